Context: an optimization exercise on an open-source flow, tuned for small area and a short achievable clock period. The choices shown serve that exercise and are no tape-out recipe. At most, simulation tests tie the RTL to the original design; equivalence was not proved. Order is by start time. A run may have started before the one above it ended, and the first run may already hold edits. Not every run is shown, and edits may drop behaviour that the tests do not exercise. The RTL of runs 13 to 17, 19, 20, 23, 27 and 28 was laid out without a check of its function. Power and IR drop assume default switching activity.

[flow/design.v]
`timescale 1ns / 1ps
module full_adder(a,b,cin,cout,s);
input a;
input b;
input cin;
output cout;
output s;
xor xor1(x1, a, b);
xor xor2(s, x1, cin);
and and1(a1, x1, cin);
and and2(a2, a, b);
or or1(cout, a1, a2);
endmodule
`timescale 1ns / 1ps
module unsigned_add(OUT, Cout, A, B, Cin);
	input [15:0] A, B;
	input Cin;
	output [15:0] OUT;
	output Cout;
	wire [14:0] carry;
	full_adder 	fa1 				(A[0], 		B[0], 		Cin, 				carry[0], 		OUT[0]);
	full_adder 	fa_	[1:14] 	(A[14:1], 	B[14:1], 	carry[13:0], 	carry[14:1], 	OUT[14:1]);
	full_adder 	fa16 				(A[15], 		B[15], 		carry[14], 		Cout, 			OUT[15]);
endmodule
`timescale 1ns / 1ps
module twos_comp(OUT, Cout, overflow, A, B, sub_en);
	input [15:0] A, B;
	input sub_en;
	output [15:0] OUT;
	output Cout, overflow;
	wire [15:0] w;
	wire [14:0] c;
	assign w[15:0] = {16{sub_en}} ^ B[15:0];
	full_adder	FADD15 			(A[15],   w[15],   c[14],   Cout_buf,    OUT[15]);
	full_adder  FADD_	 [14:1] 	(A[14:1], w[14:1], c[13:0], c[14:1], OUT[14:1]);
	full_adder	FADD0				(A[0],    w[0],    sub_en,  c[0],    OUT[0]);
	xor	(overflow_buf, Cout, c[14]);
	xor   (Cout, Cout_buf, sub_en);
	xor 	(overflow, overflow_buf, sub_en);
endmodule
`timescale 1ns / 1ps
module comparator(IN, lt, gt, eq);
	input [15:0] IN; 
	output lt, gt, eq;
	nor nor1(eq, IN[0],IN[1],IN[2],IN[3],IN[4],IN[5],IN[6],IN[7],IN[8],IN[9],IN[10],IN[11],IN[12],IN[13],IN[14],IN[15]);
	not n1 (in_msb_not, IN[15]);
	not n2 (lt, in_msb_not);
	not n3 (noteq, eq);
	and a1 (gt, noteq, in_msb_not);
endmodule
`timescale 1ns / 1ps
module and_16bit(OUT, A, B);
	input  [15:0] A, B;
	output [15:0] OUT;
	assign OUT = A & B;
endmodule
`timescale 1ns / 1ps
module or_16bit(OUT, A, B);
	input  [15:0] A, B;
	output [15:0] OUT;
	assign OUT = A | B;
endmodule
`timescale 1ns / 1ps
module mux2_1bit(A, B, sel, OUT);
	input A, B, sel;
	output OUT;
	wire c, d;
	not 	NOT1 	(sel_n, sel);
	nand 	NA1	(c, A, sel_n);
	nand 	NA2	(d, B, sel);
	nand 	NA3	(OUT, c, d);
endmodule
`timescale 1ns / 1ps
module mux2_4bit (A, B, sel, OUT);
	input [3:0] A, B;
	input sel;
	output [3:0] OUT;
	mux2_1bit	MUX2_ 	[3:0] (A[3:0], B[3:0], sel, OUT[3:0]);
endmodule
`timescale 1ns / 1ps
module mux2_16bit(A, B, sel, OUT);
	input [15:0] A;
	input [15:0] B;
	input sel;
	output [15:0] OUT;
	mux2_1bit	mux1 	(A[0],	B[0],		sel,	OUT[0]);
	mux2_1bit 	mux2 	(A[1],	B[1],		sel, 	OUT[1]);
	mux2_1bit 	mux3 	(A[2],	B[2],		sel, 	OUT[2]);
	mux2_1bit 	mux4 	(A[3],	B[3],		sel, 	OUT[3]);
	mux2_1bit 	mux5 	(A[4],	B[4],		sel, 	OUT[4]);
	mux2_1bit 	mux6 	(A[5],	B[5],		sel, 	OUT[5]);
	mux2_1bit 	mux7 	(A[6],	B[6],		sel, 	OUT[6]);
	mux2_1bit 	mux8 	(A[7],	B[7],		sel, 	OUT[7]);
	mux2_1bit 	mux9 	(A[8],	B[8],		sel, 	OUT[8]);
	mux2_1bit 	mux10	(A[9],	B[9],		sel, 	OUT[9]);
	mux2_1bit 	mux11	(A[10],	B[10],	sel, 	OUT[10]);
	mux2_1bit 	mux12	(A[11],	B[11],	sel, 	OUT[11]);
	mux2_1bit 	mux13	(A[12],	B[12],	sel, 	OUT[12]);
	mux2_1bit 	mux14	(A[13],	B[13],	sel, 	OUT[13]);
	mux2_1bit 	mux15	(A[14],	B[14],	sel, 	OUT[14]);
	mux2_1bit 	mux16	(A[15],	B[15],	sel, 	OUT[15]);
endmodule
`timescale 1ns / 1ps
module mux8_1bit(in, sel, out);
	input [7:0] in;
	input [2:0] sel;
	output out;
	wire [5:0] temp;
	mux2_1bit mux1 (in[7],   in[6],   sel[0], temp[5]);
	mux2_1bit mux2 (in[5],   in[4],   sel[0], temp[4]);
	mux2_1bit mux3 (in[3],   in[2],   sel[0], temp[3]);
	mux2_1bit mux4 (in[1],   in[0],   sel[0], temp[2]);
	mux2_1bit mux5 (temp[5], temp[4], sel[1], temp[1]);
	mux2_1bit mux6 (temp[3], temp[2], sel[1], temp[0]);
	mux2_1bit mux7 (temp[1], temp[0], sel[2], out);
endmodule
`timescale 1ns / 1ps
module mux8_16bit(A, B, C, D, E, F, G, H, sel, out);
	input [15:0] A, B, C, D, E, F, G, H;
	input [2:0] sel;
	wire [15:0] i, j, k, l, m, n;
	output [15:0] out;
	mux2_16bit mux16_1 (A, B, sel[0], i);
	mux2_16bit mux16_2 (C, D, sel[0], j);
	mux2_16bit mux16_3 (E, F, sel[0], k);
	mux2_16bit mux16_4 (G, H, sel[0], l);
	mux2_16bit mux16_5 (i, j, sel[1], m);
	mux2_16bit mux16_6 (k, l, sel[1], n);
	mux2_16bit mux16_7 (m, n, sel[2], out);
endmodule
`timescale 1ns / 1ps
module mux16_16bit(OUT, SEL, A, B, C, D, E, F, G, H, I, J, K ,L, M, N, O, P);
	input [15:0] A, B, C, D, E, F, G, H, I, J, K, L, M, N, O, P;
	input [3:0]  SEL;
	output [15:0] OUT;
	wire [15:0] w0, w1;
	mux8_16bit	MUX1 	(A, B, C, D, E, F, G, H, SEL[2:0], w0);
	mux8_16bit 	MUX2	(I, J, K, L, M, N, O, P, SEL[2:0], w1);
	mux2_16bit	MUX3	(w0, w1, SEL[3], OUT);
endmodule
`timescale 1ns / 1ps
module demux16_1bit(s,out);
	input [3:0] s;
	output [15:0] out;
	not not1 (ns0, s[0]);
	not not2 (ns1, s[1]);
	not not3 (ns2, s[2]);
	not not4 (ns3, s[3]);
	and and0  (out[15], s[0], s[1], s[2], s[3]);
	and and1  (out[14], ns0,  s[1], s[2], s[3]);
	and and2  (out[13], s[0], ns1,  s[2], s[3]);
	and and3  (out[12], ns0,  ns1,  s[2], s[3]);
	and and4  (out[11], s[0], s[1], ns2,  s[3]);
	and and5  (out[10], ns0,  s[1], ns2,  s[3]);
	and and6  (out[9],  s[0], ns1,  ns2,  s[3]);
	and and7  (out[8],  ns0,  ns1,  ns2,  s[3]);
	and and8  (out[7],  s[0], s[1], s[2], ns3);
	and and9  (out[6],  ns0,  s[1], s[2], ns3);
	and and10 (out[5],  s[0], ns1,  s[2], ns3);
	and and11 (out[4],  ns0,  ns1,  s[2], ns3);
	and and12 (out[3],  s[0], s[1], ns2,  ns3);
	and and13 (out[2],  ns0,  s[1], ns2,  ns3);
	and and14 (out[1],  s[0], ns1,  ns2,  ns3);
	and and15 (out[0],  ns0,  ns1,  ns2,  ns3);
endmodule
`timescale 1ns / 1ps
module d_ff_beh (clk, D, Q, nClear);
	input clk, D, nClear;
	output reg Q;
	always @(posedge clk or negedge nClear)
	begin
		if (~nClear) 
			Q<=0; 
		else 
			Q<=D;
	end
endmodule
`timescale 1ns / 1ps
module reg_16bit(clk, IN, OUT, nClear);
	input clk, nClear;
	input [15:0] IN;
	output [15:0] OUT;
	d_ff_beh dff_ [15:0](clk, IN[15:0], OUT[15:0], nClear);
endmodule
`timescale 1ns / 1ps
module prog_count(PC, PC_next, clk, nClear);
	input 			clk, nClear;
	input  [15:0] 	PC_next;
	output [15:0] 	PC;
	d_ff_beh 		DFF		[15:0]	(clk, PC_next[15:0], PC[15:0], nClear);	
endmodule
`timescale 1ns / 1ps
module sign_extend(IN, OUT);
	input [3:0] IN;
	output [15:0] OUT;
	assign OUT[15:4] = {12{IN[3]}};
	assign OUT[3:0] = IN[3:0];
endmodule
`timescale 1ns / 1ps
module control (opcode,RegDst,Jump,Branch,MemRead,MemToReg,ALUop,MemWrite,ALUsrc,RegWrite);
	input [3:0] opcode;
	output reg RegDst, Jump, Branch, MemRead, MemToReg,
			MemWrite, ALUsrc, RegWrite;
	output reg [2:0] ALUop;
	always @(opcode) begin
		case (opcode)
			4'h2: begin  
					RegDst<=1;
					Jump<=0;
					Branch<=0;
					MemRead<=0;
					MemToReg<=0;
					ALUop<=3'b011;
					MemWrite<=0;
					ALUsrc<=0;
					RegWrite<=1;
			end
			4'h3: begin  
					RegDst<=0;
					Jump<=0;
					Branch<=0;
					MemRead<=0;
					MemToReg<=0;
					ALUop<=3'b011;
					MemWrite<=0;
					ALUsrc<=1;
					RegWrite<=1;
			end
			4'h6: begin  
					RegDst<=1;
					Jump<=0;
					Branch<=0;
					MemRead<=0;
					MemToReg<=0;
					ALUop<=3'b100;
					MemWrite<=0;
					ALUsrc<=0;
					RegWrite<=1;
			end
			4'h0: begin  
					RegDst<=1;
					Jump<=0;
					Branch<=0;
					MemRead<=0;
					MemToReg<=0;
					ALUop<=3'b000;
					MemWrite<=0;
					ALUsrc<=0;
					RegWrite<=1;
			end
			4'h1: begin  
					RegDst<=1;
					Jump<=0;
					Branch<=0;
					MemRead<=0;
					MemToReg<=0;
					ALUop<=3'b001;
					MemWrite<=0;
					ALUsrc<=0;
					RegWrite<=1;
			end
			4'h7: begin  
					RegDst<=1;
					Jump<=0;
					Branch<=0;
					MemRead<=0;
					MemToReg<=0;
					ALUop<=3'b101;
					MemWrite<=0;
					ALUsrc<=0;
					RegWrite<=1;
			end
			4'h8: begin  
					RegDst<=0;
					Jump<=0;
					Branch<=0;
					MemRead<=1;
					MemToReg<=1;
					ALUop<=3'b011;
					MemWrite<=0;
					ALUsrc<=1;
					RegWrite<=1;
			end
			4'hA: begin  
					RegDst<=0;
					Jump<=0;
					Branch<=0;
					MemRead<=0;
					MemToReg<=0;
					ALUop<=3'b011;
					MemWrite<=1;
					ALUsrc<=1;
					RegWrite<=0;
			end
			4'hE: begin  
					RegDst<=0;
					Jump<=0;
					Branch<=1;
					MemRead<=0;
					MemToReg<=0;
					ALUop<=3'b000;
					MemWrite<=0;
					ALUsrc<=0;
					RegWrite<=0;
			end
			4'hF: begin  
					RegDst<=0;
					Jump<=1;
					Branch<=0;
					MemRead<=0;
					MemToReg<=0;
					ALUop<=3'b000;
					MemWrite<=0;
					ALUsrc<=0;
					RegWrite<=0;
			end
			default: begin
					RegDst<=0;
					Jump<=0;
					Branch<=0;
					MemRead<=0;
					MemToReg<=0;
					ALUop<=3'b000;
					MemWrite<=0;
					ALUsrc<=0;
					RegWrite<=0;
			end
		endcase
	end
endmodule
`timescale 1ns / 1ps
module alu(A, B, Cin, opcod, OUT, Cout, overflow, lt, gt, eq);
	input [15:0] A, B;
	input [2:0] opcod;
	input Cin;
	output [15:0] OUT;
	output Cout, overflow, lt, gt, eq;
	wire [15:0] and_out, or_out, u_add_out, s_add_out, s_sub_out;
	wire nul=0;
	wire hi =1;
	wire [15:0] zero16 = 0;
	and_16bit 		AND 	(and_out, A, B);
	or_16bit			OR 	(or_out,  A, B);
	unsigned_add	UADD 	(u_add_out, Cout_1, A, B, Cin);
	twos_comp		TCadd	(s_add_out, Cout_2, overflow_2, A, B, nul);
	twos_comp		TCsub	(s_sub_out, Cout_3, overflow_3, A, B, hi);
	comparator		COMP 	(s_sub_out, lt, gt, eq);
	mux8_16bit		MUX1 	(and_out, or_out, u_add_out, s_add_out, s_sub_out, {15'b0, lt}, zero16, zero16, 	opcod, OUT);
	mux8_1bit		MUX2 	({nul,    nul,    Cout_1,    Cout_2,    Cout_3,    nul,  nul, 	nul}, 	opcod, Cout);
	mux8_1bit 		MUX3	({nul,    nul,    nul,       overflow_2,overflow_3,nul,  nul,  nul},  	opcod, overflow);
endmodule
`timescale 1ns / 1ps
module reg_file_struct(A, B, Aaddr, Baddr, Caddr, C, load, nClear, clk);
	input  [3:0] 	Aaddr, Baddr, Caddr;
	input  [15:0] 	C;
	input 			load, nClear, clk;
	output [15:0]	A, B;
	wire [15:0] demux_out;
	wire [15:0] load_out;
	wire [15:0] load_mux_out1,  load_mux_out2,  load_mux_out3,  load_mux_out4,
					load_mux_out5,  load_mux_out6,  load_mux_out7,  load_mux_out8,
					load_mux_out9,  load_mux_out10, load_mux_out11, load_mux_out12,
					load_mux_out13, load_mux_out14, load_mux_out15, load_mux_out16;
	wire [15:0] reg1_out,  reg2_out,  reg3_out,  reg4_out,  reg5_out,  reg6_out,
					reg7_out,  reg8_out,  reg9_out,  reg10_out, reg11_out, reg12_out,
					reg13_out, reg14_out, reg15_out, reg16_out;
	wire [15:0] reg1_in,   reg2_in,   reg3_in,   reg4_in,   reg5_in,  reg6_in,
					reg7_in,   reg8_in,   reg9_in,   reg10_in,  reg11_in, reg12_in,
					reg13_in,  reg14_in,  reg15_in,  reg16_in;
	demux16_1bit	DEMUX					(Caddr, demux_out);
	assign load_out[15:0] = {16{load}} & demux_out[15:0];
	mux2_16bit		MUX_LOAD1	(reg1_out,  C, load_out[0],  load_mux_out1),
						MUX_LOAD2	(reg2_out,  C, load_out[1],  load_mux_out2),
						MUX_LOAD3	(reg3_out,  C, load_out[2],  load_mux_out3),
						MUX_LOAD4	(reg4_out,  C, load_out[3],  load_mux_out4),
						MUX_LOAD5	(reg5_out,  C, load_out[4],  load_mux_out5),
						MUX_LOAD6	(reg6_out,  C, load_out[5],  load_mux_out6),
						MUX_LOAD7	(reg7_out,  C, load_out[6],  load_mux_out7),
						MUX_LOAD8	(reg8_out,  C, load_out[7],  load_mux_out8),
						MUX_LOAD9	(reg9_out,  C, load_out[8],  load_mux_out9),
						MUX_LOAD10	(reg10_out, C, load_out[9],  load_mux_out10),
						MUX_LOAD11	(reg11_out, C, load_out[10], load_mux_out11),
						MUX_LOAD12	(reg12_out, C, load_out[11], load_mux_out12),
						MUX_LOAD13	(reg13_out, C, load_out[12], load_mux_out13),
						MUX_LOAD14	(reg14_out, C, load_out[13], load_mux_out14),
						MUX_LOAD15	(reg15_out, C, load_out[14], load_mux_out15),
						MUX_LOAD16	(reg16_out, C, load_out[15], load_mux_out16);
	and_16bit		AND1		(reg1_in,  {16{nClear}}, load_mux_out1),
						AND2		(reg2_in,  {16{nClear}}, load_mux_out2),
						AND3		(reg3_in,  {16{nClear}}, load_mux_out3),
						AND4		(reg4_in,  {16{nClear}}, load_mux_out4),
						AND5		(reg5_in,  {16{nClear}}, load_mux_out5),
						AND6		(reg6_in,  {16{nClear}}, load_mux_out6),
						AND7		(reg7_in,  {16{nClear}}, load_mux_out7),
						AND8		(reg8_in,  {16{nClear}}, load_mux_out8),
						AND9		(reg9_in,  {16{nClear}}, load_mux_out9),
						AND10		(reg10_in, {16{nClear}}, load_mux_out10),
						AND11		(reg11_in, {16{nClear}}, load_mux_out11),
						AND12		(reg12_in, {16{nClear}}, load_mux_out12),
						AND13		(reg13_in, {16{nClear}}, load_mux_out13),
						AND14		(reg14_in, {16{nClear}}, load_mux_out14),
						AND15		(reg15_in, {16{nClear}}, load_mux_out15),
						AND16		(reg16_in, {16{nClear}}, load_mux_out16);
	reg_16bit		REG1		(clk, reg1_in,  reg1_out,  nClear),
						REG2		(clk, reg2_in,  reg2_out,  nClear),
						REG3		(clk, reg3_in,  reg3_out,  nClear),
						REG4		(clk, reg4_in,  reg4_out,  nClear),
						REG5		(clk, reg5_in,  reg5_out,  nClear),
						REG6		(clk, reg6_in,  reg6_out,  nClear),
						REG7		(clk, reg7_in,  reg7_out,  nClear),
						REG8		(clk, reg8_in,  reg8_out,  nClear),
						REG9		(clk, reg9_in,  reg9_out,  nClear),
						REG10		(clk, reg10_in, reg10_out, nClear),
						REG11		(clk, reg11_in, reg11_out, nClear),
						REG12		(clk, reg12_in, reg12_out, nClear),
						REG13		(clk, reg13_in, reg13_out, nClear),
						REG14		(clk, reg14_in, reg14_out, nClear),
						REG15		(clk, reg15_in, reg15_out, nClear),
						REG16		(clk, reg16_in, reg16_out, nClear);
	mux16_16bit		MUXA		(A, Aaddr, reg1_out, reg2_out, reg3_out, reg4_out, reg5_out, reg6_out, reg7_out, reg8_out, reg9_out, reg10_out, reg11_out, reg12_out, reg13_out, reg14_out, reg15_out, reg16_out);
	mux16_16bit		MUXB		(B, Baddr, reg1_out, reg2_out, reg3_out, reg4_out, reg5_out, reg6_out, reg7_out, reg8_out, reg9_out, reg10_out, reg11_out, reg12_out, reg13_out, reg14_out, reg15_out, reg16_out);
endmodule
`timescale 1ns / 1ps
module reg_data_mem (data_out, addr, data_in, MemWrite, MemRead, clk);
	input  [15:0] 	addr;
	input  [15:0] 	data_in;
	input 			MemWrite, MemRead, clk;
	output [15:0]	data_out;
	wire [15:0] demux_out, load_out, A;
	wire [15:0] reg1_out,  reg2_out,  reg3_out,  reg4_out,  reg5_out,  reg6_out,
					reg7_out,  reg8_out,  reg9_out,  reg10_out, reg11_out, reg12_out,
					reg13_out, reg14_out, reg15_out, reg16_out;
	wire [15:0] reg1_in,   reg2_in,   reg3_in,   reg4_in,   reg5_in,  reg6_in,
					reg7_in,   reg8_in,   reg9_in,   reg10_in,  reg11_in, reg12_in,
					reg13_in,  reg14_in,  reg15_in,  reg16_in;
	wire hi=1;
	demux16_1bit	DEMUX					(addr[3:0], demux_out);
	assign load_out[15:0] = {16{MemWrite}} & demux_out[15:0];
	mux2_16bit		MUX_LOAD1	(reg1_out,  data_in, load_out[0],  reg1_in),
						MUX_LOAD2	(reg2_out,  data_in, load_out[1],  reg2_in),
						MUX_LOAD3	(reg3_out,  data_in, load_out[2],  reg3_in),
						MUX_LOAD4	(reg4_out,  data_in, load_out[3],  reg4_in),
						MUX_LOAD5	(reg5_out,  data_in, load_out[4],  reg5_in),
						MUX_LOAD6	(reg6_out,  data_in, load_out[5],  reg6_in),
						MUX_LOAD7	(reg7_out,  data_in, load_out[6],  reg7_in),
						MUX_LOAD8	(reg8_out,  data_in, load_out[7],  reg8_in),
						MUX_LOAD9	(reg9_out,  data_in, load_out[8],  reg9_in),
						MUX_LOAD10	(reg10_out, data_in, load_out[9],  reg10_in),
						MUX_LOAD11	(reg11_out, data_in, load_out[10], reg11_in),
						MUX_LOAD12	(reg12_out, data_in, load_out[11], reg12_in),
						MUX_LOAD13	(reg13_out, data_in, load_out[12], reg13_in),
						MUX_LOAD14	(reg14_out, data_in, load_out[13], reg14_in),
						MUX_LOAD15	(reg15_out, data_in, load_out[14], reg15_in),
						MUX_LOAD16	(reg16_out, data_in, load_out[15], reg16_in);
	reg_16bit		DREG1		(clk, reg1_in,  reg1_out,  hi),
						DREG2		(clk, reg2_in,  reg2_out,  hi),
						DREG3		(clk, reg3_in,  reg3_out,  hi),
						DREG4		(clk, reg4_in,  reg4_out,  hi),
						DREG5		(clk, reg5_in,  reg5_out,  hi),
						DREG6		(clk, reg6_in,  reg6_out,  hi),
						DREG7		(clk, reg7_in,  reg7_out,  hi),
						DREG8		(clk, reg8_in,  reg8_out,  hi),
						DREG9		(clk, reg9_in,  reg9_out,  hi),
						DREG10	(clk, reg10_in, reg10_out, hi),
						DREG11	(clk, reg11_in, reg11_out, hi),
						DREG12	(clk, reg12_in, reg12_out, hi),
						DREG13	(clk, reg13_in, reg13_out, hi),
						DREG14	(clk, reg14_in, reg14_out, hi),
						DREG15	(clk, reg15_in, reg15_out, hi),
						DREG16	(clk, reg16_in, reg16_out, hi);
	mux16_16bit		MUX_OUT	(A, addr[3:0], reg1_out, reg2_out, reg3_out, reg4_out, reg5_out, reg6_out, reg7_out, reg8_out, reg9_out, reg10_out, reg11_out, reg12_out, reg13_out, reg14_out, reg15_out, reg16_out);
	and_16bit 		AND_OUT	(data_out, {16{MemRead}}, A);
endmodule
`timescale 1ns / 1ps
module mcu_single_cycle(clk, nClear, instr_in, pc_out, write_back_data);
	input clk, nClear;
	input [15:0] instr_in;
	output [15:0] pc_out;
	output [15:0] write_back_data;
	wire [15:0] INSTR, PC, PC_next, PC_plus1;
	wire [15:0] b_mux_out, alu_mux_out;
	wire [3:0]  reg_mux_out;
	wire [15:0] sign_ext_out, branch_addr;
	wire [15:0] data1, data2, write_back_data;
	wire [15:0] alu_out;
	wire [2:0]  ALUop;
	wire [15:0] data_out;
	wire nul=0;
	wire Cin=0;
	prog_count				PCount	(PC, PC_next, clk, nClear);
	unsigned_add			PCadd		(PC_plus1, , 16'b1, PC, nul);
	assign INSTR = instr_in;
	assign pc_out = PC;
	control 					CNTRL		(INSTR[15:12],RegDst,Jump,Branch,MemRead,MemToReg,ALUop,MemWrite,ALUsrc,RegWrite);
	sign_extend				SE			(INSTR[3:0], sign_ext_out);
	unsigned_add			TCadd		(branch_addr, , PC_plus1, sign_ext_out, nul);
	and									(b_mux_sel, Branch, ~E);
	mux2_16bit				B_mux		(PC_plus1, branch_addr, b_mux_sel, b_mux_out);
	mux2_16bit				J_mux		(b_mux_out, {PC_plus1[15:12], INSTR[11:0]}, Jump, PC_next);
	mux2_4bit				MUX_REG	(INSTR[7:4], INSTR[3:0], RegDst, reg_mux_out);
	reg_file_struct 		REG		(data1, data2, INSTR[11:8], INSTR[7:4], reg_mux_out, write_back_data, RegWrite, nClear, clk);
	mux2_16bit				MUX_ALU	(data2, sign_ext_out, ALUsrc, alu_mux_out);
	alu						ALU		(data1, alu_mux_out, Cin, ALUop, alu_out, Cout, V, L, G, E);
	reg_data_mem			DMem		(data_out, alu_out, data2, MemWrite, MemRead, clk);
	mux2_16bit				DOutMux	(alu_out, data_out, MemToReg, write_back_data);
endmodule
[flow/config.mk]
export PLATFORM = sky130hd
export DESIGN_NAME = mcu_single_cycle
export DESIGN_NICKNAME = mcu_single_cycle
export VERILOG_FILES = /design/flow/design.v
export SDC_FILE = /design/flow/constraint.sdc
export NUM_CORES = 4
export LEC_CHECK = 0
export CAP_MARGIN = 20
export CORE_MARGIN = 2
export CORE_UTILIZATION = 40
export PLACE_DENSITY = 0.6
export SETUP_SLACK_MARGIN = 1.5
export SLEW_MARGIN = 20
[flow/run.sh]
#!/bin/bash
# synth_recipe.tcl (not shown) runs the flow's synth.tcl, then flattens the netlist and writes it again
# the make line also repeats each setting of config.mk as NAME=value (left out here)
make -C /OpenROAD-flow-scripts/flow DESIGN_CONFIG=/design/flow/config.mk WORK_HOME=/design/flow/orfs CLKGATE_MAP_FILE= SYNTH_SCRIPT=/design/flow/synth_recipe.tcl finish
[flow/constraint.sdc]
create_clock -name core_clock -period 16.0 [get_ports {clk}]
set_input_delay 3.2000 -clock core_clock [delete_from_list [all_inputs] [get_ports {clk}]]
set_output_delay 3.2000 -clock core_clock [all_outputs]
set_load 0.01 [all_outputs]
==> flow_summary.rst, run 1 <==
.. list-table::
   :header-rows: 1

   * - Metric
     - Value
   * - Run status
     - no timing/DRC/antenna violations
   * - CTS Sinks
     - 528
   * - Final estimated routing congestion in global placement
     - 0.8652
   * - Cell row count
     - 97
   * - Sum of overflow across all layers after global routing
     - 0
   * - Cell count after synthesis
     - 2,344
   * - Post-route ant nets
     - 0
   * - Worst Path Required
     - 12.80 ns
   * - Die Span Y
     - 270.4 µm
   * - CTS tree
     - done
   * - Number of nets produced by synthesis
     - 2,452
   * - Crit-path max cell delay
     - 0.50 ns
   * - Synthesized-area fraction occupied by and/or/nand/nor cells
     - 10.16%
   * - All-layer global routing usage
     - 24.29%
   * - Commonest non-fill, non-tap cell in the layout
     - sky130_fd_sc_hd__dfrtp_1
   * - Count of routing violations after the opening detailed-route iteration
     - 2,266
   * - Worst min path class
     - register to register
   * - Post-Synth Adder-Cell Area
     - 5.077%
   * - Largest family of logic cells by synthesized area
     - multiplexers
   * - Post-synthesis sequential area ratio
     - 51.05%
   * - Setup TNS
     - 0 ns
   * - Leakage power summed over all cells
     - 12.71 nW
   * - DR vias
     - 21,010
   * - Netlist area before placement
     - 28,390 µm²
   * - Final routed wire length divided by cell count
     - 26.64 µm
   * - Endpoint type of the worst setup path
     - output pin
   * - Final number of setup-violating endpoints
     - 0
   * - Maximum buffer depth of the clock tree
     - 3
   * - Fraction of synthesis flops using an asynchronous set or reset pin
     - 51.52%
   * - Largest net degree at the start of global routing
     - 267
   * - Library cell used as clock root buffer
     - sky130_fd_sc_hd__clkbuf_16
   * - Yosys cell types
     - 91
   * - Detailed Route WL
     - 89.52 mm
   * - Maximum clock frequency
     - 66.56 MHz
   * - Initial cell density of the core
     - 40.47%
   * - Multiplexer share of the synthesized area
     - 15.60%
   * - Number of max-cap violations
     - 0
   * - Register bit total from synthesis
     - 528
   * - Rel. slew slack
     - 19.67%
   * - Met2 usage
     - 39.78%
   * - # H-tree levels
     - 2
   * - Maximum resistive drop on vdd
     - 0.08513 mV
   * - TritonRoute pass-1 iters
     - 6
   * - Clk_skew
     - 0.02999 ns
   * - Pin slew with the least headroom to its limit
     - 1.202 ns
   * - Pwr/cell area
     - 100.7 nW/µm²
   * - Cell with the most instances on the worst path
     - sky130_fd_sc_hd__fa_2
   * - CTS buffer count
     - 54
   * - Max-slew violation total from the final report
     - 0
   * - HPWL Detailed
     - 57.10 mm
   * - Final Critical Period
     - 15.02 ns
   * - Yosys Warn Count
     - 33
   * - Number of flops mapped to enable cells by yosys
     - 256
   * - Unrepaired setup endpoints after global routing
     - yes
   * - Cell area after layout
     - 33,030 µm²
   * - Via count of the first global-routing pass
     - 20,769
   * - Compound-gate portion of the synthesized area
     - 13.02%
   * - Met1 Usage GRT
     - 31.72%
   * - Most frequently used flop master after synthesis
     - sky130_fd_sc_hd__dfrtp_1
   * - Fin crit share
     - 93.90%
   * - Cell area after placement
     - 29,840 µm²
   * - Startpoint types
     - primary input
   * - Wire length of the first global-routing pass
     - 134.6 mm
   * - Met3 usage
     - 4.054%
   * - Avg Vias per Cell
     - 6.251
   * - Post-layout net count
     - 2,484
   * - Endpoints failing hold
     - 0
   * - Share of final-layout standard cells stronger than drive strength 1
     - 24.38%
   * - Initial antenna violation count
     - 1
   * - Reg clk slew, reported paths
     - 0.06 ns
   * - I/O Pins
     - 50
   * - Total core area
     - 70,150 µm²
   * - DRC viols
     - 0
   * - Port Buffer Count
     - 49
   * - Skew-Pair Late Insertion Delay
     - 0.63 ns
   * - Critical path type
     - primary input to output pin
   * - DIE AREA
     - 73,120 µm²
   * - Most used routing layer
     - met2
   * - Horizontal die dimension
     - 270.4 µm
   * - Per-instance average area after synthesis
     - 12.11 µm²
   * - Leading cell types in the layout, fill and taps excluded
     - sky130_fd_sc_hd__dfrtp_1, sky130_fd_sc_hd__edfxtp_1, sky130_fd_sc_hd__nand3_1
   * - XOR/XNOR share of the synthesized area
     - 0.1543%
   * - Signal arrival time at the worst endpoint
     - 11.82 ns
   * - Layout-stage area growth over the synthesis result
     - 16.33%
   * - CP max stage cell
     - sky130_fd_sc_hd__mux4_2
   * - Maximum fanout count along the critical path
     - 6
==> layout make-up <==
class                      count  area, µm²
tap                          940       1176
clock inverter                27      277.8
sequential                   528      14490
inverter                      71      266.5
multi-input combinational   1521      13360
timing repair buffer         200       1979
antenna                        1      2.502
clock buffer                  73       1473
fill                        6290      37120
==> layer usage <==
| layer | wire length (µm) | share of wire [%] |
|---|---|---|
| met5 | 0 | 0 |
| met1 | 35020 | 39 |
| met3 | 6846 | 7.6 |
| met4 | 4249 | 4.7 |
| met2 | 43400 | 48 |
==> timing repair <==
item / in CTS / in global routing
hold buffers: 0 / 0
gates cloned: 4 / 1
endpoints found under the setup margin: 16 / 16
pin swaps: 35 / 39
setup buffers: 46 / 18
hold endpoints to repair: 0 / 0
resized for setup: 144 / 72
==> synth_stat cells (7+ instances only) <==
master	instances	area, µm²
sky130_fd_sc_hd__o31ai_1	16	120.1
sky130_fd_sc_hd__nor3_1	7	35.03
sky130_fd_sc_hd__fa_1	42	840.8
sky130_fd_sc_hd__buf_1	20	75.07
sky130_fd_sc_hd__ha_1	48	600.6
sky130_fd_sc_hd__edfxtp_1	256	7687
sky130_fd_sc_hd__a221o_1	8	80.08
sky130_fd_sc_hd__dfrtp_1	272	6807
sky130_fd_sc_hd__o21ai_0	160	800.8
sky130_fd_sc_hd__a21oi_1	70	350.3
sky130_fd_sc_hd__a311oi_1	11	96.34
sky130_fd_sc_hd__mux4_2	160	3603
sky130_fd_sc_hd__a21oi_2	9	78.83
sky130_fd_sc_hd__o21ai_1	99	495.5
sky130_fd_sc_hd__buf_6	7	78.83
sky130_fd_sc_hd__nand2_1	178	668.1
sky130_fd_sc_hd__or2_2	8	50.05
sky130_fd_sc_hd__a211oi_1	10	75.07
sky130_fd_sc_hd__buf_2	33	165.2
sky130_fd_sc_hd__o22ai_1	24	150.1
sky130_fd_sc_hd__nand3_1	241	1206
sky130_fd_sc_hd__clkbuf_1	115	431.7
sky130_fd_sc_hd__and3_1	16	100.1
sky130_fd_sc_hd__nor2_1	123	461.7
sky130_fd_sc_hd__o211ai_1	7	52.55
sky130_fd_sc_hd__a31oi_1	29	181.4
sky130_fd_sc_hd__a221oi_1	24	210.2
sky130_fd_sc_hd__mux2i_1	75	750.7
sky130_fd_sc_hd__buf_4	51	382.9
sky130_fd_sc_hd__o221ai_1	35	306.5
sky130_fd_sc_hd__inv_1	67	251.5
==> power breakdown <==
part | switching, mW | total [mW] | leakage, nW | internal (mW)
registers | 0.0193 | 1.47 | 6.29 | 1.45
clock network | 0.560 | 1.27 | 0.861 | 0.714
logic | 0.346 | 0.586 | 5.56 | 0.240
==> path summary, 6_finish.rpt <==
| path | from | cells after the start | endpoint | slack [ns] |
|---|---|---|---|---|
| max | instr_in[4] | 33 | write_back_data[11] | 0.98 |
| min reg2reg | REG.REG15.dff_[13].Q | 2 | REG.REG15.dff_[13].Q | 0.53 |
| min | REG.REG15.dff_[13].Q | 2 | REG.REG15.dff_[13].Q | 0.53 |
| max in group asynchronous | nClear | 3 | REG.REG12.dff_[10].Q | 11.97 |
| max reg2reg | REG.REG3.dff_[0].Q | 27 | register | 6.67 |
| min in group asynchronous | nClear | 1 | REG.REG15.dff_[3].Q | 2.52 |
==> metrics by stage <==
stage / std cells / total power [mW] / util, % / setup WS (ns) / hold WS [ns]
finish: 3361 / 3.327 / 47.08 / 0.9759 / 0.5349
global route: 3361 / 3.446 / 47.08 / 0.7845 / 0.5561
CTS: 3337 / 3.312 / 46.28 / 0.8764 / 0.5346
detailed placement: 3187 / 2.018 / 42.54 / 0.1985 / 0.5195
global placement: 3186 / 2.000 / 42.48 / 0.2252 / 0.5032
floorplan: 2344 / 1.861 / - / 1.066 / 0.4890
==> cells by family (layout without fill, tap and decap cells) <==
family | count (synthesis) | in the layout
AOI/OAI and AO/OA | 563 | 565
xor gates and xnor gates | 5 | 5
adders and majority gates | 90 | 90
buffers and inverters | 297 | 371
DFF | 528 | 528
muxes | 241 | 241
other | 0 | 1
and+or+nand+nor | 620 | 620
==> worst max-delay path: cells and delay by family <==
family | cells | cell delay [ns]
xor+xnor | 1 | 0.17
buf+inv | 8 | 0.89
mux | 4 | 1.51
fa+ha+maj | 15 | 5.15
compound gates | 5 | 0.87
==> inputs of run 2 (changes only) <==
==> flow/design.v (replaced) <==
`timescale 1ns / 1ps
module mcu_single_cycle(clk, nClear, instr_in, pc_out, write_back_data);
	input clk, nClear;
	input [15:0] instr_in;
	output [15:0] pc_out;
	output [15:0] write_back_data;
	wire [3:0] op = instr_in[15:12];
	wire [3:0] fa = instr_in[11:8];
	wire [3:0] fb = instr_in[7:4];
	wire [3:0] fc = instr_in[3:0];
	wire [15:0] imm = {{12{fc[3]}}, fc};
	wire is_and  = (op == 4'h0);
	wire is_or   = (op == 4'h1);
	wire is_add  = (op == 4'h2);
	wire is_addi = (op == 4'h3);
	wire is_sub  = (op == 4'h6);
	wire is_slt  = (op == 4'h7);
	wire is_lw   = (op == 4'h8);
	wire is_sw   = (op == 4'hA);
	wire is_bne  = (op == 4'hE);
	wire is_jmp  = (op == 4'hF);
	wire reg_write = is_and | is_or | is_add | is_addi | is_sub | is_slt | is_lw;
	wire [3:0] dst = (is_addi | is_lw) ? fb : fc;
	reg [15:0] pc;
	wire [15:0] pc1 = pc + 16'd1;
	wire [15:0] pc_br = pc1 + imm;
	reg [15:0] rf [0:15];
	reg [15:0] valid;
	wire [15:0] ra = valid[fa] ? rf[fa] : 16'd0;
	wire [15:0] rb = valid[fb] ? rf[fb] : 16'd0;
	wire sub = is_sub | is_slt;
	wire [15:0] opb = is_addi ? imm : (sub ? ~rb : rb);
	wire [15:0] sum = ra + opb + {15'd0, sub};
	reg [15:0] dm [0:15];
	wire [3:0] maddr = ra[3:0] + fc;
	wire [15:0] mdata = dm[maddr];
	reg [15:0] wb;
	always @(*) begin
		if (is_lw)       wb = mdata;
		else if (is_and) wb = ra & rb;
		else if (is_or)  wb = ra | rb;
		else if (is_slt) wb = {15'd0, sum[15]};
		else             wb = sum;
	end
	assign write_back_data = wb;
	assign pc_out = pc;
	wire taken = is_bne & (ra != rb);
	wire [15:0] pc_next = is_jmp ? {pc1[15:12], instr_in[11:0]} : (taken ? pc_br : pc1);
	always @(posedge clk or negedge nClear)
		if (!nClear) pc <= 16'd0;
		else pc <= pc_next;
	always @(posedge clk or negedge nClear)
		if (!nClear) valid <= 16'd0;
		else if (reg_write) valid[dst] <= 1'b1;
	always @(posedge clk)
		if (reg_write) rf[dst] <= wb;
	always @(posedge clk)
		if (is_sw) dm[maddr] <= rb;
endmodule
==> flow_summary.rst, run 2 <==
.. list-table::
   :header-rows: 1

   * - Metric
     - Value
   * - Startpoint types
     - primary input (unchanged)
   * - Run status
     - no timing/DRC/antenna violations (unchanged)
   * - Yosys Warn Count
     - 1 (was 33)
   * - Number of nets produced by synthesis
     - 1,610 (was 2,452)
   * - Yosys cell types
     - 55 (was 91)
   * - Maximum buffer depth of the clock tree
     - 3 (unchanged)
   * - Critical path type
     - primary input to output pin (unchanged)
   * - Detailed Route WL
     - 66.95 mm (was 89.52 mm)
   * - Unrepaired setup endpoints after global routing
     - no (was yes)
   * - Endpoints failing hold
     - 0 (unchanged)
   * - Avg Vias per Cell
     - 5.888 (was 6.251)
   * - Library cell used as clock root buffer
     - sky130_fd_sc_hd__clkbuf_16 (unchanged)
   * - CTS Sinks
     - 544 (was 528)
   * - Cell-internal power
     - 3.434 mW (was 2.402 mW)
   * - Sum of overflow across all layers after global routing
     - 0 (unchanged)
   * - Layout-stage area growth over the synthesis result
     - 14.07% (was 16.33%)
   * - Combinational share of power
     - 35.0% (was 17.6%)
   * - Total core area
     - 64,580 µm² (was 70,150 µm²)
   * - Largest registers ranked by flip-flop count
     - dm x256, rf x256
   * - Switching part of the total
     - 32.70% (was 27.81%)
   * - Rel. slew slack
     - 31.04% (was 19.67%)
   * - Post-layout net count
     - 1,686 (was 2,484)
   * - Part of the power in registers
     - 38.3% (was 44.1%)
   * - Skew-Pair Late Insertion Delay
     - 0.62 ns (was 0.63 ns)
   * - Share of final-layout standard cells stronger than drive strength 1
     - 27.47% (was 24.38%)
   * - Largest net degree at the start of global routing
     - 48 (was 267)
   * - Maximum resistive drop on vdd
     - 0.08856 mV (was 0.08513 mV)
   * - Register bit total from synthesis
     - 544 (was 528)
   * - Cell row count
     - 93 (was 97)
   * - Crit-path max cell delay
     - 0.94 ns (was 0.50 ns)
   * - Per-instance average area after synthesis
     - 17.25 µm² (was 12.11 µm²)
   * - Endpoint type of the worst setup path
     - output pin (unchanged)
   * - Family of cells with the greatest summed delay on the critical path
     - buffers and inverters (was adder cells)
   * - Count of instances resized after the clock tree is built
     - 0 (was 144)
   * - Cell type with the largest total area after synthesis
     - sky130_fd_sc_hd__edfxtp_1 (unchanged)
   * - Die Span Y
     - 260.0 µm (was 270.4 µm)
   * - Leading cell types in the layout, fill and taps excluded
     - sky130_fd_sc_hd__edfxtp_1, sky130_fd_sc_hd__mux4_2, sky130_fd_sc_hd__nand2_1 (was sky130_fd_sc_hd__dfrtp_1, sky130_fd_sc_hd__edfxtp_1, sky130_fd_sc_hd__nand3_1)
   * - Pwr/cell area
     - 170.7 nW/µm² (was 100.7 nW/µm²)
   * - Most frequently used cell type in the post-synthesis netlist
     - sky130_fd_sc_hd__edfxtp_1 (was sky130_fd_sc_hd__dfrtp_1)
   * - Most instantiated cells after synthesis
     - sky130_fd_sc_hd__edfxtp_1, sky130_fd_sc_hd__mux4_2, sky130_fd_sc_hd__nor2_1, sky130_fd_sc_hd__nand2_1, sky130_fd_sc_hd__ha_1 (was sky130_fd_sc_hd__dfrtp_1, sky130_fd_sc_hd__edfxtp_1, sky130_fd_sc_hd__nand3_1, sky130_fd_sc_hd__nand2_1)
   * - CTS buffer count
     - 57 (was 54)
   * - HPWL Detailed
     - 41.02 mm (was 57.10 mm)
   * - Diodes inserted
     - 0 (was 1)
   * - CTS tree
     - done (unchanged)
   * - DIE AREA
     - 67,580 µm² (was 73,120 µm²)
   * - Final Power
     - 5.102 mW (was 3.327 mW)
   * - Wire length of the first global-routing pass
     - 99.75 mm (was 134.6 mm)
   * - Count of hold buffers inserted by post-cts repair
     - 0 (unchanged)
   * - I/O Pins
     - 50 (unchanged)
   * - Reg clk slew, reported paths
     - 0.06 ns (about the same)
   * - Initial cell density of the core
     - 40.58% (was 40.47%)
   * - Pin slew with the least headroom to its limit
     - 1.031 ns (was 1.202 ns)
   * - Setup TNS
     - 0 ns (unchanged)
   * - Final estimated routing congestion in global placement
     - 0.8217 (was 0.8652)
   * - Worst path cell trace
     - buf_4 -> buf_4 -> mux4_2 -> mux2_2 -> o211ai_1 -> inv_1 -> ha_4 -> fa_2 -> buf_4 -> mux4_2 -> mux4_2 -> a22o_1 -> clkdlybuf4s50_1
   * - Min Hold Slack
     - 0.4775 ns (was 0.5349 ns)
   * - TritonRoute pass-1 iters
     - 5 (was 6)
   * - Final Critical Period
     - 12.75 ns (was 15.02 ns)
   * - Post-synthesis sequential area ratio
     - 61.72% (was 51.05%)
   * - Maximum clock frequency
     - 78.43 MHz (was 66.56 MHz)
   * - Post-route ant nets
     - 0 (unchanged)
   * - Fraction of synthesis flops using an asynchronous set or reset pin
     - 5.882% (was 51.52%)
   * - DRC viols
     - 0 (unchanged)
   * - Worst min path class
     - register to register (unchanged)
   * - Filler instances
     - 5,466 (was 6,290)
   * - Horizontal die dimension
     - 260.0 µm (was 270.4 µm)
   * - Synth top area share
     - 58.67% (was 27.08%)
   * - Via count of the first global-routing pass
     - 15,249 (was 20,769)
   * - Count of routing violations after the opening detailed-route iteration
     - 1,374 (was 2,266)
   * - Maximum fanout count along the critical path
     - 47 (was 6)
   * - Signal arrival time at the worst endpoint
     - 9.55 ns (was 11.82 ns)
   * - Final routed wire length divided by cell count
     - 26.81 µm (was 26.64 µm)
   * - Commonest non-fill, non-tap cell in the layout
     - sky130_fd_sc_hd__edfxtp_1 (was sky130_fd_sc_hd__dfrtp_1)
   * - Netlist area before placement
     - 26,210 µm² (was 28,390 µm²)
   * - Port Buffer Count
     - 49 (unchanged)
   * - All-layer global routing usage
     - 20.04% (was 24.29%)
   * - Cell types with the largest area share after synthesis
     - sky130_fd_sc_hd__edfxtp_1, sky130_fd_sc_hd__mux4_2, sky130_fd_sc_hd__ha_1 (was sky130_fd_sc_hd__edfxtp_1, sky130_fd_sc_hd__dfrtp_1, sky130_fd_sc_hd__mux4_2)
   * - Most frequently used flop master after synthesis
     - sky130_fd_sc_hd__edfxtp_1 (was sky130_fd_sc_hd__dfrtp_1)
   * - Number of flops mapped to enable cells by yosys
     - 512 (was 256)
   * - Total buffers and inverters traversed by the critical path
     - 5 (was 8)
   * - # H-tree levels
     - 2 (unchanged)
   * - CP max stage cell
     - sky130_fd_sc_hd__fa_2 (was sky130_fd_sc_hd__mux4_2)
   * - Final number of setup-violating endpoints
     - 0 (unchanged)
   * - Worst Path Required
     - 12.80 ns (about the same)
   * - Clk_skew
     - 0.02266 ns (was 0.02999 ns)
   * - DR vias
     - 14,703 (was 21,010)
   * - Cell count after synthesis
     - 1,519 (was 2,344)
   * - Leakage power summed over all cells
     - 10.10 nW (was 12.71 nW)
   * - Max-slew violation total from the final report
     - 0 (unchanged)
   * - Clock network fraction of total power
     - 26.8% (was 38.3%)
   * - Switching Power
     - 1.668 mW (was 0.9253 mW)
   * - Post-CTS setup buffers
     - 0 (was 46)
   * - Number of max-cap violations
     - 0 (unchanged)
   * - Fin crit share
     - 79.69% (was 93.90%)
   * - Initial antenna violation count
     - 0 (was 1)
[run 2: worst paths after layout]
path,to,slack (ns),from,cells after the start
worst max-delay path,write_back_data[13],3.25,instr_in[8],13
min in group asynchronous,pc[5],2.99,nClear,2
worst min register to register,valid[6],0.48,valid[6],1
max in group asynchronous,pc[7],12.69,nClear,2
worst max register to register,rf[5][13],10.12,valid[11],10
worst min-delay path,valid[6],0.48,valid[6],1
[run 2: area by class of cell]
class,count,area (µm²),area share (%)
Clock buffer,65,1456,4.872
Clock inverter,41,469.2,1.569
Inverter,48,180.2,0.6027
Multi-Input combinational cell,840,9668,32.34
Sequential cell,544,16180,54.11
Tap cell,855,1070,3.578
Timing Repair Buffer,104,875.8,2.930
[run 2: per-stage QoR]
step / worst slack, ns / cell area [µm²] / instances / utilization (%)
floorplan: 4.349 / 26210 / 1519 / -
global placement: 3.053 / 27960 / 2391 / 43.30
detailed placement: 2.863 / 27960 / 2391 / 43.30
CTS: 2.871 / 29890 / 2497 / 46.28
global route: 2.899 / 29890 / 2497 / 46.29
finish: 3.250 / 29890 / 2497 / 46.29
[run 2: layer usage]
| metal | vias to the layer above | track usage [%] | part of all wire, % |
|---|---|---|---|
| met5 | - | 0 | 0 |
| met4 | 0 | 5.252 | 2.2 |
| met3 | 106 | 3.801 | 7.1 |
| met2 | 539 | 32.91 | 48 |
| met1 | 7687 | 27.51 | 42 |
| li1 | 6371 | - | - |
[run 2: power by group through the flow]
| stage | combinational [mW] | sequential (mW) | clock [mW] |
|---|---|---|---|
| 4_1_cts | 1.79 | 1.95 | 1.39 |
| 3_5_place_dp | 1.79 | 1.98 | 0 |
| 6_report | 1.78 | 1.95 | 1.36 |
| 5_1_grt | 1.95 | 1.96 | 1.44 |
| 2_1_floorplan | 1.13 | 1.97 | 0 |
| 3_3_place_gp | 1.76 | 1.98 | 0 |
[run 2: cells by family after synthesis]
| kind of cell | count (synthesis) | share of synthesized area, % |
|---|---|---|
| fa+ha+maj | 73 | 3.600 |
| xor+xnor | 56 | 1.872 |
| flops | 544 | 61.72 |
| simple gates | 246 | 4.273 |
| mux | 269 | 21.56 |
| buf+inv | 135 | 2.043 |
| compound gates | 196 | 4.927 |
[run 2: worst register-to-register path, stage by stage, from the launching register on]
cell and delay (ns):
sky130_fd_sc_hd__dfrtp_1 0.43, sky130_fd_sc_hd__mux4_2 0.46, sky130_fd_sc_hd__mux4_2 0.77, sky130_fd_sc_hd__o211ai_1 0.31, sky130_fd_sc_hd__inv_1 0.21, sky130_fd_sc_hd__ha_4 0.21, sky130_fd_sc_hd__fa_2 0.94, sky130_fd_sc_hd__buf_4 0.67
sky130_fd_sc_hd__mux4_2 0.46, sky130_fd_sc_hd__mux4_2 0.51, sky130_fd_sc_hd__a22o_1 0.51
==> inputs of run 3 (changes only) <==
--- a/flow/design.v
+++ b/flow/design.v
@@ -26,14 +26,31 @@
 	wire [15:0] pc_br = pc1 + imm;
 	reg [15:0] rf [0:15];
 	reg [15:0] valid;
-	wire [15:0] ra = valid[fa] ? rf[fa] : 16'd0;
-	wire [15:0] rb = valid[fb] ? rf[fb] : 16'd0;
+	wire [15:0] sel_a = valid & (16'd1 << fa);
+	wire [15:0] sel_b = valid & (16'd1 << fb);
+	reg [15:0] ra, rb;
+	integer i;
+	always @(*) begin
+		ra = 16'd0;
+		rb = 16'd0;
+		for (i = 0; i < 16; i = i + 1) begin
+			ra = ra | ({16{sel_a[i]}} & rf[i]);
+			rb = rb | ({16{sel_b[i]}} & rf[i]);
+		end
+	end
 	wire sub = is_sub | is_slt;
 	wire [15:0] opb = is_addi ? imm : (sub ? ~rb : rb);
 	wire [15:0] sum = ra + opb + {15'd0, sub};
 	reg [15:0] dm [0:15];
 	wire [3:0] maddr = ra[3:0] + fc;
-	wire [15:0] mdata = dm[maddr];
+	wire [15:0] sel_m = 16'd1 << maddr;
+	reg [15:0] mdata;
+	integer j;
+	always @(*) begin
+		mdata = 16'd0;
+		for (j = 0; j < 16; j = j + 1)
+			mdata = mdata | ({16{sel_m[j]}} & dm[j]);
+	end
 	reg [15:0] wb;
 	always @(*) begin
 		if (is_lw)       wb = mdata;
==> flow_summary.rst, run 3 <==
.. list-table::
   :header-rows: 1

   * - Metric
     - Value
   * - Fraction of synthesis flops using an asynchronous set or reset pin
     - 5.882% (unchanged)
   * - Wire length of the first global-routing pass
     - 125.7 mm (was 99.75 mm)
   * - Share of final-layout standard cells stronger than drive strength 1
     - 12.17% (was 27.47%)
   * - Post-layout net count
     - 2,096 (was 1,686)
   * - Count of instances resized after the clock tree is built
     - 0 (unchanged)
   * - Rel. slew slack
     - 21.25% (was 31.04%)
   * - Maximum buffer depth of the clock tree
     - 3 (unchanged)
   * - Worst min path class
     - register to register (unchanged)
   * - Most frequently used cell type in the post-synthesis netlist
     - sky130_fd_sc_hd__edfxtp_1 (unchanged)
   * - Max-slew violation total from the final report
     - 0 (unchanged)
   * - Largest net degree at the start of global routing
     - 42 (was 48)
   * - Leading cell types in the layout, fill and taps excluded
     - sky130_fd_sc_hd__edfxtp_1, sky130_fd_sc_hd__a22oi_1, sky130_fd_sc_hd__nand2_1 (was sky130_fd_sc_hd__edfxtp_1, sky130_fd_sc_hd__mux4_2, sky130_fd_sc_hd__nand2_1)
   * - Number of nets produced by synthesis
     - 2,041 (was 1,610)
   * - Final number of setup-violating endpoints
     - 0 (unchanged)
   * - Min-Delay Startpoint
     - valid[11] (was valid[6])
   * - Final Critical Period
     - 13.58 ns (was 12.75 ns)
   * - Final estimated routing congestion in global placement
     - 0.9031 (was 0.8217)
   * - Maximum fanout count along the critical path
     - 17 (was 47)
   * - Critical path type
     - primary input to output pin (unchanged)
   * - Synth top area share
     - 60.28% (was 58.67%)
   * - Register bit total from synthesis
     - 544 (unchanged)
   * - Pin slew with the least headroom to its limit
     - 1.181 ns (was 1.031 ns)
   * - Maximum clock frequency
     - 73.66 MHz (was 78.43 MHz)
   * - Reg-to-reg setup timing slack
     - 9.74 ns (was 10.12 ns)
   * - Cell area after placement
     - 27,330 µm² (was 27,960 µm²)
   * - Library cell used as clock root buffer
     - sky130_fd_sc_hd__clkbuf_16 (unchanged)
   * - Cell types with the largest area share after synthesis
     - sky130_fd_sc_hd__edfxtp_1, sky130_fd_sc_hd__a22oi_1, sky130_fd_sc_hd__ha_1 (was sky130_fd_sc_hd__edfxtp_1, sky130_fd_sc_hd__mux4_2, sky130_fd_sc_hd__ha_1)
   * - Setup TNS
     - 0 ns (unchanged)
   * - Number of flops mapped to enable cells by yosys
     - 512 (unchanged)
   * - Unrepaired setup endpoints after global routing
     - no (unchanged)
   * - CTS tree
     - done (unchanged)
   * - Largest registers ranked by flip-flop count
     - dm x256, rf x256 (unchanged)
   * - Endpoint type of the worst setup path
     - output pin (unchanged)
   * - Count of routing violations after the opening detailed-route iteration
     - 2,433 (was 1,374)
   * - Fin crit share
     - 84.85% (was 79.69%)
   * - Cell count after synthesis
     - 1,950 (was 1,519)
   * - Count of hold buffers inserted by post-cts repair
     - 0 (unchanged)
   * - End of the worst hold path
     - valid[11] (was valid[6])
   * - TritonRoute pass-1 iters
     - 9 (was 5)
   * - Initial cell density of the core
     - 40.43% (was 40.58%)
   * - All-layer global routing usage
     - 25.98% (was 20.04%)
   * - Via count of the first global-routing pass
     - 18,101 (was 15,249)
   * - Total core area
     - 63,080 µm² (was 64,580 µm²)
   * - Leakage power summed over all cells
     - 10.28 nW (was 10.10 nW)
   * - Number of max-cap violations
     - 0 (unchanged)
   * - Avg Vias per Cell
     - 6.384 (was 5.888)
   * - Cell area after layout
     - 29,410 µm² (was 29,890 µm²)
   * - Startpoint types
     - primary input (unchanged)
   * - Detailed Route WL
     - 87.51 mm (was 66.95 mm)
   * - CP max stage cell
     - sky130_fd_sc_hd__clkdlybuf4s50_1 (was sky130_fd_sc_hd__fa_2)
   * - Die Span Y
     - 256.5 µm (was 260.0 µm)
   * - I/O Pins
     - 50 (unchanged)
   * - Most instantiated cells after synthesis
     - sky130_fd_sc_hd__edfxtp_1, sky130_fd_sc_hd__a22oi_1, sky130_fd_sc_hd__nand2_1, sky130_fd_sc_hd__clkbuf_1, sky130_fd_sc_hd__nor2_1 (was sky130_fd_sc_hd__edfxtp_1, sky130_fd_sc_hd__mux4_2, sky130_fd_sc_hd__nor2_1, sky130_fd_sc_hd__nand2_1, sky130_fd_sc_hd__ha_1)
   * - Post-CTS setup buffers
     - 0 (unchanged)
   * - Yosys cell types
     - 79 (was 55)
   * - Maximum resistive drop on vdd
     - 0.1410 mV (was 0.08856 mV)
   * - Post-route ant nets
     - 0 (unchanged)
   * - Cell depth of the worst hold path
     - 1 (unchanged)
   * - CTS Sinks
     - 544 (unchanged)
   * - DIE AREA
     - 65,800 µm² (was 67,580 µm²)
   * - DR vias
     - 18,515 (was 14,703)
   * - Horizontal die dimension
     - 256.5 µm (was 260.0 µm)
   * - # H-tree levels
     - 2 (unchanged)
   * - Cell type with the largest total area after synthesis
     - sky130_fd_sc_hd__edfxtp_1 (unchanged)
   * - Commonest non-fill, non-tap cell in the layout
     - sky130_fd_sc_hd__edfxtp_1 (unchanged)
   * - Worst Reg-to-Reg Cells
     - 15 (was 10)
   * - Beginning of the worst register-to-register path
     - valid[5] (was valid[11])
   * - Cell row count
     - 92 (was 93)
   * - Port Buffer Count
     - 49 (unchanged)
   * - Worst Path Required
     - 12.80 ns (about the same)
   * - Diodes inserted
     - 0 (unchanged)
   * - HPWL Detailed
     - 54.24 mm (was 41.02 mm)
   * - Most frequently used flop master after synthesis
     - sky130_fd_sc_hd__edfxtp_1 (unchanged)
   * - Capture point of the worst reg-to-reg path
     - rf[9][8] (was rf[5][13])
   * - Clk_skew
     - 0.01762 ns (was 0.02266 ns)
   * - Endpoints failing hold
     - 0 (unchanged)
   * - Signal arrival time at the worst endpoint
     - 10.38 ns (was 9.55 ns)
   * - Netlist area before placement
     - 25,500 µm² (was 26,210 µm²)
   * - Yosys Warn Count
     - 1 (unchanged)
   * - Layout-stage area growth over the synthesis result
     - 15.32% (was 14.07%)
   * - Sum of overflow across all layers after global routing
     - 0 (unchanged)
   * - Crit-path max cell delay
     - 0.83 ns (was 0.94 ns)
   * - Skew-Pair Late Insertion Delay
     - 0.63 ns (was 0.62 ns)
   * - Pwr/cell area
     - 162.2 nW/µm² (was 170.7 nW/µm²)
   * - Worst path cell trace
     - clkdlybuf4s50_1 -> nor2b_1 -> and3_1 -> buf_4 -> a22oi_1 -> nand2_1 -> nor4_1 -> xnor2_1 -> nor2_1 -> a21o_1 -> ha_1 -> a211oi_1 -> o21ai_0 -> a211o_1 -> o311ai_0 -> a21boi_0 -> o21ai_0 -> nor3b_1 -> o32a_1 -> clkdlybuf4s50_1 (was buf_4 -> buf_4 -> mux4_2 -> mux2_2 -> o211ai_1 -> inv_1 -> ha_4 -> fa_2 -> buf_4 -> mux4_2 -> mux4_2 -> a22o_1 -> clkdlybuf4s50_1)
   * - Final routed wire length divided by cell count
     - 30.18 µm (was 26.81 µm)
   * - Post-synthesis sequential area ratio
     - 63.42% (was 61.72%)
   * - Initial antenna violation count
     - 0 (unchanged)
   * - Per-instance average area after synthesis
     - 13.08 µm² (was 17.25 µm²)
   * - DRC viols
     - 0 (unchanged)
   * - Run status
     - no timing/DRC/antenna violations (unchanged)
   * - Reg clk slew, reported paths
     - 0.06 ns (about the same)
   * - CTS buffer count
     - 58 (was 57)
## run 3: changes by cell type after synthesis, moves of 15 or more
cell | previous run | this run
sky130_fd_sc_hd__o21ai_0 | 32 | 67
sky130_fd_sc_hd__nand2_1 | 72 | 154
sky130_fd_sc_hd__nand3_1 | 18 | 40
sky130_fd_sc_hd__a221oi_1 | 0 | 33
sky130_fd_sc_hd__and3_1 | 11 | 46
sky130_fd_sc_hd__and4_1 | 0 | 24
sky130_fd_sc_hd__a22oi_1 | 0 | 226
sky130_fd_sc_hd__mux4_2 | 235 | 12
sky130_fd_sc_hd__nand4_1 | 8 | 27
sky130_fd_sc_hd__a21oi_1 | 51 | 68
sky130_fd_sc_hd__o211ai_1 | 25 | 10
sky130_fd_sc_hd__clkbuf_1 | 58 | 113
## run 3: layout make-up
class	count	area, µm²
Inverter	45	168.9
Tap cell	846	1059
Clock inverter	42	553.0
Clock buffer	67	1506
Multi-Input combinational cell	1234	8909
Sequential cell	544	16180
Fill cell	5639	33670
Timing Repair Buffer	122	1040
## run 3: how the worst max path moves through the flow
stage | to | from | slack [ns] | cells past startpoint
finish | write_back_data[0] | instr_in[6] | 2.42 | 20
global route | write_back_data[0] | instr_in[6] | 1.97 | 20
CTS | write_back_data[0] | instr_in[6] | 2.60 | 20
detailed placement | write_back_data[0] | instr_in[6] | 2.64 | 20
global placement | write_back_data[4] | instr_in[11] | 2.54 | 18
floorplan | write_back_data[7] | instr_in[10] | 4.98 | 16
## run 3: layer usage
layer | share of wire (%) | vias up | global-route usage [%]
li1 | - | 7828 | -
met1 | 41 | 9249 | 35.85
met4 | 4.4 | 0 | 10.35
met2 | 45 | 1162 | 41.04
met3 | 8.7 | 276 | 4.340
met5 | 0 | - | 0
## run 3: metrics by stage
stage               power (mW)  setup slack [ns]  cells  hold WS (ns)  util, %
global placement         3.285             2.540   2789        0.5506    43.28
floorplan                2.723             4.983   1950        0.4554        -
detailed placement       3.304             2.641   2790        0.5738    43.32
global route             4.958             1.970   2900        0.5959    46.62
finish                   4.769             2.424   2900        0.5942    46.62
CTS                      4.760             2.605   2899        0.5886    46.59
## run 3: worst max-delay path: cells and delay by family
family                     cells  cell delay, ns
AOI/OAI and AO/OA              9            2.91
adders and majority gates      1            0.31
xor gates and xnor gates       1            0.20
buffers and inverters          3            1.90
and+or+nand+nor                6            1.83
## run 3: cell families (layout without fill, tap and decap cells)
group                      Yosys count  count (layout)  synth area share, %
AOI/OAI and AO/OA                  549             549                15.38
DFF                                544             544                63.42
muxes                               53              53                2.737
and+or+nand+nor                    497             497                9.973
buffers and inverters              172             276                2.654
adders and majority gates           73              73                3.699
xor gates and xnor gates            62              62                2.129
## run 3: power by group
group	internal (mW)	leakage [nW]	switching [mW]
registers	1.80	5.03	0.0893
clock network	0.884	1.00	0.575
logic	0.512	4.25	0.914
==> inputs of run 4 (changes only) <==
--- a/flow/design.v
+++ b/flow/design.v
@@ -26,31 +26,14 @@
 	wire [15:0] pc_br = pc1 + imm;
 	reg [15:0] rf [0:15];
 	reg [15:0] valid;
-	wire [15:0] sel_a = valid & (16'd1 << fa);
-	wire [15:0] sel_b = valid & (16'd1 << fb);
-	reg [15:0] ra, rb;
-	integer i;
-	always @(*) begin
-		ra = 16'd0;
-		rb = 16'd0;
-		for (i = 0; i < 16; i = i + 1) begin
-			ra = ra | ({16{sel_a[i]}} & rf[i]);
-			rb = rb | ({16{sel_b[i]}} & rf[i]);
-		end
-	end
+	wire [15:0] ra = valid[fa] ? rf[fa] : 16'd0;
+	wire [15:0] rb = valid[fb] ? rf[fb] : 16'd0;
 	wire sub = is_sub | is_slt;
 	wire [15:0] opb = is_addi ? imm : (sub ? ~rb : rb);
 	wire [15:0] sum = ra + opb + {15'd0, sub};
 	reg [15:0] dm [0:15];
 	wire [3:0] maddr = ra[3:0] + fc;
-	wire [15:0] sel_m = 16'd1 << maddr;
-	reg [15:0] mdata;
-	integer j;
-	always @(*) begin
-		mdata = 16'd0;
-		for (j = 0; j < 16; j = j + 1)
-			mdata = mdata | ({16{sel_m[j]}} & dm[j]);
-	end
+	wire [15:0] mdata = dm[maddr];
 	reg [15:0] wb;
 	always @(*) begin
 		if (is_lw)       wb = mdata;
--- a/flow/config.mk
+++ b/flow/config.mk
@@ -9,5 +9,5 @@
 export CORE_MARGIN = 2
 export CORE_UTILIZATION = 40
 export PLACE_DENSITY = 0.6
-export SETUP_SLACK_MARGIN = 1.5
+export SETUP_SLACK_MARGIN = 5
 export SLEW_MARGIN = 20
==> flow_summary.rst, run 4 <==
.. list-table::
   :header-rows: 1

   * - Metric
     - Value
   * - Pin slew with the least headroom to its limit
     - 0.9381 ns (was 1.181 ns)
   * - Initial antenna violation count
     - 0 (unchanged)
   * - Combinational share of power
     - 37.7% (was 29.9%)
   * - Maximum buffer depth of the clock tree
     - 3 (unchanged)
   * - Horizontal die dimension
     - 260.0 µm (was 256.5 µm)
   * - Per-instance average area after synthesis
     - 17.25 µm² (was 13.08 µm²)
   * - Final Critical Period
     - 10.98 ns (was 13.58 ns)
   * - Most frequently used flop master after synthesis
     - sky130_fd_sc_hd__edfxtp_1 (unchanged)
   * - Endpoint type of the worst setup path
     - output pin (unchanged)
   * - Endpoints failing hold
     - 0 (unchanged)
   * - Post-synthesis sequential area ratio
     - 61.72% (was 63.42%)
   * - HPWL Detailed
     - 40.87 mm (was 54.24 mm)
   * - Most instantiated cells after synthesis
     - sky130_fd_sc_hd__edfxtp_1, sky130_fd_sc_hd__mux4_2, sky130_fd_sc_hd__nor2_1, sky130_fd_sc_hd__nand2_1, sky130_fd_sc_hd__ha_1 (was sky130_fd_sc_hd__edfxtp_1, sky130_fd_sc_hd__a22oi_1, sky130_fd_sc_hd__nand2_1, sky130_fd_sc_hd__clkbuf_1, sky130_fd_sc_hd__nor2_1)
   * - All-layer global routing usage
     - 20.54% (was 25.98%)
   * - Layout-stage area growth over the synthesis result
     - 17.30% (was 15.32%)
   * - CP max stage cell
     - sky130_fd_sc_hd__clkdlybuf4s50_1 (unchanged)
   * - Setup slack after layout
     - 5.024 ns (was 2.424 ns)
   * - Most frequently used cell type in the post-synthesis netlist
     - sky130_fd_sc_hd__edfxtp_1 (unchanged)
   * - Beginning of the worst register-to-register path
     - valid[12] (was valid[5])
   * - Cell-internal power
     - 3.516 mW (was 3.191 mW)
   * - Pwr/cell area
     - 170.6 nW/µm² (was 162.2 nW/µm²)
   * - Cell types with the largest area share after synthesis
     - sky130_fd_sc_hd__edfxtp_1, sky130_fd_sc_hd__mux4_2, sky130_fd_sc_hd__ha_1 (was sky130_fd_sc_hd__edfxtp_1, sky130_fd_sc_hd__a22oi_1, sky130_fd_sc_hd__ha_1)
   * - Reg clk slew, reported paths
     - 0.06 ns (about the same)
   * - CTS Sinks
     - 544 (unchanged)
   * - Clock network fraction of total power
     - 25.1% (was 30.6%)
   * - Maximum clock frequency
     - 91.11 MHz (was 73.66 MHz)
   * - Port Buffer Count
     - 49 (unchanged)
   * - Wire length of the first global-routing pass
     - 101.8 mm (was 125.7 mm)
   * - Cell count after synthesis
     - 1,519 (was 1,950)
   * - Largest registers ranked by flip-flop count
     - dm x256, rf x256 (unchanged)
   * - CTS tree
     - done (unchanged)
   * - TritonRoute pass-1 iters
     - 7 (was 9)
   * - CTS buffer count
     - 58 (unchanged)
   * - Initial cell density of the core
     - 40.58% (was 40.43%)
   * - Share of final-layout standard cells stronger than drive strength 1
     - 30.20% (was 12.17%)
   * - Worst min path class
     - register to register (unchanged)
   * - Register bit total from synthesis
     - 544 (unchanged)
   * - Diodes inserted
     - 0 (unchanged)
   * - Count of hold buffers inserted by post-cts repair
     - 0 (unchanged)
   * - Final estimated routing congestion in global placement
     - 0.9151 (was 0.9031)
   * - Max-slew violation total from the final report
     - 0 (unchanged)
   * - Count of routing violations after the opening detailed-route iteration
     - 1,270 (was 2,433)
   * - Yosys cell types
     - 55 (was 79)
   * - Count of non-filler cells in the finished layout
     - 2,537 (was 2,900)
   * - Skew-Pair Late Insertion Delay
     - 0.64 ns (was 0.63 ns)
   * - Avg Vias per Cell
     - 5.851 (was 6.384)
   * - Cell row count
     - 93 (was 92)
   * - # H-tree levels
     - 2 (unchanged)
   * - Maximum resistive drop on vdd
     - 0.1219 mV (was 0.1410 mV)
   * - Number of max-cap violations
     - 0 (unchanged)
   * - Worst Reg-to-Reg Cells
     - 17 (was 15)
   * - Fraction of synthesis flops using an asynchronous set or reset pin
     - 5.882% (unchanged)
   * - Crit-path max cell delay
     - 0.68 ns (was 0.83 ns)
   * - Post-route ant nets
     - 0 (unchanged)
   * - Synth top area share
     - 58.67% (was 60.28%)
   * - DRC viols
     - 0 (unchanged)
   * - Final Power
     - 5.243 mW (was 4.769 mW)
   * - Number of nets produced by synthesis
     - 1,610 (was 2,041)
   * - Min-Delay Startpoint
     - valid[4] (was valid[11])
   * - Die Span Y
     - 260.0 µm (was 256.5 µm)
   * - Sum of overflow across all layers after global routing
     - 0 (unchanged)
   * - Number of flops mapped to enable cells by yosys
     - 512 (unchanged)
   * - Worst Path Required
     - 12.80 ns (about the same)
   * - Critical path type
     - primary input to output pin (unchanged)
   * - Reg-to-reg setup timing slack
     - 11.16 ns (was 9.74 ns)
   * - Clk_skew
     - 0.04151 ns (was 0.01762 ns)
   * - Total core area
     - 64,580 µm² (was 63,080 µm²)
   * - Maximum fanout count along the critical path
     - 17 (unchanged)
   * - # placed instances
     - 2,384 (was 2,790)
   * - Detailed Route WL
     - 68.08 mm (was 87.51 mm)
   * - End of the worst hold path
     - valid[4] (was valid[11])
   * - Rel. slew slack
     - 37.31% (was 21.25%)
   * - I/O Pins
     - 50 (unchanged)
   * - DR vias
     - 14,844 (was 18,515)
   * - Final routed wire length divided by cell count
     - 26.83 µm (was 30.18 µm)
   * - Part of the power in registers
     - 37.2% (was 39.5%)
   * - DIE AREA
     - 67,580 µm² (was 65,800 µm²)
   * - Capture point of the worst reg-to-reg path
     - rf[1][12] (was rf[9][8])
   * - Switching Power
     - 1.727 mW (was 1.578 mW)
   * - Fin crit share
     - 68.60% (was 84.85%)
   * - Library cell used as clock root buffer
     - sky130_fd_sc_hd__clkbuf_16 (unchanged)
   * - Leakage power summed over all cells
     - 10.56 nW (was 10.28 nW)
   * - Largest net degree at the start of global routing
     - 39 (was 42)
   * - Final number of setup-violating endpoints
     - 0 (unchanged)
   * - Worst path cell trace
     - clkdlybuf4s50_1 -> nor2b_2 -> nand2_4 -> xnor2_1 -> a21oi_1 -> fa_2 -> fa_1 -> a21o_1 -> a211oi_2 -> o211ai_1 -> nand2_1 -> o2111a_1 -> xnor2_1 -> a21oi_1 -> nor2_4 -> clkdlybuf4s50_1 (was clkdlybuf4s50_1 -> nor2b_1 -> and3_1 -> buf_4 -> a22oi_1 -> nand2_1 -> nor4_1 -> xnor2_1 -> nor2_1 -> a21o_1 -> ha_1 -> a211oi_1 -> o21ai_0 -> a211o_1 -> o311ai_0 -> a21boi_0 -> o21ai_0 -> nor3b_1 -> o32a_1 -> clkdlybuf4s50_1)
   * - Yosys Warn Count
     - 1 (unchanged)
   * - Cell type with the largest total area after synthesis
     - sky130_fd_sc_hd__edfxtp_1 (unchanged)
   * - Startpoint types
     - primary input (unchanged)
   * - Unrepaired setup endpoints after global routing
     - yes (was no)
   * - Signal arrival time at the worst endpoint
     - 7.78 ns (was 10.38 ns)
   * - Leading cell types in the layout, fill and taps excluded
     - sky130_fd_sc_hd__edfxtp_1, sky130_fd_sc_hd__mux4_2, sky130_fd_sc_hd__nand2_1 (was sky130_fd_sc_hd__edfxtp_1, sky130_fd_sc_hd__a22oi_1, sky130_fd_sc_hd__nand2_1)
   * - Post-layout net count
     - 1,724 (was 2,096)
   * - Run status
     - no timing/DRC/antenna violations (unchanged)
   * - Commonest non-fill, non-tap cell in the layout
     - sky130_fd_sc_hd__edfxtp_1 (unchanged)
   * - Switching part of the total
     - 32.95% (was 33.08%)
   * - Cell depth of the worst hold path
     - 1 (unchanged)
   * - Netlist area before placement
     - 26,210 µm² (was 25,500 µm²)
   * - Via count of the first global-routing pass
     - 15,535 (was 18,101)
   * - Setup TNS
     - 0 ns (unchanged)
   * - Worst slack after detailed placement
     - 3.234 ns (was 2.641 ns)
==> run 4: cell types whose count changed in the layout (fill, tap and decap cells not counted), sizes merged, moves of 34 or more <==
cell | before | now
o21ai | 76 | 34
a221oi | 34 | 0
a22oi | 226 | 0
nand2 | 154 | 73
mux4 | 12 | 235
and3 | 47 | 11
==> run 4: cell type report <==
type | instances | area [µm²]
clock buffer | 70 | 1496
multi-input combinational | 840 | 9807
timing repair buffer | 141 | 1649
tap | 855 | 1070
fill | 5398 | 33840
inverter | 48 | 180.2
sequential | 544 | 16180
clock inverter | 39 | 361.6
==> run 4: worst max-delay path: cells and delay by family <==
| family | cells | cell delay, ns |
|---|---|---|
| AND/OR/NAND/NOR | 4 | 0.88 |
| buffers and inverters | 2 | 1.25 |
| adder cells (fa/ha/maj) | 2 | 0.92 |
| AO/OA/AOI/OAI | 6 | 1.13 |
| XOR/XNOR | 2 | 0.38 |
==> run 4: cells by family (layout without fill, tap and decap cells) <==
logic type / after synthesis / in the layout / synth area share [%]
flip-flops: 544 / 544 / 61.72
multiplexers: 269 / 269 / 21.56
AND/OR/NAND/NOR: 246 / 246 / 4.273
AO/OA/AOI/OAI: 196 / 196 / 4.927
buffers and inverters: 135 / 298 / 2.043
adder cells (fa/ha/maj): 73 / 73 / 3.600
XOR/XNOR: 56 / 56 / 1.872
==> run 4: per-stage QoR <==
stage	hold slack, ns	utilization [%]	area (µm²)
floorplan	0.4387	-	26240
global placement	0.4654	43.24	27930
detailed placement	0.4704	43.24	27930
CTS	0.4832	47.24	30510
global route	0.5000	47.60	30740
finish	0.4860	47.60	30740
==> run 4: layer usage <==
metal / GRT usage (%) / wire length (µm) / share of wire (%) / up-vias
li1: - / - / - / 6444
met1: 27.19 / 27970 / 41 / 7753
met2: 34.06 / 33740 / 50 / 509
met3: 3.947 / 4237 / 6.2 / 138
met4: 7.024 / 2133 / 3.1 / 0
met5: 0 / 0 / 0 / -
==> run 4: worst max-delay path by stage <==
stage / startpoint / endpoint / slack (ns) / depth (start not counted)
floorplan: instr_in[5] / write_back_data[12] / 4.96 / 18
global placement: instr_in[5] / write_back_data[12] / 3.29 / 18
detailed placement: instr_in[5] / write_back_data[12] / 3.23 / 18
CTS: instr_in[9] / write_back_data[13] / 4.99 / 15
global route: instr_in[14] / write_back_data[6] / 4.82 / 17
finish: instr_in[14] / write_back_data[14] / 5.02 / 16
==> run 4: power groups by stage <==
stage	Combinational, mW	Clock (mW)	Sequential [mW]
3_3_place_gp	1.74	0	1.98
2_1_floorplan	1.14	0	1.97
5_1_grt	2.13	1.40	1.96
3_5_place_dp	1.77	0	1.98
6_report	1.98	1.31	1.95
4_1_cts	1.92	1.34	1.95
==> run 4: what timing repair did <==
action	4_1_cts	5_1_grt
resized for setup	71	26
buffers inserted	17	17
pin swaps	10	7
endpoints found under the setup margin	16	15
gates cloned	9	0
==> inputs of run 5 (changes only) <==
==> flow/design.v (replaced) <==
`timescale 1ns / 1ps
module mcu_single_cycle(clk, nClear, instr_in, pc_out, write_back_data);
	input clk, nClear;
	input [15:0] instr_in;
	output [15:0] pc_out;
	output [15:0] write_back_data;
	wire [3:0] op = instr_in[15:12];
	wire [3:0] fa = instr_in[11:8];
	wire [3:0] fb = instr_in[7:4];
	wire [3:0] fc = instr_in[3:0];
	wire [15:0] imm = {{12{fc[3]}}, fc};
	wire is_and  = (op == 4'h0);
	wire is_or   = (op == 4'h1);
	wire is_add  = (op == 4'h2);
	wire is_addi = (op == 4'h3);
	wire is_sub  = (op == 4'h6);
	wire is_slt  = (op == 4'h7);
	wire is_lw   = (op == 4'h8);
	wire is_sw   = (op == 4'hA);
	wire is_bne  = (op == 4'hE);
	wire is_jmp  = (op == 4'hF);
	wire reg_write = is_and | is_or | is_add | is_addi | is_sub | is_slt | is_lw;
	wire [3:0] dst = (is_addi | is_lw) ? fb : fc;
	reg [15:0] rf [0:15];
	reg [15:0] valid;
	wire [15:0] sel_a = valid & (16'd1 << fa);
	wire [15:0] sel_b = valid & (16'd1 << fb);
	reg [15:0] ra, rb;
	integer i;
	always @(*) begin
		ra = 16'd0;
		rb = 16'd0;
		for (i = 0; i < 16; i = i + 1) begin
			ra = ra | ({16{sel_a[i]}} & rf[i]);
			rb = rb | ({16{sel_b[i]}} & rf[i]);
		end
	end
	reg [15:0] dm [0:15];
	reg [15:0] sel_m;
	reg [3:0] t;
	integer j;
	always @(*)
		for (j = 0; j < 16; j = j + 1) begin
			t = j[3:0] - fc;
			sel_m[j] = (ra[3:0] == t);
		end
	reg [15:0] mdata;
	always @(*) begin
		mdata = 16'd0;
		for (j = 0; j < 16; j = j + 1)
			mdata = mdata | ({16{sel_m[j]}} & dm[j]);
	end
	wire sub = is_sub | is_slt;
	wire [15:0] opb = is_addi ? imm : (sub ? ~rb : rb);
	wire [15:0] sum = ra + opb + {15'd0, sub};
	wire [15:0] wb = ({16{is_lw}} & mdata)
	               | ({16{is_and}} & (ra & rb))
	               | ({16{is_or}} & (ra | rb))
	               | ({16{is_slt}} & {15'd0, sum[15]})
	               | ({16{is_add | is_addi | is_sub}} & sum);
	assign write_back_data = wb;
	reg [15:0] pc;
	assign pc_out = pc;
	wire taken = is_bne & (ra != rb);
	wire [4:0] k = taken ? ({fc[3], fc} + 5'd1) : 5'd1;
	wire [5:0] lo = {1'b0, pc[4:0]} + {1'b0, k};
	wire [10:0] hi_inc = pc[15:5] + 11'd1;
	wire [10:0] hi_dec = pc[15:5] - 11'd1;
	wire [10:0] hi = (lo[5] & ~k[4]) ? hi_inc : ((~lo[5] & k[4]) ? hi_dec : pc[15:5]);
	wire [15:0] pc_add = {hi, lo[4:0]};
	wire [15:0] pc_next = is_jmp ? {pc_add[15:12], instr_in[11:0]} : pc_add;
	always @(posedge clk or negedge nClear)
		if (!nClear) pc <= 16'd0;
		else pc <= pc_next;
	always @(posedge clk or negedge nClear)
		if (!nClear) valid <= 16'd0;
		else if (reg_write) valid[dst] <= 1'b1;
	always @(posedge clk)
		if (reg_write) rf[dst] <= wb;
	integer w;
	always @(posedge clk)
		for (w = 0; w < 16; w = w + 1)
			if (is_sw & sel_m[w]) dm[w] <= rb;
endmodule
==> flow/flow/run.sh (new file) <==
#!/bin/bash
# Standard layout with a larger setup-repair target; the log is kept in flow.log.
bash standard.sh SETUP_SLACK_MARGIN=8 finish > flow.log 2>&1
==> flow/standard.sh (new file) <==
#!/bin/bash
# synth_recipe.tcl (not shown) runs the flow's synth.tcl, then flattens the netlist and writes it again
# the make line also repeats each setting of config.mk as NAME=value (left out here)
make -C /OpenROAD-flow-scripts/flow DESIGN_CONFIG=/design/flow/config.mk WORK_HOME=/design/flow/orfs CLKGATE_MAP_FILE= SYNTH_SCRIPT=/design/flow/synth_recipe.tcl "${@:-finish}"
removed: flow/run.sh
==> flow_summary.rst, run 5 <==
.. list-table::
   :header-rows: 1

   * - Metric
     - Value
   * - Detailed Route WL
     - 85.81 mm (was 68.08 mm)
   * - Switching part of the total
     - 30.21% (was 32.95%)
   * - Skew-Pair Late Insertion Delay
     - 0.63 ns (was 0.64 ns)
   * - Worst path cell trace
     - buf_6 -> nor2b_1 -> and3_1 -> buf_6 -> a22o_1 -> a221oi_1 -> nand3_1 -> nor2_4 -> xnor2_1 -> o21ai_0 -> ha_1 -> a21boi_2 -> nor4_4 -> o311ai_2 -> a21o_1 -> a21oi_2 -> o21ai_2 -> a31oi_4 -> xnor2_2 -> o311ai_2 -> buf_6 -> buf_6 (was clkdlybuf4s50_1 -> nor2b_2 -> nand2_4 -> xnor2_1 -> a21oi_1 -> fa_2 -> fa_1 -> a21o_1 -> a211oi_2 -> o211ai_1 -> nand2_1 -> o2111a_1 -> xnor2_1 -> a21oi_1 -> nor2_4 -> clkdlybuf4s50_1)
   * - Cell row count
     - 91 (was 93)
   * - Endpoints failing hold
     - 0 (unchanged)
   * - Total core area
     - 61,710 µm² (was 64,580 µm²)
   * - Post-route ant nets
     - 0 (unchanged)
   * - Count of non-filler cells in the finished layout
     - 2,998 (was 2,537)
   * - Pin slew with the least headroom to its limit
     - 1.037 ns (was 0.9381 ns)
   * - Cell-internal power
     - 2.940 mW (was 3.516 mW)
   * - Final number of setup-violating endpoints
     - 0 (unchanged)
   * - Clock network fraction of total power
     - 29.4% (was 25.1%)
   * - Combinational share of power
     - 29.3% (was 37.7%)
   * - Number of flops mapped to enable cells by yosys
     - 512 (unchanged)
   * - Cell count after synthesis
     - 1,828 (was 1,519)
   * - Run status
     - no timing/DRC/antenna violations (unchanged)
   * - # placed instances
     - 2,679 (was 2,384)
   * - Post-layout net count
     - 2,212 (was 1,724)
   * - I/O Pins
     - 50 (unchanged)
   * - Maximum clock frequency
     - 93.79 MHz (was 91.11 MHz)
   * - Count of routing violations after the opening detailed-route iteration
     - 2,425 (was 1,270)
   * - Avg Vias per Cell
     - 6.203 (was 5.851)
   * - Cell area after layout
     - 31,650 µm² (was 30,740 µm²)
   * - Unrepaired setup endpoints after global routing
     - yes (unchanged)
   * - Count of hold buffers inserted by post-cts repair
     - 0 (unchanged)
   * - CTS tree
     - done (unchanged)
   * - # H-tree levels
     - 2 (unchanged)
   * - Yosys cell types
     - 77 (was 55)
   * - Final estimated routing congestion in global placement
     - 0.9768 (was 0.9151)
   * - Pwr/cell area
     - 133.1 nW/µm² (was 170.6 nW/µm²)
   * - Most frequently used cell type in the post-synthesis netlist
     - sky130_fd_sc_hd__edfxtp_1 (unchanged)
   * - Share of final-layout standard cells stronger than drive strength 1
     - 28.69% (was 30.20%)
   * - Commonest non-fill, non-tap cell in the layout
     - sky130_fd_sc_hd__edfxtp_1 (unchanged)
   * - DRC viols
     - 0 (unchanged)
   * - Part of the power in registers
     - 41.2% (was 37.2%)
   * - Netlist area before placement
     - 24,950 µm² (was 26,210 µm²)
   * - Max-slew violation total from the final report
     - 0 (unchanged)
   * - Fin crit share
     - 66.64% (was 68.60%)
   * - Crit-path max cell delay
     - 0.37 ns (was 0.68 ns)
   * - Largest registers ranked by flip-flop count
     - dm x256, rf x256 (unchanged)
   * - Fraction of synthesis flops using an asynchronous set or reset pin
     - 5.882% (unchanged)
   * - Leading cell types in the layout, fill and taps excluded
     - sky130_fd_sc_hd__edfxtp_1, sky130_fd_sc_hd__a22oi_1, sky130_fd_sc_hd__buf_4 (was sky130_fd_sc_hd__edfxtp_1, sky130_fd_sc_hd__mux4_2, sky130_fd_sc_hd__nand2_1)
   * - Register bit total from synthesis
     - 544 (unchanged)
   * - Largest net degree at the start of global routing
     - 33 (was 39)
   * - Critical path type
     - primary input to output pin (unchanged)
   * - Sum of overflow across all layers after global routing
     - 0 (unchanged)
   * - CTS Sinks
     - 544 (unchanged)
   * - Cell with the most instances on the worst path
     - sky130_fd_sc_hd__buf_6
   * - Wire length of the first global-routing pass
     - 123.5 mm (was 101.8 mm)
   * - Initial antenna violation count
     - 0 (unchanged)
   * - Final routed wire length divided by cell count
     - 28.62 µm (was 26.83 µm)
   * - Horizontal die dimension
     - 253.7 µm (was 260.0 µm)
   * - Via count of the first global-routing pass
     - 18,276 (was 15,535)
   * - Most frequently used flop master after synthesis
     - sky130_fd_sc_hd__edfxtp_1 (unchanged)
   * - Final Critical Period
     - 10.66 ns (was 10.98 ns)
   * - Per-instance average area after synthesis
     - 13.65 µm² (was 17.25 µm²)
   * - Worst Path Required
     - 12.80 ns (about the same)
   * - DR vias
     - 18,597 (was 14,844)
   * - Clk_skew
     - 0.04689 ns (was 0.04151 ns)
   * - DIE AREA
     - 64,390 µm² (was 67,580 µm²)
   * - Maximum buffer depth of the clock tree
     - 3 (unchanged)
   * - All-layer global routing usage
     - 26.42% (was 20.54%)
   * - Setup TNS
     - 0 ns (unchanged)
   * - Signal arrival time at the worst endpoint
     - 7.46 ns (was 7.78 ns)
   * - Cell type with the largest total area after synthesis
     - sky130_fd_sc_hd__edfxtp_1 (unchanged)
   * - Layout-stage area growth over the synthesis result
     - 26.86% (was 17.30%)
   * - Startpoint types
     - primary input (unchanged)
   * - Initial cell density of the core
     - 40.43% (was 40.58%)
   * - Leakage power summed over all cells
     - 11.47 nW (was 10.56 nW)
   * - Post-synthesis sequential area ratio
     - 64.83% (was 61.72%)
   * - Library cell used as clock root buffer
     - sky130_fd_sc_hd__clkbuf_16 (unchanged)
   * - Cell area after placement
     - 26,760 µm² (was 27,930 µm²)
   * - Diodes inserted
     - 0 (unchanged)
   * - Number of max-cap violations
     - 0 (unchanged)
   * - Yosys Warn Count
     - 2 (was 1)
   * - Family of cells with the greatest summed delay on the critical path
     - compound AO/OA/AOI/OAI gates (was buffers and inverters)
   * - Reg clk slew, reported paths
     - 0.06 ns (about the same)
   * - CTS buffer count
     - 56 (was 58)
   * - TritonRoute pass-1 iters
     - 7 (unchanged)
   * - Number of nets produced by synthesis
     - 1,924 (was 1,610)
   * - Switching Power
     - 1.273 mW (was 1.727 mW)
   * - Synth top area share
     - 61.62% (was 58.67%)
   * - CP max stage cell
     - sky130_fd_sc_hd__ha_1 (was sky130_fd_sc_hd__clkdlybuf4s50_1)
   * - Port Buffer Count
     - 49 (unchanged)
   * - Die Span Y
     - 253.7 µm (was 260.0 µm)
   * - Worst min path class
     - register to register (unchanged)
   * - Maximum fanout count along the critical path
     - 15 (was 17)
   * - Maximum resistive drop on vdd
     - 0.08182 mV (was 0.1219 mV)
   * - HPWL Detailed
     - 50.69 mm (was 40.87 mm)
   * - Total buffers and inverters traversed by the critical path
     - 4 (was 2)
   * - Rel. slew slack
     - 30.86% (was 37.31%)
   * - Endpoint type of the worst setup path
     - output pin (unchanged)
   * - Most instantiated cells after synthesis
     - sky130_fd_sc_hd__edfxtp_1, sky130_fd_sc_hd__a22oi_1, sky130_fd_sc_hd__nand2_1, sky130_fd_sc_hd__nor2_1 (was sky130_fd_sc_hd__edfxtp_1, sky130_fd_sc_hd__mux4_2, sky130_fd_sc_hd__nor2_1, sky130_fd_sc_hd__nand2_1, sky130_fd_sc_hd__ha_1)
   * - Cell types with the largest area share after synthesis
     - sky130_fd_sc_hd__edfxtp_1, sky130_fd_sc_hd__a22oi_1, sky130_fd_sc_hd__ha_1 (was sky130_fd_sc_hd__edfxtp_1, sky130_fd_sc_hd__mux4_2, sky130_fd_sc_hd__ha_1)
-- run 5: worst paths after layout --
kind                              from                  to  slack (ns)  depth (start not counted)
min in group asynchronous       nClear           valid[11]        3.00                          2
setup / recovery           instr_in[7]  write_back_data[0]        5.34                         22
hold reg to reg                 pc[15]              pc[15]        0.47                          1
max in group asynchronous       nClear              pc[14]       12.66                          2
hold / removal                  pc[15]              pc[15]        0.47                          1
setup reg to reg              valid[4]              pc[15]        9.44                         29
-- run 5: routing by layer --
metal | up-vias | share of wire (%) | global-route usage (%)
met3 | 334 | 9.4 | 4.794
met4 | 0 | 6.2 | 14.61
met5 | - | 0 | 0
li1 | 7831 | - | -
met1 | 9201 | 38 | 33.60
met2 | 1231 | 47 | 42.85
-- run 5: worst reg2reg max path, delay by kind of cell (launching register included) --
kind            cells  cell delay (ns)
buf+inv             2             0.20
flops               1             0.51
fa+ha+maj           4             1.13
compound gates     11             1.80
simple gates       10             2.48
xor+xnor            2             0.32
-- run 5: kinds of logic after synthesis --
kind of cell               after synthesis  share of synthesized area (%)
DFF                                    544                          64.83
AOI/OAI and AO/OA                      510                          15.35
and+or+nand+nor                        445                          9.468
buffers and inverters                  171                          3.009
adders and majority gates               78                          4.032
xor gates and xnor gates                67                          2.743
muxes                                   13                         0.5667
-- run 5: area by class of cell --
cell class	count	area, µm²
Clock buffer	70	1474
Clock inverter	33	247.7
Fill cell	5165	30060
Inverter	75	302.8
Multi-Input combinational cell	1113	9278
Sequential cell	544	16180
Tap cell	837	1047
Timing Repair Buffer	326	3126
-- run 5: timing repair --
item,4_1_cts,5_1_grt
setup endpoints to repair,315,27
setup buffers,176,38
cloned,0,1
gates resized for setup,348,75
pin swaps,100,64
-- run 5: power groups by stage --
| stage | Combinational [mW] | Sequential [mW] | Clock (mW) |
|---|---|---|---|
| 4_1_cts | 1.09 | 1.73 | 1.25 |
| 2_1_floorplan | 0.531 | 1.75 | 0 |
| 5_1_grt | 1.31 | 1.74 | 1.31 |
| 6_report | 1.23 | 1.74 | 1.24 |
| 3_5_place_dp | 0.848 | 1.76 | 0 |
| 3_3_place_gp | 0.829 | 1.76 | 0 |
-- run 5: through the flow --
step / setup slack [ns] / util (%) / hold slack [ns] / power, mW
floorplan: 5.389 / - / 0.4332 / 2.281
detailed placement: 3.525 / 43.37 / 0.4676 / 2.610
CTS: 5.396 / 50.27 / 0.4792 / 4.075
global route: 5.094 / 51.29 / 0.4898 / 4.356
global placement: 3.622 / 43.35 / 0.4611 / 2.590
finish: 5.338 / 51.29 / 0.4736 / 4.212
==> inputs of run 6 (changes only) <==
==> flow/run.sh (new file) <==
#!/bin/bash
# synth_recipe.tcl (not shown) runs the flow's synth.tcl, then flattens the netlist and writes it again
# the make line also repeats each setting of config.mk as NAME=value (left out here)
make -C /OpenROAD-flow-scripts/flow DESIGN_CONFIG=/design/flow/config.mk WORK_HOME=/design/flow/orfs CLKGATE_MAP_FILE= SYNTH_SCRIPT=/design/flow/synth_recipe.tcl finish
--- a/flow/config.mk
+++ b/flow/config.mk
@@ -7,7 +7,7 @@
 export LEC_CHECK = 0
 export CAP_MARGIN = 20
 export CORE_MARGIN = 2
-export CORE_UTILIZATION = 40
-export PLACE_DENSITY = 0.6
+export CORE_UTILIZATION = 65
+export PLACE_DENSITY = 0.75
 export SETUP_SLACK_MARGIN = 5
 export SLEW_MARGIN = 20
removed: flow/flow/run.sh
removed: flow/standard.sh
==> flow_summary.rst, run 6 <==
.. list-table::
   :header-rows: 1

   * - Metric
     - Value
   * - Run status
     - no timing/DRC/antenna violations (unchanged)
   * - Maximum resistive drop on vdd
     - 0.1244 mV (was 0.08182 mV)
   * - Diodes inserted
     - 0 (unchanged)
   * - Yosys Warn Count
     - 2 (unchanged)
   * - Reg clk slew, reported paths
     - 0.06 ns (about the same)
   * - Sum of overflow across all layers after global routing
     - 0 (unchanged)
   * - Port Buffer Count
     - 49 (unchanged)
   * - Initial antenna violation count
     - 0 (unchanged)
   * - Post-layout net count
     - 2,072 (was 2,212)
   * - CTS Sinks
     - 544 (unchanged)
   * - Share of final-layout standard cells stronger than drive strength 1
     - 18.24% (was 28.69%)
   * - Cell type with the largest total area after synthesis
     - sky130_fd_sc_hd__edfxtp_1 (unchanged)
   * - Largest net degree at the start of global routing
     - 33 (unchanged)
   * - Yosys cell types
     - 77 (unchanged)
   * - Initial cell density of the core
     - 66.08% (was 40.43%)
   * - Filler instances
     - 2,206 (was 5,165)
   * - Maximum buffer depth of the clock tree
     - 3 (unchanged)
   * - HPWL Detailed
     - 49.95 mm (was 50.69 mm)
   * - Detailed Route WL
     - 83.74 mm (was 85.81 mm)
   * - Fin crit share
     - 68.92% (was 66.64%)
   * - Leading cell types in the layout, fill and taps excluded
     - sky130_fd_sc_hd__edfxtp_1, sky130_fd_sc_hd__a22oi_1, sky130_fd_sc_hd__buf_4 (unchanged)
   * - Cell row count
     - 71 (was 91)
   * - Area of the multi-input gates
     - 8516 µm² (was 9278 µm²)
   * - Synth top area share
     - 61.62% (unchanged)
   * - Maximum fanout count along the critical path
     - 16 (was 15)
   * - Startpoint types
     - primary input (unchanged)
   * - Final number of setup-violating endpoints
     - 0 (unchanged)
   * - Sequential cell area
     - 16,180 µm² (unchanged)
   * - Largest registers ranked by flip-flop count
     - dm x256, rf x256 (unchanged)
   * - Number of nets produced by synthesis
     - 1,924 (unchanged)
   * - Most frequently used cell type in the post-synthesis netlist
     - sky130_fd_sc_hd__edfxtp_1 (unchanged)
   * - Cell with the most instances on the worst path
     - sky130_fd_sc_hd__buf_6 (unchanged)
   * - Skew-Pair Late Insertion Delay
     - 0.61 ns (was 0.63 ns)
   * - CTS tree
     - done (unchanged)
   * - Beginning of the worst register-to-register path
     - valid[8] (was valid[4])
   * - Critical path type
     - primary input to output pin (unchanged)
   * - Library cell used as clock root buffer
     - sky130_fd_sc_hd__clkbuf_16 (unchanged)
   * - Final Critical Period
     - 11.03 ns (was 10.66 ns)
   * - Fraction of synthesis flops using an asynchronous set or reset pin
     - 5.882% (unchanged)
   * - Wire length of the first global-routing pass
     - 119.2 mm (was 123.5 mm)
   * - Crit path from
     - instr_in[4] (was instr_in[7])
   * - Clk_skew
     - 0.03157 ns (was 0.04689 ns)
   * - Endpoints failing hold
     - 0 (unchanged)
   * - Rel. slew slack
     - 29.83% (was 30.86%)
   * - Count of routing violations after the opening detailed-route iteration
     - 3,016 (was 2,425)
   * - Worst Path Required
     - 12.80 ns (about the same)
   * - Via count of the first global-routing pass
     - 17,868 (was 18,276)
   * - Netlist area before placement
     - 24,950 µm² (unchanged)
   * - I/O Pins
     - 50 (unchanged)
   * - Post-synthesis sequential area ratio
     - 64.83% (unchanged)
   * - # H-tree levels
     - 2 (unchanged)
   * - Post-route ant nets
     - 0 (unchanged)
   * - All-layer global routing usage
     - 42.07% (was 26.42%)
   * - Final estimated routing congestion in global placement
     - 0.9859 (was 0.9768)
   * - Count of hold buffers inserted by post-cts repair
     - 0 (unchanged)
   * - Number of max-cap violations
     - 0 (unchanged)
   * - Endpoint type of the worst setup path
     - output pin (unchanged)
   * - TritonRoute pass-1 iters
     - 6 (was 7)
   * - Cell types with the largest area share after synthesis
     - sky130_fd_sc_hd__edfxtp_1, sky130_fd_sc_hd__a22oi_1, sky130_fd_sc_hd__ha_1 (unchanged)
   * - Pwr/cell area
     - 136.4 nW/µm² (was 133.1 nW/µm²)
   * - Setup TNS
     - 0 ns (unchanged)
   * - Register bit total from synthesis
     - 544 (unchanged)
   * - Most frequently used flop master after synthesis
     - sky130_fd_sc_hd__edfxtp_1 (unchanged)
   * - Min Hold Slack
     - 0.4807 ns (was 0.4736 ns)
   * - Cell count after synthesis
     - 1,828 (unchanged)
   * - Layout-stage area growth over the synthesis result
     - 16.10% (was 26.86%)
   * - Worst min path class
     - register to register (unchanged)
   * - Unrepaired setup endpoints after global routing
     - yes (unchanged)
   * - Crit-path max cell delay
     - 0.44 ns (was 0.37 ns)
   * - Leakage power summed over all cells
     - 10.45 nW (was 11.47 nW)
   * - Avg Vias per Cell
     - 7.334 (was 6.203)
   * - Final routed wire length divided by cell count
     - 33.11 µm (was 28.62 µm)
   * - Horizontal die dimension
     - 199.9 µm (was 253.7 µm)
   * - CP max stage cell
     - sky130_fd_sc_hd__fa_2 (was sky130_fd_sc_hd__ha_1)
   * - Max-slew violation total from the final report
     - 0 (unchanged)
   * - Total core area
     - 37,760 µm² (was 61,710 µm²)
   * - Fraction of the core area covered by cells at the end of the flow
     - 76.72% (was 51.29%)
   * - Most instantiated cells after synthesis
     - sky130_fd_sc_hd__edfxtp_1, sky130_fd_sc_hd__a22oi_1, sky130_fd_sc_hd__nand2_1, sky130_fd_sc_hd__nor2_1 (unchanged)
   * - Pin slew with the least headroom to its limit
     - 1.053 ns (was 1.037 ns)
   * - DIE AREA
     - 39,970 µm² (was 64,390 µm²)
   * - Min-Delay Startpoint
     - pc[15] (unchanged)
   * - DR vias
     - 18,547 (was 18,597)
   * - Commonest non-fill, non-tap cell in the layout
     - sky130_fd_sc_hd__edfxtp_1 (unchanged)
   * - Signal arrival time at the worst endpoint
     - 7.83 ns (was 7.46 ns)
   * - Number of flops mapped to enable cells by yosys
     - 512 (unchanged)
   * - Maximum clock frequency
     - 90.68 MHz (was 93.79 MHz)
   * - DRC viols
     - 0 (unchanged)
   * - Die Span Y
     - 199.9 µm (was 253.7 µm)
   * - CTS buffer count
     - 52 (was 56)
   * - Per-instance average area after synthesis
     - 13.65 µm² (unchanged)
## run 6: changes by cell type in the layout (fill, tap and decap cells not counted), moves of 8 or more
cell / previous run / this run
sky130_fd_sc_hd__nor2_1: 57 / 67
sky130_fd_sc_hd__a21oi_1: 28 / 38
sky130_fd_sc_hd__buf_12: 26 / 10
sky130_fd_sc_hd__nor2_4: 23 / 14
sky130_fd_sc_hd__clkinv_2: 18 / 6
sky130_fd_sc_hd__buf_4: 207 / 122
sky130_fd_sc_hd__xnor2_1: 37 / 45
sky130_fd_sc_hd__clkdlybuf4s50_1: 21 / 34
sky130_fd_sc_hd__o21ai_2: 14 / 6
sky130_fd_sc_hd__o21ai_0: 19 / 29
sky130_fd_sc_hd__buf_6: 57 / 11
sky130_fd_sc_hd__a21oi_2: 13 / 3
## run 6: stage by stage
stage,area [µm²],instances,setup WS (ns),power [mW]
floorplan,24960,1828,5.048,2.269
global placement,26270,2362,3.355,2.574
detailed placement,26270,2362,3.345,2.600
CTS,28650,2509,5.003,3.873
global route,28970,2529,4.835,4.062
finish,28970,2529,4.972,3.951
## run 6: per-layer routing
layer / share of wire [%] / routed length, µm / track usage (%)
met1: 34 / 28650 / 55.68
met2: 45 / 38060 / 65.47
met3: 14 / 11440 / 9.795
met4: 6.7 / 5584 / 22.33
met5: 0 / 0 / 0
## run 6: cells by family after synthesis
family / count (synthesis) / share of synthesized area, %
buf+inv: 171 / 3.009
flops: 544 / 64.83
mux: 13 / 0.5667
simple gates: 445 / 9.468
fa+ha+maj: 78 / 4.032
xor+xnor: 67 / 2.743
compound gates: 510 / 15.35
## run 6: critical path: cells and delay by family
family	cells	cell delay (ns)
AOI/OAI and AO/OA	10	1.73
xor gates and xnor gates	2	0.18
adders and majority gates	2	0.86
buffers and inverters	5	0.79
and+or+nand+nor	7	1.06
## run 6: power by group
| part | leakage (nW) | switching, mW | internal, mW |
|---|---|---|---|
| Clock | 0.809 | 0.539 | 0.689 |
| Sequential | 5.05 | 0.0566 | 1.68 |
| Combinational | 4.58 | 0.610 | 0.373 |
## run 6: timing repair
item | in CTS | in global routing
resized for setup | 128 | 48
cloned | 0 | 2
buffers inserted | 51 | 18
pin swaps | 28 | 38
setup endpoints to repair | 16 | 16
## run 6: worst paths after layout
| path | endpoint | slack [ns] | cells past startpoint |
|---|---|---|---|
| min in group asynchronous | valid[14] | 3.00 | 2 |
| worst min register to register | pc[15] | 0.48 | 1 |
| worst max register to register | pc[15] | 8.23 | 32 |
| max in group asynchronous | pc[14] | 12.68 | 2 |
| worst min-delay path | pc[15] | 0.48 | 1 |
| worst max-delay path | write_back_data[14] | 4.97 | 26 |
## run 6: layout make-up
class,count,area share [%]
well taps,511,2.207
clock buffers,58,4.644
multi-input cells,1115,29.40
flip-flops and latches,544,55.84
clock inverters,38,1.158
repair buffers,188,5.775
inverters,75,0.9719
==> inputs of run 7 (changes only) <==
==> flow/flow/run.sh (new file) <==
#!/bin/bash
# Standard layout with smaller clock-tree buffers and no dummy clock loads; the log is kept in flow.log.
bash standard.sh "CTS_ARGS=-sink_clustering_enable -repair_clock_nets -dont_use_dummy_load -buf_list {sky130_fd_sc_hd__clkbuf_4 sky130_fd_sc_hd__clkbuf_8}" finish > flow.log 2>&1
==> flow/standard.sh (new file) <==
#!/bin/bash
# synth_recipe.tcl (not shown) runs the flow's synth.tcl, then flattens the netlist and writes it again
# the make line also repeats each setting of config.mk as NAME=value (left out here)
make -C /OpenROAD-flow-scripts/flow DESIGN_CONFIG=/design/flow/config.mk WORK_HOME=/design/flow/orfs CLKGATE_MAP_FILE= SYNTH_SCRIPT=/design/flow/synth_recipe.tcl "${@:-finish}"
--- a/flow/config.mk
+++ b/flow/config.mk
@@ -7,7 +7,7 @@
 export LEC_CHECK = 0
 export CAP_MARGIN = 20
 export CORE_MARGIN = 2
-export CORE_UTILIZATION = 65
-export PLACE_DENSITY = 0.75
+export CORE_UTILIZATION = 40
+export PLACE_DENSITY = 0.6
 export SETUP_SLACK_MARGIN = 5
 export SLEW_MARGIN = 20
removed: flow/run.sh
==> flow_summary.rst, run 7 <==
.. list-table::
   :header-rows: 1

   * - Metric
     - Value
   * - Run status
     - no timing/DRC/antenna violations (unchanged)
   * - Count of routing violations after the opening detailed-route iteration
     - 2,309 (was 3,016)
   * - Startpoint types
     - primary input (unchanged)
   * - # H-tree levels
     - 3 (was 2)
   * - Cell-internal power
     - 2.556 mW (was 2.745 mW)
   * - Layout-stage area growth over the synthesis result
     - 17.38% (was 16.10%)
   * - Met3 usage
     - 5.603% (was 9.795%)
   * - Compound-gate portion of the synthesized area
     - 15.35% (unchanged)
   * - Endpoints failing hold
     - 0 (unchanged)
   * - Yosys cell types
     - 77 (unchanged)
   * - Switching part of the total
     - 30.83% (was 30.52%)
   * - Netlist area before placement
     - 24,950 µm² (unchanged)
   * - Fin crit share
     - 68.17% (was 68.92%)
   * - HPWL Detailed
     - 50.82 mm (was 49.95 mm)
   * - Largest net degree at the start of global routing
     - 33 (unchanged)
   * - Diodes inserted
     - 0 (unchanged)
   * - Number of nets produced by synthesis
     - 1,924 (unchanged)
   * - I/O Pins
     - 50 (unchanged)
   * - Yosys Warn Count
     - 2 (unchanged)
   * - Die Span Y
     - 253.7 µm (was 199.9 µm)
   * - Total core area
     - 61,710 µm² (was 37,760 µm²)
   * - Met1 Usage GRT
     - 34.74% (was 55.68%)
   * - All-layer global routing usage
     - 26.24% (was 42.07%)
   * - Number of max-cap violations
     - 0 (unchanged)
   * - Cell type with the largest total area after synthesis
     - sky130_fd_sc_hd__edfxtp_1 (unchanged)
   * - Multiplexer share of the synthesized area
     - 0.5667% (unchanged)
   * - Critical path type
     - primary input to output pin (unchanged)
   * - Clk_skew
     - 0.08048 ns (was 0.03157 ns)
   * - Leading cell types in the layout, fill and taps excluded
     - sky130_fd_sc_hd__edfxtp_1, sky130_fd_sc_hd__a22oi_1, sky130_fd_sc_hd__buf_4 (unchanged)
   * - Cell row count
     - 91 (was 71)
   * - Leakage power summed over all cells
     - 10.46 nW (was 10.45 nW)
   * - Per-instance average area after synthesis
     - 13.65 µm² (unchanged)
   * - Final Critical Period
     - 10.91 ns (was 11.03 ns)
   * - Post-synthesis sequential area ratio
     - 64.83% (unchanged)
   * - Setup TNS
     - 0 ns (unchanged)
   * - CTS Sinks
     - 544 (unchanged)
   * - Signal arrival time at the worst endpoint
     - 7.71 ns (was 7.83 ns)
   * - Met2 usage
     - 41.54% (was 65.47%)
   * - Worst min path class
     - register to register (unchanged)
   * - Most instantiated cells after synthesis
     - sky130_fd_sc_hd__edfxtp_1, sky130_fd_sc_hd__a22oi_1, sky130_fd_sc_hd__nand2_1, sky130_fd_sc_hd__nor2_1 (unchanged)
   * - Port Buffer Count
     - 49 (unchanged)
   * - Reg clk slew, reported paths
     - 0.06 ns (about the same)
   * - Max-slew violation total from the final report
     - 0 (unchanged)
   * - Worst Path Required
     - 12.80 ns (about the same)
   * - CTS buffer count
     - 88 (was 52)
   * - Library cell used as clock root buffer
     - sky130_fd_sc_hd__clkbuf_8 (was sky130_fd_sc_hd__clkbuf_16)
   * - Part of the power in registers
     - 47.1% (was 44.0%)
   * - Maximum clock frequency
     - 91.69 MHz (was 90.68 MHz)
   * - Synth top area share
     - 61.62% (unchanged)
   * - Cell types with the largest area share after synthesis
     - sky130_fd_sc_hd__edfxtp_1, sky130_fd_sc_hd__a22oi_1, sky130_fd_sc_hd__ha_1 (unchanged)
   * - TritonRoute pass-1 iters
     - 6 (unchanged)
   * - Initial antenna violation count
     - 0 (unchanged)
   * - Maximum buffer depth of the clock tree
     - 3 (unchanged)
   * - Post-layout net count
     - 2,127 (was 2,072)
   * - Cell area after placement
     - 26,650 µm² (was 26,270 µm²)
   * - DR vias
     - 17,978 (was 18,547)
   * - XOR/XNOR share of the synthesized area
     - 2.743% (unchanged)
   * - Largest registers ranked by flip-flop count
     - dm x256, rf x256 (unchanged)
   * - Initial cell density of the core
     - 40.43% (was 66.08%)
   * - Maximum resistive drop on vdd
     - 0.07594 mV (was 0.1244 mV)
   * - Endpoint type of the worst setup path
     - output pin (unchanged)
   * - Filler instances
     - 5,454 (was 2,206)
   * - Rel. slew slack
     - 32.82% (was 29.83%)
   * - Most frequently used flop master after synthesis
     - sky130_fd_sc_hd__edfxtp_1 (unchanged)
   * - Synthesized-area fraction occupied by and/or/nand/nor cells
     - 9.468% (unchanged)
   * - Number of flops mapped to enable cells by yosys
     - 512 (unchanged)
   * - Most frequently used cell type in the post-synthesis netlist
     - sky130_fd_sc_hd__edfxtp_1 (unchanged)
   * - Share of final-layout standard cells stronger than drive strength 1
     - 20.21% (was 18.24%)
   * - Via count of the first global-routing pass
     - 17,839 (was 17,868)
   * - DRC viols
     - 0 (unchanged)
   * - Horizontal die dimension
     - 253.7 µm (was 199.9 µm)
   * - Register bit total from synthesis
     - 544 (unchanged)
   * - Most used routing layer
     - met2 (unchanged)
   * - Clock network fraction of total power
     - 26.5% (was 31.1%)
   * - Final routed wire length divided by cell count
     - 29.65 µm (was 33.11 µm)
   * - Final estimated routing congestion in global placement
     - 0.9168 (was 0.9859)
   * - DIE AREA
     - 64,390 µm² (was 39,970 µm²)
   * - Post-Synth Adder-Cell Area
     - 4.032% (unchanged)
   * - CTS tree
     - done (unchanged)
   * - Maximum fanout count along the critical path
     - 9 (was 16)
   * - Avg Vias per Cell
     - 6.273 (was 7.334)
   * - Wire length of the first global-routing pass
     - 121.5 mm (was 119.2 mm)
   * - Cell count after synthesis
     - 1,828 (unchanged)
   * - Pwr/cell area
     - 126.2 nW/µm² (was 136.4 nW/µm²)
   * - Unrepaired setup endpoints after global routing
     - yes (unchanged)
   * - Commonest non-fill, non-tap cell in the layout
     - sky130_fd_sc_hd__edfxtp_1 (unchanged)
   * - Skew-Pair Late Insertion Delay
     - 0.69 ns (was 0.61 ns)
   * - Final number of setup-violating endpoints
     - 0 (unchanged)
   * - Post-route ant nets
     - 0 (unchanged)
   * - Pin slew with the least headroom to its limit
     - 1.008 ns (was 1.053 ns)
   * - Cell area after layout
     - 29,290 µm² (was 28,970 µm²)
   * - Fraction of synthesis flops using an asynchronous set or reset pin
     - 5.882% (unchanged)
   * - Count of hold buffers inserted by post-cts repair
     - 0 (unchanged)
   * - Sum of overflow across all layers after global routing
     - 0 (unchanged)
   * - Detailed Route WL
     - 84.98 mm (was 83.74 mm)
   * - Switching Power
     - 1.139 mW (was 1.206 mW)
   * - Combinational share of power
     - 26.4% (was 24.9%)
   * - Largest family of logic cells by synthesized area
     - compound AO/OA/AOI/OAI gates (unchanged)
## run 7: cell counts after synthesis
No cell type changed its count.
## run 7: layout make-up
type                    instances  area, µm²  area share (%)
flip-flops and latches        544      16180           55.23
well taps                     837       1047           3.576
multi-input cells            1113       8615           29.42
clock buffers                  88       1211           4.136
inverters                      75      281.5          0.9613
repair buffers                209       1956           6.678
## run 7: stage by stage
step	setup slack (ns)	util (%)	instances	hold WS [ns]	power [mW]
after floorplan	5.048	-	1828	0.4332	2.269
after global placement	3.106	43.19	2679	0.4543	2.588
after detailed placement	3.010	43.19	2679	0.4695	2.606
after CTS	5.001	46.80	2846	0.4771	3.673
after global routing	4.878	47.46	2866	0.4876	3.837
final	5.093	47.46	2866	0.4684	3.695
## run 7: per-layer routing
metal,wire length (µm),up-vias
met1,33540,8973
met4,3982,0
met5,0,-
met3,8927,269
li1,-,7595
met2,38520,1141
## run 7: critical path: stages
cell and delay, ns:
sky130_fd_sc_hd__buf_6 0.12, sky130_fd_sc_hd__nor2b_2 0.17, sky130_fd_sc_hd__and3_4 0.26, sky130_fd_sc_hd__buf_6 0.19, sky130_fd_sc_hd__a221oi_2 0.30, sky130_fd_sc_hd__nand3_2 0.14, sky130_fd_sc_hd__nor2_4 0.18, sky130_fd_sc_hd__xnor2_1 0.10
sky130_fd_sc_hd__nor2_1 0.14, sky130_fd_sc_hd__a21oi_2 0.06, sky130_fd_sc_hd__fa_2 0.45, sky130_fd_sc_hd__fa_2 0.41, sky130_fd_sc_hd__nor2b_4 0.15, sky130_fd_sc_hd__o21ai_2 0.07, sky130_fd_sc_hd__nand2b_1 0.10, sky130_fd_sc_hd__a21o_1 0.16
sky130_fd_sc_hd__a21oi_4 0.07, sky130_fd_sc_hd__o21ai_2 0.17, sky130_fd_sc_hd__buf_4 0.14, sky130_fd_sc_hd__a21oi_2 0.06, sky130_fd_sc_hd__xor2_1 0.15, sky130_fd_sc_hd__o211ai_1 0.19, sky130_fd_sc_hd__buf_6 0.18, sky130_fd_sc_hd__clkdlybuf4s50_1 0.55
## run 7: worst paths after layout
path                       slack (ns)  depth (start not counted)                  to   startpoint
setup / recovery                 5.09                         24  write_back_data[8]  instr_in[4]
hold / removal                   0.47                          1              pc[15]       pc[15]
setup reg to reg                 8.37                         31              pc[15]     valid[8]
hold reg to reg                  0.47                          1              pc[15]       pc[15]
max in group asynchronous       12.71                          2               pc[7]       nClear
min in group asynchronous        2.91                          2            valid[6]       nClear
## run 7: power groups by stage
stage / Combinational (mW) / Clock, mW / Sequential (mW)
finish: 0.975 / 0.980 / 1.74
global route: 1.05 / 1.05 / 1.74
CTS: 0.940 / 0.994 / 1.74
detailed placement: 0.841 / 0 / 1.77
global placement: 0.823 / 0 / 1.76
floorplan: 0.518 / 0 / 1.75
## run 7: logic make-up after synthesis
kind of cell | after synthesis
AOI/OAI and AO/OA | 510
xor gates and xnor gates | 67
adders and majority gates | 78
buffers and inverters | 171
DFF | 544
muxes | 13
and+or+nand+nor | 445
## run 7: repair_timing
item | in CTS | in global routing
buffers inserted | 77 | 18
gates cloned | 2 | 1
setup endpoints to repair | 16 | 16
pin swaps | 38 | 36
resized for setup | 128 | 72
==> inputs of run 8 (changes only) <==
==> flow/flow/run.sh (replaced) <==
#!/bin/bash
# Standard layout without the adder-cell mapping (adders left to abc), with smaller clock-tree buffers and no dummy clock loads; the log is kept in flow.log.
bash standard.sh "ADDER_MAP_FILE=" "CTS_ARGS=-sink_clustering_enable -repair_clock_nets -dont_use_dummy_load -buf_list {sky130_fd_sc_hd__clkbuf_4 sky130_fd_sc_hd__clkbuf_8}" finish > flow.log 2>&1
==> flow_summary.rst, run 8 <==
.. list-table::
   :header-rows: 1

   * - Metric
     - Value
   * - Per-instance average area after synthesis
     - 12.30 µm² (was 13.65 µm²)
   * - Most frequently used cell type in the post-synthesis netlist
     - sky130_fd_sc_hd__edfxtp_1 (unchanged)
   * - Number of max-cap violations
     - 0 (unchanged)
   * - Largest net degree at the start of global routing
     - 33 (unchanged)
   * - Unrepaired setup endpoints after global routing
     - yes (unchanged)
   * - Cell area after placement
     - 27,950 µm² (was 26,650 µm²)
   * - Commonest non-fill, non-tap cell in the layout
     - sky130_fd_sc_hd__edfxtp_1 (unchanged)
   * - Number of flops mapped to enable cells by yosys
     - 512 (unchanged)
   * - Maximum resistive drop on vdd
     - 0.07821 mV (was 0.07594 mV)
   * - CTS Sinks
     - 544 (unchanged)
   * - HPWL Detailed
     - 60.20 mm (was 50.82 mm)
   * - Worst Path Required
     - 12.80 ns (about the same)
   * - Final routed wire length divided by cell count
     - 32.28 µm (was 29.65 µm)
   * - Maximum clock frequency
     - 90.08 MHz (was 91.69 MHz)
   * - Maximum fanout count along the critical path
     - 19 (was 9)
   * - Critical path type
     - primary input to output pin (unchanged)
   * - Maximum buffer depth of the clock tree
     - 3 (unchanged)
   * - Worst Reg-to-Reg Cells
     - 17 (was 31)
   * - Sum of overflow across all layers after global routing
     - 0 (unchanged)
   * - TritonRoute pass-1 iters
     - 10 (was 6)
   * - Fraction of the core area covered by cells at the end of the flow
     - 48.25% (was 47.46%)
   * - Share of final-layout standard cells stronger than drive strength 1
     - 23.11% (was 20.21%)
   * - Startpoint types
     - primary input (unchanged)
   * - Initial antenna violation count
     - 6 (was 0)
   * - Clk_skew
     - 0.06940 ns (was 0.08048 ns)
   * - Max-slew violation total from the final report
     - 0 (unchanged)
   * - Pin slew with the least headroom to its limit
     - 1.053 ns (was 1.008 ns)
   * - CTS tree
     - done (unchanged)
   * - Final Critical Period
     - 11.10 ns (was 10.91 ns)
   * - Horizontal die dimension
     - 258.8 µm (was 253.7 µm)
   * - Library cell used as clock root buffer
     - sky130_fd_sc_hd__clkbuf_8 (unchanged)
   * - Worst min path class
     - register to register (unchanged)
   * - Cell type with the largest total area after synthesis
     - sky130_fd_sc_hd__edfxtp_1 (unchanged)
   * - CP max stage cell
     - sky130_fd_sc_hd__clkdlybuf4s50_1 (unchanged)
   * - Pwr/cell area
     - 120.9 nW/µm² (was 126.2 nW/µm²)
   * - # H-tree levels
     - 3 (unchanged)
   * - DRC viols
     - 0 (unchanged)
   * - Rel. slew slack
     - 29.20% (was 32.82%)
   * - Cell row count
     - 93 (was 91)
   * - Final Power
     - 3.754 mW (was 3.695 mW)
   * - Count of routing violations after the opening detailed-route iteration
     - 4,324 (was 2,309)
   * - Most instantiated cells after synthesis
     - sky130_fd_sc_hd__edfxtp_1, sky130_fd_sc_hd__nand3_1, sky130_fd_sc_hd__nor2_1, sky130_fd_sc_hd__nand2_1, sky130_fd_sc_hd__a22oi_1 (was sky130_fd_sc_hd__edfxtp_1, sky130_fd_sc_hd__a22oi_1, sky130_fd_sc_hd__nand2_1, sky130_fd_sc_hd__nor2_1)
   * - Fin crit share
     - 69.39% (was 68.17%)
   * - Post-route ant nets
     - 0 (unchanged)
   * - All-layer global routing usage
     - 30.04% (was 26.24%)
   * - Initial cell density of the core
     - 40.35% (was 40.43%)
   * - Final number of setup-violating endpoints
     - 0 (unchanged)
   * - Filler instances
     - 5,633 (was 5,454)
   * - Run status
     - no timing/DRC/antenna violations (unchanged)
   * - Most frequently used flop master after synthesis
     - sky130_fd_sc_hd__edfxtp_1 (unchanged)
   * - Total core area
     - 64,350 µm² (was 61,710 µm²)
   * - Endpoint type of the worst setup path
     - output pin (unchanged)
   * - Signal arrival time at the worst endpoint
     - 7.90 ns (was 7.71 ns)
   * - Cell with the most instances on the worst path
     - sky130_fd_sc_hd__buf_4 (was sky130_fd_sc_hd__buf_6)
   * - Count of hold buffers inserted by post-cts repair
     - 0 (unchanged)
   * - Crit-path max cell delay
     - 0.54 ns (was 0.55 ns)
   * - Layout-stage area growth over the synthesis result
     - 19.55% (was 17.38%)
   * - Via count of the first global-routing pass
     - 20,572 (was 17,839)
   * - Yosys Warn Count
     - 2 (unchanged)
   * - Skew-Pair Late Insertion Delay
     - 0.70 ns (was 0.69 ns)
   * - Cell count after synthesis
     - 2,112 (was 1,828)
   * - Final estimated routing congestion in global placement
     - 1.014 (was 0.9168)
   * - DIE AREA
     - 66,970 µm² (was 64,390 µm²)
   * - Worst slack after detailed placement
     - 2.692 ns (was 3.010 ns)
   * - Wire length of the first global-routing pass
     - 144.6 mm (was 121.5 mm)
   * - Endpoints failing hold
     - 0 (unchanged)
   * - Cell area after layout
     - 31,040 µm² (was 29,290 µm²)
   * - Port Buffer Count
     - 49 (unchanged)
   * - CTS buffer count
     - 89 (was 88)
   * - Yosys cell types
     - 95 (was 77)
   * - I/O Pins
     - 50 (unchanged)
   * - Post-synthesis sequential area ratio
     - 62.29% (was 64.83%)
   * - DR vias
     - 21,496 (was 17,978)
   * - Avg Vias per Cell
     - 6.745 (was 6.273)
   * - Fraction of synthesis flops using an asynchronous set or reset pin
     - 5.882% (unchanged)
   * - Setup TNS
     - 0 ns (unchanged)
   * - Cell types with the largest area share after synthesis
     - sky130_fd_sc_hd__edfxtp_1, sky130_fd_sc_hd__nand3_1, sky130_fd_sc_hd__dfrtp_1 (was sky130_fd_sc_hd__edfxtp_1, sky130_fd_sc_hd__a22oi_1, sky130_fd_sc_hd__ha_1)
   * - Detailed Route WL
     - 102.9 mm (was 84.98 mm)
   * - Die Span Y
     - 258.8 µm (was 253.7 µm)
   * - Cell depth of the worst hold path
     - 1 (unchanged)
   * - Setup slack after layout
     - 4.898 ns (was 5.093 ns)
   * - Netlist area before placement
     - 25,970 µm² (was 24,950 µm²)
   * - Reg-to-reg setup timing slack
     - 10.60 ns (was 8.37 ns)
   * - Synth top area share
     - 59.21% (was 61.62%)
   * - Largest registers ranked by flip-flop count
     - dm x256, rf x256 (unchanged)
   * - Worst path cell trace
     - buf_4 -> buf_8 -> and2_2 -> buf_4 -> and3_1 -> a2111oi_2 -> nand4_1 -> buf_4 -> mux2i_1 -> a21oi_2 -> nor2_1 -> o31ai_4 -> buf_4 -> o21bai_2 -> a211oi_2 -> o221a_2 -> a41oi_2 -> or2_4 -> o211ai_1 -> buf_6 -> clkdlybuf4s50_1 (was buf_6 -> nor2b_2 -> and3_4 -> buf_6 -> a221oi_2 -> nand3_2 -> nor2_4 -> xnor2_1 -> nor2_1 -> a21oi_2 -> fa_2 -> fa_2 -> nor2b_4 -> o21ai_2 -> nand2b_1 -> a21o_1 -> a21oi_4 -> o21ai_2 -> buf_4 -> a21oi_2 -> xor2_1 -> o211ai_1 -> buf_6 -> clkdlybuf4s50_1)
   * - Post-layout net count
     - 2,348 (was 2,127)
   * - Leading cell types in the layout, fill and taps excluded
     - sky130_fd_sc_hd__edfxtp_1, sky130_fd_sc_hd__nand3_1, sky130_fd_sc_hd__buf_4 (was sky130_fd_sc_hd__edfxtp_1, sky130_fd_sc_hd__a22oi_1, sky130_fd_sc_hd__buf_4)
   * - Leakage power summed over all cells
     - 10.78 nW (was 10.46 nW)
   * - Number of nets produced by synthesis
     - 2,130 (was 1,924)
   * - Reg clk slew, reported paths
     - 0.05 ns (was 0.06 ns)
   * - Register bit total from synthesis
     - 544 (unchanged)
## run 8: changes by cell type after synthesis, sizes merged, moves of 28 or more
cell | previous run | this run
buf | 32 | 64
inv | 75 | 35
a22oi | 248 | 88
nor3 | 54 | 22
mux2i | 4 | 32
a22o | 45 | 3
nand3 | 60 | 323
and2 | 2 | 37
nand4 | 26 | 82
ha | 74 | 0
and3 | 30 | 84
## run 8: kinds of logic (layout without fill, tap and decap cells)
family	Yosys count	after routing	synth area share (%)
and+or+nand+nor	884	887	18.92
xor gates and xnor gates	65	65	2.192
DFF	544	544	62.29
AOI/OAI and AO/OA	387	387	11.39
muxes	35	35	1.378
adders and majority gates	19	19	0.7324
other	0	4	0
buffers and inverters	178	391	3.098
## run 8: worst paths after layout
kind / startpoint / endpoint
setup / recovery: instr_in[4] / write_back_data[15]
hold / removal: pc[15] / pc[15]
setup reg to reg: valid[12] / pc[14]
hold reg to reg: pc[15] / pc[15]
max in group asynchronous: nClear / pc[10]
min in group asynchronous: nClear / valid[7]
## run 8: layer usage
| metal | global-route usage (%) | share of wire [%] | vias up | wire [µm] |
|---|---|---|---|---|
| met1 | 38.10 | 37 | 10412 | 37940 |
| li1 | - | - | 8737 | - |
| met4 | 14.87 | 6.4 | 2 | 6620 |
| met3 | 9.214 | 12 | 536 | 12450 |
| met5 | 0 | 0.013 | - | 13 |
| met2 | 46.75 | 45 | 1809 | 45860 |
## run 8: where the power goes
part | internal (mW) | switching [mW]
registers | 1.67 | 0.0467
clock network | 0.488 | 0.498
logic | 0.379 | 0.677
## run 8: area by class of cell
type                       count  area (µm²)  share of cell area, %
timing repair buffer         265        2375                  7.650
clock buffer                  89        1225                  3.946
multi-input combinational   1393       10050                  32.36
sequential                   544       16180                  52.10
inverter                      36       138.9                 0.4474
antenna                        4       10.01                0.03224
timing repair inverter         1       5.005                0.01612
tap                          855        1070                  3.446
## run 8: critical path: cells and delay by family
kind,cells,cell delay [ns]
AO/OA/AOI/OAI,8,1.82
buffers and inverters,7,1.68
multiplexers,1,0.15
AND/OR/NAND/NOR,5,1.01
## run 8: through the flow
step	hold slack, ns	std cells
floorplan	0.4687	2112
detailed placement	0.4614	2985
global placement	0.4548	2985
global route	0.5234	3186
finish	0.4808	3187
CTS	0.4802	3137
## run 8: what timing repair did
item | CTS | global route
pin swaps | 43 | 34
gates resized for setup | 200 | 86
setup buffers | 57 | 43
cloned | 6 | 2
endpoints found under the setup margin | 16 | 16
==> inputs of run 9 (changes only) <==
==> flow/flow/run.sh (replaced) <==
#!/bin/bash
# The standard layout (standard.sh, with its standard synthesis), with these changes:
# - clock tree: small clock buffers, no dummy clock loads
# - port buffers: a plain buffer cell, which the repair steps can resize
# Everything make prints goes to flow.log; ORFS keeps each step's own log under orfs/logs.
bash standard.sh \
  "CTS_ARGS=-sink_clustering_enable -repair_clock_nets -dont_use_dummy_load -sink_clustering_size 18 -sink_clustering_max_diameter 60 -buf_list {sky130_fd_sc_hd__clkbuf_4 sky130_fd_sc_hd__clkbuf_8}" \
  "BUFFER_PORTS_ARGS=-buffer_cell sky130_fd_sc_hd__buf_4" \
  "SETUP_SLACK_MARGIN=7" \
  finish > flow.log 2>&1
--- a/flow/config.mk
+++ b/flow/config.mk
@@ -7,7 +7,7 @@
 export LEC_CHECK = 0
 export CAP_MARGIN = 20
 export CORE_MARGIN = 2
-export CORE_UTILIZATION = 40
-export PLACE_DENSITY = 0.6
+export CORE_UTILIZATION = 65
+export PLACE_DENSITY = 0.75
 export SETUP_SLACK_MARGIN = 5
 export SLEW_MARGIN = 20
==> flow_summary.rst, run 9 <==
.. list-table::
   :header-rows: 1

   * - Metric
     - Value
   * - Yosys Warn Count
     - 2 (unchanged)
   * - Worst min path class
     - register to register (unchanged)
   * - Fin crit share
     - 66.89% (was 69.39%)
   * - Initial cell density of the core
     - 66.08% (was 40.35%)
   * - Min-Delay Startpoint
     - valid[7] (was pc[15])
   * - Register bit total from synthesis
     - 544 (unchanged)
   * - Critical path type
     - primary input to output pin (unchanged)
   * - Cell count after synthesis
     - 1,828 (was 2,112)
   * - Count of routing violations after the opening detailed-route iteration
     - 2,633 (was 4,324)
   * - Via count of the first global-routing pass
     - 18,170 (was 20,572)
   * - CTS Sinks
     - 544 (unchanged)
   * - Maximum clock frequency
     - 93.43 MHz (was 90.08 MHz)
   * - Share of final-layout standard cells stronger than drive strength 1
     - 24.83% (was 23.11%)
   * - Netlist area before placement
     - 24,950 µm² (was 25,970 µm²)
   * - Leading cell types in the layout, fill and taps excluded
     - sky130_fd_sc_hd__edfxtp_1, sky130_fd_sc_hd__a22oi_1, sky130_fd_sc_hd__buf_4 (was sky130_fd_sc_hd__edfxtp_1, sky130_fd_sc_hd__nand3_1, sky130_fd_sc_hd__buf_4)
   * - Post-synthesis sequential area ratio
     - 64.83% (was 62.29%)
   * - Final estimated routing congestion in global placement
     - 1.061 (was 1.014)
   * - End of the worst hold path
     - valid[7] (was pc[15])
   * - Yosys cell types
     - 77 (was 95)
   * - Skew-Pair Late Insertion Delay
     - 0.66 ns (was 0.70 ns)
   * - Most frequently used cell type in the post-synthesis netlist
     - sky130_fd_sc_hd__edfxtp_1 (unchanged)
   * - Cell depth of the worst hold path
     - 2 (was 1)
   * - Sum of overflow across all layers after global routing
     - 0 (unchanged)
   * - Largest net degree at the start of global routing
     - 33 (unchanged)
   * - Signal arrival time at the worst endpoint
     - 7.50 ns (was 7.90 ns)
   * - Unrepaired setup endpoints after global routing
     - yes (unchanged)
   * - Die Span Y
     - 199.9 µm (was 258.8 µm)
   * - Worst Reg-to-Reg Cells
     - 33 (was 17)
   * - Leakage power summed over all cells
     - 10.52 nW (was 10.78 nW)
   * - Capture point of the worst reg-to-reg path
     - pc[15] (was pc[14])
   * - Worst Path Required
     - 12.80 ns (about the same)
   * - Run status
     - no timing/DRC/antenna violations (unchanged)
   * - CTS tree
     - done (unchanged)
   * - Wire length of the first global-routing pass
     - 115.2 mm (was 144.6 mm)
   * - Commonest non-fill, non-tap cell in the layout
     - sky130_fd_sc_hd__edfxtp_1 (unchanged)
   * - Post-route ant nets
     - 0 (unchanged)
   * - Most instantiated cells after synthesis
     - sky130_fd_sc_hd__edfxtp_1, sky130_fd_sc_hd__a22oi_1, sky130_fd_sc_hd__nand2_1, sky130_fd_sc_hd__nor2_1 (was sky130_fd_sc_hd__edfxtp_1, sky130_fd_sc_hd__nand3_1, sky130_fd_sc_hd__nor2_1, sky130_fd_sc_hd__nand2_1, sky130_fd_sc_hd__a22oi_1)
   * - Rel. slew slack
     - 29.38% (was 29.20%)
   * - Avg Vias per Cell
     - 7.302 (was 6.745)
   * - Startpoint types
     - primary input (unchanged)
   * - Reg-to-reg setup timing slack
     - 9.40 ns (was 10.60 ns)
   * - Cell types with the largest area share after synthesis
     - sky130_fd_sc_hd__edfxtp_1, sky130_fd_sc_hd__a22oi_1, sky130_fd_sc_hd__ha_1 (was sky130_fd_sc_hd__edfxtp_1, sky130_fd_sc_hd__nand3_1, sky130_fd_sc_hd__dfrtp_1)
   * - All-layer global routing usage
     - 40.32% (was 30.04%)
   * - Layout-stage area growth over the synthesis result
     - 16.69% (was 19.55%)
   * - Largest registers ranked by flip-flop count
     - dm x256, rf x256 (unchanged)
   * - Number of flops mapped to enable cells by yosys
     - 512 (unchanged)
   * - Maximum resistive drop on vdd
     - 0.1003 mV (was 0.07821 mV)
   * - Initial antenna violation count
     - 1 (was 6)
   * - DRC viols
     - 0 (unchanged)
   * - Cell type with the largest total area after synthesis
     - sky130_fd_sc_hd__edfxtp_1 (unchanged)
   * - Cell row count
     - 71 (was 93)
   * - Port Buffer Count
     - 49 (unchanged)
   * - Library cell used as clock root buffer
     - sky130_fd_sc_hd__clkbuf_8 (unchanged)
   * - Pin slew with the least headroom to its limit
     - 1.059 ns (was 1.053 ns)
   * - Most frequently used flop master after synthesis
     - sky130_fd_sc_hd__edfxtp_1 (unchanged)
   * - Count of non-filler cells in the finished layout
     - 2,546 (was 3,187)
   * - Clk_skew
     - 0.08177 ns (was 0.06940 ns)
   * - Total core area
     - 37,760 µm² (was 64,350 µm²)
   * - Fraction of synthesis flops using an asynchronous set or reset pin
     - 5.882% (unchanged)
   * - I/O Pins
     - 50 (unchanged)
   * - CTS buffer count
     - 40 (was 89)
   * - Horizontal die dimension
     - 199.9 µm (was 258.8 µm)
   * - HPWL Detailed
     - 47.99 mm (was 60.20 mm)
   * - Per-instance average area after synthesis
     - 13.65 µm² (was 12.30 µm²)
   * - Endpoint type of the worst setup path
     - output pin (unchanged)
   * - Maximum fanout count along the critical path
     - 7 (was 19)
   * - Fraction of the core area covered by cells at the end of the flow
     - 77.11% (was 48.25%)
   * - Filler instances
     - 2,247 (was 5,633)
   * - DIE AREA
     - 39,970 µm² (was 66,970 µm²)
   * - TritonRoute pass-1 iters
     - 6 (was 10)
   * - Endpoints failing hold
     - 0 (unchanged)
   * - DR vias
     - 18,591 (was 21,496)
   * - # H-tree levels
     - 2 (was 3)
   * - Pwr/cell area
     - 118.5 nW/µm² (was 120.9 nW/µm²)
   * - Synth top area share
     - 61.62% (was 59.21%)
   * - Number of nets produced by synthesis
     - 1,924 (was 2,130)
   * - Final Critical Period
     - 10.70 ns (was 11.10 ns)
   * - Setup TNS
     - 0 ns (unchanged)
   * - Reg clk slew, reported paths
     - 0.11 ns (was 0.05 ns)
   * - Count of hold buffers inserted by post-cts repair
     - 0 (unchanged)
   * - Final number of setup-violating endpoints
     - 0 (unchanged)
   * - Maximum buffer depth of the clock tree
     - 3 (unchanged)
   * - # placed instances
     - 2,355 (was 2,985)
   * - Detailed Route WL
     - 80.99 mm (was 102.9 mm)
   * - Number of max-cap violations
     - 0 (unchanged)
   * - Beginning of the worst register-to-register path
     - valid[5] (was valid[12])
   * - Final routed wire length divided by cell count
     - 31.81 µm (was 32.28 µm)
   * - Post-layout net count
     - 2,132 (was 2,348)
   * - Max-slew violation total from the final report
     - 0 (unchanged)
-- run 9: worst max path at each step --
stage	startpoint	to	slack, ns
floorplan	instr_in[6]	write_back_data[14]	5.39
finish	instr_in[6]	write_back_data[0]	5.30
global route	instr_in[6]	write_back_data[14]	5.15
CTS	instr_in[5]	write_back_data[14]	5.45
detailed placement	instr_in[4]	write_back_data[0]	4.58
global placement	instr_in[4]	write_back_data[0]	4.67
-- run 9: routing by layer --
layer  part of all wire [%]  vias to the layer above  wire length (µm)  GRT usage (%)
met5                      0                        -                 0         0.4938
met4                    7.0                        0              5706          23.21
met3                     13                      431             10260          10.69
met2                     46                     1613             37210          63.97
met1                     34                     8950             27810          50.51
li1                       -                     7597                 -              -
-- run 9: area by class of cell --
type | instances | area (µm²) | share of cell area, %
Multi-Input combinational cell | 1114 | 9014 | 30.96
Inverter | 75 | 307.8 | 1.057
Clock buffer | 40 | 550.5 | 1.891
Antenna cell | 1 | 2.502 | 0.008596
Sequential cell | 544 | 16180 | 55.56
Tap cell | 511 | 639.4 | 2.196
Timing Repair Buffer | 261 | 2424 | 8.325
-- run 9: critical path: stages --
cell and delay [ns]:
sky130_fd_sc_hd__buf_12 0.11, sky130_fd_sc_hd__and3b_1 0.18, sky130_fd_sc_hd__and3_4 0.19, sky130_fd_sc_hd__buf_12 0.12, sky130_fd_sc_hd__buf_12 0.12, sky130_fd_sc_hd__a22o_1 0.21, sky130_fd_sc_hd__a221oi_2 0.16, sky130_fd_sc_hd__nand3_1 0.14
sky130_fd_sc_hd__nor2_4 0.18, sky130_fd_sc_hd__xnor2_1 0.16, sky130_fd_sc_hd__nor2_1 0.06, sky130_fd_sc_hd__a21o_1 0.17, sky130_fd_sc_hd__ha_1 0.28, sky130_fd_sc_hd__nor2b_2 0.16, sky130_fd_sc_hd__o21ai_2 0.20, sky130_fd_sc_hd__a21boi_4 0.09
sky130_fd_sc_hd__nor4_4 0.27, sky130_fd_sc_hd__o311ai_2 0.14, sky130_fd_sc_hd__a21o_1 0.19, sky130_fd_sc_hd__a21oi_2 0.15, sky130_fd_sc_hd__o21ai_2 0.08, sky130_fd_sc_hd__a31oi_1 0.19, sky130_fd_sc_hd__xnor2_1 0.16, sky130_fd_sc_hd__o311ai_2 0.29
sky130_fd_sc_hd__buf_6 0.18, sky130_fd_sc_hd__buf_6 0.10
-- run 9: kinds of logic after synthesis --
family                     count (synthesis)  share of synthesized area (%)
AOI/OAI and AO/OA                        510                          15.35
xor gates and xnor gates                  67                          2.743
adders and majority gates                 78                          4.032
muxes                                     13                         0.5667
DFF                                      544                          64.83
buffers and inverters                    171                          3.009
and+or+nand+nor                          445                          9.468
-- run 9: power breakdown --
group	internal [mW]	switching [mW]
combinational	0.440	0.633
sequential	1.68	0.0564
clock	0.225	0.414
-- run 9: stage by stage --
| step | instance area (µm²) | hold slack, ns | setup WS (ns) | power [mW] |
|---|---|---|---|---|
| after global placement | 26170 | 0.4690 | 4.668 | 2.560 |
| final | 29110 | 0.5394 | 5.297 | 3.449 |
| after detailed placement | 26170 | 0.5033 | 4.584 | 2.583 |
| after global routing | 29110 | 0.5431 | 5.153 | 3.556 |
| after floorplan | 25070 | 0.4332 | 5.389 | 2.277 |
| after CTS | 28570 | 0.5321 | 5.452 | 3.339 |
-- run 9: timing repair --
action,4_1_cts,5_1_grt
gates resized for setup,188,69
endpoints found under the setup margin,24,21
pin swaps,86,75
buffers inserted,121,28
cloned,0,1
==> inputs of run 10 (changes only) <==
--- a/flow/flow/run.sh
+++ b/flow/flow/run.sh
@@ -6,5 +6,5 @@
 bash standard.sh \
   "CTS_ARGS=-sink_clustering_enable -repair_clock_nets -dont_use_dummy_load -sink_clustering_size 18 -sink_clustering_max_diameter 60 -buf_list {sky130_fd_sc_hd__clkbuf_4 sky130_fd_sc_hd__clkbuf_8}" \
   "BUFFER_PORTS_ARGS=-buffer_cell sky130_fd_sc_hd__buf_4" \
-  "SETUP_SLACK_MARGIN=7" \
+  "SETUP_SLACK_MARGIN=6" \
   finish > flow.log 2>&1
==> flow_summary.rst, run 10 <==
.. list-table::
   :header-rows: 1

   * - Metric
     - Value
   * - Maximum buffer depth of the clock tree
     - 3 (unchanged)
   * - Skew-Pair Late Insertion Delay
     - 0.66 ns (about the same)
   * - Max-slew violation total from the final report
     - 0 (unchanged)
   * - Yosys Warn Count
     - 2 (unchanged)
   * - Horizontal die dimension
     - 199.9 µm (unchanged)
   * - Synth top area share
     - 61.62% (unchanged)
   * - DIE AREA
     - 39,970 µm² (unchanged)
   * - CTS tree
     - done (unchanged)
   * - Count of routing violations after the opening detailed-route iteration
     - 3,173 (was 2,633)
   * - DR vias
     - 18,679 (was 18,591)
   * - # H-tree levels
     - 2 (unchanged)
   * - Most instantiated cells after synthesis
     - sky130_fd_sc_hd__edfxtp_1, sky130_fd_sc_hd__a22oi_1, sky130_fd_sc_hd__nand2_1, sky130_fd_sc_hd__nor2_1 (unchanged)
   * - Per-instance average area after synthesis
     - 13.65 µm² (unchanged)
   * - Reg clk slew, reported paths
     - 0.11 ns (about the same)
   * - Endpoints failing hold
     - 0 (unchanged)
   * - Via count of the first global-routing pass
     - 17,709 (was 18,170)
   * - Cell row count
     - 71 (unchanged)
   * - Signal arrival time at the worst endpoint
     - 7.54 ns (was 7.50 ns)
   * - Cell count after synthesis
     - 1,828 (unchanged)
   * - Filler instances
     - 2,225 (was 2,247)
   * - Detailed Route WL
     - 81.25 mm (was 80.99 mm)
   * - Final estimated routing congestion in global placement
     - 0.9606 (was 1.061)
   * - Worst min path class
     - register to register (unchanged)
   * - Initial antenna violation count
     - 0 (was 1)
   * - Leading cell types in the layout, fill and taps excluded
     - sky130_fd_sc_hd__edfxtp_1, sky130_fd_sc_hd__a22oi_1, sky130_fd_sc_hd__buf_4 (unchanged)
   * - Rel. slew slack
     - 28.83% (was 29.38%)
   * - Endpoint type of the worst setup path
     - output pin (unchanged)
   * - Min Hold Slack
     - 0.5015 ns (was 0.5394 ns)
   * - Initial cell density of the core
     - 66.08% (unchanged)
   * - Library cell used as clock root buffer
     - sky130_fd_sc_hd__clkbuf_8 (unchanged)
   * - DRC viols
     - 0 (unchanged)
   * - TritonRoute pass-1 iters
     - 8 (was 6)
   * - Cell-internal power
     - 2.342 mW (was 2.346 mW)
   * - Maximum resistive drop on vdd
     - 0.09169 mV (was 0.1003 mV)
   * - Commonest non-fill, non-tap cell in the layout
     - sky130_fd_sc_hd__edfxtp_1 (unchanged)
   * - Critical path type
     - primary input to output pin (unchanged)
   * - CTS Sinks
     - 544 (unchanged)
   * - Largest net degree at the start of global routing
     - 33 (unchanged)
   * - Combinational share of power
     - 30.7% (was 31.1%)
   * - Most frequently used flop master after synthesis
     - sky130_fd_sc_hd__edfxtp_1 (unchanged)
   * - Layout-stage area growth over the synthesis result
     - 16.77% (was 16.69%)
   * - Count of hold buffers inserted by post-cts repair
     - 0 (unchanged)
   * - I/O Pins
     - 50 (unchanged)
   * - Port Buffer Count
     - 49 (unchanged)
   * - Yosys cell types
     - 77 (unchanged)
   * - Part of the power in registers
     - 50.7% (was 50.3%)
   * - Fraction of synthesis flops using an asynchronous set or reset pin
     - 5.882% (unchanged)
   * - Final number of setup-violating endpoints
     - 0 (unchanged)
   * - Most frequently used cell type in the post-synthesis netlist
     - sky130_fd_sc_hd__edfxtp_1 (unchanged)
   * - Final Critical Period
     - 10.74 ns (was 10.70 ns)
   * - Leakage power summed over all cells
     - 10.67 nW (was 10.52 nW)
   * - Cell type with the largest total area after synthesis
     - sky130_fd_sc_hd__edfxtp_1 (unchanged)
   * - Switching part of the total
     - 31.65% (was 32.00%)
   * - Run status
     - no timing/DRC/antenna violations (unchanged)
   * - Cell types with the largest area share after synthesis
     - sky130_fd_sc_hd__edfxtp_1, sky130_fd_sc_hd__a22oi_1, sky130_fd_sc_hd__ha_1 (unchanged)
   * - CTS buffer count
     - 40 (unchanged)
   * - Number of max-cap violations
     - 0 (unchanged)
   * - Pwr/cell area
     - 117.6 nW/µm² (was 118.5 nW/µm²)
   * - Clk_skew
     - 0.09304 ns (was 0.08177 ns)
   * - Worst slack after detailed placement
     - 4.389 ns (was 4.584 ns)
   * - Total core area
     - 37,760 µm² (unchanged)
   * - Worst Path Required
     - 12.80 ns (about the same)
   * - Share of final-layout standard cells stronger than drive strength 1
     - 24.98% (was 24.83%)
   * - Maximum clock frequency
     - 93.10 MHz (was 93.43 MHz)
   * - Avg Vias per Cell
     - 7.260 (was 7.302)
   * - Die Span Y
     - 199.9 µm (unchanged)
   * - Diodes inserted
     - 0 (was 1)
   * - Clock network fraction of total power
     - 18.7% (was 18.5%)
   * - Largest registers ranked by flip-flop count
     - dm x256, rf x256 (unchanged)
   * - Wire length of the first global-routing pass
     - 115.4 mm (was 115.2 mm)
   * - Setup slack after layout
     - 5.259 ns (was 5.297 ns)
   * - Number of nets produced by synthesis
     - 1,924 (unchanged)
   * - Register bit total from synthesis
     - 544 (unchanged)
   * - Maximum fanout count along the critical path
     - 6 (was 7)
   * - Final routed wire length divided by cell count
     - 31.58 µm (was 31.81 µm)
   * - Netlist area before placement
     - 24,950 µm² (unchanged)
   * - Switching Power
     - 1.084 mW (was 1.104 mW)
   * - Number of flops mapped to enable cells by yosys
     - 512 (unchanged)
   * - Reg-to-reg setup timing slack
     - 8.66 ns (was 9.40 ns)
   * - Post-synthesis sequential area ratio
     - 64.83% (unchanged)
   * - Post-layout net count
     - 2,160 (was 2,132)
   * - All-layer global routing usage
     - 40.80% (was 40.32%)
   * - Sum of overflow across all layers after global routing
     - 0 (unchanged)
   * - Unrepaired setup endpoints after global routing
     - yes (unchanged)
   * - HPWL Detailed
     - 47.20 mm (was 47.99 mm)
   * - Pin slew with the least headroom to its limit
     - 1.068 ns (was 1.059 ns)
   * - Setup TNS
     - 0 ns (unchanged)
   * - Fin crit share
     - 67.13% (was 66.89%)
   * - Post-route ant nets
     - 0 (unchanged)
   * - Startpoint types
     - primary input (unchanged)
## run 10: path summary, 6_finish.rpt
| path | start | end | cells past startpoint |
|---|---|---|---|
| max reg2reg | valid[5] | pc[15] | 32 |
| max | instr_in[4] | write_back_data[14] | 25 |
| max in group asynchronous | nClear | pc[1] | 1 |
| min reg2reg | pc[15] | pc[15] | 1 |
| min | pc[15] | pc[15] | 1 |
| min in group asynchronous | nClear | pc[8] | 1 |
## run 10: logic make-up (layout without fill, tap and decap cells)
| family | count (synthesis) | in the layout | share of synthesized area [%] |
|---|---|---|---|
| AOI/OAI and AO/OA | 510 | 510 | 15.35 |
| xor gates and xnor gates | 67 | 67 | 2.743 |
| adders and majority gates | 78 | 78 | 4.032 |
| buffers and inverters | 171 | 404 | 3.009 |
| DFF | 544 | 544 | 64.83 |
| muxes | 13 | 13 | 0.5667 |
| and+or+nand+nor | 445 | 446 | 9.468 |
## run 10: area by class of cell
class / instances / area (µm²) / share of cell area, %
flip-flops and latches: 544 / 16180 / 55.52
well taps: 511 / 639.4 / 2.195
inverters: 75 / 285.3 / 0.9792
repair buffers: 289 / 2601 / 8.929
clock buffers: 40 / 550.5 / 1.890
multi-input cells: 1114 / 8881 / 30.48
## run 10: metrics by stage
step | cell area, µm² | power (mW) | utilization [%] | instances
2_1_floorplan | 25040 | 2.274 | - | 1828
3_3_place_gp | 26110 | 2.555 | 69.15 | 2350
3_5_place_dp | 26110 | 2.579 | 69.15 | 2350
4_1_cts | 28310 | 3.316 | 74.99 | 2515
5_1_grt | 29130 | 3.538 | 77.16 | 2573
6_report | 29130 | 3.427 | 77.16 | 2573
## run 10: timing repair
action / in CTS / in global routing
resized for setup: 143 / 69
setup endpoints to repair: 16 / 18
gates cloned: 2 / 1
buffers inserted: 123 / 57
pin swaps: 80 / 39
## run 10: layer usage
metal	routed length (µm)	up-vias	GRT usage [%]
li1	-	7655	-
met5	0	-	0
met3	10290	444	9.089
met4	5766	0	24.91
met1	27770	9001	52.64
met2	37420	1579	63.79
## run 10: power by group through the flow
stage               logic [mW]  clock network [mW]  registers, mW
floorplan                0.523                   0           1.75
global placement         0.794                   0           1.76
global route              1.11               0.690           1.74
CTS                      0.945               0.641           1.73
finish                    1.05               0.640           1.74
detailed placement       0.818                   0           1.76
## run 10: worst max-delay path, stage by stage
cell and delay [ns]:
sky130_fd_sc_hd__buf_12 0.11, sky130_fd_sc_hd__and3b_1 0.19, sky130_fd_sc_hd__and3_4 0.21, sky130_fd_sc_hd__a22o_1 0.24, sky130_fd_sc_hd__a221oi_2 0.18, sky130_fd_sc_hd__nand3_1 0.13, sky130_fd_sc_hd__nor2_2 0.19, sky130_fd_sc_hd__xnor2_1 0.08
sky130_fd_sc_hd__nor2_1 0.15, sky130_fd_sc_hd__a21oi_2 0.05, sky130_fd_sc_hd__fa_2 0.36, sky130_fd_sc_hd__fa_2 0.40, sky130_fd_sc_hd__nor2b_4 0.15, sky130_fd_sc_hd__o21ai_2 0.07, sky130_fd_sc_hd__nand2b_1 0.11, sky130_fd_sc_hd__a21o_1 0.15
sky130_fd_sc_hd__a21oi_2 0.10, sky130_fd_sc_hd__o21ai_2 0.24, sky130_fd_sc_hd__a41oi_2 0.16, sky130_fd_sc_hd__a211o_1 0.36, sky130_fd_sc_hd__o21ai_2 0.14, sky130_fd_sc_hd__xnor2_1 0.08, sky130_fd_sc_hd__o211ai_1 0.21, sky130_fd_sc_hd__buf_6 0.17
sky130_fd_sc_hd__buf_6 0.10
==> inputs of run 11 (changes only) <==
--- a/flow/flow/run.sh
+++ b/flow/flow/run.sh
@@ -6,5 +6,4 @@
 bash standard.sh \
   "CTS_ARGS=-sink_clustering_enable -repair_clock_nets -dont_use_dummy_load -sink_clustering_size 18 -sink_clustering_max_diameter 60 -buf_list {sky130_fd_sc_hd__clkbuf_4 sky130_fd_sc_hd__clkbuf_8}" \
   "BUFFER_PORTS_ARGS=-buffer_cell sky130_fd_sc_hd__buf_4" \
-  "SETUP_SLACK_MARGIN=6" \
   finish > flow.log 2>&1
==> flow_summary.rst, run 11 <==
.. list-table::
   :header-rows: 1

   * - Metric
     - Value
   * - Run status
     - no timing/DRC/antenna violations (unchanged)
   * - Register bit total from synthesis
     - 544 (unchanged)
   * - Final Critical Period
     - 10.87 ns (was 10.74 ns)
   * - Family of cells with the greatest summed delay on the critical path
     - simple AND/OR/NAND/NOR gates (was compound AO/OA/AOI/OAI gates)
   * - CTS Sinks
     - 544 (unchanged)
   * - Most used routing layer
     - met2 (unchanged)
   * - Setup TNS
     - 0 ns (unchanged)
   * - Endpoint type of the worst setup path
     - output pin (unchanged)
   * - Per-instance average area after synthesis
     - 13.65 µm² (unchanged)
   * - TritonRoute pass-1 iters
     - 8 (unchanged)
   * - Worst min path class
     - register to register (unchanged)
   * - Total buffers and inverters traversed by the critical path
     - 4 (was 3)
   * - Pin slew with the least headroom to its limit
     - 1.049 ns (was 1.068 ns)
   * - Layout-stage area growth over the synthesis result
     - 9.133% (was 16.77%)
   * - CTS tree
     - done (unchanged)
   * - Min Hold Slack
     - 0.4883 ns (was 0.5015 ns)
   * - Switching part of the total
     - 31.54% (was 31.65%)
   * - Worst path cell trace
     - buf_4 -> nand2b_2 -> nor2_1 -> buf_4 -> a2111oi_0 -> nand4_1 -> inv_2 -> xnor3_1 -> nand3b_1 -> nor2_4 -> a22oi_1 -> nand4_1 -> a21o_1 -> buf_4
   * - Initial antenna violation count
     - 0 (unchanged)
   * - Final estimated routing congestion in global placement
     - 0.9978 (was 0.9606)
   * - Share of final-layout standard cells stronger than drive strength 1
     - 15.82% (was 24.98%)
   * - Switching Power
     - 1.028 mW (was 1.084 mW)
   * - Unrepaired setup endpoints after global routing
     - yes (unchanged)
   * - Final routed wire length divided by cell count
     - 32.08 µm (was 31.58 µm)
   * - DRC viols
     - 0 (unchanged)
   * - Count of routing violations after the opening detailed-route iteration
     - 2,696 (was 3,173)
   * - Final number of setup-violating endpoints
     - 0 (unchanged)
   * - Avg Vias per Cell
     - 7.270 (was 7.260)
   * - Met1 Usage GRT
     - 51.04% (was 52.64%)
   * - Rel. slew slack
     - 30.10% (was 28.83%)
   * - Synth top area share
     - 61.62% (unchanged)
   * - All-layer global routing usage
     - 39.55% (was 40.80%)
   * - Number of nets produced by synthesis
     - 1,924 (unchanged)
   * - Detailed Route WL
     - 78.04 mm (was 81.25 mm)
   * - Cell count after synthesis
     - 1,828 (unchanged)
   * - Maximum resistive drop on vdd
     - 0.1009 mV (was 0.09169 mV)
   * - Clk_skew
     - 0.08475 ns (was 0.09304 ns)
   * - Most frequently used cell type in the post-synthesis netlist
     - sky130_fd_sc_hd__edfxtp_1 (unchanged)
   * - Yosys cell types
     - 77 (unchanged)
   * - Worst Path Required
     - 12.80 ns (about the same)
   * - Initial cell density of the core
     - 66.08% (unchanged)
   * - DR vias
     - 17,689 (was 18,679)
   * - Largest net degree at the start of global routing
     - 33 (unchanged)
   * - Skew-Pair Late Insertion Delay
     - 0.67 ns (was 0.66 ns)
   * - Met2 usage
     - 62.76% (was 63.79%)
   * - Maximum fanout count along the critical path
     - 17 (was 6)
   * - Part of the power in registers
     - 53.2% (was 50.7%)
   * - Horizontal die dimension
     - 199.9 µm (unchanged)
   * - # H-tree levels
     - 2 (unchanged)
   * - Most instantiated cells after synthesis
     - sky130_fd_sc_hd__edfxtp_1, sky130_fd_sc_hd__a22oi_1, sky130_fd_sc_hd__nand2_1, sky130_fd_sc_hd__nor2_1 (unchanged)
   * - I/O Pins
     - 50 (unchanged)
   * - Crit-path max cell delay
     - 0.54 ns (was 0.40 ns)
   * - CP max stage cell
     - sky130_fd_sc_hd__nor2_4 (was sky130_fd_sc_hd__fa_2)
   * - Wire length of the first global-routing pass
     - 111.5 mm (was 115.4 mm)
   * - Combinational share of power
     - 27.2% (was 30.7%)
   * - Diodes inserted
     - 0 (unchanged)
   * - Met3 usage
     - 9.661% (was 9.089%)
   * - Endpoints failing hold
     - 0 (unchanged)
   * - Reg clk slew, reported paths
     - 0.09 ns (was 0.11 ns)
   * - Post-synthesis sequential area ratio
     - 64.83% (unchanged)
   * - Post-layout net count
     - 2,020 (was 2,160)
   * - Fin crit share
     - 67.93% (was 67.13%)
   * - Total core area
     - 37,760 µm² (unchanged)
   * - Via count of the first global-routing pass
     - 17,131 (was 17,709)
   * - Port Buffer Count
     - 49 (unchanged)
   * - Cell type with the largest total area after synthesis
     - sky130_fd_sc_hd__edfxtp_1 (unchanged)
   * - Sum of overflow across all layers after global routing
     - 0 (unchanged)
   * - Startpoint types
     - primary input (unchanged)
   * - CTS buffer count
     - 40 (unchanged)
   * - Final Power
     - 3.259 mW (was 3.427 mW)
   * - Die Span Y
     - 199.9 µm (unchanged)
   * - Maximum buffer depth of the clock tree
     - 3 (unchanged)
   * - Maximum clock frequency
     - 92.01 MHz (was 93.10 MHz)
   * - Cell types with the largest area share after synthesis
     - sky130_fd_sc_hd__edfxtp_1, sky130_fd_sc_hd__a22oi_1, sky130_fd_sc_hd__ha_1 (unchanged)
   * - Count of non-filler cells in the finished layout
     - 2,433 (was 2,573)
   * - Cell area after layout
     - 27,230 µm² (was 29,130 µm²)
   * - Most frequently used flop master after synthesis
     - sky130_fd_sc_hd__edfxtp_1 (unchanged)
   * - Cell row count
     - 71 (unchanged)
   * - HPWL Detailed
     - 48.19 mm (was 47.20 mm)
   * - Number of max-cap violations
     - 0 (unchanged)
   * - Leading cell types in the layout, fill and taps excluded
     - sky130_fd_sc_hd__edfxtp_1, sky130_fd_sc_hd__a22oi_1, sky130_fd_sc_hd__buf_4 (unchanged)
   * - Signal arrival time at the worst endpoint
     - 7.67 ns (was 7.54 ns)
   * - Critical path type
     - primary input to output pin (unchanged)
   * - Number of flops mapped to enable cells by yosys
     - 512 (unchanged)
   * - Cell-internal power
     - 2.231 mW (was 2.342 mW)
   * - Largest registers ranked by flip-flop count
     - dm x256, rf x256 (unchanged)
   * - Max-slew violation total from the final report
     - 0 (unchanged)
   * - Pwr/cell area
     - 119.7 nW/µm² (was 117.6 nW/µm²)
   * - Fraction of synthesis flops using an asynchronous set or reset pin
     - 5.882% (unchanged)
   * - # placed instances
     - 2,358 (was 2,350)
   * - DIE AREA
     - 39,970 µm² (unchanged)
   * - Commonest non-fill, non-tap cell in the layout
     - sky130_fd_sc_hd__edfxtp_1 (unchanged)
   * - Library cell used as clock root buffer
     - sky130_fd_sc_hd__clkbuf_8 (unchanged)
   * - Clock network fraction of total power
     - 19.6% (was 18.7%)
   * - Post-route ant nets
     - 0 (unchanged)
   * - Cell with the most instances on the worst path
     - sky130_fd_sc_hd__buf_4 (was sky130_fd_sc_hd__o21ai_2)
   * - Leakage power summed over all cells
     - 9.696 nW (was 10.67 nW)
   * - Yosys Warn Count
     - 2 (unchanged)
   * - Netlist area before placement
     - 24,950 µm² (unchanged)
   * - Cell area after placement
     - 26,130 µm² (was 26,110 µm²)
[run 11: changes by cell type in the layout (fill, tap and decap cells not counted), sizes merged]
cell,change
bufbuf,-1
nor2,-1
inv,+1
clkbuf,-1
clkinvlp,-1
buf,-137
[run 11: layout make-up]
class                           count  area, µm²
Clock buffer                       40      550.5
Inverter                           75      281.5
Timing Repair Buffer              150       1219
Sequential cell                   544      16180
Fill cell                        2475      10530
Tap cell                          511      639.4
Multi-Input combinational cell   1113       8362
[run 11: logic make-up after synthesis]
logic type	share of synthesized area [%]
DFF	64.83
AOI/OAI and AO/OA	15.35
and+or+nand+nor	9.468
buffers and inverters	3.009
adders and majority gates	4.032
xor gates and xnor gates	2.743
muxes	0.5667
[run 11: routing by layer]
metal  vias up  share of wire [%]
met5         -                  0
met4         0                6.0
met3       327                 12
met2      1405                 46
met1      8596                 35
li1       7361                  -
[run 11: power by group through the flow]
stage | Clock, mW | Sequential [mW] | Combinational (mW)
after floorplan | 0 | 1.75 | 0.518
after global placement | 0 | 1.76 | 0.796
after detailed placement | 0 | 1.76 | 0.815
after CTS | 0.641 | 1.73 | 0.840
after global routing | 0.688 | 1.74 | 0.947
final | 0.639 | 1.73 | 0.886
[run 11: final timing paths]
path	start	endpoint	slack (ns)	cells after the start
max	instr_in[11]	write_back_data[4]	5.13	14
min	pc[15]	pc[15]	0.49	1
max reg2reg	valid[5]	pc[15]	8.22	31
min reg2reg	pc[15]	pc[15]	0.49	1
max in group asynchronous	nClear	valid[10]	13.14	1
min in group asynchronous	nClear	valid[14]	2.49	1
[run 11: timing repair]
item                                    4_1_cts  5_1_grt
hold buffers                                  0        0
pin swaps                                    11       21
hold endpoints to repair                      0        0
setup buffers                                16       19
resized for setup                            27       40
endpoints found under the setup margin       12       15
[run 11: metrics by stage]
step	utilization [%]	setup WS, ns
floorplan	-	5.048
global placement	69.21	4.427
detailed placement	69.21	4.358
CTS	71.24	5.005
global route	72.12	4.953
finish	72.12	5.132
[run 11: worst register-to-register path, delay by kind of cell (launching register included)]
family,cells,cell delay [ns]
compound gates,12,2.43
xor+xnor,2,0.29
fa+ha+maj,4,1.31
buf+inv,3,0.96
flops,1,0.57
simple gates,10,2.13
==> inputs of run 12 (changes only) <==
==> flow/flow/run.sh (replaced) <==
#!/bin/bash
# The standard layout (standard.sh), with these changes:
# - clock tree: small clock buffers, no dummy clock loads
# - port buffers: a plain buffer cell, which the repair steps can resize
# Everything make prints goes to flow.log; ORFS keeps each step's own log under orfs/logs.
here=$PWD
bash standard.sh \
  "CTS_ARGS=-sink_clustering_enable -repair_clock_nets -dont_use_dummy_load -sink_clustering_size 18 -sink_clustering_max_diameter 60 -buf_list {sky130_fd_sc_hd__clkbuf_4 sky130_fd_sc_hd__clkbuf_8}" \
  "BUFFER_PORTS_ARGS=-buffer_cell sky130_fd_sc_hd__buf_2" \
  finish > flow.log 2>&1
--- a/flow/config.mk
+++ b/flow/config.mk
@@ -7,7 +7,7 @@
 export LEC_CHECK = 0
 export CAP_MARGIN = 20
 export CORE_MARGIN = 2
-export CORE_UTILIZATION = 65
-export PLACE_DENSITY = 0.75
+export CORE_UTILIZATION = 72
+export PLACE_DENSITY = 0.8
 export SETUP_SLACK_MARGIN = 5
 export SLEW_MARGIN = 20
==> flow_summary.rst, run 12 <==
.. list-table::
   :header-rows: 1

   * - Metric
     - Value
   * - All-layer global routing usage
     - 43.55% (was 39.55%)
   * - Count of routing violations after the opening detailed-route iteration
     - 3,298 (was 2,696)
   * - DRC viols
     - 0 (unchanged)
   * - Post-route ant nets
     - 0 (unchanged)
   * - Clock network fraction of total power
     - 19.0% (was 19.6%)
   * - Layout-stage area growth over the synthesis result
     - 8.601% (was 9.133%)
   * - Cell type with the largest total area after synthesis
     - sky130_fd_sc_hd__edfxtp_1 (unchanged)
   * - CTS tree
     - done (unchanged)
   * - Die Span Y
     - 190.2 µm (was 199.9 µm)
   * - Leakage power summed over all cells
     - 9.693 nW (was 9.696 nW)
   * - I/O Pins
     - 50 (unchanged)
   * - Critical path type
     - primary input to output pin (unchanged)
   * - Wire length of the first global-routing pass
     - 113.1 mm (was 111.5 mm)
   * - Switching part of the total
     - 31.69% (was 31.54%)
   * - Number of max-cap violations
     - 0 (unchanged)
   * - Min Hold Slack
     - 0.4798 ns (was 0.4883 ns)
   * - Post-synthesis sequential area ratio
     - 64.83% (unchanged)
   * - Sum of overflow across all layers after global routing
     - 0 (unchanged)
   * - Fraction of the core area covered by cells at the end of the flow
     - 78.83% (was 72.12%)
   * - Register bit total from synthesis
     - 544 (unchanged)
   * - Commonest non-fill, non-tap cell in the layout
     - sky130_fd_sc_hd__edfxtp_1 (unchanged)
   * - Unrepaired setup endpoints after global routing
     - yes (unchanged)
   * - Horizontal die dimension
     - 190.2 µm (was 199.9 µm)
   * - Pwr/cell area
     - 119.7 nW/µm² (about the same)
   * - CTS buffer count
     - 38 (was 40)
   * - Maximum clock frequency
     - 91.84 MHz (was 92.01 MHz)
   * - Fin crit share
     - 68.05% (was 67.93%)
   * - Port Buffer Count
     - 49 (unchanged)
   * - Fraction of synthesis flops using an asynchronous set or reset pin
     - 5.882% (unchanged)
   * - Most frequently used cell type in the post-synthesis netlist
     - sky130_fd_sc_hd__edfxtp_1 (unchanged)
   * - CP max stage cell
     - sky130_fd_sc_hd__fa_2 (was sky130_fd_sc_hd__nor2_4)
   * - CTS Sinks
     - 544 (unchanged)
   * - Signal arrival time at the worst endpoint
     - 7.69 ns (was 7.67 ns)
   * - Final number of setup-violating endpoints
     - 0 (unchanged)
   * - HPWL Detailed
     - 48.86 mm (was 48.19 mm)
   * - Yosys cell types
     - 77 (unchanged)
   * - Count of hold buffers inserted by post-cts repair
     - 0 (unchanged)
   * - Final estimated routing congestion in global placement
     - 1.035 (was 0.9978)
   * - Cell row count
     - 68 (was 71)
   * - Startpoint types
     - primary input (unchanged)
   * - Netlist area before placement
     - 24,950 µm² (unchanged)
   * - Crit path from
     - instr_in[7] (was instr_in[11])
   * - Setup TNS
     - 0 ns (unchanged)
   * - Filler instances
     - 1,923 (was 2,475)
   * - Switching Power
     - 1.028 mW (about the same)
   * - Rel. slew slack
     - 30.08% (was 30.10%)
   * - Synth top area share
     - 61.62% (unchanged)
   * - Avg Vias per Cell
     - 7.702 (was 7.270)
   * - Cell count after synthesis
     - 1,828 (unchanged)
   * - DIE AREA
     - 36,160 µm² (was 39,970 µm²)
   * - Number of flops mapped to enable cells by yosys
     - 512 (unchanged)
   * - Worst Path Required
     - 12.80 ns (about the same)
   * - Maximum resistive drop on vdd
     - 0.08650 mV (was 0.1009 mV)
   * - Yosys Warn Count
     - 2 (unchanged)
   * - Most frequently used flop master after synthesis
     - sky130_fd_sc_hd__edfxtp_1 (unchanged)
   * - Diodes inserted
     - 0 (unchanged)
   * - Cell-internal power
     - 2.216 mW (was 2.231 mW)
   * - Final Critical Period
     - 10.89 ns (was 10.87 ns)
   * - Total buffers and inverters traversed by the critical path
     - 4 (unchanged)
   * - Reg clk slew, reported paths
     - 0.12 ns (was 0.09 ns)
   * - Maximum fanout count along the critical path
     - 8 (was 17)
   * - Largest registers ranked by flip-flop count
     - dm x256, rf x256 (unchanged)
   * - TritonRoute pass-1 iters
     - 9 (was 8)
   * - Min-Delay Startpoint
     - pc[15] (unchanged)
   * - Cell area after layout
     - 27,090 µm² (was 27,230 µm²)
   * - Most instantiated cells after synthesis
     - sky130_fd_sc_hd__edfxtp_1, sky130_fd_sc_hd__a22oi_1, sky130_fd_sc_hd__nand2_1, sky130_fd_sc_hd__nor2_1 (unchanged)
   * - Leading cell types in the layout, fill and taps excluded
     - sky130_fd_sc_hd__edfxtp_1, sky130_fd_sc_hd__a22oi_1, sky130_fd_sc_hd__nand2_1 (was sky130_fd_sc_hd__edfxtp_1, sky130_fd_sc_hd__a22oi_1, sky130_fd_sc_hd__buf_4)
   * - Max-slew violation total from the final report
     - 0 (unchanged)
   * - Initial cell density of the core
     - 72.58% (was 66.08%)
   * - Part of the power in registers
     - 53.4% (was 53.2%)
   * - Share of final-layout standard cells stronger than drive strength 1
     - 16.63% (was 15.82%)
   * - DR vias
     - 18,322 (was 17,689)
   * - Cell types with the largest area share after synthesis
     - sky130_fd_sc_hd__edfxtp_1, sky130_fd_sc_hd__a22oi_1, sky130_fd_sc_hd__ha_1 (unchanged)
   * - Largest net degree at the start of global routing
     - 33 (unchanged)
   * - Crit-path max cell delay
     - 0.44 ns (was 0.54 ns)
   * - Combinational share of power
     - 27.5% (was 27.2%)
   * - Clk_skew
     - 0.07458 ns (was 0.08475 ns)
   * - Final Power
     - 3.244 mW (was 3.259 mW)
   * - Library cell used as clock root buffer
     - sky130_fd_sc_hd__clkbuf_8 (unchanged)
   * - # H-tree levels
     - 2 (unchanged)
   * - Endpoints failing hold
     - 0 (unchanged)
   * - Post-layout net count
     - 2,022 (was 2,020)
   * - Run status
     - no timing/DRC/antenna violations (unchanged)
   * - Worst min path class
     - register to register (unchanged)
   * - Endpoint type of the worst setup path
     - output pin (unchanged)
   * - Total core area
     - 34,370 µm² (was 37,760 µm²)
   * - Maximum buffer depth of the clock tree
     - 3 (unchanged)
   * - Per-instance average area after synthesis
     - 13.65 µm² (unchanged)
   * - Number of nets produced by synthesis
     - 1,924 (unchanged)
   * - Via count of the first global-routing pass
     - 17,628 (was 17,131)
   * - Final routed wire length divided by cell count
     - 32.81 µm (was 32.08 µm)
   * - Family of cells with the greatest summed delay on the critical path
     - compound AO/OA/AOI/OAI gates (was simple AND/OR/NAND/NOR gates)
   * - Initial antenna violation count
     - 0 (unchanged)
   * - Skew-Pair Late Insertion Delay
     - 0.61 ns (was 0.67 ns)
   * - Cell area after placement
     - 25,910 µm² (was 26,130 µm²)
   * - Beginning of the worst register-to-register path
     - valid[8] (was valid[5])
   * - Detailed Route WL
     - 78.05 mm (was 78.04 mm)
   * - Pin slew with the least headroom to its limit
     - 1.049 ns (about the same)
==> run 12: timing repair <==
| action | CTS | global route |
|---|---|---|
| pin swaps | 14 | 25 |
| setup buffers | 22 | 17 |
| resized for setup | 41 | 48 |
| setup endpoints to repair | 16 | 16 |
==> run 12: cells by family (layout without fill, tap and decap cells) <==
| kind of cell | Yosys count | after routing | synth area share, % |
|---|---|---|---|
| AND/OR/NAND/NOR | 445 | 445 | 9.468 |
| flip-flops | 544 | 544 | 64.83 |
| XOR/XNOR | 67 | 67 | 2.743 |
| multiplexers | 13 | 13 | 0.5667 |
| buffers and inverters | 171 | 267 | 3.009 |
| adder cells (fa/ha/maj) | 78 | 78 | 4.032 |
| AO/OA/AOI/OAI | 510 | 510 | 15.35 |
==> run 12: final timing paths <==
check / cells after the start / slack, ns / end
hold / removal: 1 / 0.48 / pc[15]
min in group asynchronous: 1 / 2.66 / valid[1]
setup reg to reg: 31 / 8.56 / pc[15]
hold reg to reg: 1 / 0.48 / pc[15]
setup / recovery: 26 / 5.11 / write_back_data[14]
max in group asynchronous: 1 / 12.77 / valid[10]
==> run 12: final cells by class <==
cell class | count | area [µm²] | area share (%)
clock buffer | 38 | 523.0 | 1.930
timing repair buffer | 154 | 1125 | 4.151
sequential | 544 | 16180 | 59.70
multi-input combinational | 1113 | 8421 | 31.08
inverter | 75 | 281.5 | 1.039
tap | 455 | 569.3 | 2.101
==> run 12: per-layer routing <==
metal | routed length, µm | part of all wire [%] | up-vias | track usage [%]
li1 | - | - | 7373 | -
met1 | 26180 | 34 | 8756 | 57.58
met2 | 35080 | 45 | 1778 | 66.56
met3 | 11390 | 15 | 415 | 11.57
met4 | 5404 | 6.9 | 0 | 24.06
met5 | 0 | 0 | - | 0
==> run 12: power by group through the flow <==
| stage | clock (mW) | combinational [mW] | sequential, mW |
|---|---|---|---|
| global placement | 0 | 0.769 | 1.76 |
| CTS | 0.611 | 0.838 | 1.73 |
| floorplan | 0 | 0.518 | 1.75 |
| global route | 0.661 | 0.948 | 1.74 |
| finish | 0.617 | 0.894 | 1.73 |
| detailed placement | 0 | 0.797 | 1.76 |
==> run 12: worst register-to-register path: cells and delay by family, from the launching register on <==
| kind | cells | cell delay, ns |
|---|---|---|
| simple gates | 10 | 2.02 |
| compound gates | 12 | 2.21 |
| flops | 1 | 0.51 |
| buf+inv | 3 | 0.94 |
| xor+xnor | 2 | 0.28 |
| fa+ha+maj | 4 | 1.36 |
==> run 12: stage by stage <==
step           setup WS [ns]  cells
3_3_place_gp           4.453   2301
6_report               5.112   2379
5_1_grt                4.953   2379
2_1_floorplan          5.048   1828
4_1_cts                4.963   2361
3_5_place_dp           4.271   2301
==> inputs of run 13 (changes only) <==
--- a/flow/design.v
+++ b/flow/design.v
@@ -39,9 +39,12 @@
 	reg [15:0] sel_m;
 	reg [3:0] t;
 	integer j;
+	integer v;
 	always @(*)
 		for (j = 0; j < 16; j = j + 1) begin
-			t = j[3:0] - fc;
+			t = 4'd0;
+			for (v = 0; v < 16; v = v + 1)
+				if (fc == v) t = j - v;
 			sel_m[j] = (ra[3:0] == t);
 		end
 	reg [15:0] mdata;
@@ -64,9 +67,19 @@
 	wire taken = is_bne & (ra != rb);
 	wire [4:0] k = taken ? ({fc[3], fc} + 5'd1) : 5'd1;
 	wire [5:0] lo = {1'b0, pc[4:0]} + {1'b0, k};
-	wire [10:0] hi_inc = pc[15:5] + 11'd1;
-	wire [10:0] hi_dec = pc[15:5] - 11'd1;
-	wire [10:0] hi = (lo[5] & ~k[4]) ? hi_inc : ((~lo[5] & k[4]) ? hi_dec : pc[15:5]);
+	wire up = lo[5] & ~k[4];
+	wire down = ~lo[5] & k[4];
+	reg [10:0] ones, zeros;
+	integer h;
+	always @(*) begin
+		ones[0] = 1'b1;
+		zeros[0] = 1'b1;
+		for (h = 1; h < 11; h = h + 1) begin
+			ones[h] = ones[h-1] & pc[4+h];
+			zeros[h] = zeros[h-1] & ~pc[4+h];
+		end
+	end
+	wire [10:0] hi = pc[15:5] ^ (({11{up}} & ones) | ({11{down}} & zeros));
 	wire [15:0] pc_add = {hi, lo[4:0]};
 	wire [15:0] pc_next = is_jmp ? {pc_add[15:12], instr_in[11:0]} : pc_add;
 	always @(posedge clk or negedge nClear)
--- a/flow/flow/run.sh
+++ b/flow/flow/run.sh
@@ -6,5 +6,5 @@
 here=$PWD
 bash standard.sh \
   "CTS_ARGS=-sink_clustering_enable -repair_clock_nets -dont_use_dummy_load -sink_clustering_size 18 -sink_clustering_max_diameter 60 -buf_list {sky130_fd_sc_hd__clkbuf_4 sky130_fd_sc_hd__clkbuf_8}" \
-  "BUFFER_PORTS_ARGS=-buffer_cell sky130_fd_sc_hd__buf_2" \
+  "BUFFER_PORTS_ARGS=-buffer_cell sky130_fd_sc_hd__buf_4" \
   finish > flow.log 2>&1
--- a/flow/config.mk
+++ b/flow/config.mk
@@ -7,7 +7,7 @@
 export LEC_CHECK = 0
 export CAP_MARGIN = 20
 export CORE_MARGIN = 2
-export CORE_UTILIZATION = 72
-export PLACE_DENSITY = 0.8
+export CORE_UTILIZATION = 65
+export PLACE_DENSITY = 0.75
 export SETUP_SLACK_MARGIN = 5
 export SLEW_MARGIN = 20
==> flow_summary.rst, run 13 <==
.. list-table::
   :header-rows: 1

   * - Metric
     - Value
   * - Maximum buffer depth of the clock tree
     - 3 (unchanged)
   * - Layout-stage area growth over the synthesis result
     - 9.531% (was 8.601%)
   * - Final number of setup-violating endpoints
     - 0 (unchanged)
   * - HPWL Detailed
     - 49.83 mm (was 48.86 mm)
   * - Worst path cell trace
     - buf_4 -> nor2b_2 -> and3_4 -> buf_12 -> a22oi_1 -> nand2_1 -> nor4_4 -> xor2_1 -> o21ai_2 -> fa_2 -> inv_2 -> fa_2 -> nor2b_2 -> o21ai_2 -> a21boi_2 -> o211a_1 -> o21a_1 -> o21ai_2 -> a21oi_2 -> xor2_2 -> a221oi_2 -> o211ai_1 -> buf_4 -> buf_4
   * - Commonest non-fill, non-tap cell in the layout
     - sky130_fd_sc_hd__edfxtp_1 (unchanged)
   * - Crit-path max cell delay
     - 0.40 ns (was 0.44 ns)
   * - Wire length of the first global-routing pass
     - 114.4 mm (was 113.1 mm)
   * - Total core area
     - 38,650 µm² (was 34,370 µm²)
   * - Most instantiated cells after synthesis
     - sky130_fd_sc_hd__edfxtp_1, sky130_fd_sc_hd__a22oi_1, sky130_fd_sc_hd__nand2_1, sky130_fd_sc_hd__nor2_1, sky130_fd_sc_hd__clkbuf_1 (was sky130_fd_sc_hd__edfxtp_1, sky130_fd_sc_hd__a22oi_1, sky130_fd_sc_hd__nand2_1, sky130_fd_sc_hd__nor2_1)
   * - Worst Path Required
     - 12.80 ns (about the same)
   * - Min-Delay Startpoint
     - pc[15] (unchanged)
   * - I/O Pins
     - 50 (unchanged)
   * - Number of nets produced by synthesis
     - 1,992 (was 1,924)
   * - Die Span Y
     - 202.0 µm (was 190.2 µm)
   * - CTS buffer count
     - 41 (was 38)
   * - Run status
     - no timing/DRC/antenna violations (unchanged)
   * - Pwr/cell area
     - 121.5 nW/µm² (was 119.7 nW/µm²)
   * - Initial cell density of the core
     - 65.93% (was 72.58%)
   * - Share of final-layout standard cells stronger than drive strength 1
     - 18.06% (was 16.63%)
   * - Largest registers ranked by flip-flop count
     - dm x256, rf x256 (unchanged)
   * - Cell area after layout
     - 27,910 µm² (was 27,090 µm²)
   * - Cell types with the largest area share after synthesis
     - sky130_fd_sc_hd__edfxtp_1, sky130_fd_sc_hd__a22oi_1, sky130_fd_sc_hd__dfrtp_1 (was sky130_fd_sc_hd__edfxtp_1, sky130_fd_sc_hd__a22oi_1, sky130_fd_sc_hd__ha_1)
   * - Fin crit share
     - 68.17% (was 68.05%)
   * - Cell area after placement
     - 26,650 µm² (was 25,910 µm²)
   * - Critical path type
     - primary input to output pin (unchanged)
   * - Beginning of the worst register-to-register path
     - valid[10] (was valid[8])
   * - Number of max-cap violations
     - 0 (unchanged)
   * - Most frequently used flop master after synthesis
     - sky130_fd_sc_hd__edfxtp_1 (unchanged)
   * - Fraction of synthesis flops using an asynchronous set or reset pin
     - 5.882% (unchanged)
   * - Cell count after synthesis
     - 1,912 (was 1,828)
   * - Per-instance average area after synthesis
     - 13.33 µm² (was 13.65 µm²)
   * - Maximum fanout count along the critical path
     - 16 (was 8)
   * - DIE AREA
     - 40,800 µm² (was 36,160 µm²)
   * - Via count of the first global-routing pass
     - 17,872 (was 17,628)
   * - Setup slack after layout
     - 5.093 ns (was 5.112 ns)
   * - Max-slew violation total from the final report
     - 0 (unchanged)
   * - Sum of overflow across all layers after global routing
     - 0 (unchanged)
   * - Register bit total from synthesis
     - 544 (unchanged)
   * - Maximum resistive drop on vdd
     - 0.1124 mV (was 0.08650 mV)
   * - Most frequently used cell type in the post-synthesis netlist
     - sky130_fd_sc_hd__edfxtp_1 (unchanged)
   * - Leading cell types in the layout, fill and taps excluded
     - sky130_fd_sc_hd__edfxtp_1, sky130_fd_sc_hd__a22oi_1, sky130_fd_sc_hd__buf_4 (was sky130_fd_sc_hd__edfxtp_1, sky130_fd_sc_hd__a22oi_1, sky130_fd_sc_hd__nand2_1)
   * - DR vias
     - 18,376 (was 18,322)
   * - Endpoints failing hold
     - 0 (unchanged)
   * - Final Critical Period
     - 10.91 ns (was 10.89 ns)
   * - Pin slew with the least headroom to its limit
     - 0.9555 ns (was 1.049 ns)
   * - Final estimated routing congestion in global placement
     - 1.006 (was 1.035)
   * - Setup TNS
     - 0 ns (unchanged)
   * - CTS Sinks
     - 544 (unchanged)
   * - Crit path from
     - instr_in[6] (was instr_in[7])
   * - Maximum clock frequency
     - 91.68 MHz (was 91.84 MHz)
   * - Clk_skew
     - 0.08897 ns (was 0.07458 ns)
   * - Detailed Route WL
     - 79.01 mm (was 78.05 mm)
   * - Fraction of the core area covered by cells at the end of the flow
     - 72.22% (was 78.83%)
   * - CP max stage cell
     - sky130_fd_sc_hd__fa_2 (unchanged)
   * - Leakage power summed over all cells
     - 9.910 nW (was 9.693 nW)
   * - Reg clk slew, reported paths
     - 0.05 ns (was 0.12 ns)
   * - DRC viols
     - 0 (unchanged)
   * - Horizontal die dimension
     - 202.0 µm (was 190.2 µm)
   * - Final routed wire length divided by cell count
     - 31.24 µm (was 32.81 µm)
   * - Count of routing violations after the opening detailed-route iteration
     - 2,564 (was 3,298)
   * - Final Power
     - 3.392 mW (was 3.244 mW)
   * - Post-layout net count
     - 2,092 (was 2,022)
   * - Worst min path class
     - register to register (unchanged)
   * - Initial antenna violation count
     - 0 (unchanged)
   * - Synth top area share
     - 60.34% (was 61.62%)
   * - Signal arrival time at the worst endpoint
     - 7.71 ns (was 7.69 ns)
   * - Rel. slew slack
     - 36.11% (was 30.08%)
   * - Filler instances
     - 2,519 (was 1,923)
   * - Netlist area before placement
     - 25,480 µm² (was 24,950 µm²)
   * - Skew-Pair Late Insertion Delay
     - 0.66 ns (was 0.61 ns)
   * - All-layer global routing usage
     - 38.53% (was 43.55%)
   * - Total buffers and inverters traversed by the critical path
     - 5 (was 4)
   * - Cell type with the largest total area after synthesis
     - sky130_fd_sc_hd__edfxtp_1 (unchanged)
   * - Largest net degree at the start of global routing
     - 59 (was 33)
   * - Yosys cell types
     - 86 (was 77)
   * - Library cell used as clock root buffer
     - sky130_fd_sc_hd__clkbuf_8 (unchanged)
   * - Worst slack after detailed placement
     - 3.686 ns (was 4.271 ns)
   * - Post-route ant nets
     - 0 (unchanged)
   * - Port Buffer Count
     - 49 (unchanged)
   * - Cell row count
     - 72 (was 68)
   * - Endpoint type of the worst setup path
     - output pin (unchanged)
   * - Yosys Warn Count
     - 2 (unchanged)
   * - # placed instances
     - 2,448 (was 2,301)
   * - Sequential cell area
     - 16,180 µm² (unchanged)
   * - Min Hold Slack
     - 0.4688 ns (was 0.4798 ns)
   * - Area of the multi-input gates
     - 8971 µm² (was 8421 µm²)
   * - Family of cells with the greatest summed delay on the critical path
     - compound AO/OA/AOI/OAI gates (unchanged)
   * - Unrepaired setup endpoints after global routing
     - yes (unchanged)
   * - # H-tree levels
     - 2 (unchanged)
   * - Avg Vias per Cell
     - 7.266 (was 7.702)
   * - CTS tree
     - done (unchanged)
   * - Count of non-filler cells in the finished layout
     - 2,529 (was 2,379)
   * - TritonRoute pass-1 iters
     - 8 (was 9)
   * - Startpoint types
     - primary input (unchanged)
   * - Post-synthesis sequential area ratio
     - 63.48% (was 64.83%)
   * - Number of flops mapped to enable cells by yosys
     - 512 (unchanged)
run 13: logic make-up (layout without fill, tap and decap cells):
logic type,Yosys count,after routing,synth area share (%)
AOI/OAI and AO/OA,531,531,16.07
xor gates and xnor gates,69,69,2.799
adders and majority gates,62,62,3.133
buffers and inverters,169,267,3.079
DFF,544,544,63.48
muxes,11,11,0.4517
other,0,1,0
and+or+nand+nor,526,526,10.99
run 13: final cells by class:
| type | instances | area share (%) |
|---|---|---|
| Antenna cell | 1 | 0.008966 |
| Inverter | 59 | 0.8204 |
| Timing Repair Buffer | 167 | 4.729 |
| Multi-Input combinational cell | 1199 | 32.14 |
| Clock buffer | 41 | 2.022 |
| Sequential cell | 544 | 57.95 |
| Tap cell | 518 | 2.322 |
run 13: worst reg2reg max path: stages, from the launching register on:
cell and delay, ns:
sky130_fd_sc_hd__dfrtp_1 0.54, sky130_fd_sc_hd__and3_4 0.25, sky130_fd_sc_hd__buf_4 0.14, sky130_fd_sc_hd__buf_4 0.16, sky130_fd_sc_hd__a22o_1 0.23, sky130_fd_sc_hd__a221oi_1 0.20, sky130_fd_sc_hd__nand4_1 0.78, sky130_fd_sc_hd__ha_1 0.65
sky130_fd_sc_hd__nor4_1 0.45, sky130_fd_sc_hd__nand4_1 0.27, sky130_fd_sc_hd__and3b_1 0.28, sky130_fd_sc_hd__and2_1 0.19, sky130_fd_sc_hd__ha_1 0.27, sky130_fd_sc_hd__a21o_1 0.16, sky130_fd_sc_hd__a21oi_1 0.24, sky130_fd_sc_hd__o21bai_1 0.10
sky130_fd_sc_hd__a21o_1 0.19, sky130_fd_sc_hd__inv_1 0.05, sky130_fd_sc_hd__ha_1 0.18, sky130_fd_sc_hd__nor3b_1 0.27, sky130_fd_sc_hd__nand2b_1 0.13, sky130_fd_sc_hd__or3_1 0.39, sky130_fd_sc_hd__or3_1 0.37, sky130_fd_sc_hd__o41ai_1 0.39
sky130_fd_sc_hd__xor2_1 0.11
run 13: where the power goes:
part	leakage, nW	internal, mW	total, mW	switching [mW]
clock network	0.295	0.230	0.651	0.421
logic	4.54	0.352	0.960	0.608
registers	5.07	1.69	1.78	0.0862
run 13: path summary, 6_finish.rpt:
path | end | slack [ns] | cells after the start
max | write_back_data[12] | 5.09 | 24
min | pc[15] | 0.47 | 1
max reg2reg | pc[15] | 8.80 | 24
min reg2reg | pc[15] | 0.47 | 1
max in group asynchronous | pc[15] | 13.12 | 1
min in group asynchronous | valid[7] | 2.49 | 1
run 13: repair_timing:
item | in CTS | in global routing
gates resized for setup | 56 | 51
gates cloned | 0 | 0
setup endpoints to repair | 13 | 9
endpoints found under the hold margin | 0 | 0
hold buffers | 0 | 0
buffers inserted | 9 | 30
pin swaps | 11 | 32
run 13: per-layer routing:
metal,global-route usage (%),routed length (µm)
met5,0,0
met4,18.72,4523
met3,7.852,9413
met2,62.25,37030
met1,50.39,28040
==> inputs of run 14 (changes only) <==
--- a/flow/design.v
+++ b/flow/design.v
@@ -39,14 +39,21 @@
 	reg [15:0] sel_m;
 	reg [3:0] t;
 	integer j;
-	integer v;
-	always @(*)
-		for (j = 0; j < 16; j = j + 1) begin
-			t = 4'd0;
-			for (v = 0; v < 16; v = v + 1)
-				if (fc == v) t = j - v;
-			sel_m[j] = (ra[3:0] == t);
+	reg [3:0] m_lo;
+	reg [3:0] m_hi0, m_hi1;
+	reg [1:0] d;
+	always @(*) begin
+		for (j = 0; j < 4; j = j + 1) begin
+			d = j[1:0] - fc[1:0];
+			m_lo[j] = (ra[1:0] == d);
+			d = j[1:0] - fc[3:2];
+			m_hi0[j] = (ra[3:2] == d);
+			d = j[1:0] - fc[3:2] - 2'd1;
+			m_hi1[j] = (ra[3:2] == d);
 		end
+		for (j = 0; j < 16; j = j + 1)
+			sel_m[j] = m_lo[j % 4] & ((j % 4 < fc[1:0]) ? m_hi1[j / 4] : m_hi0[j / 4]);
+	end
 	reg [15:0] mdata;
 	always @(*) begin
 		mdata = 16'd0;
==> flow_summary.rst, run 14 <==
.. list-table::
   :header-rows: 1

   * - Metric
     - Value
   * - Post-synthesis sequential area ratio
     - 65.03% (was 63.48%)
   * - Cell depth of the worst hold path
     - 1 (unchanged)
   * - Post-layout net count
     - 1,988 (was 2,092)
   * - HPWL Detailed
     - 49.63 mm (was 49.83 mm)
   * - Count of non-filler cells in the finished layout
     - 2,416 (was 2,529)
   * - Leakage power summed over all cells
     - 9.610 nW (was 9.910 nW)
   * - Cell type with the largest total area after synthesis
     - sky130_fd_sc_hd__edfxtp_1 (unchanged)
   * - Final routed wire length divided by cell count
     - 33.17 µm (was 31.24 µm)
   * - Setup TNS
     - 0 ns (unchanged)
   * - Total buffers and inverters traversed by the critical path
     - 3 (was 5)
   * - Max-slew violation total from the final report
     - 0 (unchanged)
   * - Initial antenna violation count
     - 1 (was 0)
   * - CTS Sinks
     - 544 (unchanged)
   * - Cell with the most instances on the worst path
     - sky130_fd_sc_hd__buf_4
   * - Library cell used as clock root buffer
     - sky130_fd_sc_hd__clkbuf_8 (unchanged)
   * - Run status
     - no timing/DRC/antenna violations (unchanged)
   * - Maximum clock frequency
     - 91.36 MHz (was 91.68 MHz)
   * - Final Critical Period
     - 10.95 ns (was 10.91 ns)
   * - # placed instances
     - 2,347 (was 2,448)
   * - Yosys Warn Count
     - 2 (unchanged)
   * - Per-instance average area after synthesis
     - 13.68 µm² (was 13.33 µm²)
   * - DRC viols
     - 0 (unchanged)
   * - DIE AREA
     - 39,850 µm² (was 40,800 µm²)
   * - Critical path type
     - primary input to output pin (unchanged)
   * - Fin crit share
     - 68.41% (was 68.17%)
   * - I/O Pins
     - 50 (unchanged)
   * - Count of routing violations after the opening detailed-route iteration
     - 3,343 (was 2,564)
   * - Most instantiated cells after synthesis
     - sky130_fd_sc_hd__edfxtp_1, sky130_fd_sc_hd__a22oi_1, sky130_fd_sc_hd__nand2_1, sky130_fd_sc_hd__nor2_1, sky130_fd_sc_hd__clkbuf_1 (unchanged)
   * - Register bit total from synthesis
     - 544 (unchanged)
   * - Die Span Y
     - 199.6 µm (was 202.0 µm)
   * - Post-route ant nets
     - 0 (unchanged)
   * - Layout-stage area growth over the synthesis result
     - 9.371% (was 9.531%)
   * - XOR/XNOR share of the synthesized area
     - 2.611% (was 2.799%)
   * - Post-Synth Adder-Cell Area
     - 3.260% (was 3.133%)
   * - Crit-path max cell delay
     - 0.49 ns (was 0.40 ns)
   * - Pin slew with the least headroom to its limit
     - 1.076 ns (was 0.9555 ns)
   * - Sum of overflow across all layers after global routing
     - 0 (unchanged)
   * - Synthesized-area fraction occupied by and/or/nand/nor cells
     - 10.01% (was 10.99%)
   * - Reg clk slew, reported paths
     - 0.08 ns (was 0.05 ns)
   * - Worst Path Required
     - 12.80 ns (about the same)
   * - Largest registers ranked by flip-flop count
     - dm x256, rf x256 (unchanged)
   * - Worst Reg-to-Reg Cells
     - 25 (was 24)
   * - Signal arrival time at the worst endpoint
     - 7.75 ns (was 7.71 ns)
   * - Most frequently used cell type in the post-synthesis netlist
     - sky130_fd_sc_hd__edfxtp_1 (unchanged)
   * - Largest net degree at the start of global routing
     - 46 (was 59)
   * - Wire length of the first global-routing pass
     - 114.1 mm (was 114.4 mm)
   * - Maximum buffer depth of the clock tree
     - 3 (unchanged)
   * - Cell types with the largest area share after synthesis
     - sky130_fd_sc_hd__edfxtp_1, sky130_fd_sc_hd__a22oi_1, sky130_fd_sc_hd__dfrtp_1 (unchanged)
   * - Reg-to-reg setup timing slack
     - 9.14 ns (was 8.80 ns)
   * - Diodes inserted
     - 0 (was 1)
   * - Synth top area share
     - 61.81% (was 60.34%)
   * - Capture point of the worst reg-to-reg path
     - pc[15] (unchanged)
   * - Fraction of synthesis flops using an asynchronous set or reset pin
     - 5.882% (unchanged)
   * - Compound-gate portion of the synthesized area
     - 14.87% (was 16.07%)
   * - Port Buffer Count
     - 49 (unchanged)
   * - Share of final-layout standard cells stronger than drive strength 1
     - 16.85% (was 18.06%)
   * - Endpoint type of the worst setup path
     - output pin (unchanged)
   * - Netlist area before placement
     - 24,870 µm² (was 25,480 µm²)
   * - Number of max-cap violations
     - 0 (unchanged)
   * - Cell count after synthesis
     - 1,818 (was 1,912)
   * - CTS tree
     - done (unchanged)
   * - Endpoints failing hold
     - 0 (unchanged)
   * - Horizontal die dimension
     - 199.6 µm (was 202.0 µm)
   * - Worst path cell trace
     - buf_4 -> nor2_1 -> and3_2 -> buf_4 -> a22oi_1 -> nand3_1 -> nor2_4 -> xnor2_1 -> o21ai_0 -> ha_1 -> or2_2 -> a21oi_1 -> a31oi_2 -> a31o_2 -> nor3_2 -> o21ai_1 -> a21o_1 -> a21oi_2 -> xnor2_2 -> nor4_1 -> a2111o_2 -> buf_4 (was buf_4 -> nor2b_2 -> and3_4 -> buf_12 -> a22oi_1 -> nand2_1 -> nor4_4 -> xor2_1 -> o21ai_2 -> fa_2 -> inv_2 -> fa_2 -> nor2b_2 -> o21ai_2 -> a21boi_2 -> o211a_1 -> o21a_1 -> o21ai_2 -> a21oi_2 -> xor2_2 -> a221oi_2 -> o211ai_1 -> buf_4 -> buf_4)
   * - CP max stage cell
     - sky130_fd_sc_hd__and3_2 (was sky130_fd_sc_hd__fa_2)
   * - Via count of the first global-routing pass
     - 16,991 (was 17,872)
   * - Startpoint types
     - primary input (unchanged)
   * - Number of flops mapped to enable cells by yosys
     - 512 (unchanged)
   * - TritonRoute pass-1 iters
     - 9 (was 8)
   * - Most frequently used flop master after synthesis
     - sky130_fd_sc_hd__edfxtp_1 (unchanged)
   * - Yosys cell types
     - 86 (unchanged)
   * - Pwr/cell area
     - 120.4 nW/µm² (was 121.5 nW/µm²)
   * - # H-tree levels
     - 2 (unchanged)
   * - Final number of setup-violating endpoints
     - 0 (unchanged)
   * - Maximum resistive drop on vdd
     - 0.1190 mV (was 0.1124 mV)
   * - Cell row count
     - 71 (was 72)
   * - Avg Vias per Cell
     - 7.485 (was 7.266)
   * - Number of nets produced by synthesis
     - 1,899 (was 1,992)
   * - CTS buffer count
     - 42 (was 41)
   * - Initial cell density of the core
     - 66.04% (was 65.93%)
   * - Count of hold buffers inserted by post-cts repair
     - 0 (unchanged)
   * - Unrepaired setup endpoints after global routing
     - yes (unchanged)
   * - All-layer global routing usage
     - 40.78% (was 38.53%)
   * - Beginning of the worst register-to-register path
     - valid[1] (was valid[10])
   * - Rel. slew slack
     - 28.27% (was 36.11%)
   * - Largest family of logic cells by synthesized area
     - compound AO/OA/AOI/OAI gates (unchanged)
   * - Final estimated routing congestion in global placement
     - 0.9760 (was 1.006)
   * - Commonest non-fill, non-tap cell in the layout
     - sky130_fd_sc_hd__edfxtp_1 (unchanged)
   * - Worst min path class
     - register to register (unchanged)
   * - Clk_skew
     - 0.06761 ns (was 0.08897 ns)
   * - Multiplexer share of the synthesized area
     - 1.590% (was 0.4517%)
   * - DR vias
     - 18,084 (was 18,376)
   * - Skew-Pair Late Insertion Delay
     - 0.67 ns (was 0.66 ns)
   * - Total core area
     - 37,670 µm² (was 38,650 µm²)
   * - Min-Delay Startpoint
     - pc[15] (unchanged)
   * - Leading cell types in the layout, fill and taps excluded
     - sky130_fd_sc_hd__edfxtp_1, sky130_fd_sc_hd__a22oi_1, sky130_fd_sc_hd__buf_4 (unchanged)
   * - Detailed Route WL
     - 80.14 mm (was 79.01 mm)
   * - Maximum fanout count along the critical path
     - 9 (was 16)
   * - End of the worst hold path
     - pc[15] (unchanged)
   * - Family of cells with the greatest summed delay on the critical path
     - compound AO/OA/AOI/OAI gates (unchanged)
   * - Min Hold Slack
     - 0.4704 ns (was 0.4688 ns)
run 14: area by class of cell:
type / instances / area, µm²
tap: 511 / 639.4
multi-input combinational: 1123 / 8489
sequential: 544 / 16180
timing repair buffer: 147 / 1139
fill: 2555 / 10460
clock buffer: 42 / 578.1
inverter: 49 / 183.9
run 14: worst register-to-register path, stage by stage (launching register included):
cell	delay [ns]
sky130_fd_sc_hd__dfrtp_1	0.64
sky130_fd_sc_hd__and3_4	0.41
sky130_fd_sc_hd__buf_4	0.30
sky130_fd_sc_hd__a22oi_1	0.13
sky130_fd_sc_hd__nand3_1	0.14
sky130_fd_sc_hd__nor2_4	0.08
sky130_fd_sc_hd__buf_4	0.14
sky130_fd_sc_hd__inv_1	0.55
sky130_fd_sc_hd__ha_1	0.35
sky130_fd_sc_hd__nor4_1	0.43
sky130_fd_sc_hd__nand4_1	0.32
sky130_fd_sc_hd__nand4_1	0.31
sky130_fd_sc_hd__nor2_1	0.11
sky130_fd_sc_hd__ha_1	0.29
sky130_fd_sc_hd__a21o_1	0.15
sky130_fd_sc_hd__a21oi_1	0.23
sky130_fd_sc_hd__o21bai_1	0.09
sky130_fd_sc_hd__a21o_1	0.20
sky130_fd_sc_hd__inv_1	0.06
sky130_fd_sc_hd__ha_1	0.15
sky130_fd_sc_hd__nor3b_1	0.27
sky130_fd_sc_hd__nand2b_1	0.16
sky130_fd_sc_hd__or3_1	0.37
sky130_fd_sc_hd__or3_1	0.38
sky130_fd_sc_hd__o41ai_1	0.34
sky130_fd_sc_hd__xor2_1	0.19
run 14: cells by family after synthesis:
| logic type | after synthesis |
|---|---|
| flops | 544 |
| xor+xnor | 64 |
| fa+ha+maj | 63 |
| compound gates | 476 |
| mux | 38 |
| buf+inv | 151 |
| simple gates | 482 |
run 14: routing by layer:
layer	track usage (%)	share of wire [%]	vias up
li1	-	-	7372
met1	58.40	36	8780
met2	57.11	42	1667
met3	13.22	17	263
met4	18.41	4.7	2
met5	0	0.017	-
run 14: through the flow:
step           power [mW]  area (µm²)  worst slack (ns)  utilization [%]
2_1_floorplan       2.231       24870             5.445                -
3_3_place_gp        2.533       26090             4.387            69.27
3_5_place_dp        2.555       26100             4.275            69.30
4_1_cts             3.210       26900             4.964            71.41
5_1_grt             3.371       27200             4.883            72.23
6_report            3.275       27200             5.055            72.23
run 14: what timing repair did:
action	in CTS	in global routing
pin swaps	10	17
setup endpoints to repair	15	15
gates resized for setup	41	35
hold endpoints to repair	0	0
setup buffers	9	18
gates cloned	0	0
run 14: where the power goes:
part / internal [mW] / total (mW) / switching [mW]
logic: 0.308 / 0.865 / 0.557
registers: 1.68 / 1.75 / 0.0668
clock network: 0.236 / 0.658 / 0.422
run 14: worst max path at each step:
stage	startpoint	to	slack (ns)	cells after the start
2_1_floorplan	instr_in[7]	write_back_data[14]	5.45	23
3_3_place_gp	instr_in[7]	write_back_data[0]	4.39	22
3_5_place_dp	instr_in[7]	write_back_data[0]	4.27	22
4_1_cts	instr_in[7]	write_back_data[0]	4.96	24
5_1_grt	instr_in[5]	write_back_data[0]	4.88	24
6_report	instr_in[4]	write_back_data[0]	5.05	22
==> inputs of run 15 (changes only) <==
--- a/flow/flow/run.sh
+++ b/flow/flow/run.sh
@@ -5,6 +5,7 @@
 # Everything make prints goes to flow.log; ORFS keeps each step's own log under orfs/logs.
 here=$PWD
 bash standard.sh \
+  "SETUP_SLACK_MARGIN=5.5" \
   "CTS_ARGS=-sink_clustering_enable -repair_clock_nets -dont_use_dummy_load -sink_clustering_size 18 -sink_clustering_max_diameter 60 -buf_list {sky130_fd_sc_hd__clkbuf_4 sky130_fd_sc_hd__clkbuf_8}" \
   "BUFFER_PORTS_ARGS=-buffer_cell sky130_fd_sc_hd__buf_4" \
   finish > flow.log 2>&1
==> flow_summary.rst, run 15 <==
.. list-table::
   :header-rows: 1

   * - Metric
     - Value
   * - Run status
     - no timing/DRC/antenna violations (unchanged)
   * - DR vias
     - 18,715 (was 18,084)
   * - HPWL Detailed
     - 49.82 mm (was 49.63 mm)
   * - Worst setup path endpoint
     - write_back_data[0] (unchanged)
   * - Cell count after synthesis
     - 1,818 (unchanged)
   * - Library cell used as clock root buffer
     - sky130_fd_sc_hd__clkbuf_8 (unchanged)
   * - Cell types with the largest area share after synthesis
     - sky130_fd_sc_hd__edfxtp_1, sky130_fd_sc_hd__a22oi_1, sky130_fd_sc_hd__dfrtp_1 (unchanged)
   * - Setup TNS
     - 0 ns (unchanged)
   * - DRC viols
     - 0 (unchanged)
   * - # H-tree levels
     - 2 (unchanged)
   * - Switching part of the total
     - 31.98% (was 31.95%)
   * - TritonRoute pass-1 iters
     - 10 (was 9)
   * - All-layer global routing usage
     - 40.66% (was 40.78%)
   * - Beginning of the worst register-to-register path
     - valid[0] (was valid[1])
   * - Worst Reg-to-Reg Cells
     - 26 (was 25)
   * - Count of routing violations after the opening detailed-route iteration
     - 3,594 (was 3,343)
   * - Leakage power summed over all cells
     - 10.25 nW (was 9.610 nW)
   * - Wire length of the first global-routing pass
     - 114.1 mm (about the same)
   * - Cell area after layout
     - 28,650 µm² (was 27,200 µm²)
   * - Endpoints failing hold
     - 0 (unchanged)
   * - Register bit total from synthesis
     - 544 (unchanged)
   * - Avg Vias per Cell
     - 7.474 (was 7.485)
   * - Horizontal die dimension
     - 199.6 µm (unchanged)
   * - Endpoint type of the worst setup path
     - output pin (unchanged)
   * - Initial cell density of the core
     - 66.04% (unchanged)
   * - Leading cell types in the layout, fill and taps excluded
     - sky130_fd_sc_hd__edfxtp_1, sky130_fd_sc_hd__buf_4, sky130_fd_sc_hd__a22oi_1 (was sky130_fd_sc_hd__edfxtp_1, sky130_fd_sc_hd__a22oi_1, sky130_fd_sc_hd__buf_4)
   * - Number of max-cap violations
     - 0 (unchanged)
   * - DIE AREA
     - 39,850 µm² (unchanged)
   * - Maximum buffer depth of the clock tree
     - 3 (unchanged)
   * - Rel. slew slack
     - 20.69% (was 28.27%)
   * - Most frequently used cell type in the post-synthesis netlist
     - sky130_fd_sc_hd__edfxtp_1 (unchanged)
   * - Skew-Pair Late Insertion Delay
     - 0.65 ns (was 0.67 ns)
   * - Switching Power
     - 1.078 mW (was 1.046 mW)
   * - CTS buffer count
     - 38 (was 42)
   * - Reg clk slew, reported paths
     - 0.07 ns (was 0.08 ns)
   * - Compound-gate portion of the synthesized area
     - 14.87% (unchanged)
   * - Synth top area share
     - 61.81% (unchanged)
   * - Combinational share of power
     - 29.5% (was 26.4%)
   * - Startpoint types
     - primary input (unchanged)
   * - Die Span Y
     - 199.6 µm (unchanged)
   * - Largest registers ranked by flip-flop count
     - dm x256, rf x256 (unchanged)
   * - Diodes inserted
     - 0 (unchanged)
   * - CTS Sinks
     - 544 (unchanged)
   * - Clk_skew
     - 0.04823 ns (was 0.06761 ns)
   * - Commonest non-fill, non-tap cell in the layout
     - sky130_fd_sc_hd__edfxtp_1 (unchanged)
   * - Port Buffer Count
     - 49 (unchanged)
   * - Total core area
     - 37,670 µm² (unchanged)
   * - Pwr/cell area
     - 117.6 nW/µm² (was 120.4 nW/µm²)
   * - Largest net degree at the start of global routing
     - 46 (unchanged)
   * - Capture point of the worst reg-to-reg path
     - pc[15] (unchanged)
   * - Yosys Warn Count
     - 2 (unchanged)
   * - Signal arrival time at the worst endpoint
     - 7.58 ns (was 7.75 ns)
   * - Cell row count
     - 71 (unchanged)
   * - Via count of the first global-routing pass
     - 17,490 (was 16,991)
   * - Fraction of synthesis flops using an asynchronous set or reset pin
     - 5.882% (unchanged)
   * - Cell area after placement
     - 26,120 µm² (was 26,100 µm²)
   * - Most instantiated cells after synthesis
     - sky130_fd_sc_hd__edfxtp_1, sky130_fd_sc_hd__a22oi_1, sky130_fd_sc_hd__nand2_1, sky130_fd_sc_hd__nor2_1, sky130_fd_sc_hd__clkbuf_1 (unchanged)
   * - Synthesized-area fraction occupied by and/or/nand/nor cells
     - 10.01% (unchanged)
   * - Post-synthesis sequential area ratio
     - 65.03% (unchanged)
   * - Largest family of logic cells by synthesized area
     - compound AO/OA/AOI/OAI gates (unchanged)
   * - Maximum fanout count along the critical path
     - 14 (was 9)
   * - Share of final-layout standard cells stronger than drive strength 1
     - 23.53% (was 16.85%)
   * - Crit path from
     - instr_in[9] (was instr_in[4])
   * - Fin crit share
     - 67.37% (was 68.41%)
   * - Multiplexer share of the synthesized area
     - 1.590% (unchanged)
   * - Post-Synth Adder-Cell Area
     - 3.260% (unchanged)
   * - Number of flops mapped to enable cells by yosys
     - 512 (unchanged)
   * - Maximum clock frequency
     - 92.77 MHz (was 91.36 MHz)
   * - Final number of setup-violating endpoints
     - 0 (unchanged)
   * - Post-route ant nets
     - 0 (unchanged)
   * - Final estimated routing congestion in global placement
     - 0.9845 (was 0.9760)
   * - Unrepaired setup endpoints after global routing
     - yes (unchanged)
   * - Max-slew violation total from the final report
     - 0 (unchanged)
   * - Netlist area before placement
     - 24,870 µm² (unchanged)
   * - Detailed Route WL
     - 82.55 mm (was 80.14 mm)
   * - Initial antenna violation count
     - 0 (was 1)
   * - Cell-internal power
     - 2.292 mW (was 2.228 mW)
   * - CTS tree
     - done (unchanged)
   * - Most frequently used flop master after synthesis
     - sky130_fd_sc_hd__edfxtp_1 (unchanged)
   * - Sum of overflow across all layers after global routing
     - 0 (unchanged)
   * - XOR/XNOR share of the synthesized area
     - 2.611% (unchanged)
   * - Part of the power in registers
     - 52.1% (was 53.5%)
   * - Per-instance average area after synthesis
     - 13.68 µm² (unchanged)
   * - Final routed wire length divided by cell count
     - 32.97 µm (was 33.17 µm)
   * - Yosys cell types
     - 86 (unchanged)
   * - Reg-to-reg setup timing slack
     - 8.96 ns (was 9.14 ns)
   * - I/O Pins
     - 50 (unchanged)
   * - Cell type with the largest total area after synthesis
     - sky130_fd_sc_hd__edfxtp_1 (unchanged)
   * - Pin slew with the least headroom to its limit
     - 1.190 ns (was 1.076 ns)
   * - Count of hold buffers inserted by post-cts repair
     - 0 (unchanged)
   * - Post-layout net count
     - 2,076 (was 1,988)
   * - Number of nets produced by synthesis
     - 1,899 (unchanged)
   * - Final Critical Period
     - 10.78 ns (was 10.95 ns)
   * - Layout-stage area growth over the synthesis result
     - 15.18% (was 9.371%)
   * - Worst Path Required
     - 12.80 ns (about the same)
   * - Maximum resistive drop on vdd
     - 0.1035 mV (was 0.1190 mV)
   * - Critical path type
     - primary input to output pin (unchanged)
   * - Clock network fraction of total power
     - 18.4% (was 20.1%)
   * - Worst min path class
     - register to register (unchanged)
==> run 15: cell type report <==
cell class              instances  area, µm²
clock buffers                  38      523.0
fillers                      2307       9017
inverters                      49      186.4
multi-input cells            1124       8984
flip-flops and latches        544      16180
well taps                     511      639.4
repair buffers                238       2141
==> run 15: timing repair <==
item                                    4_1_cts  5_1_grt
hold endpoints to repair                      0        0
setup buffers                                48       64
endpoints found under the setup margin       16       16
resized for setup                           119      104
pin swaps                                    47       61
gates cloned                                  0        3
==> run 15: critical path: stages <==
cell and delay [ns]:
sky130_fd_sc_hd__buf_4 0.16, sky130_fd_sc_hd__or3b_4 0.30, sky130_fd_sc_hd__nor3b_2 0.07, sky130_fd_sc_hd__buf_6 0.13, sky130_fd_sc_hd__a2111oi_1 0.60, sky130_fd_sc_hd__nand4_2 0.35, sky130_fd_sc_hd__inv_1 0.19, sky130_fd_sc_hd__fa_2 0.25
sky130_fd_sc_hd__buf_4 0.14, sky130_fd_sc_hd__nor2b_4 0.04, sky130_fd_sc_hd__o2111ai_4 0.23, sky130_fd_sc_hd__a31oi_4 0.14, sky130_fd_sc_hd__a31o_4 0.28, sky130_fd_sc_hd__nor3_4 0.15, sky130_fd_sc_hd__o21ai_2 0.09, sky130_fd_sc_hd__a21o_1 0.17
sky130_fd_sc_hd__a21oi_2 0.17, sky130_fd_sc_hd__xnor2_2 0.18, sky130_fd_sc_hd__nor4_2 0.10, sky130_fd_sc_hd__a2111o_2 0.47, sky130_fd_sc_hd__buf_6 0.15
==> run 15: worst min-delay path by stage <==
stage,slack [ns],to,cells past startpoint,from
2_1_floorplan,0.44,valid[11],1,valid[11]
3_3_place_gp,0.46,pc[15],1,pc[15]
3_5_place_dp,0.46,pc[15],1,pc[15]
4_1_cts,0.47,pc[15],1,pc[15]
5_1_grt,0.52,pc[15],1,pc[15]
6_report,0.47,pc[15],1,pc[15]
==> run 15: per-stage QoR <==
stage | hold slack (ns) | total power, mW | std cells | worst slack (ns) | util (%)
global route | 0.5193 | 3.462 | 2504 | 5.119 | 76.06
detailed placement | 0.4591 | 2.555 | 2351 | 4.279 | 69.34
global placement | 0.4558 | 2.534 | 2351 | 4.331 | 69.31
CTS | 0.4727 | 3.217 | 2437 | 5.461 | 73.14
floorplan | 0.4415 | 2.231 | 1818 | 5.527 | -
finish | 0.4718 | 3.370 | 2504 | 5.221 | 76.06
==> run 15: logic make-up after synthesis <==
kind of cell | Yosys count
buf+inv | 151
simple gates | 482
fa+ha+maj | 63
flops | 544
compound gates | 476
xor+xnor | 64
mux | 38
==> run 15: power groups by stage <==
stage | Clock [mW] | Sequential [mW] | Combinational, mW
after floorplan | 0 | 1.76 | 0.470
after global placement | 0 | 1.78 | 0.756
after detailed placement | 0 | 1.78 | 0.776
after CTS | 0.622 | 1.75 | 0.847
after global routing | 0.662 | 1.76 | 1.04
final | 0.621 | 1.76 | 0.993
==> run 15: layer usage <==
layer  wire [µm]  share of wire (%)  track usage, %  up-vias
met5           0                  0               0        -
met4        4211                5.1           17.70        0
met3       13450                 16           12.25      327
met2       35400                 43           58.71     1841
met1       29490                 36           57.56     9008
li1            -                  -               -     7539
==> inputs of run 16 (changes only) <==
--- a/flow/flow/run.sh
+++ b/flow/flow/run.sh
@@ -5,7 +5,7 @@
 # Everything make prints goes to flow.log; ORFS keeps each step's own log under orfs/logs.
 here=$PWD
 bash standard.sh \
-  "SETUP_SLACK_MARGIN=5.5" \
+  "SETUP_SLACK_MARGIN=4.5" \
   "CTS_ARGS=-sink_clustering_enable -repair_clock_nets -dont_use_dummy_load -sink_clustering_size 18 -sink_clustering_max_diameter 60 -buf_list {sky130_fd_sc_hd__clkbuf_4 sky130_fd_sc_hd__clkbuf_8}" \
   "BUFFER_PORTS_ARGS=-buffer_cell sky130_fd_sc_hd__buf_4" \
   finish > flow.log 2>&1
==> flow_summary.rst, run 16 <==
.. list-table::
   :header-rows: 1

   * - Metric
     - Value
   * - Count of routing violations after the opening detailed-route iteration
     - 3,160 (was 3,594)
   * - CTS buffer count
     - 42 (was 38)
   * - Port Buffer Count
     - 49 (unchanged)
   * - Avg Vias per Cell
     - 7.488 (was 7.474)
   * - Initial cell density of the core
     - 66.04% (unchanged)
   * - Largest net degree at the start of global routing
     - 46 (unchanged)
   * - Startpoint types
     - primary input (unchanged)
   * - Yosys Warn Count
     - 2 (unchanged)
   * - Part of the power in registers
     - 54.2% (was 52.1%)
   * - Combinational share of power
     - 25.4% (was 29.5%)
   * - Clock network fraction of total power
     - 20.4% (was 18.4%)
   * - Final Critical Period
     - 11.52 ns (was 10.78 ns)
   * - Setup slack after layout
     - 4.480 ns (was 5.221 ns)
   * - Fraction of synthesis flops using an asynchronous set or reset pin
     - 5.882% (unchanged)
   * - CTS tree
     - done (unchanged)
   * - Detailed Route WL
     - 79.58 mm (was 82.55 mm)
   * - # placed instances
     - 2,347 (was 2,351)
   * - Min-Delay Startpoint
     - pc[15] (unchanged)
   * - Pwr/cell area
     - 120.4 nW/µm² (was 117.6 nW/µm²)
   * - Signal arrival time at the worst endpoint
     - 8.32 ns (was 7.58 ns)
   * - Commonest non-fill, non-tap cell in the layout
     - sky130_fd_sc_hd__edfxtp_1 (unchanged)
   * - Netlist area before placement
     - 24,870 µm² (unchanged)
   * - Yosys cell types
     - 86 (unchanged)
   * - Library cell used as clock root buffer
     - sky130_fd_sc_hd__clkbuf_8 (unchanged)
   * - Most instantiated cells after synthesis
     - sky130_fd_sc_hd__edfxtp_1, sky130_fd_sc_hd__a22oi_1, sky130_fd_sc_hd__nand2_1, sky130_fd_sc_hd__nor2_1, sky130_fd_sc_hd__clkbuf_1 (unchanged)
   * - All-layer global routing usage
     - 40.62% (was 40.66%)
   * - Final number of setup-violating endpoints
     - 0 (unchanged)
   * - Final Power
     - 3.229 mW (was 3.370 mW)
   * - I/O Pins
     - 50 (unchanged)
   * - Number of nets produced by synthesis
     - 1,899 (unchanged)
   * - Unrepaired setup endpoints after global routing
     - yes (unchanged)
   * - Endpoints failing hold
     - 0 (unchanged)
   * - Rel. slew slack
     - 24.97% (was 20.69%)
   * - Count of hold buffers inserted by post-cts repair
     - 0 (unchanged)
   * - Cell area after placement
     - 26,100 µm² (was 26,120 µm²)
   * - Worst slack after detailed placement
     - 4.275 ns (was 4.279 ns)
   * - Horizontal die dimension
     - 199.6 µm (unchanged)
   * - Most frequently used cell type in the post-synthesis netlist
     - sky130_fd_sc_hd__edfxtp_1 (unchanged)
   * - # H-tree levels
     - 2 (unchanged)
   * - CTS Sinks
     - 544 (unchanged)
   * - Worst Path Required
     - 12.80 ns (about the same)
   * - Crit path from
     - instr_in[10] (was instr_in[9])
   * - Wire length of the first global-routing pass
     - 113.7 mm (was 114.1 mm)
   * - Endpoint type of the worst setup path
     - output pin (unchanged)
   * - Register bit total from synthesis
     - 544 (unchanged)
   * - Setup TNS
     - 0 ns (unchanged)
   * - DIE AREA
     - 39,850 µm² (unchanged)
   * - Cell count after synthesis
     - 1,818 (unchanged)
   * - Count of non-filler cells in the finished layout
     - 2,395 (was 2,504)
   * - HPWL Detailed
     - 49.63 mm (was 49.82 mm)
   * - Cell types with the largest area share after synthesis
     - sky130_fd_sc_hd__edfxtp_1, sky130_fd_sc_hd__a22oi_1, sky130_fd_sc_hd__dfrtp_1 (unchanged)
   * - Synth top area share
     - 61.81% (unchanged)
   * - Cell row count
     - 71 (unchanged)
   * - Cell type with the largest total area after synthesis
     - sky130_fd_sc_hd__edfxtp_1 (unchanged)
   * - Post-layout net count
     - 1,967 (was 2,076)
   * - Post-route ant nets
     - 0 (unchanged)
   * - Post-synthesis sequential area ratio
     - 65.03% (unchanged)
   * - Largest registers ranked by flip-flop count
     - dm x256, rf x256 (unchanged)
   * - Via count of the first global-routing pass
     - 16,942 (was 17,490)
   * - CP max stage cell
     - sky130_fd_sc_hd__a2111o_2 (was sky130_fd_sc_hd__a2111oi_1)
   * - Final estimated routing congestion in global placement
     - 0.9760 (was 0.9845)
   * - Most frequently used flop master after synthesis
     - sky130_fd_sc_hd__edfxtp_1 (unchanged)
   * - Worst min path class
     - register to register (unchanged)
   * - Sum of overflow across all layers after global routing
     - 0 (unchanged)
   * - Number of max-cap violations
     - 0 (unchanged)
   * - Switching Power
     - 1.028 mW (was 1.078 mW)
   * - Reg clk slew, reported paths
     - 0.08 ns (was 0.07 ns)
   * - Layout-stage area growth over the synthesis result
     - 7.792% (was 15.18%)
   * - Initial antenna violation count
     - 0 (unchanged)
   * - TritonRoute pass-1 iters
     - 8 (was 10)
   * - Maximum clock frequency
     - 86.81 MHz (was 92.77 MHz)
   * - Max-slew violation total from the final report
     - 0 (unchanged)
   * - Per-instance average area after synthesis
     - 13.68 µm² (unchanged)
   * - Number of flops mapped to enable cells by yosys
     - 512 (unchanged)
   * - Pin slew with the least headroom to its limit
     - 1.125 ns (was 1.190 ns)
   * - Fin crit share
     - 72.00% (was 67.37%)
   * - Crit-path max cell delay
     - 0.61 ns (was 0.60 ns)
   * - Worst path cell trace
     - buf_4 -> or3b_1 -> nor3b_2 -> buf_4 -> a2111oi_1 -> nand4_2 -> inv_1 -> fa_1 -> nor2b_1 -> o2111ai_1 -> a31oi_1 -> a31o_2 -> nor3_1 -> o21ai_0 -> a21o_1 -> a21oi_1 -> xnor2_1 -> nor4_1 -> a2111o_2 -> buf_4 (was buf_4 -> or3b_4 -> nor3b_2 -> buf_6 -> a2111oi_1 -> nand4_2 -> inv_1 -> fa_2 -> buf_4 -> nor2b_4 -> o2111ai_4 -> a31oi_4 -> a31o_4 -> nor3_4 -> o21ai_2 -> a21o_1 -> a21oi_2 -> xnor2_2 -> nor4_2 -> a2111o_2 -> buf_6)
   * - Min Hold Slack
     - 0.4701 ns (was 0.4718 ns)
   * - Run status
     - no timing/DRC/antenna violations (unchanged)
   * - DR vias
     - 17,934 (was 18,715)
   * - Die Span Y
     - 199.6 µm (unchanged)
   * - DRC viols
     - 0 (unchanged)
   * - Leading cell types in the layout, fill and taps excluded
     - sky130_fd_sc_hd__edfxtp_1, sky130_fd_sc_hd__a22oi_1, sky130_fd_sc_hd__nand2_1 (was sky130_fd_sc_hd__edfxtp_1, sky130_fd_sc_hd__buf_4, sky130_fd_sc_hd__a22oi_1)
   * - Cell area after layout
     - 26,810 µm² (was 28,650 µm²)
   * - Fraction of the core area covered by cells at the end of the flow
     - 71.18% (was 76.06%)
   * - Final routed wire length divided by cell count
     - 33.23 µm (was 32.97 µm)
   * - Share of final-layout standard cells stronger than drive strength 1
     - 14.23% (was 23.53%)
   * - Beginning of the worst register-to-register path
     - valid[2] (was valid[0])
   * - Clk_skew
     - 0.06819 ns (was 0.04823 ns)
   * - Maximum fanout count along the critical path
     - 17 (was 14)
   * - Maximum resistive drop on vdd
     - 0.1183 mV (was 0.1035 mV)
   * - Skew-Pair Late Insertion Delay
     - 0.67 ns (was 0.65 ns)
   * - Maximum buffer depth of the clock tree
     - 3 (unchanged)
   * - Total core area
     - 37,670 µm² (unchanged)
   * - Diodes inserted
     - 0 (unchanged)
   * - Cell-internal power
     - 2.202 mW (was 2.292 mW)
   * - Leakage power summed over all cells
     - 9.440 nW (was 10.25 nW)
   * - Critical path type
     - primary input to output pin (unchanged)
   * - Cell with the most instances on the worst path
     - sky130_fd_sc_hd__buf_4
   * - Switching part of the total
     - 31.82% (was 31.98%)
[run 16: cell counts after synthesis]
No cell type changed its count.
[run 16: final timing paths]
path / endpoint / slack, ns / cells after the start
max reg2reg: pc[15] / 9.11 / 25
min reg2reg: pc[15] / 0.47 / 1
min in group asynchronous: pc[0] / 2.48 / 1
min: pc[15] / 0.47 / 1
max in group asynchronous: pc[2] / 13.19 / 1
max: write_back_data[0] / 4.48 / 20
[run 16: what timing repair did]
action | in CTS | in global routing
gates resized for setup | 6 | 18
gates cloned | 0 | 0
setup endpoints to repair | 2 | 9
setup buffers | 1 | 5
pin swaps | 1 | 3
[run 16: cell type report]
type / count / area (µm²)
tap: 511 / 639.4
fill: 2575 / 10850
multi-input combinational: 1123 / 8282
sequential: 544 / 16180
timing repair buffer: 126 / 953.4
inverter: 49 / 183.9
clock buffer: 42 / 578.1
[run 16: worst max-delay path, delay by kind of cell]
kind	cells	cell delay (ns)
AOI/OAI and AO/OA	8	2.05
and+or+nand+nor	6	1.43
buffers and inverters	4	0.85
adders and majority gates	1	0.43
xor gates and xnor gates	1	0.31
[run 16: power groups by stage]
stage	Sequential [mW]	Combinational [mW]	Clock (mW)
5_1_grt	1.76	0.866	0.704
4_1_cts	1.75	0.782	0.659
3_5_place_dp	1.78	0.777	0
6_report	1.75	0.820	0.659
2_1_floorplan	1.76	0.470	0
3_3_place_gp	1.78	0.756	0
[run 16: cells by family after synthesis]
group / synth area share [%]
adder cells (fa/ha/maj): 3.260
flip-flops: 65.03
multiplexers: 1.590
AND/OR/NAND/NOR: 10.01
XOR/XNOR: 2.611
buffers and inverters: 2.631
AO/OA/AOI/OAI: 14.87
[run 16: metal layers]
layer  track usage [%]  part of all wire, %
met1             58.51                   36
met5                 0                    0
met2             56.55                   42
met3             13.03                   17
met4             18.49                  4.9
==> inputs of run 17 (changes only) <==
--- a/flow/flow/run.sh
+++ b/flow/flow/run.sh
@@ -5,7 +5,8 @@
 # Everything make prints goes to flow.log; ORFS keeps each step's own log under orfs/logs.
 here=$PWD
 bash standard.sh \
-  "SETUP_SLACK_MARGIN=4.5" \
   "CTS_ARGS=-sink_clustering_enable -repair_clock_nets -dont_use_dummy_load -sink_clustering_size 18 -sink_clustering_max_diameter 60 -buf_list {sky130_fd_sc_hd__clkbuf_4 sky130_fd_sc_hd__clkbuf_8}" \
   "BUFFER_PORTS_ARGS=-buffer_cell sky130_fd_sc_hd__buf_4" \
+  "SLEW_MARGIN=0" \
+  "CAP_MARGIN=0" \
   finish > flow.log 2>&1
==> flow_summary.rst, run 17 <==
.. list-table::
   :header-rows: 1

   * - Metric
     - Value
   * - Run status
     - no timing/DRC/antenna violations (unchanged)
   * - Cell type with the largest total area after synthesis
     - sky130_fd_sc_hd__edfxtp_1 (unchanged)
   * - Number of nets produced by synthesis
     - 1,899 (unchanged)
   * - Setup TNS
     - 0 ns (unchanged)
   * - Most frequently used flop master after synthesis
     - sky130_fd_sc_hd__edfxtp_1 (unchanged)
   * - Final routed wire length divided by cell count
     - 33.39 µm (was 33.23 µm)
   * - Synthesized-area fraction occupied by and/or/nand/nor cells
     - 10.01% (unchanged)
   * - Layout-stage area growth over the synthesis result
     - 9.291% (was 7.792%)
   * - Worst min path class
     - register to register (unchanged)
   * - Per-instance average area after synthesis
     - 13.68 µm² (unchanged)
   * - Largest registers ranked by flip-flop count
     - dm x256, rf x256 (unchanged)
   * - Fin crit share
     - 68.54% (was 72.00%)
   * - Register bit total from synthesis
     - 544 (unchanged)
   * - Cell row count
     - 71 (unchanged)
   * - Critical path type
     - primary input to output pin (unchanged)
   * - Avg Vias per Cell
     - 7.472 (was 7.488)
   * - DRC viols
     - 0 (unchanged)
   * - Most frequently used cell type in the post-synthesis netlist
     - sky130_fd_sc_hd__edfxtp_1 (unchanged)
   * - Reg clk slew, reported paths
     - 0.09 ns (was 0.08 ns)
   * - Sum of overflow across all layers after global routing
     - 0 (unchanged)
   * - Rel. slew slack
     - 5.873% (was 24.97%)
   * - Endpoints failing hold
     - 0 (unchanged)
   * - Final number of setup-violating endpoints
     - 0 (unchanged)
   * - TritonRoute pass-1 iters
     - 8 (unchanged)
   * - Pin slew with the least headroom to its limit
     - 1.400 ns (was 1.125 ns)
   * - Leakage power summed over all cells
     - 9.605 nW (was 9.440 nW)
   * - CTS tree
     - done (unchanged)
   * - Maximum buffer depth of the clock tree
     - 3 (unchanged)
   * - Final estimated routing congestion in global placement
     - 0.9760 (unchanged)
   * - Worst Path Required
     - 12.80 ns (about the same)
   * - Port Buffer Count
     - 49 (unchanged)
   * - Detailed route wirelength on metal3
     - 12.00 mm (was 13.27 mm)
   * - All-layer global routing usage
     - 40.59% (was 40.62%)
   * - Share of final-layout standard cells stronger than drive strength 1
     - 16.57% (was 14.23%)
   * - CTS buffer count
     - 42 (unchanged)
   * - Min-Delay Startpoint
     - pc[15] (unchanged)
   * - Yosys Warn Count
     - 2 (unchanged)
   * - Routed length on met1
     - 30.57 mm (was 28.97 mm)
   * - Library cell used as clock root buffer
     - sky130_fd_sc_hd__clkbuf_8 (unchanged)
   * - Top sig layer
     - met4 (unchanged)
   * - Unrepaired setup endpoints after global routing
     - yes (unchanged)
   * - Count of hold buffers inserted by post-cts repair
     - 0 (unchanged)
   * - Initial antenna violation count
     - 1 (was 0)
   * - Signal arrival time at the worst endpoint
     - 7.77 ns (was 8.32 ns)
   * - Cell count after synthesis
     - 1,818 (unchanged)
   * - Wire length on met2
     - 34.46 mm (was 33.47 mm)
   * - Count of routing violations after the opening detailed-route iteration
     - 2,915 (was 3,160)
   * - Post-route ant nets
     - 0 (unchanged)
   * - Horizontal die dimension
     - 199.6 µm (unchanged)
   * - Synth top area share
     - 61.81% (unchanged)
   * - Compound-gate portion of the synthesized area
     - 14.87% (unchanged)
   * - # H-tree levels
     - 2 (unchanged)
   * - Multiplexer share of the synthesized area
     - 1.590% (unchanged)
   * - Largest net degree at the start of global routing
     - 46 (unchanged)
   * - Netlist area before placement
     - 24,870 µm² (unchanged)
   * - Leading cell types in the layout, fill and taps excluded
     - sky130_fd_sc_hd__edfxtp_1, sky130_fd_sc_hd__a22oi_1, sky130_fd_sc_hd__buf_4 (was sky130_fd_sc_hd__edfxtp_1, sky130_fd_sc_hd__a22oi_1, sky130_fd_sc_hd__nand2_1)
   * - Pwr/cell area
     - 120.3 nW/µm² (was 120.4 nW/µm²)
   * - Maximum resistive drop on vdd
     - 0.1035 mV (was 0.1183 mV)
   * - Via count of the first global-routing pass
     - 16,869 (was 16,942)
   * - XOR/XNOR share of the synthesized area
     - 2.611% (unchanged)
   * - Largest family of logic cells by synthesized area
     - compound AO/OA/AOI/OAI gates (unchanged)
   * - Startpoint types
     - primary input (unchanged)
   * - Maximum fanout count along the critical path
     - 16 (was 17)
   * - Fraction of synthesis flops using an asynchronous set or reset pin
     - 5.882% (unchanged)
   * - Post-synthesis sequential area ratio
     - 65.03% (unchanged)
   * - Die Span Y
     - 199.6 µm (unchanged)
   * - Post-layout net count
     - 1,984 (was 1,967)
   * - Total core area
     - 37,670 µm² (unchanged)
   * - DIE AREA
     - 39,850 µm² (unchanged)
   * - Initial cell density of the core
     - 66.04% (unchanged)
   * - Clk_skew
     - 0.09741 ns (was 0.06819 ns)
   * - DR vias
     - 18,030 (was 17,934)
   * - Wire length of the first global-routing pass
     - 113.7 mm (about the same)
   * - Min Hold Slack
     - 0.4718 ns (was 0.4701 ns)
   * - Final Critical Period
     - 10.97 ns (was 11.52 ns)
   * - Most instantiated cells after synthesis
     - sky130_fd_sc_hd__edfxtp_1, sky130_fd_sc_hd__a22oi_1, sky130_fd_sc_hd__nand2_1, sky130_fd_sc_hd__nor2_1, sky130_fd_sc_hd__clkbuf_1 (unchanged)
   * - Number of max-cap violations
     - 0 (unchanged)
   * - Post-Synth Adder-Cell Area
     - 3.260% (unchanged)
   * - Yosys cell types
     - 86 (unchanged)
   * - Endpoint type of the worst setup path
     - output pin (unchanged)
   * - Cell types with the largest area share after synthesis
     - sky130_fd_sc_hd__edfxtp_1, sky130_fd_sc_hd__a22oi_1, sky130_fd_sc_hd__dfrtp_1 (unchanged)
   * - Detailed Route WL
     - 80.58 mm (was 79.58 mm)
   * - CTS Sinks
     - 544 (unchanged)
   * - I/O Pins
     - 50 (unchanged)
   * - Commonest non-fill, non-tap cell in the layout
     - sky130_fd_sc_hd__edfxtp_1 (unchanged)
   * - Skew-Pair Late Insertion Delay
     - 0.68 ns (was 0.67 ns)
   * - HPWL Detailed
     - 49.66 mm (was 49.63 mm)
   * - Crit path from
     - instr_in[4] (was instr_in[10])
   * - Max-slew violation total from the final report
     - 0 (unchanged)
   * - Beginning of the worst register-to-register path
     - valid[1] (was valid[2])
   * - Maximum clock frequency
     - 91.19 MHz (was 86.81 MHz)
   * - Number of flops mapped to enable cells by yosys
     - 512 (unchanged)
## run 17: critical path, stage by stage
cell and delay (ns):
sky130_fd_sc_hd__buf_4 0.13, sky130_fd_sc_hd__nor2b_1 0.17, sky130_fd_sc_hd__and3_1 0.19, sky130_fd_sc_hd__buf_4 0.26, sky130_fd_sc_hd__a22o_1 0.27, sky130_fd_sc_hd__a221oi_1 0.28
sky130_fd_sc_hd__nand3_1 0.13, sky130_fd_sc_hd__nor2_2 0.20, sky130_fd_sc_hd__xnor2_1 0.14, sky130_fd_sc_hd__o21ai_0 0.16, sky130_fd_sc_hd__ha_1 0.29, sky130_fd_sc_hd__and2_1 0.16
sky130_fd_sc_hd__o21ai_1 0.20, sky130_fd_sc_hd__a31oi_2 0.17, sky130_fd_sc_hd__a31o_2 0.30, sky130_fd_sc_hd__nor3_2 0.13, sky130_fd_sc_hd__o21ai_1 0.13, sky130_fd_sc_hd__a21o_1 0.21
sky130_fd_sc_hd__a21oi_2 0.18, sky130_fd_sc_hd__xnor2_2 0.16, sky130_fd_sc_hd__nor4_1 0.08, sky130_fd_sc_hd__a2111o_2 0.42, sky130_fd_sc_hd__buf_4 0.17
## run 17: kinds of logic after synthesis
family	Yosys count
muxes	38
adders and majority gates	63
DFF	544
and+or+nand+nor	482
AOI/OAI and AO/OA	476
buffers and inverters	151
xor gates and xnor gates	64
## run 17: power breakdown
part           total (mW)  switching [mW]  internal, mW
clock               0.658           0.422         0.236
sequential           1.75          0.0667          1.69
combinational       0.860           0.555         0.305
total                3.27            1.04          2.23
## run 17: per-layer routing
| metal | track usage (%) | up-vias |
|---|---|---|
| met4 | 16.30 | 0 |
| met5 | 0 | - |
| li1 | - | 7363 |
| met3 | 13.35 | 269 |
| met1 | 58.05 | 8869 |
| met2 | 57.72 | 1529 |
## run 17: final timing paths
check / endpoint / slack, ns / cells after the start
setup / recovery: write_back_data[0] / 5.03 / 23
hold / removal: pc[15] / 0.47 / 1
setup reg to reg: pc[15] / 9.03 / 26
hold reg to reg: pc[15] / 0.47 / 1
max in group asynchronous: pc[1] / 13.18 / 1
min in group asynchronous: pc[10] / 2.50 / 1
## run 17: what timing repair did
action / 4_1_cts / 5_1_grt
buffers inserted: 11 / 12
resized for setup: 39 / 38
setup endpoints to repair: 15 / 15
pin swaps: 11 / 16
## run 17: layout make-up
cell class,count,area [µm²]
sequential,544,16180
fill,2596,10480
multi-input combinational,1123,8506
timing repair buffer,143,1100
tap,511,639.4
clock buffer,42,578.1
inverter,49,183.9
antenna,1,2.502
## run 17: per-stage QoR
step	total power [mW]	util (%)	setup slack [ns]	area, µm²	instances
2_1_floorplan	2.231	-	5.445	24870	1818
3_3_place_gp	2.533	69.27	4.387	26090	2347
3_5_place_dp	2.553	69.27	4.282	26090	2347
4_1_cts	3.203	71.38	4.940	26880	2400
5_1_grt	3.367	72.17	4.861	27180	2412
6_report	3.270	72.17	5.034	27180	2413
==> inputs of run 18 (changes only) <==
--- a/flow/design.v
+++ b/flow/design.v
@@ -39,21 +39,11 @@
 	reg [15:0] sel_m;
 	reg [3:0] t;
 	integer j;
-	reg [3:0] m_lo;
-	reg [3:0] m_hi0, m_hi1;
-	reg [1:0] d;
-	always @(*) begin
-		for (j = 0; j < 4; j = j + 1) begin
-			d = j[1:0] - fc[1:0];
-			m_lo[j] = (ra[1:0] == d);
-			d = j[1:0] - fc[3:2];
-			m_hi0[j] = (ra[3:2] == d);
-			d = j[1:0] - fc[3:2] - 2'd1;
-			m_hi1[j] = (ra[3:2] == d);
+	always @(*)
+		for (j = 0; j < 16; j = j + 1) begin
+			t = j[3:0] - fc;
+			sel_m[j] = (ra[3:0] == t);
 		end
-		for (j = 0; j < 16; j = j + 1)
-			sel_m[j] = m_lo[j % 4] & ((j % 4 < fc[1:0]) ? m_hi1[j / 4] : m_hi0[j / 4]);
-	end
 	reg [15:0] mdata;
 	always @(*) begin
 		mdata = 16'd0;
@@ -74,19 +64,9 @@
 	wire taken = is_bne & (ra != rb);
 	wire [4:0] k = taken ? ({fc[3], fc} + 5'd1) : 5'd1;
 	wire [5:0] lo = {1'b0, pc[4:0]} + {1'b0, k};
-	wire up = lo[5] & ~k[4];
-	wire down = ~lo[5] & k[4];
-	reg [10:0] ones, zeros;
-	integer h;
-	always @(*) begin
-		ones[0] = 1'b1;
-		zeros[0] = 1'b1;
-		for (h = 1; h < 11; h = h + 1) begin
-			ones[h] = ones[h-1] & pc[4+h];
-			zeros[h] = zeros[h-1] & ~pc[4+h];
-		end
-	end
-	wire [10:0] hi = pc[15:5] ^ (({11{up}} & ones) | ({11{down}} & zeros));
+	wire [10:0] hi_inc = pc[15:5] + 11'd1;
+	wire [10:0] hi_dec = pc[15:5] - 11'd1;
+	wire [10:0] hi = (lo[5] & ~k[4]) ? hi_inc : ((~lo[5] & k[4]) ? hi_dec : pc[15:5]);
 	wire [15:0] pc_add = {hi, lo[4:0]};
 	wire [15:0] pc_next = is_jmp ? {pc_add[15:12], instr_in[11:0]} : pc_add;
 	always @(posedge clk or negedge nClear)
==> flow_summary.rst, run 18 <==
.. list-table::
   :header-rows: 1

   * - Metric
     - Value
   * - Run status
     - no timing/DRC/antenna violations (unchanged)
   * - Initial cell density of the core
     - 66.08% (was 66.04%)
   * - All-layer global routing usage
     - 39.55% (was 40.59%)
   * - Avg Vias per Cell
     - 7.270 (was 7.472)
   * - Total core area
     - 37,760 µm² (was 37,670 µm²)
   * - Multiplexer share of the synthesized area
     - 0.5667% (was 1.590%)
   * - Switching part of the total
     - 31.54% (was 31.91%)
   * - Endpoint type of the worst setup path
     - output pin (unchanged)
   * - Most frequently used cell type in the post-synthesis netlist
     - sky130_fd_sc_hd__edfxtp_1 (unchanged)
   * - Worst slack after detailed placement
     - 4.358 ns (was 4.282 ns)
   * - Capture point of the worst reg-to-reg path
     - pc[15] (unchanged)
   * - Min Hold Slack
     - 0.4883 ns (was 0.4718 ns)
   * - Netlist area before placement
     - 24,950 µm² (was 24,870 µm²)
   * - Worst setup path endpoint
     - write_back_data[4] (was write_back_data[0])
   * - Final Critical Period
     - 10.87 ns (was 10.97 ns)
   * - Worst Path Required
     - 12.80 ns (about the same)
   * - Final Power
     - 3.259 mW (was 3.270 mW)
   * - Cell row count
     - 71 (unchanged)
   * - Switching Power
     - 1.028 mW (was 1.043 mW)
   * - Signal arrival time at the worst endpoint
     - 7.67 ns (was 7.77 ns)
   * - # H-tree levels
     - 2 (unchanged)
   * - Initial antenna violation count
     - 0 (was 1)
   * - Critical path type
     - primary input to output pin (unchanged)
   * - Fraction of the core area covered by cells at the end of the flow
     - 72.12% (was 72.17%)
   * - Per-instance average area after synthesis
     - 13.65 µm² (was 13.68 µm²)
   * - HPWL Detailed
     - 48.19 mm (was 49.66 mm)
   * - Cell type with the largest total area after synthesis
     - sky130_fd_sc_hd__edfxtp_1 (unchanged)
   * - Combinational share of power
     - 27.2% (was 26.3%)
   * - Maximum buffer depth of the clock tree
     - 3 (unchanged)
   * - Post-layout net count
     - 2,020 (was 1,984)
   * - Post-route ant nets
     - 0 (unchanged)
   * - Clock network fraction of total power
     - 19.6% (was 20.1%)
   * - Fin crit share
     - 67.93% (was 68.54%)
   * - Maximum fanout count along the critical path
     - 17 (was 16)
   * - Cell-internal power
     - 2.231 mW (was 2.226 mW)
   * - Sum of overflow across all layers after global routing
     - 0 (unchanged)
   * - Rel. slew slack
     - 30.10% (was 5.873%)
   * - Most instantiated cells after synthesis
     - sky130_fd_sc_hd__edfxtp_1, sky130_fd_sc_hd__a22oi_1, sky130_fd_sc_hd__nand2_1, sky130_fd_sc_hd__nor2_1 (was sky130_fd_sc_hd__edfxtp_1, sky130_fd_sc_hd__a22oi_1, sky130_fd_sc_hd__nand2_1, sky130_fd_sc_hd__nor2_1, sky130_fd_sc_hd__clkbuf_1)
   * - DIE AREA
     - 39,970 µm² (was 39,850 µm²)
   * - Reg clk slew, reported paths
     - 0.09 ns (about the same)
   * - Leakage power summed over all cells
     - 9.696 nW (was 9.605 nW)
   * - Library cell used as clock root buffer
     - sky130_fd_sc_hd__clkbuf_8 (unchanged)
   * - Max-slew violation total from the final report
     - 0 (unchanged)
   * - Number of max-cap violations
     - 0 (unchanged)
   * - Maximum resistive drop on vdd
     - 0.1009 mV (was 0.1035 mV)
   * - Detailed Route WL
     - 78.04 mm (was 80.58 mm)
   * - Clk_skew
     - 0.08475 ns (was 0.09741 ns)
   * - Crit path from
     - instr_in[11] (was instr_in[4])
   * - I/O Pins
     - 50 (unchanged)
   * - Worst Reg-to-Reg Cells
     - 31 (was 26)
   * - Largest registers ranked by flip-flop count
     - dm x256, rf x256 (unchanged)
   * - Count of routing violations after the opening detailed-route iteration
     - 2,696 (was 2,915)
   * - DRC viols
     - 0 (unchanged)
   * - Endpoints failing hold
     - 0 (unchanged)
   * - Via count of the first global-routing pass
     - 17,131 (was 16,869)
   * - Synthesized-area fraction occupied by and/or/nand/nor cells
     - 9.468% (was 10.01%)
   * - Setup slack after layout
     - 5.132 ns (was 5.034 ns)
   * - Yosys Warn Count
     - 2 (unchanged)
   * - Pin slew with the least headroom to its limit
     - 1.049 ns (was 1.400 ns)
   * - Final number of setup-violating endpoints
     - 0 (unchanged)
   * - Most frequently used flop master after synthesis
     - sky130_fd_sc_hd__edfxtp_1 (unchanged)
   * - Register bit total from synthesis
     - 544 (unchanged)
   * - Largest net degree at the start of global routing
     - 33 (was 46)
   * - Port Buffer Count
     - 49 (unchanged)
   * - Number of flops mapped to enable cells by yosys
     - 512 (unchanged)
   * - CTS tree
     - done (unchanged)
   * - Startpoint types
     - primary input (unchanged)
   * - Part of the power in registers
     - 53.2% (was 53.6%)
   * - Layout-stage area growth over the synthesis result
     - 9.133% (was 9.291%)
   * - Post-synthesis sequential area ratio
     - 64.83% (was 65.03%)
   * - Diodes inserted
     - 0 (was 1)
   * - Number of nets produced by synthesis
     - 1,924 (was 1,899)
   * - Wire length of the first global-routing pass
     - 111.5 mm (was 113.7 mm)
   * - Beginning of the worst register-to-register path
     - valid[5] (was valid[1])
   * - DR vias
     - 17,689 (was 18,030)
   * - Synth top area share
     - 61.62% (was 61.81%)
   * - CTS buffer count
     - 40 (was 42)
   * - Horizontal die dimension
     - 199.9 µm (was 199.6 µm)
   * - Cell types with the largest area share after synthesis
     - sky130_fd_sc_hd__edfxtp_1, sky130_fd_sc_hd__a22oi_1, sky130_fd_sc_hd__ha_1 (was sky130_fd_sc_hd__edfxtp_1, sky130_fd_sc_hd__a22oi_1, sky130_fd_sc_hd__dfrtp_1)
   * - Worst min path class
     - register to register (unchanged)
   * - Yosys cell types
     - 77 (was 86)
   * - Final estimated routing congestion in global placement
     - 0.9978 (was 0.9760)
   * - Post-Synth Adder-Cell Area
     - 4.032% (was 3.260%)
   * - Pwr/cell area
     - 119.7 nW/µm² (was 120.3 nW/µm²)
   * - Final routed wire length divided by cell count
     - 32.08 µm (was 33.39 µm)
   * - Fraction of synthesis flops using an asynchronous set or reset pin
     - 5.882% (unchanged)
   * - Reg-to-reg setup timing slack
     - 8.22 ns (was 9.03 ns)
   * - Largest family of logic cells by synthesized area
     - compound AO/OA/AOI/OAI gates (unchanged)
   * - Skew-Pair Late Insertion Delay
     - 0.67 ns (was 0.68 ns)
   * - Filler instances
     - 2,475 (was 2,596)
   * - Unrepaired setup endpoints after global routing
     - yes (unchanged)
   * - Compound-gate portion of the synthesized area
     - 15.35% (was 14.87%)
   * - TritonRoute pass-1 iters
     - 8 (unchanged)
   * - Leading cell types in the layout, fill and taps excluded
     - sky130_fd_sc_hd__edfxtp_1, sky130_fd_sc_hd__a22oi_1, sky130_fd_sc_hd__buf_4 (unchanged)
   * - XOR/XNOR share of the synthesized area
     - 2.743% (was 2.611%)
   * - Setup TNS
     - 0 ns (unchanged)
   * - CTS Sinks
     - 544 (unchanged)
   * - Commonest non-fill, non-tap cell in the layout
     - sky130_fd_sc_hd__edfxtp_1 (unchanged)
   * - Maximum clock frequency
     - 92.01 MHz (was 91.19 MHz)
   * - Cell count after synthesis
     - 1,828 (was 1,818)
   * - Count of hold buffers inserted by post-cts repair
     - 0 (unchanged)
   * - Die Span Y
     - 199.9 µm (was 199.6 µm)
   * - Share of final-layout standard cells stronger than drive strength 1
     - 15.82% (was 16.57%)
==> run 18: cell types whose count changed in the layout (fill, tap and decap cells not counted), moves of 13 or more <==
cell and change:
sky130_fd_sc_hd__a22oi_1 +67, sky130_fd_sc_hd__nand2_1 -29, sky130_fd_sc_hd__inv_1 +27, sky130_fd_sc_hd__nor3_1 +27, sky130_fd_sc_hd__mux2i_1 -22, sky130_fd_sc_hd__a222oi_1 -18, sky130_fd_sc_hd__a21oi_1 +17, sky130_fd_sc_hd__nor2_1 -16
sky130_fd_sc_hd__ha_1 +14, sky130_fd_sc_hd__o21ai_1 +13
==> run 18: cell type report <==
cell class | count | area [µm²] | share of cell area, %
multi-input combinational | 1113 | 8362 | 30.71
clock buffer | 40 | 550.5 | 2.022
tap | 511 | 639.4 | 2.348
inverter | 75 | 281.5 | 1.034
sequential | 544 | 16180 | 59.41
timing repair buffer | 150 | 1219 | 4.476
==> run 18: how the worst min path moves through the flow <==
stage	slack [ns]	to	start	cells after the start
global placement	0.46	pc[15]	pc[15]	1
global route	0.50	pc[15]	pc[15]	1
CTS	0.49	pc[15]	pc[15]	1
finish	0.49	pc[15]	pc[15]	1
floorplan	0.43	valid[0]	valid[0]	1
detailed placement	0.47	pc[15]	pc[15]	1
==> run 18: power groups by stage <==
| stage | clock network [mW] | registers (mW) | logic (mW) |
|---|---|---|---|
| after floorplan | 0 | 1.75 | 0.518 |
| after global routing | 0.688 | 1.74 | 0.947 |
| final | 0.639 | 1.73 | 0.886 |
| after CTS | 0.641 | 1.73 | 0.840 |
| after global placement | 0 | 1.76 | 0.796 |
| after detailed placement | 0 | 1.76 | 0.815 |
==> run 18: per-stage QoR <==
stage / cells / cell area, µm²
finish: 2433 / 27230
global route: 2433 / 27230
CTS: 2414 / 26900
detailed placement: 2358 / 26130
global placement: 2358 / 26130
floorplan: 1828 / 24960
==> run 18: logic make-up (layout without fill, tap and decap cells) <==
kind of cell / count (synthesis) / count (layout)
buffers and inverters: 171 / 265
DFF: 544 / 544
AOI/OAI and AO/OA: 510 / 510
xor gates and xnor gates: 67 / 67
adders and majority gates: 78 / 78
muxes: 13 / 13
and+or+nand+nor: 445 / 445
==> run 18: routing by layer <==
metal	global-route usage [%]	routed length, µm	vias up
met5	0	0	-
met4	20.74	4691	0
met3	9.661	9494	327
met2	62.76	36170	1405
met1	51.04	27680	8596
li1	-	-	7361
==> run 18: what timing repair did <==
action	in CTS	in global routing
gates resized for setup	27	40
endpoints found under the setup margin	12	15
setup buffers	16	19
pin swaps	11	21
endpoints found under the hold margin	0	0
==> run 18: worst max-delay path, stage by stage <==
cell	delay, ns
sky130_fd_sc_hd__buf_4	0.18
sky130_fd_sc_hd__nand2b_2	0.37
sky130_fd_sc_hd__nor2_1	0.09
sky130_fd_sc_hd__buf_4	0.23
sky130_fd_sc_hd__a2111oi_0	0.43
sky130_fd_sc_hd__nand4_1	0.43
sky130_fd_sc_hd__inv_2	0.29
sky130_fd_sc_hd__xnor3_1	0.27
sky130_fd_sc_hd__nand3b_1	0.40
sky130_fd_sc_hd__nor2_4	0.54
sky130_fd_sc_hd__a22oi_1	0.20
sky130_fd_sc_hd__nand4_1	0.24
sky130_fd_sc_hd__a21o_1	0.50
sky130_fd_sc_hd__buf_4	0.25
==> inputs of run 19 (changes only) <==
--- a/flow/design.v
+++ b/flow/design.v
@@ -39,11 +39,21 @@
 	reg [15:0] sel_m;
 	reg [3:0] t;
 	integer j;
-	always @(*)
-		for (j = 0; j < 16; j = j + 1) begin
-			t = j[3:0] - fc;
-			sel_m[j] = (ra[3:0] == t);
+	reg [3:0] m_lo;
+	reg [3:0] m_hi0, m_hi1;
+	reg [1:0] d;
+	always @(*) begin
+		for (j = 0; j < 4; j = j + 1) begin
+			d = j[1:0] - fc[1:0];
+			m_lo[j] = (ra[1:0] == d);
+			d = j[1:0] - fc[3:2];
+			m_hi0[j] = (ra[3:2] == d);
+			d = j[1:0] - fc[3:2] - 2'd1;
+			m_hi1[j] = (ra[3:2] == d);
 		end
+		for (j = 0; j < 16; j = j + 1)
+			sel_m[j] = m_lo[j % 4] & ((j % 4 < fc[1:0]) ? m_hi1[j / 4] : m_hi0[j / 4]);
+	end
 	reg [15:0] mdata;
 	always @(*) begin
 		mdata = 16'd0;
@@ -64,9 +74,19 @@
 	wire taken = is_bne & (ra != rb);
 	wire [4:0] k = taken ? ({fc[3], fc} + 5'd1) : 5'd1;
 	wire [5:0] lo = {1'b0, pc[4:0]} + {1'b0, k};
-	wire [10:0] hi_inc = pc[15:5] + 11'd1;
-	wire [10:0] hi_dec = pc[15:5] - 11'd1;
-	wire [10:0] hi = (lo[5] & ~k[4]) ? hi_inc : ((~lo[5] & k[4]) ? hi_dec : pc[15:5]);
+	wire up = lo[5] & ~k[4];
+	wire down = ~lo[5] & k[4];
+	reg [10:0] ones, zeros;
+	integer h;
+	always @(*) begin
+		ones[0] = 1'b1;
+		zeros[0] = 1'b1;
+		for (h = 1; h < 11; h = h + 1) begin
+			ones[h] = ones[h-1] & pc[4+h];
+			zeros[h] = zeros[h-1] & ~pc[4+h];
+		end
+	end
+	wire [10:0] hi = pc[15:5] ^ (({11{up}} & ones) | ({11{down}} & zeros));
 	wire [15:0] pc_add = {hi, lo[4:0]};
 	wire [15:0] pc_next = is_jmp ? {pc_add[15:12], instr_in[11:0]} : pc_add;
 	always @(posedge clk or negedge nClear)
--- a/flow/flow/run.sh
+++ b/flow/flow/run.sh
@@ -7,6 +7,4 @@
 bash standard.sh \
   "CTS_ARGS=-sink_clustering_enable -repair_clock_nets -dont_use_dummy_load -sink_clustering_size 18 -sink_clustering_max_diameter 60 -buf_list {sky130_fd_sc_hd__clkbuf_4 sky130_fd_sc_hd__clkbuf_8}" \
   "BUFFER_PORTS_ARGS=-buffer_cell sky130_fd_sc_hd__buf_4" \
-  "SLEW_MARGIN=0" \
-  "CAP_MARGIN=0" \
   finish > flow.log 2>&1
--- a/flow/config.mk
+++ b/flow/config.mk
@@ -8,6 +8,7 @@
 export CAP_MARGIN = 20
 export CORE_MARGIN = 2
 export CORE_UTILIZATION = 65
+export GPL_TIMING_DRIVEN = 0
 export PLACE_DENSITY = 0.75
 export SETUP_SLACK_MARGIN = 5
 export SLEW_MARGIN = 20
==> flow_summary.rst, run 19 <==
.. list-table::
   :header-rows: 1

   * - Metric
     - Value
   * - Maximum fanout count along the critical path
     - 10 (was 17)
   * - Leakage power summed over all cells
     - 10.10 nW (was 9.696 nW)
   * - Register bit total from synthesis
     - 544 (unchanged)
   * - Port Buffer Count
     - 46 (was 49)
   * - Via count of the first global-routing pass
     - 17,191 (was 17,131)
   * - Signal arrival time at the worst endpoint
     - 7.96 ns (was 7.67 ns)
   * - Post-synthesis sequential area ratio
     - 65.03% (was 64.83%)
   * - Met3 usage
     - 11.75% (was 9.661%)
   * - Post-route ant nets
     - 0 (unchanged)
   * - Skew-Pair Late Insertion Delay
     - 0.68 ns (was 0.67 ns)
   * - Leading cell types in the layout, fill and taps excluded
     - sky130_fd_sc_hd__edfxtp_1, sky130_fd_sc_hd__a22oi_1, sky130_fd_sc_hd__nand2_1 (was sky130_fd_sc_hd__edfxtp_1, sky130_fd_sc_hd__a22oi_1, sky130_fd_sc_hd__buf_4)
   * - Yosys cell types
     - 86 (was 77)
   * - Beginning of the worst register-to-register path
     - valid[1] (was valid[5])
   * - Cell count after synthesis
     - 1,818 (was 1,828)
   * - Met2 usage
     - 57.61% (was 62.76%)
   * - Endpoint type of the worst setup path
     - output pin (unchanged)
   * - Cell type with the largest total area after synthesis
     - sky130_fd_sc_hd__edfxtp_1 (unchanged)
   * - Fraction of synthesis flops using an asynchronous set or reset pin
     - 5.882% (unchanged)
   * - DRC viols
     - 0 (unchanged)
   * - Worst Reg-to-Reg Cells
     - 23 (was 31)
   * - Maximum resistive drop on vdd
     - 0.1026 mV (was 0.1009 mV)
   * - End of the worst hold path
     - pc[15] (unchanged)
   * - CTS tree
     - done (unchanged)
   * - Final estimated routing congestion in global placement
     - 0.9810 (was 0.9978)
   * - Critical path type
     - primary input to output pin (unchanged)
   * - Horizontal die dimension
     - 199.6 µm (was 199.9 µm)
   * - Detailed Route WL
     - 82.22 mm (was 78.04 mm)
   * - Number of nets produced by synthesis
     - 1,899 (was 1,924)
   * - Most instantiated cells after synthesis
     - sky130_fd_sc_hd__edfxtp_1, sky130_fd_sc_hd__a22oi_1, sky130_fd_sc_hd__nand2_1, sky130_fd_sc_hd__nor2_1, sky130_fd_sc_hd__clkbuf_1 (was sky130_fd_sc_hd__edfxtp_1, sky130_fd_sc_hd__a22oi_1, sky130_fd_sc_hd__nand2_1, sky130_fd_sc_hd__nor2_1)
   * - Number of flops mapped to enable cells by yosys
     - 512 (unchanged)
   * - Yosys Warn Count
     - 2 (unchanged)
   * - Largest net degree at the start of global routing
     - 33 (unchanged)
   * - Startpoint types
     - primary input (unchanged)
   * - DIE AREA
     - 39,850 µm² (was 39,970 µm²)
   * - Wire length of the first global-routing pass
     - 116.1 mm (was 111.5 mm)
   * - Avg Vias per Cell
     - 7.419 (was 7.270)
   * - DR vias
     - 18,533 (was 17,689)
   * - Pwr/cell area
     - 116.8 nW/µm² (was 119.7 nW/µm²)
   * - Most frequently used cell type in the post-synthesis netlist
     - sky130_fd_sc_hd__edfxtp_1 (unchanged)
   * - I/O Pins
     - 50 (unchanged)
   * - Max-slew violation total from the final report
     - 0 (unchanged)
   * - Sum of overflow across all layers after global routing
     - 0 (unchanged)
   * - Per-instance average area after synthesis
     - 13.68 µm² (was 13.65 µm²)
   * - Worst Path Required
     - 12.80 ns (about the same)
   * - Capture point of the worst reg-to-reg path
     - pc[15] (unchanged)
   * - Number of max-cap violations
     - 0 (unchanged)
   * - Share of final-layout standard cells stronger than drive strength 1
     - 20.33% (was 15.82%)
   * - Library cell used as clock root buffer
     - sky130_fd_sc_hd__clkbuf_8 (unchanged)
   * - Synth top area share
     - 61.81% (was 61.62%)
   * - CTS Sinks
     - 544 (unchanged)
   * - Fin crit share
     - 69.73% (was 67.93%)
   * - Diodes inserted
     - 0 (unchanged)
   * - Count of routing violations after the opening detailed-route iteration
     - 3,783 (was 2,696)
   * - Cell depth of the worst hold path
     - 1 (unchanged)
   * - Unrepaired setup endpoints after global routing
     - yes (unchanged)
   * - Most frequently used flop master after synthesis
     - sky130_fd_sc_hd__edfxtp_1 (unchanged)
   * - Setup TNS
     - 0 ns (unchanged)
   * - Reg clk slew, reported paths
     - 0.09 ns (about the same)
   * - Worst path cell trace
     - buf_4 -> clkbuf_4 -> nand2b_2 -> nor3_1 -> clkbuf_4 -> a22oi_1 -> nand2_1 -> or4_4 -> ha_1 -> or2_2 -> a21oi_2 -> a31oi_4 -> a31o_2 -> nor3_2 -> o21ai_1 -> a21o_1 -> a21oi_4 -> xnor2_2 -> nor4_1 -> a2111o_2 -> buf_4 (was buf_4 -> nand2b_2 -> nor2_1 -> buf_4 -> a2111oi_0 -> nand4_1 -> inv_2 -> xnor3_1 -> nand3b_1 -> nor2_4 -> a22oi_1 -> nand4_1 -> a21o_1 -> buf_4)
   * - Crit-path max cell delay
     - 0.63 ns (was 0.54 ns)
   * - Total core area
     - 37,670 µm² (was 37,760 µm²)
   * - Post-layout net count
     - 2,070 (was 2,020)
   * - HPWL Detailed
     - 53.54 mm (was 48.19 mm)
   * - Pin slew with the least headroom to its limit
     - 1.060 ns (was 1.049 ns)
   * - Most used routing layer
     - met1 (was met2)
   * - Initial cell density of the core
     - 66.04% (was 66.08%)
   * - Reg-to-reg setup timing slack
     - 9.11 ns (was 8.22 ns)
   * - Netlist area before placement
     - 24,870 µm² (was 24,950 µm²)
   * - Cell area after layout
     - 28,340 µm² (was 27,230 µm²)
   * - Initial antenna violation count
     - 1 (was 0)
   * - Endpoints failing hold
     - 0 (unchanged)
   * - Rel. slew slack
     - 29.35% (was 30.10%)
   * - CTS buffer count
     - 40 (unchanged)
   * - TritonRoute pass-1 iters
     - 9 (was 8)
   * - CP max stage cell
     - sky130_fd_sc_hd__nor3_1 (was sky130_fd_sc_hd__nor2_4)
   * - Min-Delay Startpoint
     - pc[15] (unchanged)
   * - Die Span Y
     - 199.6 µm (was 199.9 µm)
   * - Final routed wire length divided by cell count
     - 32.92 µm (was 32.08 µm)
   * - Run status
     - no timing/DRC/antenna violations (unchanged)
   * - Commonest non-fill, non-tap cell in the layout
     - sky130_fd_sc_hd__edfxtp_1 (unchanged)
   * - All-layer global routing usage
     - 41.43% (was 39.55%)
   * - Crit path from
     - instr_in[10] (was instr_in[11])
   * - Maximum clock frequency
     - 89.63 MHz (was 92.01 MHz)
   * - Cell area after placement
     - 26,440 µm² (was 26,130 µm²)
   * - # H-tree levels
     - 2 (unchanged)
   * - Final number of setup-violating endpoints
     - 0 (unchanged)
   * - Cell row count
     - 71 (unchanged)
   * - Largest registers ranked by flip-flop count
     - dm x256, rf x256 (unchanged)
   * - Met1 Usage GRT
     - 60.67% (was 51.04%)
   * - Worst min path class
     - register to register (unchanged)
   * - Cell types with the largest area share after synthesis
     - sky130_fd_sc_hd__edfxtp_1, sky130_fd_sc_hd__a22oi_1, sky130_fd_sc_hd__dfrtp_1 (was sky130_fd_sc_hd__edfxtp_1, sky130_fd_sc_hd__a22oi_1, sky130_fd_sc_hd__ha_1)
   * - Final Critical Period
     - 11.16 ns (was 10.87 ns)
   * - Clk_skew
     - 0.1249 ns (was 0.08475 ns)
   * - Layout-stage area growth over the synthesis result
     - 13.95% (was 9.133%)
   * - Maximum buffer depth of the clock tree
     - 3 (unchanged)
## run 19: changes by cell type in the layout (fill, tap and decap cells not counted), sizes merged, moves of 13 or more
cell	change
nand2	+28
nor3	-29
clkbuf	+63
a221oi	+13
a222oi	+18
ha	-14
a22oi	-67
buf	+18
inv	-26
mux2i	+22
## run 19: routing by layer
layer	routed length, µm	share of wire (%)
met4	4506	5.5
met1	30060	37
met2	34340	42
met5	0	0
met3	13310	16
## run 19: cells by family (layout without fill, tap and decap cells)
family | count (synthesis) | count (layout) | share of synthesized area (%)
compound gates | 476 | 476 | 14.87
mux | 38 | 38 | 1.590
simple gates | 482 | 482 | 10.01
xor+xnor | 64 | 64 | 2.611
fa+ha+maj | 63 | 63 | 3.260
buf+inv | 151 | 320 | 2.631
flops | 544 | 544 | 65.03
## run 19: cell type report
type / count / area, µm²
plain buffers: 102 / 885.9
clock buffers: 40 / 550.5
fillers: 2458 / 9323
inverters: 49 / 183.9
multi-input cells: 1123 / 8735
flip-flops and latches: 544 / 16180
well taps: 511 / 639.4
repair buffers: 129 / 1174
## run 19: stage by stage
| stage | std cells | power [mW] | worst slack (ns) | utilization [%] | hold slack [ns] |
|---|---|---|---|---|---|
| 6_report | 2498 | 3.310 | 4.843 | 75.25 | 0.4804 |
| 5_1_grt | 2498 | 3.398 | 4.770 | 75.25 | 0.4995 |
| 4_1_cts | 2480 | 3.235 | 4.788 | 74.35 | 0.4834 |
| 3_5_place_dp | 2403 | 2.559 | 3.337 | 70.19 | 0.4655 |
| 3_3_place_gp | 2375 | 2.519 | 3.074 | 68.65 | 0.4572 |
| 2_1_floorplan | 1818 | 2.231 | 5.445 | - | 0.4415 |
## run 19: what timing repair did
item	in CTS	in global routing
buffers inserted	37	18
gates resized for setup	196	55
endpoints found under the setup margin	16	13
hold buffers	0	0
pin swaps	27	18
## run 19: how the worst max path moves through the flow
| stage | to | slack, ns |
|---|---|---|
| 6_report | write_back_data[0] | 4.84 |
| 3_3_place_gp | write_back_data[6] | 3.07 |
| 3_5_place_dp | write_back_data[0] | 3.34 |
| 5_1_grt | write_back_data[0] | 4.77 |
| 4_1_cts | write_back_data[0] | 4.79 |
| 2_1_floorplan | write_back_data[14] | 5.45 |
## run 19: where the power goes
| group | switching (mW) | internal, mW | leakage, nW | total, mW |
|---|---|---|---|---|
| logic | 0.579 | 0.336 | 4.73 | 0.915 |
| clock network | 0.420 | 0.225 | 0.288 | 0.645 |
| registers | 0.0656 | 1.68 | 5.08 | 1.75 |
| total | 1.06 | 2.25 | 10.1 | 3.31 |
## run 19: critical path, delay by kind of cell
kind / cells / cell delay (ns)
fa+ha+maj: 1 / 0.27
compound gates: 8 / 1.73
simple gates: 7 / 1.64
buf+inv: 4 / 0.93
xor+xnor: 1 / 0.18
==> inputs of run 20 (changes only) <==
--- a/flow/design.v
+++ b/flow/design.v
@@ -63,15 +63,17 @@
 	wire sub = is_sub | is_slt;
 	wire [15:0] opb = is_addi ? imm : (sub ? ~rb : rb);
 	wire [15:0] sum = ra + opb + {15'd0, sub};
+	wire [15:0] gen = ra & opb;
+	wire [15:0] prop = ra ^ opb;
 	wire [15:0] wb = ({16{is_lw}} & mdata)
-	               | ({16{is_and}} & (ra & rb))
-	               | ({16{is_or}} & (ra | rb))
+	               | ({16{is_and}} & gen)
+	               | ({16{is_or}} & (gen | prop))
 	               | ({16{is_slt}} & {15'd0, sum[15]})
 	               | ({16{is_add | is_addi | is_sub}} & sum);
 	assign write_back_data = wb;
 	reg [15:0] pc;
 	assign pc_out = pc;
-	wire taken = is_bne & (ra != rb);
+	wire taken = is_bne & (|prop);
 	wire [4:0] k = taken ? ({fc[3], fc} + 5'd1) : 5'd1;
 	wire [5:0] lo = {1'b0, pc[4:0]} + {1'b0, k};
 	wire up = lo[5] & ~k[4];
--- a/flow/config.mk
+++ b/flow/config.mk
@@ -8,7 +8,6 @@
 export CAP_MARGIN = 20
 export CORE_MARGIN = 2
 export CORE_UTILIZATION = 65
-export GPL_TIMING_DRIVEN = 0
 export PLACE_DENSITY = 0.75
 export SETUP_SLACK_MARGIN = 5
 export SLEW_MARGIN = 20
==> flow_summary.rst, run 20 <==
.. list-table::
   :header-rows: 1

   * - Metric
     - Value
   * - Synth top area share
     - 62.08% (was 61.81%)
   * - DR vias
     - 18,229 (was 18,533)
   * - Avg Vias per Cell
     - 7.425 (was 7.419)
   * - Reg-to-reg setup timing slack
     - 8.88 ns (was 9.11 ns)
   * - All-layer global routing usage
     - 39.29% (was 41.43%)
   * - Wire length of the first global-routing pass
     - 110.9 mm (was 116.1 mm)
   * - # H-tree levels
     - 2 (unchanged)
   * - Number of nets produced by synthesis
     - 1,881 (was 1,899)
   * - Most frequently used flop master after synthesis
     - sky130_fd_sc_hd__edfxtp_1 (unchanged)
   * - Diodes inserted
     - 0 (unchanged)
   * - Setup TNS
     - 0 ns (unchanged)
   * - Capture point of the worst reg-to-reg path
     - pc[15] (unchanged)
   * - Cell count after synthesis
     - 1,814 (was 1,818)
   * - Total core area
     - 37,580 µm² (was 37,670 µm²)
   * - Max-slew violation total from the final report
     - 0 (unchanged)
   * - I/O Pins
     - 50 (unchanged)
   * - Cell type with the largest total area after synthesis
     - sky130_fd_sc_hd__edfxtp_1 (unchanged)
   * - Count of routing violations after the opening detailed-route iteration
     - 3,264 (was 3,783)
   * - Largest registers ranked by flip-flop count
     - dm x256, rf x256 (unchanged)
   * - Unrepaired setup endpoints after global routing
     - yes (unchanged)
   * - Critical path type
     - primary input to output pin (unchanged)
   * - Largest net degree at the start of global routing
     - 56 (was 33)
   * - Yosys Warn Count
     - 2 (unchanged)
   * - Layout-stage area growth over the synthesis result
     - 10.59% (was 13.95%)
   * - Crit-path max cell delay
     - 0.48 ns (was 0.63 ns)
   * - Endpoints failing hold
     - 0 (unchanged)
   * - TritonRoute pass-1 iters
     - 10 (was 9)
   * - Via count of the first global-routing pass
     - 17,384 (was 17,191)
   * - Worst min path class
     - register to register (unchanged)
   * - Skew-Pair Late Insertion Delay
     - 0.65 ns (was 0.68 ns)
   * - Final Power
     - 3.175 mW (was 3.310 mW)
   * - Maximum fanout count along the critical path
     - 16 (was 10)
   * - Count of non-filler cells in the finished layout
     - 2,455 (was 2,498)
   * - HPWL Detailed
     - 47.00 mm (was 53.54 mm)
   * - Worst setup path endpoint
     - write_back_data[6] (was write_back_data[0])
   * - Most frequently used cell type in the post-synthesis netlist
     - sky130_fd_sc_hd__edfxtp_1 (unchanged)
   * - Post-synthesis sequential area ratio
     - 65.32% (was 65.03%)
   * - Leakage power summed over all cells
     - 9.663 nW (was 10.10 nW)
   * - Filler instances
     - 2,479 (was 2,458)
   * - Cell row count
     - 71 (unchanged)
   * - Startpoint types
     - primary input (unchanged)
   * - Count of hold buffers inserted by post-cts repair
     - 0 (unchanged)
   * - Pin slew with the least headroom to its limit
     - 1.095 ns (was 1.060 ns)
   * - Most instantiated cells after synthesis
     - sky130_fd_sc_hd__edfxtp_1, sky130_fd_sc_hd__a22oi_1, sky130_fd_sc_hd__nor2_1, sky130_fd_sc_hd__nand2_1, sky130_fd_sc_hd__nand3_1 (was sky130_fd_sc_hd__edfxtp_1, sky130_fd_sc_hd__a22oi_1, sky130_fd_sc_hd__nand2_1, sky130_fd_sc_hd__nor2_1, sky130_fd_sc_hd__clkbuf_1)
   * - Share of final-layout standard cells stronger than drive strength 1
     - 18.16% (was 20.33%)
   * - Final number of setup-violating endpoints
     - 0 (unchanged)
   * - Detailed Route WL
     - 78.08 mm (was 82.22 mm)
   * - Netlist area before placement
     - 24,770 µm² (was 24,870 µm²)
   * - Instance count on the critical path
     - 25 (was 21)
   * - Worst Path Required
     - 12.80 ns (about the same)
   * - Final routed wire length divided by cell count
     - 31.81 µm (was 32.92 µm)
   * - Fraction of synthesis flops using an asynchronous set or reset pin
     - 5.882% (unchanged)
   * - Pwr/cell area
     - 115.9 nW/µm² (was 116.8 nW/µm²)
   * - Register bit total from synthesis
     - 544 (unchanged)
   * - Endpoint type of the worst setup path
     - output pin (unchanged)
   * - Initial antenna violation count
     - 0 (was 1)
   * - Commonest non-fill, non-tap cell in the layout
     - sky130_fd_sc_hd__edfxtp_1 (unchanged)
   * - Worst Reg-to-Reg Cells
     - 30 (was 23)
   * - Initial cell density of the core
     - 65.90% (was 66.04%)
   * - Min Hold Slack
     - 0.4914 ns (was 0.4804 ns)
   * - CTS Sinks
     - 544 (unchanged)
   * - Leading cell types in the layout, fill and taps excluded
     - sky130_fd_sc_hd__edfxtp_1, sky130_fd_sc_hd__a22oi_1, sky130_fd_sc_hd__buf_4 (was sky130_fd_sc_hd__edfxtp_1, sky130_fd_sc_hd__a22oi_1, sky130_fd_sc_hd__nand2_1)
   * - Fin crit share
     - 69.42% (was 69.73%)
   * - Beginning of the worst register-to-register path
     - valid[3] (was valid[1])
   * - DRC viols
     - 0 (unchanged)
   * - Per-instance average area after synthesis
     - 13.65 µm² (was 13.68 µm²)
   * - Yosys cell types
     - 84 (was 86)
   * - Run status
     - no timing/DRC/antenna violations (unchanged)
   * - Port Buffer Count
     - 49 (was 46)
   * - Post-layout net count
     - 2,013 (was 2,070)
   * - # placed instances
     - 2,345 (was 2,403)
   * - Sum of overflow across all layers after global routing
     - 0 (unchanged)
   * - Post-route ant nets
     - 0 (unchanged)
   * - Maximum buffer depth of the clock tree
     - 3 (unchanged)
   * - Number of max-cap violations
     - 0 (unchanged)
   * - Number of flops mapped to enable cells by yosys
     - 512 (unchanged)
   * - Total buffers and inverters traversed by the critical path
     - 5 (was 4)
   * - Final Critical Period
     - 11.11 ns (was 11.16 ns)
   * - CTS buffer count
     - 40 (unchanged)
   * - CTS tree
     - done (unchanged)
   * - Clk_skew
     - 0.07058 ns (was 0.1249 ns)
   * - Die Span Y
     - 199.2 µm (was 199.6 µm)
   * - Cell types with the largest area share after synthesis
     - sky130_fd_sc_hd__edfxtp_1, sky130_fd_sc_hd__a22oi_1, sky130_fd_sc_hd__dfrtp_1 (unchanged)
   * - Reg clk slew, reported paths
     - 0.09 ns (about the same)
   * - Horizontal die dimension
     - 199.2 µm (was 199.6 µm)
   * - CP max stage cell
     - sky130_fd_sc_hd__and3_4 (was sky130_fd_sc_hd__nor3_1)
   * - Maximum resistive drop on vdd
     - 0.08530 mV (was 0.1026 mV)
   * - Signal arrival time at the worst endpoint
     - 7.91 ns (was 7.96 ns)
   * - Rel. slew slack
     - 26.99% (was 29.35%)
   * - Final estimated routing congestion in global placement
     - 0.9803 (was 0.9810)
   * - Cell with the most instances on the worst path
     - sky130_fd_sc_hd__a221oi_2
   * - Maximum clock frequency
     - 90.03 MHz (was 89.63 MHz)
   * - Crit path from
     - instr_in[6] (was instr_in[10])
   * - Family of cells with the greatest summed delay on the critical path
     - simple AND/OR/NAND/NOR gates (was compound AO/OA/AOI/OAI gates)
   * - DIE AREA
     - 39,680 µm² (was 39,850 µm²)
   * - Library cell used as clock root buffer
     - sky130_fd_sc_hd__clkbuf_8 (unchanged)
-- run 20: worst min path at each step --
stage	startpoint	to	slack (ns)	cells past startpoint
floorplan	valid[8]	valid[8]	0.46	1
global placement	pc[15]	pc[15]	0.46	1
detailed placement	pc[15]	pc[15]	0.47	1
CTS	pc[15]	pc[15]	0.49	1
global route	pc[15]	pc[15]	0.51	1
finish	pc[15]	pc[15]	0.49	1
-- run 20: per-stage QoR --
step	util [%]	area, µm²	setup WS [ns]
2_1_floorplan	-	24770	5.031
3_3_place_gp	69.04	25940	3.621
3_5_place_dp	69.04	25940	3.409
4_1_cts	71.54	26880	4.955
5_1_grt	72.88	27390	4.726
6_report	72.88	27390	4.893
-- run 20: worst register-to-register path: cells and delay by family, from the launching register on --
family	cells	cell delay (ns)
compound gates	8	1.64
xor+xnor	2	0.35
fa+ha+maj	3	0.83
buf+inv	6	0.64
flops	1	0.57
simple gates	11	3.02
-- run 20: timing repair --
item,CTS,global route
endpoints found under the setup margin,16,14
resized for setup,52,41
buffers inserted,29,41
pin swaps,22,38
-- run 20: metal layers --
| layer | up-vias | GRT usage (%) | part of all wire, % |
|---|---|---|---|
| met1 | 8705 | 50.30 | 34 |
| met5 | - | 0 | 0 |
| met3 | 471 | 10.13 | 14 |
| met4 | 0 | 22.36 | 7.0 |
| met2 | 1624 | 61.44 | 45 |
| li1 | 7429 | - | - |
-- run 20: power breakdown --
part	internal (mW)	switching, mW	leakage (nW)
Clock	0.225	0.414	0.288
Combinational	0.306	0.490	4.31
Sequential	1.68	0.0645	5.07
-- run 20: area by class of cell --
| cell class | instances | area (µm²) | area share [%] |
|---|---|---|---|
| Sequential cell | 544 | 16180 | 59.06 |
| Tap cell | 511 | 639.4 | 2.335 |
| Clock buffer | 40 | 550.5 | 2.010 |
| Timing Repair Buffer | 194 | 1559 | 5.692 |
| Multi-Input combinational cell | 1094 | 8190 | 29.91 |
| Inverter | 72 | 272.8 | 0.9959 |
-- run 20: logic make-up (layout without fill, tap and decap cells) --
family / after synthesis / count (layout) / synth area share (%)
flip-flops: 544 / 544 / 65.32
AO/OA/AOI/OAI: 502 / 502 / 15.85
AND/OR/NAND/NOR: 473 / 473 / 10.14
buffers and inverters: 176 / 306 / 3.198
XOR/XNOR: 60 / 60 / 2.516
adder cells (fa/ha/maj): 49 / 49 / 2.567
multiplexers: 10 / 10 / 0.4092
==> inputs of run 21 (changes only) <==
--- a/flow/design.v
+++ b/flow/design.v
@@ -39,21 +39,11 @@
 	reg [15:0] sel_m;
 	reg [3:0] t;
 	integer j;
-	reg [3:0] m_lo;
-	reg [3:0] m_hi0, m_hi1;
-	reg [1:0] d;
-	always @(*) begin
-		for (j = 0; j < 4; j = j + 1) begin
-			d = j[1:0] - fc[1:0];
-			m_lo[j] = (ra[1:0] == d);
-			d = j[1:0] - fc[3:2];
-			m_hi0[j] = (ra[3:2] == d);
-			d = j[1:0] - fc[3:2] - 2'd1;
-			m_hi1[j] = (ra[3:2] == d);
+	always @(*)
+		for (j = 0; j < 16; j = j + 1) begin
+			t = j[3:0] - fc;
+			sel_m[j] = (ra[3:0] == t);
 		end
-		for (j = 0; j < 16; j = j + 1)
-			sel_m[j] = m_lo[j % 4] & ((j % 4 < fc[1:0]) ? m_hi1[j / 4] : m_hi0[j / 4]);
-	end
 	reg [15:0] mdata;
 	always @(*) begin
 		mdata = 16'd0;
@@ -63,32 +53,20 @@
 	wire sub = is_sub | is_slt;
 	wire [15:0] opb = is_addi ? imm : (sub ? ~rb : rb);
 	wire [15:0] sum = ra + opb + {15'd0, sub};
-	wire [15:0] gen = ra & opb;
-	wire [15:0] prop = ra ^ opb;
 	wire [15:0] wb = ({16{is_lw}} & mdata)
-	               | ({16{is_and}} & gen)
-	               | ({16{is_or}} & (gen | prop))
+	               | ({16{is_and}} & (ra & rb))
+	               | ({16{is_or}} & (ra | rb))
 	               | ({16{is_slt}} & {15'd0, sum[15]})
 	               | ({16{is_add | is_addi | is_sub}} & sum);
 	assign write_back_data = wb;
 	reg [15:0] pc;
 	assign pc_out = pc;
-	wire taken = is_bne & (|prop);
+	wire taken = is_bne & (ra != rb);
 	wire [4:0] k = taken ? ({fc[3], fc} + 5'd1) : 5'd1;
 	wire [5:0] lo = {1'b0, pc[4:0]} + {1'b0, k};
-	wire up = lo[5] & ~k[4];
-	wire down = ~lo[5] & k[4];
-	reg [10:0] ones, zeros;
-	integer h;
-	always @(*) begin
-		ones[0] = 1'b1;
-		zeros[0] = 1'b1;
-		for (h = 1; h < 11; h = h + 1) begin
-			ones[h] = ones[h-1] & pc[4+h];
-			zeros[h] = zeros[h-1] & ~pc[4+h];
-		end
-	end
-	wire [10:0] hi = pc[15:5] ^ (({11{up}} & ones) | ({11{down}} & zeros));
+	wire [10:0] hi_inc = pc[15:5] + 11'd1;
+	wire [10:0] hi_dec = pc[15:5] - 11'd1;
+	wire [10:0] hi = (lo[5] & ~k[4]) ? hi_inc : ((~lo[5] & k[4]) ? hi_dec : pc[15:5]);
 	wire [15:0] pc_add = {hi, lo[4:0]};
 	wire [15:0] pc_next = is_jmp ? {pc_add[15:12], instr_in[11:0]} : pc_add;
 	always @(posedge clk or negedge nClear)
--- a/flow/config.mk
+++ b/flow/config.mk
@@ -11,3 +11,4 @@
 export PLACE_DENSITY = 0.75
 export SETUP_SLACK_MARGIN = 5
 export SLEW_MARGIN = 20
+export TNS_END_PERCENT = 0
==> flow_summary.rst, run 21 <==
.. list-table::
   :header-rows: 1

   * - Metric
     - Value
   * - Run status
     - no timing/DRC/antenna violations (unchanged)
   * - Worst path cell trace
     - buf_4 -> nor2b_1 -> and3_2 -> a22o_1 -> a221oi_1 -> nand3_1 -> nor2_1 -> xnor2_1 -> o21ai_0 -> ha_1 -> a21boi_2 -> nor4_2 -> buf_4 -> o311ai_4 -> a21o_1 -> a21oi_2 -> o21ai_2 -> a31oi_2 -> xnor2_1 -> o311ai_2 -> buf_6 -> buf_4
   * - Post-route ant nets
     - 0 (unchanged)
   * - Maximum fanout count along the critical path
     - 16 (unchanged)
   * - Netlist area before placement
     - 24,950 µm² (was 24,770 µm²)
   * - Final number of setup-violating endpoints
     - 0 (unchanged)
   * - Number of max-cap violations
     - 0 (unchanged)
   * - Reg-to-reg setup timing slack
     - 8.25 ns (was 8.88 ns)
   * - Most frequently used flop master after synthesis
     - sky130_fd_sc_hd__edfxtp_1 (unchanged)
   * - Total buffers and inverters traversed by the critical path
     - 4 (was 5)
   * - Die Span Y
     - 199.9 µm (was 199.2 µm)
   * - Rel. slew slack
     - 29.56% (was 26.99%)
   * - CTS tree
     - done (unchanged)
   * - Pwr/cell area
     - 120.7 nW/µm² (was 115.9 nW/µm²)
   * - Largest registers ranked by flip-flop count
     - dm x256, rf x256 (unchanged)
   * - I/O Pins
     - 50 (unchanged)
   * - Family of cells with the greatest summed delay on the critical path
     - compound AO/OA/AOI/OAI gates (was simple AND/OR/NAND/NOR gates)
   * - Post-synthesis sequential area ratio
     - 64.83% (was 65.32%)
   * - Critical path type
     - primary input to output pin (unchanged)
   * - Endpoint type of the worst setup path
     - output pin (unchanged)
   * - Port Buffer Count
     - 49 (unchanged)
   * - Setup TNS
     - 0 ns (unchanged)
   * - Cell type with the largest total area after synthesis
     - sky130_fd_sc_hd__edfxtp_1 (unchanged)
   * - Fraction of synthesis flops using an asynchronous set or reset pin
     - 5.882% (unchanged)
   * - Per-instance average area after synthesis
     - 13.65 µm² (about the same)
   * - Diodes inserted
     - 0 (unchanged)
   * - Cell row count
     - 71 (unchanged)
   * - Min Hold Slack
     - 0.4882 ns (was 0.4914 ns)
   * - End of the worst hold path
     - pc[15] (unchanged)
   * - Fin crit share
     - 68.37% (was 69.42%)
   * - Count of routing violations after the opening detailed-route iteration
     - 2,779 (was 3,264)
   * - Capture point of the worst reg-to-reg path
     - pc[15] (unchanged)
   * - Wire length of the first global-routing pass
     - 111.8 mm (was 110.9 mm)
   * - Reg clk slew, reported paths
     - 0.11 ns (was 0.09 ns)
   * - Cell depth of the worst hold path
     - 1 (unchanged)
   * - Initial cell density of the core
     - 66.08% (was 65.90%)
   * - Clk_skew
     - 0.07204 ns (was 0.07058 ns)
   * - Leading cell types in the layout, fill and taps excluded
     - sky130_fd_sc_hd__edfxtp_1, sky130_fd_sc_hd__a22oi_1, sky130_fd_sc_hd__buf_4 (unchanged)
   * - Sum of overflow across all layers after global routing
     - 0 (unchanged)
   * - Count of hold buffers inserted by post-cts repair
     - 0 (unchanged)
   * - DRC viols
     - 0 (unchanged)
   * - Crit-path max cell delay
     - 0.45 ns (was 0.48 ns)
   * - Number of flops mapped to enable cells by yosys
     - 512 (unchanged)
   * - All-layer global routing usage
     - 39.44% (was 39.29%)
   * - DR vias
     - 17,817 (was 18,229)
   * - Yosys Warn Count
     - 2 (unchanged)
   * - Final estimated routing congestion in global placement
     - 1.004 (was 0.9803)
   * - Number of nets produced by synthesis
     - 1,924 (was 1,881)
   * - Max-slew violation total from the final report
     - 0 (unchanged)
   * - CTS buffer count
     - 40 (unchanged)
   * - DIE AREA
     - 39,970 µm² (was 39,680 µm²)
   * - Leakage power summed over all cells
     - 9.645 nW (was 9.663 nW)
   * - Library cell used as clock root buffer
     - sky130_fd_sc_hd__clkbuf_8 (unchanged)
   * - Worst min path class
     - register to register (unchanged)
   * - Pin slew with the least headroom to its limit
     - 1.057 ns (was 1.095 ns)
   * - Worst Reg-to-Reg Cells
     - 31 (was 30)
   * - Signal arrival time at the worst endpoint
     - 7.74 ns (was 7.91 ns)
   * - Maximum clock frequency
     - 91.41 MHz (was 90.03 MHz)
   * - CTS Sinks
     - 544 (unchanged)
   * - Startpoint types
     - primary input (unchanged)
   * - Initial antenna violation count
     - 0 (unchanged)
   * - Cell count after synthesis
     - 1,828 (was 1,814)
   * - Unrepaired setup endpoints after global routing
     - yes (unchanged)
   * - Cell with the most instances on the worst path
     - sky130_fd_sc_hd__buf_4 (was sky130_fd_sc_hd__a221oi_2)
   * - Cell types with the largest area share after synthesis
     - sky130_fd_sc_hd__edfxtp_1, sky130_fd_sc_hd__a22oi_1, sky130_fd_sc_hd__ha_1 (was sky130_fd_sc_hd__edfxtp_1, sky130_fd_sc_hd__a22oi_1, sky130_fd_sc_hd__dfrtp_1)
   * - Most instantiated cells after synthesis
     - sky130_fd_sc_hd__edfxtp_1, sky130_fd_sc_hd__a22oi_1, sky130_fd_sc_hd__nand2_1, sky130_fd_sc_hd__nor2_1 (was sky130_fd_sc_hd__edfxtp_1, sky130_fd_sc_hd__a22oi_1, sky130_fd_sc_hd__nor2_1, sky130_fd_sc_hd__nand2_1, sky130_fd_sc_hd__nand3_1)
   * - Skew-Pair Late Insertion Delay
     - 0.66 ns (was 0.65 ns)
   * - Detailed Route WL
     - 77.79 mm (was 78.08 mm)
   * - Layout-stage area growth over the synthesis result
     - 8.536% (was 10.59%)
   * - Final Critical Period
     - 10.94 ns (was 11.11 ns)
   * - Maximum resistive drop on vdd
     - 0.09232 mV (was 0.08530 mV)
   * - Total core area
     - 37,760 µm² (was 37,580 µm²)
   * - Via count of the first global-routing pass
     - 16,969 (was 17,384)
   * - TritonRoute pass-1 iters
     - 9 (was 10)
   * - CP max stage cell
     - sky130_fd_sc_hd__nor2_1 (was sky130_fd_sc_hd__and3_4)
   * - Maximum buffer depth of the clock tree
     - 3 (unchanged)
   * - Post-layout net count
     - 2,014 (was 2,013)
   * - Final routed wire length divided by cell count
     - 32.05 µm (was 31.81 µm)
   * - Min-Delay Startpoint
     - pc[15] (unchanged)
   * - Beginning of the worst register-to-register path
     - valid[5] (was valid[3])
   * - Largest net degree at the start of global routing
     - 33 (was 56)
   * - Register bit total from synthesis
     - 544 (unchanged)
   * - Endpoints failing hold
     - 0 (unchanged)
   * - # H-tree levels
     - 2 (unchanged)
   * - Share of final-layout standard cells stronger than drive strength 1
     - 15.14% (was 18.16%)
   * - Yosys cell types
     - 77 (was 84)
   * - Synth top area share
     - 61.62% (was 62.08%)
   * - Commonest non-fill, non-tap cell in the layout
     - sky130_fd_sc_hd__edfxtp_1 (unchanged)
   * - Most frequently used cell type in the post-synthesis netlist
     - sky130_fd_sc_hd__edfxtp_1 (unchanged)
   * - HPWL Detailed
     - 48.37 mm (was 47.00 mm)
   * - Avg Vias per Cell
     - 7.341 (was 7.425)
   * - Horizontal die dimension
     - 199.9 µm (was 199.2 µm)
   * - Worst Path Required
     - 12.80 ns (about the same)
==> run 21: changes by cell type after synthesis, moves of 19 or more <==
cell / delta
sky130_fd_sc_hd__a22oi_1: +39
sky130_fd_sc_hd__ha_1: +28
sky130_fd_sc_hd__a221oi_1: -26
sky130_fd_sc_hd__nor3_1: +34
sky130_fd_sc_hd__nand3_1: -19
sky130_fd_sc_hd__nor2_1: -27
==> run 21: power breakdown <==
group          internal (mW)  leakage (nW)  switching (mW)
Combinational          0.327          4.30           0.564
Clock                  0.225         0.288           0.417
Sequential              1.68          5.05          0.0528
Total                   2.23          9.65            1.03
==> run 21: metrics by stage <==
step	utilization [%]	setup WS (ns)	total power, mW	cell area [µm²]	std cells
after floorplan	-	5.000	2.269	24960	1828
after global placement	69.18	3.892	2.559	26120	2359
after detailed placement	69.18	3.706	2.582	26120	2359
after CTS	71.21	4.969	3.224	26890	2417
after global routing	71.72	4.879	3.382	27080	2427
final	71.72	5.060	3.267	27080	2427
==> run 21: kinds of logic (layout without fill, tap and decap cells) <==
family,count (synthesis),count (layout),synth area share (%)
flops,544,544,64.83
mux,13,13,0.5667
fa+ha+maj,78,78,4.032
compound gates,510,510,15.35
buf+inv,171,259,3.009
simple gates,445,445,9.468
xor+xnor,67,67,2.743
==> run 21: what timing repair did <==
item / CTS / global route
buffers inserted: 18 / 10
gates resized for setup: 27 / 22
pin swaps: 12 / 18
setup endpoints to repair: 16 / 16
==> run 21: per-layer routing <==
layer	wire length (µm)	GRT usage, %	up-vias
li1	-	-	7356
met1	27920	53.23	8644
met2	35380	61.33	1463
met3	9677	8.333	354
met4	4805	20.03	0
met5	0	0	-
==> run 21: worst max path at each step <==
stage / startpoint / to / slack (ns) / depth (start not counted)
final: instr_in[6] / write_back_data[0] / 5.06 / 22
after global routing: instr_in[7] / write_back_data[14] / 4.88 / 26
after CTS: instr_in[7] / write_back_data[14] / 4.97 / 26
after detailed placement: instr_in[6] / write_back_data[15] / 3.71 / 22
after global placement: instr_in[6] / write_back_data[15] / 3.89 / 23
after floorplan: instr_in[6] / write_back_data[14] / 5.00 / 25
==> run 21: cell type report <==
type,instances,area [µm²]
Multi-Input combinational cell,1113,8308
Clock buffer,40,550.5
Fill cell,2478,10680
Inverter,75,281.5
Timing Repair Buffer,144,1124
Sequential cell,544,16180
Tap cell,511,639.4
==> inputs of run 22 (changes only) <==
--- a/flow/flow/run.sh
+++ b/flow/flow/run.sh
@@ -5,6 +5,7 @@
 # Everything make prints goes to flow.log; ORFS keeps each step's own log under orfs/logs.
 here=$PWD
 bash standard.sh \
+  "SETUP_SLACK_MARGIN=5.2" \
   "CTS_ARGS=-sink_clustering_enable -repair_clock_nets -dont_use_dummy_load -sink_clustering_size 18 -sink_clustering_max_diameter 60 -buf_list {sky130_fd_sc_hd__clkbuf_4 sky130_fd_sc_hd__clkbuf_8}" \
   "BUFFER_PORTS_ARGS=-buffer_cell sky130_fd_sc_hd__buf_4" \
   finish > flow.log 2>&1
--- a/flow/config.mk
+++ b/flow/config.mk
@@ -11,4 +11,3 @@
 export PLACE_DENSITY = 0.75
 export SETUP_SLACK_MARGIN = 5
 export SLEW_MARGIN = 20
-export TNS_END_PERCENT = 0
==> flow_summary.rst, run 22 <==
.. list-table::
   :header-rows: 1

   * - Metric
     - Value
   * - Run status
     - no timing/DRC/antenna violations (unchanged)
   * - Cell area after placement
     - 26,110 µm² (was 26,120 µm²)
   * - Synth top area share
     - 61.62% (unchanged)
   * - Final number of setup-violating endpoints
     - 0 (unchanged)
   * - Per-instance average area after synthesis
     - 13.65 µm² (unchanged)
   * - Min Hold Slack
     - 0.4904 ns (was 0.4882 ns)
   * - Critical path type
     - primary input to output pin (unchanged)
   * - Cell types with the largest area share after synthesis
     - sky130_fd_sc_hd__edfxtp_1, sky130_fd_sc_hd__a22oi_1, sky130_fd_sc_hd__ha_1 (unchanged)
   * - Pin slew with the least headroom to its limit
     - 1.123 ns (was 1.057 ns)
   * - DRC viols
     - 0 (unchanged)
   * - Maximum resistive drop on vdd
     - 0.08086 mV (was 0.09232 mV)
   * - Count of routing violations after the opening detailed-route iteration
     - 2,714 (was 2,779)
   * - Part of the power in registers
     - 52.7% (was 53.1%)
   * - Worst slack after detailed placement
     - 4.371 ns (was 3.706 ns)
   * - Worst Path Required
     - 12.80 ns (about the same)
   * - Count of non-filler cells in the finished layout
     - 2,466 (was 2,427)
   * - DR vias
     - 17,960 (was 17,817)
   * - Signal arrival time at the worst endpoint
     - 7.74 ns (about the same)
   * - Final Critical Period
     - 10.94 ns (about the same)
   * - Yosys cell types
     - 77 (unchanged)
   * - Maximum fanout count along the critical path
     - 16 (unchanged)
   * - Netlist area before placement
     - 24,950 µm² (unchanged)
   * - Family of cells with the greatest summed delay on the critical path
     - compound AO/OA/AOI/OAI gates (unchanged)
   * - Unrepaired setup endpoints after global routing
     - yes (unchanged)
   * - Setup TNS
     - 0 ns (unchanged)
   * - CTS tree
     - done (unchanged)
   * - HPWL Detailed
     - 47.56 mm (was 48.37 mm)
   * - Worst min path class
     - register to register (unchanged)
   * - DIE AREA
     - 39,970 µm² (unchanged)
   * - Library cell used as clock root buffer
     - sky130_fd_sc_hd__clkbuf_8 (unchanged)
   * - CP max stage cell
     - sky130_fd_sc_hd__nor2_2 (was sky130_fd_sc_hd__nor2_1)
   * - Sum of overflow across all layers after global routing
     - 0 (unchanged)
   * - Port Buffer Count
     - 49 (unchanged)
   * - Clock network fraction of total power
     - 19.4% (was 19.7%)
   * - Most frequently used flop master after synthesis
     - sky130_fd_sc_hd__edfxtp_1 (unchanged)
   * - Register bit total from synthesis
     - 544 (unchanged)
   * - # H-tree levels
     - 2 (unchanged)
   * - Setup slack after layout
     - 5.063 ns (was 5.060 ns)
   * - Leading cell types in the layout, fill and taps excluded
     - sky130_fd_sc_hd__edfxtp_1, sky130_fd_sc_hd__a22oi_1, sky130_fd_sc_hd__buf_4 (unchanged)
   * - Switching Power
     - 1.041 mW (was 1.034 mW)
   * - Cell-internal power
     - 2.252 mW (was 2.233 mW)
   * - Cell depth of the worst hold path
     - 1 (unchanged)
   * - Largest registers ranked by flip-flop count
     - dm x256, rf x256 (unchanged)
   * - Crit-path max cell delay
     - 0.35 ns (was 0.45 ns)
   * - Number of flops mapped to enable cells by yosys
     - 512 (unchanged)
   * - Detailed Route WL
     - 78.34 mm (was 77.79 mm)
   * - Crit path from
     - instr_in[7] (was instr_in[6])
   * - Avg Vias per Cell
     - 7.283 (was 7.341)
   * - Endpoint type of the worst setup path
     - output pin (unchanged)
   * - Pwr/cell area
     - 119.7 nW/µm² (was 120.7 nW/µm²)
   * - Maximum buffer depth of the clock tree
     - 3 (unchanged)
   * - Post-synthesis sequential area ratio
     - 64.83% (unchanged)
   * - Combinational share of power
     - 27.9% (was 27.3%)
   * - Fraction of synthesis flops using an asynchronous set or reset pin
     - 5.882% (unchanged)
   * - Final Power
     - 3.294 mW (was 3.267 mW)
   * - Beginning of the worst register-to-register path
     - valid[5] (unchanged)
   * - Maximum clock frequency
     - 91.43 MHz (was 91.41 MHz)
   * - Cell type with the largest total area after synthesis
     - sky130_fd_sc_hd__edfxtp_1 (unchanged)
   * - Switching part of the total
     - 31.61% (was 31.64%)
   * - Reg clk slew, reported paths
     - 0.11 ns (about the same)
   * - Yosys Warn Count
     - 2 (unchanged)
   * - Min-Delay Startpoint
     - pc[15] (unchanged)
   * - Post-layout net count
     - 2,052 (was 2,014)
   * - CTS buffer count
     - 40 (unchanged)
   * - Rel. slew slack
     - 25.05% (was 29.56%)
   * - Initial antenna violation count
     - 1 (was 0)
   * - Largest net degree at the start of global routing
     - 33 (unchanged)
   * - I/O Pins
     - 50 (unchanged)
   * - Final routed wire length divided by cell count
     - 31.77 µm (was 32.05 µm)
   * - Die Span Y
     - 199.9 µm (unchanged)
   * - Reg-to-reg setup timing slack
     - 8.23 ns (was 8.25 ns)
   * - Clk_skew
     - 0.06192 ns (was 0.07204 ns)
   * - Final estimated routing congestion in global placement
     - 1.017 (was 1.004)
   * - Number of max-cap violations
     - 0 (unchanged)
   * - CTS Sinks
     - 544 (unchanged)
   * - Number of nets produced by synthesis
     - 1,924 (unchanged)
   * - Count of hold buffers inserted by post-cts repair
     - 0 (unchanged)
   * - Cell row count
     - 71 (unchanged)
   * - Share of final-layout standard cells stronger than drive strength 1
     - 17.76% (was 15.14%)
   * - Layout-stage area growth over the synthesis result
     - 10.33% (was 8.536%)
   * - Max-slew violation total from the final report
     - 0 (unchanged)
   * - # placed instances
     - 2,356 (was 2,359)
   * - Worst Reg-to-Reg Cells
     - 29 (was 31)
   * - Most frequently used cell type in the post-synthesis netlist
     - sky130_fd_sc_hd__edfxtp_1 (unchanged)
   * - Wire length of the first global-routing pass
     - 111.8 mm (about the same)
   * - Skew-Pair Late Insertion Delay
     - 0.66 ns (about the same)
   * - Leakage power summed over all cells
     - 9.872 nW (was 9.645 nW)
   * - Fraction of the core area covered by cells at the end of the flow
     - 72.90% (was 71.72%)
   * - Fin crit share
     - 68.36% (was 68.37%)
   * - Via count of the first global-routing pass
     - 17,020 (was 16,969)
   * - Horizontal die dimension
     - 199.9 µm (unchanged)
   * - Startpoint types
     - primary input (unchanged)
   * - Endpoints failing hold
     - 0 (unchanged)
   * - Initial cell density of the core
     - 66.08% (unchanged)
   * - Most instantiated cells after synthesis
     - sky130_fd_sc_hd__edfxtp_1, sky130_fd_sc_hd__a22oi_1, sky130_fd_sc_hd__nand2_1, sky130_fd_sc_hd__nor2_1 (unchanged)
   * - All-layer global routing usage
     - 39.51% (was 39.44%)
   * - Cell count after synthesis
     - 1,828 (unchanged)
   * - Capture point of the worst reg-to-reg path
     - pc[15] (unchanged)
   * - TritonRoute pass-1 iters
     - 8 (was 9)
   * - Total core area
     - 37,760 µm² (unchanged)
   * - Commonest non-fill, non-tap cell in the layout
     - sky130_fd_sc_hd__edfxtp_1 (unchanged)
   * - End of the worst hold path
     - pc[15] (unchanged)
   * - Cell area after layout
     - 27,530 µm² (was 27,080 µm²)
   * - Total buffers and inverters traversed by the critical path
     - 8 (was 4)
   * - Post-route ant nets
     - 0 (unchanged)
   * - Cell with the most instances on the worst path
     - sky130_fd_sc_hd__buf_4 (unchanged)
==> run 22: cell count changes in the layout (fill, tap and decap cells not counted), sizes merged <==
cell	change
diode	+1
buf	+38
==> run 22: cell type report <==
class	instances	area, µm²
multi-input combinational	1113	8414
clock buffer	40	550.5
sequential	544	16180
tap	511	639.4
antenna	1	2.502
inverter	75	281.5
fill	2448	10230
timing repair buffer	182	1461
==> run 22: logic make-up after synthesis <==
| group | after synthesis | share of synthesized area (%) |
|---|---|---|
| XOR/XNOR | 67 | 2.743 |
| AO/OA/AOI/OAI | 510 | 15.35 |
| AND/OR/NAND/NOR | 445 | 9.468 |
| buffers and inverters | 171 | 3.009 |
| adder cells (fa/ha/maj) | 78 | 4.032 |
| multiplexers | 13 | 0.5667 |
| flip-flops | 544 | 64.83 |
==> run 22: metal layers <==
metal	vias up	wire, µm	global-route usage (%)
met4	2	4654	20.49
met1	8664	27880	51.71
met2	1513	35860	62.64
li1	7429	-	-
met3	352	9933	8.770
met5	-	10	0.3704
==> run 22: worst max path at each step <==
stage                           to  slack, ns  cells past startpoint
6_report        write_back_data[8]       5.06                     25
3_3_place_gp   write_back_data[12]       4.51                     24
4_1_cts         write_back_data[0]       5.18                     25
5_1_grt        write_back_data[14]       4.94                     25
2_1_floorplan  write_back_data[14]       5.23                     25
3_5_place_dp   write_back_data[12]       4.37                     24
==> run 22: power by group through the flow <==
| stage | Clock [mW] | Sequential [mW] | Combinational [mW] |
|---|---|---|---|
| 2_1_floorplan | 0 | 1.75 | 0.519 |
| 3_3_place_gp | 0 | 1.76 | 0.794 |
| 3_5_place_dp | 0 | 1.76 | 0.814 |
| 4_1_cts | 0.640 | 1.73 | 0.864 |
| 5_1_grt | 0.686 | 1.74 | 0.981 |
| 6_report | 0.640 | 1.74 | 0.918 |
==> run 22: worst register-to-register path: cells and delay by family (launching register included) <==
kind	cells	cell delay [ns]
simple gates	10	3.02
compound gates	11	2.22
fa+ha+maj	4	1.12
flops	1	0.58
buf+inv	2	0.42
xor+xnor	2	0.28
==> run 22: what timing repair did <==
action / 4_1_cts / 5_1_grt
gates resized for setup: 49 / 39
pin swaps: 21 / 31
setup endpoints to repair: 16 / 16
buffers inserted: 42 / 27
==> inputs of run 23 (changes only) <==
--- a/flow/design.v
+++ b/flow/design.v
@@ -39,11 +39,21 @@
 	reg [15:0] sel_m;
 	reg [3:0] t;
 	integer j;
-	always @(*)
-		for (j = 0; j < 16; j = j + 1) begin
-			t = j[3:0] - fc;
-			sel_m[j] = (ra[3:0] == t);
+	reg [3:0] m_lo;
+	reg [3:0] m_hi0, m_hi1;
+	reg [1:0] d;
+	always @(*) begin
+		for (j = 0; j < 4; j = j + 1) begin
+			d = j[1:0] - fc[1:0];
+			m_lo[j] = (ra[1:0] == d);
+			d = j[1:0] - fc[3:2];
+			m_hi0[j] = (ra[3:2] == d);
+			d = j[1:0] - fc[3:2] - 2'd1;
+			m_hi1[j] = (ra[3:2] == d);
 		end
+		for (j = 0; j < 16; j = j + 1)
+			sel_m[j] = m_lo[j % 4] & ((j % 4 < fc[1:0]) ? m_hi1[j / 4] : m_hi0[j / 4]);
+	end
 	reg [15:0] mdata;
 	always @(*) begin
 		mdata = 16'd0;
@@ -64,9 +74,19 @@
 	wire taken = is_bne & (ra != rb);
 	wire [4:0] k = taken ? ({fc[3], fc} + 5'd1) : 5'd1;
 	wire [5:0] lo = {1'b0, pc[4:0]} + {1'b0, k};
-	wire [10:0] hi_inc = pc[15:5] + 11'd1;
-	wire [10:0] hi_dec = pc[15:5] - 11'd1;
-	wire [10:0] hi = (lo[5] & ~k[4]) ? hi_inc : ((~lo[5] & k[4]) ? hi_dec : pc[15:5]);
+	wire up = lo[5] & ~k[4];
+	wire down = ~lo[5] & k[4];
+	reg [10:0] ones, zeros;
+	integer h;
+	always @(*) begin
+		ones[0] = 1'b1;
+		zeros[0] = 1'b1;
+		for (h = 1; h < 11; h = h + 1) begin
+			ones[h] = ones[h-1] & pc[4+h];
+			zeros[h] = zeros[h-1] & ~pc[4+h];
+		end
+	end
+	wire [10:0] hi = pc[15:5] ^ (({11{up}} & ones) | ({11{down}} & zeros));
 	wire [15:0] pc_add = {hi, lo[4:0]};
 	wire [15:0] pc_next = is_jmp ? {pc_add[15:12], instr_in[11:0]} : pc_add;
 	always @(posedge clk or negedge nClear)
--- a/flow/flow/run.sh
+++ b/flow/flow/run.sh
@@ -5,7 +5,6 @@
 # Everything make prints goes to flow.log; ORFS keeps each step's own log under orfs/logs.
 here=$PWD
 bash standard.sh \
-  "SETUP_SLACK_MARGIN=5.2" \
   "CTS_ARGS=-sink_clustering_enable -repair_clock_nets -dont_use_dummy_load -sink_clustering_size 18 -sink_clustering_max_diameter 60 -buf_list {sky130_fd_sc_hd__clkbuf_4 sky130_fd_sc_hd__clkbuf_8}" \
-  "BUFFER_PORTS_ARGS=-buffer_cell sky130_fd_sc_hd__buf_4" \
+  "BUFFER_PORTS_ARGS=-buffer_cell sky130_fd_sc_hd__buf_2" \
   finish > flow.log 2>&1
--- a/flow/config.mk
+++ b/flow/config.mk
@@ -7,7 +7,8 @@
 export LEC_CHECK = 0
 export CAP_MARGIN = 20
 export CORE_MARGIN = 2
-export CORE_UTILIZATION = 65
-export PLACE_DENSITY = 0.75
+export CORE_UTILIZATION = 70
+export PLACE_DENSITY = 0.8
 export SETUP_SLACK_MARGIN = 5
 export SLEW_MARGIN = 20
+export TNS_END_PERCENT = 0
==> flow_summary.rst, run 23 <==
.. list-table::
   :header-rows: 1

   * - Metric
     - Value
   * - Run status
     - no timing/DRC/antenna violations (unchanged)
   * - Maximum buffer depth of the clock tree
     - 3 (unchanged)
   * - Post-route ant nets
     - 0 (unchanged)
   * - DIE AREA
     - 37,060 µm² (was 39,970 µm²)
   * - Final Critical Period
     - 11.07 ns (was 10.94 ns)
   * - Leakage power summed over all cells
     - 9.594 nW (was 9.872 nW)
   * - Die Span Y
     - 192.5 µm (was 199.9 µm)
   * - All-layer global routing usage
     - 41.46% (was 39.51%)
   * - TritonRoute pass-1 iters
     - 9 (was 8)
   * - Unrepaired setup endpoints after global routing
     - yes (unchanged)
   * - Cell row count
     - 69 (was 71)
   * - Netlist area before placement
     - 24,870 µm² (was 24,950 µm²)
   * - Cell depth of the worst hold path
     - 1 (unchanged)
   * - Port Buffer Count
     - 49 (unchanged)
   * - Initial antenna violation count
     - 0 (was 1)
   * - Most instantiated cells after synthesis
     - sky130_fd_sc_hd__edfxtp_1, sky130_fd_sc_hd__a22oi_1, sky130_fd_sc_hd__nand2_1, sky130_fd_sc_hd__nor2_1, sky130_fd_sc_hd__clkbuf_1 (was sky130_fd_sc_hd__edfxtp_1, sky130_fd_sc_hd__a22oi_1, sky130_fd_sc_hd__nand2_1, sky130_fd_sc_hd__nor2_1)
   * - Wire length of the first global-routing pass
     - 109.6 mm (was 111.8 mm)
   * - Endpoints failing hold
     - 0 (unchanged)
   * - Beginning of the worst register-to-register path
     - valid[1] (was valid[5])
   * - Pwr/cell area
     - 119.0 nW/µm² (was 119.7 nW/µm²)
   * - # H-tree levels
     - 2 (unchanged)
   * - Post-synthesis sequential area ratio
     - 65.03% (was 64.83%)
   * - Clk_skew
     - 0.07212 ns (was 0.06192 ns)
   * - Skew-Pair Late Insertion Delay
     - 0.65 ns (was 0.66 ns)
   * - Library cell used as clock root buffer
     - sky130_fd_sc_hd__clkbuf_8 (unchanged)
   * - Number of max-cap violations
     - 0 (unchanged)
   * - Capture point of the worst reg-to-reg path
     - pc[15] (unchanged)
   * - Setup TNS
     - 0 ns (unchanged)
   * - Switching part of the total
     - 31.66% (was 31.61%)
   * - Maximum fanout count along the critical path
     - 16 (unchanged)
   * - Switching Power
     - 1.018 mW (was 1.041 mW)
   * - Most frequently used flop master after synthesis
     - sky130_fd_sc_hd__edfxtp_1 (unchanged)
   * - End of the worst hold path
     - pc[15] (unchanged)
   * - Fin crit share
     - 69.19% (was 68.36%)
   * - Reg-to-reg setup timing slack
     - 9.18 ns (was 8.23 ns)
   * - Endpoint type of the worst setup path
     - output pin (unchanged)
   * - Count of routing violations after the opening detailed-route iteration
     - 3,020 (was 2,714)
   * - CP max stage cell
     - sky130_fd_sc_hd__a2111o_2 (was sky130_fd_sc_hd__nor2_2)
   * - Count of hold buffers inserted by post-cts repair
     - 0 (unchanged)
   * - Post-layout net count
     - 1,991 (was 2,052)
   * - DRC viols
     - 0 (unchanged)
   * - CTS tree
     - done (unchanged)
   * - Layout-stage area growth over the synthesis result
     - 8.607% (was 10.33%)
   * - Clock network fraction of total power
     - 19.6% (was 19.4%)
   * - Signal arrival time at the worst endpoint
     - 7.87 ns (was 7.74 ns)
   * - Leading cell types in the layout, fill and taps excluded
     - sky130_fd_sc_hd__edfxtp_1, sky130_fd_sc_hd__a22oi_1, sky130_fd_sc_hd__nand2_1 (was sky130_fd_sc_hd__edfxtp_1, sky130_fd_sc_hd__a22oi_1, sky130_fd_sc_hd__buf_4)
   * - CTS Sinks
     - 544 (unchanged)
   * - CTS buffer count
     - 39 (was 40)
   * - Worst Path Required
     - 12.80 ns (about the same)
   * - HPWL Detailed
     - 48.22 mm (was 47.56 mm)
   * - Critical path type
     - primary input to output pin (unchanged)
   * - Yosys cell types
     - 86 (was 77)
   * - Cell type with the largest total area after synthesis
     - sky130_fd_sc_hd__edfxtp_1 (unchanged)
   * - Cell types with the largest area share after synthesis
     - sky130_fd_sc_hd__edfxtp_1, sky130_fd_sc_hd__a22oi_1, sky130_fd_sc_hd__dfrtp_1 (was sky130_fd_sc_hd__edfxtp_1, sky130_fd_sc_hd__a22oi_1, sky130_fd_sc_hd__ha_1)
   * - Detailed Route WL
     - 76.92 mm (was 78.34 mm)
   * - Yosys Warn Count
     - 2 (unchanged)
   * - Largest registers ranked by flip-flop count
     - dm x256, rf x256 (unchanged)
   * - Startpoint types
     - primary input (unchanged)
   * - Maximum resistive drop on vdd
     - 0.09987 mV (was 0.08086 mV)
   * - Via count of the first global-routing pass
     - 17,241 (was 17,020)
   * - Part of the power in registers
     - 54.5% (was 52.7%)
   * - Final routed wire length divided by cell count
     - 32.47 µm (was 31.77 µm)
   * - Worst min path class
     - register to register (unchanged)
   * - Final number of setup-violating endpoints
     - 0 (unchanged)
   * - Fraction of the core area covered by cells at the end of the flow
     - 76.51% (was 72.90%)
   * - Share of final-layout standard cells stronger than drive strength 1
     - 16.72% (was 17.76%)
   * - Worst Reg-to-Reg Cells
     - 23 (was 29)
   * - Crit-path max cell delay
     - 0.57 ns (was 0.35 ns)
   * - Sum of overflow across all layers after global routing
     - 0 (unchanged)
   * - Cell-internal power
     - 2.198 mW (was 2.252 mW)
   * - Max-slew violation total from the final report
     - 0 (unchanged)
   * - Per-instance average area after synthesis
     - 13.68 µm² (was 13.65 µm²)
   * - Worst path cell trace
     - buf_2 -> nor2b_1 -> and3_1 -> buf_6 -> a22o_1 -> a221oi_2 -> nand3_1 -> nor2_4 -> xor2_1 -> nor2_1 -> a21oi_2 -> ha_1 -> nor2b_1 -> o2111ai_2 -> a31oi_2 -> a31o_2 -> nor3_4 -> o21ai_2 -> a21o_1 -> a21oi_2 -> xnor2_2 -> nor4_1 -> a2111o_2 -> buf_4
   * - DR vias
     - 18,074 (was 17,960)
   * - Combinational share of power
     - 25.9% (was 27.9%)
   * - Rel. slew slack
     - 27.66% (was 25.05%)
   * - Cell count after synthesis
     - 1,818 (was 1,828)
   * - Final estimated routing congestion in global placement
     - 0.9853 (was 1.017)
   * - Fraction of synthesis flops using an asynchronous set or reset pin
     - 5.882% (unchanged)
   * - Pin slew with the least headroom to its limit
     - 1.085 ns (was 1.123 ns)
   * - I/O Pins
     - 50 (unchanged)
   * - Number of nets produced by synthesis
     - 1,899 (was 1,924)
   * - Avg Vias per Cell
     - 7.629 (was 7.283)
   * - Diodes inserted
     - 0 (was 1)
   * - Maximum clock frequency
     - 90.33 MHz (was 91.43 MHz)
   * - Synth top area share
     - 61.81% (was 61.62%)
   * - Initial cell density of the core
     - 70.44% (was 66.08%)
   * - Total core area
     - 35,310 µm² (was 37,760 µm²)
   * - Reg clk slew, reported paths
     - 0.10 ns (was 0.11 ns)
   * - Commonest non-fill, non-tap cell in the layout
     - sky130_fd_sc_hd__edfxtp_1 (unchanged)
   * - Register bit total from synthesis
     - 544 (unchanged)
   * - Largest net degree at the start of global routing
     - 46 (was 33)
   * - Most frequently used cell type in the post-synthesis netlist
     - sky130_fd_sc_hd__edfxtp_1 (unchanged)
   * - Min-Delay Startpoint
     - pc[15] (unchanged)
   * - Number of flops mapped to enable cells by yosys
     - 512 (unchanged)
   * - Horizontal die dimension
     - 192.5 µm (was 199.9 µm)
==> run 23: changes by cell type after synthesis, sizes merged, moves of 11 or more <==
cell / delta
inv: -26
nand2: +28
a22oi: -67
a222oi: +18
ha: -14
nor3: -29
a21oi: -11
a221oi: +13
mux2i: +22
==> run 23: through the flow <==
step | instances | worst slack, ns | area (µm²) | total power, mW | hold WS [ns]
after detailed placement | 2303 | 3.825 | 25950 | 2.526 | 0.4542
after global routing | 2369 | 4.756 | 27010 | 3.308 | 0.4984
final | 2369 | 4.929 | 27010 | 3.216 | 0.4674
after global placement | 2303 | 3.963 | 25950 | 2.499 | 0.4513
after CTS | 2345 | 4.675 | 26560 | 3.135 | 0.4705
after floorplan | 1818 | 5.445 | 24870 | 2.231 | 0.4415
==> run 23: timing repair <==
| item | in CTS | in global routing |
|---|---|---|
| gates resized for setup | 15 | 63 |
| setup buffers | 3 | 24 |
| endpoints found under the hold margin | 0 | 0 |
| endpoints found under the setup margin | 16 | 16 |
| pin swaps | 5 | 20 |
==> run 23: how the worst max path moves through the flow <==
stage / from / end / slack (ns) / cells after the start
2_1_floorplan: instr_in[7] / write_back_data[14] / 5.45 / 23
3_3_place_gp: instr_in[8] / write_back_data[15] / 3.96 / 18
3_5_place_dp: instr_in[8] / write_back_data[15] / 3.82 / 18
4_1_cts: instr_in[6] / write_back_data[0] / 4.68 / 23
5_1_grt: instr_in[6] / write_back_data[14] / 4.76 / 26
6_report: instr_in[6] / write_back_data[0] / 4.93 / 24
==> run 23: logic make-up (layout without fill, tap and decap cells) <==
| logic type | after synthesis | in the layout | share of synthesized area (%) |
|---|---|---|---|
| AND/OR/NAND/NOR | 482 | 482 | 10.01 |
| AO/OA/AOI/OAI | 476 | 476 | 14.87 |
| buffers and inverters | 151 | 241 | 2.631 |
| multiplexers | 38 | 38 | 1.590 |
| XOR/XNOR | 64 | 64 | 2.611 |
| flip-flops | 544 | 544 | 65.03 |
| adder cells (fa/ha/maj) | 63 | 63 | 3.260 |
==> run 23: final cells by class <==
type | count | area [µm²]
Clock buffer | 39 | 536.8
Fill cell | 2162 | 8295
Inverter | 49 | 183.9
Multi-Input combinational cell | 1123 | 8449
Sequential cell | 544 | 16180
Tap cell | 461 | 576.8
Timing Repair Buffer | 153 | 1092
==> run 23: routing by layer <==
metal	track usage [%]	vias to the layer above	wire length, µm
met5	0	-	0
met3	12.60	400	11010
li1	-	7369	-
met2	64.50	1675	34710
met1	53.13	8630	26320
met4	21.32	0	4882
==> run 23: critical path, delay by kind of cell <==
family                     cells  cell delay (ns)
adders and majority gates      1             0.31
xor gates and xnor gates       2             0.33
AOI/OAI and AO/OA             10             2.07
and+or+nand+nor                8             1.29
buffers and inverters          3             0.65
==> run 23: power groups by stage <==
stage	clock network [mW]	logic, mW	registers (mW)
3_5_place_dp	0	0.746	1.78
5_1_grt	0.674	0.879	1.76
6_report	0.630	0.832	1.75
3_3_place_gp	0	0.721	1.78
2_1_floorplan	0	0.470	1.76
4_1_cts	0.631	0.756	1.75
==> inputs of run 24 (changes only) <==
--- a/flow/design.v
+++ b/flow/design.v
@@ -39,21 +39,11 @@
 	reg [15:0] sel_m;
 	reg [3:0] t;
 	integer j;
-	reg [3:0] m_lo;
-	reg [3:0] m_hi0, m_hi1;
-	reg [1:0] d;
-	always @(*) begin
-		for (j = 0; j < 4; j = j + 1) begin
-			d = j[1:0] - fc[1:0];
-			m_lo[j] = (ra[1:0] == d);
-			d = j[1:0] - fc[3:2];
-			m_hi0[j] = (ra[3:2] == d);
-			d = j[1:0] - fc[3:2] - 2'd1;
-			m_hi1[j] = (ra[3:2] == d);
+	always @(*)
+		for (j = 0; j < 16; j = j + 1) begin
+			t = j[3:0] - fc;
+			sel_m[j] = (ra[3:0] == t);
 		end
-		for (j = 0; j < 16; j = j + 1)
-			sel_m[j] = m_lo[j % 4] & ((j % 4 < fc[1:0]) ? m_hi1[j / 4] : m_hi0[j / 4]);
-	end
 	reg [15:0] mdata;
 	always @(*) begin
 		mdata = 16'd0;
@@ -74,19 +64,9 @@
 	wire taken = is_bne & (ra != rb);
 	wire [4:0] k = taken ? ({fc[3], fc} + 5'd1) : 5'd1;
 	wire [5:0] lo = {1'b0, pc[4:0]} + {1'b0, k};
-	wire up = lo[5] & ~k[4];
-	wire down = ~lo[5] & k[4];
-	reg [10:0] ones, zeros;
-	integer h;
-	always @(*) begin
-		ones[0] = 1'b1;
-		zeros[0] = 1'b1;
-		for (h = 1; h < 11; h = h + 1) begin
-			ones[h] = ones[h-1] & pc[4+h];
-			zeros[h] = zeros[h-1] & ~pc[4+h];
-		end
-	end
-	wire [10:0] hi = pc[15:5] ^ (({11{up}} & ones) | ({11{down}} & zeros));
+	wire [10:0] hi_inc = pc[15:5] + 11'd1;
+	wire [10:0] hi_dec = pc[15:5] - 11'd1;
+	wire [10:0] hi = (lo[5] & ~k[4]) ? hi_inc : ((~lo[5] & k[4]) ? hi_dec : pc[15:5]);
 	wire [15:0] pc_add = {hi, lo[4:0]};
 	wire [15:0] pc_next = is_jmp ? {pc_add[15:12], instr_in[11:0]} : pc_add;
 	always @(posedge clk or negedge nClear)
==> flow_summary.rst, run 24 <==
.. list-table::
   :header-rows: 1

   * - Metric
     - Value
   * - Run status
     - no timing/DRC/antenna violations (unchanged)
   * - Worst slack after detailed placement
     - 3.725 ns (was 3.825 ns)
   * - Worst Reg-to-Reg Cells
     - 31 (was 23)
   * - Cell area after layout
     - 27,120 µm² (was 27,010 µm²)
   * - CTS buffer count
     - 40 (was 39)
   * - Endpoint type of the worst setup path
     - output pin (unchanged)
   * - DIE AREA
     - 37,170 µm² (was 37,060 µm²)
   * - Cell-internal power
     - 2.229 mW (was 2.198 mW)
   * - Number of max-cap violations
     - 0 (unchanged)
   * - Fin crit share
     - 68.22% (was 69.19%)
   * - Combinational share of power
     - 27.4% (was 25.9%)
   * - # H-tree levels
     - 2 (unchanged)
   * - Worst min path class
     - register to register (unchanged)
   * - Cell type with the largest total area after synthesis
     - sky130_fd_sc_hd__edfxtp_1 (unchanged)
   * - Signal arrival time at the worst endpoint
     - 7.72 ns (was 7.87 ns)
   * - Worst Path Required
     - 12.80 ns (about the same)
   * - Maximum fanout count along the critical path
     - 17 (was 16)
   * - Cell depth of the worst hold path
     - 1 (unchanged)
   * - Most frequently used flop master after synthesis
     - sky130_fd_sc_hd__edfxtp_1 (unchanged)
   * - Number of flops mapped to enable cells by yosys
     - 512 (unchanged)
   * - Unrepaired setup endpoints after global routing
     - no (was yes)
   * - Min-Delay Startpoint
     - pc[15] (unchanged)
   * - Largest registers ranked by flip-flop count
     - dm x256, rf x256 (unchanged)
   * - Cell row count
     - 69 (unchanged)
   * - Maximum buffer depth of the clock tree
     - 3 (unchanged)
   * - Per-instance average area after synthesis
     - 13.65 µm² (was 13.68 µm²)
   * - Netlist area before placement
     - 24,950 µm² (was 24,870 µm²)
   * - Count of hold buffers inserted by post-cts repair
     - 0 (unchanged)
   * - Final number of setup-violating endpoints
     - 0 (unchanged)
   * - Synth top area share
     - 61.62% (was 61.81%)
   * - Share of final-layout standard cells stronger than drive strength 1
     - 16.66% (was 16.72%)
   * - Count of non-filler cells in the finished layout
     - 2,382 (was 2,369)
   * - Count of routing violations after the opening detailed-route iteration
     - 3,141 (was 3,020)
   * - CTS tree
     - done (unchanged)
   * - Leading cell types in the layout, fill and taps excluded
     - sky130_fd_sc_hd__edfxtp_1, sky130_fd_sc_hd__a22oi_1, sky130_fd_sc_hd__nand2_1 (unchanged)
   * - CTS Sinks
     - 544 (unchanged)
   * - Clk_skew
     - 0.09714 ns (was 0.07212 ns)
   * - Die Span Y
     - 192.8 µm (was 192.5 µm)
   * - Post-synthesis sequential area ratio
     - 64.83% (was 65.03%)
   * - Part of the power in registers
     - 53.1% (was 54.5%)
   * - Final estimated routing congestion in global placement
     - 1.007 (was 0.9853)
   * - Reg clk slew, reported paths
     - 0.08 ns (was 0.10 ns)
   * - Crit path from
     - instr_in[11] (was instr_in[6])
   * - Crit-path max cell delay
     - 0.73 ns (was 0.57 ns)
   * - Horizontal die dimension
     - 192.8 µm (was 192.5 µm)
   * - Max-slew violation total from the final report
     - 0 (unchanged)
   * - Leakage power summed over all cells
     - 9.689 nW (was 9.594 nW)
   * - Port Buffer Count
     - 49 (unchanged)
   * - Post-route ant nets
     - 0 (unchanged)
   * - Final Critical Period
     - 10.92 ns (was 11.07 ns)
   * - Setup slack after layout
     - 5.084 ns (was 4.929 ns)
   * - All-layer global routing usage
     - 42.40% (was 41.46%)
   * - I/O Pins
     - 50 (unchanged)
   * - Pwr/cell area
     - 120.5 nW/µm² (was 119.0 nW/µm²)
   * - Total core area
     - 35,310 µm² (unchanged)
   * - Cell count after synthesis
     - 1,828 (was 1,818)
   * - Final routed wire length divided by cell count
     - 32.68 µm (was 32.47 µm)
   * - Min Hold Slack
     - 0.4667 ns (was 0.4674 ns)
   * - HPWL Detailed
     - 48.11 mm (was 48.22 mm)
   * - TritonRoute pass-1 iters
     - 7 (was 9)
   * - Skew-Pair Late Insertion Delay
     - 0.69 ns (was 0.65 ns)
   * - Most frequently used cell type in the post-synthesis netlist
     - sky130_fd_sc_hd__edfxtp_1 (unchanged)
   * - Critical path type
     - primary input to output pin (unchanged)
   * - Number of nets produced by synthesis
     - 1,924 (was 1,899)
   * - Yosys cell types
     - 77 (was 86)
   * - Cell area after placement
     - 25,900 µm² (was 25,950 µm²)
   * - Post-layout net count
     - 2,019 (was 1,991)
   * - Rel. slew slack
     - 31.31% (was 27.66%)
   * - Beginning of the worst register-to-register path
     - valid[8] (was valid[1])
   * - Initial antenna violation count
     - 0 (unchanged)
   * - Diodes inserted
     - 0 (unchanged)
   * - Initial cell density of the core
     - 70.66% (was 70.44%)
   * - Pin slew with the least headroom to its limit
     - 1.030 ns (was 1.085 ns)
   * - Wire length of the first global-routing pass
     - 111.9 mm (was 109.6 mm)
   * - Final Power
     - 3.269 mW (was 3.216 mW)
   * - Worst path cell trace
     - buf_2 -> nand2b_4 -> nor2_1 -> buf_4 -> a2111oi_2 -> nand4_2 -> buf_4 -> xnor2_4 -> buf_12 -> buf_4 -> nor4b_4 -> a22o_1 -> a221oi_1 -> nand3_1 -> o21ai_1 -> o211ai_1 -> buf_4 -> buf_2 (was buf_2 -> nor2b_1 -> and3_1 -> buf_6 -> a22o_1 -> a221oi_2 -> nand3_1 -> nor2_4 -> xor2_1 -> nor2_1 -> a21oi_2 -> ha_1 -> nor2b_1 -> o2111ai_2 -> a31oi_2 -> a31o_2 -> nor3_4 -> o21ai_2 -> a21o_1 -> a21oi_2 -> xnor2_2 -> nor4_1 -> a2111o_2 -> buf_4)
   * - Sum of overflow across all layers after global routing
     - 0 (unchanged)
   * - Largest net degree at the start of global routing
     - 33 (was 46)
   * - Cell with the most instances on the worst path
     - sky130_fd_sc_hd__buf_4
   * - CP max stage cell
     - sky130_fd_sc_hd__nor4b_4 (was sky130_fd_sc_hd__a2111o_2)
   * - Layout-stage area growth over the synthesis result
     - 8.721% (was 8.607%)
   * - Startpoint types
     - primary input (unchanged)
   * - Detailed Route WL
     - 77.84 mm (was 76.92 mm)
   * - DRC viols
     - 0 (unchanged)
   * - # placed instances
     - 2,302 (was 2,303)
   * - Filler instances
     - 2,120 (was 2,162)
   * - Commonest non-fill, non-tap cell in the layout
     - sky130_fd_sc_hd__edfxtp_1 (unchanged)
   * - Register bit total from synthesis
     - 544 (unchanged)
   * - Cell types with the largest area share after synthesis
     - sky130_fd_sc_hd__edfxtp_1, sky130_fd_sc_hd__a22oi_1, sky130_fd_sc_hd__ha_1 (was sky130_fd_sc_hd__edfxtp_1, sky130_fd_sc_hd__a22oi_1, sky130_fd_sc_hd__dfrtp_1)
   * - Fraction of the core area covered by cells at the end of the flow
     - 76.82% (was 76.51%)
   * - Most instantiated cells after synthesis
     - sky130_fd_sc_hd__edfxtp_1, sky130_fd_sc_hd__a22oi_1, sky130_fd_sc_hd__nand2_1, sky130_fd_sc_hd__nor2_1 (was sky130_fd_sc_hd__edfxtp_1, sky130_fd_sc_hd__a22oi_1, sky130_fd_sc_hd__nand2_1, sky130_fd_sc_hd__nor2_1, sky130_fd_sc_hd__clkbuf_1)
   * - Switching Power
     - 1.040 mW (was 1.018 mW)
   * - DR vias
     - 18,022 (was 18,074)
   * - Endpoints failing hold
     - 0 (unchanged)
   * - Setup TNS
     - 0 ns (unchanged)
   * - Switching part of the total
     - 31.81% (was 31.66%)
   * - Maximum clock frequency
     - 91.61 MHz (was 90.33 MHz)
   * - Library cell used as clock root buffer
     - sky130_fd_sc_hd__clkbuf_8 (unchanged)
   * - Clock network fraction of total power
     - 19.5% (was 19.6%)
   * - Maximum resistive drop on vdd
     - 0.09663 mV (was 0.09987 mV)
   * - Yosys Warn Count
     - 2 (unchanged)
   * - Avg Vias per Cell
     - 7.566 (was 7.629)
   * - Fraction of synthesis flops using an asynchronous set or reset pin
     - 5.882% (unchanged)
   * - Via count of the first global-routing pass
     - 17,387 (was 17,241)
[run 24: cell count changes after synthesis, moves of 16 or more]
cell and change:
sky130_fd_sc_hd__a22oi_1 +67, sky130_fd_sc_hd__nor3_1 +32, sky130_fd_sc_hd__nand2_1 -28, sky130_fd_sc_hd__inv_1 +27, sky130_fd_sc_hd__mux2i_1 -22, sky130_fd_sc_hd__a222oi_1 -18
sky130_fd_sc_hd__nor2_1 -18, sky130_fd_sc_hd__a221oi_1 -16
[run 24: cells by family after synthesis]
group / synth area share [%]
AO/OA/AOI/OAI: 15.35
XOR/XNOR: 2.743
adder cells (fa/ha/maj): 4.032
buffers and inverters: 3.009
flip-flops: 64.83
multiplexers: 0.5667
AND/OR/NAND/NOR: 9.468
[run 24: layout make-up]
cell class | count | area, µm² | area share (%)
clock buffer | 40 | 550.5 | 2.030
sequential | 544 | 16180 | 59.63
tap | 461 | 576.8 | 2.126
inverter | 75 | 281.5 | 1.038
timing repair buffer | 149 | 1100 | 4.055
multi-input combinational | 1113 | 8441 | 31.12
[run 24: power by group through the flow]
stage / Clock, mW / Sequential [mW] / Combinational [mW]
floorplan: 0 / 1.75 / 0.518
global route: 0.687 / 1.74 / 0.954
CTS: 0.636 / 1.73 / 0.832
detailed placement: 0 / 1.76 / 0.802
finish: 0.639 / 1.73 / 0.895
global placement: 0 / 1.76 / 0.773
[run 24: timing repair]
item	in CTS	in global routing
pin swaps	12	25
buffers inserted	11	29
resized for setup	38	55
cloned	0	0
endpoints found under the setup margin	16	16
[run 24: final timing paths]
kind,endpoint,slack [ns]
max reg2reg,pc[15],8.68
max in group asynchronous,valid[15],12.85
max,write_back_data[7],5.08
min reg2reg,pc[15],0.47
min in group asynchronous,pc[6],2.63
min,pc[15],0.47
[run 24: metal layers]
metal	track usage, %	vias to the layer above	share of wire [%]
met3	10.44	383	14
met2	65.81	1623	46
li1	-	7365	-
met5	0	-	0
met4	22.96	0	6.6
met1	55.55	8651	34
[run 24: worst max-delay path, delay by kind of cell]
kind | cells | cell delay [ns]
and+or+nand+nor | 5 | 1.73
buffers and inverters | 7 | 1.49
AOI/OAI and AO/OA | 5 | 1.13
xor gates and xnor gates | 1 | 0.14
==> inputs of run 25 (changes only) <==
--- a/flow/config.mk
+++ b/flow/config.mk
@@ -7,8 +7,8 @@
 export LEC_CHECK = 0
 export CAP_MARGIN = 20
 export CORE_MARGIN = 2
-export CORE_UTILIZATION = 70
-export PLACE_DENSITY = 0.8
+export CORE_UTILIZATION = 78
+export PLACE_DENSITY = 0.85
 export SETUP_SLACK_MARGIN = 5
 export SLEW_MARGIN = 20
 export TNS_END_PERCENT = 0
==> flow_summary.rst, run 25 <==
.. list-table::
   :header-rows: 1

   * - Metric
     - Value
   * - Per-instance average area after synthesis
     - 13.65 µm² (unchanged)
   * - Leakage power summed over all cells
     - 9.799 nW (was 9.689 nW)
   * - HPWL Detailed
     - 48.75 mm (was 48.11 mm)
   * - Most frequently used flop master after synthesis
     - sky130_fd_sc_hd__edfxtp_1 (unchanged)
   * - Crit path from
     - instr_in[10] (was instr_in[11])
   * - Maximum buffer depth of the clock tree
     - 3 (unchanged)
   * - Netlist area before placement
     - 24,950 µm² (unchanged)
   * - Cell types with the largest area share after synthesis
     - sky130_fd_sc_hd__edfxtp_1, sky130_fd_sc_hd__a22oi_1, sky130_fd_sc_hd__ha_1 (unchanged)
   * - DR vias
     - 20,491 (was 18,022)
   * - Via count of the first global-routing pass
     - 18,844 (was 17,387)
   * - Total buffers and inverters traversed by the critical path
     - 3 (was 7)
   * - Worst Reg-to-Reg Cells
     - 30 (was 31)
   * - Horizontal die dimension
     - 182.8 µm (was 192.8 µm)
   * - Share of final-layout standard cells stronger than drive strength 1
     - 17.30% (was 16.66%)
   * - Clk_skew
     - 0.08348 ns (was 0.09714 ns)
   * - Filler instances
     - 1,362 (was 2,120)
   * - Commonest non-fill, non-tap cell in the layout
     - sky130_fd_sc_hd__edfxtp_1 (unchanged)
   * - Min-Delay Startpoint
     - pc[15] (unchanged)
   * - Cell area after layout
     - 27,210 µm² (was 27,120 µm²)
   * - CTS tree
     - done (unchanged)
   * - Fin crit share
     - 78.58% (was 68.22%)
   * - All-layer global routing usage
     - 52.03% (was 42.40%)
   * - Setup slack after layout
     - 3.427 ns (was 5.084 ns)
   * - Pin slew with the least headroom to its limit
     - 1.987 ns (was 1.030 ns)
   * - I/O Pins
     - 50 (unchanged)
   * - Final estimated routing congestion in global placement
     - 1.017 (was 1.007)
   * - Worst path cell trace
     - clkbuf_4 -> or2_4 -> nor2_4 -> a2111oi_0 -> and4_4 -> xnor2_1 -> nor4_4 -> buf_4 -> a222oi_1 -> and3_1 -> nand4_1 -> a21o_4 -> buf_2 (was buf_2 -> nand2b_4 -> nor2_1 -> buf_4 -> a2111oi_2 -> nand4_2 -> buf_4 -> xnor2_4 -> buf_12 -> buf_4 -> nor4b_4 -> a22o_1 -> a221oi_1 -> nand3_1 -> o21ai_1 -> o211ai_1 -> buf_4 -> buf_2)
   * - Library cell used as clock root buffer
     - sky130_fd_sc_hd__clkbuf_8 (unchanged)
   * - Post-synthesis sequential area ratio
     - 64.83% (unchanged)
   * - End of the worst hold path
     - pc[15] (unchanged)
   * - Layout-stage area growth over the synthesis result
     - 9.062% (was 8.721%)
   * - Worst min path class
     - register to register (unchanged)
   * - Cell row count
     - 65 (was 69)
   * - Count of hold buffers inserted by post-cts repair
     - 0 (unchanged)
   * - Sum of overflow across all layers after global routing
     - 0 (unchanged)
   * - CTS buffer count
     - 42 (was 40)
   * - Max-slew violation total from the final report
     - 1 (was 0)
   * - Run status
     - failed layout checks (was no timing/DRC/antenna violations)
   * - Count of routing violations after the opening detailed-route iteration
     - 5,234 (was 3,141)
   * - Post-route ant nets
     - 0 (unchanged)
   * - Die Span Y
     - 182.8 µm (was 192.8 µm)
   * - Maximum resistive drop on vdd
     - 0.1295 mV (was 0.09663 mV)
   * - Sequential cell area
     - 16,180 µm² (unchanged)
   * - Worst slack after detailed placement
     - 3.776 ns (was 3.725 ns)
   * - Cell area after placement
     - 25,840 µm² (was 25,900 µm²)
   * - Reg clk slew, reported paths
     - 0.12 ns (was 0.08 ns)
   * - Detailed Route WL
     - 92.35 mm (was 77.84 mm)
   * - Setup TNS
     - 0 ns (unchanged)
   * - Cell count after synthesis
     - 1,828 (unchanged)
   * - Most instantiated cells after synthesis
     - sky130_fd_sc_hd__edfxtp_1, sky130_fd_sc_hd__a22oi_1, sky130_fd_sc_hd__nand2_1, sky130_fd_sc_hd__nor2_1 (unchanged)
   * - Reg-to-reg setup timing slack
     - 7.29 ns (was 8.68 ns)
   * - Avg Vias per Cell
     - 8.764 (was 7.566)
   * - Area of the multi-input gates
     - 8472 µm² (was 8441 µm²)
   * - Most frequently used cell type in the post-synthesis netlist
     - sky130_fd_sc_hd__edfxtp_1 (unchanged)
   * - Port Buffer Count
     - 49 (unchanged)
   * - Family of cells with the greatest summed delay on the critical path
     - simple AND/OR/NAND/NOR gates (unchanged)
   * - Skew-Pair Late Insertion Delay
     - 0.65 ns (was 0.69 ns)
   * - Causes of the layout check failure
     - max-slew violations
   * - # H-tree levels
     - 2 (unchanged)
   * - Fraction of synthesis flops using an asynchronous set or reset pin
     - 5.882% (unchanged)
   * - Endpoint type of the worst setup path
     - output pin (unchanged)
   * - Total core area
     - 31,560 µm² (was 35,310 µm²)
   * - Final routed wire length divided by cell count
     - 39.50 µm (was 32.68 µm)
   * - Number of flops mapped to enable cells by yosys
     - 512 (unchanged)
   * - Critical path type
     - primary input to output pin (unchanged)
   * - Startpoint types
     - primary input (unchanged)
   * - Crit-path max cell delay
     - 1.62 ns (was 0.73 ns)
   * - Signal arrival time at the worst endpoint
     - 9.37 ns (was 7.72 ns)
   * - Capture point of the worst reg-to-reg path
     - pc[15] (unchanged)
   * - Unrepaired setup endpoints after global routing
     - yes (was no)
   * - Largest net degree at the start of global routing
     - 33 (unchanged)
   * - Synth top area share
     - 61.62% (unchanged)
   * - Endpoints failing hold
     - 0 (unchanged)
   * - Leading cell types in the layout, fill and taps excluded
     - sky130_fd_sc_hd__edfxtp_1, sky130_fd_sc_hd__a22oi_1, sky130_fd_sc_hd__nand2_1 (unchanged)
   * - DIE AREA
     - 33,430 µm² (was 37,170 µm²)
   * - Yosys cell types
     - 77 (unchanged)
   * - TritonRoute pass-1 iters
     - 13 (was 7)
   * - CTS Sinks
     - 544 (unchanged)
   * - Final number of setup-violating endpoints
     - 0 (unchanged)
   * - Final Critical Period
     - 12.57 ns (was 10.92 ns)
   * - Cell type with the largest total area after synthesis
     - sky130_fd_sc_hd__edfxtp_1 (unchanged)
   * - Number of nets produced by synthesis
     - 1,924 (unchanged)
   * - Wire length of the first global-routing pass
     - 123.9 mm (was 111.9 mm)
   * - Post-layout net count
     - 2,029 (was 2,019)
   * - Cell depth of the worst hold path
     - 1 (unchanged)
   * - Initial cell density of the core
     - 79.06% (was 70.66%)
   * - Pwr/cell area
     - 127.3 nW/µm² (was 120.5 nW/µm²)
   * - DRC viols
     - 0 (unchanged)
   * - Worst Path Required
     - 12.80 ns (about the same)
   * - Maximum fanout count along the critical path
     - 17 (unchanged)
   * - Largest registers ranked by flip-flop count
     - dm x256, rf x256 (unchanged)
   * - Number of max-cap violations
     - 0 (unchanged)
   * - Maximum clock frequency
     - 79.53 MHz (was 91.61 MHz)
   * - Initial antenna violation count
     - 12 (was 0)
   * - Beginning of the worst register-to-register path
     - valid[5] (was valid[8])
   * - CP max stage cell
     - sky130_fd_sc_hd__a222oi_1 (was sky130_fd_sc_hd__nor4b_4)
   * - Register bit total from synthesis
     - 544 (unchanged)
   * - Yosys Warn Count
     - 2 (unchanged)
   * - Rel. slew slack
     - -32.49% (was 31.31%)
[run 25: cell types whose count changed in the layout (fill, tap and decap cells not counted), moves of 2 or more]
cell / before / now
sky130_fd_sc_hd__buf_6: 5 / 11
sky130_fd_sc_hd__nand3_1: 60 / 56
sky130_fd_sc_hd__and3_4: 10 / 5
sky130_fd_sc_hd__nor2_4: 12 / 9
sky130_fd_sc_hd__and3_1: 18 / 23
sky130_fd_sc_hd__nor2_2: 19 / 22
sky130_fd_sc_hd__a221oi_1: 41 / 39
sky130_fd_sc_hd__clkbuf_8: 40 / 42
sky130_fd_sc_hd__nand3_2: 0 / 4
sky130_fd_sc_hd__buf_4: 91 / 96
sky130_fd_sc_hd__diode_2: 0 / 5
sky130_fd_sc_hd__buf_2: 45 / 43
[run 25: layer usage]
metal  part of all wire, %  GRT usage, %
met2                    42         77.06
met5                  0.41         1.037
met4                    11         35.62
met1                    29         63.02
met3                    19         21.19
[run 25: how the worst max path moves through the flow]
| stage | endpoint | cells past startpoint |
|---|---|---|
| 6_report | write_back_data[12] | 13 |
| 5_1_grt | write_back_data[12] | 13 |
| 4_1_cts | write_back_data[0] | 25 |
| 3_5_place_dp | write_back_data[0] | 22 |
| 3_3_place_gp | write_back_data[0] | 22 |
| 2_1_floorplan | write_back_data[14] | 25 |
[run 25: repair_timing]
action / 4_1_cts / 5_1_grt
setup buffers: 17 / 24
setup endpoints to repair: 16 / 16
pin swaps: 14 / 36
gates resized for setup: 35 / 76
[run 25: power by group]
part	switching (mW)	leakage, nW	total, mW	internal [mW]
Clock	0.441	0.302	0.678	0.236
Combinational	0.722	4.44	1.05	0.326
Sequential	0.0563	5.05	1.74	1.68
[run 25: area by class of cell]
cell class                 instances  share of cell area [%]
timing repair buffer             157                   4.364
inverter                          75                   1.035
multi-input combinational       1113                   31.14
sequential                       544                   59.45
clock buffer                      42                   2.124
antenna                            5                 0.04598
tap                              402                   1.849
[run 25: metrics by stage]
stage               hold slack, ns  instances  util, %  total power [mW]
floorplan                   0.4332       1828        -             2.269
global placement            0.4607       2249    81.90             2.520
detailed placement          0.4559       2249    81.90             2.562
CTS                         0.4704       2308    84.57             3.227
global route                0.4957       2334    86.20             3.505
finish                      0.4734       2338    86.23             3.464
[run 25: kinds of logic after synthesis]
group	synth area share [%]
xor+xnor	2.743
mux	0.5667
simple gates	9.468
buf+inv	3.009
flops	64.83
compound gates	15.35
fa+ha+maj	4.032
==> inputs of run 26 (changes only) <==
--- a/flow/config.mk
+++ b/flow/config.mk
@@ -7,8 +7,8 @@
 export LEC_CHECK = 0
 export CAP_MARGIN = 20
 export CORE_MARGIN = 2
-export CORE_UTILIZATION = 78
-export PLACE_DENSITY = 0.85
+export CORE_UTILIZATION = 60
+export PLACE_DENSITY = 0.7
 export SETUP_SLACK_MARGIN = 5
 export SLEW_MARGIN = 20
 export TNS_END_PERCENT = 0
==> flow_summary.rst, run 26 <==
.. list-table::
   :header-rows: 1

   * - Metric
     - Value
   * - Switching Power
     - 1.037 mW (was 1.220 mW)
   * - Detailed Route WL
     - 80.00 mm (was 92.35 mm)
   * - # H-tree levels
     - 2 (unchanged)
   * - Number of nets produced by synthesis
     - 1,924 (unchanged)
   * - CP max stage cell
     - sky130_fd_sc_hd__xnor2_1 (was sky130_fd_sc_hd__a222oi_1)
   * - Number of max-cap violations
     - 0 (unchanged)
   * - Synth top area share
     - 61.62% (unchanged)
   * - Final Power
     - 3.253 mW (was 3.464 mW)
   * - Clk_skew
     - 0.08107 ns (was 0.08348 ns)
   * - Initial cell density of the core
     - 60.96% (was 79.06%)
   * - TritonRoute pass-1 iters
     - 8 (was 13)
   * - Setup slack after layout
     - 5.014 ns (was 3.427 ns)
   * - Netlist area before placement
     - 24,950 µm² (unchanged)
   * - Most frequently used flop master after synthesis
     - sky130_fd_sc_hd__edfxtp_1 (unchanged)
   * - Largest registers ranked by flip-flop count
     - dm x256, rf x256 (unchanged)
   * - Share of final-layout standard cells stronger than drive strength 1
     - 15.01% (was 17.30%)
   * - Max-slew violation total from the final report
     - 0 (was 1)
   * - Leakage power summed over all cells
     - 9.578 nW (was 9.799 nW)
   * - Maximum clock frequency
     - 91.02 MHz (was 79.53 MHz)
   * - Reg-to-reg setup timing slack
     - 8.22 ns (was 7.29 ns)
   * - Run status
     - no timing/DRC/antenna violations (was failed layout checks)
   * - Cell types with the largest area share after synthesis
     - sky130_fd_sc_hd__edfxtp_1, sky130_fd_sc_hd__a22oi_1, sky130_fd_sc_hd__ha_1 (unchanged)
   * - Pwr/cell area
     - 120.5 nW/µm² (was 127.3 nW/µm²)
   * - Largest net degree at the start of global routing
     - 33 (unchanged)
   * - Final Critical Period
     - 10.99 ns (was 12.57 ns)
   * - Signal arrival time at the worst endpoint
     - 7.79 ns (was 9.37 ns)
   * - Most instantiated cells after synthesis
     - sky130_fd_sc_hd__edfxtp_1, sky130_fd_sc_hd__a22oi_1, sky130_fd_sc_hd__nand2_1, sky130_fd_sc_hd__nor2_1 (unchanged)
   * - Cell count after synthesis
     - 1,828 (unchanged)
   * - Sum of overflow across all layers after global routing
     - 0 (unchanged)
   * - Post-synthesis sequential area ratio
     - 64.83% (unchanged)
   * - Leading cell types in the layout, fill and taps excluded
     - sky130_fd_sc_hd__edfxtp_1, sky130_fd_sc_hd__a22oi_1, sky130_fd_sc_hd__nand2_1 (unchanged)
   * - Count of hold buffers inserted by post-cts repair
     - 0 (unchanged)
   * - Final routed wire length divided by cell count
     - 32.80 µm (was 39.50 µm)
   * - Worst slack after detailed placement
     - 3.734 ns (was 3.776 ns)
   * - Cell type with the largest total area after synthesis
     - sky130_fd_sc_hd__edfxtp_1 (unchanged)
   * - Cell-internal power
     - 2.217 mW (was 2.244 mW)
   * - Final estimated routing congestion in global placement
     - 0.9812 (was 1.017)
   * - Cell row count
     - 74 (was 65)
   * - Per-instance average area after synthesis
     - 13.65 µm² (unchanged)
   * - Pin slew with the least headroom to its limit
     - 1.022 ns (was 1.987 ns)
   * - Endpoint type of the worst setup path
     - output pin (unchanged)
   * - Combinational share of power
     - 26.9% (was 30.3%)
   * - Post-layout net count
     - 2,004 (was 2,029)
   * - Post-route ant nets
     - 0 (unchanged)
   * - # placed instances
     - 2,374 (was 2,249)
   * - Count of routing violations after the opening detailed-route iteration
     - 2,758 (was 5,234)
   * - Reg clk slew, reported paths
     - 0.09 ns (was 0.12 ns)
   * - DRC viols
     - 0 (unchanged)
   * - DR vias
     - 17,624 (was 20,491)
   * - Final number of setup-violating endpoints
     - 0 (unchanged)
   * - Port Buffer Count
     - 49 (unchanged)
   * - Total core area
     - 40,920 µm² (was 31,560 µm²)
   * - Library cell used as clock root buffer
     - sky130_fd_sc_hd__clkbuf_8 (unchanged)
   * - Wire length of the first global-routing pass
     - 115.3 mm (was 123.9 mm)
   * - Filler instances
     - 2,992 (was 1,362)
   * - Maximum buffer depth of the clock tree
     - 3 (unchanged)
   * - Avg Vias per Cell
     - 7.226 (was 8.764)
   * - Maximum resistive drop on vdd
     - 0.08474 mV (was 0.1295 mV)
   * - Layout-stage area growth over the synthesis result
     - 8.225% (was 9.062%)
   * - Initial antenna violation count
     - 1 (was 12)
   * - CTS buffer count
     - 41 (was 42)
   * - I/O Pins
     - 50 (unchanged)
   * - CTS tree
     - done (unchanged)
   * - Startpoint types
     - primary input (unchanged)
   * - Commonest non-fill, non-tap cell in the layout
     - sky130_fd_sc_hd__edfxtp_1 (unchanged)
   * - Worst min path class
     - register to register (unchanged)
   * - Part of the power in registers
     - 53.3% (was 50.2%)
   * - Yosys Warn Count
     - 2 (unchanged)
   * - Count of non-filler cells in the finished layout
     - 2,439 (was 2,338)
   * - HPWL Detailed
     - 49.27 mm (was 48.75 mm)
   * - Horizontal die dimension
     - 207.9 µm (was 182.8 µm)
   * - Fraction of the core area covered by cells at the end of the flow
     - 65.98% (was 86.23%)
   * - CTS Sinks
     - 544 (unchanged)
   * - Maximum fanout count along the critical path
     - 16 (was 17)
   * - DIE AREA
     - 43,230 µm² (was 33,430 µm²)
   * - Skew-Pair Late Insertion Delay
     - 0.66 ns (was 0.65 ns)
   * - Yosys cell types
     - 77 (unchanged)
   * - Endpoints failing hold
     - 0 (unchanged)
   * - Switching part of the total
     - 31.86% (was 35.21%)
   * - Unrepaired setup endpoints after global routing
     - yes (unchanged)
   * - Rel. slew slack
     - 31.69% (was -32.49%)
   * - Critical path type
     - primary input to output pin (unchanged)
   * - Fraction of synthesis flops using an asynchronous set or reset pin
     - 5.882% (unchanged)
   * - Register bit total from synthesis
     - 544 (unchanged)
   * - Number of flops mapped to enable cells by yosys
     - 512 (unchanged)
   * - Crit-path max cell delay
     - 0.30 ns (was 1.62 ns)
   * - Clock network fraction of total power
     - 19.8% (was 19.6%)
   * - Worst Path Required
     - 12.80 ns (about the same)
   * - Setup TNS
     - 0 ns (unchanged)
   * - All-layer global routing usage
     - 36.72% (was 52.03%)
   * - Die Span Y
     - 207.9 µm (was 182.8 µm)
   * - Via count of the first global-routing pass
     - 17,099 (was 18,844)
   * - Most frequently used cell type in the post-synthesis netlist
     - sky130_fd_sc_hd__edfxtp_1 (unchanged)
   * - Fin crit share
     - 68.67% (was 78.58%)
[run 26: changes by cell type in the layout (fill, tap and decap cells not counted), sizes merged]
cell    previous run  this run
buf              156       132
diode              5         1
clkbuf            43        42
[run 26: metrics by stage]
stage / hold WS, ns / cell area, µm²
after CTS: 0.4885 / 26850
after detailed placement: 0.4648 / 26010
after floorplan: 0.4332 / 24960
after global routing: 0.5049 / 27000
after global placement: 0.4529 / 26010
final: 0.4835 / 27000
[run 26: routing by layer]
metal	track usage [%]	vias to the layer above	routed length [µm]
met5	0	-	0
met4	16.07	0	4110
met3	8.634	296	9926
met2	57.18	1373	36440
met1	49.85	8616	29530
li1	-	7339	-
[run 26: what timing repair did]
| item | CTS | global route |
|---|---|---|
| pin swaps | 16 | 21 |
| gates cloned | 0 | 0 |
| buffers inserted | 20 | 3 |
| endpoints found under the setup margin | 16 | 16 |
| hold endpoints to repair | 0 | 0 |
| resized for setup | 32 | 26 |
[run 26: area by class of cell]
cell class	instances	area (µm²)	share of cell area [%]
Antenna cell	1	2.502	0.009268
Tap cell	532	665.6	2.465
Clock buffer	41	564.3	2.090
Multi-Input combinational cell	1113	8368	30.99
Sequential cell	544	16180	59.91
Inverter	75	281.5	1.043
Timing Repair Buffer	133	943.4	3.494
[run 26: logic make-up after synthesis]
| family | count (synthesis) | synth area share [%] |
|---|---|---|
| DFF | 544 | 64.83 |
| muxes | 13 | 0.5667 |
| xor gates and xnor gates | 67 | 2.743 |
| buffers and inverters | 171 | 3.009 |
| AOI/OAI and AO/OA | 510 | 15.35 |
| and+or+nand+nor | 445 | 9.468 |
| adders and majority gates | 78 | 4.032 |
[run 26: final timing paths]
check / startpoint / to / cells after the start
min in group asynchronous: nClear / valid[12] / 1
min: pc[15] / pc[15] / 1
min reg2reg: pc[15] / pc[15] / 1
max reg2reg: valid[5] / pc[15] / 31
max in group asynchronous: nClear / pc[7] / 1
max: instr_in[4] / write_back_data[15] / 25
[run 26: critical path: cells and delay by family]
| family | cells | cell delay, ns |
|---|---|---|
| compound gates | 11 | 2.03 |
| xor+xnor | 2 | 0.44 |
| fa+ha+maj | 1 | 0.29 |
| buf+inv | 4 | 0.65 |
| simple gates | 7 | 1.14 |
[run 26: power by group through the flow]
stage | Combinational, mW | Clock (mW) | Sequential, mW
3_5_place_dp | 0.809 | 0 | 1.76
2_1_floorplan | 0.518 | 0 | 1.75
4_1_cts | 0.844 | 0.653 | 1.73
3_3_place_gp | 0.787 | 0 | 1.76
6_report | 0.874 | 0.644 | 1.74
5_1_grt | 0.938 | 0.697 | 1.74
==> inputs of run 27 (changes only) <==
--- a/flow/design.v
+++ b/flow/design.v
@@ -39,11 +39,21 @@
 	reg [15:0] sel_m;
 	reg [3:0] t;
 	integer j;
-	always @(*)
-		for (j = 0; j < 16; j = j + 1) begin
-			t = j[3:0] - fc;
-			sel_m[j] = (ra[3:0] == t);
+	reg [3:0] m_lo;
+	reg [3:0] m_hi0, m_hi1;
+	reg [1:0] d;
+	always @(*) begin
+		for (j = 0; j < 4; j = j + 1) begin
+			d = j[1:0] - fc[1:0];
+			m_lo[j] = (ra[1:0] == d);
+			d = j[1:0] - fc[3:2];
+			m_hi0[j] = (ra[3:2] == d);
+			d = j[1:0] - fc[3:2] - 2'd1;
+			m_hi1[j] = (ra[3:2] == d);
 		end
+		for (j = 0; j < 16; j = j + 1)
+			sel_m[j] = m_lo[j % 4] & ((j % 4 < fc[1:0]) ? m_hi1[j / 4] : m_hi0[j / 4]);
+	end
 	reg [15:0] mdata;
 	always @(*) begin
 		mdata = 16'd0;
@@ -51,8 +61,9 @@
 			mdata = mdata | ({16{sel_m[j]}} & dm[j]);
 	end
 	wire sub = is_sub | is_slt;
-	wire [15:0] opb = is_addi ? imm : (sub ? ~rb : rb);
-	wire [15:0] sum = ra + opb + {15'd0, sub};
+	wire [15:0] add_res = ra + (is_addi ? imm : rb);
+	wire [15:0] sub_res = ra - rb;
+	wire [15:0] sum = sub ? sub_res : add_res;
 	wire [15:0] wb = ({16{is_lw}} & mdata)
 	               | ({16{is_and}} & (ra & rb))
 	               | ({16{is_or}} & (ra | rb))
@@ -64,9 +75,19 @@
 	wire taken = is_bne & (ra != rb);
 	wire [4:0] k = taken ? ({fc[3], fc} + 5'd1) : 5'd1;
 	wire [5:0] lo = {1'b0, pc[4:0]} + {1'b0, k};
-	wire [10:0] hi_inc = pc[15:5] + 11'd1;
-	wire [10:0] hi_dec = pc[15:5] - 11'd1;
-	wire [10:0] hi = (lo[5] & ~k[4]) ? hi_inc : ((~lo[5] & k[4]) ? hi_dec : pc[15:5]);
+	wire up = lo[5] & ~k[4];
+	wire down = ~lo[5] & k[4];
+	reg [10:0] ones, zeros;
+	integer h;
+	always @(*) begin
+		ones[0] = 1'b1;
+		zeros[0] = 1'b1;
+		for (h = 1; h < 11; h = h + 1) begin
+			ones[h] = ones[h-1] & pc[4+h];
+			zeros[h] = zeros[h-1] & ~pc[4+h];
+		end
+	end
+	wire [10:0] hi = pc[15:5] ^ (({11{up}} & ones) | ({11{down}} & zeros));
 	wire [15:0] pc_add = {hi, lo[4:0]};
 	wire [15:0] pc_next = is_jmp ? {pc_add[15:12], instr_in[11:0]} : pc_add;
 	always @(posedge clk or negedge nClear)
--- a/flow/config.mk
+++ b/flow/config.mk
@@ -7,8 +7,8 @@
 export LEC_CHECK = 0
 export CAP_MARGIN = 20
 export CORE_MARGIN = 2
-export CORE_UTILIZATION = 60
-export PLACE_DENSITY = 0.7
+export CORE_UTILIZATION = 70
+export PLACE_DENSITY = 0.8
 export SETUP_SLACK_MARGIN = 5
 export SLEW_MARGIN = 20
 export TNS_END_PERCENT = 0
==> flow_summary.rst, run 27 <==
.. list-table::
   :header-rows: 1

   * - Metric
     - Value
   * - Sum of overflow across all layers after global routing
     - 0 (unchanged)
   * - Crit path from
     - instr_in[6] (was instr_in[4])
   * - Avg Vias per Cell
     - 7.866 (was 7.226)
   * - Initial antenna violation count
     - 0 (was 1)
   * - Final Power
     - 3.419 mW (was 3.253 mW)
   * - CTS tree
     - done (unchanged)
   * - Rel. slew slack
     - 25.82% (was 31.69%)
   * - Capture point of the worst reg-to-reg path
     - pc[15] (unchanged)
   * - Yosys Warn Count
     - 2 (unchanged)
   * - Worst Reg-to-Reg Cells
     - 28 (was 31)
   * - Worst setup path endpoint
     - write_back_data[4] (was write_back_data[15])
   * - Worst path cell trace
     - buf_4 -> nor2b_2 -> and3_4 -> buf_12 -> a22o_1 -> a221oi_2 -> nand3_1 -> nor3_4 -> buf_6 -> inv_4 -> ha_2 -> fa_2 -> o21bai_1 -> a21oi_2 -> xnor2_1 -> nor2_1 -> a21oi_2 -> o221ai_2 -> a21oi_2 -> nand3_2 -> a2111oi_4 -> a21oi_2 -> buf_6 -> buf_2
   * - Cell with the most instances on the worst path
     - sky130_fd_sc_hd__a21oi_2
   * - Leakage power summed over all cells
     - 9.906 nW (was 9.578 nW)
   * - Run status
     - no timing/DRC/antenna violations (unchanged)
   * - Critical path type
     - primary input to output pin (unchanged)
   * - Fraction of synthesis flops using an asynchronous set or reset pin
     - 5.882% (unchanged)
   * - Fraction of the core area covered by cells at the end of the flow
     - 78.54% (was 65.98%)
   * - Worst min path class
     - register to register (unchanged)
   * - Beginning of the worst register-to-register path
     - valid[10] (was valid[5])
   * - Final Critical Period
     - 11.05 ns (was 10.99 ns)
   * - Number of flops mapped to enable cells by yosys
     - 512 (unchanged)
   * - Post-layout net count
     - 2,134 (was 2,004)
   * - Total buffers and inverters traversed by the critical path
     - 6 (was 4)
   * - Post-route ant nets
     - 0 (unchanged)
   * - Routed length on met1
     - 29.04 mm (was 29.53 mm)
   * - Final routed wire length divided by cell count
     - 33.35 µm (was 32.80 µm)
   * - Filler instances
     - 2,103 (was 2,992)
   * - TritonRoute pass-1 iters
     - 10 (was 8)
   * - Top sig layer
     - met4 (unchanged)
   * - Total core area
     - 35,740 µm² (was 40,920 µm²)
   * - Library cell used as clock root buffer
     - sky130_fd_sc_hd__clkbuf_8 (unchanged)
   * - CTS Sinks
     - 544 (unchanged)
   * - Register bit total from synthesis
     - 544 (unchanged)
   * - Synth top area share
     - 60.34% (was 61.62%)
   * - Switching part of the total
     - 33.18% (was 31.86%)
   * - Most frequently used cell type in the post-synthesis netlist
     - sky130_fd_sc_hd__edfxtp_1 (unchanged)
   * - Reg-to-reg setup timing slack
     - 8.82 ns (was 8.22 ns)
   * - Leading cell types in the layout, fill and taps excluded
     - sky130_fd_sc_hd__edfxtp_1, sky130_fd_sc_hd__a22oi_1, sky130_fd_sc_hd__nand2_1 (unchanged)
   * - Clk_skew
     - 0.05876 ns (was 0.08107 ns)
   * - Skew-Pair Late Insertion Delay
     - 0.66 ns (about the same)
   * - Most instantiated cells after synthesis
     - sky130_fd_sc_hd__edfxtp_1, sky130_fd_sc_hd__a22oi_1, sky130_fd_sc_hd__nand2_1, sky130_fd_sc_hd__nor2_1, sky130_fd_sc_hd__clkbuf_1 (was sky130_fd_sc_hd__edfxtp_1, sky130_fd_sc_hd__a22oi_1, sky130_fd_sc_hd__nand2_1, sky130_fd_sc_hd__nor2_1)
   * - I/O Pins
     - 50 (unchanged)
   * - Pin slew with the least headroom to its limit
     - 1.113 ns (was 1.022 ns)
   * - # H-tree levels
     - 2 (unchanged)
   * - Diodes inserted
     - 0 (was 1)
   * - Horizontal die dimension
     - 194.8 µm (was 207.9 µm)
   * - Per-instance average area after synthesis
     - 13.14 µm² (was 13.65 µm²)
   * - Die Span Y
     - 194.8 µm (was 207.9 µm)
   * - HPWL Detailed
     - 52.05 mm (was 49.27 mm)
   * - CP max stage cell
     - sky130_fd_sc_hd__a2111oi_4 (was sky130_fd_sc_hd__xnor2_1)
   * - Combinational share of power
     - 29.8% (was 26.9%)
   * - Cell-internal power
     - 2.285 mW (was 2.217 mW)
   * - All-layer global routing usage
     - 43.24% (was 36.72%)
   * - DRC viols
     - 0 (unchanged)
   * - Pwr/cell area
     - 121.8 nW/µm² (was 120.5 nW/µm²)
   * - Most frequently used flop master after synthesis
     - sky130_fd_sc_hd__edfxtp_1 (unchanged)
   * - Endpoint type of the worst setup path
     - output pin (unchanged)
   * - Family of cells with the greatest summed delay on the critical path
     - compound AO/OA/AOI/OAI gates (unchanged)
   * - Via count of the first global-routing pass
     - 18,510 (was 17,099)
   * - Final number of setup-violating endpoints
     - 0 (unchanged)
   * - DR vias
     - 19,633 (was 17,624)
   * - Max-slew violation total from the final report
     - 0 (unchanged)
   * - Setup slack after layout
     - 4.952 ns (was 5.014 ns)
   * - Maximum clock frequency
     - 90.51 MHz (was 91.02 MHz)
   * - Fin crit share
     - 69.05% (was 68.67%)
   * - Detailed route wirelength on metal3
     - 13.37 mm (was 9.926 mm)
   * - CTS buffer count
     - 41 (unchanged)
   * - Largest registers ranked by flip-flop count
     - dm x256, rf x256 (unchanged)
   * - Part of the power in registers
     - 51.1% (was 53.3%)
   * - Initial cell density of the core
     - 71.29% (was 60.96%)
   * - Worst slack after detailed placement
     - 3.536 ns (was 3.734 ns)
   * - Layout-stage area growth over the synthesis result
     - 10.17% (was 8.225%)
   * - Cell row count
     - 69 (was 74)
   * - Cell types with the largest area share after synthesis
     - sky130_fd_sc_hd__edfxtp_1, sky130_fd_sc_hd__a22oi_1, sky130_fd_sc_hd__ha_1 (unchanged)
   * - Yosys cell types
     - 85 (was 77)
   * - Netlist area before placement
     - 25,480 µm² (was 24,950 µm²)
   * - Maximum fanout count along the critical path
     - 18 (was 16)
   * - Commonest non-fill, non-tap cell in the layout
     - sky130_fd_sc_hd__edfxtp_1 (unchanged)
   * - DIE AREA
     - 37,940 µm² (was 43,230 µm²)
   * - Signal arrival time at the worst endpoint
     - 7.85 ns (was 7.79 ns)
   * - Setup TNS
     - 0 ns (unchanged)
   * - Largest net degree at the start of global routing
     - 34 (was 33)
   * - Switching Power
     - 1.134 mW (was 1.037 mW)
   * - Share of final-layout standard cells stronger than drive strength 1
     - 18.82% (was 15.01%)
   * - Wire length of the first global-routing pass
     - 118.9 mm (was 115.3 mm)
   * - Instance count on the critical path
     - 24 (was 25)
   * - Maximum buffer depth of the clock tree
     - 3 (unchanged)
   * - Unrepaired setup endpoints after global routing
     - yes (unchanged)
   * - Post-synthesis sequential area ratio
     - 63.48% (was 64.83%)
   * - Final estimated routing congestion in global placement
     - 1.020 (was 0.9812)
   * - Crit-path max cell delay
     - 0.43 ns (was 0.30 ns)
   * - Cell type with the largest total area after synthesis
     - sky130_fd_sc_hd__edfxtp_1 (unchanged)
   * - # placed instances
     - 2,414 (was 2,374)
   * - Worst Path Required
     - 12.80 ns (about the same)
   * - Port Buffer Count
     - 49 (unchanged)
   * - Wire length on met2
     - 35.61 mm (was 36.44 mm)
   * - Count of routing violations after the opening detailed-route iteration
     - 3,881 (was 2,758)
   * - Endpoints failing hold
     - 0 (unchanged)
   * - Number of nets produced by synthesis
     - 2,036 (was 1,924)
   * - Cell count after synthesis
     - 1,939 (was 1,828)
   * - Detailed Route WL
     - 83.25 mm (was 80.00 mm)
   * - Number of max-cap violations
     - 0 (unchanged)
   * - Count of non-filler cells in the finished layout
     - 2,496 (was 2,439)
   * - Clock network fraction of total power
     - 19.0% (was 19.8%)
   * - Startpoint types
     - primary input (unchanged)
   * - Reg clk slew, reported paths
     - 0.09 ns (about the same)
   * - Maximum resistive drop on vdd
     - 0.1288 mV (was 0.08474 mV)
-- run 27: cell types whose count changed in the layout (fill, tap and decap cells not counted), sizes merged, moves of 9 or more --
cell,before,now
buf,132,157
a21oi,41,61
nand3,60,71
nor3,54,32
and4,5,14
nand2,101,147
a31oi,2,17
a22oi,248,213
xnor2,50,38
and2,2,16
a221o,0,9
o21bai,11,21
a222oi,7,18
-- run 27: per-layer routing --
metal / GRT usage (%) / vias up
met1: 60.72 / 9287
met5: 0 / -
met3: 12.15 / 474
met4: 20.44 / 0
li1: - / 7849
met2: 63.26 / 2023
-- run 27: repair_timing --
| item | 4_1_cts | 5_1_grt |
|---|---|---|
| setup endpoints to repair | 16 | 16 |
| cloned | 0 | 1 |
| setup buffers | 13 | 27 |
| pin swaps | 7 | 38 |
| hold buffers | 0 | 0 |
| resized for setup | 65 | 112 |
-- run 27: how the worst min path moves through the flow --
stage,startpoint,end,cells past startpoint
2_1_floorplan,valid[9],valid[9],1
3_3_place_gp,pc[15],pc[15],1
3_5_place_dp,pc[15],pc[15],1
4_1_cts,pc[15],pc[15],1
5_1_grt,pc[15],pc[15],1
6_report,pc[15],pc[15],1
-- run 27: cells by family after synthesis --
group,Yosys count,synth area share [%]
AOI/OAI and AO/OA,551,16.48
DFF,544,63.48
and+or+nand+nor,513,10.36
buffers and inverters,177,2.853
adders and majority gates,79,3.968
xor gates and xnor gates,56,2.067
muxes,19,0.7955
-- run 27: cell type report --
class / instances / area [µm²] / area share, %
clock buffers: 41 / 564.3 / 2.010
inverters: 74 / 309.0 / 1.101
multi-input cells: 1218 / 9324 / 33.21
flip-flops and latches: 544 / 16180 / 57.62
well taps: 461 / 576.8 / 2.055
repair buffers: 158 / 1122 / 3.998
-- run 27: power groups by stage --
| stage | Sequential (mW) | Combinational [mW] | Clock (mW) |
|---|---|---|---|
| after global routing | 1.75 | 1.07 | 0.689 |
| final | 1.75 | 1.02 | 0.650 |
| after CTS | 1.74 | 0.890 | 0.644 |
| after detailed placement | 1.77 | 0.849 | 0 |
| after floorplan | 1.76 | 0.556 | 0 |
| after global placement | 1.77 | 0.820 | 0 |
-- run 27: worst register-to-register path, delay by kind of cell, from the launching register on --
family / cells / cell delay [ns]
AND/OR/NAND/NOR: 12 / 3.39
buffers and inverters: 5 / 0.85
AO/OA/AOI/OAI: 7 / 1.32
flip-flops: 1 / 0.48
XOR/XNOR: 1 / 0.13
adder cells (fa/ha/maj): 3 / 0.91
-- run 27: per-stage QoR --
step                      hold slack [ns]  instance area [µm²]
after floorplan                    0.4569                25480
after global placement             0.4650                26490
after detailed placement           0.4763                26490
after CTS                          0.4900                27370
after global routing               0.5230                28070
final                              0.4845                28070
==> inputs of run 28 (changes only) <==
--- a/flow/design.v
+++ b/flow/design.v
@@ -39,21 +39,11 @@
 	reg [15:0] sel_m;
 	reg [3:0] t;
 	integer j;
-	reg [3:0] m_lo;
-	reg [3:0] m_hi0, m_hi1;
-	reg [1:0] d;
-	always @(*) begin
-		for (j = 0; j < 4; j = j + 1) begin
-			d = j[1:0] - fc[1:0];
-			m_lo[j] = (ra[1:0] == d);
-			d = j[1:0] - fc[3:2];
-			m_hi0[j] = (ra[3:2] == d);
-			d = j[1:0] - fc[3:2] - 2'd1;
-			m_hi1[j] = (ra[3:2] == d);
+	always @(*)
+		for (j = 0; j < 16; j = j + 1) begin
+			t = j[3:0] - fc;
+			sel_m[j] = (ra[3:0] == t);
 		end
-		for (j = 0; j < 16; j = j + 1)
-			sel_m[j] = m_lo[j % 4] & ((j % 4 < fc[1:0]) ? m_hi1[j / 4] : m_hi0[j / 4]);
-	end
 	reg [15:0] mdata;
 	always @(*) begin
 		mdata = 16'd0;
@@ -75,19 +65,9 @@
 	wire taken = is_bne & (ra != rb);
 	wire [4:0] k = taken ? ({fc[3], fc} + 5'd1) : 5'd1;
 	wire [5:0] lo = {1'b0, pc[4:0]} + {1'b0, k};
-	wire up = lo[5] & ~k[4];
-	wire down = ~lo[5] & k[4];
-	reg [10:0] ones, zeros;
-	integer h;
-	always @(*) begin
-		ones[0] = 1'b1;
-		zeros[0] = 1'b1;
-		for (h = 1; h < 11; h = h + 1) begin
-			ones[h] = ones[h-1] & pc[4+h];
-			zeros[h] = zeros[h-1] & ~pc[4+h];
-		end
-	end
-	wire [10:0] hi = pc[15:5] ^ (({11{up}} & ones) | ({11{down}} & zeros));
+	wire [10:0] hi_inc = pc[15:5] + 11'd1;
+	wire [10:0] hi_dec = pc[15:5] - 11'd1;
+	wire [10:0] hi = (lo[5] & ~k[4]) ? hi_inc : ((~lo[5] & k[4]) ? hi_dec : pc[15:5]);
 	wire [15:0] pc_add = {hi, lo[4:0]};
 	wire [15:0] pc_next = is_jmp ? {pc_add[15:12], instr_in[11:0]} : pc_add;
 	always @(posedge clk or negedge nClear)
==> flow_summary.rst, run 28 <==
.. list-table::
   :header-rows: 1

   * - Metric
     - Value
   * - Cell row count
     - 69 (unchanged)
   * - Final number of setup-violating endpoints
     - 0 (unchanged)
   * - Endpoint type of the worst setup path
     - output pin (unchanged)
   * - Endpoints failing hold
     - 0 (unchanged)
   * - Leakage power summed over all cells
     - 9.911 nW (was 9.906 nW)
   * - Netlist area before placement
     - 25,340 µm² (was 25,480 µm²)
   * - Detailed Route WL
     - 78.42 mm (was 83.25 mm)
   * - CTS buffer count
     - 40 (was 41)
   * - Rel. slew slack
     - 23.56% (was 25.82%)
   * - Post-synthesis sequential area ratio
     - 63.84% (was 63.48%)
   * - Final Power
     - 3.382 mW (was 3.419 mW)
   * - CTS Sinks
     - 544 (unchanged)
   * - Maximum fanout count along the critical path
     - 17 (was 18)
   * - Critical path type
     - primary input to output pin (unchanged)
   * - Horizontal die dimension
     - 194.3 µm (was 194.8 µm)
   * - Most frequently used flop master after synthesis
     - sky130_fd_sc_hd__edfxtp_1 (unchanged)
   * - End of the worst hold path
     - pc[15] (unchanged)
   * - Layout-stage area growth over the synthesis result
     - 8.631% (was 10.17%)
   * - Cell with the most instances on the worst path
     - sky130_fd_sc_hd__buf_2 (was sky130_fd_sc_hd__a21oi_2)
   * - Reg clk slew, reported paths
     - 0.09 ns (about the same)
   * - Clk_skew
     - 0.09971 ns (was 0.05876 ns)
   * - Crit-path max cell delay
     - 0.62 ns (was 0.43 ns)
   * - Post-layout net count
     - 2,125 (was 2,134)
   * - Worst slack after detailed placement
     - 4.059 ns (was 3.536 ns)
   * - Maximum clock frequency
     - 91.15 MHz (was 90.51 MHz)
   * - Via count of the first global-routing pass
     - 18,363 (was 18,510)
   * - Number of max-cap violations
     - 0 (unchanged)
   * - CP max stage cell
     - sky130_fd_sc_hd__and2_1 (was sky130_fd_sc_hd__a2111oi_4)
   * - Startpoint types
     - primary input (unchanged)
   * - Setup slack after layout
     - 5.029 ns (was 4.952 ns)
   * - Yosys cell types
     - 81 (was 85)
   * - Run status
     - no timing/DRC/antenna violations (unchanged)
   * - HPWL Detailed
     - 49.39 mm (was 52.05 mm)
   * - Fraction of the core area covered by cells at the end of the flow
     - 77.39% (was 78.54%)
   * - Met3 usage
     - 9.880% (was 12.15%)
   * - Number of flops mapped to enable cells by yosys
     - 512 (unchanged)
   * - Worst Path Required
     - 12.80 ns (about the same)
   * - # placed instances
     - 2,403 (was 2,414)
   * - Yosys Warn Count
     - 2 (unchanged)
   * - Total core area
     - 35,570 µm² (was 35,740 µm²)
   * - Fin crit share
     - 68.57% (was 69.05%)
   * - Unrepaired setup endpoints after global routing
     - yes (unchanged)
   * - DRC viols
     - 0 (unchanged)
   * - Count of non-filler cells in the finished layout
     - 2,472 (was 2,496)
   * - TritonRoute pass-1 iters
     - 7 (was 10)
   * - Cell types with the largest area share after synthesis
     - sky130_fd_sc_hd__edfxtp_1, sky130_fd_sc_hd__a22oi_1, sky130_fd_sc_hd__ha_1 (unchanged)
   * - Wire length of the first global-routing pass
     - 114.7 mm (was 118.9 mm)
   * - Synth top area share
     - 60.68% (was 60.34%)
   * - Sum of overflow across all layers after global routing
     - 0 (unchanged)
   * - Register bit total from synthesis
     - 544 (unchanged)
   * - Leading cell types in the layout, fill and taps excluded
     - sky130_fd_sc_hd__edfxtp_1, sky130_fd_sc_hd__a22oi_1, sky130_fd_sc_hd__nand2_1 (unchanged)
   * - Skew-Pair Late Insertion Delay
     - 0.68 ns (was 0.66 ns)
   * - Most frequently used cell type in the post-synthesis netlist
     - sky130_fd_sc_hd__edfxtp_1 (unchanged)
   * - Setup TNS
     - 0 ns (unchanged)
   * - Cell count after synthesis
     - 1,912 (was 1,939)
   * - Avg Vias per Cell
     - 7.531 (was 7.866)
   * - Final estimated routing congestion in global placement
     - 1.023 (was 1.020)
   * - Signal arrival time at the worst endpoint
     - 7.77 ns (was 7.85 ns)
   * - Die Span Y
     - 194.3 µm (was 194.8 µm)
   * - Initial cell density of the core
     - 71.24% (was 71.29%)
   * - Post-route ant nets
     - 0 (unchanged)
   * - Per-instance average area after synthesis
     - 13.25 µm² (was 13.14 µm²)
   * - Min-Delay Startpoint
     - pc[15] (unchanged)
   * - Count of routing violations after the opening detailed-route iteration
     - 3,098 (was 3,881)
   * - Initial antenna violation count
     - 0 (unchanged)
   * - Fraction of synthesis flops using an asynchronous set or reset pin
     - 5.882% (unchanged)
   * - DR vias
     - 18,616 (was 19,633)
   * - Worst Reg-to-Reg Cells
     - 31 (was 28)
   * - All-layer global routing usage
     - 41.34% (was 43.24%)
   * - Most instantiated cells after synthesis
     - sky130_fd_sc_hd__edfxtp_1, sky130_fd_sc_hd__a22oi_1, sky130_fd_sc_hd__nand2_1, sky130_fd_sc_hd__nor2_1, sky130_fd_sc_hd__ha_1 (was sky130_fd_sc_hd__edfxtp_1, sky130_fd_sc_hd__a22oi_1, sky130_fd_sc_hd__nand2_1, sky130_fd_sc_hd__nor2_1, sky130_fd_sc_hd__clkbuf_1)
   * - Beginning of the worst register-to-register path
     - valid[13] (was valid[10])
   * - Port Buffer Count
     - 49 (unchanged)
   * - Largest net degree at the start of global routing
     - 44 (was 34)
   * - I/O Pins
     - 50 (unchanged)
   * - Number of nets produced by synthesis
     - 2,024 (was 2,036)
   * - Cell depth of the worst hold path
     - 1 (unchanged)
   * - DIE AREA
     - 37,740 µm² (was 37,940 µm²)
   * - Cell type with the largest total area after synthesis
     - sky130_fd_sc_hd__edfxtp_1 (unchanged)
   * - Pin slew with the least headroom to its limit
     - 1.147 ns (was 1.113 ns)
   * - Largest registers ranked by flip-flop count
     - dm x256, rf x256 (unchanged)
   * - Max-slew violation total from the final report
     - 0 (unchanged)
   * - Reg-to-reg setup timing slack
     - 8.17 ns (was 8.82 ns)
   * - Capture point of the worst reg-to-reg path
     - pc[15] (unchanged)
   * - Met1 Usage GRT
     - 53.28% (was 60.72%)
   * - Share of final-layout standard cells stronger than drive strength 1
     - 15.17% (was 18.82%)
   * - Final routed wire length divided by cell count
     - 31.72 µm (was 33.35 µm)
   * - Final Critical Period
     - 10.97 ns (was 11.05 ns)
   * - Maximum resistive drop on vdd
     - 0.1097 mV (was 0.1288 mV)
   * - Worst min path class
     - register to register (unchanged)
   * - Commonest non-fill, non-tap cell in the layout
     - sky130_fd_sc_hd__edfxtp_1 (unchanged)
   * - Diodes inserted
     - 0 (unchanged)
   * - # H-tree levels
     - 2 (unchanged)
   * - CTS tree
     - done (unchanged)
   * - Maximum buffer depth of the clock tree
     - 3 (unchanged)
   * - Worst path cell trace
     - buf_2 -> nor3b_1 -> and3_4 -> a2111oi_0 -> and4_1 -> nand3_1 -> and2_1 -> and4b_1 -> buf_4 -> a22o_1 -> a221oi_1 -> a31oi_1 -> or3_4 -> buf_2 (was buf_4 -> nor2b_2 -> and3_4 -> buf_12 -> a22o_1 -> a221oi_2 -> nand3_1 -> nor3_4 -> buf_6 -> inv_4 -> ha_2 -> fa_2 -> o21bai_1 -> a21oi_2 -> xnor2_1 -> nor2_1 -> a21oi_2 -> o221ai_2 -> a21oi_2 -> nand3_2 -> a2111oi_4 -> a21oi_2 -> buf_6 -> buf_2)
   * - Library cell used as clock root buffer
     - sky130_fd_sc_hd__clkbuf_8 (unchanged)
   * - Met2 usage
     - 65.35% (was 63.26%)
   * - Most used routing layer
     - met2 (unchanged)
   * - Pwr/cell area
     - 122.9 nW/µm² (was 121.8 nW/µm²)
## run 28: cells by family (layout without fill, tap and decap cells)
group,Yosys count,count (layout),share of synthesized area [%]
xor+xnor,63,63,2.370
buf+inv,166,265,2.578
fa+ha+maj,94,94,4.760
compound gates,549,549,15.92
simple gates,483,483,10.01
mux,13,13,0.5284
flops,544,544,63.84
## run 28: how the worst max path moves through the flow
stage / cells after the start / startpoint / to
2_1_floorplan: 19 / instr_in[5] / write_back_data[0]
3_3_place_gp: 19 / instr_in[8] / write_back_data[14]
3_5_place_dp: 19 / instr_in[8] / write_back_data[14]
4_1_cts: 15 / instr_in[9] / write_back_data[9]
5_1_grt: 23 / instr_in[7] / write_back_data[6]
6_report: 14 / instr_in[10] / write_back_data[9]
## run 28: layout make-up
class	instances	area (µm²)
clock buffer	40	550.5
timing repair buffer	159	1097
tap	461	576.8
multi-input combinational	1202	8862
inverter	66	262.8
sequential	544	16180
fill	2175	8044
## run 28: power breakdown
group	internal, mW	leakage [nW]	switching [mW]	total, mW
registers	1.68	5.06	0.0592	1.74
clock network	0.225	0.288	0.411	0.636
logic	0.367	4.56	0.636	1.00
total	2.28	9.91	1.11	3.38
## run 28: timing repair
action,in CTS,in global routing
endpoints found under the setup margin,16,16
gates cloned,0,0
hold buffers,0,0
pin swaps,1,16
buffers inserted,1,28
gates resized for setup,12,47
## run 28: layer usage
layer / share of wire (%) / routed length (µm) / vias to the layer above
li1: - / - / 7692
met1: 34 / 26780 / 8848
met2: 45 / 35560 / 1668
met3: 14 / 10780 / 408
met4: 6.8 / 5297 / 0
met5: 0 / 0 / -
## run 28: worst max-delay path: cells and delay by family
family	cells	cell delay, ns
AO/OA/AOI/OAI	4	0.92
buffers and inverters	3	0.69
AND/OR/NAND/NOR	7	2.94
## run 28: per-stage QoR
stage | area (µm²) | hold WS (ns)
2_1_floorplan | 25340 | 0.4489
3_3_place_gp | 26510 | 0.4576
3_5_place_dp | 26510 | 0.4550
4_1_cts | 27100 | 0.4773
5_1_grt | 27530 | 0.5051
6_report | 27530 | 0.4763

[afterwards: timing with drivers on the ports]
No port has a modelled driver above. Below, the same layouts with a new extraction and two added sets of constraints.
Step 1 (the two cells are an assumption about what drives the block):
set clk [get_ports {clk}]
set_driving_cell -lib_cell sky130_fd_sc_hd__clkbuf_16 $clk
set_driving_cell -lib_cell sky130_fd_sc_hd__buf_2 [delete_from_list [all_inputs] $clk]
Step 2 adds t to the input delays and takes it off the output delays; t is the mean of the earliest and latest rising clock arrival at the registers after step 1. Input paths then give back, and output paths get back, about the clock's delay inside the block.
a / b / c = no drivers / after step 1 / after step 2; a / b = the first two.
run	shift t [ns]	setup WS [ns]	slew at the worst register clock pin (ns)
run 1	0.684	0.976 / 0.914 / 0.914	0.07 / 0.07
run 2	0.671	3.250 / 3.221 / 3.221	0.07 / 0.07
run 3	0.680	2.424 / 2.400 / 2.400	0.07 / 0.07
run 4	0.678	5.024 / 4.861 / 4.861	0.07 / 0.07
run 5	0.666	5.338 / 5.303 / 5.303	0.07 / 0.07
run 6	0.647	4.972 / 4.928 / 4.928	0.07 / 0.07
run 7	0.707	5.093 / 5.016 / 5.016	0.07 / 0.07
run 8	0.730	4.898 / 4.871 / 4.871	0.07 / 0.07
run 9	0.667	5.297 / 5.252 / 5.252	0.11 / 0.11
run 10	0.666	5.259 / 5.200 / 5.200	0.11 / 0.11
run 11	0.682	5.132 / 5.108 / 5.108	0.12 / 0.12
run 12	0.621	5.112 / 5.083 / 5.083	0.12 / 0.12
run 13	0.669	5.093 / 5.070 / 5.070	0.11 / 0.11
run 14	0.686	5.055 / 5.025 / 5.025	0.11 / 0.11
run 15	0.675	5.221 / 5.197 / 5.197	0.11 / 0.11
run 16	0.693	4.480 / 4.448 / 4.448	0.11 / 0.11
run 17	0.682	5.034 / 5.005 / 5.005	0.11 / 0.11
run 18	0.682	5.132 / 5.108 / 5.108	0.12 / 0.12
run 19	0.673	4.843 / 4.809 / 4.809	0.11 / 0.11
run 20	0.665	4.893 / 4.846 / 4.846	0.11 / 0.11
run 21	0.677	5.060 / 5.035 / 5.035	0.11 / 0.11
run 22	0.677	5.063 / 5.035 / 5.035	0.11 / 0.11
run 23	0.667	4.929 / 4.903 / 4.903	0.11 / 0.11
run 24	0.689	5.084 / 5.063 / 5.063	0.11 / 0.11
run 25	0.657	3.427 / 3.405 / 3.405	0.12 / 0.12
run 26	0.674	5.014 / 4.991 / 4.991	0.11 / 0.11
run 27	0.681	4.952 / 4.922 / 4.922	0.11 / 0.11
run 28	0.677	5.029 / 5.005 / 5.005	0.12 / 0.12
For run 4, which loses most, drivers alone change the setup slack by -0.163 ns; drivers and shift together by -0.163 ns.
